From an optimization exercise on the open Yosys and OpenROAD flow, aimed at small area and a short achievable clock period; shortcuts taken in it are not production practice. RTL that was checked went through simulation tests only; none was proved equivalent to the original. The runs stand in the order in which they began. Some may have run side by side, so a run need not build on the results above it, and the first need not be the original design. The series may have gaps, and a smaller design here may also do less where the tests do not look. Function not checked in runs 1, 3 to 11 and 14 to 27: the RTL went through the layout flow alone. No activity file was given, so power comes from the tool's default toggle rates.

`design/flow/design.v`:
```
module carry4(
  input   wire    [3:0]   p   ,
  input   wire    [3:0]   g   ,
  input   wire            cin ,
  output  wire    [3:1]   c   ,
  output  wire            P   ,
  output  wire            G   
);
  assign  {c[1]} = (cin & p[0]) | g[0] ;
  assign  {c[2]} = (cin & p[0] & p[1]) | (g[0] & p[1]) | g[1] ;
  assign  {c[3]} = (cin & p[0] & p[1] & p[2]) | (g[0] & p[1] & p[2]) | (g[1] & p[2]) | g[2] ;
  assign  P =  p[0] & p[1] & p[2] & p[3] ;
  assign  G = (g[0] & p[1] & p[2] & p[3]) | (g[1] & p[2] & p[3]) | (g[2] & p[3]) | g[3] ;
endmodule
module single_adder(
  input   wire  a   ,
  input   wire  b   ,
  input   wire  cin ,
  output  wire  s
);
  assign s = (a & b & cin) | (a & ~b & ~cin) | (~a & b & ~cin) | (~a & ~b & cin) ;
endmodule
module carry64(
  input   wire    [63:0]  p   ,
  input   wire    [63:0]  g   ,
  input   wire            cin ,
  output  wire    [63:0]  c   ,
  output  wire            P   ,
  output  wire            G   
);
  assign  c[0] = cin ;
  wire  [15:0]  P_1 ;
  wire  [15:0]  G_1 ;
  wire  [3:0]   P_2 ;
  wire  [3:0]   G_2 ;
  genvar i;
  generate
    for(i=0; i<16; i=i+1) begin
      carry4 carry4_inst(
        .p  (p[i*4+3:i*4]) ,
        .g  (g[i*4+3:i*4]) ,
        .cin(c[i*4]) ,
        .c  (c[i*4+3:i*4+1]) ,
        .P  (P_1[i]) ,
        .G  (G_1[i]) 
      );
    end
  endgenerate
  generate
    for(i=0; i<4; i=i+1) begin
      carry4 carry4_inst(
        .p  (P_1[i*4+3:i*4]) ,
        .g  (G_1[i*4+3:i*4]) ,
        .cin(c[i*16] ) ,
        .c  ({c[i*16+12],c[i*16+8],c[i*16+4]}) ,
        .P  (P_2[i]  ) ,
        .G  (G_2[i]  ) 
      );
    end
  endgenerate
  carry4 carry4_inst(
    .p  (P_2)  ,
    .g  (G_2)  ,
    .cin(c[0]) ,
    .c  ({c[48],c[32],c[16]})  ,
    .P  (P  )  ,
    .G  (G  )  
  );
endmodule
module alu(
  input   wire  [63:0]    in1       ,
  input   wire  [63:0]    in2       ,
  input   wire  [2:0]     op        ,
  input   wire            in_valid  ,
  output  wire            in_ready  ,
  output  reg   [63:0]    res       ,
  output  reg             out_valid ,
  input   wire            out_ready ,
  input   wire            clk       ,
  input   wire            rstn      
);
  parameter  OP_ADD = 3'b000;
  parameter  OP_SUB = 3'b001;
  parameter  OP_XOR = 3'b010;
  parameter  OP_AND = 3'b110;
  parameter  OP_OR  = 3'b111;
  wire  [63:0]  adder_in1 = in1;
  wire  [63:0]  adder_in2 = ( op==OP_SUB ) ? (~in2) : in2;
  wire          cin = (op==OP_SUB);
  wire  [63:0]  p  =  adder_in1 | adder_in2 ;
  wire  [63:0]  g  =  adder_in1 & adder_in2 ;
  wire  [63:0]  c;
  wire  [63:0]  sum;
  carry64 carry64_inst(
    .p  (p),
    .g  (g),
    .cin(cin),
    .c  (c),
    .P  ( ),
    .G  ( )
  );
  wire  [63:0]  carry_in =  (op[2:1]==2'b01) ? 64'b0 : c ;
  genvar i;
  generate
    for(i=0; i<64; i=i+1) begin
      single_adder single_adder_inst(
        .a  (adder_in1[i]),
        .b  (adder_in2[i]),
        .cin(carry_in[i] ),
        .s  (sum[i]      )
      );
    end
  endgenerate
  wire  [63:0]  result = ( {64{(op[2]==1'b0)}} & sum )  |
                         ( {64{(op==OP_AND )}} & g   )  |
                         ( {64{(op==OP_OR  )}} & p   )  ;
  always@(posedge clk) begin
    if(!rstn)
      res <= 64'b0;
    else if(in_valid && in_ready)
      res <= result;
  end
  always@(posedge clk) begin
    if(!rstn)
      out_valid <= 1'b0;
    else if(in_valid && in_ready)
      out_valid <= 1'b1;
    else if(out_valid && out_ready)
      out_valid <= 1'b0;
  end
  assign in_ready = ~(out_valid & !out_ready) ;
endmodule
```
`design/flow/run.sh`:
```
#!/bin/bash
# synth_recipe.tcl (not shown) runs the flow's synth.tcl, then flattens the netlist and writes it again
# the make line also repeats each setting of config.mk as NAME=value (left out here)
make -C /OpenROAD-flow-scripts/flow DESIGN_CONFIG=/design/flow/config.mk WORK_HOME=/design/flow/orfs CLKGATE_MAP_FILE= SYNTH_SCRIPT=/design/flow/synth_recipe.tcl finish
```
`design/flow/config.mk`:
```
export PLATFORM = sky130hd
export DESIGN_NAME = alu
export DESIGN_NICKNAME = alu
export VERILOG_FILES = /design/flow/design.v
export SDC_FILE = /design/flow/constraint.sdc
export NUM_CORES = 4
export LEC_CHECK = 0
export CAP_MARGIN = 20
export CORE_MARGIN = 2
export CORE_UTILIZATION = 40
export SLEW_MARGIN = 20
```
`design/flow/constraint.sdc`:
```
create_clock -name core_clock -period 4.6 [get_ports {clk}]
set_input_delay 0.9200 -clock core_clock [delete_from_list [all_inputs] [get_ports {clk}]]
set_output_delay 0.9200 -clock core_clock [all_outputs]
set_load 0.01 [all_outputs]
```
==> impl_metrics.py, run 1 <==
metrics = {
    "yosys": {
        "synth_most_common_cell": "nor2_1",
        "synth_top_area_share_pct": 11.5,
        "ys_ff_latch": 65,
        "async_flop_share_pct": 0,
        "seq_area_frac_synth_pct": 11.5,
        "synth.distinct_cells": 87,
        "synth_common_cells": "192 x nor2_1, 191 x o21ai_0, 170 x nand2_1, 153 x a21oi_1, 143 x clkbuf_1",
        "synth_area_um2": 11300,
        "yosys_warnings": 1,
        "syn-instance-count": 1766,
        "synthTopCellsByArea": "dfxtp_1 11%, xnor2_1 9.2%, o21ai_0 8.4%, a21oi_1 6.8%, nor2_1 6.4%",
        "synth_nets": 1901,
        "synth_edf_count": 0,
        "synth_top_area_cell": "dfxtp_1",
        "synthFlopType": "dfxtp_1",
        "avgSynthCellArea_um2": 6.41,
    },
    "detailed_routing": {
        "avgRoutedWirePerCell_um": 18.5,
        "drt_first_pass_iters": 6,
        "via_per_inst": 5.96,
        "dr_total_vias": 14600,
        "drt-total-wl_um": 45300,
        "drt_iter0_markers": 1335,
        "antenna_left": 0,
        "drc": 0,
    },
    "pwr": {
        "switching_share_pct": 39.9,
        "netSwitchingPower_mw": 1.37,
        "seq_power_share_pct": 18.7,
        "combinationalPowerShare_pct": 55.9,
        "leakage_nw": 6.00,
        "clkPwrFrac_pct": 25.4,
        "ir_drop_mv": 0.247,
        "cell_internal_pwr_mw": 2.07,
        "power_per_cell_area_nw_per_um2": 221,
    },
    "critical_path": {
        "worstRegToRegCells": 8,
        "path_max_fanout": 15,
        "r2r_slack_ns": 2.28,
        "critical_path.startpoint_type": "primary input",
        "crit_path_end_kind": "flip-flop",
        "criticalPathCategory": "primary input to flip-flop",
        "worstPathArrival_ns": 4.76,
        "rr_endpoint": "res[46]$_SDFFE_PN0P_",
        "required_ns": 4.84,
        "reg2reg_from": "out_valid$_SDFFE_PN0P_",
    },
    "worst_hold_path": {
        "min_to": "res[0]$_SDFFE_PN0P_",
        "worstHoldPathType": "flip-flop to flip-flop",
        "hold_path_startpoint": "res[0]$_SDFFE_PN0P_",
        "whs_path_depth": 2,
    },
    "layout": {
        "fin_nets": 2196,
        "finish.cell_count_without_fillers": 2445,
        "areaGrowthSynthToFinish_pct": 37.5,
        "fin_util_pct": 55.9,
        "drive_gt1_share_pct": 16.5,
    },
    "job": {
        "cap_violations": 0,
    },
    "timing": {
        "period_minus_slack_ns": 4.52,
        "fmaxAchievable_mhz": 221,
        "worst_slew_pin_slew_ns": 0.887,
        "period_share_pct": 98.2,
        "drv_slew": 0,
        "finalHoldViolCount": 0,
        "finalSetupViolCount": 0,
        "setup_tns_ns": 0,
        "rsz0062_at_grt": "yes",
        "fin_worst_skew_ns": 0.00953,
        "max_slew_margin_pct": 40.8,
        "whs_ns": 0.458,
    },
    "clock_tree": {
        "clk_transition_reported_paths_ns": 0.06,
        "cts_max_path_buffers": 2,
        "cts_tree": "yes",
        "cts.sinks": 65,
        "root_buffer": "clkbuf_16",
        "cts_hold_buf": 0,
        "clock_latency_ns": 0.36,
        "htreeDepth": 3,
        "numCtsBuffers": 9,
    },
    "die": {
        "die-area_um2": 29700,
        "core-area_um2": 27900,
        "die_h_um": 172,
        "pin_count": 201,
        "num_rows": 61,
        "start_util_pct": 40.6,
        "fp.dieW_um": 172,
    },
    "grt": {
        "antenna_found_initial": 1,
        "grt_max_degree": 79,
        "grt_overflow_total": 0,
        "grt_pass1_wl_um": 71100,
        "grt_pass1_vias": 13600,
        "grtUsageTotal_pct": 30.0,
    },
    "status": {
        "status": "timing/DRC/antenna clean",
    },
    "placement": {
        "gp_congestion": 0.952,
        "dp.cells": 2425,
        "dp_hpwl_um": 33100,
        "port_buffers": 200,
    },
}
## cell families (layout without fill, tap and decap cells)
kind of cell	Yosys count	in the layout	share of synthesized area (%)
flip-flops	65	65	11.5
AND/OR/NAND/NOR	573	573	23.0
other	0	1	0
XOR/XNOR	140	140	11.0
adder cells (fa/ha/maj)	35	35	3.10
buffers and inverters	237	537	8.38
multiplexers	43	43	4.00
AO/OA/AOI/OAI	673	673	39.0
## what timing repair did
item | 4_1_cts | 5_1_grt
gates resized for setup | 1 | 27
setup endpoints to repair | 1 | 36
buffers inserted | 0 | 2
pin swaps | 0 | 9
## power by group through the flow
stage	Combinational (mW)	Sequential (mW)	Clock, mW
2_1_floorplan	1.08	0.670	0
3_3_place_gp	1.83	0.656	0
3_5_place_dp	1.86	0.656	0
4_1_cts	1.87	0.644	0.886
5_1_grt	2.11	0.649	0.902
6_report	1.92	0.644	0.872
## state kept, by name, summed over array words and instances (netlist names)
register and count:
out_valid 1, res 64
## through the flow
step | worst slack, ns | area (um2) | total power [mW]
6_report | 0.0807 | 15600 | 3.44
5_1_grt | -0.0761 | 15600 | 3.66
4_1_cts | 0.00842 | 15400 | 3.40
3_5_place_dp | -0.394 | 15100 | 2.52
3_3_place_gp | -0.311 | 15100 | 2.49
2_1_floorplan | 0.0102 | 11300 | 1.75
## critical path, cell delays in order
cell,delay (ns)
buf_2,0.12
or3b_4,0.49
buf_6,0.20
o21ai_0,0.23
o21ai_0,0.16
o211ai_1,0.42
buf_4,0.22
o21ai_1,0.10
a21o_1,0.23
o21a_1,0.22
nor4_1,0.35
nor3_2,0.11
buf_4,0.16
buf_4,0.13
xnor2_1,0.15
nand2_1,0.07
a221o_1,0.29
a22o_1,0.19
## layer usage
layer,track usage [%],vias to the layer above,share of wire [%]
li1,-,7068,-
met4,10.0,0,2.7
met1,40.5,6760,45
met2,49.1,652,44
met5,0,-,0
met3,4.26,89,8.2
## layout by cell type, fill, tap and decap left out, drive strengths merged, types with 21 or more instances in the layout
cell type,count
buf,266
o21ai,199
clkdlybuf4s50,197
nor2,192
nand2,170
a21oi,154
xnor2,120
dfxtp,65
inv,59
nor3,49
nand3,45
o211ai,43
maj3,35
mux2i,34
a31oi,27
a211oi,24
o22ai,23
nand2b,21
## cell type report
class                           count  area (um2)
Clock buffer                       10         239
Antenna cell                        1        2.50
Inverter                           58         218
Timing Repair Buffer              463        4030
Sequential cell                    65        1300
Tap cell                          378         473
Clock inverter                      6         114
Fill cell                        2730       12300
Multi-Input combinational cell   1464        9190
## how the worst max path moves through the flow
stage / slack [ns] / to / from
3_5_place_dp: -0.39 / res[59]$_SDFFE_PN0P_ / in2[37]
6_report: 0.08 / res[11]$_SDFFE_PN0P_ / op[2]
5_1_grt: -0.08 / res[11]$_SDFFE_PN0P_ / op[2]
3_3_place_gp: -0.31 / res[59]$_SDFFE_PN0P_ / in2[37]
2_1_floorplan: 0.01 / res[43]$_SDFFE_PN0P_ / op[2]
4_1_cts: 0.008 / res[55]$_SDFFE_PN0P_ / op[1]
==> inputs of run 2 (changes only) <==
==> design/flow/design.v (replaced) <==
module alu(
  input   wire  [63:0]    in1       ,
  input   wire  [63:0]    in2       ,
  input   wire  [2:0]     op        ,
  input   wire            in_valid  ,
  output  wire            in_ready  ,
  output  reg   [63:0]    res       ,
  output  reg             out_valid ,
  input   wire            out_ready ,
  input   wire            clk       ,
  input   wire            rstn      
);
  wire sub   = ~op[2] & ~op[1] & op[0];
  wire addop = ~op[2] & ~op[1];
  wire [63:0] b = in2 ^ {64{sub}};
  wire [63:0] p = in1 ^ b;    
  wire [63:0] g = in1 & b;    
  wire        cin = sub;
  wire [63:0] c;              
  wire bg0_1 = g[1] | (p[1] & g[0]);
  wire bp0_1 = p[1] & p[0];
  wire bg0_2 = g[2] | (p[2] & bg0_1);
  wire bp0_2 = p[2] & bp0_1;
  wire bg0_3 = g[3] | (p[3] & bg0_2);
  wire bp0_3 = p[3] & bp0_2;
  wire bg1_1 = g[5] | (p[5] & g[4]);
  wire bp1_1 = p[5] & p[4];
  wire bg1_2 = g[6] | (p[6] & bg1_1);
  wire bp1_2 = p[6] & bp1_1;
  wire bg1_3 = g[7] | (p[7] & bg1_2);
  wire bp1_3 = p[7] & bp1_2;
  wire bg2_1 = g[9] | (p[9] & g[8]);
  wire bp2_1 = p[9] & p[8];
  wire bg2_2 = g[10] | (p[10] & bg2_1);
  wire bp2_2 = p[10] & bp2_1;
  wire bg2_3 = g[11] | (p[11] & bg2_2);
  wire bp2_3 = p[11] & bp2_2;
  wire bg3_1 = g[13] | (p[13] & g[12]);
  wire bp3_1 = p[13] & p[12];
  wire bg3_2 = g[14] | (p[14] & bg3_1);
  wire bp3_2 = p[14] & bp3_1;
  wire bg3_3 = g[15] | (p[15] & bg3_2);
  wire bp3_3 = p[15] & bp3_2;
  wire bg4_1 = g[17] | (p[17] & g[16]);
  wire bp4_1 = p[17] & p[16];
  wire bg4_2 = g[18] | (p[18] & bg4_1);
  wire bp4_2 = p[18] & bp4_1;
  wire bg4_3 = g[19] | (p[19] & bg4_2);
  wire bp4_3 = p[19] & bp4_2;
  wire bg5_1 = g[21] | (p[21] & g[20]);
  wire bp5_1 = p[21] & p[20];
  wire bg5_2 = g[22] | (p[22] & bg5_1);
  wire bp5_2 = p[22] & bp5_1;
  wire bg5_3 = g[23] | (p[23] & bg5_2);
  wire bp5_3 = p[23] & bp5_2;
  wire bg6_1 = g[25] | (p[25] & g[24]);
  wire bp6_1 = p[25] & p[24];
  wire bg6_2 = g[26] | (p[26] & bg6_1);
  wire bp6_2 = p[26] & bp6_1;
  wire bg6_3 = g[27] | (p[27] & bg6_2);
  wire bp6_3 = p[27] & bp6_2;
  wire bg7_1 = g[29] | (p[29] & g[28]);
  wire bp7_1 = p[29] & p[28];
  wire bg7_2 = g[30] | (p[30] & bg7_1);
  wire bp7_2 = p[30] & bp7_1;
  wire bg7_3 = g[31] | (p[31] & bg7_2);
  wire bp7_3 = p[31] & bp7_2;
  wire bg8_1 = g[33] | (p[33] & g[32]);
  wire bp8_1 = p[33] & p[32];
  wire bg8_2 = g[34] | (p[34] & bg8_1);
  wire bp8_2 = p[34] & bp8_1;
  wire bg8_3 = g[35] | (p[35] & bg8_2);
  wire bp8_3 = p[35] & bp8_2;
  wire bg9_1 = g[37] | (p[37] & g[36]);
  wire bp9_1 = p[37] & p[36];
  wire bg9_2 = g[38] | (p[38] & bg9_1);
  wire bp9_2 = p[38] & bp9_1;
  wire bg9_3 = g[39] | (p[39] & bg9_2);
  wire bp9_3 = p[39] & bp9_2;
  wire bg10_1 = g[41] | (p[41] & g[40]);
  wire bp10_1 = p[41] & p[40];
  wire bg10_2 = g[42] | (p[42] & bg10_1);
  wire bp10_2 = p[42] & bp10_1;
  wire bg10_3 = g[43] | (p[43] & bg10_2);
  wire bp10_3 = p[43] & bp10_2;
  wire bg11_1 = g[45] | (p[45] & g[44]);
  wire bp11_1 = p[45] & p[44];
  wire bg11_2 = g[46] | (p[46] & bg11_1);
  wire bp11_2 = p[46] & bp11_1;
  wire bg11_3 = g[47] | (p[47] & bg11_2);
  wire bp11_3 = p[47] & bp11_2;
  wire bg12_1 = g[49] | (p[49] & g[48]);
  wire bp12_1 = p[49] & p[48];
  wire bg12_2 = g[50] | (p[50] & bg12_1);
  wire bp12_2 = p[50] & bp12_1;
  wire bg12_3 = g[51] | (p[51] & bg12_2);
  wire bp12_3 = p[51] & bp12_2;
  wire bg13_1 = g[53] | (p[53] & g[52]);
  wire bp13_1 = p[53] & p[52];
  wire bg13_2 = g[54] | (p[54] & bg13_1);
  wire bp13_2 = p[54] & bp13_1;
  wire bg13_3 = g[55] | (p[55] & bg13_2);
  wire bp13_3 = p[55] & bp13_2;
  wire bg14_1 = g[57] | (p[57] & g[56]);
  wire bp14_1 = p[57] & p[56];
  wire bg14_2 = g[58] | (p[58] & bg14_1);
  wire bp14_2 = p[58] & bp14_1;
  wire bg14_3 = g[59] | (p[59] & bg14_2);
  wire bp14_3 = p[59] & bp14_2;
  wire bg15_1 = g[61] | (p[61] & g[60]);
  wire bp15_1 = p[61] & p[60];
  wire bg15_2 = g[62] | (p[62] & bg15_1);
  wire bp15_2 = p[62] & bp15_1;
  wire bg15_3 = g[63] | (p[63] & bg15_2);
  wire bp15_3 = p[63] & bp15_2;
  wire G0_1 = bg0_3 | (bp0_3 & cin);
  wire G0_3 = bg2_3 | (bp2_3 & bg1_3);
  wire P0_3 = bp2_3 & bp1_3;
  wire G0_5 = bg4_3 | (bp4_3 & bg3_3);
  wire P0_5 = bp4_3 & bp3_3;
  wire G0_7 = bg6_3 | (bp6_3 & bg5_3);
  wire P0_7 = bp6_3 & bp5_3;
  wire G0_9 = bg8_3 | (bp8_3 & bg7_3);
  wire P0_9 = bp8_3 & bp7_3;
  wire G0_11 = bg10_3 | (bp10_3 & bg9_3);
  wire P0_11 = bp10_3 & bp9_3;
  wire G0_13 = bg12_3 | (bp12_3 & bg11_3);
  wire P0_13 = bp12_3 & bp11_3;
  wire G0_15 = bg14_3 | (bp14_3 & bg13_3);
  wire P0_15 = bp14_3 & bp13_3;
  wire G1_2 = bg1_3 | (bp1_3 & G0_1);
  wire G1_3 = G0_3 | (P0_3 & G0_1);
  wire G1_6 = bg5_3 | (bp5_3 & G0_5);
  wire P1_6 = bp5_3 & P0_5;
  wire G1_7 = G0_7 | (P0_7 & G0_5);
  wire P1_7 = P0_7 & P0_5;
  wire G1_10 = bg9_3 | (bp9_3 & G0_9);
  wire P1_10 = bp9_3 & P0_9;
  wire G1_11 = G0_11 | (P0_11 & G0_9);
  wire P1_11 = P0_11 & P0_9;
  wire G1_14 = bg13_3 | (bp13_3 & G0_13);
  wire P1_14 = bp13_3 & P0_13;
  wire G1_15 = G0_15 | (P0_15 & G0_13);
  wire P1_15 = P0_15 & P0_13;
  wire G2_4 = bg3_3 | (bp3_3 & G1_3);
  wire G2_5 = G0_5 | (P0_5 & G1_3);
  wire G2_6 = G1_6 | (P1_6 & G1_3);
  wire G2_7 = G1_7 | (P1_7 & G1_3);
  wire G2_12 = bg11_3 | (bp11_3 & G1_11);
  wire P2_12 = bp11_3 & P1_11;
  wire G2_13 = G0_13 | (P0_13 & G1_11);
  wire P2_13 = P0_13 & P1_11;
  wire G2_14 = G1_14 | (P1_14 & G1_11);
  wire P2_14 = P1_14 & P1_11;
  wire G2_15 = G1_15 | (P1_15 & G1_11);
  wire P2_15 = P1_15 & P1_11;
  wire G3_8 = bg7_3 | (bp7_3 & G2_7);
  wire G3_9 = G0_9 | (P0_9 & G2_7);
  wire G3_10 = G1_10 | (P1_10 & G2_7);
  wire G3_11 = G1_11 | (P1_11 & G2_7);
  wire G3_12 = G2_12 | (P2_12 & G2_7);
  wire G3_13 = G2_13 | (P2_13 & G2_7);
  wire G3_14 = G2_14 | (P2_14 & G2_7);
  wire G3_15 = G2_15 | (P2_15 & G2_7);
  wire G4_16 = bg15_3 | (bp15_3 & G3_15);
  assign c[0] = cin;
  assign c[1] = g[0] | (p[0] & c[0]);
  assign c[2] = g[1] | (p[1] & c[1]);
  assign c[3] = g[2] | (p[2] & c[2]);
  assign c[4] = G0_1;
  assign c[5] = g[4] | (p[4] & c[4]);
  assign c[6] = g[5] | (p[5] & c[5]);
  assign c[7] = g[6] | (p[6] & c[6]);
  assign c[8] = G1_2;
  assign c[9] = g[8] | (p[8] & c[8]);
  assign c[10] = g[9] | (p[9] & c[9]);
  assign c[11] = g[10] | (p[10] & c[10]);
  assign c[12] = G1_3;
  assign c[13] = g[12] | (p[12] & c[12]);
  assign c[14] = g[13] | (p[13] & c[13]);
  assign c[15] = g[14] | (p[14] & c[14]);
  assign c[16] = G2_4;
  assign c[17] = g[16] | (p[16] & c[16]);
  assign c[18] = g[17] | (p[17] & c[17]);
  assign c[19] = g[18] | (p[18] & c[18]);
  assign c[20] = G2_5;
  assign c[21] = g[20] | (p[20] & c[20]);
  assign c[22] = g[21] | (p[21] & c[21]);
  assign c[23] = g[22] | (p[22] & c[22]);
  assign c[24] = G2_6;
  assign c[25] = g[24] | (p[24] & c[24]);
  assign c[26] = g[25] | (p[25] & c[25]);
  assign c[27] = g[26] | (p[26] & c[26]);
  assign c[28] = G2_7;
  assign c[29] = g[28] | (p[28] & c[28]);
  assign c[30] = g[29] | (p[29] & c[29]);
  assign c[31] = g[30] | (p[30] & c[30]);
  assign c[32] = G3_8;
  assign c[33] = g[32] | (p[32] & c[32]);
  assign c[34] = g[33] | (p[33] & c[33]);
  assign c[35] = g[34] | (p[34] & c[34]);
  assign c[36] = G3_9;
  assign c[37] = g[36] | (p[36] & c[36]);
  assign c[38] = g[37] | (p[37] & c[37]);
  assign c[39] = g[38] | (p[38] & c[38]);
  assign c[40] = G3_10;
  assign c[41] = g[40] | (p[40] & c[40]);
  assign c[42] = g[41] | (p[41] & c[41]);
  assign c[43] = g[42] | (p[42] & c[42]);
  assign c[44] = G3_11;
  assign c[45] = g[44] | (p[44] & c[44]);
  assign c[46] = g[45] | (p[45] & c[45]);
  assign c[47] = g[46] | (p[46] & c[46]);
  assign c[48] = G3_12;
  assign c[49] = g[48] | (p[48] & c[48]);
  assign c[50] = g[49] | (p[49] & c[49]);
  assign c[51] = g[50] | (p[50] & c[50]);
  assign c[52] = G3_13;
  assign c[53] = g[52] | (p[52] & c[52]);
  assign c[54] = g[53] | (p[53] & c[53]);
  assign c[55] = g[54] | (p[54] & c[54]);
  assign c[56] = G3_14;
  assign c[57] = g[56] | (p[56] & c[56]);
  assign c[58] = g[57] | (p[57] & c[57]);
  assign c[59] = g[58] | (p[58] & c[58]);
  assign c[60] = G3_15;
  assign c[61] = g[60] | (p[60] & c[60]);
  assign c[62] = g[61] | (p[61] & c[61]);
  assign c[63] = g[62] | (p[62] & c[62]);
  wire [63:0] result = op[2] ? ({64{op[1]}} & (g | ({64{op[0]}} & p)))
                             : (p ^ (c & {64{addop}}));
  assign in_ready = ~(out_valid & ~out_ready);
  always @(posedge clk) begin
    if (in_ready)
      res <= result;
  end
  always @(posedge clk) begin
    out_valid <= rstn & (in_valid | ~in_ready);
  end
endmodule
==> design/flow/flow/run.sh (new file) <==
#!/bin/bash
# Layout flow: the standard ORFS flow (standard.sh, with the standard
# synthesis unchanged), except that the port buffers that global placement
# puts on every input and output are sky130_fd_sc_hd__buf_1 instead of the
# delay buffer buffer_ports picks by default. Every port still gets its own
# buffer. The make output goes to standard.log in the work folder; ORFS keeps
# each step's log under orfs/logs/.
set -euo pipefail
bash standard.sh "BUFFER_PORTS_ARGS=-buffer_cell sky130_fd_sc_hd__buf_1" finish > standard.log 2>&1
==> design/flow/standard.sh (new file) <==
#!/bin/bash
# synth_recipe.tcl (not shown) runs the flow's synth.tcl, then flattens the netlist and writes it again
# the make line also repeats each setting of config.mk as NAME=value (left out here)
make -C /OpenROAD-flow-scripts/flow DESIGN_CONFIG=/design/flow/config.mk WORK_HOME=/design/flow/orfs CLKGATE_MAP_FILE= SYNTH_SCRIPT=/design/flow/synth_recipe.tcl "${@:-finish}"
--- a/design/flow/config.mk
+++ b/design/flow/config.mk
@@ -7,2 +7,3 @@
 export LEC_CHECK = 0
+export ABC_AREA = 1
 export CAP_MARGIN = 20
removed: design/flow/run.sh
==> run 2 against run 1 <==
Still clean on timing, DRC and antenna. Via count is 56% lower. Core utilization decreased by 6.8 points. Die area down 42%. Global-route usage fell by 9.3 points. Clock skew shrank 0.0060 ns. Largest power group is now sequential cells.
==> impl_metrics.py, run 2 <==
metrics = {
    "clock_tree": {
        "cts_hold_buf": 0,
        "cts.sinks": 65,
        "clock_latency_ns": 0.33,
        "cts_tree": "yes",
        "root_buffer": "clkbuf_16",
        "cts_max_path_buffers": 2,
        "clk_transition_reported_paths_ns": 0.06,
        "htreeDepth": 3,
        "post_cts_buffers": 0,
        "cts_repair_resize_count": 0,
        "numCtsBuffers": 9,
    },
    "placement": {
        "port_buffers": 200,
        "dp_hpwl_um": 12900,
        "dpl_cell_area_um2": 7410,
        "gp_congestion": 0.845,
    },
    "layout": {
        "layout_common_cells": "275 x nand2_1, 199 x buf_1, 80 x a21oi_1",
        "fin_area_um2": 7740,
        "areaGrowthSynthToFinish_pct": 20.4,
        "layout_commonest_cell": "nand2_1",
        "fin_nets": 1272,
        "diodes": 0,
        "largest-register": "res",
        "reg_top3": "res x64, out_valid x1",
        "drive_gt1_share_pct": 4.36,
        "largest_reg_flops": 64,
        "fin_util_pct": 49.1,
    },
    "critical_path": {
        "crit_path_end_kind": "flip-flop",
        "required_ns": 4.69,
        "criticalPathCategory": "primary input to flip-flop",
        "crit_path_max_incr_delay_ns": 0.31,
        "path_max_fanout": 35,
        "worstPathArrival_ns": 3.81,
        "cpMostUsedCell": "nand2_1",
        "slowest_stage": "ha_1",
        "critical_path.startpoint_type": "primary input",
    },
    "yosys": {
        "synth_nets": 1085,
        "synth_top_area_share_pct": 29.9,
        "synth_most_common_cell": "nand2_1",
        "synth.distinct_cells": 39,
        "async_flop_share_pct": 0,
        "synth_common_cells": "277 x nand2_1, 80 x a21oi_1, 68 x nor2_1, 67 x inv_1, 65 x xor2_1",
        "yosys_warnings": 1,
        "seq_area_frac_synth_pct": 30.2,
        "avgSynthCellArea_um2": 7.26,
        "ys_ff_latch": 65,
        "syn-instance-count": 886,
        "synth_edf_count": 64,
        "synthFlopType": "edfxtp_1",
        "synth_top_area_cell": "edfxtp_1",
        "synthTopCellsByArea": "edfxtp_1 30%, nand2_1 16%, ha_1 12%, xor2_1 8.9%, a21oi_1 6.2%",
        "synth_area_um2": 6430,
    },
    "status": {
        "status": "timing/DRC/antenna clean",
    },
    "worst_hold_path": {
        "worstHoldPathType": "primary input to flip-flop",
    },
    "detailed_routing": {
        "wl_met1_um": 8410,
        "antenna_left": 0,
        "via_per_inst": 4.96,
        "drt_first_pass_iters": 5,
        "avgRoutedWirePerCell_um": 13.9,
        "met3_length_um": 1080,
        "dr_total_vias": 6423,
        "drc": 0,
        "drt-total-wl_um": 18000,
        "top_layer": "met4",
        "drt_iter0_markers": 372,
        "wl_met2_um": 8210,
    },
    "grt": {
        "grtUsageTotal_pct": 20.7,
        "grt_max_degree": 58,
        "grt_pass1_vias": 5648,
        "grt_pass1_wl_um": 27600,
        "antenna_found_initial": 0,
        "grt_overflow_total": 0,
    },
    "timing": {
        "whs_ns": 0.802,
        "fmaxAchievable_mhz": 269,
        "period_minus_slack_ns": 3.72,
        "drv_slew": 0,
        "fin_worst_skew_ns": 0.00354,
        "finalHoldViolCount": 0,
        "worst_slew_pin_slew_ns": 0.722,
        "period_share_pct": 80.9,
        "finalSetupViolCount": 0,
        "max_slew_margin_pct": 51.8,
        "rsz0062_at_grt": "no",
        "setup_tns_ns": 0,
    },
    "die": {
        "start_util_pct": 40.8,
        "pin_count": 201,
        "core-area_um2": 15800,
        "num_rows": 46,
        "die-area_um2": 17100,
        "fp.dieW_um": 131,
        "die_h_um": 131,
    },
    "pwr": {
        "ir_drop_mv": 0.174,
        "power_per_cell_area_nw_per_um2": 302,
        "leakage_nw": 3.63,
    },
    "job": {
        "cap_violations": 0,
    },
}
[run 2: cell types whose count changed in the layout (fill, tap and decap cells not counted), sizes merged, moves of 35 or more]
cell / change
ha: +64
o211ai: -42
buf: -57
xor2: +46
clkdlybuf4s50: -197
nor3: -44
a21oi: -73
nor2: -123
dfxtp: -64
xnor2: -120
maj3: -35
edfxtp: +64
nand2: +111
o21ai: -166
[run 2: metrics by stage]
| step | std cells | total power, mW | worst slack, ns |
|---|---|---|---|
| detailed placement | 1278 | 1.59 | 0.531 |
| CTS | 1294 | 2.35 | 0.876 |
| finish | 1294 | 2.34 | 0.877 |
| global route | 1294 | 2.49 | 0.560 |
| global placement | 1278 | 1.59 | 0.562 |
| floorplan | 886 | 1.35 | 0.599 |
[run 2: cell families after synthesis]
kind of cell / after synthesis / share of synthesized area (%)
simple gates: 418 / 27.0
compound gates: 170 / 15.0
buf+inv: 104 / 6.48
xor+xnor: 65 / 8.86
flops: 65 / 30.2
fa+ha+maj: 64 / 12.5
[run 2: power by group]
group          internal [mW]  leakage (nW)  switching [mW]
Combinational          0.299          2.77           0.491
Clock                  0.494         0.162           0.263
Sequential             0.764         0.705          0.0261
Total                   1.56          3.63           0.780
[run 2: critical path: cells and delay by family]
family	cells	cell delay, ns
XOR/XNOR	1	0.17
AND/OR/NAND/NOR	19	1.83
buffers and inverters	3	0.47
adder cells (fa/ha/maj)	1	0.31
AO/OA/AOI/OAI	1	0.08
[run 2: final timing paths]
check | from | to | slack (ns) | cells after the start
setup / recovery | op[2] | res[55]$_DFFE_PN_ | 0.88 | 25
hold / removal | in_valid | out_valid$_DFF_P_ | 0.80 | 3
setup reg to reg | out_valid$_DFF_P_ | res[62]$_DFFE_PN_ | 3.00 | 2
hold reg to reg | out_valid$_DFF_P_ | out_valid$_DFF_P_ | 0.85 | 2
[run 2: final cells by class]
| class | instances | area, um2 |
|---|---|---|
| tap | 216 | 270 |
| fill | 1622 | 8030 |
| clock buffer | 15 | 298 |
| sequential | 65 | 1940 |
| timing repair buffer | 210 | 852 |
| inverter | 70 | 265 |
| clock inverter | 1 | 30.0 |
| multi-input combinational | 717 | 4080 |
[run 2: layer usage]
layer | GRT usage, % | vias up
li1 | - | 3383
met3 | 3.09 | 19
met5 | 0 | -
met4 | 6.76 | 0
met1 | 28.3 | 2812
met2 | 33.7 | 209
==> inputs of run 3 (changes only) <==
--- a/design/flow/design.v
+++ b/design/flow/design.v
@@ -13,4 +13,3 @@
   wire sub   = ~op[2] & ~op[1] & op[0];
-  wire addop = ~op[2] & ~op[1];
-  wire [63:0] b = in2 ^ {64{sub}};
+  wire [63:0] b = in2 ^ {64{op[0]}};
   wire [63:0] p = in1 ^ b;    
@@ -229,4 +228,4 @@
   assign c[63] = g[62] | (p[62] & c[62]);
-  wire [63:0] result = op[2] ? ({64{op[1]}} & (g | ({64{op[0]}} & p)))
-                             : (p ^ (c & {64{addop}}));
+  wire [63:0] result = op[2] ? ({64{op[1]}} & (op[0] ? (in1 | in2) : (in1 & in2)))
+                             : (op[1] ? (in1 ^ in2) : (p ^ c));
   assign in_ready = ~(out_valid & ~out_ready);
==> run 3 against run 2 <==
Worst hold slack got worse by 0.012 ns. Largest cell class unchanged. Cell area increased by 52%. Register-to-register slack improved by 0.11 ns. Critical path type unchanged. Critical endpoint is now res[63]$_DFFE_PN_. Total power increased by 18%. Highest routed layer unchanged.
==> impl_metrics.py, run 3 <==
metrics = {
    "status": {
        "status": "timing/DRC/antenna clean",
    },
    "timing": {
        "fmaxAchievable_mhz": 228,
        "fin_worst_skew_ns": 0.00526,
        "drv_slew": 0,
        "rsz0062_at_grt": "no",
        "whs_ns": 0.790,
        "fin_ws_ns": 0.215,
        "finalHoldViolCount": 0,
        "finalSetupViolCount": 0,
        "worst_slew_pin_slew_ns": 0.892,
        "period_minus_slack_ns": 4.39,
        "max_slew_margin_pct": 40.4,
        "period_share_pct": 95.3,
    },
    "layout": {
        "layout_commonest_cell": "inv_1",
        "diodes": 0,
        "reg_top3": "res x64, out_valid x1",
        "layout_common_cells": "204 x inv_1, 197 x buf_1, 188 x ha_1",
        "ff_latch_area_um2": 1940,
        "drive_gt1_share_pct": 11.7,
        "largest-register": "res",
        "multiInputGateArea_um2": 6670,
        "areaGrowthSynthToFinish_pct": 23.8,
        "fin_util_pct": 50.2,
        "largest_reg_flops": 64,
        "fin_nets": 1760,
        "fillerInstances": 2329,
    },
    "placement": {
        "gp_congestion": 0.805,
        "place_ws_ns": -0.242,
        "port_buffers": 200,
        "dp_hpwl_um": 18400,
    },
    "detailed_routing": {
        "drt-total-wl_um": 24400,
        "dr_total_vias": 8370,
        "via_per_inst": 4.89,
        "drt_iter0_markers": 350,
        "avgRoutedWirePerCell_um": 14.2,
        "drc": 0,
        "drt_first_pass_iters": 5,
        "antenna_left": 0,
    },
    "clock_tree": {
        "root_buffer": "clkbuf_16",
        "cts_tree": "yes",
        "numCtsBuffers": 9,
        "cts.sinks": 65,
        "clock_latency_ns": 0.35,
        "htreeDepth": 3,
        "cts_hold_buf": 0,
        "cts_max_path_buffers": 2,
        "clk_transition_reported_paths_ns": 0.06,
    },
    "critical_path": {
        "required_ns": 4.67,
        "worstPathArrival_ns": 4.45,
        "worstSetupStartpoint": "op[0]",
        "reg2reg_from": "out_valid$_DFF_P_",
        "critical_path.startpoint_type": "primary input",
        "r2r_slack_ns": 3.11,
        "criticalPathCategory": "primary input to flip-flop",
        "path_max_fanout": 20,
        "crit_path_end_kind": "flip-flop",
    },
    "yosys": {
        "synth_fa_ha_area_share_pct": 34.9,
        "synth_common_cells": "204 x inv_1, 188 x ha_1, 149 x nand2_1, 99 x o21ai_0, 64 x edfxtp_1",
        "synth_area_um2": 9500,
        "synth_top_area_cell": "ha_1",
        "synth_nets": 1496,
        "synthFlopType": "edfxtp_1",
        "seq_area_frac_synth_pct": 20.4,
        "synthMuxAreaShare_pct": 0,
        "async_flop_share_pct": 0,
        "synth_top_area_share_pct": 24.8,
        "ys_ff_latch": 65,
        "syn-instance-count": 1125,
        "synth-compound-area-share_pct": 15.5,
        "synth_edf_count": 64,
        "avgSynthCellArea_um2": 8.44,
        "synthTopCellsByArea": "ha_1 25%, edfxtp_1 20%, fa_1 10%, inv_1 8.1%, nand2_1 5.9%",
        "synth_most_common_cell": "inv_1",
        "yosys.area_share.simple_pct": 11.0,
        "synth_top_family_by_area": "adder cells",
        "synth-xor-area-share_pct": 7.47,
        "yosys_warnings": 1,
        "synth.distinct_cells": 40,
    },
    "die": {
        "core-area_um2": 23400,
        "fp.dieW_um": 158,
        "pin_count": 201,
        "die_h_um": 158,
        "start_util_pct": 40.6,
        "num_rows": 56,
        "die-area_um2": 25000,
    },
    "pwr": {
        "leakage_nw": 5.70,
        "power_per_cell_area_nw_per_um2": 234,
        "finalPower_mw": 2.75,
        "ir_drop_mv": 0.192,
    },
    "job": {
        "cap_violations": 0,
    },
    "grt": {
        "grt_max_degree": 87,
        "grt_pass1_vias": 7692,
        "grtUsageTotal_pct": 19.4,
        "grt_overflow_total": 0,
        "grt_pass1_wl_um": 38000,
        "antenna_found_initial": 0,
    },
    "worst_hold_path": {
        "worstHoldPathType": "flip-flop to flip-flop",
        "hold_path_startpoint": "out_valid$_DFF_P_",
    },
}
run 3: path summary, 6_finish.rpt:
| check | depth (start not counted) | endpoint |
|---|---|---|
| max | 18 | res[63]$_DFFE_PN_ |
| min | 2 | out_valid$_DFF_P_ |
| max reg2reg | 2 | res[32]$_DFFE_PN_ |
| min reg2reg | 2 | out_valid$_DFF_P_ |
run 3: critical path: stages:
cell      delay (ns)
buf_8           0.14
buf_16          0.18
xnor2_1         0.26
inv_1           0.07
ha_1            0.32
nand4_1         0.16
nor2_1          0.19
nand2_1         0.11
nor3_1          0.23
a21oi_2         0.11
fa_2            0.37
fa_2            0.37
fa_1            0.41
xor2_1          0.18
xnor2_1         0.15
nand2_1         0.06
o211ai_1        0.10
o31ai_1         0.09
run 3: report_power, final:
group	switching [mW]	total, mW	internal [mW]
Combinational	0.685	1.23	0.542
Sequential	0.0256	0.788	0.762
Clock	0.284	0.733	0.449
Total	0.995	2.75	1.75
run 3: per-layer routing:
layer,up-vias,wire (um),track usage (%)
met5,-,0,0
met4,0,397,5.19
met3,25,976,2.71
met2,198,11300,32.2
met1,3894,11800,26.4
li1,4253,-,-
run 3: kinds of logic (layout without fill, tap and decap cells):
| logic type | count (synthesis) | in the layout |
|---|---|---|
| AOI/OAI and AO/OA | 243 | 243 |
| xor gates and xnor gates | 81 | 81 |
| adders and majority gates | 236 | 236 |
| buffers and inverters | 260 | 529 |
| DFF | 65 | 65 |
| and+or+nand+nor | 240 | 240 |
run 3: per-stage QoR:
| stage | cell area, um2 | TNS [ns] | instances |
|---|---|---|---|
| 4_1_cts | 11600 | 0 | 1711 |
| 6_report | 11800 | 0 | 1713 |
| 5_1_grt | 11800 | 0 | 1713 |
| 2_1_floorplan | 9580 | 0 | 1125 |
| 3_5_place_dp | 11300 | -2.56 | 1695 |
| 3_3_place_gp | 11300 | -1.64 | 1695 |
run 3: area by class of cell:
type | instances | share of cell area (%)
multi-input combinational | 800 | 56.8
clock inverter | 3 | 0.341
sequential | 65 | 16.5
timing repair buffer | 306 | 14.1
inverter | 207 | 6.64
clock buffer | 13 | 2.21
tap | 319 | 3.40
run 3: repair_timing:
| item | 4_1_cts | 5_1_grt |
|---|---|---|
| setup endpoints to repair | 0 | 12 |
| buffers inserted | 0 | 0 |
| endpoints found under the hold margin | 0 | 0 |
| resized for setup | 0 | 16 |
==> inputs of run 4 (changes only) <==
--- a/design/flow/design.v
+++ b/design/flow/design.v
@@ -166,64 +166,128 @@
   assign c[1] = g[0] | (p[0] & c[0]);
-  assign c[2] = g[1] | (p[1] & c[1]);
-  assign c[3] = g[2] | (p[2] & c[2]);
+  wire ig0_1 = g[1] | (p[1] & g[0]);
+  wire ip0_1 = p[1] & p[0];
+  assign c[2] = ig0_1 | (ip0_1 & c[0]);
+  wire ig0_2 = g[2] | (p[2] & ig0_1);
+  wire ip0_2 = p[2] & ip0_1;
+  assign c[3] = ig0_2 | (ip0_2 & c[0]);
   assign c[4] = G0_1;
   assign c[5] = g[4] | (p[4] & c[4]);
-  assign c[6] = g[5] | (p[5] & c[5]);
-  assign c[7] = g[6] | (p[6] & c[6]);
+  wire ig1_1 = g[5] | (p[5] & g[4]);
+  wire ip1_1 = p[5] & p[4];
+  assign c[6] = ig1_1 | (ip1_1 & c[4]);
+  wire ig1_2 = g[6] | (p[6] & ig1_1);
+  wire ip1_2 = p[6] & ip1_1;
+  assign c[7] = ig1_2 | (ip1_2 & c[4]);
   assign c[8] = G1_2;
   assign c[9] = g[8] | (p[8] & c[8]);
-  assign c[10] = g[9] | (p[9] & c[9]);
-  assign c[11] = g[10] | (p[10] & c[10]);
+  wire ig2_1 = g[9] | (p[9] & g[8]);
+  wire ip2_1 = p[9] & p[8];
+  assign c[10] = ig2_1 | (ip2_1 & c[8]);
+  wire ig2_2 = g[10] | (p[10] & ig2_1);
+  wire ip2_2 = p[10] & ip2_1;
+  assign c[11] = ig2_2 | (ip2_2 & c[8]);
   assign c[12] = G1_3;
   assign c[13] = g[12] | (p[12] & c[12]);
-  assign c[14] = g[13] | (p[13] & c[13]);
-  assign c[15] = g[14] | (p[14] & c[14]);
+  wire ig3_1 = g[13] | (p[13] & g[12]);
+  wire ip3_1 = p[13] & p[12];
+  assign c[14] = ig3_1 | (ip3_1 & c[12]);
+  wire ig3_2 = g[14] | (p[14] & ig3_1);
+  wire ip3_2 = p[14] & ip3_1;
+  assign c[15] = ig3_2 | (ip3_2 & c[12]);
   assign c[16] = G2_4;
   assign c[17] = g[16] | (p[16] & c[16]);
-  assign c[18] = g[17] | (p[17] & c[17]);
-  assign c[19] = g[18] | (p[18] & c[18]);
+  wire ig4_1 = g[17] | (p[17] & g[16]);
+  wire ip4_1 = p[17] & p[16];
+  assign c[18] = ig4_1 | (ip4_1 & c[16]);
+  wire ig4_2 = g[18] | (p[18] & ig4_1);
+  wire ip4_2 = p[18] & ip4_1;
+  assign c[19] = ig4_2 | (ip4_2 & c[16]);
   assign c[20] = G2_5;
   assign c[21] = g[20] | (p[20] & c[20]);
-  assign c[22] = g[21] | (p[21] & c[21]);
-  assign c[23] = g[22] | (p[22] & c[22]);
+  wire ig5_1 = g[21] | (p[21] & g[20]);
+  wire ip5_1 = p[21] & p[20];
+  assign c[22] = ig5_1 | (ip5_1 & c[20]);
+  wire ig5_2 = g[22] | (p[22] & ig5_1);
+  wire ip5_2 = p[22] & ip5_1;
+  assign c[23] = ig5_2 | (ip5_2 & c[20]);
   assign c[24] = G2_6;
   assign c[25] = g[24] | (p[24] & c[24]);
-  assign c[26] = g[25] | (p[25] & c[25]);
-  assign c[27] = g[26] | (p[26] & c[26]);
+  wire ig6_1 = g[25] | (p[25] & g[24]);
+  wire ip6_1 = p[25] & p[24];
+  assign c[26] = ig6_1 | (ip6_1 & c[24]);
+  wire ig6_2 = g[26] | (p[26] & ig6_1);
+  wire ip6_2 = p[26] & ip6_1;
+  assign c[27] = ig6_2 | (ip6_2 & c[24]);
   assign c[28] = G2_7;
   assign c[29] = g[28] | (p[28] & c[28]);
-  assign c[30] = g[29] | (p[29] & c[29]);
-  assign c[31] = g[30] | (p[30] & c[30]);
+  wire ig7_1 = g[29] | (p[29] & g[28]);
+  wire ip7_1 = p[29] & p[28];
+  assign c[30] = ig7_1 | (ip7_1 & c[28]);
+  wire ig7_2 = g[30] | (p[30] & ig7_1);
+  wire ip7_2 = p[30] & ip7_1;
+  assign c[31] = ig7_2 | (ip7_2 & c[28]);
   assign c[32] = G3_8;
   assign c[33] = g[32] | (p[32] & c[32]);
-  assign c[34] = g[33] | (p[33] & c[33]);
-  assign c[35] = g[34] | (p[34] & c[34]);
+  wire ig8_1 = g[33] | (p[33] & g[32]);
+  wire ip8_1 = p[33] & p[32];
+  assign c[34] = ig8_1 | (ip8_1 & c[32]);
+  wire ig8_2 = g[34] | (p[34] & ig8_1);
+  wire ip8_2 = p[34] & ip8_1;
+  assign c[35] = ig8_2 | (ip8_2 & c[32]);
   assign c[36] = G3_9;
   assign c[37] = g[36] | (p[36] & c[36]);
-  assign c[38] = g[37] | (p[37] & c[37]);
-  assign c[39] = g[38] | (p[38] & c[38]);
+  wire ig9_1 = g[37] | (p[37] & g[36]);
+  wire ip9_1 = p[37] & p[36];
+  assign c[38] = ig9_1 | (ip9_1 & c[36]);
+  wire ig9_2 = g[38] | (p[38] & ig9_1);
+  wire ip9_2 = p[38] & ip9_1;
+  assign c[39] = ig9_2 | (ip9_2 & c[36]);
   assign c[40] = G3_10;
   assign c[41] = g[40] | (p[40] & c[40]);
-  assign c[42] = g[41] | (p[41] & c[41]);
-  assign c[43] = g[42] | (p[42] & c[42]);
+  wire ig10_1 = g[41] | (p[41] & g[40]);
+  wire ip10_1 = p[41] & p[40];
+  assign c[42] = ig10_1 | (ip10_1 & c[40]);
+  wire ig10_2 = g[42] | (p[42] & ig10_1);
+  wire ip10_2 = p[42] & ip10_1;
+  assign c[43] = ig10_2 | (ip10_2 & c[40]);
   assign c[44] = G3_11;
   assign c[45] = g[44] | (p[44] & c[44]);
-  assign c[46] = g[45] | (p[45] & c[45]);
-  assign c[47] = g[46] | (p[46] & c[46]);
+  wire ig11_1 = g[45] | (p[45] & g[44]);
+  wire ip11_1 = p[45] & p[44];
+  assign c[46] = ig11_1 | (ip11_1 & c[44]);
+  wire ig11_2 = g[46] | (p[46] & ig11_1);
+  wire ip11_2 = p[46] & ip11_1;
+  assign c[47] = ig11_2 | (ip11_2 & c[44]);
   assign c[48] = G3_12;
   assign c[49] = g[48] | (p[48] & c[48]);
-  assign c[50] = g[49] | (p[49] & c[49]);
-  assign c[51] = g[50] | (p[50] & c[50]);
+  wire ig12_1 = g[49] | (p[49] & g[48]);
+  wire ip12_1 = p[49] & p[48];
+  assign c[50] = ig12_1 | (ip12_1 & c[48]);
+  wire ig12_2 = g[50] | (p[50] & ig12_1);
+  wire ip12_2 = p[50] & ip12_1;
+  assign c[51] = ig12_2 | (ip12_2 & c[48]);
   assign c[52] = G3_13;
   assign c[53] = g[52] | (p[52] & c[52]);
-  assign c[54] = g[53] | (p[53] & c[53]);
-  assign c[55] = g[54] | (p[54] & c[54]);
+  wire ig13_1 = g[53] | (p[53] & g[52]);
+  wire ip13_1 = p[53] & p[52];
+  assign c[54] = ig13_1 | (ip13_1 & c[52]);
+  wire ig13_2 = g[54] | (p[54] & ig13_1);
+  wire ip13_2 = p[54] & ip13_1;
+  assign c[55] = ig13_2 | (ip13_2 & c[52]);
   assign c[56] = G3_14;
   assign c[57] = g[56] | (p[56] & c[56]);
-  assign c[58] = g[57] | (p[57] & c[57]);
-  assign c[59] = g[58] | (p[58] & c[58]);
+  wire ig14_1 = g[57] | (p[57] & g[56]);
+  wire ip14_1 = p[57] & p[56];
+  assign c[58] = ig14_1 | (ip14_1 & c[56]);
+  wire ig14_2 = g[58] | (p[58] & ig14_1);
+  wire ip14_2 = p[58] & ip14_1;
+  assign c[59] = ig14_2 | (ip14_2 & c[56]);
   assign c[60] = G3_15;
   assign c[61] = g[60] | (p[60] & c[60]);
-  assign c[62] = g[61] | (p[61] & c[61]);
-  assign c[63] = g[62] | (p[62] & c[62]);
+  wire ig15_1 = g[61] | (p[61] & g[60]);
+  wire ip15_1 = p[61] & p[60];
+  assign c[62] = ig15_1 | (ip15_1 & c[60]);
+  wire ig15_2 = g[62] | (p[62] & ig15_1);
+  wire ip15_2 = p[62] & ip15_1;
+  assign c[63] = ig15_2 | (ip15_2 & c[60]);
   wire [63:0] result = op[2] ? ({64{op[1]}} & (op[0] ? (in1 | in2) : (in1 & in2)))
==> run 4 against run 3 <==
Still clean. Clock power is 11% lower. Maximum frequency is 14% higher. Area after synthesis is 0.90% higher. Global-route usage is 0.39 points higher. Sequential power hardly changed. Worst hold slack better by 0.011 ns. Synthesized cell count is 17% higher. Register-to-register slack better by 0.05 ns. Total power is 7.2% lower. Critical path type unchanged.
==> impl_metrics.py, run 4 <==
metrics = {
    "yosys": {
        "syn-instance-count": 1319,
        "synth_top_area_share_pct": 24.9,
        "yosys_warnings": 1,
        "synthTopCellsByArea": "ha_1 25%, edfxtp_1 20%, nand2_1 10%, inv_1 9.5%, xor2_1 6.9%",
        "synthFlopType": "edfxtp_1",
        "ys_ff_latch": 65,
        "synth_most_common_cell": "nand2_1",
        "synth_edf_count": 64,
        "async_flop_share_pct": 0,
        "seq_area_frac_synth_pct": 20.3,
        "synth_top_area_cell": "ha_1",
        "synth.distinct_cells": 39,
        "synth_nets": 1661,
        "synth_common_cells": "268 x nand2_1, 242 x inv_1, 191 x ha_1, 121 x nor2_1, 101 x o21ai_0",
        "avgSynthCellArea_um2": 7.26,
        "synth_area_um2": 9580,
    },
    "placement": {
        "dp_hpwl_um": 18500,
        "place_ws_ns": 0.406,
        "gp_congestion": 0.807,
        "port_buffers": 200,
    },
    "clock_tree": {
        "cts_hold_buf": 0,
        "htreeDepth": 3,
        "cts_repair_resize_count": 0,
        "clk_transition_reported_paths_ns": 0.06,
        "numCtsBuffers": 9,
        "root_buffer": "clkbuf_16",
        "clock_latency_ns": 0.34,
        "post_cts_buffers": 0,
        "cts_tree": "yes",
        "cts_max_path_buffers": 2,
        "cts.sinks": 65,
    },
    "critical_path": {
        "path_max_fanout": 69,
        "worstPathArrival_ns": 3.90,
        "criticalPathCategory": "primary input to flip-flop",
        "critical_path.startpoint_type": "primary input",
        "required_ns": 4.66,
        "crit_path_end_kind": "flip-flop",
    },
    "timing": {
        "whs_ns": 0.801,
        "period_share_pct": 83.6,
        "fin_ws_ns": 0.755,
        "rsz0062_at_grt": "no",
        "max_slew_margin_pct": 58.6,
        "setup_tns_ns": 0,
        "fin_worst_skew_ns": 0.00538,
        "worst_slew_pin_slew_ns": 0.621,
        "finalSetupViolCount": 0,
        "drv_slew": 0,
        "fmaxAchievable_mhz": 260,
        "finalHoldViolCount": 0,
        "period_minus_slack_ns": 3.84,
    },
    "pwr": {
        "power_per_cell_area_nw_per_um2": 233,
        "ir_drop_mv": 0.0969,
        "finalPower_mw": 2.55,
        "leakage_nw": 5.72,
    },
    "layout": {
        "layout_common_cells": "266 x nand2_1, 240 x inv_1, 197 x buf_1",
        "largest_reg_flops": 64,
        "fin_nets": 1838,
        "diodes": 0,
        "fin_util_pct": 46.6,
        "reg_top3": "res x64, out_valid x1",
        "fillerInstances": 2452,
        "areaGrowthSynthToFinish_pct": 14.1,
        "drive_gt1_share_pct": 3.00,
        "layout_commonest_cell": "nand2_1",
        "largest-register": "res",
    },
    "grt": {
        "grtUsageTotal_pct": 19.8,
        "grt_max_degree": 70,
        "antenna_found_initial": 0,
        "grt_overflow_total": 0,
        "grt_pass1_vias": 8182,
        "grt_pass1_wl_um": 40600,
    },
    "die": {
        "core-area_um2": 23500,
        "die-area_um2": 25200,
        "pin_count": 201,
        "fp.dieW_um": 159,
        "die_h_um": 159,
        "start_util_pct": 40.8,
        "num_rows": 56,
    },
    "detailed_routing": {
        "drt-total-wl_um": 24800,
        "via_per_inst": 4.76,
        "antenna_left": 0,
        "dr_total_vias": 8664,
        "avgRoutedWirePerCell_um": 13.6,
        "drc": 0,
        "drt_iter0_markers": 424,
        "drt_first_pass_iters": 7,
    },
    "job": {
        "cap_violations": 0,
    },
    "worst_hold_path": {
        "worstHoldPathType": "primary input to flip-flop",
    },
    "status": {
        "status": "timing/DRC/antenna clean",
    },
}
==> run 4: cell count changes after synthesis, moves of 38 or more <==
| cell | change |
|---|---|
| nand2_1 | +119 |
| nor2_1 | +81 |
| xor2_1 | +57 |
| xnor2_1 | -49 |
| o31ai_1 | -40 |
| inv_1 | +38 |
==> run 4: cells by family after synthesis <==
logic type / synth area share (%)
xor gates and xnor gates: 8.14
AOI/OAI and AO/OA: 11.9
DFF: 20.3
buffers and inverters: 11.6
adders and majority gates: 28.3
and+or+nand+nor: 19.8
==> run 4: layout make-up <==
class                   count  area (um2)  area share, %
clock buffers              15         248           2.27
multi-input cells         963        6540           59.8
well taps                 319         399           3.65
clock inverters             1        5.00         0.0458
inverters                 243         913           8.35
repair buffers            214         887           8.11
flip-flops and latches     65        1940           17.8
==> run 4: metrics by stage <==
step                std cells  instance area [um2]
finish                   1820                10900
global route             1820                10900
CTS                      1820                10900
detailed placement       1804                10700
global placement         1804                10700
floorplan                1319                 9580
==> run 4: final timing paths <==
kind,startpoint,to,slack [ns],cells after the start
max,op[0],res[60]$_DFFE_PN_,0.76,17
min,rstn,out_valid$_DFF_P_,0.80,2
max reg2reg,out_valid$_DFF_P_,res[55]$_DFFE_PN_,3.16,2
min reg2reg,out_valid$_DFF_P_,res[5]$_DFFE_PN_,0.84,1
==> run 4: worst max-delay path, stage by stage <==
cell and delay (ns):
clkbuf_4 0.17, buf_12 0.28, xor2_1 0.12, ha_1 0.34, nand2_1 0.09, nor2_1 0.14, nand2_1 0.12, nor3_2 0.19
inv_1 0.10, nor4_1 0.35, nand2_1 0.12, nand2_2 0.09, inv_1 0.06, fa_1 0.50, nor2_1 0.04, a21oi_1 0.14
o22ai_1 0.09
==> run 4: routing by layer <==
layer  GRT usage (%)  wire [um]  part of all wire, %  vias up
li1                -          -                    -     4553
met1            26.1      11800                   48     3900
met2            33.5      11500                   46      182
met3            2.48        947                  3.8       29
met4            6.42        495                  2.0        0
met5               0          0                    0        -
==> run 4: where the power goes <==
| part | internal (mW) | total, mW | switching (mW) |
|---|---|---|---|
| logic | 0.414 | 1.11 | 0.695 |
| clock network | 0.367 | 0.653 | 0.286 |
| registers | 0.760 | 0.788 | 0.0280 |
| total | 1.54 | 2.55 | 1.01 |
==> inputs of run 5 (changes only) <==
--- a/design/flow/design.v
+++ b/design/flow/design.v
@@ -13,3 +13,4 @@
   wire sub   = ~op[2] & ~op[1] & op[0];
-  wire [63:0] b = in2 ^ {64{op[0]}};
+  wire addop = ~op[2] & ~op[1];
+  wire [63:0] b = in2 ^ {64{sub}};
   wire [63:0] p = in1 ^ b;    
@@ -292,4 +293,4 @@
   assign c[63] = ig15_2 | (ip15_2 & c[60]);
-  wire [63:0] result = op[2] ? ({64{op[1]}} & (op[0] ? (in1 | in2) : (in1 & in2)))
-                             : (op[1] ? (in1 ^ in2) : (p ^ c));
+  wire [63:0] result = op[2] ? ({64{op[1]}} & (g | ({64{op[0]}} & p)))
+                             : (p ^ (c & {64{addop}}));
   assign in_ready = ~(out_valid & ~out_ready);
==> run 5 against run 4 <==
Flip-flop and latch count stayed put. Largest power group unchanged. Wire length down 19%. Cell area shrank 25%. Core utilization increased by 1.4 points. Die area decreased by 27%. Worst setup slack improved by 0.072 ns. First-iteration DRC count shrank 5.0%. Still clean.
==> impl_metrics.py, run 5 <==
metrics = {
    "status": {
        "status": "timing/DRC/antenna clean",
    },
    "die": {
        "start_util_pct": 40.4,
        "num_rows": 48,
        "core-area_um2": 17100,
        "fp.dieW_um": 135,
        "pin_count": 201,
        "die-area_um2": 18300,
        "die_h_um": 135,
    },
    "yosys": {
        "seq_area_frac_synth_pct": 28.2,
        "avgSynthCellArea_um2": 6.83,
        "synth_area_um2": 6890,
        "synth_edf_count": 64,
        "synth_nets": 1209,
        "synth_most_common_cell": "nand2_1",
        "synth_top_area_share_pct": 27.9,
        "yosys_warnings": 1,
        "synthFlopType": "edfxtp_1",
        "ys_ff_latch": 65,
        "synth.distinct_cells": 37,
        "synth_common_cells": "349 x nand2_1, 108 x inv_1, 75 x nand3_1, 67 x a21oi_1, 65 x xor2_1",
        "synth_top_area_cell": "edfxtp_1",
        "synthTopCellsByArea": "edfxtp_1 28%, nand2_1 19%, ha_1 12%, xor2_1 8.3%, inv_1 5.9%",
        "async_flop_share_pct": 0,
        "syn-instance-count": 1010,
    },
    "detailed_routing": {
        "antenna_left": 0,
        "dr_total_vias": 7032,
        "drc": 0,
        "met3_length_um": 1150,
        "drt_iter0_markers": 403,
        "via_per_inst": 4.92,
        "top_layer": "met4",
        "drt-total-wl_um": 20000,
        "wl_met2_um": 9190,
        "drt_first_pass_iters": 5,
        "avgRoutedWirePerCell_um": 14.0,
        "wl_met1_um": 9260,
    },
    "placement": {
        "dpl_cell_area_um2": 7910,
        "dp.cells": 1413,
        "port_buffers": 200,
        "gp_congestion": 0.824,
        "dp_hpwl_um": 14000,
    },
    "timing": {
        "fmaxAchievable_mhz": 265,
        "fin_worst_skew_ns": 0.0107,
        "worst_slew_pin_slew_ns": 0.949,
        "max_slew_margin_pct": 36.5,
        "finalHoldViolCount": 0,
        "setup_tns_ns": 0,
        "period_minus_slack_ns": 3.77,
        "rsz0062_at_grt": "no",
        "period_share_pct": 82.0,
        "finalSetupViolCount": 0,
        "drv_slew": 0,
    },
    "layout": {
        "fin_util_pct": 48.0,
        "layout_commonest_cell": "nand2_1",
        "largest-register": "res",
        "finish.cell_count_without_fillers": 1430,
        "largest_reg_flops": 64,
        "layout_common_cells": "347 x nand2_1, 199 x buf_1, 108 x inv_1",
        "areaGrowthSynthToFinish_pct": 18.8,
        "drive_gt1_share_pct": 5.23,
        "fin_nets": 1398,
        "reg_top3": "res x64, out_valid x1",
        "fin_area_um2": 8190,
    },
    "critical_path": {
        "worstPathCellList": "buf_1 -> inv_1 -> nand2_4 -> nor2_4 -> buf_12 -> xor2_1 -> ha_1 -> inv_1 -> nor3_1 -> nand2_1 -> nor2_1 -> nand2_2 -> nand3_4 -> nand3_2 -> nand2_2 -> nand2_1 -> nand2_2 -> nand2_1 -> nand2_1 -> nand2_1 -> nand3_1 -> nand2_1",
        "cpMostUsedCell": "nand2_1",
        "critical_path.startpoint_type": "primary input",
        "worstPathArrival_ns": 3.88,
        "rr_endpoint": "res[4]$_DFFE_PN_",
        "criticalPathCategory": "primary input to flip-flop",
        "crit_path_end_kind": "flip-flop",
        "worstRegToRegCells": 2,
        "required_ns": 4.70,
        "r2r_slack_ns": 3.07,
        "reg2reg_from": "out_valid$_DFF_P_",
        "path_max_fanout": 42,
        "slowest_stage": "ha_1",
        "crit_path_max_incr_delay_ns": 0.37,
    },
    "job": {
        "cap_violations": 0,
    },
    "worst_hold_path": {
        "whs_path_depth": 2,
        "min_to": "out_valid$_DFF_P_",
        "worstHoldPathType": "primary input to flip-flop",
        "hold_path_startpoint": "rstn",
    },
    "grt": {
        "grtUsageTotal_pct": 21.9,
        "grt_pass1_wl_um": 31400,
        "grt_overflow_total": 0,
        "antenna_found_initial": 1,
        "grt_pass1_vias": 6516,
        "grt_max_degree": 66,
    },
    "pwr": {
        "leakage_nw": 4.04,
        "ir_drop_mv": 0.194,
        "power_per_cell_area_nw_per_um2": 285,
    },
    "clock_tree": {
        "clock_latency_ns": 0.35,
        "cts_tree": "yes",
        "clk_transition_reported_paths_ns": 0.06,
        "cts.sinks": 65,
        "cts_hold_buf": 0,
        "cts_repair_resize_count": 0,
        "post_cts_buffers": 0,
        "cts_max_path_buffers": 2,
        "numCtsBuffers": 9,
        "htreeDepth": 3,
        "root_buffer": "clkbuf_16",
    },
}
-- run 5: logic make-up (layout without fill, tap and decap cells) --
family                     count (synthesis)  in the layout  synth area share, %
xor gates and xnor gates                  66             66                 8.38
and+or+nand+nor                          511            511                 31.1
adders and majority gates                 64             64                 11.6
buffers and inverters                    146            340                 8.11
AOI/OAI and AO/OA                        158            158                 12.6
DFF                                       65             65                 28.2
other                                      0              1                    0
-- run 5: worst max-delay path by stage --
stage / to / cells after the start / start / slack [ns]
2_1_floorplan: res[19]$_DFFE_PN_ / 21 / op[1] / 0.88
3_3_place_gp: res[60]$_DFFE_PN_ / 20 / op[1] / 0.42
3_5_place_dp: res[60]$_DFFE_PN_ / 20 / op[1] / 0.48
4_1_cts: res[60]$_DFFE_PN_ / 20 / op[1] / 0.83
5_1_grt: res[60]$_DFFE_PN_ / 20 / op[1] / 0.51
6_report: res[43]$_DFFE_PN_ / 22 / op[1] / 0.83
-- run 5: where the power goes --
group          leakage [nW]  switching [mW]  internal [mW]
sequential            0.705          0.0254          0.764
clock                 0.136           0.280          0.414
combinational          3.20           0.539          0.311
total                  4.04           0.845           1.49
-- run 5: layout make-up --
cell class,count,area [um2]
fill,1803,8860
timing repair buffer,210,852
inverter,114,428
multi-input combinational,799,4410
antenna,1,2.50
clock buffer,11,233
sequential,65,1940
clock inverter,5,46.3
tap,225,282
-- run 5: metrics by stage --
step	worst slack [ns]	hold WS, ns	power (mW)
CTS	0.826	0.785	2.35
global placement	0.419	1.11	1.64
global route	0.506	0.813	2.49
floorplan	0.878	1.06	1.40
finish	0.827	0.796	2.33
detailed placement	0.484	1.13	1.65
-- run 5: layer usage --
| metal | up-vias | track usage, % |
|---|---|---|
| met1 | 3118 | 29.1 |
| met2 | 196 | 35.9 |
| li1 | 3694 | - |
| met4 | 0 | 7.75 |
| met3 | 24 | 3.52 |
| met5 | - | 0 |
-- run 5: worst max-delay path, delay by kind of cell --
family	cells	cell delay, ns
AND/OR/NAND/NOR	16	1.79
buffers and inverters	4	0.66
XOR/XNOR	1	0.11
adder cells (fa/ha/maj)	1	0.37
==> inputs of run 6 (changes only) <==
--- a/design/flow/design.v
+++ b/design/flow/design.v
@@ -12,4 +12,6 @@
 );
-  wire sub   = ~op[2] & ~op[1] & op[0];
-  wire addop = ~op[2] & ~op[1];
+  wire sub   = op[0] & ~op[1];
+  wire addop = ~op[2] & ~op[1];          
+  wire andor = op[2] & op[1];            
+  wire keepp = ~op[2] | (op[1] & op[0]);  
   wire [63:0] b = in2 ^ {64{sub}};
@@ -167,130 +169,65 @@
   assign c[1] = g[0] | (p[0] & c[0]);
-  wire ig0_1 = g[1] | (p[1] & g[0]);
-  wire ip0_1 = p[1] & p[0];
-  assign c[2] = ig0_1 | (ip0_1 & c[0]);
-  wire ig0_2 = g[2] | (p[2] & ig0_1);
-  wire ip0_2 = p[2] & ip0_1;
-  assign c[3] = ig0_2 | (ip0_2 & c[0]);
+  assign c[2] = g[1] | (p[1] & c[1]);
+  assign c[3] = g[2] | (p[2] & c[2]);
   assign c[4] = G0_1;
   assign c[5] = g[4] | (p[4] & c[4]);
-  wire ig1_1 = g[5] | (p[5] & g[4]);
-  wire ip1_1 = p[5] & p[4];
-  assign c[6] = ig1_1 | (ip1_1 & c[4]);
-  wire ig1_2 = g[6] | (p[6] & ig1_1);
-  wire ip1_2 = p[6] & ip1_1;
-  assign c[7] = ig1_2 | (ip1_2 & c[4]);
+  assign c[6] = g[5] | (p[5] & c[5]);
+  assign c[7] = g[6] | (p[6] & c[6]);
   assign c[8] = G1_2;
   assign c[9] = g[8] | (p[8] & c[8]);
-  wire ig2_1 = g[9] | (p[9] & g[8]);
-  wire ip2_1 = p[9] & p[8];
-  assign c[10] = ig2_1 | (ip2_1 & c[8]);
-  wire ig2_2 = g[10] | (p[10] & ig2_1);
-  wire ip2_2 = p[10] & ip2_1;
-  assign c[11] = ig2_2 | (ip2_2 & c[8]);
+  assign c[10] = g[9] | (p[9] & c[9]);
+  assign c[11] = g[10] | (p[10] & c[10]);
   assign c[12] = G1_3;
   assign c[13] = g[12] | (p[12] & c[12]);
-  wire ig3_1 = g[13] | (p[13] & g[12]);
-  wire ip3_1 = p[13] & p[12];
-  assign c[14] = ig3_1 | (ip3_1 & c[12]);
-  wire ig3_2 = g[14] | (p[14] & ig3_1);
-  wire ip3_2 = p[14] & ip3_1;
-  assign c[15] = ig3_2 | (ip3_2 & c[12]);
+  assign c[14] = g[13] | (p[13] & c[13]);
+  assign c[15] = g[14] | (p[14] & c[14]);
   assign c[16] = G2_4;
   assign c[17] = g[16] | (p[16] & c[16]);
-  wire ig4_1 = g[17] | (p[17] & g[16]);
-  wire ip4_1 = p[17] & p[16];
-  assign c[18] = ig4_1 | (ip4_1 & c[16]);
-  wire ig4_2 = g[18] | (p[18] & ig4_1);
-  wire ip4_2 = p[18] & ip4_1;
-  assign c[19] = ig4_2 | (ip4_2 & c[16]);
+  assign c[18] = g[17] | (p[17] & c[17]);
+  assign c[19] = g[18] | (p[18] & c[18]);
   assign c[20] = G2_5;
   assign c[21] = g[20] | (p[20] & c[20]);
-  wire ig5_1 = g[21] | (p[21] & g[20]);
-  wire ip5_1 = p[21] & p[20];
-  assign c[22] = ig5_1 | (ip5_1 & c[20]);
-  wire ig5_2 = g[22] | (p[22] & ig5_1);
-  wire ip5_2 = p[22] & ip5_1;
-  assign c[23] = ig5_2 | (ip5_2 & c[20]);
+  assign c[22] = g[21] | (p[21] & c[21]);
+  assign c[23] = g[22] | (p[22] & c[22]);
   assign c[24] = G2_6;
   assign c[25] = g[24] | (p[24] & c[24]);
-  wire ig6_1 = g[25] | (p[25] & g[24]);
-  wire ip6_1 = p[25] & p[24];
-  assign c[26] = ig6_1 | (ip6_1 & c[24]);
-  wire ig6_2 = g[26] | (p[26] & ig6_1);
-  wire ip6_2 = p[26] & ip6_1;
-  assign c[27] = ig6_2 | (ip6_2 & c[24]);
+  assign c[26] = g[25] | (p[25] & c[25]);
+  assign c[27] = g[26] | (p[26] & c[26]);
   assign c[28] = G2_7;
   assign c[29] = g[28] | (p[28] & c[28]);
-  wire ig7_1 = g[29] | (p[29] & g[28]);
-  wire ip7_1 = p[29] & p[28];
-  assign c[30] = ig7_1 | (ip7_1 & c[28]);
-  wire ig7_2 = g[30] | (p[30] & ig7_1);
-  wire ip7_2 = p[30] & ip7_1;
-  assign c[31] = ig7_2 | (ip7_2 & c[28]);
+  assign c[30] = g[29] | (p[29] & c[29]);
+  assign c[31] = g[30] | (p[30] & c[30]);
   assign c[32] = G3_8;
   assign c[33] = g[32] | (p[32] & c[32]);
-  wire ig8_1 = g[33] | (p[33] & g[32]);
-  wire ip8_1 = p[33] & p[32];
-  assign c[34] = ig8_1 | (ip8_1 & c[32]);
-  wire ig8_2 = g[34] | (p[34] & ig8_1);
-  wire ip8_2 = p[34] & ip8_1;
-  assign c[35] = ig8_2 | (ip8_2 & c[32]);
+  assign c[34] = g[33] | (p[33] & c[33]);
+  assign c[35] = g[34] | (p[34] & c[34]);
   assign c[36] = G3_9;
   assign c[37] = g[36] | (p[36] & c[36]);
-  wire ig9_1 = g[37] | (p[37] & g[36]);
-  wire ip9_1 = p[37] & p[36];
-  assign c[38] = ig9_1 | (ip9_1 & c[36]);
-  wire ig9_2 = g[38] | (p[38] & ig9_1);
-  wire ip9_2 = p[38] & ip9_1;
-  assign c[39] = ig9_2 | (ip9_2 & c[36]);
+  assign c[38] = g[37] | (p[37] & c[37]);
+  assign c[39] = g[38] | (p[38] & c[38]);
   assign c[40] = G3_10;
   assign c[41] = g[40] | (p[40] & c[40]);
-  wire ig10_1 = g[41] | (p[41] & g[40]);
-  wire ip10_1 = p[41] & p[40];
-  assign c[42] = ig10_1 | (ip10_1 & c[40]);
-  wire ig10_2 = g[42] | (p[42] & ig10_1);
-  wire ip10_2 = p[42] & ip10_1;
-  assign c[43] = ig10_2 | (ip10_2 & c[40]);
+  assign c[42] = g[41] | (p[41] & c[41]);
+  assign c[43] = g[42] | (p[42] & c[42]);
   assign c[44] = G3_11;
   assign c[45] = g[44] | (p[44] & c[44]);
-  wire ig11_1 = g[45] | (p[45] & g[44]);
-  wire ip11_1 = p[45] & p[44];
-  assign c[46] = ig11_1 | (ip11_1 & c[44]);
-  wire ig11_2 = g[46] | (p[46] & ig11_1);
-  wire ip11_2 = p[46] & ip11_1;
-  assign c[47] = ig11_2 | (ip11_2 & c[44]);
+  assign c[46] = g[45] | (p[45] & c[45]);
+  assign c[47] = g[46] | (p[46] & c[46]);
   assign c[48] = G3_12;
   assign c[49] = g[48] | (p[48] & c[48]);
-  wire ig12_1 = g[49] | (p[49] & g[48]);
-  wire ip12_1 = p[49] & p[48];
-  assign c[50] = ig12_1 | (ip12_1 & c[48]);
-  wire ig12_2 = g[50] | (p[50] & ig12_1);
-  wire ip12_2 = p[50] & ip12_1;
-  assign c[51] = ig12_2 | (ip12_2 & c[48]);
+  assign c[50] = g[49] | (p[49] & c[49]);
+  assign c[51] = g[50] | (p[50] & c[50]);
   assign c[52] = G3_13;
   assign c[53] = g[52] | (p[52] & c[52]);
-  wire ig13_1 = g[53] | (p[53] & g[52]);
-  wire ip13_1 = p[53] & p[52];
-  assign c[54] = ig13_1 | (ip13_1 & c[52]);
-  wire ig13_2 = g[54] | (p[54] & ig13_1);
-  wire ip13_2 = p[54] & ip13_1;
-  assign c[55] = ig13_2 | (ip13_2 & c[52]);
+  assign c[54] = g[53] | (p[53] & c[53]);
+  assign c[55] = g[54] | (p[54] & c[54]);
   assign c[56] = G3_14;
   assign c[57] = g[56] | (p[56] & c[56]);
-  wire ig14_1 = g[57] | (p[57] & g[56]);
-  wire ip14_1 = p[57] & p[56];
-  assign c[58] = ig14_1 | (ip14_1 & c[56]);
-  wire ig14_2 = g[58] | (p[58] & ig14_1);
-  wire ip14_2 = p[58] & ip14_1;
-  assign c[59] = ig14_2 | (ip14_2 & c[56]);
+  assign c[58] = g[57] | (p[57] & c[57]);
+  assign c[59] = g[58] | (p[58] & c[58]);
   assign c[60] = G3_15;
   assign c[61] = g[60] | (p[60] & c[60]);
-  wire ig15_1 = g[61] | (p[61] & g[60]);
-  wire ip15_1 = p[61] & p[60];
-  assign c[62] = ig15_1 | (ip15_1 & c[60]);
-  wire ig15_2 = g[62] | (p[62] & ig15_1);
-  wire ip15_2 = p[62] & ip15_1;
-  assign c[63] = ig15_2 | (ip15_2 & c[60]);
-  wire [63:0] result = op[2] ? ({64{op[1]}} & (g | ({64{op[0]}} & p)))
-                             : (p ^ (c & {64{addop}}));
+  assign c[62] = g[61] | (p[61] & c[61]);
+  assign c[63] = g[62] | (p[62] & c[62]);
+  wire [63:0] result = (p & {64{keepp}}) ^ ((c & {64{addop}}) | (g & {64{andor}}));
   assign in_ready = ~(out_valid & ~out_ready);
==> run 6 against run 5 <==
Worst setup slack better by 0.25 ns. Wire length down 13%. Critical path type unchanged. Synthesized cell count down 16%. Critical endpoint is now res[31]$_DFFE_PN_. Cell area down 6.7%. Largest power group unchanged. Highest routed layer unchanged. Worst hold slack better by 0.019 ns. Critical path depth down 5. Count of clock-buffer cells in the layout up 4. Still clean on timing, DRC and antenna.
==> impl_metrics.py, run 6 <==
metrics = {
    "status": {
        "status": "timing/DRC/antenna clean",
    },
    "timing": {
        "fin_worst_skew_ns": 0.00500,
        "rsz0062_at_grt": "no",
        "max_slew_margin_pct": 36.2,
        "period_share_pct": 76.5,
        "whs_ns": 0.815,
        "finalHoldViolCount": 0,
        "setup_tns_ns": 0,
        "fmaxAchievable_mhz": 284,
        "fin_ws_ns": 1.08,
        "finalSetupViolCount": 0,
        "period_minus_slack_ns": 3.52,
        "drv_slew": 0,
        "worst_slew_pin_slew_ns": 0.955,
    },
    "clock_tree": {
        "cts_hold_buf": 0,
        "cts.sinks": 65,
        "clk_transition_reported_paths_ns": 0.05,
        "cts_repair_resize_count": 0,
        "root_buffer": "clkbuf_16",
        "cts_max_path_buffers": 2,
        "numCtsBuffers": 9,
        "post_cts_buffers": 0,
        "htreeDepth": 3,
        "cts_tree": "yes",
        "clock_latency_ns": 0.33,
    },
    "yosys": {
        "syn-instance-count": 845,
        "synth_common_cells": "265 x nand2_1, 105 x xor2_1, 98 x inv_1, 64 x edfxtp_1, 64 x ha_1",
        "yosys.area_share.simple_pct": 25.0,
        "synthMuxAreaShare_pct": 0,
        "synth_edf_count": 64,
        "avgSynthCellArea_um2": 7.56,
        "ys_ff_latch": 65,
        "synth_nets": 1044,
        "synth_fa_ha_area_share_pct": 12.5,
        "synth-xor-area-share_pct": 15.5,
        "yosys_warnings": 1,
        "synth_top_area_share_pct": 30.1,
        "synthTopCellsByArea": "edfxtp_1 30%, nand2_1 16%, xor2_1 14%, ha_1 13%, inv_1 5.8%",
        "seq_area_frac_synth_pct": 30.4,
        "synth_top_area_cell": "edfxtp_1",
        "synthFlopType": "edfxtp_1",
        "async_flop_share_pct": 0,
        "synth_top_family_by_area": "simple AND/OR/NAND/NOR gates",
        "synth_area_um2": 6390,
        "synth.distinct_cells": 37,
        "synth-compound-area-share_pct": 8.73,
        "synth_most_common_cell": "nand2_1",
    },
    "pwr": {
        "ir_drop_mv": 0.160,
        "power_per_cell_area_nw_per_um2": 311,
        "leakage_nw": 3.61,
    },
    "layout": {
        "reg_top3": "res x64, out_valid x1",
        "layout_common_cells": "263 x nand2_1, 200 x buf_1, 105 x xor2_1",
        "areaGrowthSynthToFinish_pct": 19.7,
        "largest_reg_flops": 64,
        "drive_gt1_share_pct": 4.13,
        "layout_commonest_cell": "nand2_1",
        "fin_nets": 1235,
        "fillerInstances": 1643,
        "fin_area_um2": 7650,
        "finish.cell_count_without_fillers": 1257,
        "diodes": 0,
        "largest-register": "res",
    },
    "critical_path": {
        "crit_path_max_incr_delay_ns": 0.41,
        "worstPathArrival_ns": 3.60,
        "path_max_fanout": 27,
        "required_ns": 4.68,
        "worstPathCellList": "buf_1 -> nor2_4 -> buf_4 -> xor2_1 -> ha_1 -> a21oi_1 -> o21ai_0 -> nor2_1 -> nand2_1 -> nand2_1 -> nand3_4 -> a21oi_1 -> nor2_1 -> a21boi_1 -> nor2_1 -> o21bai_1 -> nand2_1",
        "crit_path_end_kind": "flip-flop",
        "slowest_stage": "buf_4",
        "critical_path.startpoint_type": "primary input",
        "criticalPathCategory": "primary input to flip-flop",
    },
    "die": {
        "core-area_um2": 15800,
        "die-area_um2": 17000,
        "die_h_um": 130,
        "start_util_pct": 40.5,
        "pin_count": 201,
        "num_rows": 46,
        "fp.dieW_um": 130,
    },
    "detailed_routing": {
        "via_per_inst": 4.78,
        "avgRoutedWirePerCell_um": 13.8,
        "antenna_left": 0,
        "dr_total_vias": 6006,
        "drt_iter0_markers": 283,
        "drt_first_pass_iters": 5,
        "drc": 0,
        "drt-total-wl_um": 17300,
    },
    "grt": {
        "grt_pass1_vias": 5542,
        "grt_pass1_wl_um": 26900,
        "grt_max_degree": 66,
        "antenna_found_initial": 0,
        "grt_overflow_total": 0,
        "grtUsageTotal_pct": 20.3,
    },
    "job": {
        "cap_violations": 0,
    },
    "placement": {
        "port_buffers": 200,
        "dpl_cell_area_um2": 7370,
        "dp_hpwl_um": 12600,
        "place_ws_ns": 0.716,
        "gp_congestion": 0.855,
        "dp.cells": 1241,
    },
    "worst_hold_path": {
        "worstHoldPathType": "primary input to flip-flop",
    },
}
-- run 6: cell count changes after synthesis, moves of 15 or more --
cell and delta:
a21oi_1 -38, a22oi_1 +15, xor2_1 +40, o21ai_0 -27, nand2_1 -84, nand3_1 -43
-- run 6: routing by layer --
layer,wire [um],global-route usage [%],vias up,share of wire [%]
met5,0,0,-,0
met4,348,7.51,0,2.0
met3,893,2.69,23,5.1
met2,8100,34.7,175,47
met1,8000,26.5,2676,46
li1,-,-,3132,-
-- run 6: worst max-delay path: cells and delay by family --
family	cells	cell delay [ns]
AND/OR/NAND/NOR	8	0.87
AO/OA/AOI/OAI	5	0.74
buffers and inverters	2	0.57
adder cells (fa/ha/maj)	1	0.27
XOR/XNOR	1	0.19
-- run 6: path summary, 6_finish.rpt --
path / startpoint / to / slack, ns / cells after the start
max reg2reg: out_valid$_DFF_P_ / res[52]$_DFFE_PN_ / 3.05 / 2
min reg2reg: out_valid$_DFF_P_ / res[11]$_DFFE_PN_ / 1.14 / 2
min: rstn / out_valid$_DFF_P_ / 0.81 / 2
max: op[1] / res[31]$_DFFE_PN_ / 1.08 / 17
-- run 6: where the power goes --
| group | switching, mW | internal, mW |
|---|---|---|
| registers | 0.0397 | 0.812 |
| logic | 0.549 | 0.323 |
| clock network | 0.258 | 0.395 |
-- run 6: final cells by class --
type | count | area (um2) | area share (%)
multi-input combinational | 651 | 3960 | 51.8
sequential | 65 | 1940 | 25.4
timing repair buffer | 207 | 816 | 10.7
inverter | 102 | 383 | 5.01
tap | 216 | 270 | 3.53
clock buffer | 15 | 268 | 3.50
clock inverter | 1 | 5.00 | 0.0655
-- run 6: through the flow --
stage / power, mW / utilization, %
2_1_floorplan: 1.46 / -
3_3_place_gp: 1.73 / 46.8
3_5_place_dp: 1.73 / 46.8
4_1_cts: 2.40 / 48.5
5_1_grt: 2.55 / 48.5
6_report: 2.38 / 48.5
-- run 6: cells by family after synthesis --
kind of cell	after synthesis
xor gates and xnor gates	113
adders and majority gates	64
and+or+nand+nor	382
buffers and inverters	129
AOI/OAI and AO/OA	92
DFF	65
==> inputs of run 7 (changes only) <==
--- a/design/flow/design.v
+++ b/design/flow/design.v
@@ -132,37 +132,27 @@
   wire P0_15 = bp14_3 & bp13_3;
-  wire G1_2 = bg1_3 | (bp1_3 & G0_1);
   wire G1_3 = G0_3 | (P0_3 & G0_1);
-  wire G1_6 = bg5_3 | (bp5_3 & G0_5);
-  wire P1_6 = bp5_3 & P0_5;
   wire G1_7 = G0_7 | (P0_7 & G0_5);
   wire P1_7 = P0_7 & P0_5;
-  wire G1_10 = bg9_3 | (bp9_3 & G0_9);
-  wire P1_10 = bp9_3 & P0_9;
   wire G1_11 = G0_11 | (P0_11 & G0_9);
   wire P1_11 = P0_11 & P0_9;
-  wire G1_14 = bg13_3 | (bp13_3 & G0_13);
-  wire P1_14 = bp13_3 & P0_13;
   wire G1_15 = G0_15 | (P0_15 & G0_13);
   wire P1_15 = P0_15 & P0_13;
-  wire G2_4 = bg3_3 | (bp3_3 & G1_3);
   wire G2_5 = G0_5 | (P0_5 & G1_3);
-  wire G2_6 = G1_6 | (P1_6 & G1_3);
   wire G2_7 = G1_7 | (P1_7 & G1_3);
-  wire G2_12 = bg11_3 | (bp11_3 & G1_11);
-  wire P2_12 = bp11_3 & P1_11;
   wire G2_13 = G0_13 | (P0_13 & G1_11);
   wire P2_13 = P0_13 & P1_11;
-  wire G2_14 = G1_14 | (P1_14 & G1_11);
-  wire P2_14 = P1_14 & P1_11;
   wire G2_15 = G1_15 | (P1_15 & G1_11);
   wire P2_15 = P1_15 & P1_11;
-  wire G3_8 = bg7_3 | (bp7_3 & G2_7);
   wire G3_9 = G0_9 | (P0_9 & G2_7);
-  wire G3_10 = G1_10 | (P1_10 & G2_7);
   wire G3_11 = G1_11 | (P1_11 & G2_7);
-  wire G3_12 = G2_12 | (P2_12 & G2_7);
   wire G3_13 = G2_13 | (P2_13 & G2_7);
-  wire G3_14 = G2_14 | (P2_14 & G2_7);
   wire G3_15 = G2_15 | (P2_15 & G2_7);
-  wire G4_16 = bg15_3 | (bp15_3 & G3_15);
+  wire G5_2 = bg1_3 | (bp1_3 & G0_1);
+  wire G5_4 = bg3_3 | (bp3_3 & G1_3);
+  wire G5_6 = bg5_3 | (bp5_3 & G2_5);
+  wire G5_8 = bg7_3 | (bp7_3 & G2_7);
+  wire G5_10 = bg9_3 | (bp9_3 & G3_9);
+  wire G5_12 = bg11_3 | (bp11_3 & G3_11);
+  wire G5_14 = bg13_3 | (bp13_3 & G3_13);
+  wire G5_16 = bg15_3 | (bp15_3 & G3_15);
   assign c[0] = cin;
@@ -175,3 +165,3 @@
   assign c[7] = g[6] | (p[6] & c[6]);
-  assign c[8] = G1_2;
+  assign c[8] = G5_2;
   assign c[9] = g[8] | (p[8] & c[8]);
@@ -183,3 +173,3 @@
   assign c[15] = g[14] | (p[14] & c[14]);
-  assign c[16] = G2_4;
+  assign c[16] = G5_4;
   assign c[17] = g[16] | (p[16] & c[16]);
@@ -191,3 +181,3 @@
   assign c[23] = g[22] | (p[22] & c[22]);
-  assign c[24] = G2_6;
+  assign c[24] = G5_6;
   assign c[25] = g[24] | (p[24] & c[24]);
@@ -199,3 +189,3 @@
   assign c[31] = g[30] | (p[30] & c[30]);
-  assign c[32] = G3_8;
+  assign c[32] = G5_8;
   assign c[33] = g[32] | (p[32] & c[32]);
@@ -207,3 +197,3 @@
   assign c[39] = g[38] | (p[38] & c[38]);
-  assign c[40] = G3_10;
+  assign c[40] = G5_10;
   assign c[41] = g[40] | (p[40] & c[40]);
@@ -215,3 +205,3 @@
   assign c[47] = g[46] | (p[46] & c[46]);
-  assign c[48] = G3_12;
+  assign c[48] = G5_12;
   assign c[49] = g[48] | (p[48] & c[48]);
@@ -223,3 +213,3 @@
   assign c[55] = g[54] | (p[54] & c[54]);
-  assign c[56] = G3_14;
+  assign c[56] = G5_14;
   assign c[57] = g[56] | (p[56] & c[56]);
==> run 7 against run 6 <==
Area after synthesis down 3.7%. Wire length fell by 6.5%. Core utilization up 0.53 points. Still clean on timing, DRC and antenna. Critical path type unchanged. Sequential share of layout area grew 0.86 points.
==> impl_metrics.py, run 7 <==
metrics = {
    "timing": {
        "fin_worst_skew_ns": 0.0102,
        "period_minus_slack_ns": 3.66,
        "finalHoldViolCount": 0,
        "setup_tns_ns": 0,
        "drv_slew": 0,
        "rsz0062_at_grt": "no",
        "max_slew_margin_pct": 38.0,
        "fmaxAchievable_mhz": 273,
        "finalSetupViolCount": 0,
        "period_share_pct": 79.6,
        "fin_ws_ns": 0.939,
        "whs_ns": 0.804,
        "worst_slew_pin_slew_ns": 0.929,
    },
    "die": {
        "die_h_um": 128,
        "pin_count": 201,
        "start_util_pct": 40.8,
        "die-area_um2": 16400,
        "fp.dieW_um": 128,
        "num_rows": 45,
        "core-area_um2": 15100,
    },
    "layout": {
        "fin_nets": 1167,
        "finish.cell_count_without_fillers": 1161,
        "fin_util_pct": 49.0,
        "layout_commonest_cell": "nand2_1",
        "diodes": 0,
        "fin_area_um2": 7400,
        "reg_top3": "res x64, out_valid x1",
        "layout_common_cells": "209 x nand2_1, 200 x buf_1, 112 x xor2_1",
        "drive_gt1_share_pct": 4.42,
        "largest_reg_flops": 64,
        "largest-register": "res",
        "areaGrowthSynthToFinish_pct": 20.2,
    },
    "detailed_routing": {
        "top_layer": "met4",
        "wl_met2_um": 7140,
        "wl_met1_um": 7690,
        "drt_iter0_markers": 372,
        "drt-total-wl_um": 16200,
        "met3_length_um": 1050,
        "dr_total_vias": 5742,
        "antenna_left": 0,
        "drt_first_pass_iters": 5,
        "drc": 0,
        "avgRoutedWirePerCell_um": 14.0,
        "via_per_inst": 4.95,
    },
    "pwr": {
        "leakage_nw": 3.40,
        "ir_drop_mv": 0.176,
        "power_per_cell_area_nw_per_um2": 316,
        "finalPower_mw": 2.34,
    },
    "placement": {
        "dp.cells": 1145,
        "port_buffers": 200,
        "gp_congestion": 0.836,
        "place_ws_ns": 0.603,
        "dpl_cell_area_um2": 7130,
        "dp_hpwl_um": 11800,
    },
    "yosys": {
        "synth_top_family_by_area": "simple AND/OR/NAND/NOR gates",
        "yosys.area_share.simple_pct": 20.7,
        "avgSynthCellArea_um2": 7.93,
        "synth_edf_count": 64,
        "seq_area_frac_synth_pct": 31.6,
        "synth-compound-area-share_pct": 10.5,
        "synth_top_area_share_pct": 31.2,
        "synthMuxAreaShare_pct": 0,
        "synth_nets": 975,
        "synth_most_common_cell": "nand2_1",
        "syn-instance-count": 776,
        "synthFlopType": "edfxtp_1",
        "synth_top_area_cell": "edfxtp_1",
        "synth-xor-area-share_pct": 17.1,
        "synth_fa_ha_area_share_pct": 13.0,
        "synthTopCellsByArea": "edfxtp_1 31%, xor2_1 16%, ha_1 13%, nand2_1 13%, inv_1 5.3%",
        "synth_area_um2": 6150,
        "synth_common_cells": "211 x nand2_1, 112 x xor2_1, 87 x inv_1, 64 x edfxtp_1, 64 x ha_1",
        "yosys_warnings": 1,
        "async_flop_share_pct": 0,
        "ys_ff_latch": 65,
        "synth.distinct_cells": 35,
    },
    "clock_tree": {
        "cts_tree": "yes",
        "cts_max_path_buffers": 2,
        "post_cts_buffers": 0,
        "cts_repair_resize_count": 0,
        "root_buffer": "clkbuf_16",
        "numCtsBuffers": 9,
        "cts_hold_buf": 0,
        "clk_transition_reported_paths_ns": 0.05,
        "cts.sinks": 65,
        "htreeDepth": 3,
        "clock_latency_ns": 0.34,
    },
    "grt": {
        "grt_pass1_wl_um": 25700,
        "antenna_found_initial": 0,
        "grt_overflow_total": 0,
        "grtUsageTotal_pct": 19.9,
        "grt_pass1_vias": 5321,
        "grt_max_degree": 56,
    },
    "worst_hold_path": {
        "min_to": "out_valid$_DFF_P_",
        "whs_path_depth": 3,
        "hold_path_startpoint": "in_valid",
        "worstHoldPathType": "primary input to flip-flop",
    },
    "status": {
        "status": "timing/DRC/antenna clean",
    },
    "critical_path": {
        "required_ns": 4.69,
        "worstPathArrival_ns": 3.75,
        "rr_endpoint": "res[56]$_DFFE_PN_",
        "reg2reg_from": "out_valid$_DFF_P_",
        "worstRegToRegCells": 2,
        "path_max_fanout": 26,
        "criticalPathCategory": "primary input to flip-flop",
        "crit_path_end_kind": "flip-flop",
        "critical_path.startpoint_type": "primary input",
        "r2r_slack_ns": 2.95,
    },
    "job": {
        "cap_violations": 0,
    },
}
## run 7: changes by cell type after synthesis, sizes merged, moves of 7 or more
| cell | before | now |
|---|---|---|
| xor2 | 105 | 112 |
| nand3 | 35 | 25 |
| inv | 102 | 87 |
| a21oi | 30 | 42 |
| nand2 | 273 | 222 |
| nor2 | 56 | 39 |
## run 7: power breakdown
part	internal (mW)	leakage, nW	switching [mW]
Combinational	0.321	2.57	0.524
Clock	0.380	0.128	0.258
Sequential	0.814	0.700	0.0415
Total	1.52	3.40	0.823
## run 7: final cells by class
class	count	area [um2]
Tap cell	188	235
Sequential cell	65	1940
Fill cell	1585	7690
Timing Repair Buffer	208	836
Clock buffer	15	258
Multi-Input combinational cell	597	3790
Clock inverter	1	5.00
Inverter	87	327
## run 7: worst max-delay path, cell delays in order
cell and delay, ns:
buf_1 0.16, nor2_4 0.31, buf_4 0.45, xor2_1 0.19
ha_1 0.29, nand3_1 0.10, nand3_1 0.07, a21oi_1 0.17
nor2_1 0.06, nor2_1 0.08, nand2_1 0.10, a21oi_1 0.16
nand2_2 0.09, nand2_1 0.06, nand2_1 0.06, nand2_1 0.06
nand2_1 0.06, nand2_1 0.07, nand2_1 0.05, nand2_1 0.07
nand2_1 0.05, nand2_1 0.05, nand2_1 0.05
## run 7: metal layers
metal / vias up / track usage, %
li1: 2949 / -
met1: 2574 / 27.7
met2: 196 / 31.1
met3: 23 / 3.55
met4: 0 / 7.05
met5: - / 0
## run 7: worst max path at each step
stage	startpoint	cells after the start	slack (ns)	endpoint
finish	op[1]	23	0.94	res[59]$_DFFE_PN_
global route	op[1]	23	0.62	res[59]$_DFFE_PN_
CTS	op[1]	23	0.94	res[59]$_DFFE_PN_
detailed placement	op[1]	23	0.60	res[59]$_DFFE_PN_
global placement	op[1]	23	0.64	res[59]$_DFFE_PN_
floorplan	op[0]	24	0.87	res[62]$_DFFE_PN_
## run 7: cell families (layout without fill, tap and decap cells)
| family | Yosys count | count (layout) |
|---|---|---|
| AND/OR/NAND/NOR | 304 | 304 |
| XOR/XNOR | 120 | 120 |
| buffers and inverters | 114 | 311 |
| AO/OA/AOI/OAI | 109 | 109 |
| flip-flops | 65 | 65 |
| adder cells (fa/ha/maj) | 64 | 64 |
==> inputs of run 8 (changes only) <==
==> design/flow/design.v: back to that of run 6 <==
--- a/design/flow/config.mk
+++ b/design/flow/config.mk
@@ -11,2 +11,3 @@
 export CORE_UTILIZATION = 40
+export CTS_BUF_LIST = sky130_fd_sc_hd__clkbuf_4
 export SLEW_MARGIN = 20
==> run 8 against run 7 <==
Wire length up 6.5%. Global-route usage up 0.54 points. Sequential power down 0.8%. Clock skew down 0.0011 ns. Count of clock-buffer cells in the layout down 2. Flip-flop and latch count unchanged. Synthesized cell count up 8.9%. Clock power down 44%. Sequential share of layout area down 0.32 points. Final cell count up 8.4%. Worst hold slack worse by 0.097 ns. Via count up 4.4%.
==> impl_metrics.py, run 8 <==
metrics = {
    "layout": {
        "fin_nets": 1235,
        "layout_common_cells": "263 x nand2_1, 200 x buf_1, 105 x xor2_1",
        "fin_util_pct": 47.5,
        "drive_gt1_share_pct": 4.32,
        "reg_top3": "res x64, out_valid x1",
        "largest-register": "res",
        "fillerInstances": 1655,
        "areaGrowthSynthToFinish_pct": 17.2,
        "layout_commonest_cell": "nand2_1",
        "largest_reg_flops": 64,
    },
    "yosys": {
        "avgSynthCellArea_um2": 7.56,
        "seq_area_frac_synth_pct": 30.4,
        "synth-compound-area-share_pct": 8.73,
        "synthFlopType": "edfxtp_1",
        "async_flop_share_pct": 0,
        "synth_area_um2": 6390,
        "synth_nets": 1044,
        "synthTopCellsByArea": "edfxtp_1 30%, nand2_1 16%, xor2_1 14%, ha_1 13%, inv_1 5.8%",
        "synth_top_area_cell": "edfxtp_1",
        "synthMuxAreaShare_pct": 0,
        "synth_fa_ha_area_share_pct": 12.5,
        "ys_ff_latch": 65,
        "synth-xor-area-share_pct": 15.5,
        "yosys.area_share.simple_pct": 25.0,
        "synth.distinct_cells": 37,
        "synth_top_area_share_pct": 30.1,
        "synth_top_family_by_area": "simple AND/OR/NAND/NOR gates",
        "synth_edf_count": 64,
        "yosys_warnings": 1,
        "syn-instance-count": 845,
        "synth_most_common_cell": "nand2_1",
        "synth_common_cells": "265 x nand2_1, 105 x xor2_1, 98 x inv_1, 64 x edfxtp_1, 64 x ha_1",
    },
    "critical_path": {
        "criticalPathCategory": "primary input to flip-flop",
        "path_max_fanout": 27,
        "required_ns": 4.79,
        "path_delay_family": "simple AND/OR/NAND/NOR gates",
        "worstPathArrival_ns": 3.60,
        "worstRegToRegCells": 2,
        "slowest_stage": "buf_4",
        "crit_path_max_incr_delay_ns": 0.41,
        "rr_endpoint": "res[52]$_DFFE_PN_",
        "worstPathCellList": "buf_1 -> nor2_4 -> buf_4 -> xor2_1 -> ha_1 -> nand3_1 -> nand3_1 -> nand2_1 -> nand2_1 -> nand2_1 -> inv_1 -> nor2_1 -> nand3_4 -> a21oi_1 -> nor2_1 -> a21boi_1 -> nor2_1 -> o21bai_1 -> nand2_1",
        "r2r_slack_ns": 3.05,
        "path_buf_inv": 3,
        "critical_path.startpoint_type": "primary input",
        "crit_path_end_kind": "flip-flop",
        "reg2reg_from": "out_valid$_DFF_P_",
        "cpMostUsedCell": "nand2_1",
    },
    "worst_hold_path": {
        "min_to": "out_valid$_DFF_P_",
        "hold_path_startpoint": "rstn",
        "worstHoldPathType": "primary input to flip-flop",
        "whs_path_depth": 2,
    },
    "pwr": {
        "seq_power_share_pct": 40.9,
        "netSwitchingPower_uw": 814,
        "cell_internal_pwr_mw": 1.26,
        "finalPower_mw": 2.08,
        "switching_share_pct": 39.2,
        "leakage_nw": 3.55,
        "clkPwrFrac_pct": 17.2,
        "ir_drop_mv": 0.136,
        "power_per_cell_area_nw_per_um2": 277,
        "combinationalPowerShare_pct": 41.9,
    },
    "timing": {
        "finalSetupViolCount": 0,
        "fin_worst_skew_ns": 0.00916,
        "setup_tns_ns": 0,
        "rsz0062_at_grt": "no",
        "period_share_pct": 74.1,
        "finalHoldViolCount": 0,
        "fmaxAchievable_mhz": 293,
        "worst_slew_pin_slew_ns": 0.984,
        "drv_slew": 0,
        "period_minus_slack_ns": 3.41,
        "max_slew_margin_pct": 34.3,
    },
    "job": {
        "cap_violations": 0,
    },
    "clock_tree": {
        "clock_latency_ns": 0.43,
        "post_cts_buffers": 0,
        "cts_hold_buf": 0,
        "cts_repair_resize_count": 0,
        "clk_transition_reported_paths_ns": 0.11,
        "cts.sinks": 65,
        "numCtsBuffers": 9,
        "cts_tree": "yes",
        "cts_max_path_buffers": 2,
        "root_buffer": "clkbuf_4",
        "htreeDepth": 3,
    },
    "detailed_routing": {
        "via_per_inst": 4.77,
        "drt_first_pass_iters": 5,
        "drt_iter0_markers": 274,
        "drt-total-wl_um": 17300,
        "dr_total_vias": 5997,
        "antenna_left": 0,
        "drc": 0,
        "avgRoutedWirePerCell_um": 13.7,
    },
    "die": {
        "start_util_pct": 40.5,
        "die-area_um2": 17000,
        "pin_count": 201,
        "fp.dieW_um": 130,
        "core-area_um2": 15800,
        "die_h_um": 130,
        "num_rows": 46,
    },
    "grt": {
        "grt_pass1_wl_um": 27000,
        "grt_max_degree": 66,
        "grt_pass1_vias": 5547,
        "grt_overflow_total": 0,
        "grtUsageTotal_pct": 20.4,
        "antenna_found_initial": 1,
    },
    "placement": {
        "dp_hpwl_um": 12600,
        "gp_congestion": 0.855,
        "port_buffers": 200,
    },
    "status": {
        "status": "timing/DRC/antenna clean",
    },
}
-- run 8: cell count changes in the layout (fill, tap and decap cells not counted), sizes merged, moves of 6 or more --
cell	delta
nand3	+10
nand2	+51
inv	+15
o21ai	-6
a21oi	-12
xor2	-7
nor2	+17
-- run 8: how the worst max path moves through the flow --
stage,start,to,slack [ns],cells after the start
finish,op[1],res[31]$_DFFE_PN_,1.19,19
global route,op[1],res[31]$_DFFE_PN_,0.86,17
CTS,op[1],res[31]$_DFFE_PN_,1.20,17
detailed placement,op[1],res[31]$_DFFE_PN_,0.72,17
global placement,op[1],res[59]$_DFFE_PN_,0.77,20
floorplan,op[0],res[30]$_DFFE_PN_,1.05,17
-- run 8: layer usage --
layer	global-route usage, %	part of all wire (%)	vias up
met5	0	0	-
met4	7.51	2.0	0
met3	2.73	5.2	23
met2	34.9	47	164
met1	26.6	46	2681
li1	-	-	3129
-- run 8: layout make-up --
cell class                      instances  area [um2]  area share [%]
Clock buffer                           13        97.6            1.30
Multi-Input combinational cell        651        3960            52.9
Clock inverter                          3        12.5           0.167
Inverter                              102         383            5.11
Antenna cell                            1        2.50          0.0334
Sequential cell                        65        1940            25.9
Timing Repair Buffer                  207         816            10.9
Tap cell                              216         270            3.61
-- run 8: through the flow --
stage,hold slack [ns],instances,worst slack (ns),cell area [um2]
final,0.707,1258,1.19,7490
after detailed placement,1.16,1241,0.716,7370
after CTS,0.660,1257,1.20,7480
after floorplan,1.06,845,1.05,6390
after global placement,1.14,1241,0.773,7370
after global routing,0.675,1258,0.857,7490
-- run 8: cells by family after synthesis --
family / after synthesis
fa+ha+maj: 64
simple gates: 382
flops: 65
xor+xnor: 113
buf+inv: 129
compound gates: 92
-- run 8: worst register-to-register path: stages (launching register included) --
cell and delay (ns):
dfxtp_1 0.35, nand2_4 0.10, buf_4 0.70
-- run 8: power by group through the flow --
stage                     Sequential, mW  Clock, mW  Combinational (mW)
after floorplan                    0.926          0               0.530
final                              0.849      0.358               0.871
after global placement             0.864          0               0.863
after CTS                          0.850      0.376               0.875
after global routing               0.861      0.400               0.989
after detailed placement           0.863          0               0.871
==> inputs of run 9 (changes only) <==
--- a/design/flow/config.mk
+++ b/design/flow/config.mk
@@ -10,4 +10,3 @@
 export CORE_MARGIN = 2
-export CORE_UTILIZATION = 40
-export CTS_BUF_LIST = sky130_fd_sc_hd__clkbuf_4
+export CORE_UTILIZATION = 60
 export SLEW_MARGIN = 20
==> run 9 against run 8 <==
Still clean. Worst setup slack worse by 0.11 ns. Flip-flop and latch count stayed put. Critical path depth is 1 higher. Core utilization is 24 points higher. Clock skew hardly changed. Highest routed layer unchanged.
==> impl_metrics.py, run 9 <==
metrics = {
    "yosys": {
        "async_flop_share_pct": 0,
        "synth_nets": 1044,
        "syn-instance-count": 845,
        "synth_edf_count": 64,
        "synth_area_um2": 6390,
        "seq_area_frac_synth_pct": 30.4,
        "synth_common_cells": "265 x nand2_1, 105 x xor2_1, 98 x inv_1, 64 x edfxtp_1, 64 x ha_1",
        "avgSynthCellArea_um2": 7.56,
        "synthFlopType": "edfxtp_1",
        "synthTopCellsByArea": "edfxtp_1 30%, nand2_1 16%, xor2_1 14%, ha_1 13%, inv_1 5.8%",
        "synth.distinct_cells": 37,
        "synth_top_area_share_pct": 30.1,
        "ys_ff_latch": 65,
        "synth_most_common_cell": "nand2_1",
        "yosys_warnings": 1,
        "synth_top_area_cell": "edfxtp_1",
    },
    "clock_tree": {
        "numCtsBuffers": 9,
        "post_cts_buffers": 0,
        "cts_tree": "yes",
        "cts_repair_resize_count": 0,
        "cts_max_path_buffers": 2,
        "clock_latency_ns": 0.35,
        "cts.sinks": 65,
        "root_buffer": "clkbuf_8",
        "cts_hold_buf": 0,
        "htreeDepth": 3,
        "clk_transition_reported_paths_ns": 0.07,
    },
    "critical_path": {
        "worstSetupStartpoint": "op[1]",
        "critical_path.startpoint_type": "primary input",
        "worstRegToRegCells": 2,
        "worstPathArrival_ns": 3.61,
        "rr_endpoint": "res[6]$_DFFE_PN_",
        "criticalPathCategory": "primary input to flip-flop",
        "crit_path_end_kind": "flip-flop",
        "reg2reg_from": "out_valid$_DFF_P_",
        "path_max_fanout": 66,
        "cpMostUsedCell": "nand2_1",
        "required_ns": 4.69,
        "crit_path_max_incr_delay_ns": 0.38,
        "worstPathCellList": "buf_1 -> nor2_4 -> buf_12 -> xor2_1 -> ha_1 -> a21oi_1 -> o21ai_0 -> nor2_1 -> nand2_1 -> nand2_1 -> nand3_4 -> nand2_1 -> nand2_1 -> nand2_1 -> nand2_1 -> nand2_1 -> nand2_1 -> nand2_1 -> nand2_1 -> xor2_1",
        "slowest_stage": "buf_12",
        "r2r_slack_ns": 2.97,
    },
    "layout": {
        "largest_reg_flops": 64,
        "fin_nets": 1234,
        "layout_common_cells": "263 x nand2_1, 200 x buf_1, 105 x xor2_1",
        "areaGrowthSynthToFinish_pct": 16.0,
        "reg_top3": "res x64, out_valid x1",
        "largest-register": "res",
        "drive_gt1_share_pct": 3.76,
        "diodes": 0,
        "finish.cell_count_without_fillers": 1174,
        "layout_commonest_cell": "nand2_1",
        "fin_util_pct": 71.8,
    },
    "placement": {
        "port_buffers": 200,
        "place_ws_ns": 0.792,
        "dp_hpwl_um": 11400,
        "dp.cells": 1160,
        "gp_congestion": 0.892,
    },
    "timing": {
        "rsz0062_at_grt": "no",
        "period_minus_slack_ns": 3.51,
        "max_slew_margin_pct": 36.8,
        "finalHoldViolCount": 0,
        "finalSetupViolCount": 0,
        "fin_ws_ns": 1.09,
        "worst_slew_pin_slew_ns": 0.947,
        "period_share_pct": 76.4,
        "fin_worst_skew_ns": 0.00895,
        "fmaxAchievable_mhz": 285,
        "drv_slew": 0,
        "setup_tns_ns": 0,
        "whs_ns": 0.795,
    },
    "worst_hold_path": {
        "hold_path_startpoint": "rstn",
        "whs_path_depth": 2,
        "worstHoldPathType": "primary input to flip-flop",
        "min_to": "out_valid$_DFF_P_",
    },
    "die": {
        "die-area_um2": 11500,
        "start_util_pct": 61.9,
        "num_rows": 37,
        "fp.dieW_um": 107,
        "core-area_um2": 10300,
        "pin_count": 201,
        "die_h_um": 107,
    },
    "detailed_routing": {
        "via_per_inst": 5.13,
        "drt_first_pass_iters": 5,
        "antenna_left": 0,
        "dr_total_vias": 6026,
        "drt_iter0_markers": 317,
        "avgRoutedWirePerCell_um": 13.3,
        "drt-total-wl_um": 15600,
        "drc": 0,
    },
    "grt": {
        "grt_pass1_vias": 5586,
        "grt_overflow_total": 0,
        "antenna_found_initial": 0,
        "grtUsageTotal_pct": 27.7,
        "grt_max_degree": 67,
        "grt_pass1_wl_um": 25400,
    },
    "job": {
        "cap_violations": 0,
    },
    "pwr": {
        "power_per_cell_area_nw_per_um2": 286,
        "leakage_nw": 3.54,
        "ir_drop_mv": 0.154,
    },
    "status": {
        "status": "timing/DRC/antenna clean",
    },
}
[run 9: changes by cell type in the layout (fill, tap and decap cells not counted)]
cell	before	now
clkbuf_1	0	3
buf_4	6	5
clkbuf_4	13	0
diode_2	1	0
clkbuf_8	0	9
clkinv_2	1	0
[run 9: where the power goes]
group / switching [mW] / internal (mW)
registers: 0.0395 / 0.810
clock network: 0.220 / 0.187
logic: 0.537 / 0.322
total: 0.797 / 1.32
[run 9: worst max-delay path by stage]
stage	cells past startpoint	to	slack (ns)
global placement	18	res[30]$_DFFE_PN_	0.85
floorplan	17	res[30]$_DFFE_PN_	1.05
global route	20	res[55]$_DFFE_PN_	0.86
detailed placement	16	res[30]$_DFFE_PN_	0.79
CTS	17	res[31]$_DFFE_PN_	1.15
finish	20	res[34]$_DFFE_PN_	1.09
[run 9: logic make-up (layout without fill, tap and decap cells)]
logic type                 count (synthesis)  count (layout)  synth area share [%]
DFF                                       65              65                  30.4
AOI/OAI and AO/OA                         92              92                  8.73
xor gates and xnor gates                 113             113                  15.5
buffers and inverters                    129             322                  7.85
adders and majority gates                 64              64                  12.5
and+or+nand+nor                          382             382                  25.0
[run 9: area by class of cell]
| type | count | area, um2 |
|---|---|---|
| flip-flops and latches | 65 | 1940 |
| clock inverters | 2 | 7.51 |
| well taps | 136 | 170 |
| multi-input cells | 651 | 3960 |
| inverters | 102 | 383 |
| clock buffers | 12 | 135 |
| fillers | 890 | 2920 |
| repair buffers | 206 | 808 |
[run 9: metrics by stage]
stage          power (mW)  instance area, um2
3_3_place_gp         1.71                7270
4_1_cts              2.12                7410
5_1_grt              2.27                7410
3_5_place_dp         1.71                7270
6_report             2.12                7410
2_1_floorplan        1.46                6390
[run 9: routing by layer]
layer	wire [um]	GRT usage, %
met1	7050	36.4
met2	7280	47.1
met3	1050	4.07
met4	242	8.91
met5	0	0
[run 9: worst max-delay path, delay by kind of cell]
kind / cells / cell delay, ns
adder cells (fa/ha/maj): 1 / 0.28
XOR/XNOR: 2 / 0.34
buffers and inverters: 2 / 0.54
AND/OR/NAND/NOR: 13 / 1.22
AO/OA/AOI/OAI: 2 / 0.27
==> inputs of run 10 (changes only) <==
--- a/design/flow/config.mk
+++ b/design/flow/config.mk
@@ -10,3 +10,5 @@
 export CORE_MARGIN = 2
-export CORE_UTILIZATION = 60
+export CORE_UTILIZATION = 40
+export CTS_BUF_LIST = sky130_fd_sc_hd__clkbuf_4
+export SETUP_SLACK_MARGIN = 1.0
 export SLEW_MARGIN = 20
==> run 10 against run 9 <==
Wire length grew 11%. Core utilization fell by 24 points. Maximum frequency grew 3.9%. Die area grew 48%. Count of clock-buffer cells in the layout is 1 higher. Clock skew rose by 0.0014 ns. Register-to-register slack improved by 0.07 ns. Worst setup slack improved by 0.13 ns. Global-route usage fell by 7.3 points. Total power shrank 1.7%. Synthesized cell count did not move. Clock power decreased by 12%. Largest power group unchanged. Highest routed layer unchanged.
==> impl_metrics.py, run 10 <==
metrics = {
    "clock_tree": {
        "root_buffer": "clkbuf_4",
        "clock_latency_ns": 0.43,
        "cts_tree": "yes",
        "post_cts_buffers": 0,
        "clk_transition_reported_paths_ns": 0.11,
        "cts_max_path_buffers": 2,
        "numCtsBuffers": 9,
        "cts_hold_buf": 0,
        "cts.sinks": 65,
        "htreeDepth": 3,
    },
    "grt": {
        "grt_pass1_wl_um": 27000,
        "grt_overflow_total": 0,
        "grt_max_degree": 66,
        "antenna_found_initial": 1,
        "grtUsageTotal_pct": 20.4,
        "grt_pass1_vias": 5547,
    },
    "detailed_routing": {
        "via_per_inst": 4.77,
        "drc": 0,
        "drt_iter0_markers": 307,
        "antenna_left": 0,
        "drt_first_pass_iters": 5,
        "avgRoutedWirePerCell_um": 13.8,
        "dr_total_vias": 6006,
        "drt-total-wl_um": 17300,
    },
    "yosys": {
        "syn-instance-count": 845,
        "synthTopCellsByArea": "edfxtp_1 30%, nand2_1 16%, xor2_1 14%, ha_1 13%, inv_1 5.8%",
        "async_flop_share_pct": 0,
        "synth.distinct_cells": 37,
        "yosys_warnings": 1,
        "synth_area_um2": 6390,
        "ys_ff_latch": 65,
        "synth_common_cells": "265 x nand2_1, 105 x xor2_1, 98 x inv_1, 64 x edfxtp_1, 64 x ha_1",
        "synth_top_area_cell": "edfxtp_1",
        "synth_most_common_cell": "nand2_1",
        "synth_edf_count": 64,
        "avgSynthCellArea_um2": 7.56,
        "seq_area_frac_synth_pct": 30.4,
        "synthFlopType": "edfxtp_1",
        "synth_top_area_share_pct": 30.1,
        "synth_nets": 1044,
    },
    "timing": {
        "rsz0062_at_grt": "no",
        "finalHoldViolCount": 0,
        "drv_slew": 0,
        "setup_tns_ns": 0,
        "finalSetupViolCount": 0,
        "period_share_pct": 73.5,
        "worst_slew_pin_slew_ns": 0.978,
        "period_minus_slack_ns": 3.38,
        "max_slew_margin_pct": 34.8,
        "fin_worst_skew_ns": 0.0104,
        "fmaxAchievable_mhz": 296,
    },
    "critical_path": {
        "critical_path.startpoint_type": "primary input",
        "path_max_fanout": 39,
        "criticalPathCategory": "primary input to flip-flop",
        "crit_path_end_kind": "flip-flop",
        "required_ns": 4.79,
        "worstRegToRegCells": 2,
        "worstPathArrival_ns": 3.57,
    },
    "pwr": {
        "ir_drop_mv": 0.136,
        "power_per_cell_area_nw_per_um2": 277,
        "leakage_nw": 3.55,
    },
    "layout": {
        "largest_reg_flops": 64,
        "layout_commonest_cell": "nand2_1",
        "areaGrowthSynthToFinish_pct": 17.4,
        "fin_nets": 1235,
        "layout_common_cells": "263 x nand2_1, 200 x buf_1, 105 x xor2_1",
        "largest-register": "res",
        "drive_gt1_share_pct": 4.32,
        "fin_util_pct": 47.5,
        "reg_top3": "res x64, out_valid x1",
    },
    "placement": {
        "dp_hpwl_um": 12600,
        "port_buffers": 200,
        "gp_congestion": 0.855,
    },
    "job": {
        "cap_violations": 0,
    },
    "die": {
        "num_rows": 46,
        "core-area_um2": 15800,
        "fp.dieW_um": 130,
        "die-area_um2": 17000,
        "start_util_pct": 40.5,
        "pin_count": 201,
        "die_h_um": 130,
    },
    "status": {
        "status": "timing/DRC/antenna clean",
    },
    "worst_hold_path": {
        "worstHoldPathType": "primary input to flip-flop",
        "whs_path_depth": 2,
    },
}
## run 10: cell types whose count changed in the layout (fill, tap and decap cells not counted)
cell,change
diode_2,+1
clkbuf_8,-9
clkbuf_1,-3
clkbuf_4,+13
clkinv_2,+1
buf_12,+1
## run 10: worst paths after layout
check | start | end | slack, ns
max | op[1] | res[31]$_DFFE_PN_ | 1.22
min | rstn | out_valid$_DFF_P_ | 0.71
max reg2reg | out_valid$_DFF_P_ | res[52]$_DFFE_PN_ | 3.04
min reg2reg | out_valid$_DFF_P_ | res[12]$_DFFE_PN_ | 1.15
## run 10: logic make-up (layout without fill, tap and decap cells)
group	count (synthesis)	after routing	share of synthesized area [%]
AND/OR/NAND/NOR	382	382	25.0
buffers and inverters	129	325	7.85
XOR/XNOR	113	113	15.5
AO/OA/AOI/OAI	92	92	8.73
flip-flops	65	65	30.4
adder cells (fa/ha/maj)	64	64	12.5
other	0	1	0
## run 10: metrics by stage
step / area [um2] / instances / hold WS (ns) / power, mW / worst slack [ns]
after floorplan: 6390 / 845 / 1.06 / 1.46 / 1.05
after global placement: 7370 / 1241 / 1.14 / 1.73 / 0.773
after detailed placement: 7370 / 1241 / 1.16 / 1.73 / 0.716
after CTS: 7480 / 1257 / 0.660 / 2.10 / 1.20
after global routing: 7500 / 1258 / 0.675 / 2.25 / 1.00
final: 7500 / 1258 / 0.707 / 2.08 / 1.22
## run 10: layout make-up
type,count,area (um2)
antenna,1,2.50
clock buffer,13,97.6
clock inverter,3,12.5
fill,1652,8270
inverter,102,383
multi-input combinational,651,3960
sequential,65,1940
tap,216,270
timing repair buffer,207,828
## run 10: worst max-delay path, cell delays in order
cell and delay [ns]:
buf_1 0.16, nor2_4 0.20, buf_12 0.28, xor2_1 0.20
ha_1 0.28, a21oi_1 0.25, a21oi_2 0.09, nor2_2 0.14
nand2_4 0.10, nand2_2 0.09, nand3_4 0.12, a21oi_1 0.16
nor2_1 0.07, a21boi_1 0.20, nor2_1 0.07, o21bai_1 0.12
nand2_1 0.07
## run 10: where the power goes
| part | switching, mW | internal, mW | total (mW) |
|---|---|---|---|
| combinational | 0.549 | 0.324 | 0.873 |
| clock | 0.227 | 0.132 | 0.359 |
| sequential | 0.0396 | 0.809 | 0.849 |
| total | 0.815 | 1.27 | 2.08 |
## run 10: routing by layer
metal / up-vias / share of wire, % / GRT usage [%]
met2: 175 / 47 / 34.9
met4: 0 / 1.9 / 7.51
met3: 21 / 5.0 / 2.73
li1: 3132 / - / -
met1: 2678 / 46 / 26.6
met5: - / 0 / 0
## run 10: timing repair
item,4_1_cts,5_1_grt
gates resized for setup,0,4
endpoints found under the setup margin,0,20
endpoints found under the hold margin,0,0
==> inputs of run 11 (changes only) <==
--- a/design/flow/config.mk
+++ b/design/flow/config.mk
@@ -12,3 +12,3 @@
 export CTS_BUF_LIST = sky130_fd_sc_hd__clkbuf_4
-export SETUP_SLACK_MARGIN = 1.0
+export SETUP_SLACK_MARGIN = 1.4
 export SLEW_MARGIN = 20
==> run 11 against run 10 <==
Largest power group unchanged. Still clean. Synthesized cell count unchanged. Worst hold slack worse by 0.036 ns. Sequential power is essentially flat. Largest cell class unchanged. Total power grew 6.0%.
==> impl_metrics.py, run 11 <==
metrics = {
    "yosys": {
        "synth.distinct_cells": 37,
        "synthFlopType": "edfxtp_1",
        "yosys_warnings": 1,
        "syn-instance-count": 845,
        "synth_top_area_cell": "edfxtp_1",
        "synth_common_cells": "265 x nand2_1, 105 x xor2_1, 98 x inv_1, 64 x edfxtp_1, 64 x ha_1",
        "synth_top_area_share_pct": 30.1,
        "synth_edf_count": 64,
        "async_flop_share_pct": 0,
        "synthTopCellsByArea": "edfxtp_1 30%, nand2_1 16%, xor2_1 14%, ha_1 13%, inv_1 5.8%",
        "synth_nets": 1044,
        "seq_area_frac_synth_pct": 30.4,
        "ys_ff_latch": 65,
        "synth_most_common_cell": "nand2_1",
        "synth_area_um2": 6390,
        "avgSynthCellArea_um2": 7.56,
    },
    "worst_hold_path": {
        "min_to": "out_valid$_DFF_P_",
        "hold_path_startpoint": "rstn",
        "whs_path_depth": 2,
        "worstHoldPathType": "primary input to flip-flop",
    },
    "die": {
        "start_util_pct": 40.5,
        "die_h_um": 130,
        "core-area_um2": 15800,
        "die-area_um2": 17000,
        "num_rows": 46,
        "fp.dieW_um": 130,
        "pin_count": 201,
    },
    "placement": {
        "place_ws_ns": 0.787,
        "gp_congestion": 0.809,
        "dp_hpwl_um": 12500,
        "port_buffers": 200,
        "dp.cells": 1242,
    },
    "timing": {
        "period_minus_slack_ns": 3.31,
        "max_slew_margin_pct": 52.3,
        "fin_ws_ns": 1.29,
        "drv_slew": 0,
        "finalHoldViolCount": 0,
        "period_share_pct": 72.0,
        "finalSetupViolCount": 0,
        "fin_worst_skew_ns": 0.00981,
        "worst_slew_pin_slew_ns": 0.713,
        "rsz0062_at_grt": "yes",
        "setup_tns_ns": 0,
        "fmaxAchievable_mhz": 302,
    },
    "critical_path": {
        "r2r_slack_ns": 2.97,
        "rr_endpoint": "res[49]$_DFFE_PN_",
        "worstRegToRegCells": 2,
        "worstPathArrival_ns": 3.54,
        "path_max_fanout": 6,
        "crit_path_end_kind": "flip-flop",
        "criticalPathCategory": "primary input to flip-flop",
        "required_ns": 4.83,
        "reg2reg_from": "out_valid$_DFF_P_",
        "critical_path.startpoint_type": "primary input",
    },
    "grt": {
        "grtUsageTotal_pct": 21.1,
        "grt_pass1_wl_um": 27500,
        "grt_overflow_total": 0,
        "grt_pass1_vias": 5579,
        "grt_max_degree": 57,
        "antenna_found_initial": 1,
    },
    "layout": {
        "fin_util_pct": 52.5,
        "reg_top3": "res x64, out_valid x1",
        "drive_gt1_share_pct": 15.0,
        "multiInputGateArea_um2": 4270,
        "largest_reg_flops": 64,
        "layout_commonest_cell": "nand2_1",
        "finish.cell_count_without_fillers": 1291,
        "fillerInstances": 1598,
        "fin_nets": 1270,
        "largest-register": "res",
        "ff_latch_area_um2": 1940,
        "layout_common_cells": "233 x nand2_1, 198 x buf_1, 99 x xor2_1",
        "areaGrowthSynthToFinish_pct": 29.5,
    },
    "status": {
        "status": "timing/DRC/antenna clean",
    },
    "detailed_routing": {
        "drt-total-wl_um": 19300,
        "drt_first_pass_iters": 5,
        "antenna_left": 0,
        "dr_total_vias": 6319,
        "drt_iter0_markers": 384,
        "avgRoutedWirePerCell_um": 14.9,
        "drc": 0,
        "via_per_inst": 4.89,
    },
    "clock_tree": {
        "numCtsBuffers": 9,
        "htreeDepth": 3,
        "root_buffer": "clkbuf_4",
        "clock_latency_ns": 0.46,
        "clk_transition_reported_paths_ns": 0.11,
        "cts_tree": "yes",
        "cts.sinks": 65,
        "cts_hold_buf": 0,
        "cts_max_path_buffers": 2,
    },
    "pwr": {
        "leakage_nw": 3.82,
        "ir_drop_mv": 0.114,
        "power_per_cell_area_nw_per_um2": 267,
    },
    "job": {
        "cap_violations": 0,
    },
}
[run 11: worst max-delay path by stage]
stage               cells past startpoint   from  slack [ns]           endpoint
finish                                 23  op[1]        1.29  res[23]$_DFFE_PN_
global route                           22  op[1]        1.12  res[27]$_DFFE_PN_
CTS                                    22  op[0]        1.40  res[55]$_DFFE_PN_
detailed placement                     21  op[0]        0.79  res[59]$_DFFE_PN_
global placement                       19  op[0]        0.87  res[30]$_DFFE_PN_
floorplan                              23  op[0]        1.38  res[42]$_DFFE_PN_
[run 11: critical path, cell delays in order]
cell and delay [ns]:
buf_8 0.11, nor2_4 0.19, buf_6 0.16, clkbuf_16 0.16, xor2_1 0.15, ha_1 0.30, nand2_1 0.11, nand2_1 0.07
nand2_2 0.08, a21oi_2 0.06, nor2_2 0.15, nand2_4 0.11, buf_4 0.16, nand2_1 0.05, nand3_1 0.13, a21oi_2 0.15
nor2_1 0.07, nand2_1 0.10, o21ai_1 0.07, nand2_1 0.09, nand2_1 0.05, nand2_1 0.05, nand2_1 0.05
[run 11: layout make-up]
| type | instances | area share, % |
|---|---|---|
| clock buffer | 12 | 1.09 |
| timing repair buffer | 242 | 15.7 |
| clock inverter | 2 | 0.0907 |
| antenna | 1 | 0.0302 |
| multi-input combinational | 651 | 51.6 |
| sequential | 65 | 23.5 |
| inverter | 102 | 4.69 |
| tap | 216 | 3.27 |
[run 11: per-stage QoR]
stage | cell area, um2 | total power, mW | hold slack [ns]
after CTS | 7670 | 2.11 | 0.634
after detailed placement | 7390 | 1.73 | 0.752
after global placement | 7390 | 1.73 | 0.734
after global routing | 8270 | 2.36 | 0.669
after floorplan | 6470 | 1.47 | 1.06
final | 8270 | 2.21 | 0.671
[run 11: where the power goes]
part | switching (mW) | leakage [nW] | internal (mW) | total [mW]
Clock | 0.228 | 0.0584 | 0.120 | 0.349
Combinational | 0.607 | 3.06 | 0.400 | 1.01
Sequential | 0.0408 | 0.700 | 0.809 | 0.850
Total | 0.876 | 3.82 | 1.33 | 2.21
[run 11: metal layers]
metal  GRT usage [%]  vias to the layer above  share of wire (%)
li1                -                     3204                  -
met1            29.1                     2863                 45
met2            33.5                      223                 46
met3            3.05                       29                6.5
met4            8.76                        0                2.3
met5               0                        -                  0
[run 11: cells by family (layout without fill, tap and decap cells)]
family | after synthesis | count (layout) | share of synthesized area (%)
xor gates and xnor gates | 113 | 113 | 15.5
and+or+nand+nor | 382 | 382 | 25.0
adders and majority gates | 64 | 64 | 12.5
other | 0 | 1 | 0
AOI/OAI and AO/OA | 92 | 92 | 8.73
DFF | 65 | 65 | 30.4
buffers and inverters | 129 | 358 | 7.85
[run 11: timing repair]
item	4_1_cts	5_1_grt
pin swaps	4	86
gates cloned	3	4
setup buffers	6	21
endpoints found under the setup margin	18	46
resized for setup	8	108
==> inputs of run 12 (changes only) <==
==> design/flow/design.v (replaced) <==
module alu(
  input   wire  [63:0]    in1       ,
  input   wire  [63:0]    in2       ,
  input   wire  [2:0]     op        ,
  input   wire            in_valid  ,
  output  wire            in_ready  ,
  output  wire  [63:0]    res       ,
  output  reg             out_valid ,
  input   wire            out_ready ,
  input   wire            clk       ,
  input   wire            rstn      
);
  wire sub   = op[0] & ~op[1];
  wire addop = ~op[2] & ~op[1];           
  wire andor = op[2] & op[1];             
  wire keepp = ~op[2] | (op[1] & op[0]);  
  wire [63:0] b = in2 ^ {64{sub}};
  wire [63:0] p = in1 ^ b;    
  wire [63:0] g = in1 & b;    
  wire [63:0] ci;
  wire [15:0] bg;         
  wire [15:0] bp;         
  assign ci[0] = sub;
  assign ci[1] = g[0] | (p[0] & ci[0]);
  assign ci[2] = g[1] | (p[1] & ci[1]);
  assign ci[3] = g[2] | (p[2] & ci[2]);
  assign bg[0] = g[3] | (p[3] & ci[3]);
  assign bp[0] = &p[3:0];
  assign ci[4] = 1'b0;
  assign ci[5] = g[4] | (p[4] & ci[4]);
  assign ci[6] = g[5] | (p[5] & ci[5]);
  assign ci[7] = g[6] | (p[6] & ci[6]);
  assign bg[1] = g[7] | (p[7] & ci[7]);
  assign bp[1] = &p[7:4];
  assign ci[8] = 1'b0;
  assign ci[9] = g[8] | (p[8] & ci[8]);
  assign ci[10] = g[9] | (p[9] & ci[9]);
  assign ci[11] = g[10] | (p[10] & ci[10]);
  assign bg[2] = g[11] | (p[11] & ci[11]);
  assign bp[2] = &p[11:8];
  assign ci[12] = 1'b0;
  assign ci[13] = g[12] | (p[12] & ci[12]);
  assign ci[14] = g[13] | (p[13] & ci[13]);
  assign ci[15] = g[14] | (p[14] & ci[14]);
  assign bg[3] = g[15] | (p[15] & ci[15]);
  assign bp[3] = &p[15:12];
  assign ci[16] = 1'b0;
  assign ci[17] = g[16] | (p[16] & ci[16]);
  assign ci[18] = g[17] | (p[17] & ci[17]);
  assign ci[19] = g[18] | (p[18] & ci[18]);
  assign bg[4] = g[19] | (p[19] & ci[19]);
  assign bp[4] = &p[19:16];
  assign ci[20] = 1'b0;
  assign ci[21] = g[20] | (p[20] & ci[20]);
  assign ci[22] = g[21] | (p[21] & ci[21]);
  assign ci[23] = g[22] | (p[22] & ci[22]);
  assign bg[5] = g[23] | (p[23] & ci[23]);
  assign bp[5] = &p[23:20];
  assign ci[24] = 1'b0;
  assign ci[25] = g[24] | (p[24] & ci[24]);
  assign ci[26] = g[25] | (p[25] & ci[25]);
  assign ci[27] = g[26] | (p[26] & ci[26]);
  assign bg[6] = g[27] | (p[27] & ci[27]);
  assign bp[6] = &p[27:24];
  assign ci[28] = 1'b0;
  assign ci[29] = g[28] | (p[28] & ci[28]);
  assign ci[30] = g[29] | (p[29] & ci[29]);
  assign ci[31] = g[30] | (p[30] & ci[30]);
  assign bg[7] = g[31] | (p[31] & ci[31]);
  assign bp[7] = &p[31:28];
  assign ci[32] = 1'b0;
  assign ci[33] = g[32] | (p[32] & ci[32]);
  assign ci[34] = g[33] | (p[33] & ci[33]);
  assign ci[35] = g[34] | (p[34] & ci[34]);
  assign bg[8] = g[35] | (p[35] & ci[35]);
  assign bp[8] = &p[35:32];
  assign ci[36] = 1'b0;
  assign ci[37] = g[36] | (p[36] & ci[36]);
  assign ci[38] = g[37] | (p[37] & ci[37]);
  assign ci[39] = g[38] | (p[38] & ci[38]);
  assign bg[9] = g[39] | (p[39] & ci[39]);
  assign bp[9] = &p[39:36];
  assign ci[40] = 1'b0;
  assign ci[41] = g[40] | (p[40] & ci[40]);
  assign ci[42] = g[41] | (p[41] & ci[41]);
  assign ci[43] = g[42] | (p[42] & ci[42]);
  assign bg[10] = g[43] | (p[43] & ci[43]);
  assign bp[10] = &p[43:40];
  assign ci[44] = 1'b0;
  assign ci[45] = g[44] | (p[44] & ci[44]);
  assign ci[46] = g[45] | (p[45] & ci[45]);
  assign ci[47] = g[46] | (p[46] & ci[46]);
  assign bg[11] = g[47] | (p[47] & ci[47]);
  assign bp[11] = &p[47:44];
  assign ci[48] = 1'b0;
  assign ci[49] = g[48] | (p[48] & ci[48]);
  assign ci[50] = g[49] | (p[49] & ci[49]);
  assign ci[51] = g[50] | (p[50] & ci[50]);
  assign bg[12] = g[51] | (p[51] & ci[51]);
  assign bp[12] = &p[51:48];
  assign ci[52] = 1'b0;
  assign ci[53] = g[52] | (p[52] & ci[52]);
  assign ci[54] = g[53] | (p[53] & ci[53]);
  assign ci[55] = g[54] | (p[54] & ci[54]);
  assign bg[13] = g[55] | (p[55] & ci[55]);
  assign bp[13] = &p[55:52];
  assign ci[56] = 1'b0;
  assign ci[57] = g[56] | (p[56] & ci[56]);
  assign ci[58] = g[57] | (p[57] & ci[57]);
  assign ci[59] = g[58] | (p[58] & ci[58]);
  assign bg[14] = g[59] | (p[59] & ci[59]);
  assign bp[14] = &p[59:56];
  assign ci[60] = 1'b0;
  assign ci[61] = g[60] | (p[60] & ci[60]);
  assign ci[62] = g[61] | (p[61] & ci[61]);
  assign ci[63] = g[62] | (p[62] & ci[62]);
  assign bg[15] = g[63] | (p[63] & ci[63]);
  assign bp[15] = &p[63:60];
  wire tg0_1 = bg[1] | (bp[1] & bg[0]);
  wire tg0_3 = bg[3] | (bp[3] & bg[2]);
  wire tp0_3 = bp[3] & bp[2];
  wire tg0_5 = bg[5] | (bp[5] & bg[4]);
  wire tp0_5 = bp[5] & bp[4];
  wire tg0_7 = bg[7] | (bp[7] & bg[6]);
  wire tp0_7 = bp[7] & bp[6];
  wire tg0_9 = bg[9] | (bp[9] & bg[8]);
  wire tp0_9 = bp[9] & bp[8];
  wire tg0_11 = bg[11] | (bp[11] & bg[10]);
  wire tp0_11 = bp[11] & bp[10];
  wire tg0_13 = bg[13] | (bp[13] & bg[12]);
  wire tp0_13 = bp[13] & bp[12];
  wire tg0_15 = bg[15] | (bp[15] & bg[14]);
  wire tp0_15 = bp[15] & bp[14];
  wire tg1_2 = bg[2] | (bp[2] & tg0_1);
  wire tg1_3 = tg0_3 | (tp0_3 & tg0_1);
  wire tg1_6 = bg[6] | (bp[6] & tg0_5);
  wire tp1_6 = bp[6] & tp0_5;
  wire tg1_7 = tg0_7 | (tp0_7 & tg0_5);
  wire tp1_7 = tp0_7 & tp0_5;
  wire tg1_10 = bg[10] | (bp[10] & tg0_9);
  wire tp1_10 = bp[10] & tp0_9;
  wire tg1_11 = tg0_11 | (tp0_11 & tg0_9);
  wire tp1_11 = tp0_11 & tp0_9;
  wire tg1_14 = bg[14] | (bp[14] & tg0_13);
  wire tp1_14 = bp[14] & tp0_13;
  wire tg1_15 = tg0_15 | (tp0_15 & tg0_13);
  wire tp1_15 = tp0_15 & tp0_13;
  wire tg2_4 = bg[4] | (bp[4] & tg1_3);
  wire tg2_5 = tg0_5 | (tp0_5 & tg1_3);
  wire tg2_6 = tg1_6 | (tp1_6 & tg1_3);
  wire tg2_7 = tg1_7 | (tp1_7 & tg1_3);
  wire tg2_12 = bg[12] | (bp[12] & tg1_11);
  wire tp2_12 = bp[12] & tp1_11;
  wire tg2_13 = tg0_13 | (tp0_13 & tg1_11);
  wire tp2_13 = tp0_13 & tp1_11;
  wire tg2_14 = tg1_14 | (tp1_14 & tg1_11);
  wire tp2_14 = tp1_14 & tp1_11;
  wire tg2_15 = tg1_15 | (tp1_15 & tg1_11);
  wire tp2_15 = tp1_15 & tp1_11;
  wire tg3_8 = bg[8] | (bp[8] & tg2_7);
  wire tg3_9 = tg0_9 | (tp0_9 & tg2_7);
  wire tg3_10 = tg1_10 | (tp1_10 & tg2_7);
  wire tg3_11 = tg1_11 | (tp1_11 & tg2_7);
  wire tg3_12 = tg2_12 | (tp2_12 & tg2_7);
  wire tg3_13 = tg2_13 | (tp2_13 & tg2_7);
  wire tg3_14 = tg2_14 | (tp2_14 & tg2_7);
  wire tg3_15 = tg2_15 | (tp2_15 & tg2_7);
  wire [15:1] cb;
  assign cb[1] = bg[0];
  assign cb[2] = tg0_1;
  assign cb[3] = tg1_2;
  assign cb[4] = tg1_3;
  assign cb[5] = tg2_4;
  assign cb[6] = tg2_5;
  assign cb[7] = tg2_6;
  assign cb[8] = tg2_7;
  assign cb[9] = tg3_8;
  assign cb[10] = tg3_9;
  assign cb[11] = tg3_10;
  assign cb[12] = tg3_11;
  assign cb[13] = tg3_12;
  assign cb[14] = tg3_13;
  assign cb[15] = tg3_14;
  wire [63:0] part = (p & {64{keepp}}) ^ ((ci & {64{addop}}) | (g & {64{andor}}));
  assign in_ready = ~(out_valid & ~out_ready);
  reg [63:0] part_q;           
  reg [15:1] cb_q;           
  always @(posedge clk) begin
    if (in_ready) begin
      part_q <= part;
      cb_q   <= cb & {15{addop}};
    end
  end
  always @(posedge clk) begin
    out_valid <= rstn & (in_valid | ~in_ready);
  end
  wire [63:0] inc;
  assign inc[0] = 1'b0;
  assign inc[1] = 1'b0;
  assign inc[2] = 1'b0;
  assign inc[3] = 1'b0;
  assign inc[4] = cb_q[1];
  assign inc[5] = cb_q[1] & (&part_q[4:4]);
  assign inc[6] = cb_q[1] & (&part_q[5:4]);
  assign inc[7] = cb_q[1] & (&part_q[6:4]);
  assign inc[8] = cb_q[2];
  assign inc[9] = cb_q[2] & (&part_q[8:8]);
  assign inc[10] = cb_q[2] & (&part_q[9:8]);
  assign inc[11] = cb_q[2] & (&part_q[10:8]);
  assign inc[12] = cb_q[3];
  assign inc[13] = cb_q[3] & (&part_q[12:12]);
  assign inc[14] = cb_q[3] & (&part_q[13:12]);
  assign inc[15] = cb_q[3] & (&part_q[14:12]);
  assign inc[16] = cb_q[4];
  assign inc[17] = cb_q[4] & (&part_q[16:16]);
  assign inc[18] = cb_q[4] & (&part_q[17:16]);
  assign inc[19] = cb_q[4] & (&part_q[18:16]);
  assign inc[20] = cb_q[5];
  assign inc[21] = cb_q[5] & (&part_q[20:20]);
  assign inc[22] = cb_q[5] & (&part_q[21:20]);
  assign inc[23] = cb_q[5] & (&part_q[22:20]);
  assign inc[24] = cb_q[6];
  assign inc[25] = cb_q[6] & (&part_q[24:24]);
  assign inc[26] = cb_q[6] & (&part_q[25:24]);
  assign inc[27] = cb_q[6] & (&part_q[26:24]);
  assign inc[28] = cb_q[7];
  assign inc[29] = cb_q[7] & (&part_q[28:28]);
  assign inc[30] = cb_q[7] & (&part_q[29:28]);
  assign inc[31] = cb_q[7] & (&part_q[30:28]);
  assign inc[32] = cb_q[8];
  assign inc[33] = cb_q[8] & (&part_q[32:32]);
  assign inc[34] = cb_q[8] & (&part_q[33:32]);
  assign inc[35] = cb_q[8] & (&part_q[34:32]);
  assign inc[36] = cb_q[9];
  assign inc[37] = cb_q[9] & (&part_q[36:36]);
  assign inc[38] = cb_q[9] & (&part_q[37:36]);
  assign inc[39] = cb_q[9] & (&part_q[38:36]);
  assign inc[40] = cb_q[10];
  assign inc[41] = cb_q[10] & (&part_q[40:40]);
  assign inc[42] = cb_q[10] & (&part_q[41:40]);
  assign inc[43] = cb_q[10] & (&part_q[42:40]);
  assign inc[44] = cb_q[11];
  assign inc[45] = cb_q[11] & (&part_q[44:44]);
  assign inc[46] = cb_q[11] & (&part_q[45:44]);
  assign inc[47] = cb_q[11] & (&part_q[46:44]);
  assign inc[48] = cb_q[12];
  assign inc[49] = cb_q[12] & (&part_q[48:48]);
  assign inc[50] = cb_q[12] & (&part_q[49:48]);
  assign inc[51] = cb_q[12] & (&part_q[50:48]);
  assign inc[52] = cb_q[13];
  assign inc[53] = cb_q[13] & (&part_q[52:52]);
  assign inc[54] = cb_q[13] & (&part_q[53:52]);
  assign inc[55] = cb_q[13] & (&part_q[54:52]);
  assign inc[56] = cb_q[14];
  assign inc[57] = cb_q[14] & (&part_q[56:56]);
  assign inc[58] = cb_q[14] & (&part_q[57:56]);
  assign inc[59] = cb_q[14] & (&part_q[58:56]);
  assign inc[60] = cb_q[15];
  assign inc[61] = cb_q[15] & (&part_q[60:60]);
  assign inc[62] = cb_q[15] & (&part_q[61:60]);
  assign inc[63] = cb_q[15] & (&part_q[62:60]);
  assign res = part_q ^ inc;
endmodule
--- a/design/flow/config.mk
+++ b/design/flow/config.mk
@@ -11,4 +11,4 @@
 export CORE_UTILIZATION = 40
-export CTS_BUF_LIST = sky130_fd_sc_hd__clkbuf_4
-export SETUP_SLACK_MARGIN = 1.4
+export CTS_BUF_LIST = sky130_fd_sc_hd__clkbuf_8
+export SETUP_SLACK_MARGIN = 1.8
 export SLEW_MARGIN = 20
==> run 12 against run 11 <==
Total power increased by 17%. Area after synthesis increased by 7.7%. Via count decreased by 6.9%. Sequential power grew 21%. First-iteration DRC count down 20%. Flip-flop and latch count rose by 15. Synthesized cell count fell by 9.0%. Register-to-register slack got worse by 0.10 ns. Core utilization decreased by 1.5 points. Maximum frequency grew 23%. Critical endpoint is now cb_q[12]$_DFFE_PN_. Largest power group is now sequential cells. Highest routed layer unchanged.
==> impl_metrics.py, run 12 <==
metrics = {
    "critical_path": {
        "required_ns": 4.74,
        "crit_path_max_incr_delay_ns": 0.29,
        "critical_path.startpoint_type": "primary input",
        "criticalPathCategory": "primary input to flip-flop",
        "slowest_stage": "ha_1",
        "path_max_fanout": 8,
        "worstPathArrival_ns": 2.83,
        "worstPathCellList": "buf_6 -> inv_16 -> nand2_8 -> xnor2_2 -> ha_1 -> nand2_1 -> nand2_2 -> a21oi_4 -> nor2_2 -> a22oi_1 -> nand2_2 -> nand2_2 -> nand2_4 -> nand2_4 -> nand2_8 -> nand2_1 -> nand2_1",
        "crit_path_end_kind": "flip-flop",
    },
    "yosys": {
        "async_flop_share_pct": 0,
        "synthFlopType": "edfxtp_1",
        "synth_most_common_cell": "nand2_1",
        "synth_top_area_cell": "edfxtp_1",
        "synth_edf_count": 79,
        "yosys_warnings": 1,
        "synth.distinct_cells": 28,
        "synth_nets": 983,
        "synthTopCellsByArea": "edfxtp_1 34%, ha_1 14%, xnor2_1 13%, xor2_1 9.3%, nand2_1 8.8%",
        "syn-instance-count": 769,
        "synth_common_cells": "161 x nand2_1, 99 x xnor2_1, 79 x edfxtp_1, 79 x ha_1, 73 x xor2_1",
        "ys_ff_latch": 80,
        "synth_area_um2": 6880,
        "seq_area_frac_synth_pct": 34.8,
        "avgSynthCellArea_um2": 8.94,
        "synth_top_area_share_pct": 34.5,
    },
    "timing": {
        "period_share_pct": 58.6,
        "finalSetupViolCount": 0,
        "finalHoldViolCount": 0,
        "fmaxAchievable_mhz": 371,
        "worst_slew_pin_slew_ns": 0.921,
        "max_slew_margin_pct": 38.5,
        "drv_slew": 0,
        "setup_tns_ns": 0,
        "rsz0062_at_grt": "yes",
        "fin_worst_skew_ns": 0.0112,
        "period_minus_slack_ns": 2.70,
    },
    "grt": {
        "antenna_found_initial": 0,
        "grtUsageTotal_pct": 19.6,
        "grt_pass1_vias": 5445,
        "grt_max_degree": 65,
        "grt_pass1_wl_um": 27700,
        "grt_overflow_total": 0,
    },
    "layout": {
        "diodes": 0,
        "largest_reg_flops": 64,
        "areaGrowthSynthToFinish_pct": 23.7,
        "fin_nets": 1194,
        "fillerInstances": 1628,
        "fin_area_um2": 8510,
        "layout_common_cells": "198 x buf_1, 154 x nand2_1, 94 x xnor2_1",
        "layout_commonest_cell": "buf_1",
        "largest-register": "part_q",
        "drive_gt1_share_pct": 9.04,
        "reg_top3": "part_q x64, cb_q x15, out_valid x1",
    },
    "detailed_routing": {
        "drt_first_pass_iters": 5,
        "avgRoutedWirePerCell_um": 15.2,
        "drt_iter0_markers": 307,
        "drc": 0,
        "drt-total-wl_um": 18300,
        "via_per_inst": 4.88,
        "antenna_left": 0,
        "dr_total_vias": 5881,
    },
    "pwr": {
        "ir_drop_mv": 0.153,
        "leakage_nw": 3.60,
        "power_per_cell_area_nw_per_um2": 304,
    },
    "clock_tree": {
        "clock_latency_ns": 0.38,
        "htreeDepth": 3,
        "numCtsBuffers": 9,
        "cts.sinks": 80,
        "root_buffer": "clkbuf_8",
        "cts_max_path_buffers": 2,
        "clk_transition_reported_paths_ns": 0.08,
        "cts_tree": "yes",
    },
    "die": {
        "num_rows": 47,
        "die-area_um2": 18300,
        "core-area_um2": 16700,
        "fp.dieW_um": 135,
        "pin_count": 201,
        "start_util_pct": 41.2,
        "die_h_um": 135,
    },
    "worst_hold_path": {
        "worstHoldPathType": "primary input to flip-flop",
    },
    "placement": {
        "dpl_cell_area_um2": 7900,
        "gp_congestion": 0.818,
        "dp_hpwl_um": 12400,
        "port_buffers": 200,
    },
    "job": {
        "cap_violations": 0,
    },
    "status": {
        "status": "timing/DRC/antenna clean",
    },
}
## run 12: cell count changes in the layout (fill, tap and decap cells not counted), sizes merged, moves of 10 or more
cell,change
ha,+15
xor2,-32
nand3,-15
a22o,+10
buf,-15
nand2,-101
nor2,-25
inv,-27
xnor2,+91
edfxtp,+15
## run 12: worst paths after layout
check | start | to | slack, ns | cells past startpoint
max | op[1] | cb_q[12]$_DFFE_PN_ | 1.90 | 17
min | in_valid | out_valid$_DFF_P_ | 0.77 | 3
max reg2reg | out_valid$_DFF_P_ | cb_q[12]$_DFFE_PN_ | 2.87 | 2
min reg2reg | out_valid$_DFF_P_ | out_valid$_DFF_P_ | 0.94 | 2
## run 12: routing by layer
metal | track usage [%] | wire length (um) | vias up
met5 | 0 | 0 | -
met4 | 5.38 | 227 | 0
met3 | 3.97 | 1030 | 13
met2 | 31.8 | 8560 | 182
met1 | 26.8 | 8470 | 2684
li1 | - | - | 3002
## run 12: where the power goes
part	leakage [nW]	switching, mW	internal, mW
registers	0.873	0.0659	0.964
logic	2.62	0.566	0.407
clock network	0.108	0.281	0.301
## run 12: cell families after synthesis
group                    count (synthesis)  share of synthesized area [%]
AO/OA/AOI/OAI                          103                           8.99
XOR/XNOR                               172                           21.9
AND/OR/NAND/NOR                        234                           14.0
adder cells (fa/ha/maj)                 79                           14.4
flip-flops                              80                           34.8
buffers and inverters                  101                           5.91
## run 12: per-stage QoR
stage	setup WS, ns	hold WS, ns	power [mW]	util (%)	instances
floorplan	1.79	1.06	1.68	-	769
global placement	0.976	0.950	1.94	47.3	1168
detailed placement	0.921	0.970	1.95	47.3	1168
CTS	1.80	0.751	2.54	48.9	1187
global route	1.80	0.766	2.76	50.9	1205
finish	1.90	0.766	2.59	50.9	1205
## run 12: area by class of cell
type	instances	area, um2	share of cell area (%)
multi-input cells	592	4370	51.4
flip-flops and latches	80	2390	28.1
repair buffers	223	958	11.3
inverters	74	297	3.49
well taps	220	275	3.24
clock buffers	9	124	1.46
clock inverters	7	86.3	1.01
## run 12: critical path: cells and delay by family
family	cells	cell delay, ns
AND/OR/NAND/NOR	11	0.87
AO/OA/AOI/OAI	2	0.32
adder cells (fa/ha/maj)	1	0.29
buffers and inverters	2	0.22
XOR/XNOR	1	0.18
## run 12: repair_timing
action,CTS,global route
pin swaps,2,31
hold buffers,0,0
setup endpoints to repair,18,10
setup buffers,0,17
gates cloned,3,1
resized for setup,6,51
==> inputs of run 13 (changes only) <==
--- a/design/flow/config.mk
+++ b/design/flow/config.mk
@@ -12,3 +12,3 @@
 export CTS_BUF_LIST = sky130_fd_sc_hd__clkbuf_8
-export SETUP_SLACK_MARGIN = 1.8
+export SETUP_SLACK_MARGIN = 2.0
 export SLEW_MARGIN = 20
==> run 13 against run 12 <==
Clock power fell by 17%. Largest cell class unchanged. Non-clock buffer count fell by 8. Worst hold slack improved by 0.0074 ns. Core utilization fell by 0.60 points. Still clean. Sequential power barely moved.
==> impl_metrics.py, run 13 <==
metrics = {
    "pwr": {
        "leakage_nw": 3.55,
        "cell_internal_pwr_mw": 1.60,
        "switching_share_pct": 35.6,
        "seq_power_share_pct": 41.5,
        "combinationalPowerShare_pct": 38.9,
        "ir_drop_mv": 0.122,
        "clkPwrFrac_pct": 19.6,
        "finalPower_mw": 2.48,
        "power_per_cell_area_nw_per_um2": 295,
        "netSwitchingPower_uw": 882,
    },
    "die": {
        "fp.dieW_um": 135,
        "die_h_um": 135,
        "num_rows": 47,
        "start_util_pct": 41.2,
        "die-area_um2": 18300,
        "pin_count": 201,
        "core-area_um2": 16700,
    },
    "timing": {
        "max_slew_margin_pct": 51.5,
        "period_minus_slack_ns": 2.66,
        "period_share_pct": 57.7,
        "rsz0062_at_grt": "yes",
        "whs_ns": 0.774,
        "drv_slew": 0,
        "fmaxAchievable_mhz": 377,
        "finalSetupViolCount": 0,
        "fin_ws_ns": 1.94,
        "worst_slew_pin_slew_ns": 0.728,
        "finalHoldViolCount": 0,
        "fin_worst_skew_ns": 0.00518,
        "setup_tns_ns": 0,
    },
    "critical_path": {
        "path_max_fanout": 8,
        "critical_path.startpoint_type": "primary input",
        "criticalPathCategory": "primary input to flip-flop",
        "required_ns": 4.72,
        "crit_path_end_kind": "flip-flop",
        "worstPathArrival_ns": 2.78,
    },
    "detailed_routing": {
        "drt-total-wl_um": 18400,
        "drt_first_pass_iters": 5,
        "drc": 0,
        "avgRoutedWirePerCell_um": 15.4,
        "dr_total_vias": 5865,
        "antenna_left": 0,
        "via_per_inst": 4.91,
        "drt_iter0_markers": 269,
    },
    "yosys": {
        "synthFlopType": "edfxtp_1",
        "synth.distinct_cells": 28,
        "synth_area_um2": 6880,
        "synth_common_cells": "161 x nand2_1, 99 x xnor2_1, 79 x edfxtp_1, 79 x ha_1, 73 x xor2_1",
        "syn-instance-count": 769,
        "yosys_warnings": 1,
        "async_flop_share_pct": 0,
        "synth_top_area_cell": "edfxtp_1",
        "synth_nets": 983,
        "ys_ff_latch": 80,
        "synth_top_area_share_pct": 34.5,
        "synth_most_common_cell": "nand2_1",
        "seq_area_frac_synth_pct": 34.8,
        "synthTopCellsByArea": "edfxtp_1 34%, ha_1 14%, xnor2_1 13%, xor2_1 9.3%, nand2_1 8.8%",
        "synth_edf_count": 79,
        "avgSynthCellArea_um2": 8.94,
    },
    "grt": {
        "grt_use_met3_pct": 3.97,
        "grt_pass1_vias": 5577,
        "use_met1_pct": 26.0,
        "grtUsageTotal_pct": 20.1,
        "use_met2_pct": 33.6,
        "grt_overflow_total": 0,
        "antenna_found_initial": 0,
        "grt_busiest_layer": "met2",
        "grt_pass1_wl_um": 28100,
        "grt_max_degree": 65,
    },
    "layout": {
        "largest-register": "part_q",
        "fin_area_um2": 8410,
        "areaGrowthSynthToFinish_pct": 22.2,
        "drive_gt1_share_pct": 8.00,
        "finish.cell_count_without_fillers": 1195,
        "fin_util_pct": 50.3,
        "layout_commonest_cell": "buf_1",
        "reg_top3": "part_q x64, cb_q x15, out_valid x1",
        "layout_common_cells": "198 x buf_1, 151 x nand2_1, 95 x xnor2_1",
        "fin_nets": 1187,
        "largest_reg_flops": 64,
        "diodes": 0,
    },
    "worst_hold_path": {
        "worstHoldPathType": "primary input to flip-flop",
    },
    "clock_tree": {
        "cts_max_path_buffers": 2,
        "clock_latency_ns": 0.36,
        "htreeDepth": 3,
        "cts_hold_buf": 0,
        "cts.sinks": 80,
        "numCtsBuffers": 9,
        "cts_tree": "yes",
        "root_buffer": "clkbuf_8",
        "clk_transition_reported_paths_ns": 0.08,
    },
    "placement": {
        "dpl_cell_area_um2": 7880,
        "place_ws_ns": 0.928,
        "dp_hpwl_um": 12500,
        "port_buffers": 200,
        "dp.cells": 1168,
        "gp_congestion": 0.802,
    },
    "job": {
        "cap_violations": 0,
    },
    "status": {
        "status": "timing/DRC/antenna clean",
    },
}
[run 13: cell types whose count changed in the layout (fill, tap and decap cells not counted), moves of 3 or more]
cell,change
a21oi_1,+3
a21oi_2,-3
buf_4,-7
nand2_1,-3
o21ai_1,-3
[run 13: layout make-up]
class,instances,area [um2]
tap,220,275
inverter,74,309
timing repair buffer,215,900
multi-input combinational,593,4370
clock buffer,9,124
fill,1656,8290
sequential,80,2390
clock inverter,4,41.3
[run 13: layer usage]
metal / share of wire [%] / routed length [um]
met5: 0 / 0
met4: 2.0 / 369
met3: 6.3 / 1160
met2: 47 / 8720
met1: 44 / 8190
[run 13: worst max-delay path: stages]
cell	delay, ns
buf_12	0.12
clkinv_16	0.08
nand2_8	0.13
xnor2_1	0.16
ha_1	0.31
a21oi_2	0.20
o21ai_2	0.08
a21oi_2	0.15
o21ai_0	0.09
nor2_1	0.18
o21ai_4	0.10
a31oi_1	0.17
nand2_2	0.06
[run 13: kinds of logic (layout without fill, tap and decap cells)]
| group | Yosys count | in the layout | synth area share (%) |
|---|---|---|---|
| AO/OA/AOI/OAI | 103 | 103 | 8.99 |
| XOR/XNOR | 172 | 172 | 21.9 |
| adder cells (fa/ha/maj) | 79 | 79 | 14.4 |
| buffers and inverters | 101 | 302 | 5.91 |
| flip-flops | 80 | 80 | 34.8 |
| AND/OR/NAND/NOR | 234 | 239 | 14.0 |
[run 13: power by group through the flow]
| stage | logic, mW | registers, mW | clock network [mW] |
|---|---|---|---|
| after detailed placement | 0.899 | 1.05 | 0 |
| final | 0.964 | 1.03 | 0.486 |
| after floorplan | 0.650 | 1.03 | 0 |
| after global placement | 0.893 | 1.04 | 0 |
| after global routing | 1.08 | 1.04 | 0.526 |
| after CTS | 0.944 | 1.03 | 0.498 |
[run 13: timing repair]
item / in CTS / in global routing
buffers inserted: 7 / 2
resized for setup: 29 / 32
pin swaps: 24 / 19
setup endpoints to repair: 47 / 21
gates cloned: 5 / 0
[run 13: worst paths after layout]
check / startpoint / end / depth (start not counted) / slack [ns]
max: op[1] / cb_q[14]$_DFFE_PN_ / 13 / 1.94
min: in_valid / out_valid$_DFF_P_ / 3 / 0.77
max reg2reg: out_valid$_DFF_P_ / cb_q[9]$_DFFE_PN_ / 2 / 3.04
min reg2reg: out_valid$_DFF_P_ / part_q[16]$_DFFE_PN_ / 1 / 0.86
==> inputs of run 14 (changes only) <==
--- a/design/flow/design.v
+++ b/design/flow/design.v
@@ -185,2 +185,3 @@
   assign in_ready = ~(out_valid & ~out_ready);
+  wire load = in_valid & in_ready;
   reg [63:0] part_q;           
@@ -188,3 +189,3 @@
   always @(posedge clk) begin
-    if (in_ready) begin
+    if (load) begin
       part_q <= part;
==> run 14 against run 13 <==
Non-clock buffer count rose by 2. Critical path depth rose by 2. Die area barely moved.
==> impl_metrics.py, run 14 <==
metrics = {
    "status": {
        "status": "timing/DRC/antenna clean",
    },
    "die": {
        "start_util_pct": 41.2,
        "die-area_um2": 18300,
        "core-area_um2": 16700,
        "pin_count": 201,
        "fp.dieW_um": 135,
        "num_rows": 47,
        "die_h_um": 135,
    },
    "timing": {
        "setup_tns_ns": 0,
        "period_share_pct": 58.2,
        "whs_ns": 0.549,
        "finalSetupViolCount": 0,
        "finalHoldViolCount": 0,
        "fin_worst_skew_ns": 0.00615,
        "drv_slew": 0,
        "period_minus_slack_ns": 2.68,
        "worst_slew_pin_slew_ns": 0.722,
        "max_slew_margin_pct": 51.9,
        "rsz0062_at_grt": "yes",
        "fmaxAchievable_mhz": 374,
    },
    "clock_tree": {
        "root_buffer": "clkbuf_8",
        "clock_latency_ns": 0.37,
        "cts_hold_buf": 0,
        "cts_max_path_buffers": 2,
        "cts.sinks": 80,
        "htreeDepth": 3,
        "cts_tree": "yes",
        "numCtsBuffers": 9,
        "clk_transition_reported_paths_ns": 0.08,
    },
    "critical_path": {
        "cp-endpoint": "cb_q[9]$_DFFE_PP_",
        "critical_path.startpoint_type": "primary input",
        "crit_path_end_kind": "flip-flop",
        "r2r_slack_ns": 3.22,
        "worstPathArrival_ns": 2.81,
        "required_ns": 4.74,
        "worstRegToRegCells": 2,
        "path_max_fanout": 8,
        "rr_endpoint": "part_q[1]$_DFFE_PP_",
        "reg2reg_from": "out_valid$_DFF_P_",
        "criticalPathCategory": "primary input to flip-flop",
        "worstSetupStartpoint": "op[1]",
    },
    "yosys": {
        "ys_ff_latch": 80,
        "synth_most_common_cell": "nand2_1",
        "synth_common_cells": "161 x nand2_1, 99 x xnor2_1, 79 x edfxtp_1, 79 x ha_1, 73 x xor2_1",
        "syn-instance-count": 770,
        "yosys_warnings": 1,
        "synth_area_um2": 6880,
        "synth_nets": 984,
        "synth_top_area_cell": "edfxtp_1",
        "synthTopCellsByArea": "edfxtp_1 34%, ha_1 14%, xnor2_1 13%, xor2_1 9.3%, nand2_1 8.8%",
        "synth_edf_count": 79,
        "seq_area_frac_synth_pct": 34.8,
        "avgSynthCellArea_um2": 8.94,
        "synthFlopType": "edfxtp_1",
        "async_flop_share_pct": 0,
        "synth.distinct_cells": 28,
        "synth_top_area_share_pct": 34.5,
    },
    "grt": {
        "grtUsageTotal_pct": 19.8,
        "antenna_found_initial": 1,
        "grt_max_degree": 65,
        "grt_overflow_total": 0,
        "grt_pass1_vias": 5535,
        "grt_pass1_wl_um": 27800,
    },
    "layout": {
        "fin_area_um2": 8420,
        "reg_top3": "part_q x64, cb_q x15, out_valid x1",
        "multiInputGateArea_um2": 4360,
        "layout_common_cells": "198 x buf_1, 154 x nand2_1, 94 x xnor2_1",
        "largest_reg_flops": 64,
        "fillerInstances": 1626,
        "layout_commonest_cell": "buf_1",
        "finish.cell_count_without_fillers": 1201,
        "fin_nets": 1190,
        "ff_latch_area_um2": 2390,
        "fin_util_pct": 50.4,
        "diodes": 0,
        "drive_gt1_share_pct": 8.26,
        "largest-register": "part_q",
        "areaGrowthSynthToFinish_pct": 22.3,
    },
    "worst_hold_path": {
        "worstHoldPathType": "flip-flop to flip-flop",
    },
    "detailed_routing": {
        "via_per_inst": 4.93,
        "antenna_left": 0,
        "drt_first_pass_iters": 5,
        "avgRoutedWirePerCell_um": 15.2,
        "dr_total_vias": 5922,
        "drt_iter0_markers": 293,
        "drt-total-wl_um": 18300,
        "drc": 0,
    },
    "pwr": {
        "leakage_nw": 3.46,
        "ir_drop_mv": 0.113,
        "power_per_cell_area_nw_per_um2": 274,
    },
    "placement": {
        "dpl_cell_area_um2": 7910,
        "dp.cells": 1169,
        "dp_hpwl_um": 12400,
        "port_buffers": 200,
        "gp_congestion": 0.790,
    },
    "job": {
        "cap_violations": 0,
    },
}
## run 14: changes by cell type after synthesis, sizes merged
cell    delta
buf        -1
clkbuf     +1
a21oi      +1
## run 14: area by class of cell
cell class                      count  area share [%]
Sequential cell                    80            28.4
Clock inverter                      7           0.357
Multi-Input combinational cell    594            51.8
Inverter                           74            3.82
Timing Repair Buffer              217            10.9
Tap cell                          220            3.27
Clock buffer                        9            1.47
## run 14: how the worst min path moves through the flow
stage                      start                end  slack (ns)  cells past startpoint
5_1_grt        out_valid$_DFF_P_  out_valid$_DFF_P_        0.59                      2
4_1_cts        out_valid$_DFF_P_  out_valid$_DFF_P_        0.55                      2
3_3_place_gp   out_valid$_DFF_P_  out_valid$_DFF_P_        0.54                      2
2_1_floorplan  out_valid$_DFF_P_  out_valid$_DFF_P_        0.63                      2
6_report       out_valid$_DFF_P_  out_valid$_DFF_P_        0.55                      2
3_5_place_dp   out_valid$_DFF_P_  out_valid$_DFF_P_        0.54                      2
## run 14: logic make-up after synthesis
kind of cell	count (synthesis)	share of synthesized area, %
and+or+nand+nor	234	14.0
xor gates and xnor gates	172	21.9
AOI/OAI and AO/OA	104	9.05
buffers and inverters	101	5.91
DFF	80	34.8
adders and majority gates	79	14.4
## run 14: worst max-delay path: stages
cell and delay [ns]:
buf_12 0.12, clkinv_16 0.07, nand2_8 0.13, xnor2_2 0.17, ha_1 0.34, a21oi_2 0.21, o21ai_2 0.08, a21oi_1 0.14
nand2_1 0.12, nand3_1 0.09, nand3_1 0.09, nand2_2 0.13, nand2_8 0.09, nand2_2 0.07, nand2_1 0.04
## run 14: power breakdown
group	switching, mW	leakage [nW]	total, mW	internal [mW]
clock network	0.270	0.0865	0.456	0.186
logic	0.519	2.58	0.888	0.369
registers	0.0420	0.791	0.963	0.921
total	0.831	3.46	2.31	1.48
## run 14: layer usage
layer  part of all wire [%]  up-vias  routed length, um  GRT usage, %
met5                  0.060        -                 11             0
met4                    1.2        2                221          6.13
met3                    6.1       18               1110          3.29
met2                     48      186               8740          32.0
met1                     45     2716               8160          27.2
li1                       -     3000                  -             -
## run 14: stage by stage
step | total power, mW | setup slack [ns]
6_report | 2.31 | 1.92
4_1_cts | 2.30 | 1.96
3_5_place_dp | 1.81 | 0.901
2_1_floorplan | 1.57 | 1.78
5_1_grt | 2.45 | 1.81
3_3_place_gp | 1.80 | 0.966
## run 14: what timing repair did
item                                    CTS  global route
hold endpoints to repair                  0             0
endpoints found under the setup margin   47            22
cloned                                    5             0
buffers inserted                          4             7
pin swaps                                14            26
gates resized for setup                  23            30
==> inputs of run 15 (changes only) <==
--- a/design/flow/design.v
+++ b/design/flow/design.v
@@ -185,3 +185,3 @@
   assign in_ready = ~(out_valid & ~out_ready);
-  wire load = in_valid & in_ready;
+  wire load = in_ready;
   reg [63:0] part_q;           
--- a/design/flow/config.mk
+++ b/design/flow/config.mk
@@ -14 +14,2 @@
 export SLEW_MARGIN = 20
+export TNS_END_PERCENT = 10
==> run 15 against run 14 <==
Core utilization up 2.5 points. First-iteration DRC count down 4.8%. Wire length up 2.5%. Global-route usage up 0.66 points. Still clean. Register-to-register slack worse by 0.29 ns. Final cell count up 2.2%. Worst setup slack worse by 0.032 ns. Flip-flop and latch count unchanged. Via count up 1.4%.
==> impl_metrics.py, run 15 <==
metrics = {
    "status": {
        "status": "timing/DRC/antenna clean",
    },
    "yosys": {
        "yosys_warnings": 1,
        "async_flop_share_pct": 0,
        "synth_most_common_cell": "nand2_1",
        "synth_nets": 983,
        "synth_edf_count": 79,
        "synth.distinct_cells": 28,
        "synthFlopType": "edfxtp_1",
        "synth_area_um2": 6880,
        "synth_top_area_cell": "edfxtp_1",
        "avgSynthCellArea_um2": 8.94,
        "ys_ff_latch": 80,
        "synth_common_cells": "161 x nand2_1, 99 x xnor2_1, 79 x edfxtp_1, 79 x ha_1, 73 x xor2_1",
        "synthTopCellsByArea": "edfxtp_1 34%, ha_1 14%, xnor2_1 13%, xor2_1 9.3%, nand2_1 8.8%",
        "synth_top_area_share_pct": 34.5,
        "syn-instance-count": 769,
        "seq_area_frac_synth_pct": 34.8,
    },
    "layout": {
        "reg_top3": "part_q x64, cb_q x15, out_valid x1",
        "layout_commonest_cell": "buf_1",
        "layout_common_cells": "198 x buf_1, 153 x nand2_1, 96 x xnor2_1",
        "fin_nets": 1217,
        "finish.cell_count_without_fillers": 1227,
        "largest-register": "part_q",
        "fin_area_um2": 8840,
        "drive_gt1_share_pct": 12.8,
        "largest_reg_flops": 64,
        "diodes": 0,
        "areaGrowthSynthToFinish_pct": 28.5,
    },
    "grt": {
        "grt_max_degree": 77,
        "grt_overflow_total": 0,
        "grtUsageTotal_pct": 20.4,
        "grt_pass1_vias": 5905,
        "grt_pass1_wl_um": 28700,
        "antenna_found_initial": 1,
    },
    "clock_tree": {
        "cts_tree": "yes",
        "cts_max_path_buffers": 2,
        "clk_transition_reported_paths_ns": 0.08,
        "root_buffer": "clkbuf_8",
        "clock_latency_ns": 0.36,
        "htreeDepth": 3,
        "numCtsBuffers": 9,
        "cts.sinks": 80,
    },
    "die": {
        "pin_count": 201,
        "die_h_um": 135,
        "fp.dieW_um": 135,
        "num_rows": 47,
        "die-area_um2": 18300,
        "start_util_pct": 41.2,
        "core-area_um2": 16700,
    },
    "detailed_routing": {
        "drt_first_pass_iters": 5,
        "avgRoutedWirePerCell_um": 15.2,
        "via_per_inst": 4.89,
        "drt-total-wl_um": 18700,
        "drc": 0,
        "antenna_left": 0,
        "dr_total_vias": 6005,
        "drt_iter0_markers": 279,
    },
    "placement": {
        "gp_congestion": 0.804,
        "port_buffers": 200,
        "dp_hpwl_um": 12400,
        "dp.cells": 1167,
        "dpl_cell_area_um2": 7840,
    },
    "timing": {
        "period_share_pct": 58.9,
        "fmaxAchievable_mhz": 369,
        "period_minus_slack_ns": 2.71,
        "finalSetupViolCount": 0,
        "setup_tns_ns": 0,
        "rsz0062_at_grt": "yes",
        "drv_slew": 0,
        "max_slew_margin_pct": 33.1,
        "finalHoldViolCount": 0,
        "worst_slew_pin_slew_ns": 1.00,
        "fin_worst_skew_ns": 0.00890,
    },
    "critical_path": {
        "path_buf_inv": 4,
        "worstPathArrival_ns": 2.82,
        "crit_path_end_kind": "flip-flop",
        "critical_path.startpoint_type": "primary input",
        "criticalPathCategory": "primary input to flip-flop",
        "crit_path_max_incr_delay_ns": 0.32,
        "required_ns": 4.72,
        "path_delay_family": "compound AO/OA/AOI/OAI gates",
        "worstPathCellList": "buf_8 -> clkinv_8 -> nand2_8 -> buf_12 -> buf_16 -> xnor2_1 -> ha_1 -> a21oi_2 -> o21ai_1 -> a21oi_1 -> nand2_2 -> nand2_4 -> o21ai_4 -> a31oi_1 -> nand2_1",
        "slowest_stage": "ha_1",
        "path_max_fanout": 6,
    },
    "pwr": {
        "ir_drop_mv": 0.119,
        "power_per_cell_area_nw_per_um2": 290,
        "leakage_nw": 3.77,
    },
    "worst_hold_path": {
        "worstHoldPathType": "flip-flop to flip-flop",
    },
    "job": {
        "cap_violations": 0,
    },
}
==> run 15: what timing repair did <==
action	in CTS	in global routing
gates resized for setup	75	16
buffers inserted	34	4
endpoints found under the setup margin	32	21
pin swaps	50	31
hold buffers	0	0
cloned	6	1
==> run 15: worst reg2reg max path, delay by kind of cell (launching register included) <==
family	cells	cell delay, ns
flops	1	0.34
simple gates	1	0.12
buf+inv	1	0.79
==> run 15: final timing paths <==
check             slack, ns  cells past startpoint               from                    to
setup / recovery       1.89                     15              op[1]    cb_q[14]$_DFFE_PN_
hold / removal         0.60                      1  out_valid$_DFF_P_  part_q[16]$_DFFE_PN_
setup reg to reg       2.93                      2  out_valid$_DFF_P_     cb_q[8]$_DFFE_PN_
hold reg to reg        0.60                      1  out_valid$_DFF_P_  part_q[16]$_DFFE_PN_
==> run 15: power breakdown <==
group | leakage (nW) | switching, mW | internal, mW | total, mW
logic | 2.80 | 0.578 | 0.446 | 1.02
clock network | 0.0975 | 0.267 | 0.242 | 0.509
registers | 0.873 | 0.0636 | 0.964 | 1.03
==> run 15: layer usage <==
metal	track usage [%]	share of wire (%)	up-vias
met5	0	0	-
met4	7.35	2.1	0
met3	3.82	5.9	25
met2	35.1	49	175
met1	25.7	43	2765
li1	-	-	3040
==> run 15: layout make-up <==
class	instances	area (um2)
Clock inverter	6	52.6
Tap cell	220	275
Fill cell	1630	7870
Sequential cell	80	2390
Clock buffer	9	124
Inverter	74	290
Timing Repair Buffer	247	1330
Multi-Input combinational cell	591	4380
==> run 15: metrics by stage <==
stage | setup slack, ns | total power [mW] | hold WS (ns) | util, %
after floorplan | 1.75 | 1.67 | 1.06 | -
after global placement | 0.993 | 1.92 | 0.574 | 47.0
after detailed placement | 0.958 | 1.94 | 0.584 | 47.0
after CTS | 1.90 | 2.55 | 0.604 | 52.2
after global routing | 1.78 | 2.73 | 0.614 | 52.9
final | 1.89 | 2.56 | 0.596 | 52.9
==> run 15: cell families after synthesis <==
| logic type | count (synthesis) | synth area share (%) |
|---|---|---|
| adder cells (fa/ha/maj) | 79 | 14.4 |
| AO/OA/AOI/OAI | 103 | 8.99 |
| buffers and inverters | 101 | 5.91 |
| XOR/XNOR | 172 | 21.9 |
| AND/OR/NAND/NOR | 234 | 14.0 |
| flip-flops | 80 | 34.8 |
==> inputs of run 16 (changes only) <==
--- a/design/flow/config.mk
+++ b/design/flow/config.mk
@@ -10,3 +10,3 @@
 export CORE_MARGIN = 2
-export CORE_UTILIZATION = 40
+export CORE_UTILIZATION = 55
 export CTS_BUF_LIST = sky130_fd_sc_hd__clkbuf_8
@@ -14,2 +14 @@
 export SLEW_MARGIN = 20
-export TNS_END_PERCENT = 10
==> run 16 against run 15 <==
Cell area shrank 3.3%. First-iteration DRC count rose by 13%. Critical path depth is 3 higher. Highest routed layer unchanged. Wire length decreased by 4.3%. Count of clock-buffer cells in the layout unchanged. Clock skew up 0.0012 ns. Combinational power about the same.
==> impl_metrics.py, run 16 <==
metrics = {
    "critical_path": {
        "criticalPathCategory": "primary input to flip-flop",
        "worstRegToRegCells": 2,
        "critical_path.startpoint_type": "primary input",
        "reg2reg_from": "out_valid$_DFF_P_",
        "worstPathArrival_ns": 2.83,
        "required_ns": 4.70,
        "worstSetupStartpoint": "op[1]",
        "rr_endpoint": "cb_q[1]$_DFFE_PN_",
        "crit_path_end_kind": "flip-flop",
        "path_max_fanout": 7,
        "cp-endpoint": "cb_q[7]$_DFFE_PN_",
        "r2r_slack_ns": 2.96,
    },
    "timing": {
        "rsz0062_at_grt": "yes",
        "worst_slew_pin_slew_ns": 0.654,
        "fin_ws_ns": 1.88,
        "period_minus_slack_ns": 2.72,
        "fmaxAchievable_mhz": 367,
        "setup_tns_ns": 0,
        "period_share_pct": 59.2,
        "max_slew_margin_pct": 56.4,
        "fin_worst_skew_ns": 0.0101,
        "finalHoldViolCount": 0,
        "drv_slew": 0,
        "finalSetupViolCount": 0,
    },
    "grt": {
        "antenna_found_initial": 0,
        "grt_busiest_layer": "met2",
        "grt_overflow_total": 0,
        "grtUsageTotal_pct": 26.8,
        "grt_max_degree": 50,
        "grt_pass1_vias": 5743,
        "use_met2_pct": 44.8,
        "grt_use_met3_pct": 4.18,
        "grt_pass1_wl_um": 27600,
        "use_met1_pct": 35.2,
    },
    "job": {
        "cap_violations": 0,
    },
    "pwr": {
        "leakage_nw": 3.65,
        "ir_drop_mv": 0.206,
        "finalPower_mw": 2.52,
        "power_per_cell_area_nw_per_um2": 295,
    },
    "layout": {
        "layout_common_cells": "198 x buf_1, 145 x nand2_1, 94 x xnor2_1",
        "fin_util_pct": 70.6,
        "diodes": 0,
        "reg_top3": "part_q x64, cb_q x15, out_valid x1",
        "areaGrowthSynthToFinish_pct": 24.2,
        "largest-register": "part_q",
        "largest_reg_flops": 64,
        "fillerInstances": 1003,
        "layout_commonest_cell": "buf_1",
        "fin_nets": 1202,
        "drive_gt1_share_pct": 11.1,
    },
    "yosys": {
        "synth_area_um2": 6880,
        "seq_area_frac_synth_pct": 34.8,
        "syn-instance-count": 769,
        "synthTopCellsByArea": "edfxtp_1 34%, ha_1 14%, xnor2_1 13%, xor2_1 9.3%, nand2_1 8.8%",
        "yosys_warnings": 1,
        "ys_ff_latch": 80,
        "synth_common_cells": "161 x nand2_1, 99 x xnor2_1, 79 x edfxtp_1, 79 x ha_1, 73 x xor2_1",
        "synth_edf_count": 79,
        "synth_top_area_share_pct": 34.5,
        "async_flop_share_pct": 0,
        "synthFlopType": "edfxtp_1",
        "synth.distinct_cells": 28,
        "synth_top_area_cell": "edfxtp_1",
        "synth_nets": 983,
        "synth_most_common_cell": "nand2_1",
        "avgSynthCellArea_um2": 8.94,
    },
    "clock_tree": {
        "htreeDepth": 3,
        "cts_tree": "yes",
        "numCtsBuffers": 9,
        "cts.sinks": 80,
        "clock_latency_ns": 0.35,
        "clk_transition_reported_paths_ns": 0.08,
        "root_buffer": "clkbuf_8",
        "cts_max_path_buffers": 2,
    },
    "detailed_routing": {
        "drt_iter0_markers": 316,
        "drt_first_pass_iters": 5,
        "drc": 0,
        "dr_total_vias": 6044,
        "via_per_inst": 5.22,
        "avgRoutedWirePerCell_um": 15.5,
        "antenna_left": 0,
        "drt-total-wl_um": 17900,
    },
    "die": {
        "fp.dieW_um": 116,
        "num_rows": 40,
        "pin_count": 201,
        "die_h_um": 116,
        "core-area_um2": 12100,
        "start_util_pct": 56.8,
        "die-area_um2": 13400,
    },
    "placement": {
        "port_buffers": 200,
        "gp_congestion": 0.892,
        "dp_hpwl_um": 12100,
        "place_ws_ns": 0.916,
    },
    "status": {
        "status": "timing/DRC/antenna clean",
    },
    "worst_hold_path": {
        "worstHoldPathType": "flip-flop to flip-flop",
    },
}
[run 16: power breakdown]
part	leakage, nW	switching [mW]	total [mW]	internal (mW)
clock	0.0911	0.254	0.491	0.237
sequential	0.873	0.0642	1.03	0.964
combinational	2.69	0.577	0.999	0.422
[run 16: how the worst min path moves through the flow]
stage | cells past startpoint | endpoint | start | slack [ns]
after detailed placement | 2 | out_valid$_DFF_P_ | out_valid$_DFF_P_ | 0.91
after floorplan | 2 | out_valid$_DFF_P_ | in_valid | 1.06
final | 2 | out_valid$_DFF_P_ | out_valid$_DFF_P_ | 0.78
after global placement | 2 | out_valid$_DFF_P_ | out_valid$_DFF_P_ | 0.88
after CTS | 2 | out_valid$_DFF_P_ | rstn | 0.77
after global routing | 2 | out_valid$_DFF_P_ | rstn | 0.78
[run 16: cell families after synthesis]
group	after synthesis	synth area share, %
buffers and inverters	101	5.91
xor gates and xnor gates	172	21.9
and+or+nand+nor	234	14.0
DFF	80	34.8
AOI/OAI and AO/OA	103	8.99
adders and majority gates	79	14.4
[run 16: critical path, cell delays in order]
cell       delay [ns]
buf_12           0.12
clkinv_16        0.08
nand2_8          0.12
buf_8            0.16
xnor2_2          0.12
ha_1             0.32
buf_6            0.13
buf_6            0.10
nand3_2          0.07
nand2_2          0.06
a21oi_2          0.13
o21bai_1         0.09
nand2_1          0.06
nand2_1          0.07
nand2_1          0.07
nand2_1          0.06
nand2_1          0.09
a21oi_2          0.05
[run 16: per-stage QoR]
| step | cell area, um2 | hold slack (ns) | cells |
|---|---|---|---|
| final | 8550 | 0.779 | 1158 |
| after global routing | 8550 | 0.775 | 1158 |
| after CTS | 8250 | 0.770 | 1150 |
| after detailed placement | 7830 | 0.905 | 1118 |
| after global placement | 7830 | 0.883 | 1118 |
| after floorplan | 6970 | 1.06 | 769 |
[run 16: final cells by class]
class	instances	area [um2]	share of cell area (%)
clock buffer	9	124	1.45
tap	168	210	2.46
sequential	80	2390	28.0
timing repair buffer	230	1050	12.3
inverter	74	309	3.62
multi-input combinational	593	4420	51.7
clock inverter	4	41.3	0.483
[run 16: what timing repair did]
action	4_1_cts	5_1_grt
setup endpoints to repair	41	17
cloned	5	0
hold buffers	0	0
setup buffers	14	8
pin swaps	17	32
endpoints found under the hold margin	0	0
resized for setup	22	63
[run 16: metal layers]
layer | up-vias | wire [um] | share of wire (%)
li1 | 3015 | - | -
met3 | 22 | 1200 | 6.7
met4 | 0 | 351 | 2.0
met1 | 2795 | 7660 | 43
met2 | 212 | 8690 | 49
met5 | - | 0 | 0
==> inputs of run 17 (changes only) <==
--- a/design/flow/design.v
+++ b/design/flow/design.v
@@ -183,3 +183,32 @@
   assign cb[15] = tg3_14;
-  wire [63:0] part = (p & {64{keepp}}) ^ ((ci & {64{addop}}) | (g & {64{andor}}));
+  wire [63:0] cf;   
+  assign cf[3:0] = ci[3:0];
+  assign cf[4] = cb[1];
+  assign cf[5] = ci[5] | ((&p[4:4]) & cb[1]);
+  assign cf[6] = ci[6] | ((&p[5:4]) & cb[1]);
+  assign cf[7] = ci[7] | ((&p[6:4]) & cb[1]);
+  assign cf[8] = cb[2];
+  assign cf[9] = ci[9] | ((&p[8:8]) & cb[2]);
+  assign cf[10] = ci[10] | ((&p[9:8]) & cb[2]);
+  assign cf[11] = ci[11] | ((&p[10:8]) & cb[2]);
+  assign cf[12] = cb[3];
+  assign cf[13] = ci[13] | ((&p[12:12]) & cb[3]);
+  assign cf[14] = ci[14] | ((&p[13:12]) & cb[3]);
+  assign cf[15] = ci[15] | ((&p[14:12]) & cb[3]);
+  assign cf[16] = cb[4];
+  assign cf[17] = ci[17] | ((&p[16:16]) & cb[4]);
+  assign cf[18] = ci[18] | ((&p[17:16]) & cb[4]);
+  assign cf[19] = ci[19] | ((&p[18:16]) & cb[4]);
+  assign cf[23:20] = ci[23:20];
+  assign cf[27:24] = ci[27:24];
+  assign cf[31:28] = ci[31:28];
+  assign cf[35:32] = ci[35:32];
+  assign cf[39:36] = ci[39:36];
+  assign cf[43:40] = ci[43:40];
+  assign cf[47:44] = ci[47:44];
+  assign cf[51:48] = ci[51:48];
+  assign cf[55:52] = ci[55:52];
+  assign cf[59:56] = ci[59:56];
+  assign cf[63:60] = ci[63:60];
+  wire [63:0] part = (p & {64{keepp}}) ^ ((cf & {64{addop}}) | (g & {64{andor}}));
   assign in_ready = ~(out_valid & ~out_ready);
@@ -187,3 +216,3 @@
   reg [63:0] part_q;           
-  reg [15:1] cb_q;           
+  reg [15:5] cb_q;           
   always @(posedge clk) begin
@@ -191,3 +220,3 @@
       part_q <= part;
-      cb_q   <= cb & {15{addop}};
+      cb_q   <= cb[15:5] & {11{addop}};
     end
@@ -202,18 +231,18 @@
   assign inc[3] = 1'b0;
-  assign inc[4] = cb_q[1];
-  assign inc[5] = cb_q[1] & (&part_q[4:4]);
-  assign inc[6] = cb_q[1] & (&part_q[5:4]);
-  assign inc[7] = cb_q[1] & (&part_q[6:4]);
-  assign inc[8] = cb_q[2];
-  assign inc[9] = cb_q[2] & (&part_q[8:8]);
-  assign inc[10] = cb_q[2] & (&part_q[9:8]);
-  assign inc[11] = cb_q[2] & (&part_q[10:8]);
-  assign inc[12] = cb_q[3];
-  assign inc[13] = cb_q[3] & (&part_q[12:12]);
-  assign inc[14] = cb_q[3] & (&part_q[13:12]);
-  assign inc[15] = cb_q[3] & (&part_q[14:12]);
-  assign inc[16] = cb_q[4];
-  assign inc[17] = cb_q[4] & (&part_q[16:16]);
-  assign inc[18] = cb_q[4] & (&part_q[17:16]);
-  assign inc[19] = cb_q[4] & (&part_q[18:16]);
+  assign inc[4] = 1'b0;
+  assign inc[5] = 1'b0;
+  assign inc[6] = 1'b0;
+  assign inc[7] = 1'b0;
+  assign inc[8] = 1'b0;
+  assign inc[9] = 1'b0;
+  assign inc[10] = 1'b0;
+  assign inc[11] = 1'b0;
+  assign inc[12] = 1'b0;
+  assign inc[13] = 1'b0;
+  assign inc[14] = 1'b0;
+  assign inc[15] = 1'b0;
+  assign inc[16] = 1'b0;
+  assign inc[17] = 1'b0;
+  assign inc[18] = 1'b0;
+  assign inc[19] = 1'b0;
   assign inc[20] = cb_q[5];
--- a/design/flow/config.mk
+++ b/design/flow/config.mk
@@ -10,3 +10,3 @@
 export CORE_MARGIN = 2
-export CORE_UTILIZATION = 55
+export CORE_UTILIZATION = 40
 export CTS_BUF_LIST = sky130_fd_sc_hd__clkbuf_8
==> run 17 against run 16 <==
Still clean on timing, DRC and antenna. Core utilization shrank 16 points. Worst hold slack lost 0.0064 ns. Register-to-register slack gained 0.05 ns. Synthesized cell count grew 3.9%. Final cell count grew 8.2%. Total power grew 4.8%. Combinational power grew 12%. Critical path depth shrank 1. Wire length grew 7.6%. Clock skew grew 0.0085 ns. Sequential share of layout area shrank 2.9 points. Area after synthesis shrank 0.11%.
==> impl_metrics.py, run 17 <==
metrics = {
    "status": {
        "status": "timing/DRC/antenna clean",
    },
    "yosys": {
        "synth_edf_count": 75,
        "synth_fa_ha_area_share_pct": 13.7,
        "synth-compound-area-share_pct": 9.18,
        "ys_ff_latch": 76,
        "synthFlopType": "edfxtp_1",
        "seq_area_frac_synth_pct": 33.1,
        "synth_common_cells": "154 x nand2_1, 85 x xnor2_1, 81 x inv_1, 75 x edfxtp_1, 75 x ha_1",
        "synthMuxAreaShare_pct": 0,
        "yosys.area_share.simple_pct": 16.4,
        "async_flop_share_pct": 0,
        "syn-instance-count": 799,
        "synth_top_area_cell": "edfxtp_1",
        "synth_top_family_by_area": "XOR/XNOR gates",
        "synth.distinct_cells": 34,
        "synth_top_area_share_pct": 32.8,
        "synth_area_um2": 6870,
        "synthTopCellsByArea": "edfxtp_1 33%, ha_1 14%, xnor2_1 11%, xor2_1 8.5%, nand2_1 8.4%",
        "synth_nets": 1009,
        "yosys_warnings": 1,
        "avgSynthCellArea_um2": 8.60,
        "synth_most_common_cell": "nand2_1",
        "synth-xor-area-share_pct": 19.4,
    },
    "grt": {
        "grt_overflow_total": 0,
        "grtUsageTotal_pct": 20.7,
        "grt_pass1_vias": 6044,
        "grt_max_degree": 55,
        "grt_pass1_wl_um": 29100,
        "antenna_found_initial": 1,
    },
    "detailed_routing": {
        "avgRoutedWirePerCell_um": 15.4,
        "drc": 0,
        "drt-total-wl_um": 19300,
        "drt_first_pass_iters": 5,
        "drt_iter0_markers": 270,
        "via_per_inst": 4.95,
        "antenna_left": 0,
        "dr_total_vias": 6205,
    },
    "layout": {
        "drive_gt1_share_pct": 18.0,
        "layout_commonest_cell": "buf_1",
        "layout_common_cells": "198 x buf_1, 138 x nand2_1, 77 x xnor2_1",
        "reg_top3": "part_q x64, cb_q x11, out_valid x1",
        "fin_nets": 1236,
        "fillerInstances": 1572,
        "areaGrowthSynthToFinish_pct": 32.0,
        "largest_reg_flops": 64,
        "largest-register": "part_q",
    },
    "critical_path": {
        "required_ns": 4.74,
        "path_buf_inv": 4,
        "cpMostUsedCell": "nand2_8",
        "worstPathArrival_ns": 2.88,
        "slowest_stage": "ha_1",
        "crit_path_max_incr_delay_ns": 0.34,
        "crit_path_end_kind": "flip-flop",
        "critical_path.startpoint_type": "primary input",
        "path_delay_family": "simple AND/OR/NAND/NOR gates",
        "worstPathCellList": "buf_12 -> inv_12 -> nand2_8 -> buf_12 -> buf_6 -> xnor2_1 -> ha_1 -> nand2_1 -> nand2_2 -> a21oi_2 -> nand2_4 -> nand2_4 -> nand2_8 -> nand2_8 -> nand2_8 -> nand3_2 -> nand2_1",
        "criticalPathCategory": "primary input to flip-flop",
        "path_max_fanout": 7,
    },
    "timing": {
        "finalSetupViolCount": 0,
        "fmaxAchievable_mhz": 364,
        "drv_slew": 0,
        "finalHoldViolCount": 0,
        "fin_worst_skew_ns": 0.0185,
        "rsz0062_at_grt": "yes",
        "max_slew_margin_pct": 27.6,
        "worst_slew_pin_slew_ns": 1.08,
        "period_share_pct": 59.6,
        "period_minus_slack_ns": 2.74,
        "setup_tns_ns": 0,
        "whs_ns": 0.773,
    },
    "clock_tree": {
        "root_buffer": "clkbuf_8",
        "htreeDepth": 3,
        "cts_max_path_buffers": 2,
        "cts_hold_buf": 0,
        "numCtsBuffers": 9,
        "cts_tree": "yes",
        "clock_latency_ns": 0.38,
        "cts.sinks": 76,
        "clk_transition_reported_paths_ns": 0.09,
    },
    "die": {
        "num_rows": 47,
        "die-area_um2": 18200,
        "start_util_pct": 41.1,
        "die_h_um": 135,
        "pin_count": 201,
        "core-area_um2": 16700,
        "fp.dieW_um": 135,
    },
    "placement": {
        "port_buffers": 200,
        "dp_hpwl_um": 12700,
        "gp_congestion": 0.826,
    },
    "pwr": {
        "power_per_cell_area_nw_per_um2": 291,
        "ir_drop_mv": 0.140,
        "leakage_nw": 3.91,
    },
    "job": {
        "cap_violations": 0,
    },
    "worst_hold_path": {
        "worstHoldPathType": "primary input to flip-flop",
    },
}
[run 17: cell types whose count changed in the layout (fill, tap and decap cells not counted), moves of 6 or more]
cell / previous run / this run
xor2_1: 73 / 67
ha_1: 78 / 67
nor2_1: 30 / 38
xnor2_1: 94 / 77
nand3_2: 3 / 14
buf_4: 20 / 45
o21ai_0: 14 / 8
nand2_1: 145 / 138
nand3_1: 17 / 23
[run 17: per-stage QoR]
| step | std cells | worst slack [ns] | instance area, um2 | util, % | power [mW] |
|---|---|---|---|---|---|
| global placement | 1179 | 0.952 | 7780 | 46.6 | 1.89 |
| floorplan | 799 | 1.70 | 6960 | - | 1.66 |
| finish | 1253 | 1.86 | 9070 | 54.3 | 2.64 |
| CTS | 1233 | 1.89 | 8550 | 51.2 | 2.54 |
| detailed placement | 1179 | 0.852 | 7780 | 46.6 | 1.90 |
| global route | 1251 | 1.78 | 9060 | 54.3 | 2.80 |
[run 17: layout make-up]
cell class                      count  area (um2)  share of cell area [%]
Multi-Input combinational cell    594        4560                    50.3
Clock buffer                        9         124                    1.37
Timing Repair Buffer              262        1430                    15.8
Inverter                           83         329                    3.63
Sequential cell                    76        2270                    25.1
Antenna cell                        2        5.00                  0.0552
Tap cell                          220         275                    3.04
Clock inverter                      7        68.8                   0.759
[run 17: logic make-up (layout without fill, tap and decap cells)]
kind of cell | count (synthesis) | in the layout
AO/OA/AOI/OAI | 103 | 103
XOR/XNOR | 152 | 152
adder cells (fa/ha/maj) | 75 | 75
buffers and inverters | 129 | 361
flip-flops | 76 | 76
other | 0 | 2
AND/OR/NAND/NOR | 264 | 264
[run 17: final timing paths]
| kind | from | endpoint | slack (ns) | cells after the start |
|---|---|---|---|---|
| worst max-delay path | op[1] | cb_q[10]$_DFFE_PN_ | 1.86 | 17 |
| worst min-delay path | in_valid | out_valid$_DFF_P_ | 0.77 | 3 |
| worst max register to register | out_valid$_DFF_P_ | part_q[29]$_DFFE_PN_ | 3.01 | 2 |
| worst min register to register | out_valid$_DFF_P_ | out_valid$_DFF_P_ | 0.82 | 2 |
[run 17: layer usage]
layer | vias to the layer above | wire length (um) | global-route usage [%]
met2 | 185 | 9710 | 37.4
met3 | 34 | 1310 | 4.84
li1 | 3116 | - | -
met1 | 2870 | 7790 | 23.3
met5 | - | 0 | 0
met4 | 0 | 453 | 8.62
[run 17: timing repair]
item	CTS	global route
pin swaps	27	67
endpoints found under the setup margin	66	35
buffers inserted	34	17
resized for setup	55	82
cloned	4	1
[run 17: worst register-to-register path, stage by stage (launching register included)]
cell     delay [ns]
dfxtp_1        0.36
nand2_8        0.27
buf_4          0.56
[run 17: power by group]
part           leakage (nW)  switching, mW  internal, mW  total, mW
combinational          3.00          0.631         0.494       1.12
sequential            0.828         0.0599         0.920      0.980
clock                0.0887          0.285         0.248      0.533
total                  3.91          0.976          1.66       2.64
==> inputs of run 18 (changes only) <==
--- a/design/flow/design.v
+++ b/design/flow/design.v
@@ -201,6 +201,18 @@
   assign cf[19] = ci[19] | ((&p[18:16]) & cb[4]);
-  assign cf[23:20] = ci[23:20];
-  assign cf[27:24] = ci[27:24];
-  assign cf[31:28] = ci[31:28];
-  assign cf[35:32] = ci[35:32];
+  assign cf[20] = cb[5];
+  assign cf[21] = ci[21] | ((&p[20:20]) & cb[5]);
+  assign cf[22] = ci[22] | ((&p[21:20]) & cb[5]);
+  assign cf[23] = ci[23] | ((&p[22:20]) & cb[5]);
+  assign cf[24] = cb[6];
+  assign cf[25] = ci[25] | ((&p[24:24]) & cb[6]);
+  assign cf[26] = ci[26] | ((&p[25:24]) & cb[6]);
+  assign cf[27] = ci[27] | ((&p[26:24]) & cb[6]);
+  assign cf[28] = cb[7];
+  assign cf[29] = ci[29] | ((&p[28:28]) & cb[7]);
+  assign cf[30] = ci[30] | ((&p[29:28]) & cb[7]);
+  assign cf[31] = ci[31] | ((&p[30:28]) & cb[7]);
+  assign cf[32] = cb[8];
+  assign cf[33] = ci[33] | ((&p[32:32]) & cb[8]);
+  assign cf[34] = ci[34] | ((&p[33:32]) & cb[8]);
+  assign cf[35] = ci[35] | ((&p[34:32]) & cb[8]);
   assign cf[39:36] = ci[39:36];
@@ -216,3 +228,3 @@
   reg [63:0] part_q;           
-  reg [15:5] cb_q;           
+  reg [15:9] cb_q;           
   always @(posedge clk) begin
@@ -220,3 +232,3 @@
       part_q <= part;
-      cb_q   <= cb[15:5] & {11{addop}};
+      cb_q   <= cb[15:9] & {7{addop}};
     end
@@ -247,18 +259,18 @@
   assign inc[19] = 1'b0;
-  assign inc[20] = cb_q[5];
-  assign inc[21] = cb_q[5] & (&part_q[20:20]);
-  assign inc[22] = cb_q[5] & (&part_q[21:20]);
-  assign inc[23] = cb_q[5] & (&part_q[22:20]);
-  assign inc[24] = cb_q[6];
-  assign inc[25] = cb_q[6] & (&part_q[24:24]);
-  assign inc[26] = cb_q[6] & (&part_q[25:24]);
-  assign inc[27] = cb_q[6] & (&part_q[26:24]);
-  assign inc[28] = cb_q[7];
-  assign inc[29] = cb_q[7] & (&part_q[28:28]);
-  assign inc[30] = cb_q[7] & (&part_q[29:28]);
-  assign inc[31] = cb_q[7] & (&part_q[30:28]);
-  assign inc[32] = cb_q[8];
-  assign inc[33] = cb_q[8] & (&part_q[32:32]);
-  assign inc[34] = cb_q[8] & (&part_q[33:32]);
-  assign inc[35] = cb_q[8] & (&part_q[34:32]);
+  assign inc[20] = 1'b0;
+  assign inc[21] = 1'b0;
+  assign inc[22] = 1'b0;
+  assign inc[23] = 1'b0;
+  assign inc[24] = 1'b0;
+  assign inc[25] = 1'b0;
+  assign inc[26] = 1'b0;
+  assign inc[27] = 1'b0;
+  assign inc[28] = 1'b0;
+  assign inc[29] = 1'b0;
+  assign inc[30] = 1'b0;
+  assign inc[31] = 1'b0;
+  assign inc[32] = 1'b0;
+  assign inc[33] = 1'b0;
+  assign inc[34] = 1'b0;
+  assign inc[35] = 1'b0;
   assign inc[36] = cb_q[9];
==> run 18 against run 17 <==
Largest cell class unchanged. Total power decreased by 4.0%. Cell area decreased by 2.8%. Area after synthesis increased by 0.84%. Clock power shrank 6.2%. Still clean. Wire length grew 1.2%. Sequential share of layout area decreased by 0.64 points. Largest power group unchanged. Sequential power down 4.2%. First-iteration DRC count is 12% higher. Register-to-register slack lost 0.02 ns.
==> impl_metrics.py, run 18 <==
metrics = {
    "pwr": {
        "netSwitchingPower_uw": 959,
        "clkPwrFrac_pct": 19.8,
        "power_per_cell_area_nw_per_um2": 287,
        "switching_share_pct": 37.9,
        "leakage_nw": 3.89,
        "ir_drop_mv": 0.122,
        "seq_power_share_pct": 37.1,
        "cell_internal_pwr_mw": 1.57,
        "combinationalPowerShare_pct": 43.1,
    },
    "timing": {
        "drv_slew": 0,
        "setup_tns_ns": 0,
        "rsz0062_at_grt": "yes",
        "finalSetupViolCount": 0,
        "worst_slew_pin_slew_ns": 1.03,
        "finalHoldViolCount": 0,
        "fin_worst_skew_ns": 0.00991,
        "max_slew_margin_pct": 31.2,
        "fmaxAchievable_mhz": 340,
        "whs_ns": 0.776,
        "period_minus_slack_ns": 2.94,
        "period_share_pct": 64.0,
    },
    "die": {
        "fp.dieW_um": 136,
        "num_rows": 48,
        "die_h_um": 136,
        "die-area_um2": 18400,
        "core-area_um2": 17100,
        "pin_count": 201,
        "start_util_pct": 40.5,
    },
    "yosys": {
        "synth_common_cells": "178 x nand2_1, 95 x inv_1, 88 x xnor2_1, 71 x edfxtp_1, 71 x ha_1",
        "yosys_warnings": 1,
        "synth_top_area_share_pct": 30.8,
        "synthFlopType": "edfxtp_1",
        "ys_ff_latch": 72,
        "synth_nets": 1055,
        "synth_most_common_cell": "nand2_1",
        "synth_edf_count": 71,
        "synth.distinct_cells": 37,
        "synth_area_um2": 6930,
        "avgSynthCellArea_um2": 8.16,
        "async_flop_share_pct": 0,
        "synth_top_area_cell": "edfxtp_1",
        "syn-instance-count": 849,
        "synthTopCellsByArea": "edfxtp_1 31%, ha_1 13%, xnor2_1 11%, nand2_1 9.6%, xor2_1 5.6%",
        "seq_area_frac_synth_pct": 31.1,
    },
    "detailed_routing": {
        "avgRoutedWirePerCell_um": 15.2,
        "drc": 0,
        "dr_total_vias": 6291,
        "drt-total-wl_um": 19500,
        "antenna_left": 0,
        "via_per_inst": 4.91,
        "drt_first_pass_iters": 5,
        "drt_iter0_markers": 303,
    },
    "critical_path": {
        "worstPathArrival_ns": 3.06,
        "crit_path_end_kind": "flip-flop",
        "r2r_slack_ns": 2.99,
        "worstSetupStartpoint": "op[1]",
        "reg2reg_from": "out_valid$_DFF_P_",
        "path_max_fanout": 8,
        "required_ns": 4.72,
        "critical_path.startpoint_type": "primary input",
        "criticalPathCategory": "primary input to flip-flop",
    },
    "clock_tree": {
        "root_buffer": "clkbuf_8",
        "clk_transition_reported_paths_ns": 0.08,
        "numCtsBuffers": 9,
        "cts_tree": "yes",
        "cts_max_path_buffers": 2,
        "clock_latency_ns": 0.36,
        "cts_hold_buf": 0,
        "htreeDepth": 3,
        "cts.sinks": 72,
    },
    "layout": {
        "largest_reg_flops": 64,
        "largest-register": "part_q",
        "reg_top3": "part_q x64, cb_q x7, out_valid x1",
        "layout_common_cells": "198 x buf_1, 157 x nand2_1, 97 x inv_1",
        "fin_util_pct": 51.5,
        "diodes": 0,
        "areaGrowthSynthToFinish_pct": 27.2,
        "drive_gt1_share_pct": 17.3,
        "fin_nets": 1256,
        "layout_commonest_cell": "buf_1",
    },
    "worst_hold_path": {
        "hold_path_startpoint": "in_valid",
        "worstHoldPathType": "primary input to flip-flop",
    },
    "grt": {
        "grt_pass1_vias": 5829,
        "antenna_found_initial": 0,
        "grt_overflow_total": 0,
        "grt_max_degree": 53,
        "grtUsageTotal_pct": 20.3,
        "grt_pass1_wl_um": 28800,
    },
    "placement": {
        "dp_hpwl_um": 12800,
        "gp_congestion": 0.806,
        "port_buffers": 200,
    },
    "status": {
        "status": "timing/DRC/antenna clean",
    },
    "job": {
        "cap_violations": 0,
    },
}
## run 18: critical path, cell delays in order
cell and delay [ns]:
buf_12 0.11, inv_12 0.06, nand2_8 0.08, buf_16 0.17, xnor2_2 0.13, ha_1 0.33, a21oi_2 0.14, inv_1 0.07
nand2_1 0.07, nand2_2 0.08, a21oi_4 0.18, nand2_4 0.09, nand2_4 0.10, nand2_8 0.09, nand2_8 0.10, buf_12 0.11
nand2_8 0.07, nand3b_1 0.11, a21oi_2 0.06
## run 18: final timing paths
check,to,cells past startpoint
setup / recovery,cb_q[11]$_DFFE_PN_,19
hold / removal,out_valid$_DFF_P_,3
setup reg to reg,part_q[61]$_DFFE_PN_,2
hold reg to reg,part_q[1]$_DFFE_PN_,1
## run 18: power groups by stage
| stage | registers, mW | logic (mW) | clock network (mW) |
|---|---|---|---|
| after global routing | 0.950 | 1.21 | 0.540 |
| after floorplan | 0.927 | 0.737 | 0 |
| after global placement | 0.954 | 0.906 | 0 |
| final | 0.939 | 1.09 | 0.500 |
| after detailed placement | 0.952 | 0.912 | 0 |
| after CTS | 0.940 | 0.987 | 0.516 |
## run 18: routing by layer
metal,global-route usage [%],wire length [um],vias to the layer above
met2,34.7,9660,215
met3,3.44,1220,31
li1,-,-,3170
met5,0,0,-
met1,25.8,8220,2875
met4,7.58,391,0
## run 18: cells by family after synthesis
kind of cell	after synthesis	synth area share (%)
buffers and inverters	159	10.7
AOI/OAI and AO/OA	111	9.61
xor gates and xnor gates	132	16.7
adders and majority gates	71	12.8
DFF	72	31.1
and+or+nand+nor	304	19.1
## run 18: layout make-up
| cell class | instances | area, um2 |
|---|---|---|
| Clock inverter | 7 | 56.3 |
| Tap cell | 225 | 282 |
| Timing Repair Buffer | 250 | 1250 |
| Multi-Input combinational cell | 620 | 4570 |
| Sequential cell | 72 | 2150 |
| Fill cell | 1700 | 8300 |
| Inverter | 97 | 379 |
| Clock buffer | 9 | 124 |
## run 18: through the flow
step           power, mW  cell area [um2]  setup WS [ns]  std cells
3_3_place_gp        1.86             7730          0.805       1220
2_1_floorplan       1.66             7030           1.56        849
6_report            2.53             8810           1.66       1280
4_1_cts             2.44             8320           1.71       1258
3_5_place_dp        1.86             7730          0.828       1220
5_1_grt             2.70             8810           1.56       1280
## run 18: repair_timing
item,4_1_cts,5_1_grt
gates cloned,4,0
resized for setup,52,84
endpoints found under the setup margin,67,58
setup buffers,18,22
pin swaps,28,41
==> inputs of run 19 (changes only) <==
--- a/design/flow/design.v
+++ b/design/flow/design.v
@@ -185,34 +185,10 @@
   assign cf[3:0] = ci[3:0];
-  assign cf[4] = cb[1];
-  assign cf[5] = ci[5] | ((&p[4:4]) & cb[1]);
-  assign cf[6] = ci[6] | ((&p[5:4]) & cb[1]);
-  assign cf[7] = ci[7] | ((&p[6:4]) & cb[1]);
-  assign cf[8] = cb[2];
-  assign cf[9] = ci[9] | ((&p[8:8]) & cb[2]);
-  assign cf[10] = ci[10] | ((&p[9:8]) & cb[2]);
-  assign cf[11] = ci[11] | ((&p[10:8]) & cb[2]);
-  assign cf[12] = cb[3];
-  assign cf[13] = ci[13] | ((&p[12:12]) & cb[3]);
-  assign cf[14] = ci[14] | ((&p[13:12]) & cb[3]);
-  assign cf[15] = ci[15] | ((&p[14:12]) & cb[3]);
-  assign cf[16] = cb[4];
-  assign cf[17] = ci[17] | ((&p[16:16]) & cb[4]);
-  assign cf[18] = ci[18] | ((&p[17:16]) & cb[4]);
-  assign cf[19] = ci[19] | ((&p[18:16]) & cb[4]);
-  assign cf[20] = cb[5];
-  assign cf[21] = ci[21] | ((&p[20:20]) & cb[5]);
-  assign cf[22] = ci[22] | ((&p[21:20]) & cb[5]);
-  assign cf[23] = ci[23] | ((&p[22:20]) & cb[5]);
-  assign cf[24] = cb[6];
-  assign cf[25] = ci[25] | ((&p[24:24]) & cb[6]);
-  assign cf[26] = ci[26] | ((&p[25:24]) & cb[6]);
-  assign cf[27] = ci[27] | ((&p[26:24]) & cb[6]);
-  assign cf[28] = cb[7];
-  assign cf[29] = ci[29] | ((&p[28:28]) & cb[7]);
-  assign cf[30] = ci[30] | ((&p[29:28]) & cb[7]);
-  assign cf[31] = ci[31] | ((&p[30:28]) & cb[7]);
-  assign cf[32] = cb[8];
-  assign cf[33] = ci[33] | ((&p[32:32]) & cb[8]);
-  assign cf[34] = ci[34] | ((&p[33:32]) & cb[8]);
-  assign cf[35] = ci[35] | ((&p[34:32]) & cb[8]);
+  assign cf[7:4] = ci[7:4];
+  assign cf[11:8] = ci[11:8];
+  assign cf[15:12] = ci[15:12];
+  assign cf[19:16] = ci[19:16];
+  assign cf[23:20] = ci[23:20];
+  assign cf[27:24] = ci[27:24];
+  assign cf[31:28] = ci[31:28];
+  assign cf[35:32] = ci[35:32];
   assign cf[39:36] = ci[39:36];
@@ -226,5 +202,6 @@
   assign in_ready = ~(out_valid & ~out_ready);
-  wire load = in_ready;
+  wire load = in_valid & in_ready;
   reg [63:0] part_q;           
-  reg [15:9] cb_q;           
+  reg [15:1] cb_q;           
+  reg addop_q;                 
   always @(posedge clk) begin
@@ -232,3 +209,4 @@
       part_q <= part;
-      cb_q   <= cb[15:9] & {7{addop}};
+      cb_q   <= cb[15:1];
+      addop_q <= addop;
     end
@@ -239,2 +217,3 @@
   wire [63:0] inc;
+  wire [15:1] cbm = cb_q & {15{addop_q}};   
   assign inc[0] = 1'b0;
@@ -243,62 +222,62 @@
   assign inc[3] = 1'b0;
-  assign inc[4] = 1'b0;
-  assign inc[5] = 1'b0;
-  assign inc[6] = 1'b0;
-  assign inc[7] = 1'b0;
-  assign inc[8] = 1'b0;
-  assign inc[9] = 1'b0;
-  assign inc[10] = 1'b0;
-  assign inc[11] = 1'b0;
-  assign inc[12] = 1'b0;
-  assign inc[13] = 1'b0;
-  assign inc[14] = 1'b0;
-  assign inc[15] = 1'b0;
-  assign inc[16] = 1'b0;
-  assign inc[17] = 1'b0;
-  assign inc[18] = 1'b0;
-  assign inc[19] = 1'b0;
-  assign inc[20] = 1'b0;
-  assign inc[21] = 1'b0;
-  assign inc[22] = 1'b0;
-  assign inc[23] = 1'b0;
-  assign inc[24] = 1'b0;
-  assign inc[25] = 1'b0;
-  assign inc[26] = 1'b0;
-  assign inc[27] = 1'b0;
-  assign inc[28] = 1'b0;
-  assign inc[29] = 1'b0;
-  assign inc[30] = 1'b0;
-  assign inc[31] = 1'b0;
-  assign inc[32] = 1'b0;
-  assign inc[33] = 1'b0;
-  assign inc[34] = 1'b0;
-  assign inc[35] = 1'b0;
-  assign inc[36] = cb_q[9];
-  assign inc[37] = cb_q[9] & (&part_q[36:36]);
-  assign inc[38] = cb_q[9] & (&part_q[37:36]);
-  assign inc[39] = cb_q[9] & (&part_q[38:36]);
-  assign inc[40] = cb_q[10];
-  assign inc[41] = cb_q[10] & (&part_q[40:40]);
-  assign inc[42] = cb_q[10] & (&part_q[41:40]);
-  assign inc[43] = cb_q[10] & (&part_q[42:40]);
-  assign inc[44] = cb_q[11];
-  assign inc[45] = cb_q[11] & (&part_q[44:44]);
-  assign inc[46] = cb_q[11] & (&part_q[45:44]);
-  assign inc[47] = cb_q[11] & (&part_q[46:44]);
-  assign inc[48] = cb_q[12];
-  assign inc[49] = cb_q[12] & (&part_q[48:48]);
-  assign inc[50] = cb_q[12] & (&part_q[49:48]);
-  assign inc[51] = cb_q[12] & (&part_q[50:48]);
-  assign inc[52] = cb_q[13];
-  assign inc[53] = cb_q[13] & (&part_q[52:52]);
-  assign inc[54] = cb_q[13] & (&part_q[53:52]);
-  assign inc[55] = cb_q[13] & (&part_q[54:52]);
-  assign inc[56] = cb_q[14];
-  assign inc[57] = cb_q[14] & (&part_q[56:56]);
-  assign inc[58] = cb_q[14] & (&part_q[57:56]);
-  assign inc[59] = cb_q[14] & (&part_q[58:56]);
-  assign inc[60] = cb_q[15];
-  assign inc[61] = cb_q[15] & (&part_q[60:60]);
-  assign inc[62] = cb_q[15] & (&part_q[61:60]);
-  assign inc[63] = cb_q[15] & (&part_q[62:60]);
+  assign inc[4] = cbm[1];
+  assign inc[5] = cbm[1] & (&part_q[4:4]);
+  assign inc[6] = cbm[1] & (&part_q[5:4]);
+  assign inc[7] = cbm[1] & (&part_q[6:4]);
+  assign inc[8] = cbm[2];
+  assign inc[9] = cbm[2] & (&part_q[8:8]);
+  assign inc[10] = cbm[2] & (&part_q[9:8]);
+  assign inc[11] = cbm[2] & (&part_q[10:8]);
+  assign inc[12] = cbm[3];
+  assign inc[13] = cbm[3] & (&part_q[12:12]);
+  assign inc[14] = cbm[3] & (&part_q[13:12]);
+  assign inc[15] = cbm[3] & (&part_q[14:12]);
+  assign inc[16] = cbm[4];
+  assign inc[17] = cbm[4] & (&part_q[16:16]);
+  assign inc[18] = cbm[4] & (&part_q[17:16]);
+  assign inc[19] = cbm[4] & (&part_q[18:16]);
+  assign inc[20] = cbm[5];
+  assign inc[21] = cbm[5] & (&part_q[20:20]);
+  assign inc[22] = cbm[5] & (&part_q[21:20]);
+  assign inc[23] = cbm[5] & (&part_q[22:20]);
+  assign inc[24] = cbm[6];
+  assign inc[25] = cbm[6] & (&part_q[24:24]);
+  assign inc[26] = cbm[6] & (&part_q[25:24]);
+  assign inc[27] = cbm[6] & (&part_q[26:24]);
+  assign inc[28] = cbm[7];
+  assign inc[29] = cbm[7] & (&part_q[28:28]);
+  assign inc[30] = cbm[7] & (&part_q[29:28]);
+  assign inc[31] = cbm[7] & (&part_q[30:28]);
+  assign inc[32] = cbm[8];
+  assign inc[33] = cbm[8] & (&part_q[32:32]);
+  assign inc[34] = cbm[8] & (&part_q[33:32]);
+  assign inc[35] = cbm[8] & (&part_q[34:32]);
+  assign inc[36] = cbm[9];
+  assign inc[37] = cbm[9] & (&part_q[36:36]);
+  assign inc[38] = cbm[9] & (&part_q[37:36]);
+  assign inc[39] = cbm[9] & (&part_q[38:36]);
+  assign inc[40] = cbm[10];
+  assign inc[41] = cbm[10] & (&part_q[40:40]);
+  assign inc[42] = cbm[10] & (&part_q[41:40]);
+  assign inc[43] = cbm[10] & (&part_q[42:40]);
+  assign inc[44] = cbm[11];
+  assign inc[45] = cbm[11] & (&part_q[44:44]);
+  assign inc[46] = cbm[11] & (&part_q[45:44]);
+  assign inc[47] = cbm[11] & (&part_q[46:44]);
+  assign inc[48] = cbm[12];
+  assign inc[49] = cbm[12] & (&part_q[48:48]);
+  assign inc[50] = cbm[12] & (&part_q[49:48]);
+  assign inc[51] = cbm[12] & (&part_q[50:48]);
+  assign inc[52] = cbm[13];
+  assign inc[53] = cbm[13] & (&part_q[52:52]);
+  assign inc[54] = cbm[13] & (&part_q[53:52]);
+  assign inc[55] = cbm[13] & (&part_q[54:52]);
+  assign inc[56] = cbm[14];
+  assign inc[57] = cbm[14] & (&part_q[56:56]);
+  assign inc[58] = cbm[14] & (&part_q[57:56]);
+  assign inc[59] = cbm[14] & (&part_q[58:56]);
+  assign inc[60] = cbm[15];
+  assign inc[61] = cbm[15] & (&part_q[60:60]);
+  assign inc[62] = cbm[15] & (&part_q[61:60]);
+  assign inc[63] = cbm[15] & (&part_q[62:60]);
   assign res = part_q ^ inc;
==> run 19 against run 18 <==
Still clean on timing, DRC and antenna. Area after synthesis about the same. Core utilization increased by 0.93 points. First-iteration DRC count decreased by 8.3%. Largest cell class unchanged.
==> impl_metrics.py, run 19 <==
metrics = {
    "placement": {
        "port_buffers": 200,
        "gp_congestion": 0.833,
        "dp_hpwl_um": 12600,
        "dp.cells": 1187,
        "place_ws_ns": 0.777,
        "dpl_cell_area_um2": 7950,
    },
    "clock_tree": {
        "numCtsBuffers": 9,
        "cts.sinks": 81,
        "cts_hold_buf": 0,
        "clk_transition_reported_paths_ns": 0.09,
        "clock_latency_ns": 0.37,
        "cts_tree": "yes",
        "root_buffer": "clkbuf_8",
        "htreeDepth": 3,
        "cts_max_path_buffers": 2,
    },
    "detailed_routing": {
        "avgRoutedWirePerCell_um": 15.1,
        "via_per_inst": 4.77,
        "drc": 0,
        "dr_total_vias": 5918,
        "antenna_left": 0,
        "drt-total-wl_um": 18700,
        "drt_iter0_markers": 278,
        "drt_first_pass_iters": 6,
    },
    "pwr": {
        "finalPower_mw": 2.44,
        "cell_internal_pwr_mw": 1.57,
        "combinationalPowerShare_pct": 40.0,
        "leakage_nw": 3.79,
        "switching_share_pct": 35.7,
        "clkPwrFrac_pct": 19.3,
        "seq_power_share_pct": 40.7,
        "netSwitchingPower_uw": 870,
        "power_per_cell_area_nw_per_um2": 272,
        "ir_drop_mv": 0.144,
    },
    "critical_path": {
        "path_max_fanout": 10,
        "worstRegToRegCells": 2,
        "cp-endpoint": "cb_q[15]$_DFFE_PP_",
        "crit_path_max_incr_delay_ns": 0.32,
        "worstSetupStartpoint": "op[1]",
        "required_ns": 4.73,
        "rr_endpoint": "part_q[53]$_DFFE_PP_",
        "reg2reg_from": "out_valid$_DFF_P_",
        "worstPathArrival_ns": 2.80,
        "r2r_slack_ns": 2.90,
        "critical_path.startpoint_type": "primary input",
        "criticalPathCategory": "primary input to flip-flop",
        "slowest_stage": "ha_1",
        "crit_path_end_kind": "flip-flop",
        "worstPathCellList": "buf_12 -> inv_12 -> nand2_8 -> buf_12 -> buf_16 -> xnor2_1 -> ha_1 -> a21oi_2 -> o21ai_1 -> a21oi_1 -> nand2_1 -> nand2_1 -> nand2_1 -> a21oi_2 -> nand2_1",
        "cpMostUsedCell": "nand2_1",
    },
    "timing": {
        "max_slew_margin_pct": 29.2,
        "period_minus_slack_ns": 2.66,
        "whs_ns": 0.564,
        "worst_slew_pin_slew_ns": 1.06,
        "fin_worst_skew_ns": 0.00666,
        "drv_slew": 0,
        "period_share_pct": 57.9,
        "finalHoldViolCount": 0,
        "finalSetupViolCount": 0,
        "rsz0062_at_grt": "yes",
        "fmaxAchievable_mhz": 375,
        "fin_ws_ns": 1.94,
        "setup_tns_ns": 0,
    },
    "yosys": {
        "synth_nets": 998,
        "synth_common_cells": "193 x nand2_1, 113 x xnor2_1, 80 x edfxtp_1, 79 x ha_1, 75 x inv_1",
        "synth_most_common_cell": "nand2_1",
        "ys_ff_latch": 81,
        "syn-instance-count": 784,
        "synth_top_area_cell": "edfxtp_1",
        "synth.distinct_cells": 27,
        "seq_area_frac_synth_pct": 35.0,
        "avgSynthCellArea_um2": 8.84,
        "async_flop_share_pct": 0,
        "synth_edf_count": 80,
        "synth_top_area_share_pct": 34.7,
        "synthTopCellsByArea": "edfxtp_1 35%, xnor2_1 14%, ha_1 14%, nand2_1 10%, xor2_1 7.5%",
        "synthFlopType": "edfxtp_1",
        "yosys_warnings": 1,
        "synth_area_um2": 6930,
    },
    "grt": {
        "antenna_found_initial": 0,
        "grt_pass1_wl_um": 28700,
        "grt_max_degree": 81,
        "grtUsageTotal_pct": 20.4,
        "grt_pass1_vias": 5756,
        "grt_overflow_total": 0,
    },
    "layout": {
        "layout_commonest_cell": "buf_1",
        "finish.cell_count_without_fillers": 1240,
        "drive_gt1_share_pct": 18.1,
        "areaGrowthSynthToFinish_pct": 29.5,
        "ff_latch_area_um2": 2420,
        "largest_reg_flops": 64,
        "diodes": 0,
        "layout_common_cells": "173 x buf_1, 167 x nand2_1, 103 x xnor2_1",
        "fin_area_um2": 8970,
        "fillerInstances": 1581,
        "fin_nets": 1224,
        "multiInputGateArea_um2": 4550,
        "largest-register": "part_q",
        "reg_top3": "part_q x64, cb_q x15",
        "fin_util_pct": 52.4,
    },
    "job": {
        "cap_violations": 0,
    },
    "die": {
        "pin_count": 201,
        "start_util_pct": 40.5,
        "num_rows": 48,
        "fp.dieW_um": 136,
        "die-area_um2": 18400,
        "core-area_um2": 17100,
        "die_h_um": 136,
    },
    "status": {
        "status": "timing/DRC/antenna clean",
    },
    "worst_hold_path": {
        "worstHoldPathType": "flip-flop to flip-flop",
    },
}
## run 19: power by group through the flow
stage / registers [mW] / logic (mW) / clock network [mW]
after floorplan: 0.994 / 0.596 / 0
after global placement: 1.01 / 0.815 / 0
after detailed placement: 1.01 / 0.823 / 0
after CTS: 0.988 / 0.923 / 0.484
after global routing: 1.00 / 1.09 / 0.502
final: 0.991 / 0.975 / 0.470
## run 19: layer usage
| layer | part of all wire, % | global-route usage, % | vias up | wire length [um] |
|---|---|---|---|---|
| li1 | - | - | 3048 | - |
| met1 | 42 | 24.5 | 2677 | 7840 |
| met2 | 49 | 35.3 | 165 | 9190 |
| met3 | 6.7 | 4.45 | 28 | 1250 |
| met4 | 2.1 | 8.04 | 0 | 399 |
| met5 | 0 | 0 | - | 0 |
## run 19: cell type report
cell class	instances	area share, %
sequential	81	27.0
multi-input combinational	600	50.7
timing repair buffer	241	13.8
tap	225	3.14
inverter	77	3.53
clock inverter	7	0.432
clock buffer	9	1.38
## run 19: worst max-delay path, delay by kind of cell
family                   cells  cell delay (ns)
XOR/XNOR                     1             0.13
adder cells (fa/ha/maj)      1             0.32
AND/OR/NAND/NOR              5             0.35
AO/OA/AOI/OAI                4             0.59
buffers and inverters        4             0.48
## run 19: timing repair
action | 4_1_cts | 5_1_grt
endpoints found under the setup margin | 115 | 52
buffers inserted | 26 | 6
gates resized for setup | 62 | 93
gates cloned | 5 | 0
pin swaps | 33 | 32
## run 19: cell families after synthesis
kind of cell	Yosys count	share of synthesized area, %
AOI/OAI and AO/OA	94	8.16
DFF	81	35.0
adders and majority gates	79	14.3
and+or+nand+nor	253	14.9
buffers and inverters	105	6.03
xor gates and xnor gates	172	21.7
## run 19: how the worst min path moves through the flow
stage / startpoint / to / slack [ns] / cells after the start
2_1_floorplan: out_valid$_DFF_P_ / out_valid$_DFF_P_ / 0.63 / 2
3_3_place_gp: out_valid$_DFF_P_ / out_valid$_DFF_P_ / 0.54 / 2
3_5_place_dp: out_valid$_DFF_P_ / out_valid$_DFF_P_ / 0.55 / 2
4_1_cts: out_valid$_DFF_P_ / out_valid$_DFF_P_ / 0.56 / 2
5_1_grt: out_valid$_DFF_P_ / out_valid$_DFF_P_ / 0.61 / 2
6_report: out_valid$_DFF_P_ / out_valid$_DFF_P_ / 0.56 / 2
==> inputs of run 20 (changes only) <==
--- a/design/flow/design.v
+++ b/design/flow/design.v
@@ -119,49 +119,83 @@
   wire tg0_1 = bg[1] | (bp[1] & bg[0]);
+  wire tg0_2 = bg[2] | (bp[2] & bg[1]);
+  wire tp0_2 = bp[2] & bp[1];
   wire tg0_3 = bg[3] | (bp[3] & bg[2]);
   wire tp0_3 = bp[3] & bp[2];
+  wire tg0_4 = bg[4] | (bp[4] & bg[3]);
+  wire tp0_4 = bp[4] & bp[3];
   wire tg0_5 = bg[5] | (bp[5] & bg[4]);
   wire tp0_5 = bp[5] & bp[4];
+  wire tg0_6 = bg[6] | (bp[6] & bg[5]);
+  wire tp0_6 = bp[6] & bp[5];
   wire tg0_7 = bg[7] | (bp[7] & bg[6]);
   wire tp0_7 = bp[7] & bp[6];
+  wire tg0_8 = bg[8] | (bp[8] & bg[7]);
+  wire tp0_8 = bp[8] & bp[7];
   wire tg0_9 = bg[9] | (bp[9] & bg[8]);
   wire tp0_9 = bp[9] & bp[8];
+  wire tg0_10 = bg[10] | (bp[10] & bg[9]);
+  wire tp0_10 = bp[10] & bp[9];
   wire tg0_11 = bg[11] | (bp[11] & bg[10]);
   wire tp0_11 = bp[11] & bp[10];
+  wire tg0_12 = bg[12] | (bp[12] & bg[11]);
+  wire tp0_12 = bp[12] & bp[11];
   wire tg0_13 = bg[13] | (bp[13] & bg[12]);
   wire tp0_13 = bp[13] & bp[12];
+  wire tg0_14 = bg[14] | (bp[14] & bg[13]);
+  wire tp0_14 = bp[14] & bp[13];
   wire tg0_15 = bg[15] | (bp[15] & bg[14]);
   wire tp0_15 = bp[15] & bp[14];
-  wire tg1_2 = bg[2] | (bp[2] & tg0_1);
+  wire tg1_2 = tg0_2 | (tp0_2 & bg[0]);
   wire tg1_3 = tg0_3 | (tp0_3 & tg0_1);
-  wire tg1_6 = bg[6] | (bp[6] & tg0_5);
-  wire tp1_6 = bp[6] & tp0_5;
+  wire tg1_4 = tg0_4 | (tp0_4 & tg0_2);
+  wire tp1_4 = tp0_4 & tp0_2;
+  wire tg1_5 = tg0_5 | (tp0_5 & tg0_3);
+  wire tp1_5 = tp0_5 & tp0_3;
+  wire tg1_6 = tg0_6 | (tp0_6 & tg0_4);
+  wire tp1_6 = tp0_6 & tp0_4;
   wire tg1_7 = tg0_7 | (tp0_7 & tg0_5);
   wire tp1_7 = tp0_7 & tp0_5;
-  wire tg1_10 = bg[10] | (bp[10] & tg0_9);
-  wire tp1_10 = bp[10] & tp0_9;
+  wire tg1_8 = tg0_8 | (tp0_8 & tg0_6);
+  wire tp1_8 = tp0_8 & tp0_6;
+  wire tg1_9 = tg0_9 | (tp0_9 & tg0_7);
+  wire tp1_9 = tp0_9 & tp0_7;
+  wire tg1_10 = tg0_10 | (tp0_10 & tg0_8);
+  wire tp1_10 = tp0_10 & tp0_8;
   wire tg1_11 = tg0_11 | (tp0_11 & tg0_9);
   wire tp1_11 = tp0_11 & tp0_9;
-  wire tg1_14 = bg[14] | (bp[14] & tg0_13);
-  wire tp1_14 = bp[14] & tp0_13;
+  wire tg1_12 = tg0_12 | (tp0_12 & tg0_10);
+  wire tp1_12 = tp0_12 & tp0_10;
+  wire tg1_13 = tg0_13 | (tp0_13 & tg0_11);
+  wire tp1_13 = tp0_13 & tp0_11;
+  wire tg1_14 = tg0_14 | (tp0_14 & tg0_12);
+  wire tp1_14 = tp0_14 & tp0_12;
   wire tg1_15 = tg0_15 | (tp0_15 & tg0_13);
   wire tp1_15 = tp0_15 & tp0_13;
-  wire tg2_4 = bg[4] | (bp[4] & tg1_3);
-  wire tg2_5 = tg0_5 | (tp0_5 & tg1_3);
-  wire tg2_6 = tg1_6 | (tp1_6 & tg1_3);
+  wire tg2_4 = tg1_4 | (tp1_4 & bg[0]);
+  wire tg2_5 = tg1_5 | (tp1_5 & tg0_1);
+  wire tg2_6 = tg1_6 | (tp1_6 & tg1_2);
   wire tg2_7 = tg1_7 | (tp1_7 & tg1_3);
-  wire tg2_12 = bg[12] | (bp[12] & tg1_11);
-  wire tp2_12 = bp[12] & tp1_11;
-  wire tg2_13 = tg0_13 | (tp0_13 & tg1_11);
-  wire tp2_13 = tp0_13 & tp1_11;
-  wire tg2_14 = tg1_14 | (tp1_14 & tg1_11);
-  wire tp2_14 = tp1_14 & tp1_11;
+  wire tg2_8 = tg1_8 | (tp1_8 & tg1_4);
+  wire tp2_8 = tp1_8 & tp1_4;
+  wire tg2_9 = tg1_9 | (tp1_9 & tg1_5);
+  wire tp2_9 = tp1_9 & tp1_5;
+  wire tg2_10 = tg1_10 | (tp1_10 & tg1_6);
+  wire tp2_10 = tp1_10 & tp1_6;
+  wire tg2_11 = tg1_11 | (tp1_11 & tg1_7);
+  wire tp2_11 = tp1_11 & tp1_7;
+  wire tg2_12 = tg1_12 | (tp1_12 & tg1_8);
+  wire tp2_12 = tp1_12 & tp1_8;
+  wire tg2_13 = tg1_13 | (tp1_13 & tg1_9);
+  wire tp2_13 = tp1_13 & tp1_9;
+  wire tg2_14 = tg1_14 | (tp1_14 & tg1_10);
+  wire tp2_14 = tp1_14 & tp1_10;
   wire tg2_15 = tg1_15 | (tp1_15 & tg1_11);
   wire tp2_15 = tp1_15 & tp1_11;
-  wire tg3_8 = bg[8] | (bp[8] & tg2_7);
-  wire tg3_9 = tg0_9 | (tp0_9 & tg2_7);
-  wire tg3_10 = tg1_10 | (tp1_10 & tg2_7);
-  wire tg3_11 = tg1_11 | (tp1_11 & tg2_7);
-  wire tg3_12 = tg2_12 | (tp2_12 & tg2_7);
-  wire tg3_13 = tg2_13 | (tp2_13 & tg2_7);
-  wire tg3_14 = tg2_14 | (tp2_14 & tg2_7);
+  wire tg3_8 = tg2_8 | (tp2_8 & bg[0]);
+  wire tg3_9 = tg2_9 | (tp2_9 & tg0_1);
+  wire tg3_10 = tg2_10 | (tp2_10 & tg1_2);
+  wire tg3_11 = tg2_11 | (tp2_11 & tg1_3);
+  wire tg3_12 = tg2_12 | (tp2_12 & tg2_4);
+  wire tg3_13 = tg2_13 | (tp2_13 & tg2_5);
+  wire tg3_14 = tg2_14 | (tp2_14 & tg2_6);
   wire tg3_15 = tg2_15 | (tp2_15 & tg2_7);
==> run 20 against run 19 <==
Highest routed layer unchanged. Cell area up 3.7%. Synthesized cell count up 7.0%. Global-route usage down 0.65 points. First-iteration DRC count down 7.9%. Die area up 3.4%.
==> impl_metrics.py, run 20 <==
metrics = {
    "status": {
        "status": "timing/DRC/antenna clean",
    },
    "layout": {
        "largest-register": "part_q",
        "reg_top3": "part_q x64, cb_q x15",
        "largest_reg_flops": 64,
        "layout_common_cells": "180 x nand2_1, 175 x buf_1, 101 x xnor2_1",
        "finish.cell_count_without_fillers": 1304,
        "fin_area_um2": 9310,
        "fin_nets": 1288,
        "fin_util_pct": 53.4,
        "diodes": 0,
        "layout_commonest_cell": "nand2_1",
        "drive_gt1_share_pct": 18.8,
        "areaGrowthSynthToFinish_pct": 29.7,
    },
    "yosys": {
        "avgSynthCellArea_um2": 8.55,
        "async_flop_share_pct": 0,
        "synth_top_area_cell": "edfxtp_1",
        "synthTopCellsByArea": "edfxtp_1 33%, ha_1 14%, xnor2_1 14%, nand2_1 11%, xor2_1 7.4%",
        "syn-instance-count": 839,
        "yosys_warnings": 1,
        "synthFlopType": "edfxtp_1",
        "seq_area_frac_synth_pct": 33.8,
        "synth_area_um2": 7180,
        "synth_common_cells": "214 x nand2_1, 111 x xnor2_1, 96 x inv_1, 80 x edfxtp_1, 79 x ha_1",
        "synth_most_common_cell": "nand2_1",
        "synth_top_area_share_pct": 33.5,
        "synth_nets": 1053,
        "ys_ff_latch": 81,
        "synth.distinct_cells": 26,
        "synth_edf_count": 80,
    },
    "die": {
        "fp.dieW_um": 138,
        "start_util_pct": 41.2,
        "num_rows": 48,
        "die-area_um2": 19000,
        "pin_count": 201,
        "core-area_um2": 17400,
        "die_h_um": 138,
    },
    "timing": {
        "period_minus_slack_ns": 2.65,
        "setup_tns_ns": 0,
        "fin_worst_skew_ns": 0.0101,
        "whs_ns": 0.541,
        "rsz0062_at_grt": "yes",
        "drv_slew": 0,
        "fin_ws_ns": 1.95,
        "max_slew_margin_pct": 44.8,
        "finalSetupViolCount": 0,
        "worst_slew_pin_slew_ns": 0.826,
        "fmaxAchievable_mhz": 378,
        "period_share_pct": 57.5,
        "finalHoldViolCount": 0,
    },
    "detailed_routing": {
        "drt_first_pass_iters": 4,
        "drt-total-wl_um": 18800,
        "avgRoutedWirePerCell_um": 14.4,
        "drc": 0,
        "antenna_left": 0,
        "via_per_inst": 4.73,
        "drt_iter0_markers": 256,
        "dr_total_vias": 6168,
    },
    "worst_hold_path": {
        "worstHoldPathType": "flip-flop to flip-flop",
    },
    "pwr": {
        "power_per_cell_area_nw_per_um2": 264,
        "combinationalPowerShare_pct": 41.4,
        "clkPwrFrac_pct": 18.3,
        "netSwitchingPower_uw": 876,
        "leakage_nw": 3.98,
        "ir_drop_mv": 0.113,
        "switching_share_pct": 35.6,
        "seq_power_share_pct": 40.3,
        "cell_internal_pwr_mw": 1.58,
        "finalPower_mw": 2.46,
    },
    "critical_path": {
        "worstPathCellList": "buf_12 -> inv_12 -> nand2_8 -> buf_12 -> buf_16 -> xnor2_1 -> ha_1 -> nand4_1 -> nor2_2 -> inv_2 -> nor3_2 -> nand2_1 -> nand2_2 -> nand2_1 -> nand2_1",
        "crit_path_max_incr_delay_ns": 0.32,
        "path_max_fanout": 8,
        "criticalPathCategory": "primary input to flip-flop",
        "slowest_stage": "ha_1",
        "critical_path.startpoint_type": "primary input",
        "worstPathArrival_ns": 2.88,
        "required_ns": 4.83,
        "cpMostUsedCell": "nand2_1",
        "crit_path_end_kind": "flip-flop",
    },
    "clock_tree": {
        "root_buffer": "clkbuf_8",
        "numCtsBuffers": 9,
        "clock_latency_ns": 0.36,
        "htreeDepth": 3,
        "cts_max_path_buffers": 2,
        "cts.sinks": 81,
        "cts_hold_buf": 0,
        "cts_tree": "yes",
        "clk_transition_reported_paths_ns": 0.08,
    },
    "grt": {
        "grt_max_degree": 49,
        "grtUsageTotal_pct": 19.7,
        "grt_pass1_wl_um": 28700,
        "grt_pass1_vias": 5910,
        "grt_overflow_total": 0,
        "antenna_found_initial": 0,
    },
    "placement": {
        "port_buffers": 200,
        "dp.cells": 1243,
        "place_ws_ns": 0.936,
        "dp_hpwl_um": 13300,
        "gp_congestion": 0.792,
        "dpl_cell_area_um2": 8220,
    },
    "job": {
        "cap_violations": 0,
    },
}
[run 20: cell count changes in the layout (fill, tap and decap cells not counted), moves of 5 or more]
cell | before | now
buf_12 | 3 | 8
nand2_1 | 167 | 180
nor2_1 | 14 | 25
o21ai_0 | 14 | 8
inv_1 | 72 | 91
buf_4 | 30 | 36
nand2_2 | 29 | 38
[run 20: cell type report]
cell class	instances	area, um2
clock buffer	9	124
clock inverter	7	28.8
fill	1669	8110
inverter	98	399
multi-input combinational	634	4690
sequential	81	2420
tap	225	282
timing repair buffer	250	1360
[run 20: logic make-up after synthesis]
| logic type | count (synthesis) | share of synthesized area [%] |
|---|---|---|
| AND/OR/NAND/NOR | 286 | 15.9 |
| XOR/XNOR | 172 | 21.0 |
| buffers and inverters | 126 | 7.29 |
| AO/OA/AOI/OAI | 95 | 8.27 |
| flip-flops | 81 | 33.8 |
| adder cells (fa/ha/maj) | 79 | 13.8 |
[run 20: path summary, 6_finish.rpt]
path,endpoint,depth (start not counted),slack (ns),start
hold / removal,out_valid$_DFF_P_,2,0.54,out_valid$_DFF_P_
setup reg to reg,cb_q[11]$_DFFE_PP_,2,2.71,out_valid$_DFF_P_
setup / recovery,cb_q[11]$_DFFE_PP_,15,1.95,op[1]
hold reg to reg,out_valid$_DFF_P_,2,0.54,out_valid$_DFF_P_
[run 20: worst max-delay path: cells and delay by family]
family	cells	cell delay, ns
adders and majority gates	1	0.32
and+or+nand+nor	8	0.96
buffers and inverters	5	0.53
xor gates and xnor gates	1	0.13
[run 20: timing repair]
action,in CTS,in global routing
setup endpoints to repair,107,46
cloned,5,0
setup buffers,27,13
pin swaps,29,47
gates resized for setup,41,105
[run 20: routing by layer]
| metal | part of all wire (%) | up-vias | global-route usage (%) |
|---|---|---|---|
| li1 | - | 3222 | - |
| met3 | 5.3 | 27 | 2.70 |
| met2 | 48 | 163 | 32.9 |
| met4 | 2.6 | 0 | 8.39 |
| met5 | 0 | - | 0 |
| met1 | 44 | 2756 | 25.5 |
[run 20: power by group through the flow]
| stage | logic (mW) | registers, mW | clock network [mW] |
|---|---|---|---|
| after global placement | 0.860 | 1.00 | 0 |
| after CTS | 0.951 | 0.987 | 0.468 |
| after detailed placement | 0.866 | 1.01 | 0 |
| after floorplan | 0.635 | 0.994 | 0 |
| final | 1.02 | 0.991 | 0.449 |
| after global routing | 1.14 | 1.00 | 0.491 |
==> inputs of run 21 (changes only) <==
--- a/design/flow/design.v
+++ b/design/flow/design.v
@@ -119,83 +119,49 @@
   wire tg0_1 = bg[1] | (bp[1] & bg[0]);
-  wire tg0_2 = bg[2] | (bp[2] & bg[1]);
-  wire tp0_2 = bp[2] & bp[1];
   wire tg0_3 = bg[3] | (bp[3] & bg[2]);
   wire tp0_3 = bp[3] & bp[2];
-  wire tg0_4 = bg[4] | (bp[4] & bg[3]);
-  wire tp0_4 = bp[4] & bp[3];
   wire tg0_5 = bg[5] | (bp[5] & bg[4]);
   wire tp0_5 = bp[5] & bp[4];
-  wire tg0_6 = bg[6] | (bp[6] & bg[5]);
-  wire tp0_6 = bp[6] & bp[5];
   wire tg0_7 = bg[7] | (bp[7] & bg[6]);
   wire tp0_7 = bp[7] & bp[6];
-  wire tg0_8 = bg[8] | (bp[8] & bg[7]);
-  wire tp0_8 = bp[8] & bp[7];
   wire tg0_9 = bg[9] | (bp[9] & bg[8]);
   wire tp0_9 = bp[9] & bp[8];
-  wire tg0_10 = bg[10] | (bp[10] & bg[9]);
-  wire tp0_10 = bp[10] & bp[9];
   wire tg0_11 = bg[11] | (bp[11] & bg[10]);
   wire tp0_11 = bp[11] & bp[10];
-  wire tg0_12 = bg[12] | (bp[12] & bg[11]);
-  wire tp0_12 = bp[12] & bp[11];
   wire tg0_13 = bg[13] | (bp[13] & bg[12]);
   wire tp0_13 = bp[13] & bp[12];
-  wire tg0_14 = bg[14] | (bp[14] & bg[13]);
-  wire tp0_14 = bp[14] & bp[13];
   wire tg0_15 = bg[15] | (bp[15] & bg[14]);
   wire tp0_15 = bp[15] & bp[14];
-  wire tg1_2 = tg0_2 | (tp0_2 & bg[0]);
+  wire tg1_2 = bg[2] | (bp[2] & tg0_1);
   wire tg1_3 = tg0_3 | (tp0_3 & tg0_1);
-  wire tg1_4 = tg0_4 | (tp0_4 & tg0_2);
-  wire tp1_4 = tp0_4 & tp0_2;
-  wire tg1_5 = tg0_5 | (tp0_5 & tg0_3);
-  wire tp1_5 = tp0_5 & tp0_3;
-  wire tg1_6 = tg0_6 | (tp0_6 & tg0_4);
-  wire tp1_6 = tp0_6 & tp0_4;
+  wire tg1_6 = bg[6] | (bp[6] & tg0_5);
+  wire tp1_6 = bp[6] & tp0_5;
   wire tg1_7 = tg0_7 | (tp0_7 & tg0_5);
   wire tp1_7 = tp0_7 & tp0_5;
-  wire tg1_8 = tg0_8 | (tp0_8 & tg0_6);
-  wire tp1_8 = tp0_8 & tp0_6;
-  wire tg1_9 = tg0_9 | (tp0_9 & tg0_7);
-  wire tp1_9 = tp0_9 & tp0_7;
-  wire tg1_10 = tg0_10 | (tp0_10 & tg0_8);
-  wire tp1_10 = tp0_10 & tp0_8;
+  wire tg1_10 = bg[10] | (bp[10] & tg0_9);
+  wire tp1_10 = bp[10] & tp0_9;
   wire tg1_11 = tg0_11 | (tp0_11 & tg0_9);
   wire tp1_11 = tp0_11 & tp0_9;
-  wire tg1_12 = tg0_12 | (tp0_12 & tg0_10);
-  wire tp1_12 = tp0_12 & tp0_10;
-  wire tg1_13 = tg0_13 | (tp0_13 & tg0_11);
-  wire tp1_13 = tp0_13 & tp0_11;
-  wire tg1_14 = tg0_14 | (tp0_14 & tg0_12);
-  wire tp1_14 = tp0_14 & tp0_12;
+  wire tg1_14 = bg[14] | (bp[14] & tg0_13);
+  wire tp1_14 = bp[14] & tp0_13;
   wire tg1_15 = tg0_15 | (tp0_15 & tg0_13);
   wire tp1_15 = tp0_15 & tp0_13;
-  wire tg2_4 = tg1_4 | (tp1_4 & bg[0]);
-  wire tg2_5 = tg1_5 | (tp1_5 & tg0_1);
-  wire tg2_6 = tg1_6 | (tp1_6 & tg1_2);
+  wire tg2_4 = bg[4] | (bp[4] & tg1_3);
+  wire tg2_5 = tg0_5 | (tp0_5 & tg1_3);
+  wire tg2_6 = tg1_6 | (tp1_6 & tg1_3);
   wire tg2_7 = tg1_7 | (tp1_7 & tg1_3);
-  wire tg2_8 = tg1_8 | (tp1_8 & tg1_4);
-  wire tp2_8 = tp1_8 & tp1_4;
-  wire tg2_9 = tg1_9 | (tp1_9 & tg1_5);
-  wire tp2_9 = tp1_9 & tp1_5;
-  wire tg2_10 = tg1_10 | (tp1_10 & tg1_6);
-  wire tp2_10 = tp1_10 & tp1_6;
-  wire tg2_11 = tg1_11 | (tp1_11 & tg1_7);
-  wire tp2_11 = tp1_11 & tp1_7;
-  wire tg2_12 = tg1_12 | (tp1_12 & tg1_8);
-  wire tp2_12 = tp1_12 & tp1_8;
-  wire tg2_13 = tg1_13 | (tp1_13 & tg1_9);
-  wire tp2_13 = tp1_13 & tp1_9;
-  wire tg2_14 = tg1_14 | (tp1_14 & tg1_10);
-  wire tp2_14 = tp1_14 & tp1_10;
+  wire tg2_12 = bg[12] | (bp[12] & tg1_11);
+  wire tp2_12 = bp[12] & tp1_11;
+  wire tg2_13 = tg0_13 | (tp0_13 & tg1_11);
+  wire tp2_13 = tp0_13 & tp1_11;
+  wire tg2_14 = tg1_14 | (tp1_14 & tg1_11);
+  wire tp2_14 = tp1_14 & tp1_11;
   wire tg2_15 = tg1_15 | (tp1_15 & tg1_11);
   wire tp2_15 = tp1_15 & tp1_11;
-  wire tg3_8 = tg2_8 | (tp2_8 & bg[0]);
-  wire tg3_9 = tg2_9 | (tp2_9 & tg0_1);
-  wire tg3_10 = tg2_10 | (tp2_10 & tg1_2);
-  wire tg3_11 = tg2_11 | (tp2_11 & tg1_3);
-  wire tg3_12 = tg2_12 | (tp2_12 & tg2_4);
-  wire tg3_13 = tg2_13 | (tp2_13 & tg2_5);
-  wire tg3_14 = tg2_14 | (tp2_14 & tg2_6);
+  wire tg3_8 = bg[8] | (bp[8] & tg2_7);
+  wire tg3_9 = tg0_9 | (tp0_9 & tg2_7);
+  wire tg3_10 = tg1_10 | (tp1_10 & tg2_7);
+  wire tg3_11 = tg1_11 | (tp1_11 & tg2_7);
+  wire tg3_12 = tg2_12 | (tp2_12 & tg2_7);
+  wire tg3_13 = tg2_13 | (tp2_13 & tg2_7);
+  wire tg3_14 = tg2_14 | (tp2_14 & tg2_7);
   wire tg3_15 = tg2_15 | (tp2_15 & tg2_7);
@@ -236,6 +202,5 @@
   assign in_ready = ~(out_valid & ~out_ready);
-  wire load = in_valid & in_ready;
+  wire load = in_ready;
   reg [63:0] part_q;           
   reg [15:1] cb_q;           
-  reg addop_q;                 
   always @(posedge clk) begin
@@ -243,4 +208,3 @@
       part_q <= part;
-      cb_q   <= cb[15:1];
-      addop_q <= addop;
+      cb_q   <= cb[15:1] & {15{addop}};
     end
@@ -251,3 +215,2 @@
   wire [63:0] inc;
-  wire [15:1] cbm = cb_q & {15{addop_q}};   
   assign inc[0] = 1'b0;
@@ -256,62 +219,62 @@
   assign inc[3] = 1'b0;
-  assign inc[4] = cbm[1];
-  assign inc[5] = cbm[1] & (&part_q[4:4]);
-  assign inc[6] = cbm[1] & (&part_q[5:4]);
-  assign inc[7] = cbm[1] & (&part_q[6:4]);
-  assign inc[8] = cbm[2];
-  assign inc[9] = cbm[2] & (&part_q[8:8]);
-  assign inc[10] = cbm[2] & (&part_q[9:8]);
-  assign inc[11] = cbm[2] & (&part_q[10:8]);
-  assign inc[12] = cbm[3];
-  assign inc[13] = cbm[3] & (&part_q[12:12]);
-  assign inc[14] = cbm[3] & (&part_q[13:12]);
-  assign inc[15] = cbm[3] & (&part_q[14:12]);
-  assign inc[16] = cbm[4];
-  assign inc[17] = cbm[4] & (&part_q[16:16]);
-  assign inc[18] = cbm[4] & (&part_q[17:16]);
-  assign inc[19] = cbm[4] & (&part_q[18:16]);
-  assign inc[20] = cbm[5];
-  assign inc[21] = cbm[5] & (&part_q[20:20]);
-  assign inc[22] = cbm[5] & (&part_q[21:20]);
-  assign inc[23] = cbm[5] & (&part_q[22:20]);
-  assign inc[24] = cbm[6];
-  assign inc[25] = cbm[6] & (&part_q[24:24]);
-  assign inc[26] = cbm[6] & (&part_q[25:24]);
-  assign inc[27] = cbm[6] & (&part_q[26:24]);
-  assign inc[28] = cbm[7];
-  assign inc[29] = cbm[7] & (&part_q[28:28]);
-  assign inc[30] = cbm[7] & (&part_q[29:28]);
-  assign inc[31] = cbm[7] & (&part_q[30:28]);
-  assign inc[32] = cbm[8];
-  assign inc[33] = cbm[8] & (&part_q[32:32]);
-  assign inc[34] = cbm[8] & (&part_q[33:32]);
-  assign inc[35] = cbm[8] & (&part_q[34:32]);
-  assign inc[36] = cbm[9];
-  assign inc[37] = cbm[9] & (&part_q[36:36]);
-  assign inc[38] = cbm[9] & (&part_q[37:36]);
-  assign inc[39] = cbm[9] & (&part_q[38:36]);
-  assign inc[40] = cbm[10];
-  assign inc[41] = cbm[10] & (&part_q[40:40]);
-  assign inc[42] = cbm[10] & (&part_q[41:40]);
-  assign inc[43] = cbm[10] & (&part_q[42:40]);
-  assign inc[44] = cbm[11];
-  assign inc[45] = cbm[11] & (&part_q[44:44]);
-  assign inc[46] = cbm[11] & (&part_q[45:44]);
-  assign inc[47] = cbm[11] & (&part_q[46:44]);
-  assign inc[48] = cbm[12];
-  assign inc[49] = cbm[12] & (&part_q[48:48]);
-  assign inc[50] = cbm[12] & (&part_q[49:48]);
-  assign inc[51] = cbm[12] & (&part_q[50:48]);
-  assign inc[52] = cbm[13];
-  assign inc[53] = cbm[13] & (&part_q[52:52]);
-  assign inc[54] = cbm[13] & (&part_q[53:52]);
-  assign inc[55] = cbm[13] & (&part_q[54:52]);
-  assign inc[56] = cbm[14];
-  assign inc[57] = cbm[14] & (&part_q[56:56]);
-  assign inc[58] = cbm[14] & (&part_q[57:56]);
-  assign inc[59] = cbm[14] & (&part_q[58:56]);
-  assign inc[60] = cbm[15];
-  assign inc[61] = cbm[15] & (&part_q[60:60]);
-  assign inc[62] = cbm[15] & (&part_q[61:60]);
-  assign inc[63] = cbm[15] & (&part_q[62:60]);
+  assign inc[4] = cb_q[1];
+  assign inc[5] = cb_q[1] & (&part_q[4:4]);
+  assign inc[6] = cb_q[1] & (&part_q[5:4]);
+  assign inc[7] = cb_q[1] & (&part_q[6:4]);
+  assign inc[8] = cb_q[2];
+  assign inc[9] = cb_q[2] & (&part_q[8:8]);
+  assign inc[10] = cb_q[2] & (&part_q[9:8]);
+  assign inc[11] = cb_q[2] & (&part_q[10:8]);
+  assign inc[12] = cb_q[3];
+  assign inc[13] = cb_q[3] & (&part_q[12:12]);
+  assign inc[14] = cb_q[3] & (&part_q[13:12]);
+  assign inc[15] = cb_q[3] & (&part_q[14:12]);
+  assign inc[16] = cb_q[4];
+  assign inc[17] = cb_q[4] & (&part_q[16:16]);
+  assign inc[18] = cb_q[4] & (&part_q[17:16]);
+  assign inc[19] = cb_q[4] & (&part_q[18:16]);
+  assign inc[20] = cb_q[5];
+  assign inc[21] = cb_q[5] & (&part_q[20:20]);
+  assign inc[22] = cb_q[5] & (&part_q[21:20]);
+  assign inc[23] = cb_q[5] & (&part_q[22:20]);
+  assign inc[24] = cb_q[6];
+  assign inc[25] = cb_q[6] & (&part_q[24:24]);
+  assign inc[26] = cb_q[6] & (&part_q[25:24]);
+  assign inc[27] = cb_q[6] & (&part_q[26:24]);
+  assign inc[28] = cb_q[7];
+  assign inc[29] = cb_q[7] & (&part_q[28:28]);
+  assign inc[30] = cb_q[7] & (&part_q[29:28]);
+  assign inc[31] = cb_q[7] & (&part_q[30:28]);
+  assign inc[32] = cb_q[8];
+  assign inc[33] = cb_q[8] & (&part_q[32:32]);
+  assign inc[34] = cb_q[8] & (&part_q[33:32]);
+  assign inc[35] = cb_q[8] & (&part_q[34:32]);
+  assign inc[36] = cb_q[9];
+  assign inc[37] = cb_q[9] & (&part_q[36:36]);
+  assign inc[38] = cb_q[9] & (&part_q[37:36]);
+  assign inc[39] = cb_q[9] & (&part_q[38:36]);
+  assign inc[40] = cb_q[10];
+  assign inc[41] = cb_q[10] & (&part_q[40:40]);
+  assign inc[42] = cb_q[10] & (&part_q[41:40]);
+  assign inc[43] = cb_q[10] & (&part_q[42:40]);
+  assign inc[44] = cb_q[11];
+  assign inc[45] = cb_q[11] & (&part_q[44:44]);
+  assign inc[46] = cb_q[11] & (&part_q[45:44]);
+  assign inc[47] = cb_q[11] & (&part_q[46:44]);
+  assign inc[48] = cb_q[12];
+  assign inc[49] = cb_q[12] & (&part_q[48:48]);
+  assign inc[50] = cb_q[12] & (&part_q[49:48]);
+  assign inc[51] = cb_q[12] & (&part_q[50:48]);
+  assign inc[52] = cb_q[13];
+  assign inc[53] = cb_q[13] & (&part_q[52:52]);
+  assign inc[54] = cb_q[13] & (&part_q[53:52]);
+  assign inc[55] = cb_q[13] & (&part_q[54:52]);
+  assign inc[56] = cb_q[14];
+  assign inc[57] = cb_q[14] & (&part_q[56:56]);
+  assign inc[58] = cb_q[14] & (&part_q[57:56]);
+  assign inc[59] = cb_q[14] & (&part_q[58:56]);
+  assign inc[60] = cb_q[15];
+  assign inc[61] = cb_q[15] & (&part_q[60:60]);
+  assign inc[62] = cb_q[15] & (&part_q[61:60]);
+  assign inc[63] = cb_q[15] & (&part_q[62:60]);
   assign res = part_q ^ inc;
--- a/design/flow/config.mk
+++ b/design/flow/config.mk
@@ -12,3 +12,3 @@
 export CTS_BUF_LIST = sky130_fd_sc_hd__clkbuf_8
-export SETUP_SLACK_MARGIN = 2.0
+export SETUP_SLACK_MARGIN = 2.1
 export SLEW_MARGIN = 20
==> run 21 against run 20 <==
Still clean on timing, DRC and antenna. Maximum frequency decreased by 1.4%. Global-route usage rose by 1.0 points. First-iteration DRC count grew 18%. Area after synthesis decreased by 4.1%. Core utilization down 1.9 points. Critical path depth increased by 3. Non-clock buffer count decreased by 23. Cell area down 7.5%. Clock power grew 27%. Register-to-register slack better by 0.34 ns. Worst hold slack improved by 0.23 ns. Total power grew 5.2%. Critical endpoint is now cb_q[14]$_DFFE_PN_. Largest cell class unchanged. Highest routed layer unchanged.
==> impl_metrics.py, run 21 <==
metrics = {
    "status": {
        "status": "timing/DRC/antenna clean",
    },
    "yosys": {
        "synth_edf_count": 79,
        "synth_common_cells": "161 x nand2_1, 99 x xnor2_1, 79 x edfxtp_1, 79 x ha_1, 73 x xor2_1",
        "async_flop_share_pct": 0,
        "synth_most_common_cell": "nand2_1",
        "synthFlopType": "edfxtp_1",
        "seq_area_frac_synth_pct": 34.8,
        "syn-instance-count": 769,
        "avgSynthCellArea_um2": 8.94,
        "synthTopCellsByArea": "edfxtp_1 34%, ha_1 14%, xnor2_1 13%, xor2_1 9.3%, nand2_1 8.8%",
        "ys_ff_latch": 80,
        "synth_top_area_share_pct": 34.5,
        "synth_nets": 983,
        "yosys_warnings": 1,
        "synth.distinct_cells": 28,
        "synth_top_area_cell": "edfxtp_1",
        "synth_area_um2": 6880,
    },
    "clock_tree": {
        "root_buffer": "clkbuf_8",
        "clock_latency_ns": 0.38,
        "cts_tree": "yes",
        "cts_max_path_buffers": 2,
        "cts.sinks": 80,
        "clk_transition_reported_paths_ns": 0.08,
        "numCtsBuffers": 9,
        "htreeDepth": 3,
    },
    "grt": {
        "grt_max_degree": 65,
        "grt_pass1_vias": 5737,
        "grt_overflow_total": 0,
        "antenna_found_initial": 0,
        "grtUsageTotal_pct": 20.7,
        "grt_pass1_wl_um": 29000,
    },
    "timing": {
        "fin_worst_skew_ns": 0.0146,
        "drv_slew": 0,
        "finalSetupViolCount": 0,
        "fmaxAchievable_mhz": 372,
        "finalHoldViolCount": 0,
        "whs_ns": 0.770,
        "period_minus_slack_ns": 2.68,
        "rsz0062_at_grt": "yes",
        "worst_slew_pin_slew_ns": 0.574,
        "setup_tns_ns": 0,
        "max_slew_margin_pct": 61.7,
        "period_share_pct": 58.4,
    },
    "layout": {
        "fin_nets": 1201,
        "areaGrowthSynthToFinish_pct": 25.2,
        "largest-register": "part_q",
        "layout_common_cells": "198 x buf_1, 150 x nand2_1, 95 x xnor2_1",
        "diodes": 0,
        "reg_top3": "part_q x64, cb_q x15, out_valid x1",
        "drive_gt1_share_pct": 10.1,
        "multiInputGateArea_um2": 4400,
        "layout_commonest_cell": "buf_1",
        "ff_latch_area_um2": 2390,
        "largest_reg_flops": 64,
        "fillerInstances": 1641,
    },
    "die": {
        "die-area_um2": 18300,
        "num_rows": 47,
        "start_util_pct": 41.2,
        "fp.dieW_um": 135,
        "core-area_um2": 16700,
        "pin_count": 201,
        "die_h_um": 135,
    },
    "job": {
        "cap_violations": 0,
    },
    "detailed_routing": {
        "via_per_inst": 4.89,
        "drc": 0,
        "antenna_left": 0,
        "dr_total_vias": 5932,
        "drt-total-wl_um": 18900,
        "avgRoutedWirePerCell_um": 15.6,
        "drt_iter0_markers": 301,
        "drt_first_pass_iters": 8,
    },
    "critical_path": {
        "worstRegToRegCells": 2,
        "criticalPathCategory": "primary input to flip-flop",
        "reg2reg_from": "out_valid$_DFF_P_",
        "critical_path.startpoint_type": "primary input",
        "worstPathArrival_ns": 2.82,
        "path_max_fanout": 8,
        "r2r_slack_ns": 3.05,
        "crit_path_end_kind": "flip-flop",
        "rr_endpoint": "part_q[1]$_DFFE_PN_",
        "required_ns": 4.73,
    },
    "placement": {
        "dp_hpwl_um": 12600,
        "port_buffers": 200,
        "gp_congestion": 0.814,
    },
    "worst_hold_path": {
        "worstHoldPathType": "primary input to flip-flop",
        "min_to": "out_valid$_DFF_P_",
        "hold_path_startpoint": "in_valid",
        "whs_path_depth": 3,
    },
    "pwr": {
        "leakage_nw": 3.65,
        "ir_drop_mv": 0.123,
        "power_per_cell_area_nw_per_um2": 300,
    },
}
run 21: repair_timing:
item                       in CTS  in global routing
pin swaps                      18                 31
hold buffers                    0                  0
gates cloned                    6                  1
resized for setup              36                 36
setup endpoints to repair      76                 40
setup buffers                  12                  9
run 21: routing by layer:
layer | track usage (%) | vias to the layer above | wire length, um
met5 | 0 | - | 0
met4 | 6.02 | 0 | 284
met3 | 3.22 | 16 | 1160
met2 | 34.4 | 183 | 9050
met1 | 28.0 | 2717 | 8460
li1 | - | 3016 | -
run 21: metrics by stage:
stage	power, mW	utilization [%]	worst slack [ns]	area, um2	std cells
floorplan	1.68	-	1.79	6970	769
global placement	1.94	47.3	0.975	7900	1168
detailed placement	1.95	47.3	0.916	7900	1168
CTS	2.57	50.2	1.96	8390	1202
global route	2.75	51.6	1.79	8610	1212
finish	2.58	51.6	1.92	8610	1212
run 21: cell type report:
type	instances	area share (%)
inverters	74	3.59
well taps	220	3.20
repair buffers	227	11.9
multi-input cells	594	51.1
clock buffers	9	1.44
clock inverters	7	0.930
repair inverters	1	0.102
flip-flops and latches	80	27.8
run 21: cells by family (layout without fill, tap and decap cells):
family          count (synthesis)  in the layout  share of synthesized area, %
buf+inv                       101            318                          5.91
flops                          80             80                          34.8
compound gates                103            103                          8.99
fa+ha+maj                      79             79                          14.4
xor+xnor                      172            172                          21.9
simple gates                  234            240                          14.0
run 21: worst max-delay path, cell delays in order:
cell and delay, ns:
buf_12 0.13, clkinv_16 0.07, nand2_8 0.13, buf_6 0.15, xnor2_1 0.11, ha_1 0.33
nand2_2 0.08, nand2_2 0.05, a21oi_2 0.16, o21ai_2 0.08, nand2_1 0.07, o22ai_1 0.07
inv_1 0.09, nand2_4 0.07, nand2_4 0.08, nand2_8 0.08, nand2_1 0.07, nand2_1 0.04
run 21: worst max-delay path by stage:
stage | to | slack, ns | cells past startpoint | startpoint
2_1_floorplan | cb_q[14]$_DFFE_PN_ | 1.79 | 17 | op[1]
3_3_place_gp | cb_q[15]$_DFFE_PN_ | 0.97 | 17 | op[1]
3_5_place_dp | cb_q[12]$_DFFE_PN_ | 0.92 | 17 | op[1]
4_1_cts | cb_q[15]$_DFFE_PN_ | 1.96 | 17 | op[1]
5_1_grt | cb_q[15]$_DFFE_PN_ | 1.79 | 17 | op[1]
6_report | cb_q[14]$_DFFE_PN_ | 1.92 | 18 | op[1]
run 21: where the power goes:
group / total, mW / internal (mW) / switching (mW) / leakage [nW]
Clock: 0.568 / 0.298 / 0.271 / 0.114
Sequential: 1.03 / 0.963 / 0.0650 / 0.873
Combinational: 0.988 / 0.414 / 0.573 / 2.66
==> inputs of run 22 (changes only) <==
--- a/design/flow/config.mk
+++ b/design/flow/config.mk
@@ -12,3 +12,3 @@
 export CTS_BUF_LIST = sky130_fd_sc_hd__clkbuf_8
-export SETUP_SLACK_MARGIN = 2.1
+export SETUP_SLACK_MARGIN = 1.9
 export SLEW_MARGIN = 20
==> run 22 against run 21 <==
Clock power rose by 3%. Wire length fell by 2.2%. Largest power group unchanged. Global-route usage is 0.21 points lower. Core utilization is 0.87 points lower. Worst setup slack gained 0.021 ns. Total power barely moved. Area after synthesis unchanged.
==> impl_metrics.py, run 22 <==
metrics = {
    "status": {
        "status": "timing/DRC/antenna clean",
    },
    "die": {
        "pin_count": 201,
        "core-area_um2": 16700,
        "die-area_um2": 18300,
        "die_h_um": 135,
        "start_util_pct": 41.2,
        "fp.dieW_um": 135,
        "num_rows": 47,
    },
    "layout": {
        "areaGrowthSynthToFinish_pct": 23.1,
        "fillerInstances": 1622,
        "layout_commonest_cell": "buf_1",
        "largest-register": "part_q",
        "multiInputGateArea_um2": 4320,
        "fin_nets": 1192,
        "diodes": 0,
        "largest_reg_flops": 64,
        "fin_util_pct": 50.7,
        "layout_common_cells": "198 x buf_1, 155 x nand2_1, 96 x xnor2_1",
        "drive_gt1_share_pct": 8.34,
        "ff_latch_area_um2": 2390,
        "reg_top3": "part_q x64, cb_q x15, out_valid x1",
    },
    "pwr": {
        "clkPwrFrac_pct": 22.6,
        "netSwitchingPower_uw": 915,
        "combinationalPowerShare_pct": 37.5,
        "finalPower_mw": 2.58,
        "leakage_nw": 3.59,
        "seq_power_share_pct": 39.8,
        "switching_share_pct": 35.4,
        "power_per_cell_area_nw_per_um2": 305,
        "cell_internal_pwr_mw": 1.67,
        "ir_drop_mv": 0.159,
    },
    "clock_tree": {
        "numCtsBuffers": 9,
        "cts.sinks": 80,
        "clk_transition_reported_paths_ns": 0.09,
        "htreeDepth": 3,
        "clock_latency_ns": 0.38,
        "cts_tree": "yes",
        "cts_hold_buf": 0,
        "root_buffer": "clkbuf_8",
        "cts_max_path_buffers": 2,
    },
    "critical_path": {
        "crit_path_end_kind": "flip-flop",
        "worstPathCellList": "buf_12 -> clkinv_16 -> nand2_8 -> xnor2_1 -> ha_1 -> a21oi_2 -> o21ai_2 -> a21oi_2 -> nand2_1 -> nand3_1 -> nand3_1 -> nand2_2 -> nand2_8 -> nand2_1 -> nand2_1",
        "crit_path_max_incr_delay_ns": 0.34,
        "path_max_fanout": 8,
        "reg2reg_from": "out_valid$_DFF_P_",
        "required_ns": 4.74,
        "rr_endpoint": "cb_q[15]$_DFFE_PN_",
        "cpMostUsedCell": "nand2_1",
        "r2r_slack_ns": 2.87,
        "criticalPathCategory": "primary input to flip-flop",
        "worstPathArrival_ns": 2.80,
        "worstSetupStartpoint": "op[1]",
        "slowest_stage": "ha_1",
        "worstRegToRegCells": 2,
        "critical_path.startpoint_type": "primary input",
    },
    "yosys": {
        "syn-instance-count": 769,
        "synth_nets": 983,
        "seq_area_frac_synth_pct": 34.8,
        "yosys_warnings": 1,
        "synthFlopType": "edfxtp_1",
        "synth.distinct_cells": 28,
        "synth_edf_count": 79,
        "synth_common_cells": "161 x nand2_1, 99 x xnor2_1, 79 x edfxtp_1, 79 x ha_1, 73 x xor2_1",
        "avgSynthCellArea_um2": 8.94,
        "ys_ff_latch": 80,
        "synth_area_um2": 6880,
        "async_flop_share_pct": 0,
        "synthTopCellsByArea": "edfxtp_1 34%, ha_1 14%, xnor2_1 13%, xor2_1 9.3%, nand2_1 8.8%",
        "synth_most_common_cell": "nand2_1",
        "synth_top_area_cell": "edfxtp_1",
        "synth_top_area_share_pct": 34.5,
    },
    "detailed_routing": {
        "drt_first_pass_iters": 5,
        "dr_total_vias": 5891,
        "avgRoutedWirePerCell_um": 15.4,
        "drt_iter0_markers": 319,
        "antenna_left": 0,
        "via_per_inst": 4.90,
        "drt-total-wl_um": 18500,
        "drc": 0,
    },
    "grt": {
        "grtUsageTotal_pct": 20.5,
        "grt_max_degree": 65,
        "grt_pass1_vias": 5607,
        "grt_pass1_wl_um": 28800,
        "antenna_found_initial": 0,
        "grt_overflow_total": 0,
    },
    "timing": {
        "period_minus_slack_ns": 2.66,
        "worst_slew_pin_slew_ns": 0.966,
        "fin_worst_skew_ns": 0.0111,
        "drv_slew": 0,
        "setup_tns_ns": 0,
        "period_share_pct": 57.9,
        "finalSetupViolCount": 0,
        "max_slew_margin_pct": 35.5,
        "finalHoldViolCount": 0,
        "rsz0062_at_grt": "yes",
        "fmaxAchievable_mhz": 375,
    },
    "worst_hold_path": {
        "worstHoldPathType": "primary input to flip-flop",
        "min_to": "out_valid$_DFF_P_",
        "whs_path_depth": 3,
        "hold_path_startpoint": "in_valid",
    },
    "placement": {
        "gp_congestion": 0.818,
        "port_buffers": 200,
        "dp_hpwl_um": 12400,
    },
    "job": {
        "cap_violations": 0,
    },
}
## run 22: worst max-delay path by stage
stage | cells past startpoint | to | slack, ns
4_1_cts | 13 | cb_q[13]$_DFFE_PN_ | 1.90
6_report | 15 | cb_q[13]$_DFFE_PN_ | 1.94
2_1_floorplan | 17 | cb_q[14]$_DFFE_PN_ | 1.79
3_5_place_dp | 15 | cb_q[15]$_DFFE_PN_ | 0.92
5_1_grt | 18 | cb_q[13]$_DFFE_PN_ | 1.81
3_3_place_gp | 13 | cb_q[13]$_DFFE_PN_ | 0.98
## run 22: through the flow
step	std cells	hold slack [ns]	instance area, um2	worst slack (ns)
finish	1203	0.764	8470	1.94
global route	1203	0.766	8470	1.81
global placement	1168	0.950	7900	0.976
detailed placement	1168	0.970	7900	0.921
CTS	1199	0.751	8370	1.90
floorplan	769	1.06	6970	1.79
## run 22: metal layers
layer / part of all wire (%) / GRT usage (%)
met5: 0 / 0
met4: 1.8 / 6.37
met3: 5.7 / 4.30
met2: 46 / 33.2
met1: 47 / 27.6
## run 22: logic make-up after synthesis
kind of cell	count (synthesis)	share of synthesized area, %
AND/OR/NAND/NOR	234	14.0
XOR/XNOR	172	21.9
AO/OA/AOI/OAI	103	8.99
buffers and inverters	101	5.91
flip-flops	80	34.8
adder cells (fa/ha/maj)	79	14.4
## run 22: worst max-delay path: cells and delay by family
| kind | cells | cell delay (ns) |
|---|---|---|
| buffers and inverters | 2 | 0.21 |
| AO/OA/AOI/OAI | 3 | 0.43 |
| XOR/XNOR | 1 | 0.17 |
| AND/OR/NAND/NOR | 8 | 0.73 |
| adder cells (fa/ha/maj) | 1 | 0.34 |
## run 22: cell type report
| class | count | area share [%] |
|---|---|---|
| well taps | 220 | 3.25 |
| clock buffers | 9 | 1.46 |
| multi-input cells | 593 | 51.1 |
| repair buffers | 220 | 11.3 |
| clock inverters | 7 | 1.02 |
| flip-flops and latches | 80 | 28.3 |
| inverters | 74 | 3.62 |
## run 22: repair_timing
action	4_1_cts	5_1_grt
gates cloned	5	0
hold endpoints to repair	0	0
resized for setup	33	16
endpoints found under the setup margin	26	11
pin swaps	21	14
setup buffers	10	4
## run 22: power by group through the flow
stage	Clock (mW)	Combinational (mW)	Sequential (mW)
2_1_floorplan	0	0.650	1.03
3_3_place_gp	0	0.894	1.04
3_5_place_dp	0	0.900	1.05
4_1_cts	0.598	0.954	1.03
5_1_grt	0.625	1.08	1.05
6_report	0.585	0.970	1.03
==> inputs of run 23 (changes only) <==
--- a/design/flow/flow/run.sh
+++ b/design/flow/flow/run.sh
@@ -8,2 +8,2 @@
 set -euo pipefail
-bash standard.sh "BUFFER_PORTS_ARGS=-buffer_cell sky130_fd_sc_hd__buf_1" finish > standard.log 2>&1
+bash standard.sh "BUFFER_PORTS_ARGS=-buffer_cell sky130_fd_sc_hd__buf_1" RECOVER_POWER=100 finish > standard.log 2>&1
--- a/design/flow/config.mk
+++ b/design/flow/config.mk
@@ -12,3 +12,3 @@
 export CTS_BUF_LIST = sky130_fd_sc_hd__clkbuf_8
-export SETUP_SLACK_MARGIN = 1.9
+export SETUP_SLACK_MARGIN = 2.0
 export SLEW_MARGIN = 20
==> run 23 against run 22 <==
The layout now fails its checks (max-capacitance violations, max-slew violations). Global-route usage is 0.35 points lower. Clock skew fell by 0.0051 ns. Worst setup slack got worse by 0.82 ns. Sequential share of layout area rose by 0.39 points. Die area stayed put. Critical path depth unchanged. Core utilization down 0.68 points. Flip-flop and latch count did not move.
==> impl_metrics.py, run 23 <==
metrics = {
    "grt": {
        "grtUsageTotal_pct": 20.1,
        "grt_max_degree": 65,
        "grt_pass1_vias": 5577,
        "antenna_found_initial": 0,
        "grt_pass1_wl_um": 28100,
        "grt_overflow_total": 0,
    },
    "layout": {
        "areaGrowthSynthToFinish_pct": 21.4,
        "fin_area_um2": 8350,
        "diodes": 0,
        "finish.cell_count_without_fillers": 1195,
        "fin_util_pct": 50.0,
        "reg_top3": "part_q x64, cb_q x15, out_valid x1",
        "fin_nets": 1187,
        "largest-register": "part_q",
        "layout_common_cells": "198 x buf_1, 154 x nand2_1, 95 x xnor2_1",
        "drive_gt1_share_pct": 7.08,
        "largest_reg_flops": 64,
        "layout_commonest_cell": "buf_1",
    },
    "timing": {
        "worst_slew_pin_slew_ns": 2.15,
        "setup_tns_ns": 0,
        "fmaxAchievable_mhz": 287,
        "fin_worst_skew_ns": 0.00596,
        "fin_ws_ns": 1.12,
        "rsz0062_at_grt": "yes",
        "period_share_pct": 75.7,
        "drv_slew": 41,
        "whs_ns": 0.773,
        "period_minus_slack_ns": 3.48,
        "max_slew_margin_pct": -43.2,
        "finalHoldViolCount": 0,
        "finalSetupViolCount": 0,
    },
    "pwr": {
        "finalPower_mw": 2.47,
        "ir_drop_mv": 0.122,
        "leakage_nw": 3.53,
        "power_per_cell_area_nw_per_um2": 296,
    },
    "critical_path": {
        "cp-endpoint": "cb_q[13]$_DFFE_PN_",
        "rr_endpoint": "out_valid$_DFF_P_",
        "r2r_slack_ns": 1.92,
        "required_ns": 4.72,
        "cpMostUsedCell": "nand2_1",
        "worstSetupStartpoint": "op[1]",
        "criticalPathCategory": "primary input to flip-flop",
        "reg2reg_from": "out_valid$_DFF_P_",
        "crit_path_max_incr_delay_ns": 0.58,
        "worstPathCellList": "clkbuf_1 -> clkinv_16 -> nand2_1 -> xnor2_1 -> ha_1 -> a21oi_2 -> inv_1 -> a21oi_1 -> o21ai_1 -> a22oi_1 -> nand3_1 -> nand2_2 -> nand2_8 -> nand2_1 -> nand2_1",
        "worstPathArrival_ns": 3.60,
        "path_max_fanout": 8,
        "slowest_stage": "nand2_1",
        "worstRegToRegCells": 3,
        "critical_path.startpoint_type": "primary input",
        "crit_path_end_kind": "flip-flop",
    },
    "yosys": {
        "synth_common_cells": "161 x nand2_1, 99 x xnor2_1, 79 x edfxtp_1, 79 x ha_1, 73 x xor2_1",
        "synth_nets": 983,
        "seq_area_frac_synth_pct": 34.8,
        "yosys_warnings": 1,
        "synth_top_area_share_pct": 34.5,
        "synth_edf_count": 79,
        "synthTopCellsByArea": "edfxtp_1 34%, ha_1 14%, xnor2_1 13%, xor2_1 9.3%, nand2_1 8.8%",
        "async_flop_share_pct": 0,
        "syn-instance-count": 769,
        "avgSynthCellArea_um2": 8.94,
        "synth_most_common_cell": "nand2_1",
        "synth.distinct_cells": 28,
        "synth_top_area_cell": "edfxtp_1",
        "synth_area_um2": 6880,
        "synthFlopType": "edfxtp_1",
        "ys_ff_latch": 80,
    },
    "detailed_routing": {
        "via_per_inst": 4.89,
        "drt_first_pass_iters": 5,
        "drc": 0,
        "drt-total-wl_um": 18400,
        "dr_total_vias": 5844,
        "antenna_left": 0,
        "drt_iter0_markers": 267,
        "avgRoutedWirePerCell_um": 15.4,
    },
    "clock_tree": {
        "cts_max_path_buffers": 2,
        "root_buffer": "clkbuf_8",
        "cts.sinks": 80,
        "htreeDepth": 3,
        "cts_tree": "yes",
        "clock_latency_ns": 0.36,
        "numCtsBuffers": 9,
        "clk_transition_reported_paths_ns": 0.08,
    },
    "die": {
        "core-area_um2": 16700,
        "pin_count": 201,
        "die_h_um": 135,
        "start_util_pct": 41.2,
        "die-area_um2": 18300,
        "fp.dieW_um": 135,
        "num_rows": 47,
    },
    "status": {
        "so_faults": "max-capacitance violations, max-slew violations",
        "status": "finished with violations",
    },
    "worst_hold_path": {
        "worstHoldPathType": "primary input to flip-flop",
    },
    "placement": {
        "place_ws_ns": 0.928,
        "gp_congestion": 0.802,
        "dp_hpwl_um": 12500,
        "dp.cells": 1168,
        "port_buffers": 200,
        "dpl_cell_area_um2": 7880,
    },
    "job": {
        "cap_violations": 1,
    },
}
## run 23: cell counts after synthesis
No cell type changed its count.
## run 23: worst max-delay path, delay by kind of cell
kind            cells  cell delay, ns
fa+ha+maj           1            0.31
buf+inv             3            0.62
compound gates      4            0.55
xor+xnor            1            0.20
simple gates        6            0.99
## run 23: area by class of cell
cell class	instances	area [um2]
clock buffers	9	124
clock inverters	4	41.3
fillers	1669	8350
inverters	74	309
multi-input cells	593	4340
flip-flops and latches	80	2390
well taps	220	275
repair buffers	215	873
## run 23: power by group
part / leakage, nW / switching, mW / total (mW) / internal [mW]
logic: 2.57 / 0.565 / 0.958 / 0.393
registers: 0.873 / 0.0642 / 1.03 / 0.964
clock network: 0.0911 / 0.250 / 0.486 / 0.236
## run 23: worst min-delay path by stage
stage	startpoint	endpoint	slack [ns]	depth (start not counted)
final	in_valid	out_valid$_DFF_P_	0.77	3
after floorplan	in_valid	out_valid$_DFF_P_	1.06	2
after global routing	rstn	out_valid$_DFF_P_	0.79	2
after CTS	in_valid	out_valid$_DFF_P_	0.76	3
after global placement	out_valid$_DFF_P_	part_q[16]$_DFFE_PN_	1.02	1
after detailed placement	out_valid$_DFF_P_	part_q[16]$_DFFE_PN_	1.03	1
## run 23: what timing repair did
item,4_1_cts,5_1_grt
endpoints found under the setup margin,47,21
gates cloned,5,0
buffers inserted,7,2
pin swaps,24,19
hold buffers,0,0
gates resized for setup,29,32
## run 23: logic make-up (layout without fill, tap and decap cells)
| kind of cell | Yosys count | in the layout | synth area share (%) |
|---|---|---|---|
| XOR/XNOR | 172 | 172 | 21.9 |
| AND/OR/NAND/NOR | 234 | 239 | 14.0 |
| flip-flops | 80 | 80 | 34.8 |
| adder cells (fa/ha/maj) | 79 | 79 | 14.4 |
| AO/OA/AOI/OAI | 103 | 103 | 8.99 |
| buffers and inverters | 101 | 302 | 5.91 |
## run 23: metal layers
layer / vias to the layer above / track usage (%) / share of wire, %
li1: 2988 / - / -
met1: 2649 / 26.0 / 45
met2: 184 / 33.6 / 47
met3: 23 / 3.97 / 6.1
met4: 0 / 7.41 / 2.0
met5: - / 0 / 0
==> inputs of run 24 (changes only) <==
--- a/design/flow/flow/run.sh
+++ b/design/flow/flow/run.sh
@@ -8,2 +8,2 @@
 set -euo pipefail
-bash standard.sh "BUFFER_PORTS_ARGS=-buffer_cell sky130_fd_sc_hd__buf_1" RECOVER_POWER=100 finish > standard.log 2>&1
+bash standard.sh "BUFFER_PORTS_ARGS=-buffer_cell sky130_fd_sc_hd__buf_1" finish > standard.log 2>&1
--- a/design/flow/config.mk
+++ b/design/flow/config.mk
@@ -12,2 +12,3 @@
 export CTS_BUF_LIST = sky130_fd_sc_hd__clkbuf_8
+export GPL_TIMING_DRIVEN = 0
 export SETUP_SLACK_MARGIN = 2.0
==> run 24 against run 23 <==
Area after synthesis unchanged. Critical path type unchanged. Via count increased by 7.5%. Register-to-register slack better by 1.0 ns. Clock skew grew 0.0085 ns. Non-clock buffer count increased by 60. Sequential share of layout area decreased by 1.8 points. Highest routed layer unchanged. The run now finishes clean.
==> impl_metrics.py, run 24 <==
metrics = {
    "status": {
        "status": "timing/DRC/antenna clean",
    },
    "yosys": {
        "ys_ff_latch": 80,
        "syn-instance-count": 769,
        "async_flop_share_pct": 0,
        "synth_top_area_share_pct": 34.5,
        "synth_common_cells": "161 x nand2_1, 99 x xnor2_1, 79 x edfxtp_1, 79 x ha_1, 73 x xor2_1",
        "synth_most_common_cell": "nand2_1",
        "synth_top_area_cell": "edfxtp_1",
        "yosys_warnings": 1,
        "avgSynthCellArea_um2": 8.94,
        "synth.distinct_cells": 28,
        "synth_area_um2": 6880,
        "seq_area_frac_synth_pct": 34.8,
        "synth_nets": 983,
        "synth_edf_count": 79,
        "synthTopCellsByArea": "edfxtp_1 34%, ha_1 14%, xnor2_1 13%, xor2_1 9.3%, nand2_1 8.8%",
        "synthFlopType": "edfxtp_1",
    },
    "layout": {
        "fillerInstances": 1667,
        "layout_common_cells": "198 x buf_1, 145 x nand2_1, 95 x xnor2_1",
        "areaGrowthSynthToFinish_pct": 29.5,
        "reg_top3": "part_q x64, cb_q x15, out_valid x1",
        "layout_commonest_cell": "buf_1",
        "largest-register": "part_q",
        "drive_gt1_share_pct": 14.6,
        "fin_nets": 1246,
        "multiInputGateArea_um2": 4390,
        "ff_latch_area_um2": 2390,
        "diodes": 0,
        "largest_reg_flops": 64,
    },
    "grt": {
        "grt_max_degree": 41,
        "grtUsageTotal_pct": 23.0,
        "grt_pass1_wl_um": 31700,
        "grt_pass1_vias": 5986,
        "antenna_found_initial": 0,
        "grt_overflow_total": 0,
    },
    "timing": {
        "finalHoldViolCount": 0,
        "drv_slew": 0,
        "period_share_pct": 60.5,
        "fmaxAchievable_mhz": 359,
        "finalSetupViolCount": 0,
        "fin_worst_skew_ns": 0.0145,
        "period_minus_slack_ns": 2.78,
        "fin_ws_ns": 1.82,
        "setup_tns_ns": 0,
        "max_slew_margin_pct": 45.4,
        "rsz0062_at_grt": "yes",
        "worst_slew_pin_slew_ns": 0.820,
    },
    "detailed_routing": {
        "via_per_inst": 5.00,
        "drt-total-wl_um": 21400,
        "dr_total_vias": 6283,
        "drt_first_pass_iters": 5,
        "drt_iter0_markers": 489,
        "met3_length_um": 1480,
        "top_layer": "met4",
        "antenna_left": 0,
        "wl_met2_um": 10300,
        "wl_met1_um": 9260,
        "drc": 0,
        "avgRoutedWirePerCell_um": 17.0,
    },
    "critical_path": {
        "slowest_stage": "ha_1",
        "path_delay_family": "simple AND/OR/NAND/NOR gates",
        "crit_path_end_kind": "flip-flop",
        "reg2reg_from": "out_valid$_DFF_P_",
        "critical_path.startpoint_type": "primary input",
        "cpMostUsedCell": "nand2_2",
        "worstPathCellList": "buf_12 -> inv_16 -> nand2_8 -> buf_12 -> xnor2_1 -> ha_1 -> nand2_1 -> nand2_2 -> a21oi_2 -> o21ai_2 -> nand2_1 -> nand2_2 -> nand3_1 -> nand3_2 -> nand2_2 -> nand2_8 -> nand2_2 -> nand2_1",
        "criticalPathCategory": "primary input to flip-flop",
        "path_buf_inv": 3,
        "path_max_fanout": 8,
        "crit_path_max_incr_delay_ns": 0.34,
        "required_ns": 4.74,
        "worstSetupStartpoint": "op[1]",
        "worstPathArrival_ns": 2.92,
    },
    "placement": {
        "place_ws_ns": 1.03,
        "dp_hpwl_um": 14600,
        "port_buffers": 200,
        "gp_congestion": 0.829,
    },
    "die": {
        "start_util_pct": 41.2,
        "pin_count": 201,
        "num_rows": 47,
        "die_h_um": 135,
        "core-area_um2": 16700,
        "fp.dieW_um": 135,
        "die-area_um2": 18300,
    },
    "clock_tree": {
        "clk_transition_reported_paths_ns": 0.08,
        "cts_tree": "yes",
        "cts.sinks": 80,
        "cts_max_path_buffers": 2,
        "clock_latency_ns": 0.38,
        "root_buffer": "clkbuf_8",
        "htreeDepth": 3,
        "numCtsBuffers": 9,
    },
    "pwr": {
        "ir_drop_mv": 0.131,
        "combinationalPowerShare_pct": 41.0,
        "power_per_cell_area_nw_per_um2": 294,
        "netSwitchingPower_uw": 955,
        "leakage_nw": 3.86,
        "switching_share_pct": 36.4,
        "cell_internal_pwr_mw": 1.67,
        "clkPwrFrac_pct": 19.7,
        "seq_power_share_pct": 39.2,
    },
    "job": {
        "cap_violations": 0,
    },
    "worst_hold_path": {
        "hold_path_startpoint": "rstn",
        "worstHoldPathType": "primary input to flip-flop",
    },
}
-- run 24: power groups by stage --
| stage | Sequential [mW] | Combinational (mW) | Clock (mW) |
|---|---|---|---|
| after detailed placement | 1.04 | 0.942 | 0 |
| final | 1.03 | 1.08 | 0.517 |
| after global placement | 1.04 | 0.933 | 0 |
| after global routing | 1.04 | 1.19 | 0.543 |
| after floorplan | 1.03 | 0.650 | 0 |
| after CTS | 1.03 | 1.01 | 0.518 |
-- run 24: cells by family after synthesis --
logic type | count (synthesis) | share of synthesized area, %
AOI/OAI and AO/OA | 103 | 8.99
xor gates and xnor gates | 172 | 21.9
adders and majority gates | 79 | 14.4
buffers and inverters | 101 | 5.91
DFF | 80 | 34.8
and+or+nand+nor | 234 | 14.0
-- run 24: layout make-up --
cell class	count	area share [%]
Sequential cell	80	26.9
Tap cell	220	3.09
Inverter	74	3.34
Buffer	27	2.56
Timing Repair Buffer	248	12.8
Clock inverter	7	0.604
Multi-Input combinational cell	592	49.3
Clock buffer	9	1.39
-- run 24: worst paths after layout --
| check | endpoint | slack, ns | cells past startpoint |
|---|---|---|---|
| max | cb_q[13]$_DFFE_PN_ | 1.82 | 18 |
| min | out_valid$_DFF_P_ | 0.77 | 2 |
| max reg2reg | part_q[20]$_DFFE_PN_ | 2.96 | 1 |
| min reg2reg | part_q[49]$_DFFE_PN_ | 0.91 | 1 |
-- run 24: metal layers --
layer	up-vias	track usage, %
li1	3104	-
met2	251	38.6
met4	0	7.35
met5	-	0
met1	2902	31.0
met3	26	2.99
-- run 24: through the flow --
| step | hold WS, ns | instances | power [mW] | util [%] | area [um2] |
|---|---|---|---|---|---|
| CTS | 0.756 | 1239 | 2.56 | 51.5 | 8610 |
| detailed placement | 1.15 | 1189 | 1.99 | 47.9 | 8000 |
| floorplan | 1.06 | 769 | 1.68 | - | 6970 |
| global placement | 1.14 | 1189 | 1.97 | 47.9 | 8000 |
| global route | 0.785 | 1257 | 2.77 | 53.3 | 8910 |
| finish | 0.768 | 1257 | 2.62 | 53.3 | 8910 |
-- run 24: what timing repair did --
item                                    4_1_cts  5_1_grt
hold buffers                                  0        0
pin swaps                                    29       38
endpoints found under the hold margin         0        0
resized for setup                            51       43
endpoints found under the setup margin       79       17
gates cloned                                  4        0
buffers inserted                             30       18
==> inputs of run 25 (changes only) <==
--- a/design/flow/config.mk
+++ b/design/flow/config.mk
@@ -12,3 +12,3 @@
 export CTS_BUF_LIST = sky130_fd_sc_hd__clkbuf_8
-export GPL_TIMING_DRIVEN = 0
+export GPL_ROUTABILITY_DRIVEN = 0
 export SETUP_SLACK_MARGIN = 2.0
==> run 25 against run 24 <==
Still clean. Maximum frequency is 4.9% higher. Clock skew is 0.0093 ns lower. Non-clock buffer count is 60 lower. Flip-flop and latch count stayed put. Sequential share of layout area is 1.6 points higher. Cell area is 5.6% lower. Combinational power is 11% lower. Sequential power hardly changed. Core utilization is 3.0 points lower.
==> impl_metrics.py, run 25 <==
metrics = {
    "critical_path": {
        "worstRegToRegCells": 2,
        "crit_path_end_kind": "flip-flop",
        "worstPathArrival_ns": 2.78,
        "criticalPathCategory": "primary input to flip-flop",
        "required_ns": 4.72,
        "path_max_fanout": 8,
        "critical_path.startpoint_type": "primary input",
    },
    "worst_hold_path": {
        "whs_path_depth": 3,
        "worstHoldPathType": "primary input to flip-flop",
    },
    "grt": {
        "antenna_found_initial": 0,
        "grt_overflow_total": 0,
        "grt_pass1_vias": 5577,
        "grtUsageTotal_pct": 20.1,
        "grt_pass1_wl_um": 28100,
        "grt_max_degree": 65,
    },
    "yosys": {
        "synthFlopType": "edfxtp_1",
        "synth_top_area_cell": "edfxtp_1",
        "synth_common_cells": "161 x nand2_1, 99 x xnor2_1, 79 x edfxtp_1, 79 x ha_1, 73 x xor2_1",
        "async_flop_share_pct": 0,
        "avgSynthCellArea_um2": 8.94,
        "synth_nets": 983,
        "seq_area_frac_synth_pct": 34.8,
        "syn-instance-count": 769,
        "synth_top_area_share_pct": 34.5,
        "synth_area_um2": 6880,
        "synth_most_common_cell": "nand2_1",
        "ys_ff_latch": 80,
        "synth.distinct_cells": 28,
        "synth_edf_count": 79,
        "yosys_warnings": 1,
        "synthTopCellsByArea": "edfxtp_1 34%, ha_1 14%, xnor2_1 13%, xor2_1 9.3%, nand2_1 8.8%",
    },
    "clock_tree": {
        "htreeDepth": 3,
        "root_buffer": "clkbuf_8",
        "cts.sinks": 80,
        "clock_latency_ns": 0.36,
        "cts_max_path_buffers": 2,
        "numCtsBuffers": 9,
        "cts_tree": "yes",
        "clk_transition_reported_paths_ns": 0.08,
    },
    "detailed_routing": {
        "drc": 0,
        "drt-total-wl_um": 18400,
        "via_per_inst": 4.91,
        "avgRoutedWirePerCell_um": 15.4,
        "dr_total_vias": 5865,
        "drt_first_pass_iters": 5,
        "antenna_left": 0,
        "drt_iter0_markers": 269,
    },
    "die": {
        "core-area_um2": 16700,
        "num_rows": 47,
        "die_h_um": 135,
        "fp.dieW_um": 135,
        "pin_count": 201,
        "die-area_um2": 18300,
        "start_util_pct": 41.2,
    },
    "timing": {
        "setup_tns_ns": 0,
        "period_share_pct": 57.7,
        "worst_slew_pin_slew_ns": 0.728,
        "max_slew_margin_pct": 51.5,
        "period_minus_slack_ns": 2.66,
        "fin_worst_skew_ns": 0.00518,
        "whs_ns": 0.774,
        "fmaxAchievable_mhz": 377,
        "finalSetupViolCount": 0,
        "drv_slew": 0,
        "rsz0062_at_grt": "yes",
        "finalHoldViolCount": 0,
    },
    "layout": {
        "drive_gt1_share_pct": 8.00,
        "areaGrowthSynthToFinish_pct": 22.2,
        "layout_common_cells": "198 x buf_1, 151 x nand2_1, 95 x xnor2_1",
        "fillerInstances": 1656,
        "fin_util_pct": 50.3,
        "largest-register": "part_q",
        "largest_reg_flops": 64,
        "fin_nets": 1187,
        "layout_commonest_cell": "buf_1",
        "reg_top3": "part_q x64, cb_q x15, out_valid x1",
        "diodes": 0,
    },
    "job": {
        "cap_violations": 0,
    },
    "pwr": {
        "power_per_cell_area_nw_per_um2": 295,
        "leakage_nw": 3.55,
        "ir_drop_mv": 0.122,
        "finalPower_mw": 2.48,
    },
    "placement": {
        "dp_hpwl_um": 12500,
        "port_buffers": 200,
    },
    "status": {
        "status": "timing/DRC/antenna clean",
    },
}
run 25: cell types whose count changed in the layout (fill, tap and decap cells not counted), sizes merged:
| cell | change |
|---|---|
| clkbuf | -9 |
| clkinvlp | -1 |
| buf | -51 |
| inv | +1 |
| nand2 | +1 |
| clkinv | -3 |
run 25: cells by family (layout without fill, tap and decap cells):
logic type	count (synthesis)	in the layout	share of synthesized area [%]
AOI/OAI and AO/OA	103	103	8.99
xor gates and xnor gates	172	172	21.9
and+or+nand+nor	234	239	14.0
buffers and inverters	101	302	5.91
adders and majority gates	79	79	14.4
DFF	80	80	34.8
run 25: cell type report:
class | instances | area [um2] | share of cell area [%]
Timing Repair Buffer | 215 | 900 | 10.7
Clock inverter | 4 | 41.3 | 0.491
Sequential cell | 80 | 2390 | 28.5
Multi-Input combinational cell | 593 | 4370 | 51.9
Clock buffer | 9 | 124 | 1.47
Inverter | 74 | 309 | 3.68
Tap cell | 220 | 275 | 3.27
run 25: layer usage:
metal  part of all wire, %  GRT usage [%]
met1                    44           26.0
met2                    47           33.6
met3                   6.3           3.97
met4                   2.0           7.41
met5                     0              0
run 25: report_power, final:
group,internal (mW),leakage [nW],switching [mW]
clock,0.236,0.0911,0.250
sequential,0.964,0.873,0.0645
combinational,0.397,2.59,0.568
total,1.60,3.55,0.882
run 25: timing repair:
item	in CTS	in global routing
pin swaps	24	19
gates resized for setup	29	32
setup buffers	7	2
cloned	5	0
hold buffers	0	0
setup endpoints to repair	47	21
hold endpoints to repair	0	0
run 25: stage by stage:
step | setup WS, ns | instances | cell area (um2)
final | 1.94 | 1195 | 8410
after global routing | 1.81 | 1195 | 8410
after CTS | 1.93 | 1193 | 8270
after detailed placement | 0.928 | 1168 | 7880
after floorplan | 1.79 | 769 | 6970
after global placement | 1.01 | 1168 | 7880
run 25: path summary, 6_finish.rpt:
path	startpoint	endpoint	slack (ns)
worst max register to register	out_valid$_DFF_P_	cb_q[9]$_DFFE_PN_	3.04
worst min-delay path	in_valid	out_valid$_DFF_P_	0.77
worst max-delay path	op[1]	cb_q[14]$_DFFE_PN_	1.94
worst min register to register	out_valid$_DFF_P_	part_q[16]$_DFFE_PN_	0.86
run 25: worst max-delay path, stage by stage:
cell and delay (ns):
buf_12 0.12, clkinv_16 0.08, nand2_8 0.13, xnor2_1 0.16
ha_1 0.31, a21oi_2 0.20, o21ai_2 0.08, a21oi_2 0.15
o21ai_0 0.09, nor2_1 0.18, o21ai_4 0.10, a31oi_1 0.17
nand2_2 0.06
==> inputs of run 26 (changes only) <==
--- a/design/flow/design.v
+++ b/design/flow/design.v
@@ -133,36 +133,26 @@
   wire tp0_15 = bp[15] & bp[14];
-  wire tg1_2 = bg[2] | (bp[2] & tg0_1);
   wire tg1_3 = tg0_3 | (tp0_3 & tg0_1);
-  wire tg1_6 = bg[6] | (bp[6] & tg0_5);
-  wire tp1_6 = bp[6] & tp0_5;
   wire tg1_7 = tg0_7 | (tp0_7 & tg0_5);
   wire tp1_7 = tp0_7 & tp0_5;
-  wire tg1_10 = bg[10] | (bp[10] & tg0_9);
-  wire tp1_10 = bp[10] & tp0_9;
   wire tg1_11 = tg0_11 | (tp0_11 & tg0_9);
   wire tp1_11 = tp0_11 & tp0_9;
-  wire tg1_14 = bg[14] | (bp[14] & tg0_13);
-  wire tp1_14 = bp[14] & tp0_13;
   wire tg1_15 = tg0_15 | (tp0_15 & tg0_13);
   wire tp1_15 = tp0_15 & tp0_13;
-  wire tg2_4 = bg[4] | (bp[4] & tg1_3);
   wire tg2_5 = tg0_5 | (tp0_5 & tg1_3);
-  wire tg2_6 = tg1_6 | (tp1_6 & tg1_3);
   wire tg2_7 = tg1_7 | (tp1_7 & tg1_3);
-  wire tg2_12 = bg[12] | (bp[12] & tg1_11);
-  wire tp2_12 = bp[12] & tp1_11;
   wire tg2_13 = tg0_13 | (tp0_13 & tg1_11);
   wire tp2_13 = tp0_13 & tp1_11;
-  wire tg2_14 = tg1_14 | (tp1_14 & tg1_11);
-  wire tp2_14 = tp1_14 & tp1_11;
   wire tg2_15 = tg1_15 | (tp1_15 & tg1_11);
   wire tp2_15 = tp1_15 & tp1_11;
-  wire tg3_8 = bg[8] | (bp[8] & tg2_7);
   wire tg3_9 = tg0_9 | (tp0_9 & tg2_7);
-  wire tg3_10 = tg1_10 | (tp1_10 & tg2_7);
   wire tg3_11 = tg1_11 | (tp1_11 & tg2_7);
-  wire tg3_12 = tg2_12 | (tp2_12 & tg2_7);
   wire tg3_13 = tg2_13 | (tp2_13 & tg2_7);
-  wire tg3_14 = tg2_14 | (tp2_14 & tg2_7);
   wire tg3_15 = tg2_15 | (tp2_15 & tg2_7);
+  wire tg4_2 = bg[2] | (bp[2] & tg0_1);
+  wire tg4_4 = bg[4] | (bp[4] & tg1_3);
+  wire tg4_6 = bg[6] | (bp[6] & tg2_5);
+  wire tg4_8 = bg[8] | (bp[8] & tg2_7);
+  wire tg4_10 = bg[10] | (bp[10] & tg3_9);
+  wire tg4_12 = bg[12] | (bp[12] & tg3_11);
+  wire tg4_14 = bg[14] | (bp[14] & tg3_13);
   wire [15:1] cb;
@@ -170,15 +160,15 @@
   assign cb[2] = tg0_1;
-  assign cb[3] = tg1_2;
+  assign cb[3] = tg4_2;
   assign cb[4] = tg1_3;
-  assign cb[5] = tg2_4;
+  assign cb[5] = tg4_4;
   assign cb[6] = tg2_5;
-  assign cb[7] = tg2_6;
+  assign cb[7] = tg4_6;
   assign cb[8] = tg2_7;
-  assign cb[9] = tg3_8;
+  assign cb[9] = tg4_8;
   assign cb[10] = tg3_9;
-  assign cb[11] = tg3_10;
+  assign cb[11] = tg4_10;
   assign cb[12] = tg3_11;
-  assign cb[13] = tg3_12;
+  assign cb[13] = tg4_12;
   assign cb[14] = tg3_13;
-  assign cb[15] = tg3_14;
+  assign cb[15] = tg4_14;
   wire [63:0] cf;   
--- a/design/flow/config.mk
+++ b/design/flow/config.mk
@@ -12,3 +12,2 @@
 export CTS_BUF_LIST = sky130_fd_sc_hd__clkbuf_8
-export GPL_ROUTABILITY_DRIVEN = 0
 export SETUP_SLACK_MARGIN = 2.0
==> run 26 against run 25 <==
Register-to-register slack worse by 0.05 ns. Still clean. Worst hold slack worse by 0.0024 ns. Flip-flop and latch count unchanged. Largest cell class unchanged.
==> impl_metrics.py, run 26 <==
metrics = {
    "yosys": {
        "synth_common_cells": "149 x nand2_1, 98 x xnor2_1, 79 x edfxtp_1, 79 x ha_1, 74 x xor2_1",
        "synth_area_um2": 6780,
        "synth_nets": 959,
        "synth_top_area_share_pct": 35.0,
        "avgSynthCellArea_um2": 9.10,
        "synth.distinct_cells": 29,
        "synth_top_area_cell": "edfxtp_1",
        "synth_most_common_cell": "nand2_1",
        "synthTopCellsByArea": "edfxtp_1 35%, ha_1 15%, xnor2_1 13%, xor2_1 9.6%, nand2_1 8.2%",
        "yosys_warnings": 1,
        "syn-instance-count": 745,
        "ys_ff_latch": 80,
        "async_flop_share_pct": 0,
        "synth_edf_count": 79,
        "seq_area_frac_synth_pct": 35.3,
        "synthFlopType": "edfxtp_1",
    },
    "detailed_routing": {
        "drt_first_pass_iters": 5,
        "dr_total_vias": 5747,
        "via_per_inst": 4.85,
        "antenna_left": 0,
        "avgRoutedWirePerCell_um": 15.2,
        "drc": 0,
        "drt_iter0_markers": 303,
        "drt-total-wl_um": 18000,
    },
    "critical_path": {
        "path_max_fanout": 6,
        "criticalPathCategory": "primary input to flip-flop",
        "worstRegToRegCells": 2,
        "critical_path.startpoint_type": "primary input",
        "crit_path_end_kind": "flip-flop",
        "required_ns": 4.73,
        "worstPathArrival_ns": 2.87,
    },
    "clock_tree": {
        "cts_max_path_buffers": 2,
        "htreeDepth": 3,
        "cts.sinks": 80,
        "root_buffer": "clkbuf_8",
        "clock_latency_ns": 0.37,
        "cts_tree": "yes",
        "clk_transition_reported_paths_ns": 0.09,
        "numCtsBuffers": 9,
    },
    "timing": {
        "finalSetupViolCount": 0,
        "fin_worst_skew_ns": 0.00518,
        "max_slew_margin_pct": 51.9,
        "period_minus_slack_ns": 2.74,
        "finalHoldViolCount": 0,
        "fmaxAchievable_mhz": 365,
        "setup_tns_ns": 0,
        "worst_slew_pin_slew_ns": 0.722,
        "rsz0062_at_grt": "yes",
        "drv_slew": 0,
        "period_share_pct": 59.6,
    },
    "placement": {
        "dpl_cell_area_um2": 7780,
        "dp_hpwl_um": 12100,
        "gp_congestion": 0.807,
        "port_buffers": 200,
    },
    "die": {
        "pin_count": 201,
        "die_h_um": 134,
        "fp.dieW_um": 134,
        "start_util_pct": 40.9,
        "die-area_um2": 18000,
        "core-area_um2": 16600,
        "num_rows": 47,
    },
    "pwr": {
        "leakage_nw": 3.57,
        "ir_drop_mv": 0.122,
        "finalPower_mw": 2.44,
        "power_per_cell_area_nw_per_um2": 289,
    },
    "job": {
        "cap_violations": 0,
    },
    "layout": {
        "drive_gt1_share_pct": 10.7,
        "ff_latch_area_um2": 2390,
        "fillerInstances": 1600,
        "areaGrowthSynthToFinish_pct": 24.7,
        "layout_commonest_cell": "buf_1",
        "reg_top3": "part_q x64, cb_q x15, out_valid x1",
        "largest-register": "part_q",
        "largest_reg_flops": 64,
        "layout_common_cells": "198 x buf_1, 140 x nand2_1, 94 x xnor2_1",
        "multiInputGateArea_um2": 4310,
        "fin_area_um2": 8460,
        "fin_nets": 1171,
    },
    "grt": {
        "antenna_found_initial": 2,
        "grt_pass1_wl_um": 26700,
        "grt_pass1_vias": 5346,
        "grt_overflow_total": 0,
        "grt_max_degree": 65,
        "grtUsageTotal_pct": 19.3,
    },
    "worst_hold_path": {
        "worstHoldPathType": "primary input to flip-flop",
        "whs_path_depth": 3,
    },
    "status": {
        "status": "timing/DRC/antenna clean",
    },
}
run 26: cell types whose count changed after synthesis, moves of 2 or more:
cell	previous run	this run
clkbuf_1	9	14
inv_2	5	9
nand3_1	20	18
o22ai_1	14	11
nand2_1	161	149
a31oi_1	2	0
buf_4	7	4
o21ai_0	22	11
o21ai_1	6	14
nand2_4	2	5
nor2_1	31	29
inv_1	69	57
clkinv_1	0	2
run 26: critical path, cell delays in order:
cell and delay [ns]:
buf_12 0.12, clkinv_16 0.06, nand2_8 0.08, buf_12 0.16, xnor2_1 0.12, ha_1 0.31
a21oi_1 0.20, o21ai_1 0.10, a21oi_1 0.19, o22ai_2 0.11, inv_2 0.08, nand2_4 0.07
nand2_4 0.06, nand2_4 0.07, nand2_2 0.06, nand2_2 0.05, nand2_1 0.06, nand2_1 0.04
run 26: what timing repair did:
| item | in CTS | in global routing |
|---|---|---|
| resized for setup | 25 | 35 |
| pin swaps | 15 | 26 |
| endpoints found under the setup margin | 65 | 36 |
| setup buffers | 6 | 15 |
| hold buffers | 0 | 0 |
| cloned | 2 | 1 |
run 26: worst paths after layout:
check	end	from	slack, ns
hold reg to reg	out_valid$_DFF_P_	out_valid$_DFF_P_	0.78
hold / removal	out_valid$_DFF_P_	in_valid	0.77
setup / recovery	cb_q[15]$_DFFE_PN_	op[1]	1.86
setup reg to reg	part_q[18]$_DFFE_PN_	out_valid$_DFF_P_	2.99
run 26: stage by stage:
step | worst slack (ns) | utilization, % | instances | hold WS, ns
detailed placement | 0.881 | 46.9 | 1142 | 0.893
global route | 1.73 | 51.0 | 1184 | 0.780
CTS | 1.86 | 49.0 | 1166 | 0.751
floorplan | 1.72 | - | 745 | 1.06
global placement | 0.944 | 46.9 | 1142 | 0.878
finish | 1.86 | 51.0 | 1184 | 0.771
run 26: per-layer routing:
metal / routed length [um] / track usage (%)
met5: 0 / 0
met1: 7940 / 24.3
met3: 944 / 3.40
met2: 8630 / 32.6
met4: 472 / 8.65
run 26: layout make-up:
cell class              instances  area share, %
multi-input cells             572           51.0
flip-flops and latches         80           28.3
repair buffers                226           12.2
inverters                      68           3.39
well taps                     220           3.25
clock buffers                   9           1.46
clock inverters                 7          0.370
diodes                          2         0.0592
run 26: cell families after synthesis:
kind of cell / Yosys count / synth area share, %
simple gates: 224 / 14.1
xor+xnor: 172 / 22.2
buf+inv: 96 / 5.55
compound gates: 94 / 8.28
flops: 80 / 35.3
fa+ha+maj: 79 / 14.6
run 26: power breakdown:
| part | internal (mW) | switching [mW] |
|---|---|---|
| registers | 0.964 | 0.0627 |
| clock network | 0.187 | 0.268 |
| logic | 0.403 | 0.557 |
==> inputs of run 27 (changes only) <==
--- a/design/flow/design.v
+++ b/design/flow/design.v
@@ -133,26 +133,36 @@
   wire tp0_15 = bp[15] & bp[14];
+  wire tg1_2 = bg[2] | (bp[2] & tg0_1);
   wire tg1_3 = tg0_3 | (tp0_3 & tg0_1);
+  wire tg1_6 = bg[6] | (bp[6] & tg0_5);
+  wire tp1_6 = bp[6] & tp0_5;
   wire tg1_7 = tg0_7 | (tp0_7 & tg0_5);
   wire tp1_7 = tp0_7 & tp0_5;
+  wire tg1_10 = bg[10] | (bp[10] & tg0_9);
+  wire tp1_10 = bp[10] & tp0_9;
   wire tg1_11 = tg0_11 | (tp0_11 & tg0_9);
   wire tp1_11 = tp0_11 & tp0_9;
+  wire tg1_14 = bg[14] | (bp[14] & tg0_13);
+  wire tp1_14 = bp[14] & tp0_13;
   wire tg1_15 = tg0_15 | (tp0_15 & tg0_13);
   wire tp1_15 = tp0_15 & tp0_13;
+  wire tg2_4 = bg[4] | (bp[4] & tg1_3);
   wire tg2_5 = tg0_5 | (tp0_5 & tg1_3);
+  wire tg2_6 = tg1_6 | (tp1_6 & tg1_3);
   wire tg2_7 = tg1_7 | (tp1_7 & tg1_3);
+  wire tg2_12 = bg[12] | (bp[12] & tg1_11);
+  wire tp2_12 = bp[12] & tp1_11;
   wire tg2_13 = tg0_13 | (tp0_13 & tg1_11);
   wire tp2_13 = tp0_13 & tp1_11;
+  wire tg2_14 = tg1_14 | (tp1_14 & tg1_11);
+  wire tp2_14 = tp1_14 & tp1_11;
   wire tg2_15 = tg1_15 | (tp1_15 & tg1_11);
   wire tp2_15 = tp1_15 & tp1_11;
+  wire tg3_8 = bg[8] | (bp[8] & tg2_7);
   wire tg3_9 = tg0_9 | (tp0_9 & tg2_7);
+  wire tg3_10 = tg1_10 | (tp1_10 & tg2_7);
   wire tg3_11 = tg1_11 | (tp1_11 & tg2_7);
+  wire tg3_12 = tg2_12 | (tp2_12 & tg2_7);
   wire tg3_13 = tg2_13 | (tp2_13 & tg2_7);
+  wire tg3_14 = tg2_14 | (tp2_14 & tg2_7);
   wire tg3_15 = tg2_15 | (tp2_15 & tg2_7);
-  wire tg4_2 = bg[2] | (bp[2] & tg0_1);
-  wire tg4_4 = bg[4] | (bp[4] & tg1_3);
-  wire tg4_6 = bg[6] | (bp[6] & tg2_5);
-  wire tg4_8 = bg[8] | (bp[8] & tg2_7);
-  wire tg4_10 = bg[10] | (bp[10] & tg3_9);
-  wire tg4_12 = bg[12] | (bp[12] & tg3_11);
-  wire tg4_14 = bg[14] | (bp[14] & tg3_13);
   wire [15:1] cb;
@@ -160,15 +170,15 @@
   assign cb[2] = tg0_1;
-  assign cb[3] = tg4_2;
+  assign cb[3] = tg1_2;
   assign cb[4] = tg1_3;
-  assign cb[5] = tg4_4;
+  assign cb[5] = tg2_4;
   assign cb[6] = tg2_5;
-  assign cb[7] = tg4_6;
+  assign cb[7] = tg2_6;
   assign cb[8] = tg2_7;
-  assign cb[9] = tg4_8;
+  assign cb[9] = tg3_8;
   assign cb[10] = tg3_9;
-  assign cb[11] = tg4_10;
+  assign cb[11] = tg3_10;
   assign cb[12] = tg3_11;
-  assign cb[13] = tg4_12;
+  assign cb[13] = tg3_12;
   assign cb[14] = tg3_13;
-  assign cb[15] = tg4_14;
+  assign cb[15] = tg3_14;
   wire [63:0] cf;   
@@ -195,2 +205,3 @@
   reg [15:1] cb_q;           
+  reg addop_q;                 
   always @(posedge clk) begin
@@ -198,3 +209,4 @@
       part_q <= part;
-      cb_q   <= cb[15:1] & {15{addop}};
+      cb_q   <= cb[15:1];
+      addop_q <= addop;
     end
@@ -205,2 +217,3 @@
   wire [63:0] inc;
+  wire [15:1] cbm = cb_q & {15{addop_q}};   
   assign inc[0] = 1'b0;
@@ -209,62 +222,62 @@
   assign inc[3] = 1'b0;
-  assign inc[4] = cb_q[1];
-  assign inc[5] = cb_q[1] & (&part_q[4:4]);
-  assign inc[6] = cb_q[1] & (&part_q[5:4]);
-  assign inc[7] = cb_q[1] & (&part_q[6:4]);
-  assign inc[8] = cb_q[2];
-  assign inc[9] = cb_q[2] & (&part_q[8:8]);
-  assign inc[10] = cb_q[2] & (&part_q[9:8]);
-  assign inc[11] = cb_q[2] & (&part_q[10:8]);
-  assign inc[12] = cb_q[3];
-  assign inc[13] = cb_q[3] & (&part_q[12:12]);
-  assign inc[14] = cb_q[3] & (&part_q[13:12]);
-  assign inc[15] = cb_q[3] & (&part_q[14:12]);
-  assign inc[16] = cb_q[4];
-  assign inc[17] = cb_q[4] & (&part_q[16:16]);
-  assign inc[18] = cb_q[4] & (&part_q[17:16]);
-  assign inc[19] = cb_q[4] & (&part_q[18:16]);
-  assign inc[20] = cb_q[5];
-  assign inc[21] = cb_q[5] & (&part_q[20:20]);
-  assign inc[22] = cb_q[5] & (&part_q[21:20]);
-  assign inc[23] = cb_q[5] & (&part_q[22:20]);
-  assign inc[24] = cb_q[6];
-  assign inc[25] = cb_q[6] & (&part_q[24:24]);
-  assign inc[26] = cb_q[6] & (&part_q[25:24]);
-  assign inc[27] = cb_q[6] & (&part_q[26:24]);
-  assign inc[28] = cb_q[7];
-  assign inc[29] = cb_q[7] & (&part_q[28:28]);
-  assign inc[30] = cb_q[7] & (&part_q[29:28]);
-  assign inc[31] = cb_q[7] & (&part_q[30:28]);
-  assign inc[32] = cb_q[8];
-  assign inc[33] = cb_q[8] & (&part_q[32:32]);
-  assign inc[34] = cb_q[8] & (&part_q[33:32]);
-  assign inc[35] = cb_q[8] & (&part_q[34:32]);
-  assign inc[36] = cb_q[9];
-  assign inc[37] = cb_q[9] & (&part_q[36:36]);
-  assign inc[38] = cb_q[9] & (&part_q[37:36]);
-  assign inc[39] = cb_q[9] & (&part_q[38:36]);
-  assign inc[40] = cb_q[10];
-  assign inc[41] = cb_q[10] & (&part_q[40:40]);
-  assign inc[42] = cb_q[10] & (&part_q[41:40]);
-  assign inc[43] = cb_q[10] & (&part_q[42:40]);
-  assign inc[44] = cb_q[11];
-  assign inc[45] = cb_q[11] & (&part_q[44:44]);
-  assign inc[46] = cb_q[11] & (&part_q[45:44]);
-  assign inc[47] = cb_q[11] & (&part_q[46:44]);
-  assign inc[48] = cb_q[12];
-  assign inc[49] = cb_q[12] & (&part_q[48:48]);
-  assign inc[50] = cb_q[12] & (&part_q[49:48]);
-  assign inc[51] = cb_q[12] & (&part_q[50:48]);
-  assign inc[52] = cb_q[13];
-  assign inc[53] = cb_q[13] & (&part_q[52:52]);
-  assign inc[54] = cb_q[13] & (&part_q[53:52]);
-  assign inc[55] = cb_q[13] & (&part_q[54:52]);
-  assign inc[56] = cb_q[14];
-  assign inc[57] = cb_q[14] & (&part_q[56:56]);
-  assign inc[58] = cb_q[14] & (&part_q[57:56]);
-  assign inc[59] = cb_q[14] & (&part_q[58:56]);
-  assign inc[60] = cb_q[15];
-  assign inc[61] = cb_q[15] & (&part_q[60:60]);
-  assign inc[62] = cb_q[15] & (&part_q[61:60]);
-  assign inc[63] = cb_q[15] & (&part_q[62:60]);
+  assign inc[4] = cbm[1];
+  assign inc[5] = cbm[1] & (&part_q[4:4]);
+  assign inc[6] = cbm[1] & (&part_q[5:4]);
+  assign inc[7] = cbm[1] & (&part_q[6:4]);
+  assign inc[8] = cbm[2];
+  assign inc[9] = cbm[2] & (&part_q[8:8]);
+  assign inc[10] = cbm[2] & (&part_q[9:8]);
+  assign inc[11] = cbm[2] & (&part_q[10:8]);
+  assign inc[12] = cbm[3];
+  assign inc[13] = cbm[3] & (&part_q[12:12]);
+  assign inc[14] = cbm[3] & (&part_q[13:12]);
+  assign inc[15] = cbm[3] & (&part_q[14:12]);
+  assign inc[16] = cbm[4];
+  assign inc[17] = cbm[4] & (&part_q[16:16]);
+  assign inc[18] = cbm[4] & (&part_q[17:16]);
+  assign inc[19] = cbm[4] & (&part_q[18:16]);
+  assign inc[20] = cbm[5];
+  assign inc[21] = cbm[5] & (&part_q[20:20]);
+  assign inc[22] = cbm[5] & (&part_q[21:20]);
+  assign inc[23] = cbm[5] & (&part_q[22:20]);
+  assign inc[24] = cbm[6];
+  assign inc[25] = cbm[6] & (&part_q[24:24]);
+  assign inc[26] = cbm[6] & (&part_q[25:24]);
+  assign inc[27] = cbm[6] & (&part_q[26:24]);
+  assign inc[28] = cbm[7];
+  assign inc[29] = cbm[7] & (&part_q[28:28]);
+  assign inc[30] = cbm[7] & (&part_q[29:28]);
+  assign inc[31] = cbm[7] & (&part_q[30:28]);
+  assign inc[32] = cbm[8];
+  assign inc[33] = cbm[8] & (&part_q[32:32]);
+  assign inc[34] = cbm[8] & (&part_q[33:32]);
+  assign inc[35] = cbm[8] & (&part_q[34:32]);
+  assign inc[36] = cbm[9];
+  assign inc[37] = cbm[9] & (&part_q[36:36]);
+  assign inc[38] = cbm[9] & (&part_q[37:36]);
+  assign inc[39] = cbm[9] & (&part_q[38:36]);
+  assign inc[40] = cbm[10];
+  assign inc[41] = cbm[10] & (&part_q[40:40]);
+  assign inc[42] = cbm[10] & (&part_q[41:40]);
+  assign inc[43] = cbm[10] & (&part_q[42:40]);
+  assign inc[44] = cbm[11];
+  assign inc[45] = cbm[11] & (&part_q[44:44]);
+  assign inc[46] = cbm[11] & (&part_q[45:44]);
+  assign inc[47] = cbm[11] & (&part_q[46:44]);
+  assign inc[48] = cbm[12];
+  assign inc[49] = cbm[12] & (&part_q[48:48]);
+  assign inc[50] = cbm[12] & (&part_q[49:48]);
+  assign inc[51] = cbm[12] & (&part_q[50:48]);
+  assign inc[52] = cbm[13];
+  assign inc[53] = cbm[13] & (&part_q[52:52]);
+  assign inc[54] = cbm[13] & (&part_q[53:52]);
+  assign inc[55] = cbm[13] & (&part_q[54:52]);
+  assign inc[56] = cbm[14];
+  assign inc[57] = cbm[14] & (&part_q[56:56]);
+  assign inc[58] = cbm[14] & (&part_q[57:56]);
+  assign inc[59] = cbm[14] & (&part_q[58:56]);
+  assign inc[60] = cbm[15];
+  assign inc[61] = cbm[15] & (&part_q[60:60]);
+  assign inc[62] = cbm[15] & (&part_q[61:60]);
+  assign inc[63] = cbm[15] & (&part_q[62:60]);
   assign res = part_q ^ inc;
==> run 27 against run 26 <==
Still clean. Global-route usage up 0.88 points. Area after synthesis grew 2.1%. Cell area rose by 11%. Core utilization increased by 3.9 points. Non-clock buffer count grew 21. Flip-flop and latch count is 1 higher. Clock power is essentially flat. Sequential power increased by 7%. First-iteration DRC count down 18%. Clock skew rose by 0.0048 ns. Count of clock-buffer cells in the layout is the same. Largest power group is now combinational logic. Highest routed layer is now met5.
==> impl_metrics.py, run 27 <==
metrics = {
    "yosys": {
        "synth_nets": 997,
        "synth_edf_count": 80,
        "synthMuxAreaShare_pct": 0,
        "seq_area_frac_synth_pct": 35.0,
        "synthFlopType": "edfxtp_1",
        "synth_common_cells": "193 x nand2_1, 113 x xnor2_1, 80 x edfxtp_1, 79 x ha_1, 75 x inv_1",
        "synth_most_common_cell": "nand2_1",
        "synth_top_area_share_pct": 34.7,
        "synth_top_area_cell": "edfxtp_1",
        "yosys_warnings": 1,
        "synth-xor-area-share_pct": 21.8,
        "synth.distinct_cells": 27,
        "syn-instance-count": 783,
        "ys_ff_latch": 81,
        "yosys.area_share.simple_pct": 14.9,
        "synth_top_family_by_area": "XOR/XNOR gates",
        "synth_area_um2": 6930,
        "synth-compound-area-share_pct": 8.09,
        "synthTopCellsByArea": "edfxtp_1 35%, xnor2_1 14%, ha_1 14%, nand2_1 10%, xor2_1 7.5%",
        "avgSynthCellArea_um2": 8.84,
        "async_flop_share_pct": 0,
        "synth_fa_ha_area_share_pct": 14.3,
    },
    "layout": {
        "fin_nets": 1228,
        "layout_common_cells": "164 x buf_1, 163 x nand2_1, 101 x xnor2_1",
        "drive_gt1_share_pct": 23.0,
        "largest-register": "part_q",
        "layout_commonest_cell": "buf_1",
        "areaGrowthSynthToFinish_pct": 35.7,
        "fillerInstances": 1584,
        "largest_reg_flops": 64,
        "reg_top3": "part_q x64, cb_q x15",
    },
    "die": {
        "core-area_um2": 17100,
        "die-area_um2": 18400,
        "num_rows": 48,
        "die_h_um": 136,
        "start_util_pct": 40.5,
        "pin_count": 201,
        "fp.dieW_um": 136,
    },
    "worst_hold_path": {
        "whs_path_depth": 1,
        "worstHoldPathType": "flip-flop to flip-flop",
    },
    "timing": {
        "finalSetupViolCount": 0,
        "setup_tns_ns": 0,
        "fin_ws_ns": 1.90,
        "drv_slew": 0,
        "worst_slew_pin_slew_ns": 0.892,
        "rsz0062_at_grt": "yes",
        "finalHoldViolCount": 0,
        "max_slew_margin_pct": 40.4,
        "fin_worst_skew_ns": 0.0100,
        "period_share_pct": 58.7,
        "fmaxAchievable_mhz": 371,
        "period_minus_slack_ns": 2.70,
    },
    "clock_tree": {
        "cts_hold_buf": 0,
        "cts_tree": "yes",
        "clk_transition_reported_paths_ns": 0.09,
        "htreeDepth": 3,
        "numCtsBuffers": 9,
        "cts.sinks": 81,
        "root_buffer": "clkbuf_8",
        "clock_latency_ns": 0.37,
        "cts_max_path_buffers": 2,
    },
    "detailed_routing": {
        "antenna_left": 0,
        "drt_first_pass_iters": 5,
        "dr_total_vias": 6010,
        "drc": 0,
        "via_per_inst": 4.83,
        "drt-total-wl_um": 19100,
        "drt_iter0_markers": 249,
        "avgRoutedWirePerCell_um": 15.3,
    },
    "critical_path": {
        "path_max_fanout": 6,
        "critical_path.startpoint_type": "primary input",
        "worstPathArrival_ns": 2.95,
        "crit_path_end_kind": "flip-flop",
        "criticalPathCategory": "primary input to flip-flop",
        "worstRegToRegCells": 2,
        "required_ns": 4.85,
    },
    "placement": {
        "place_ws_ns": 0.862,
        "port_buffers": 200,
        "gp_congestion": 0.788,
        "dp_hpwl_um": 12700,
    },
    "pwr": {
        "combinationalPowerShare_pct": 42.3,
        "clkPwrFrac_pct": 16.9,
        "power_per_cell_area_nw_per_um2": 287,
        "cell_internal_pwr_mw": 1.70,
        "switching_share_pct": 36.8,
        "seq_power_share_pct": 40.8,
        "leakage_nw": 4.02,
        "netSwitchingPower_uw": 992,
        "ir_drop_mv": 0.133,
    },
    "grt": {
        "grt_pass1_wl_um": 28500,
        "antenna_found_initial": 3,
        "grt_max_degree": 64,
        "grt_pass1_vias": 5733,
        "grt_overflow_total": 0,
        "grtUsageTotal_pct": 20.2,
    },
    "status": {
        "status": "timing/DRC/antenna clean",
    },
    "job": {
        "cap_violations": 0,
    },
}
## run 27: path summary, 6_finish.rpt
kind / start / endpoint / slack, ns
worst min-delay path: out_valid$_DFF_P_ / part_q[38]$_DFFE_PN_ / 0.73
worst min register to register: out_valid$_DFF_P_ / part_q[38]$_DFFE_PN_ / 0.73
worst max-delay path: op[1] / cb_q[15]$_DFFE_PN_ / 1.90
worst max register to register: out_valid$_DFF_P_ / part_q[11]$_DFFE_PN_ / 2.90
## run 27: critical path: stages
cell	delay [ns]
buf_12	0.11
inv_12	0.06
nand2_8	0.07
buf_16	0.16
buf_12	0.13
buf_12	0.13
xnor2_1	0.12
ha_2	0.33
nand4_1	0.23
nor2_1	0.25
nand2_1	0.13
nor3_2	0.16
nand2_2	0.07
nand2_1	0.06
## run 27: layout make-up
class	instances	area [um2]	share of cell area, %
Antenna cell	1	2.50	0.0266
Clock buffer	9	124	1.32
Clock inverter	7	28.8	0.306
Inverter	77	307	3.26
Multi-Input combinational cell	598	4840	51.6
Sequential cell	81	2420	25.8
Tap cell	225	282	3.00
Timing Repair Buffer	247	1390	14.8
## run 27: power by group through the flow
stage               combinational (mW)  sequential [mW]  clock [mW]
CTS                               1.02             1.07       0.470
finish                            1.14             1.10       0.455
detailed placement               0.903             1.08           0
global placement                 0.898             1.08           0
floorplan                        0.645             1.06           0
global route                      1.25             1.11       0.495
## run 27: kinds of logic (layout without fill, tap and decap cells)
group,count (synthesis),after routing
AND/OR/NAND/NOR,253,254
XOR/XNOR,172,172
buffers and inverters,105,340
AO/OA/AOI/OAI,93,93
flip-flops,81,81
adder cells (fa/ha/maj),79,79
other,0,1
## run 27: layer usage
metal	GRT usage, %	wire, um	vias up
met5	0	27	-
met4	6.77	367	4
met3	3.74	1110	30
met2	35.7	9560	184
met1	24.8	8010	2745
li1	-	-	3047
## run 27: stage by stage
step | hold WS, ns | total power, mW | area (um2) | cells | util (%)
after global placement | 0.734 | 1.98 | 7930 | 1186 | 46.3
after floorplan | 1.06 | 1.71 | 6980 | 783 | -
final | 0.731 | 2.69 | 9400 | 1245 | 54.9
after CTS | 0.746 | 2.56 | 8680 | 1238 | 50.7
after detailed placement | 0.735 | 1.99 | 7930 | 1186 | 46.3
after global routing | 0.765 | 2.86 | 9390 | 1244 | 54.9
## run 27: repair_timing
action                                  4_1_cts  5_1_grt
setup buffers                                32        5
endpoints found under the hold margin         0        0
endpoints found under the setup margin      121       58
resized for setup                            64      187
cloned                                        4        1
pin swaps                                    37       63

## re-timing with driven ports
In the flow no input, the clock included, has a driving cell. The finished layouts below were timed again as built, in two steps. Step 1 assumes that a clkbuf_16 drives the clock port and a buf_2 every other input. Step 2 times the ports against the registers' clock, not the clock port: input delays grow and output delays shrink by t, the midpoint of the rising clock arrivals with the driver on. Three values: ideal, step 1, step 2; two values: the first two.
run | shift t [ns] | setup slack, ns | latest minus earliest clock arrival (ns)
run 1 | 0.401 | 0.081 / 0.074 / -0.327 | 0.010 / 0.010
run 2 | 0.375 | 0.877 / 0.886 / 0.511 | 0.007 / 0.006
run 3 | 0.384 | 0.215 / 0.213 / -0.171 | 0.009 / 0.010
run 4 | 0.384 | 0.755 / 0.768 / 0.384 | 0.007 / 0.007
run 5 | 0.383 | 0.827 / 0.836 / 0.453 | 0.011 / 0.012
run 6 | 0.367 | 1.080 / 1.098 / 0.730 | 0.008 / 0.007
run 7 | 0.373 | 0.939 / 0.958 / 0.584 | 0.011 / 0.011
run 8 | 0.459 | 1.192 / 1.204 / 0.745 | 0.012 / 0.012
run 9 | 0.377 | 1.085 / 1.101 / 0.725 | 0.013 / 0.013
run 10 | 0.459 | 1.217 / 1.229 / 0.770 | 0.014 / 0.014
run 11 | 0.492 | 1.290 / 1.287 / 0.795 | 0.012 / 0.012
run 12 | 0.408 | 1.904 / 1.905 / 1.497 | 0.014 / 0.014
run 13 | 0.393 | 1.945 / 1.931 / 1.538 | 0.008 / 0.008
run 14 | 0.405 | 1.924 / 1.903 / 1.498 | 0.008 / 0.008
run 15 | 0.397 | 1.893 / 1.893 / 1.496 | 0.018 / 0.017
run 16 | 0.388 | 1.877 / 1.867 / 1.479 | 0.015 / 0.014
run 17 | 0.409 | 1.856 / 1.848 / 1.439 | 0.022 / 0.022
run 18 | 0.393 | 1.656 / 1.647 / 1.255 | 0.016 / 0.017
run 19 | 0.407 | 1.935 / 1.903 / 1.496 | 0.008 / 0.008
run 20 | 0.394 | 1.953 / 1.929 / 1.535 | 0.010 / 0.010
run 21 | 0.408 | 1.915 / 1.895 / 1.486 | 0.015 / 0.015
run 22 | 0.410 | 1.936 / 1.924 / 1.513 | 0.014 / 0.015
run 23 | 0.392 | 1.120 / 1.131 / 0.739 | 0.008 / 0.008
run 24 | 0.411 | 1.816 / 1.806 / 1.394 | 0.017 / 0.017
run 25 | 0.393 | 1.945 / 1.931 / 1.538 | 0.008 / 0.008
run 26 | 0.403 | 1.860 / 1.852 / 1.448 | 0.010 / 0.009
run 27 | 0.407 | 1.902 / 1.865 / 1.488 | 0.010 / 0.010
With both steps, setup timing fails in run 1 and run 3, where it was met with ideal ports. For run 11, which loses most, drivers alone change the setup slack by -0.003 ns; drivers and shift together by -0.495 ns.
